From an optimization exercise on the open Yosys and OpenROAD flow, aimed at small area, a short achievable clock period and few clock cycles per item; shortcuts taken in it are not production practice. RTL that was checked went through simulation tests only; none was proved equivalent to the original. The runs stand in the order in which they began. Some may have run side by side, so a run need not build on the results above it, and the first need not be the original design. Not every run is shown, and edits may drop behaviour that the tests do not exercise. Function not checked in runs 2 to 8, 12, 14 to 22, 25, 27, 28, 30, 33 and 34: the RTL went through the layout flow alone.

--- design/flow/config.mk ---
export PLATFORM = sky130hd
export DESIGN_NAME = mandel_engine
export DESIGN_NICKNAME = mandel_engine
export VERILOG_FILES = /design/flow/design.v
export SDC_FILE = /design/flow/constraint.sdc
export NUM_CORES = 4
export LEC_CHECK = 0
export CAP_MARGIN = 20
export CORE_MARGIN = 2
export CORE_UTILIZATION = 40
export SLEW_MARGIN = 20
--- design/flow/constraint.sdc ---
create_clock -name core_clock -period 20.0 [get_ports {clk}]
set_input_delay 4.0000 -clock core_clock [delete_from_list [all_inputs] [get_ports {clk}]]
set_output_delay 4.0000 -clock core_clock [all_outputs]
set_load 0.01 [all_outputs]
--- design/flow/design.v ---
module fix_mpy #(
    parameter DW = 16,         
    parameter FRAC_BITS = 11   
) (
    input  [DW-1:0] md,   
    input  [DW-1:0] mr,   
    output [DW-1:0] out   
);
localparam NIN = DW-FRAC_BITS;   
wire [DW-1:0]d;     
wire [DW-2:0]r;     
assign r=mr[DW-1]? ((~mr[DW-2:0])+1) : mr[DW-2:0];
assign d=mr[DW-1]? ((~md)+1) : md;
wire s;   
assign s=d[DW-1];
/*verilator lint_off UNOPTFLAT*/
wire [DW+NIN:0]tsum[1:DW-2];  
generate
  genvar i;
  if (NIN>1)  
    assign tsum[1]= 3 +     
      (r[DW-2] ? {    d[DW-1:0],{{(NIN){1'b0}}}}: 'h0) +
      (r[DW-3] ? { s, d[DW-1:0],{{(NIN-1){1'b0}}}}: 'h0) ;
  else       
    assign tsum[1]= 3 +     
      (r[DW-2] ? { s, d[DW-1:0],1'b0}: 'h0) +
      (r[DW-3] ? { s, s, d[DW-1:0]}: 'h0) ;
  for (i=2; i<=NIN; i=i+1)     
    assign tsum[i] = tsum[i-1] + ( r[DW-2-i] ?  {{(i){s}}, d[DW-1:0],{(NIN-i){1'b0}}} : 'h0 );
  for (i=NIN+1; i<DW-1; i=i+1)  
     assign tsum[i] = tsum[i-1] + ( r[DW-2-i] ?  {{(i+(NIN<2)){s}}, d[DW-1:i-NIN] } : 'h0 );
endgenerate
assign out=tsum[DW-2][DW+1:2];  
/*verilator lint_on UNOPTFLAT*/
endmodule
module mandel_engine (
    input             clk,
    input             reset,      
    input             start,      
    input  [31:0]     x,          
    input  [31:0]     y,          
    input  [20:0]     delta,      
    output            busy,       
    output reg        wr_en,      
    output reg [8:0]  wr_addr,    
    output reg [15:0] wr_data     
);
parameter DW = 32;     
reg [DW-1:0] a;    
reg [DW-1:0] b;    
wire [DW-1:0] a2;
wire [DW-1:0] b2;
wire [DW-1:0] ab;
wire [DW:0] abs2;
fix_mpy #(.DW(DW), .FRAC_BITS(DW-5)) fmul0 (.md(a), .mr(a), .out(a2));
fix_mpy #(.DW(DW), .FRAC_BITS(DW-5)) fmul1 (.md(b), .mr(a), .out(ab));
fix_mpy #(.DW(DW), .FRAC_BITS(DW-5)) fmul2 (.md(b), .mr(b), .out(b2));
assign abs2 = a2 + b2;     
wire plus4;                
assign plus4 = abs2[DW] | abs2[DW-1] | abs2[DW-2] | abs2[DW-3];
reg [8:0] icount;          
wire init;                 
assign init = plus4 | (icount[8]);
reg running;               
reg [DW-1:0] c;            
reg [DW-1:0] d;            
reg [DW-1:0] xr;           
reg [DW-12:0] dr;          
reg [11:0] pix3;           
reg [10:0] pixcnt;         
wire [3:0] pix;            
assign pix = (icount[7:0] > 8'd133) ? 4'd15 : (
             (icount[7:0] > 8'd96) ? 4'd14 : (
             (icount[7:0] > 8'd69) ? 4'd13 : (
             (icount[7:0] > 8'd50) ? 4'd12 : (
             (icount[7:0] > 8'd36) ? 4'd11 : (
             (icount[7:0] > 8'd26) ? 4'd10 : (
             (icount[7:0] > 8'd19) ? 4'd9 : (
             (icount[7:0] > 8'd13) ? 4'd8 : (
             (icount[7:0] > 8'd10) ? 4'd7 : (
             (icount[7:0] >= 8'd7) ? 4'd6 : (
             (icount[7:0] >= 8'd5) ? 4'd5 : icount[3:0] ))))))))));
assign busy = running | wr_en;
always @(posedge clk) begin
    wr_en <= 0;
    if (reset) begin
        running <= 0;
    end else if (!running) begin
        if (start & ~wr_en) begin
            running <= 1;
            xr <= x;
            dr <= delta;
            c <= x - {delta, 5'h0};
            d <= y + {delta, 4'h0};
            a <= 0;
            b <= 0;
            icount <= 0;
            pixcnt <= 0;
        end
    end else begin
        a <= init ? 0 : a2 - b2 + c;
        b <= init ? 0 : {ab[DW-2:0], 1'b0} + d;
        icount <= init ? 0 : icount + 1;
        if (init) begin
            pixcnt <= pixcnt + 1;
            pix3 <= {pix3[7:0], pix};
            c <= (pixcnt[5:0] == 63) ? (xr - {dr, 5'h0}) : (c + dr);
            if (pixcnt[5:0] == 63)
                d <= d - dr;
            if (pixcnt[1:0] == 2'b11) begin
                wr_en <= 1;
                wr_data <= {pix3, pix};
                wr_addr <= pixcnt[10:2];
            end
            if (pixcnt == 11'd2047)
                running <= 0;
        end
    end
end
endmodule
--- design/flow/run.sh ---
#!/bin/bash
# synth_recipe.tcl (not shown) runs the flow's synth.tcl, then flattens the netlist and writes it again
# the make line also repeats each setting of config.mk as NAME=value (left out here)
make -C /OpenROAD-flow-scripts/flow DESIGN_CONFIG=/design/flow/config.mk WORK_HOME=/design/flow/orfs CLKGATE_MAP_FILE= SYNTH_SCRIPT=/design/flow/synth_recipe.tcl finish
==> results.yml, run 1 <==
run_status:
  status: "timing/DRC/antenna clean"
floorplanning:
  coreArea_sq_um: 212100
  start_util_pct: 40.22
  placementRows: 169
  die_h_um: 465.8
  ios: 115
  dieArea_sq_um: 216900
  dieWidth_um: 465.8
clock_tree:
  cts.path.max_buffers: 3
  cts_tree: "done"
  cts_root_buffer: "clkbuf_16"
  cts_setup_buffers: 0
  cts_buffers: 29
  path_clk_slew_ns: 0.07
  postCtsHoldBufs: 0
  postCtsResizedCells: 0
  cts_num_sinks: 240
  clock_latency_ns: 0.62
  cts_htree_levels: 1
global_routing:
  grt.busiest_layer: "met2"
  grt_use_met1_pct: 34.67
  grt_pass1_wl_um: 424600
  grt_max_degree: 81
  grt_util_met2_pct: 43.32
  grtUsageMet3_pct: 3.824
  antenna_found_initial: 8
  gr-total-overflow: 0
  grt_pass1_vias: 68630
  gr-usage-all-layers_pct: 26.11
finish:
  area_growth_syn_to_layout_pct: 7.826
  layout.nets: 11800
  drive_above_1_share_pct: 3.759
drt:
  drt_iter0_drc: 4714
  wl_um: 274500
  wire_per_inst_um: 22.92
  first_pass_iters: 6
  drtAntennaViolNets: 0
  drc: 0
  detailroute.via_count: 62630
  viasPerCell: 5.230
worst_hold_path:
  worstHoldStart: "pix3[9]"
  hold_depth: 0
  min_to: "wr_data[13]"
  worstHoldPathType: "flop to flop"
yosys:
  yosys-top-cells-count: "inv_1, fa_1, nand2_1, nor2_1, ha_1"
  synth_top_area_share_pct: 51.89
  syn_area_sq_um: 85300
  yosys_warnings: 2
  synth.distinct_cells: 85
  async_reset_ff_share_pct: 0
  ys_seq_area_share_pct: 8.426
  synth-edff-count: 238
  ys.flop_type: "edfxtp_1"
  synthCells: 9057
  synth_top_area_cell: "fa_1"
  avgSynthCellArea_sq_um: 9.418
  synthTopCellsByArea: "fa_1, inv_1, edfxtp_1, ha_1, nand2_1"
  yosysMostFrequentCell: "inv_1"
  ys_seq_elements: 240
sta:
  drv_slew: 0
  final-setup-viol-count: 0
  skew_ns: 0.03994
  rsz0062_at_grt: "no"
  final-hold-violation-count: 0
  fmax_mhz: 66.20
  fin_crit_sh_pct: 75.53
  relSlewSlack_pct: 21.04
  worst_pin_slew_ns: 1.179
  post-route-min-period_ns: 15.11
  tns_ns: 0
placed_design:
  hpwl_um: 227500
  io_buffers: 114
  globalplace.congestion: 0.9584
critical_path:
  crit_path_frequent_cell: "fa_1"
  crit_path_end_kind: "flop"
  cp-startpoint: "b[0]"
  required_ns: 20.37
  r2r-start: "b[0]"
  cp_max_fo: 58
  r2r-end: "a[4]"
  rr_worst_depth: 48
  critPathLaunchType: "flop"
  slowest_delay_ns: 0.61
  cpMaxStageDelayCell: "edfxtp_1"
  cp.arrival_ns: 15.47
  regToRegSetupSlack_ns: 4.89
  worst-setup-path-type: "flop to flop"
job:
  max_cap_viol_count: 0
layout make-up:
class	count	area, sq um
Fill cell	20530	120100
Inverter	2454	9211
Timing Repair Buffer	282	2426
Antenna cell	4	10.01
Clock inverter	22	206.4
Multi-Input combinational cell	6122	68650
Tap cell	2821	3530
Clock buffer	32	747.0
Sequential cell	240	7191
worst max-delay path: cells and delay by family, from the launching register on:
family                   cells  cell delay [ns]
AO/OA/AOI/OAI               13             2.19
XOR/XNOR                     1             0.14
adder cells (fa/ha/maj)     11             4.94
buffers and inverters        9             1.94
flip-flops                   1             0.61
multiplexers                 1             0.34
AND/OR/NAND/NOR             13             4.58
worst max-delay path by stage:
stage / to / cells after the start
2_1_floorplan: c[0] / 38
3_3_place_gp: wr_data[1] / 47
5_1_grt: wr_data[7] / 44
3_5_place_dp: a[5] / 46
6_report: a[4] / 48
4_1_cts: wr_data[1] / 45
cells by family (layout without fill, tap and decap cells):
kind of cell | count (synthesis) | count (layout) | synth area share, %
buffers and inverters | 2720 | 2790 | 12.01
adder cells (fa/ha/maj) | 2580 | 2580 | 57.31
AND/OR/NAND/NOR | 2186 | 2186 | 10.87
AO/OA/AOI/OAI | 854 | 854 | 6.397
XOR/XNOR | 466 | 466 | 4.876
flip-flops | 240 | 240 | 8.426
multiplexers | 9 | 9 | 0.1086
other | 2 | 31 | 0.008805
stage by stage:
step / utilization, % / cell area, sq um / std cells / hold WS [ns] / setup WS (ns)
floorplan: - / 85390 / 9082 / 0.4003 / 5.338
global placement: 42.87 / 90910 / 11920 / 0.4109 / 4.367
detailed placement: 42.89 / 90970 / 11920 / 0.4095 / 5.122
CTS: 43.34 / 91920 / 11970 / 0.4320 / 5.038
global route: 43.36 / 91960 / 11970 / 0.4416 / 4.260
finish: 43.36 / 91970 / 11980 / 0.4318 / 4.893
cells in the final DEF (no fill, tap or decap), types with 32 or more instances in the layout:
cell	count
clkdlybuf4s50_1	114
edfxtp_1	238
a21o_1	111
ha_1	369
o21ai_0	186
xor2_1	142
or3_1	36
a31oi_1	36
o21a_1	53
fa_1	2211
inv_1	2438
a21oi_1	257
nand3_1	67
and2_1	38
nor2_1	674
nand2_1	1045
nand2b_1	59
nor3_1	67
xnor2_2	38
o21bai_1	32
xnor2_1	251
nor2b_1	48
buf_4	165
state kept, by name, summed over array words and instances, names as in the netlist, 11 cells and up:
signal	count
pixcnt	11
d	32
dr	21
xr	32
b	32
pix3	12
c	32
wr_data	16
a	32
metal layers:
| metal | vias to the layer above | wire (um) | part of all wire (%) |
|---|---|---|---|
| met2 | 2496 | 130900 | 48 |
| met3 | 530 | 20970 | 7.6 |
| met5 | - | 16 | 0.0058 |
| met1 | 32760 | 109400 | 40 |
| li1 | 26850 | - | - |
| met4 | 2 | 13150 | 4.8 |
Testbench counts, summed over its fixed seeds: cycles 7,993,201, pixels 98,304.
Power of run 1 is left out: the tool's default activity adds up to more than one toggle a clock period on the data nets, which glitch-free logic cannot reach.
## Run 2: large edit since run 1, in outline
design/flow/design.v: 120 -> 6476 lines; modules unchanged: 0
  me_sq: new, 1694 lines, not shown
  me_mul: new, 3754 lines, shown in part
  me_suma: new, 517 lines, not shown
  me_sumb: new, 253 lines, not shown
  me_por: new, 83 lines
  mandel_engine: edited, 85 -> 175 lines, not shown
  removed: fix_mpy
==> module me_mul as of run 2, first 141 of 3754 lines <==
module me_mul (input [30:0] r, input [31:0] D, output [33:0] X, output [33:0] Y);
wire t_p0;
wire t_p1;
wire t_p2;
wire t_p3;
wire t_p4;
wire t_p5;
wire t_p6;
wire t_p7;
wire t_p8;
wire t_p9;
wire t_p10;
wire t_p11;
wire t_p12;
wire t_p13;
wire t_p14;
wire t_p15;
wire t_p16;
wire t_p17;
wire t_p18;
wire t_p19;
wire t_p20;
wire t_p21;
wire t_p22;
wire t_p23;
wire t_p24;
wire t_p25;
wire t_p26;
wire t_p27;
wire t_p28;
wire t_p29;
wire t_p30;
wire t_p31;
wire t_p32;
wire t_p33;
wire t_p34;
wire t_p35;
wire t_p36;
wire t_p37;
wire t_p38;
wire t_p39;
wire t_p40;
wire t_p41;
wire t_p42;
wire t_p43;
wire t_p44;
wire t_p45;
wire t_p46;
wire t_p47;
wire t_p48;
wire t_p49;
wire t_p50;
wire t_p51;
wire t_p52;
wire t_p53;
wire t_p54;
wire t_p55;
wire t_p56;
wire t_p57;
wire t_p58;
wire t_p59;
wire t_p60;
wire t_p61;
wire t_p62;
wire t_p63;
wire t_p64;
wire t_p65;
wire t_p66;
wire t_p67;
wire t_p68;
wire t_p69;
wire t_p70;
wire t_p71;
wire t_p72;
wire t_p73;
wire t_p74;
wire t_p75;
wire t_p76;
wire t_p77;
wire t_p78;
wire t_p79;
wire t_p80;
wire t_p81;
wire t_p82;
wire t_p83;
wire t_p84;
wire t_p85;
wire t_p86;
wire t_p87;
wire t_p88;
wire t_p89;
wire t_p90;
wire t_p91;
wire t_p92;
wire t_p93;
wire t_p94;
wire t_p95;
wire t_p96;
wire t_p97;
wire t_p98;
wire t_p99;
wire t_p100;
wire t_p101;
wire t_p102;
wire t_p103;
wire t_p104;
wire t_p105;
wire t_p106;
wire t_p107;
wire t_p108;
wire t_p109;
wire t_p110;
wire t_p111;
wire t_p112;
wire t_p113;
wire t_p114;
wire t_p115;
wire t_p116;
wire t_p117;
wire t_p118;
wire t_p119;
wire t_p120;
wire t_p121;
wire t_p122;
wire t_p123;
wire t_p124;
wire t_p125;
wire t_p126;
wire t_p127;
wire t_p128;
wire t_p129;
wire t_p130;
wire t_p131;
wire t_p132;
wire t_p133;
wire t_p134;
wire t_p135;
wire t_p136;
wire t_p137;
wire t_p138;
wire t_p139;
==> module me_por as of run 2 <==
module me_por (input [31:0] x, output [31:0] P);
wire o0_1 = x[1] | x[0];
wire o0_3 = x[3] | x[2];
wire o0_5 = x[5] | x[4];
wire o0_7 = x[7] | x[6];
wire o0_9 = x[9] | x[8];
wire o0_11 = x[11] | x[10];
wire o0_13 = x[13] | x[12];
wire o0_15 = x[15] | x[14];
wire o0_17 = x[17] | x[16];
wire o0_19 = x[19] | x[18];
wire o0_21 = x[21] | x[20];
wire o0_23 = x[23] | x[22];
wire o0_25 = x[25] | x[24];
wire o0_27 = x[27] | x[26];
wire o0_29 = x[29] | x[28];
wire o0_31 = x[31] | x[30];
wire o1_2 = x[2] | o0_1;
wire o1_3 = o0_3 | o0_1;
wire o1_6 = x[6] | o0_5;
wire o1_7 = o0_7 | o0_5;
wire o1_10 = x[10] | o0_9;
wire o1_11 = o0_11 | o0_9;
wire o1_14 = x[14] | o0_13;
wire o1_15 = o0_15 | o0_13;
wire o1_18 = x[18] | o0_17;
wire o1_19 = o0_19 | o0_17;
wire o1_22 = x[22] | o0_21;
wire o1_23 = o0_23 | o0_21;
wire o1_26 = x[26] | o0_25;
wire o1_27 = o0_27 | o0_25;
wire o1_30 = x[30] | o0_29;
wire o1_31 = o0_31 | o0_29;
wire o2_4 = x[4] | o1_3;
wire o2_5 = o0_5 | o1_3;
wire o2_6 = o1_6 | o1_3;
wire o2_7 = o1_7 | o1_3;
wire o2_12 = x[12] | o1_11;
wire o2_13 = o0_13 | o1_11;
wire o2_14 = o1_14 | o1_11;
wire o2_15 = o1_15 | o1_11;
wire o2_20 = x[20] | o1_19;
wire o2_21 = o0_21 | o1_19;
wire o2_22 = o1_22 | o1_19;
wire o2_23 = o1_23 | o1_19;
wire o2_28 = x[28] | o1_27;
wire o2_29 = o0_29 | o1_27;
wire o2_30 = o1_30 | o1_27;
wire o2_31 = o1_31 | o1_27;
wire o3_8 = x[8] | o2_7;
wire o3_9 = o0_9 | o2_7;
wire o3_10 = o1_10 | o2_7;
wire o3_11 = o1_11 | o2_7;
wire o3_12 = o2_12 | o2_7;
wire o3_13 = o2_13 | o2_7;
wire o3_14 = o2_14 | o2_7;
wire o3_15 = o2_15 | o2_7;
wire o3_24 = x[24] | o2_23;
wire o3_25 = o0_25 | o2_23;
wire o3_26 = o1_26 | o2_23;
wire o3_27 = o1_27 | o2_23;
wire o3_28 = o2_28 | o2_23;
wire o3_29 = o2_29 | o2_23;
wire o3_30 = o2_30 | o2_23;
wire o3_31 = o2_31 | o2_23;
wire o4_16 = x[16] | o3_15;
wire o4_17 = o0_17 | o3_15;
wire o4_18 = o1_18 | o3_15;
wire o4_19 = o1_19 | o3_15;
wire o4_20 = o2_20 | o3_15;
wire o4_21 = o2_21 | o3_15;
wire o4_22 = o2_22 | o3_15;
wire o4_23 = o2_23 | o3_15;
wire o4_24 = o3_24 | o3_15;
wire o4_25 = o3_25 | o3_15;
wire o4_26 = o3_26 | o3_15;
wire o4_27 = o3_27 | o3_15;
wire o4_28 = o3_28 | o3_15;
wire o4_29 = o3_29 | o3_15;
wire o4_30 = o3_30 | o3_15;
wire o4_31 = o3_31 | o3_15;
assign P = {o4_30, o4_29, o4_28, o4_27, o4_26, o4_25, o4_24, o4_23, o4_22, o4_21, o4_20, o4_19, o4_18, o4_17, o4_16, o3_15, o3_14, o3_13, o3_12, o3_11, o3_10, o3_9, o3_8, o2_7, o2_6, o2_5, o2_4, o1_3, o1_2, o0_1, x[0], 1'b0};
endmodule
==> results.yml, run 2 <==
yosys:
  synth_top_area_share_pct: 30.98
  yosys_warnings: 1
  synthCells: 8603
  ys_seq_elements: 778
  synth-edff-count: 136
  yosys-top-cells-count: "inv_1, fa_1, and2_1, nand2_1, dfxtp_1"
  yosysMostFrequentCell: "inv_1"
  synthTopCellsByArea: "fa_1, dfxtp_1, and2_1, inv_1, ha_1"
  ys.flop_type: "dfxtp_1"
  synth_top_area_cell: "fa_1"
  async_reset_ff_share_pct: 0
  avgSynthCellArea_sq_um: 9.218
  synth.distinct_cells: 91
  syn_area_sq_um: 79300
  ys_seq_area_share_pct: 21.36
critical_path:
  crit_path_frequent_cell: "a21oi_1"
  worst-setup-path-type: "flop to flop"
  cp_max_fo: 86
  critPathLaunchType: "flop"
  slowest_delay_ns: 0.76
  cpMaxStageDelayCell: "buf_4"
  cp.arrival_ns: 9.37
  required_ns: 20.59
  crit_path_end_kind: "flop"
drt:
  wl_um: 254400
  wire_per_inst_um: 22.60
  drc: 0
  drtAntennaViolNets: 0
  drt_iter0_drc: 4601
  detailroute.via_count: 59470
  first_pass_iters: 8
  viasPerCell: 5.283
job:
  max_cap_viol_count: 0
global_routing:
  gr-total-overflow: 0
  grt_pass1_vias: 62100
  gr-usage-all-layers_pct: 25.19
  antenna_found_initial: 21
  grt_pass1_wl_um: 385200
  grt_max_degree: 87
sta:
  drv_slew: 0
  skew_ns: 0.06039
  final-hold-violation-count: 0
  fin_crit_sh_pct: 43.91
  tns_ns: 0
  worst_pin_slew_ns: 1.170
  post-route-min-period_ns: 8.782
  rsz0062_at_grt: "no"
  fmax_mhz: 113.9
  relSlewSlack_pct: 21.91
  final-setup-viol-count: 0
floorplanning:
  die_h_um: 449.3
  dieWidth_um: 449.3
  placementRows: 163
  dieArea_sq_um: 201800
  ios: 115
  start_util_pct: 40.21
  coreArea_sq_um: 197200
finish:
  area_growth_syn_to_layout_pct: 9.287
  fill_cells: 19050
  layout_commonest_cell: "inv_1"
  most-common-layout-cells: "inv_1, fa_1, and2_1, nand2_1, dfxtp_1"
  layout.nets: 10230
  drive_above_1_share_pct: 5.479
  top_regs: "sv0 (64), sv1 (64)"
clock_tree:
  cts_htree_levels: 3
  cts_tree: "done"
  clock_latency_ns: 0.74
  postCtsHoldBufs: 0
  path_clk_slew_ns: 0.06
  postCtsResizedCells: 0
  cts_setup_buffers: 0
  cts_buffers: 93
  cts_num_sinks: 778
  cts.path.max_buffers: 3
  cts_root_buffer: "clkbuf_16"
worst_hold_path:
  worstHoldPathType: "flop to flop"
run_status:
  status: "timing/DRC/antenna clean"
placed_design:
  io_buffers: 114
  hpwl_um: 187500
  globalplace.congestion: 0.9206
-- run 2: cell types whose count changed after synthesis, moves of 71 or more --
cell      before   now
dfxtp_1        2   642
mux2_2         2    85
and2_1        39   989
a21oi_1      259   330
clkbuf_1     229   382
fa_1        2211  1227
nand2_1     1048   706
edfxtp_1     238   136
inv_1       2439  1586
nor2_1       678   336
o21ai_0      186   294
-- run 2: worst paths after layout --
kind | startpoint | endpoint | slack [ns] | depth (start not counted)
worst min-delay path | d0[1] | d1[1] | 0.31 | 0
worst min register to register | d0[1] | d1[1] | 0.31 | 0
worst max register to register | xb[1] | d0[20] | 11.22 | 33
worst max-delay path | xb[1] | d0[20] | 11.22 | 33
-- run 2: area by class of cell --
type                            count  area (sq um)  area share, %
Tap cell                         2640          3303          3.812
Multi-Input combinational cell   5831         54920          63.37
Sequential cell                   778         16990          19.60
Antenna cell                        3         7.507       0.008663
Timing Repair Buffer              243          2122          2.449
Clock buffer                      123          2689          3.103
Inverter                         1588          5961          6.878
Clock inverter                     51         678.2         0.7825
-- run 2: metrics by stage --
step	instances	area (sq um)	util, %	setup slack (ns)	hold WS (ns)
after detailed placement	11080	83280	42.23	11.19	0.3121
after CTS	11250	86650	43.94	11.18	0.3091
after global placement	11080	83280	42.23	11.23	0.3100
final	11260	86660	43.94	11.22	0.3066
after floorplan	8603	79300	-	12.12	0.3096
after global routing	11250	86660	43.94	10.43	0.3173
-- run 2: kinds of logic (layout without fill, tap and decap cells) --
kind of cell	Yosys count	count (layout)	synth area share, %
simple gates	2522	2522	16.56
xor+xnor	428	428	4.727
fa+ha+maj	1605	1605	36.94
compound gates	1147	1147	9.188
flops	778	778	21.36
buf+inv	1994	2005	9.462
other cells	0	3	0
mux	129	129	1.762
-- run 2: critical path: cells and delay by family, from the launching register on --
kind	cells	cell delay, ns
adder cells (fa/ha/maj)	3	0.94
AND/OR/NAND/NOR	9	1.47
AO/OA/AOI/OAI	15	4.19
flip-flops	1	0.30
XOR/XNOR	1	0.17
buffers and inverters	5	1.45
-- run 2: routing by layer --
layer  part of all wire [%]  track usage, %  wire length (um)  vias to the layer above
li1                       -               -                 -                    26690
met1                     42           32.87            106100                    30230
met2                     47           41.75            120300                     2029
met3                    6.7           4.036             17080                      521
met4                    4.3           10.00             10910                        2
met5                 0.0079               0                20                        -
Power of run 2 is left out for the same reason.
## Run 3: large edit since run 2, in outline
design/flow/design.v: 6476 -> 5225 lines; modules unchanged: 1
  me_fa: new, 4 lines
  me_ha: new, 4 lines
  me_sq: edited, 1694 -> 1425 lines, not shown
  me_mul: edited, 3754 -> 3147 lines, shown in part
  me_suma: edited, 517 -> 197 lines, not shown
  me_sumb: edited, 253 -> 191 lines, not shown
  mandel_engine: edited, 175 -> 174 lines
==> module me_fa as of run 3 <==
module me_fa (input a, input b, input c, output s, output co);
assign s = a ^ b ^ c;
assign co = (a & b) | (a & c) | (b & c);
endmodule
==> module me_ha as of run 3 <==
module me_ha (input a, input b, output s, output co);
assign s = a ^ b;
assign co = a & b;
endmodule
==> module me_mul as of run 3, first 141 of 3147 lines <==
module me_mul (input [30:0] r, input [31:0] D, output [33:0] X, output [33:0] Y);
wire t_p0;
wire t_p1;
wire t_p2;
wire t_p3;
wire t_p4;
wire t_p5;
wire t_p6;
wire t_p7;
wire t_p8;
wire t_p9;
wire t_p10;
wire t_p11;
wire t_p12;
wire t_p13;
wire t_p14;
wire t_p15;
wire t_p16;
wire t_p17;
wire t_p18;
wire t_p19;
wire t_p20;
wire t_p21;
wire t_p22;
wire t_p23;
wire t_p24;
wire t_p25;
wire t_p26;
wire t_p27;
wire t_p28;
wire t_p29;
wire t_p30;
wire t_p31;
wire t_p32;
wire t_p33;
wire t_p34;
wire t_p35;
wire t_p36;
wire t_p37;
wire t_p38;
wire t_p39;
wire t_p40;
wire t_p41;
wire t_p42;
wire t_p43;
wire t_p44;
wire t_p45;
wire t_p46;
wire t_p47;
wire t_p48;
wire t_p49;
wire t_p50;
wire t_p51;
wire t_p52;
wire t_p53;
wire t_p54;
wire t_p55;
wire t_p56;
wire t_p57;
wire t_p58;
wire t_p59;
wire t_p60;
wire t_p61;
wire t_p62;
wire t_p63;
wire t_p64;
wire t_p65;
wire t_p66;
wire t_p67;
wire t_p68;
wire t_p69;
wire t_p70;
wire t_p71;
wire t_p72;
wire t_p73;
wire t_p74;
wire t_p75;
wire t_p76;
wire t_p77;
wire t_p78;
wire t_p79;
wire t_p80;
wire t_p81;
wire t_p82;
wire t_p83;
wire t_p84;
wire t_p85;
wire t_p86;
wire t_p87;
wire t_p88;
wire t_p89;
wire t_p90;
wire t_p91;
wire t_p92;
wire t_p93;
wire t_p94;
wire t_p95;
wire t_p96;
wire t_p97;
wire t_p98;
wire t_p99;
wire t_p100;
wire t_p101;
wire t_p102;
wire t_p103;
wire t_p104;
wire t_p105;
wire t_p106;
wire t_p107;
wire t_p108;
wire t_p109;
wire t_p110;
wire t_p111;
wire t_p112;
wire t_p113;
wire t_p114;
wire t_p115;
wire t_p116;
wire t_p117;
wire t_p118;
wire t_p119;
wire t_p120;
wire t_p121;
wire t_p122;
wire t_p123;
wire t_p124;
wire t_p125;
wire t_p126;
wire t_p127;
wire t_p128;
wire t_p129;
wire t_p130;
wire t_p131;
wire t_p132;
wire t_p133;
wire t_p134;
wire t_p135;
wire t_p136;
wire t_p137;
wire t_p138;
wire t_p139;
==> module mandel_engine, changes in run 3 <==
@@ -31,4 +31,5 @@
 reg        act0;
-reg [33:0] xa, ya, xb, yb;
-reg [32:0] xab, yab;
+reg [31:0] a2, b2;        
+reg [30:0] xab, yab;      
+reg        cab;           
 reg        cyc1;
@@ -48,7 +49,11 @@
 wire save   = (k0[2:0] == 3'd0);
+wire [33:0] sqa_s = txa + tya;
+wire [33:0] sqb_s = txb + tyb;
+wire tcab = (txab[1] & tyab[1]) | ((txab[1] | tyab[1]) & txab[0] & tyab[0]);
 always @(posedge clk) begin
-    xa   <= txa;  ya  <= tya;
-    xb   <= txb;  yb  <= tyb;
-    xab  <= txab[32:0];
-    yab  <= tyab[32:0];
+    a2   <= sqa_s[33:2];
+    b2   <= sqb_s[33:2];
+    xab  <= txab[32:2];
+    yab  <= tyab[32:2];
+    cab  <= tcab;
     cyc1 <= cmp_en & (st == sv0);
@@ -60,13 +65,7 @@
 end
-wire ca  = (xa[1] & ya[1])   | ((xa[1] | ya[1])   & xa[0] & ya[0]);
-wire cb  = (xb[1] & yb[1])   | ((xb[1] | yb[1])   & xb[0] & yb[0]);
-wire cab = (xab[1] & yab[1]) | ((xab[1] | yab[1]) & xab[0] & yab[0]);
-wire [31:0] a2 = xa[33:2] + ya[33:2] + {31'd0, ca};
-wire [31:0] b2 = xb[33:2] + yb[33:2] + {31'd0, cb};
-wire [32:0] s2 = {1'b0, a2} + {1'b0, b2};
-wire esc = |s2[32:29];
+wire [29:0] s29 = {1'b0, a2[28:0]} + {1'b0, b2[28:0]};
+wire esc = (|a2[31:29]) | (|b2[31:29]) | s29[29];
 wire [31:0] an, bn;
-me_suma suma (.xa(xa[33:2]), .ya(ya[33:2]), .xb(xb[33:2]), .yb(yb[33:2]),
-              .c(c1), .ca(ca), .cb(cb), .S(an));
-me_sumb sumb (.x(xab[32:2]), .y(yab[32:2]), .d(d1), .cab(cab), .S(bn));
+me_suma suma (.a2(a2), .b2(b2), .c(c1), .S(an));
+me_sumb sumb (.x(xab), .y(yab), .d(d1), .cab(cab), .S(bn));
 wire [31:0] pan, pbn;
==> results.yml, run 3 <==
sta:
  tns_ns: 0
  rsz0062_at_grt: "no"
  worst_pin_slew_ns: 1.157
  post-route-min-period_ns: 7.809
  fin_crit_sh_pct: 39.05
  final-hold-violation-count: 0
  skew_ns: 0.07310
  fmax_mhz: 128.1
  final-setup-viol-count: 0
  timing.hold.ws_ns: 0.3105
  relSlewSlack_pct: 22.83
  drv_slew: 0
floorplanning:
  die_h_um: 439.4
  ios: 115
  dieArea_sq_um: 193100
  placementRows: 159
  coreArea_sq_um: 188000
  start_util_pct: 40.34
  dieWidth_um: 439.4
critical_path:
  critPathLaunchType: "flop"
  required_ns: 20.59
  crit_path_end_kind: "flop"
  cp_max_fo: 43
  cp.arrival_ns: 8.39
  worst-setup-path-type: "flop to flop"
yosys:
  synthTopCellsByArea: "fa_1, dfxtp_1, inv_1, and2_1, ha_1"
  ys_seq_area_share_pct: 20.46
  synth.distinct_cells: 100
  synth-edff-count: 136
  synth_top_area_cell: "fa_1"
  yosysMostFrequentCell: "inv_1"
  ys.flop_type: "dfxtp_1"
  async_reset_ff_share_pct: 0
  synth_top_area_share_pct: 30.64
  synthCells: 8344
  syn_area_sq_um: 75850
  ys_seq_elements: 707
  yosys-top-cells-count: "inv_1, fa_1, and2_1, nand2_1, dfxtp_1"
  avgSynthCellArea_sq_um: 9.090
  yosys_warnings: 1
drt:
  wire_per_inst_um: 21.72
  wl_um: 235700
  viasPerCell: 5.231
  drc: 0
  drt_iter0_drc: 4362
  first_pass_iters: 5
  detailroute.via_count: 56760
  drtAntennaViolNets: 0
clock_tree:
  clock_latency_ns: 0.72
  cts_num_sinks: 707
  postCtsHoldBufs: 0
  cts.path.max_buffers: 3
  cts_htree_levels: 3
  path_clk_slew_ns: 0.06
  cts_root_buffer: "clkbuf_16"
  cts_buffers: 85
  cts_setup_buffers: 0
  cts_tree: "done"
  postCtsResizedCells: 0
finish:
  area_growth_syn_to_layout_pct: 8.626
  fill_cells: 18330
  top_regs: "sv0 (64), sv1 (64)"
  layout_commonest_cell: "inv_1"
  drive_above_1_share_pct: 5.228
  most-common-layout-cells: "inv_1, fa_1, and2_1, nand2_1, dfxtp_1"
  design_area_sq_um: 82390
  layout.nets: 9898
  fin_util_pct: 43.82
global_routing:
  antenna_found_initial: 14
  grt_pass1_wl_um: 361800
  grt_pass1_vias: 59160
  gr-usage-all-layers_pct: 24.76
  grt_max_degree: 85
  gr-total-overflow: 0
placed_design:
  io_buffers: 114
  hpwl_um: 176200
  post_dp_cell_area_sq_um: 79500
  globalplace.congestion: 0.9317
worst_hold_path:
  worstHoldPathType: "flop to flop"
run_status:
  status: "timing/DRC/antenna clean"
job:
  max_cap_viol_count: 0
-- run 3: changes by cell type after synthesis, moves of 20 or more --
cell,previous run,this run
o21ai_0,294,226
a21oi_1,330,310
clkbuf_1,382,352
and2_1,989,869
fa_1,1227,1161
dfxtp_1,642,571
nand2_1,706,760
mux2_2,85,111
o21ai_1,9,57
inv_1,1586,1564
xor2_1,177,203
nor2_1,336,414
nand3_1,95,65
or3_1,59,28
-- run 3: per-layer routing --
| layer | GRT usage, % | vias to the layer above | wire [um] |
|---|---|---|---|
| li1 | - | 25720 | - |
| met1 | 32.87 | 28560 | 97730 |
| met4 | 11.17 | 12 | 12050 |
| met3 | 4.380 | 480 | 17620 |
| met5 | 0 | - | 92 |
| met2 | 39.42 | 1991 | 108200 |
-- run 3: worst max-delay path: stages (launching register included) --
cell and delay, ns:
dfxtp_2 0.54, buf_4 0.60, and2_1 0.26, fa_1 0.46, fa_1 0.52, fa_1 0.53, fa_1 0.46, fa_1 0.55
inv_1 0.06, fa_1 0.54, inv_1 0.04, ha_1 0.33, o21a_1 0.12, o21a_1 0.13, and2_1 0.16, a21boi_0 0.12
o31ai_1 0.65, a31oi_1 0.23, o31ai_1 0.56, nand4_1 0.20, a41oi_1 0.22, o21ai_0 0.13, a21oi_1 0.16, a31oi_1 0.05
-- run 3: logic make-up (layout without fill, tap and decap cells) --
logic type	after synthesis	count (layout)	share of synthesized area [%]
other	0	16	0
XOR/XNOR	455	455	5.254
multiplexers	147	147	2.123
adder cells (fa/ha/maj)	1541	1541	36.91
buffers and inverters	1953	1949	9.756
AO/OA/AOI/OAI	1080	1080	9.034
flip-flops	707	707	20.46
AND/OR/NAND/NOR	2461	2461	16.46
-- run 3: layout make-up --
class,instances,area [sq um],area share [%]
multi-input cells,5684,52990,64.32
flip-flops and latches,707,15540,18.86
inverters,1568,5886,7.144
well taps,2495,3122,3.789
clock buffers,114,2397,2.910
repair buffers,223,1959,2.378
clock inverters,44,451.7,0.5482
diodes,16,40.04,0.04860
-- run 3: worst paths after layout --
path | slack [ns] | to | cells past startpoint | start
min reg2reg | 0.31 | c1[22] | 0 | c0[22]
min | 0.31 | c1[22] | 0 | c0[22]
max | 12.19 | a2[31] | 23 | ra[28]
max reg2reg | 12.19 | a2[31] | 23 | ra[28]
-- run 3: metrics by stage --
stage               std cells  setup WS, ns
finish                  10850         12.19
global route            10840         11.84
CTS                     10840         12.20
detailed placement      10680         12.24
global placement        10680         12.40
floorplan                8344         13.32
Power of run 3 is left out for the same reason.
==> run 4, diff against run 3 <==
--- a/design/flow/config.mk
+++ b/design/flow/config.mk
@@ -7,2 +7,3 @@
 export LEC_CHECK = 0
+export ABC_CLOCK_PERIOD_IN_PS = 4000
 export CAP_MARGIN = 20
==> results.yml, run 4 <==
critical_path:
  cp_max_fo: 43
  cp.arrival_ns: 8.39
  critPathLaunchType: "flop"
  crit_path_end_kind: "flop"
  worst-setup-path-type: "flop to flop"
  required_ns: 20.59
yosys:
  ys.flop_type: "dfxtp_1"
  async_reset_ff_share_pct: 0
  synth_top_area_share_pct: 30.64
  avgSynthCellArea_sq_um: 9.090
  synth-edff-count: 136
  yosys_warnings: 1
  yosys-top-cells-count: "inv_1, fa_1, and2_1, nand2_1, dfxtp_1"
  synthCells: 8344
  yosysMostFrequentCell: "inv_1"
  ys_seq_elements: 707
  syn_area_sq_um: 75850
  synth_top_area_cell: "fa_1"
  synth.distinct_cells: 100
  ys_seq_area_share_pct: 20.46
  synthTopCellsByArea: "fa_1, dfxtp_1, inv_1, and2_1, ha_1"
drt:
  detailroute.via_count: 56760
  viasPerCell: 5.231
  drtAntennaViolNets: 0
  drt_iter0_drc: 4362
  wl_um: 235700
  drc: 0
  wire_per_inst_um: 21.72
  first_pass_iters: 5
placed_design:
  post_dp_cell_area_sq_um: 79500
  io_buffers: 114
  globalplace.congestion: 0.9317
  hpwl_um: 176200
clock_tree:
  cts.path.max_buffers: 3
  clock_latency_ns: 0.72
  cts_buffers: 85
  cts_root_buffer: "clkbuf_16"
  path_clk_slew_ns: 0.06
  postCtsResizedCells: 0
  cts_htree_levels: 3
  cts_num_sinks: 707
  cts_tree: "done"
  postCtsHoldBufs: 0
  cts_setup_buffers: 0
floorplanning:
  dieArea_sq_um: 193100
  dieWidth_um: 439.4
  ios: 115
  start_util_pct: 40.34
  die_h_um: 439.4
  coreArea_sq_um: 188000
  placementRows: 159
run_status:
  status: "timing/DRC/antenna clean"
sta:
  fmax_mhz: 128.1
  worst_pin_slew_ns: 1.157
  final-hold-violation-count: 0
  final-setup-viol-count: 0
  relSlewSlack_pct: 22.83
  drv_slew: 0
  post-route-min-period_ns: 7.809
  rsz0062_at_grt: "no"
  tns_ns: 0
  fin_crit_sh_pct: 39.05
  skew_ns: 0.07310
finish:
  layout_commonest_cell: "inv_1"
  top_regs: "sv0 (64), sv1 (64)"
  area_growth_syn_to_layout_pct: 8.626
  most-common-layout-cells: "inv_1, fa_1, and2_1, nand2_1, dfxtp_1"
  design_area_sq_um: 82390
  layout.nets: 9898
  drive_above_1_share_pct: 5.228
global_routing:
  gr-usage-all-layers_pct: 24.76
  grt_pass1_wl_um: 361800
  antenna_found_initial: 14
  gr-total-overflow: 0
  grt_max_degree: 85
  grt_pass1_vias: 59160
job:
  max_cap_viol_count: 0
worst_hold_path:
  worstHoldPathType: "flop to flop"
## run 4: cell counts after synthesis
Identical to the previous run, type by type.
## run 4: cells by family after synthesis
group           synth area share [%]
compound gates                 9.034
xor+xnor                       5.254
fa+ha+maj                      36.91
buf+inv                        9.756
flops                          20.46
mux                            2.123
simple gates                   16.46
## run 4: worst paths after layout
| kind | startpoint | to | slack (ns) | depth (start not counted) |
|---|---|---|---|---|
| min | c0[22] | c1[22] | 0.31 | 0 |
| max reg2reg | ra[28] | a2[31] | 12.19 | 23 |
| max | ra[28] | a2[31] | 12.19 | 23 |
| min reg2reg | c0[22] | c1[22] | 0.31 | 0 |
## run 4: final cells by class
cell class              count  area, sq um
multi-input cells        5684        52990
inverters                1568         5886
fillers                 18330       105600
clock buffers             114         2397
well taps                2495         3122
flip-flops and latches    707        15540
diodes                     16        40.04
repair buffers            223         1959
clock inverters            44        451.7
## run 4: routing by layer
layer	part of all wire [%]	global-route usage [%]	vias to the layer above
met1	41	32.87	28560
li1	-	-	25720
met5	0.039	0	-
met4	5.1	11.17	12
met2	46	39.42	1991
met3	7.5	4.380	480
## run 4: metrics by stage
stage / hold WS [ns] / utilization, % / std cells / setup WS [ns]
3_5_place_dp: 0.3121 / 42.29 / 10680 / 12.24
4_1_cts: 0.3027 / 43.80 / 10840 / 12.20
6_report: 0.3105 / 43.82 / 10850 / 12.19
3_3_place_gp: 0.3095 / 42.29 / 10680 / 12.40
2_1_floorplan: 0.3096 / - / 8344 / 13.32
5_1_grt: 0.3113 / 43.81 / 10840 / 11.84
## run 4: worst max-delay path: stages, from the launching register on
cell and delay [ns]:
dfxtp_2 0.54, buf_4 0.60, and2_1 0.26, fa_1 0.46, fa_1 0.52, fa_1 0.53
fa_1 0.46, fa_1 0.55, inv_1 0.06, fa_1 0.54, inv_1 0.04, ha_1 0.33
o21a_1 0.12, o21a_1 0.13, and2_1 0.16, a21boi_0 0.12, o31ai_1 0.65, a31oi_1 0.23
o31ai_1 0.56, nand4_1 0.20, a41oi_1 0.22, o21ai_0 0.13, a21oi_1 0.16, a31oi_1 0.05
Power of run 4 is left out for the same reason.
==> run 5, diff against run 4 <==
==> design/flow/flow/run.sh (new file) <==
#!/bin/bash
# Standard ORFS layout, with timing repair aimed below the design's period:
# the SDC is unchanged (20 ns); repair_timing is asked to leave MARGIN ns of
# setup slack, so it optimises the paths as if the clock were faster.
set -euo pipefail
MARGIN=${MARGIN:-14}
bash standard.sh synth > synth.log 2>&1
bash standard.sh SETUP_SLACK_MARGIN=$MARGIN finish > layout.log 2>&1
==> design/flow/standard.sh (new file) <==
#!/bin/bash
# synth_recipe.tcl (not shown) runs the flow's synth.tcl, then flattens the netlist and writes it again
# the make line also repeats each setting of config.mk as NAME=value (left out here)
make -C /OpenROAD-flow-scripts/flow DESIGN_CONFIG=/design/flow/config.mk WORK_HOME=/design/flow/orfs CLKGATE_MAP_FILE= SYNTH_SCRIPT=/design/flow/synth_recipe.tcl "${@:-finish}"
--- a/design/flow/config.mk
+++ b/design/flow/config.mk
@@ -7,3 +7,2 @@
 export LEC_CHECK = 0
-export ABC_CLOCK_PERIOD_IN_PS = 4000
 export CAP_MARGIN = 20
removed: design/flow/run.sh
==> results.yml, run 5 <==
global_routing:
  grt_max_degree: 74
  gr-usage-all-layers_pct: 25.40
  gr-total-overflow: 0
  antenna_found_initial: 25
  grt_pass1_wl_um: 370800
  grt_pass1_vias: 60110
yosys:
  synthCells: 8344
  async_reset_ff_share_pct: 0
  synthTopCellsByArea: "fa_1, dfxtp_1, inv_1, and2_1, ha_1"
  ys_seq_area_share_pct: 20.46
  synth.distinct_cells: 100
  avgSynthCellArea_sq_um: 9.090
  yosys-top-cells-count: "inv_1, fa_1, and2_1, nand2_1, dfxtp_1"
  ys_seq_elements: 707
  synth_top_area_share_pct: 30.64
  yosys_warnings: 1
  ys.flop_type: "dfxtp_1"
  syn_area_sq_um: 75850
  yosysMostFrequentCell: "inv_1"
  synth_top_area_cell: "fa_1"
  synth-edff-count: 136
sta:
  final-hold-violation-count: 0
  drv_slew: 0
  fmax_mhz: 163.5
  post-route-min-period_ns: 6.117
  worst_pin_slew_ns: 1.178
  rsz0062_at_grt: "yes"
  timing.hold.ws_ns: 0.3144
  tns_ns: 0
  fin_crit_sh_pct: 30.58
  final-setup-viol-count: 0
  skew_ns: 0.05418
  relSlewSlack_pct: 21.49
finish:
  area_growth_syn_to_layout_pct: 12.01
  drive_above_1_share_pct: 8.079
  layout.nets: 10010
  top_regs: "sv0 (64), sv1 (64)"
  fin_util_pct: 45.19
  fill_cells: 18020
  layout_commonest_cell: "inv_1"
  most-common-layout-cells: "inv_1, fa_1, and2_1, nand2_1, dfxtp_1"
critical_path:
  r2r-end: "a2[31]"
  regToRegSetupSlack_ns: 13.88
  critPathLaunchType: "flop"
  required_ns: 20.62
  cp-endpoint: "a2[31]"
  rr_worst_depth: 26
  cp_max_fo: 8
  cp.arrival_ns: 6.73
  crit_path_end_kind: "flop"
  cp-startpoint: "ra[24]"
  worst-setup-path-type: "flop to flop"
  r2r-start: "ra[24]"
floorplanning:
  dieWidth_um: 439.4
  dieArea_sq_um: 193100
  start_util_pct: 40.34
  coreArea_sq_um: 188000
  die_h_um: 439.4
  ios: 115
  placementRows: 159
drt:
  first_pass_iters: 6
  drtAntennaViolNets: 0
  wire_per_inst_um: 22.38
  viasPerCell: 5.292
  wl_um: 244900
  drt_iter0_drc: 4389
  detailroute.via_count: 57910
  drc: 0
clock_tree:
  cts_num_sinks: 707
  cts.path.max_buffers: 3
  path_clk_slew_ns: 0.06
  cts_root_buffer: "clkbuf_16"
  cts_htree_levels: 3
  cts_tree: "done"
  clock_latency_ns: 0.72
  cts_buffers: 82
job:
  max_cap_viol_count: 0
run_status:
  status: "timing/DRC/antenna clean"
placed_design:
  globalplace.congestion: 0.9289
  hpwl_um: 176200
  io_buffers: 114
worst_hold_path:
  worstHoldPathType: "flop to flop"
-- run 5: cell counts after synthesis --
Identical to the previous run, type by type.
-- run 5: worst min path at each step --
stage | start | to | slack [ns] | cells past startpoint
2_1_floorplan | c0[0] | c1[0] | 0.31 | 0
3_3_place_gp | c0[5] | c1[5] | 0.31 | 0
3_5_place_dp | c0[19] | c1[19] | 0.31 | 0
4_1_cts | sv1[11] | sv0[11] | 0.31 | 0
5_1_grt | sv1[11] | sv0[11] | 0.31 | 0
6_report | sv1[11] | sv0[11] | 0.31 | 0
-- run 5: metrics by stage --
step	cells	instance area, sq um	setup WS [ns]
after CTS	10910	84280	13.86
after floorplan	8344	76020	13.98
final	10940	84960	13.88
after global routing	10940	84950	13.66
after global placement	10680	79610	12.98
after detailed placement	10680	79620	12.96
-- run 5: logic make-up (layout without fill, tap and decap cells) --
family | after synthesis | count (layout) | share of synthesized area, %
mux | 147 | 147 | 2.123
compound gates | 1080 | 1080 | 9.034
other cells | 0 | 6 | 0
fa+ha+maj | 1541 | 1541 | 36.91
xor+xnor | 455 | 455 | 5.254
buf+inv | 1953 | 2051 | 9.756
simple gates | 2461 | 2461 | 16.46
flops | 707 | 707 | 20.46
-- run 5: layer usage --
layer  wire length [um]  track usage (%)
met1             102500            34.21
met3              17710            3.902
met4              11330            9.988
met5                 61                0
met2             113200            40.98
-- run 5: layout make-up --
class	count	area, sq um	area share, %
Antenna cell	6	15.01	0.01767
Clock buffer	108	2301	2.708
Clock inverter	40	505.5	0.5950
Inverter	1568	5912	6.959
Multi-Input combinational cell	5684	53600	63.09
Sequential cell	707	15650	18.42
Tap cell	2495	3122	3.675
Timing Repair Buffer	335	3852	4.535
-- run 5: timing repair --
action / 4_1_cts / 5_1_grt
hold buffers: 0 / 0
buffers inserted: 66 / 22
pin swaps: 45 / 60
setup endpoints to repair: 42 / 31
cloned: 14 / 5
gates resized for setup: 219 / 103
-- run 5: critical path, cell delays in order (launching register included) --
cell and delay (ns):
dfxtp_4 0.35, buf_12 0.13, buf_12 0.13, and2_4 0.16
fa_2 0.40, fa_1 0.51, fa_1 0.55, inv_1 0.05
fa_2 0.33, inv_2 0.06, fa_1 0.42, inv_2 0.08
fa_1 0.42, inv_2 0.08, ha_4 0.21, a21o_1 0.15
a21o_1 0.21, a2111oi_4 0.39, a21boi_4 0.28, o31ai_4 0.10
a31oi_4 0.25, o31ai_4 0.08, nand4_1 0.14, a41oi_2 0.15
o21ai_2 0.18, a21oi_1 0.08, a31oi_1 0.15
Power of run 5 is left out for the same reason.
==> run 6, diff against run 5 <==
--- a/design/flow/flow/run.sh
+++ b/design/flow/flow/run.sh
@@ -5,3 +5,3 @@
 set -euo pipefail
-MARGIN=${MARGIN:-14}
+MARGIN=${MARGIN:-12}
 bash standard.sh synth > synth.log 2>&1
==> results.yml, run 6 <==
drt:
  viasPerCell: 5.229
  first_pass_iters: 5
  wl_um: 235600
  detailroute.via_count: 56750
  drc: 0
  wire_per_inst_um: 21.72
  drt_iter0_drc: 4363
  drtAntennaViolNets: 0
clock_tree:
  cts_setup_buffers: 0
  cts.path.max_buffers: 3
  cts_tree: "done"
  cts_num_sinks: 707
  cts_root_buffer: "clkbuf_16"
  path_clk_slew_ns: 0.06
  cts_buffers: 85
  clock_latency_ns: 0.72
  cts_htree_levels: 3
yosys:
  synth_top_area_cell: "fa_1"
  synth-edff-count: 136
  synth_compound_area_share_pct: 9.034
  ys.flop_type: "dfxtp_1"
  synth_fa_ha_area_share_pct: 36.91
  yosys_warnings: 1
  avgSynthCellArea_sq_um: 9.090
  ys_seq_area_share_pct: 20.46
  synth.distinct_cells: 100
  yosys-top-cells-count: "inv_1, fa_1, and2_1, nand2_1, dfxtp_1"
  ys_seq_elements: 707
  synth_top_family_by_area: "adder cells"
  synth_xor_area_share_pct: 5.254
  synthCells: 8344
  synthTopCellsByArea: "fa_1, dfxtp_1, inv_1, and2_1, ha_1"
  async_reset_ff_share_pct: 0
  yosysMostFrequentCell: "inv_1"
  syn_area_sq_um: 75850
  synth_top_area_share_pct: 30.64
  synthSimpleGateAreaFrac_pct: 16.46
  synth.mux.area_fraction_pct: 2.123
floorplanning:
  coreArea_sq_um: 188000
  ios: 115
  die_h_um: 439.4
  placementRows: 159
  dieArea_sq_um: 193100
  dieWidth_um: 439.4
  start_util_pct: 40.34
sta:
  tns_ns: 0
  relSlewSlack_pct: 22.83
  rsz0062_at_grt: "no"
  fmax_mhz: 130.9
  worst_pin_slew_ns: 1.157
  fin_crit_sh_pct: 38.20
  skew_ns: 0.07315
  final-setup-viol-count: 0
  drv_slew: 0
  final-hold-violation-count: 0
  post-route-min-period_ns: 7.639
placed_design:
  globalplace.congestion: 0.9317
  hpwl_um: 176200
  post_dp_cell_area_sq_um: 79500
  io_buffers: 114
critical_path:
  cp.arrival_ns: 8.22
  worst-setup-path-type: "flop to flop"
  crit_path_frequent_cell: "fa_1"
  critPathLaunchType: "flop"
  rr_worst_depth: 23
  cp_max_fo: 43
  crit_path_end_kind: "flop"
  worstPathCellList: "buf_6 > and2_1 > fa_1 > fa_1 > fa_1 > fa_1 > fa_1 > inv_1 > fa_1 > inv_1 > ha_1 > o21a_1 > o21a_1 > and2_1 > a21boi_0 > o31ai_1 > a31oi_1 > o31ai_1 > nand4_1 > a41oi_1 > o21ai_0 > a21oi_1 > a31oi_1"
  slowest_delay_ns: 0.65
  required_ns: 20.59
  cpMaxStageDelayCell: "o31ai_1"
global_routing:
  grt_pass1_vias: 59160
  gr-usage-all-layers_pct: 24.76
  grt_pass1_wl_um: 361800
  gr-total-overflow: 0
  grt_max_degree: 85
  antenna_found_initial: 14
finish:
  top_regs: "sv0 (64), sv1 (64)"
  layout.nets: 9898
  drive_above_1_share_pct: 5.228
  design_area_sq_um: 82390
  area_growth_syn_to_layout_pct: 8.631
  most-common-layout-cells: "inv_1, fa_1, and2_1, nand2_1, dfxtp_1"
  fill_cells: 18330
  layout_commonest_cell: "inv_1"
worst_hold_path:
  worstHoldPathType: "flop to flop"
  hold_depth: 0
run_status:
  status: "timing/DRC/antenna clean"
job:
  max_cap_viol_count: 0
==> run 6: cell counts after synthesis <==
No cell type changed its count.
==> run 6: worst max-delay path: cells and delay by family (launching register included) <==
family / cells / cell delay (ns)
flops: 1 / 0.55
fa+ha+maj: 7 / 3.39
buf+inv: 3 / 0.55
simple gates: 3 / 0.60
compound gates: 10 / 2.37
==> run 6: layout make-up <==
| cell class | instances | area, sq um | share of cell area (%) |
|---|---|---|---|
| multi-input cells | 5684 | 52990 | 64.32 |
| clock inverters | 44 | 451.7 | 0.5482 |
| diodes | 16 | 40.04 | 0.04860 |
| repair buffers | 223 | 1963 | 2.383 |
| clock buffers | 114 | 2397 | 2.910 |
| inverters | 1568 | 5886 | 7.144 |
| flip-flops and latches | 707 | 15540 | 18.86 |
| well taps | 2495 | 3122 | 3.789 |
==> run 6: path summary, 6_finish.rpt <==
path                            startpoint  endpoint  slack [ns]
worst max-delay path                ra[28]    a2[31]       12.36
worst min-delay path                c0[22]    c1[22]        0.31
worst min register to register      c0[22]    c1[22]        0.31
worst max register to register      ra[28]    a2[31]       12.36
==> run 6: cells by family after synthesis <==
group	Yosys count
adders and majority gates	1541
muxes	147
buffers and inverters	1953
xor gates and xnor gates	455
AOI/OAI and AO/OA	1080
and+or+nand+nor	2461
DFF	707
==> run 6: what timing repair did <==
| action | CTS | global route |
|---|---|---|
| setup endpoints to repair | 0 | 1 |
| resized for setup | 0 | 1 |
| hold buffers | 0 | 0 |
==> run 6: through the flow <==
step | setup WS (ns) | utilization, % | cells | hold slack (ns)
3_5_place_dp | 12.24 | 42.29 | 10680 | 0.3121
3_3_place_gp | 12.40 | 42.29 | 10680 | 0.3095
5_1_grt | 12.01 | 43.81 | 10840 | 0.3113
4_1_cts | 12.20 | 43.80 | 10840 | 0.3027
6_report | 12.36 | 43.83 | 10850 | 0.3106
2_1_floorplan | 13.32 | - | 8344 | 0.3096
==> run 6: routing by layer <==
metal  global-route usage (%)  share of wire [%]
met1                    32.87                 41
met2                    39.42                 46
met3                    4.380                7.5
met4                    11.17                5.1
met5                        0              0.039
Power of run 6 is left out for the same reason.
==> run 7, diff against run 6 <==
--- a/design/flow/design.v
+++ b/design/flow/design.v
@@ -4580,3 +4580,3 @@
 endmodule
-module me_suma (input [31:0] a2, input [31:0] b2, input [31:0] c, output [31:0] S);
+module me_suma (input [31:0] xa, input [31:0] ya, input [31:0] xb, input [31:0] yb, input [31:0] c, input ca, input cb, output [31:0] S);
 wire u_s0;
@@ -4709,68 +4709,260 @@
 wire u_c127;
-me_ha hu_s0 (.a(a2[0]), .b(~b2[0]), .s(u_s0), .co(u_c1));
-me_ha hu_s2 (.a(a2[1]), .b(~b2[1]), .s(u_s2), .co(u_c3));
-me_ha hu_s4 (.a(a2[2]), .b(~b2[2]), .s(u_s4), .co(u_c5));
-me_ha hu_s6 (.a(a2[3]), .b(~b2[3]), .s(u_s6), .co(u_c7));
-me_ha hu_s8 (.a(a2[4]), .b(~b2[4]), .s(u_s8), .co(u_c9));
-me_ha hu_s10 (.a(a2[5]), .b(~b2[5]), .s(u_s10), .co(u_c11));
-me_ha hu_s12 (.a(a2[6]), .b(~b2[6]), .s(u_s12), .co(u_c13));
-me_ha hu_s14 (.a(a2[7]), .b(~b2[7]), .s(u_s14), .co(u_c15));
-me_ha hu_s16 (.a(a2[8]), .b(~b2[8]), .s(u_s16), .co(u_c17));
-me_ha hu_s18 (.a(a2[9]), .b(~b2[9]), .s(u_s18), .co(u_c19));
-me_ha hu_s20 (.a(a2[10]), .b(~b2[10]), .s(u_s20), .co(u_c21));
-me_ha hu_s22 (.a(a2[11]), .b(~b2[11]), .s(u_s22), .co(u_c23));
-me_ha hu_s24 (.a(a2[12]), .b(~b2[12]), .s(u_s24), .co(u_c25));
-me_ha hu_s26 (.a(a2[13]), .b(~b2[13]), .s(u_s26), .co(u_c27));
-me_ha hu_s28 (.a(a2[14]), .b(~b2[14]), .s(u_s28), .co(u_c29));
-me_ha hu_s30 (.a(a2[15]), .b(~b2[15]), .s(u_s30), .co(u_c31));
-me_ha hu_s32 (.a(a2[16]), .b(~b2[16]), .s(u_s32), .co(u_c33));
-me_ha hu_s34 (.a(a2[17]), .b(~b2[17]), .s(u_s34), .co(u_c35));
-me_ha hu_s36 (.a(a2[18]), .b(~b2[18]), .s(u_s36), .co(u_c37));
-me_ha hu_s38 (.a(a2[19]), .b(~b2[19]), .s(u_s38), .co(u_c39));
-me_ha hu_s40 (.a(a2[20]), .b(~b2[20]), .s(u_s40), .co(u_c41));
-me_ha hu_s42 (.a(a2[21]), .b(~b2[21]), .s(u_s42), .co(u_c43));
-me_ha hu_s44 (.a(a2[22]), .b(~b2[22]), .s(u_s44), .co(u_c45));
-me_ha hu_s46 (.a(a2[23]), .b(~b2[23]), .s(u_s46), .co(u_c47));
-me_ha hu_s48 (.a(a2[24]), .b(~b2[24]), .s(u_s48), .co(u_c49));
-me_ha hu_s50 (.a(a2[25]), .b(~b2[25]), .s(u_s50), .co(u_c51));
-me_ha hu_s52 (.a(a2[26]), .b(~b2[26]), .s(u_s52), .co(u_c53));
-me_ha hu_s54 (.a(a2[27]), .b(~b2[27]), .s(u_s54), .co(u_c55));
-me_ha hu_s56 (.a(a2[28]), .b(~b2[28]), .s(u_s56), .co(u_c57));
-me_ha hu_s58 (.a(a2[29]), .b(~b2[29]), .s(u_s58), .co(u_c59));
-me_ha hu_s60 (.a(a2[30]), .b(~b2[30]), .s(u_s60), .co(u_c61));
-me_ha hu_s62 (.a(a2[31]), .b(~b2[31]), .s(u_s62), .co(u_c63));
-me_ha hu_s64 (.a(c[0]), .b(1'b1), .s(u_s64), .co(u_c65));
-me_fa fu_s66 (.a(c[1]), .b(u_c1), .c(u_s2), .s(u_s66), .co(u_c67));
-me_fa fu_s68 (.a(c[2]), .b(u_c3), .c(u_s4), .s(u_s68), .co(u_c69));
-me_fa fu_s70 (.a(c[3]), .b(u_c5), .c(u_s6), .s(u_s70), .co(u_c71));
-me_fa fu_s72 (.a(c[4]), .b(u_c7), .c(u_s8), .s(u_s72), .co(u_c73));
-me_fa fu_s74 (.a(c[5]), .b(u_c9), .c(u_s10), .s(u_s74), .co(u_c75));
-me_fa fu_s76 (.a(c[6]), .b(u_c11), .c(u_s12), .s(u_s76), .co(u_c77));
-me_fa fu_s78 (.a(c[7]), .b(u_c13), .c(u_s14), .s(u_s78), .co(u_c79));
-me_fa fu_s80 (.a(c[8]), .b(u_c15), .c(u_s16), .s(u_s80), .co(u_c81));
-me_fa fu_s82 (.a(c[9]), .b(u_c17), .c(u_s18), .s(u_s82), .co(u_c83));
-me_fa fu_s84 (.a(c[10]), .b(u_c19), .c(u_s20), .s(u_s84), .co(u_c85));
-me_fa fu_s86 (.a(c[11]), .b(u_c21), .c(u_s22), .s(u_s86), .co(u_c87));
-me_fa fu_s88 (.a(c[12]), .b(u_c23), .c(u_s24), .s(u_s88), .co(u_c89));
-me_fa fu_s90 (.a(c[13]), .b(u_c25), .c(u_s26), .s(u_s90), .co(u_c91));
-me_fa fu_s92 (.a(c[14]), .b(u_c27), .c(u_s28), .s(u_s92), .co(u_c93));
-me_fa fu_s94 (.a(c[15]), .b(u_c29), .c(u_s30), .s(u_s94), .co(u_c95));
-me_fa fu_s96 (.a(c[16]), .b(u_c31), .c(u_s32), .s(u_s96), .co(u_c97));
-me_fa fu_s98 (.a(c[17]), .b(u_c33), .c(u_s34), .s(u_s98), .co(u_c99));
-me_fa fu_s100 (.a(c[18]), .b(u_c35), .c(u_s36), .s(u_s100), .co(u_c101));
-me_fa fu_s102 (.a(c[19]), .b(u_c37), .c(u_s38), .s(u_s102), .co(u_c103));
-me_fa fu_s104 (.a(c[20]), .b(u_c39), .c(u_s40), .s(u_s104), .co(u_c105));
-me_fa fu_s106 (.a(c[21]), .b(u_c41), .c(u_s42), .s(u_s106), .co(u_c107));
-me_fa fu_s108 (.a(c[22]), .b(u_c43), .c(u_s44), .s(u_s108), .co(u_c109));
-me_fa fu_s110 (.a(c[23]), .b(u_c45), .c(u_s46), .s(u_s110), .co(u_c111));
-me_fa fu_s112 (.a(c[24]), .b(u_c47), .c(u_s48), .s(u_s112), .co(u_c113));
-me_fa fu_s114 (.a(c[25]), .b(u_c49), .c(u_s50), .s(u_s114), .co(u_c115));
-me_fa fu_s116 (.a(c[26]), .b(u_c51), .c(u_s52), .s(u_s116), .co(u_c117));
-me_fa fu_s118 (.a(c[27]), .b(u_c53), .c(u_s54), .s(u_s118), .co(u_c119));
-me_fa fu_s120 (.a(c[28]), .b(u_c55), .c(u_s56), .s(u_s120), .co(u_c121));
-me_fa fu_s122 (.a(c[29]), .b(u_c57), .c(u_s58), .s(u_s122), .co(u_c123));
-me_fa fu_s124 (.a(c[30]), .b(u_c59), .c(u_s60), .s(u_s124), .co(u_c125));
-me_fa fu_s126 (.a(c[31]), .b(u_c61), .c(u_s62), .s(u_s126), .co(u_c127));
-wire [31:0] X = {u_s126, u_s124, u_s122, u_s120, u_s118, u_s116, u_s114, u_s112, u_s110, u_s108, u_s106, u_s104, u_s102, u_s100, u_s98, u_s96, u_s94, u_s92, u_s90, u_s88, u_s86, u_s84, u_s82, u_s80, u_s78, u_s76, u_s74, u_s72, u_s70, u_s68, u_s66, u_s0};
-wire [31:0] Y = {u_c125, u_c123, u_c121, u_c119, u_c117, u_c115, u_c113, u_c111, u_c109, u_c107, u_c105, u_c103, u_c101, u_c99, u_c97, u_c95, u_c93, u_c91, u_c89, u_c87, u_c85, u_c83, u_c81, u_c79, u_c77, u_c75, u_c73, u_c71, u_c69, u_c67, u_c65, u_s64};
+wire u_s128;
+wire u_c129;
+wire u_s130;
+wire u_c131;
+wire u_s132;
+wire u_c133;
+wire u_s134;
+wire u_c135;
+wire u_s136;
+wire u_c137;
+wire u_s138;
+wire u_c139;
+wire u_s140;
+wire u_c141;
+wire u_s142;
+wire u_c143;
+wire u_s144;
+wire u_c145;
+wire u_s146;
+wire u_c147;
+wire u_s148;
+wire u_c149;
+wire u_s150;
+wire u_c151;
+wire u_s152;
+wire u_c153;
+wire u_s154;
+wire u_c155;
+wire u_s156;
+wire u_c157;
+wire u_s158;
+wire u_c159;
+wire u_s160;
+wire u_c161;
+wire u_s162;
+wire u_c163;
+wire u_s164;
+wire u_c165;
+wire u_s166;
+wire u_c167;
+wire u_s168;
+wire u_c169;
+wire u_s170;
+wire u_c171;
+wire u_s172;
+wire u_c173;
+wire u_s174;
+wire u_c175;
+wire u_s176;
+wire u_c177;
+wire u_s178;
+wire u_c179;
+wire u_s180;
+wire u_c181;
+wire u_s182;
+wire u_c183;
+wire u_s184;
+wire u_c185;
+wire u_s186;
+wire u_c187;
+wire u_s188;
+wire u_c189;
+wire u_s190;
+wire u_c191;
+wire u_s192;
+wire u_c193;
+wire u_s194;
+wire u_c195;
+wire u_s196;
+wire u_c197;
+wire u_s198;
+wire u_c199;
+wire u_s200;
+wire u_c201;
+wire u_s202;
+wire u_c203;
+wire u_s204;
+wire u_c205;
+wire u_s206;
+wire u_c207;
+wire u_s208;
+wire u_c209;
+wire u_s210;
+wire u_c211;
+wire u_s212;
+wire u_c213;
+wire u_s214;
+wire u_c215;
+wire u_s216;
+wire u_c217;
+wire u_s218;
+wire u_c219;
+wire u_s220;
+wire u_c221;
+wire u_s222;
+wire u_c223;
+wire u_s224;
+wire u_c225;
+wire u_s226;
+wire u_c227;
+wire u_s228;
+wire u_c229;
+wire u_s230;
+wire u_c231;
+wire u_s232;
+wire u_c233;
+wire u_s234;
+wire u_c235;
+wire u_s236;
+wire u_c237;
+wire u_s238;
+wire u_c239;
+wire u_s240;
+wire u_c241;
+wire u_s242;
+wire u_c243;
+wire u_s244;
+wire u_c245;
+wire u_s246;
+wire u_c247;
+wire u_s248;
+wire u_c249;
+wire u_s250;
+wire u_c251;
+wire u_s252;
+wire u_c253;
+wire u_s254;
+wire u_c255;
+me_fa fu_s0 (.a(xa[0]), .b(ya[0]), .c(~xb[0]), .s(u_s0), .co(u_c1));
+me_fa fu_s2 (.a(~yb[0]), .b(c[0]), .c(ca), .s(u_s2), .co(u_c3));
+me_fa fu_s4 (.a(xa[1]), .b(ya[1]), .c(~xb[1]), .s(u_s4), .co(u_c5));
+me_ha hu_s6 (.a(~yb[1]), .b(c[1]), .s(u_s6), .co(u_c7));
+me_fa fu_s8 (.a(xa[2]), .b(ya[2]), .c(~xb[2]), .s(u_s8), .co(u_c9));
+me_ha hu_s10 (.a(~yb[2]), .b(c[2]), .s(u_s10), .co(u_c11));
+me_fa fu_s12 (.a(xa[3]), .b(ya[3]), .c(~xb[3]), .s(u_s12), .co(u_c13));
+me_ha hu_s14 (.a(~yb[3]), .b(c[3]), .s(u_s14), .co(u_c15));
+me_fa fu_s16 (.a(xa[4]), .b(ya[4]), .c(~xb[4]), .s(u_s16), .co(u_c17));
+me_ha hu_s18 (.a(~yb[4]), .b(c[4]), .s(u_s18), .co(u_c19));
+me_fa fu_s20 (.a(xa[5]), .b(ya[5]), .c(~xb[5]), .s(u_s20), .co(u_c21));
+me_ha hu_s22 (.a(~yb[5]), .b(c[5]), .s(u_s22), .co(u_c23));
+me_fa fu_s24 (.a(xa[6]), .b(ya[6]), .c(~xb[6]), .s(u_s24), .co(u_c25));
+me_ha hu_s26 (.a(~yb[6]), .b(c[6]), .s(u_s26), .co(u_c27));
+me_fa fu_s28 (.a(xa[7]), .b(ya[7]), .c(~xb[7]), .s(u_s28), .co(u_c29));
+me_ha hu_s30 (.a(~yb[7]), .b(c[7]), .s(u_s30), .co(u_c31));
+me_fa fu_s32 (.a(xa[8]), .b(ya[8]), .c(~xb[8]), .s(u_s32), .co(u_c33));
+me_ha hu_s34 (.a(~yb[8]), .b(c[8]), .s(u_s34), .co(u_c35));
+me_fa fu_s36 (.a(xa[9]), .b(ya[9]), .c(~xb[9]), .s(u_s36), .co(u_c37));
+me_ha hu_s38 (.a(~yb[9]), .b(c[9]), .s(u_s38), .co(u_c39));
+me_fa fu_s40 (.a(xa[10]), .b(ya[10]), .c(~xb[10]), .s(u_s40), .co(u_c41));
+me_ha hu_s42 (.a(~yb[10]), .b(c[10]), .s(u_s42), .co(u_c43));
+me_fa fu_s44 (.a(xa[11]), .b(ya[11]), .c(~xb[11]), .s(u_s44), .co(u_c45));
+me_ha hu_s46 (.a(~yb[11]), .b(c[11]), .s(u_s46), .co(u_c47));
+me_fa fu_s48 (.a(xa[12]), .b(ya[12]), .c(~xb[12]), .s(u_s48), .co(u_c49));
+me_ha hu_s50 (.a(~yb[12]), .b(c[12]), .s(u_s50), .co(u_c51));
+me_fa fu_s52 (.a(xa[13]), .b(ya[13]), .c(~xb[13]), .s(u_s52), .co(u_c53));
+me_ha hu_s54 (.a(~yb[13]), .b(c[13]), .s(u_s54), .co(u_c55));
+me_fa fu_s56 (.a(xa[14]), .b(ya[14]), .c(~xb[14]), .s(u_s56), .co(u_c57));
+me_ha hu_s58 (.a(~yb[14]), .b(c[14]), .s(u_s58), .co(u_c59));
+me_fa fu_s60 (.a(xa[15]), .b(ya[15]), .c(~xb[15]), .s(u_s60), .co(u_c61));
+me_ha hu_s62 (.a(~yb[15]), .b(c[15]), .s(u_s62), .co(u_c63));
+me_fa fu_s64 (.a(xa[16]), .b(ya[16]), .c(~xb[16]), .s(u_s64), .co(u_c65));
+me_ha hu_s66 (.a(~yb[16]), .b(c[16]), .s(u_s66), .co(u_c67));
+me_fa fu_s68 (.a(xa[17]), .b(ya[17]), .c(~xb[17]), .s(u_s68), .co(u_c69));
+me_ha hu_s70 (.a(~yb[17]), .b(c[17]), .s(u_s70), .co(u_c71));
+me_fa fu_s72 (.a(xa[18]), .b(ya[18]), .c(~xb[18]), .s(u_s72), .co(u_c73));
+me_ha hu_s74 (.a(~yb[18]), .b(c[18]), .s(u_s74), .co(u_c75));
+me_fa fu_s76 (.a(xa[19]), .b(ya[19]), .c(~xb[19]), .s(u_s76), .co(u_c77));
+me_ha hu_s78 (.a(~yb[19]), .b(c[19]), .s(u_s78), .co(u_c79));
+me_fa fu_s80 (.a(xa[20]), .b(ya[20]), .c(~xb[20]), .s(u_s80), .co(u_c81));
+me_ha hu_s82 (.a(~yb[20]), .b(c[20]), .s(u_s82), .co(u_c83));
+me_fa fu_s84 (.a(xa[21]), .b(ya[21]), .c(~xb[21]), .s(u_s84), .co(u_c85));
+me_ha hu_s86 (.a(~yb[21]), .b(c[21]), .s(u_s86), .co(u_c87));
+me_fa fu_s88 (.a(xa[22]), .b(ya[22]), .c(~xb[22]), .s(u_s88), .co(u_c89));
+me_ha hu_s90 (.a(~yb[22]), .b(c[22]), .s(u_s90), .co(u_c91));
+me_fa fu_s92 (.a(xa[23]), .b(ya[23]), .c(~xb[23]), .s(u_s92), .co(u_c93));
+me_ha hu_s94 (.a(~yb[23]), .b(c[23]), .s(u_s94), .co(u_c95));
+me_fa fu_s96 (.a(xa[24]), .b(ya[24]), .c(~xb[24]), .s(u_s96), .co(u_c97));
+me_ha hu_s98 (.a(~yb[24]), .b(c[24]), .s(u_s98), .co(u_c99));
+me_fa fu_s100 (.a(xa[25]), .b(ya[25]), .c(~xb[25]), .s(u_s100), .co(u_c101));
+me_ha hu_s102 (.a(~yb[25]), .b(c[25]), .s(u_s102), .co(u_c103));
+me_fa fu_s104 (.a(xa[26]), .b(ya[26]), .c(~xb[26]), .s(u_s104), .co(u_c105));
+me_ha hu_s106 (.a(~yb[26]), .b(c[26]), .s(u_s106), .co(u_c107));
+me_fa fu_s108 (.a(xa[27]), .b(ya[27]), .c(~xb[27]), .s(u_s108), .co(u_c109));
+me_ha hu_s110 (.a(~yb[27]), .b(c[27]), .s(u_s110), .co(u_c111));
+me_fa fu_s112 (.a(xa[28]), .b(ya[28]), .c(~xb[28]), .s(u_s112), .co(u_c113));
+me_ha hu_s114 (.a(~yb[28]), .b(c[28]), .s(u_s114), .co(u_c115));
+me_fa fu_s116 (.a(xa[29]), .b(ya[29]), .c(~xb[29]), .s(u_s116), .co(u_c117));
+me_ha hu_s118 (.a(~yb[29]), .b(c[29]), .s(u_s118), .co(u_c119));
+me_fa fu_s120 (.a(xa[30]), .b(ya[30]), .c(~xb[30]), .s(u_s120), .co(u_c121));
+me_ha hu_s122 (.a(~yb[30]), .b(c[30]), .s(u_s122), .co(u_c123));
+me_fa fu_s124 (.a(xa[31]), .b(ya[31]), .c(~xb[31]), .s(u_s124), .co(u_c125));
+me_ha hu_s126 (.a(~yb[31]), .b(c[31]), .s(u_s126), .co(u_c127));
+me_ha hu_s128 (.a(1'b1), .b(~cb), .s(u_s128), .co(u_c129));
+me_fa fu_s130 (.a(u_s6), .b(u_c1), .c(u_c3), .s(u_s130), .co(u_c131));
+me_fa fu_s132 (.a(u_c7), .b(u_s10), .c(u_c5), .s(u_s132), .co(u_c133));
+me_fa fu_s134 (.a(u_c11), .b(u_s14), .c(u_c9), .s(u_s134), .co(u_c135));
+me_fa fu_s136 (.a(u_c15), .b(u_s18), .c(u_c13), .s(u_s136), .co(u_c137));
+me_fa fu_s138 (.a(u_c19), .b(u_s22), .c(u_c17), .s(u_s138), .co(u_c139));
+me_fa fu_s140 (.a(u_c23), .b(u_s26), .c(u_c21), .s(u_s140), .co(u_c141));
+me_fa fu_s142 (.a(u_c27), .b(u_s30), .c(u_c25), .s(u_s142), .co(u_c143));
+me_fa fu_s144 (.a(u_c31), .b(u_s34), .c(u_c29), .s(u_s144), .co(u_c145));
+me_fa fu_s146 (.a(u_c35), .b(u_s38), .c(u_c33), .s(u_s146), .co(u_c147));
+me_fa fu_s148 (.a(u_c39), .b(u_s42), .c(u_c37), .s(u_s148), .co(u_c149));
+me_fa fu_s150 (.a(u_c43), .b(u_s46), .c(u_c41), .s(u_s150), .co(u_c151));
+me_fa fu_s152 (.a(u_c47), .b(u_s50), .c(u_c45), .s(u_s152), .co(u_c153));
+me_fa fu_s154 (.a(u_c51), .b(u_s54), .c(u_c49), .s(u_s154), .co(u_c155));
+me_fa fu_s156 (.a(u_c55), .b(u_s58), .c(u_c53), .s(u_s156), .co(u_c157));
+me_fa fu_s158 (.a(u_c59), .b(u_s62), .c(u_c57), .s(u_s158), .co(u_c159));
+me_fa fu_s160 (.a(u_c63), .b(u_s66), .c(u_c61), .s(u_s160), .co(u_c161));
+me_fa fu_s162 (.a(u_c67), .b(u_s70), .c(u_c65), .s(u_s162), .co(u_c163));
+me_fa fu_s164 (.a(u_c71), .b(u_s74), .c(u_c69), .s(u_s164), .co(u_c165));
+me_fa fu_s166 (.a(u_c75), .b(u_s78), .c(u_c73), .s(u_s166), .co(u_c167));
+me_fa fu_s168 (.a(u_c79), .b(u_s82), .c(u_c77), .s(u_s168), .co(u_c169));
+me_fa fu_s170 (.a(u_c83), .b(u_s86), .c(u_c81), .s(u_s170), .co(u_c171));
+me_fa fu_s172 (.a(u_c87), .b(u_s90), .c(u_c85), .s(u_s172), .co(u_c173));
+me_fa fu_s174 (.a(u_c91), .b(u_s94), .c(u_c89), .s(u_s174), .co(u_c175));
+me_fa fu_s176 (.a(u_c95), .b(u_s98), .c(u_c93), .s(u_s176), .co(u_c177));
+me_fa fu_s178 (.a(u_c99), .b(u_s102), .c(u_c97), .s(u_s178), .co(u_c179));
+me_fa fu_s180 (.a(u_c103), .b(u_s106), .c(u_c101), .s(u_s180), .co(u_c181));
+me_fa fu_s182 (.a(u_c107), .b(u_s110), .c(u_c105), .s(u_s182), .co(u_c183));
+me_fa fu_s184 (.a(u_c111), .b(u_s114), .c(u_c109), .s(u_s184), .co(u_c185));
+me_fa fu_s186 (.a(u_c115), .b(u_s118), .c(u_c113), .s(u_s186), .co(u_c187));
+me_fa fu_s188 (.a(u_c119), .b(u_s122), .c(u_c117), .s(u_s188), .co(u_c189));
+me_fa fu_s190 (.a(u_c123), .b(u_s126), .c(u_c121), .s(u_s190), .co(u_c191));
+me_ha hu_s192 (.a(u_s128), .b(u_s0), .s(u_s192), .co(u_c193));
+me_fa fu_s194 (.a(u_c129), .b(u_s4), .c(u_s130), .s(u_s194), .co(u_c195));
+me_fa fu_s196 (.a(u_s8), .b(u_c131), .c(u_s132), .s(u_s196), .co(u_c197));
+me_fa fu_s198 (.a(u_s12), .b(u_c133), .c(u_s134), .s(u_s198), .co(u_c199));
+me_fa fu_s200 (.a(u_s16), .b(u_c135), .c(u_s136), .s(u_s200), .co(u_c201));
+me_fa fu_s202 (.a(u_s20), .b(u_c137), .c(u_s138), .s(u_s202), .co(u_c203));
+me_fa fu_s204 (.a(u_s24), .b(u_c139), .c(u_s140), .s(u_s204), .co(u_c205));
+me_fa fu_s206 (.a(u_s28), .b(u_c141), .c(u_s142), .s(u_s206), .co(u_c207));
+me_fa fu_s208 (.a(u_s32), .b(u_c143), .c(u_s144), .s(u_s208), .co(u_c209));
+me_fa fu_s210 (.a(u_s36), .b(u_c145), .c(u_s146), .s(u_s210), .co(u_c211));
+me_fa fu_s212 (.a(u_s40), .b(u_c147), .c(u_s148), .s(u_s212), .co(u_c213));
+me_fa fu_s214 (.a(u_s44), .b(u_c149), .c(u_s150), .s(u_s214), .co(u_c215));
+me_fa fu_s216 (.a(u_s48), .b(u_c151), .c(u_s152), .s(u_s216), .co(u_c217));
+me_fa fu_s218 (.a(u_s52), .b(u_c153), .c(u_s154), .s(u_s218), .co(u_c219));
+me_fa fu_s220 (.a(u_s56), .b(u_c155), .c(u_s156), .s(u_s220), .co(u_c221));
+me_fa fu_s222 (.a(u_s60), .b(u_c157), .c(u_s158), .s(u_s222), .co(u_c223));
+me_fa fu_s224 (.a(u_s64), .b(u_c159), .c(u_s160), .s(u_s224), .co(u_c225));
+me_fa fu_s226 (.a(u_s68), .b(u_c161), .c(u_s162), .s(u_s226), .co(u_c227));
+me_fa fu_s228 (.a(u_s72), .b(u_c163), .c(u_s164), .s(u_s228), .co(u_c229));
+me_fa fu_s230 (.a(u_s76), .b(u_c165), .c(u_s166), .s(u_s230), .co(u_c231));
+me_fa fu_s232 (.a(u_s80), .b(u_c167), .c(u_s168), .s(u_s232), .co(u_c233));
+me_fa fu_s234 (.a(u_s84), .b(u_c169), .c(u_s170), .s(u_s234), .co(u_c235));
+me_fa fu_s236 (.a(u_s88), .b(u_c171), .c(u_s172), .s(u_s236), .co(u_c237));
+me_fa fu_s238 (.a(u_s92), .b(u_c173), .c(u_s174), .s(u_s238), .co(u_c239));
+me_fa fu_s240 (.a(u_s96), .b(u_c175), .c(u_s176), .s(u_s240), .co(u_c241));
+me_fa fu_s242 (.a(u_s100), .b(u_c177), .c(u_s178), .s(u_s242), .co(u_c243));
+me_fa fu_s244 (.a(u_s104), .b(u_c179), .c(u_s180), .s(u_s244), .co(u_c245));
+me_fa fu_s246 (.a(u_s108), .b(u_c181), .c(u_s182), .s(u_s246), .co(u_c247));
+me_fa fu_s248 (.a(u_s112), .b(u_c183), .c(u_s184), .s(u_s248), .co(u_c249));
+me_fa fu_s250 (.a(u_s116), .b(u_c185), .c(u_s186), .s(u_s250), .co(u_c251));
+me_fa fu_s252 (.a(u_s120), .b(u_c187), .c(u_s188), .s(u_s252), .co(u_c253));
+me_fa fu_s254 (.a(u_s124), .b(u_c189), .c(u_s190), .s(u_s254), .co(u_c255));
+wire [31:0] X = {u_s254, u_s252, u_s250, u_s248, u_s246, u_s244, u_s242, u_s240, u_s238, u_s236, u_s234, u_s232, u_s230, u_s228, u_s226, u_s224, u_s222, u_s220, u_s218, u_s216, u_s214, u_s212, u_s210, u_s208, u_s206, u_s204, u_s202, u_s200, u_s198, u_s196, u_s194, u_s2};
+wire [31:0] Y = {u_c253, u_c251, u_c249, u_c247, u_c245, u_c243, u_c241, u_c239, u_c237, u_c235, u_c233, u_c231, u_c229, u_c227, u_c225, u_c223, u_c221, u_c219, u_c217, u_c215, u_c213, u_c211, u_c209, u_c207, u_c205, u_c203, u_c201, u_c199, u_c197, u_c195, u_c193, u_s192};
 assign S = X + Y;
@@ -4968,2 +5160,297 @@
 endmodule
+module me_esct (input [31:0] xa, input [31:0] ya, input [31:0] xb, input [31:0] yb, input ca, input cb, output [33:0] U, output [33:0] V);
+wire e_s0;
+wire e_c1;
+wire e_s2;
+wire e_c3;
+wire e_s4;
+wire e_c5;
+wire e_s6;
+wire e_c7;
+wire e_s8;
+wire e_c9;
+wire e_s10;
+wire e_c11;
+wire e_s12;
+wire e_c13;
+wire e_s14;
+wire e_c15;
+wire e_s16;
+wire e_c17;
+wire e_s18;
+wire e_c19;
+wire e_s20;
+wire e_c21;
+wire e_s22;
+wire e_c23;
+wire e_s24;
+wire e_c25;
+wire e_s26;
+wire e_c27;
+wire e_s28;
+wire e_c29;
+wire e_s30;
+wire e_c31;
+wire e_s32;
+wire e_c33;
+wire e_s34;
+wire e_c35;
+wire e_s36;
+wire e_c37;
+wire e_s38;
+wire e_c39;
+wire e_s40;
+wire e_c41;
+wire e_s42;
+wire e_c43;
+wire e_s44;
+wire e_c45;
+wire e_s46;
+wire e_c47;
+wire e_s48;
+wire e_c49;
+wire e_s50;
+wire e_c51;
+wire e_s52;
+wire e_c53;
+wire e_s54;
+wire e_c55;
+wire e_s56;
+wire e_c57;
+wire e_s58;
+wire e_c59;
+wire e_s60;
+wire e_c61;
+wire e_s62;
+wire e_c63;
+wire e_s64;
+wire e_c65;
+wire e_s66;
+wire e_c67;
+wire e_s68;
+wire e_c69;
+wire e_s70;
+wire e_c71;
+wire e_s72;
+wire e_c73;
+wire e_s74;
+wire e_c75;
+wire e_s76;
+wire e_c77;
+wire e_s78;
+wire e_c79;
+wire e_s80;
+wire e_c81;
+wire e_s82;
+wire e_c83;
+wire e_s84;
+wire e_c85;
+wire e_s86;
+wire e_c87;
+wire e_s88;
+wire e_c89;
+wire e_s90;
+wire e_c91;
+wire e_s92;
+wire e_c93;
+wire e_s94;
+wire e_c95;
+wire e_s96;
+wire e_c97;
+wire e_s98;
+wire e_c99;
+wire e_s100;
+wire e_c101;
+wire e_s102;
+wire e_c103;
+wire e_s104;
+wire e_c105;
+wire e_s106;
+wire e_c107;
+wire e_s108;
+wire e_c109;
+wire e_s110;
+wire e_c111;
+wire e_s112;
+wire e_c113;
+wire e_s114;
+wire e_c115;
+wire e_s116;
+wire e_c117;
+wire e_s118;
+wire e_c119;
+wire e_s120;
+wire e_c121;
+wire e_s122;
+wire e_c123;
+wire e_s124;
+wire e_c125;
+wire e_s126;
+wire e_c127;
+wire e_s128;
+wire e_c129;
+wire e_s130;
+wire e_c131;
+wire e_s132;
+wire e_c133;
+wire e_s134;
+wire e_c135;
+wire e_s136;
+wire e_c137;
+wire e_s138;
+wire e_c139;
+wire e_s140;
+wire e_c141;
+wire e_s142;
+wire e_c143;
+wire e_s144;
+wire e_c145;
+wire e_s146;
+wire e_c147;
+wire e_s148;
+wire e_c149;
+wire e_s150;
+wire e_c151;
+wire e_s152;
+wire e_c153;
+wire e_s154;
+wire e_c155;
+wire e_s156;
+wire e_c157;
+wire e_s158;
+wire e_c159;
+wire e_s160;
+wire e_c161;
+wire e_s162;
+wire e_c163;
+wire e_s164;
+wire e_c165;
+wire e_s166;
+wire e_c167;
+wire e_s168;
+wire e_c169;
+wire e_s170;
+wire e_c171;
+wire e_s172;
+wire e_c173;
+wire e_s174;
+wire e_c175;
+wire e_s176;
+wire e_c177;
+wire e_s178;
+wire e_c179;
+wire e_s180;
+wire e_c181;
+wire e_s182;
+wire e_c183;
+wire e_s184;
+wire e_c185;
+wire e_s186;
+wire e_c187;
+wire e_s188;
+wire e_c189;
+wire e_s190;
+wire e_c191;
+wire e_s192;
+wire e_c193;
+me_fa fe_s0 (.a(xa[0]), .b(ya[0]), .c(xb[0]), .s(e_s0), .co(e_c1));
+me_ha he_s2 (.a(xa[1]), .b(ya[1]), .s(e_s2), .co(e_c3));
+me_ha he_s4 (.a(xa[2]), .b(ya[2]), .s(e_s4), .co(e_c5));
+me_ha he_s6 (.a(xa[3]), .b(ya[3]), .s(e_s6), .co(e_c7));
+me_ha he_s8 (.a(xa[4]), .b(ya[4]), .s(e_s8), .co(e_c9));
+me_ha he_s10 (.a(xa[5]), .b(ya[5]), .s(e_s10), .co(e_c11));
+me_ha he_s12 (.a(xa[6]), .b(ya[6]), .s(e_s12), .co(e_c13));
+me_ha he_s14 (.a(xa[7]), .b(ya[7]), .s(e_s14), .co(e_c15));
+me_ha he_s16 (.a(xa[8]), .b(ya[8]), .s(e_s16), .co(e_c17));
+me_ha he_s18 (.a(xa[9]), .b(ya[9]), .s(e_s18), .co(e_c19));
+me_ha he_s20 (.a(xa[10]), .b(ya[10]), .s(e_s20), .co(e_c21));
+me_ha he_s22 (.a(xa[11]), .b(ya[11]), .s(e_s22), .co(e_c23));
+me_ha he_s24 (.a(xa[12]), .b(ya[12]), .s(e_s24), .co(e_c25));
+me_ha he_s26 (.a(xa[13]), .b(ya[13]), .s(e_s26), .co(e_c27));
+me_ha he_s28 (.a(xa[14]), .b(ya[14]), .s(e_s28), .co(e_c29));
+me_ha he_s30 (.a(xa[15]), .b(ya[15]), .s(e_s30), .co(e_c31));
+me_ha he_s32 (.a(xa[16]), .b(ya[16]), .s(e_s32), .co(e_c33));
+me_ha he_s34 (.a(xa[17]), .b(ya[17]), .s(e_s34), .co(e_c35));
+me_ha he_s36 (.a(xa[18]), .b(ya[18]), .s(e_s36), .co(e_c37));
+me_ha he_s38 (.a(xa[19]), .b(ya[19]), .s(e_s38), .co(e_c39));
+me_ha he_s40 (.a(xa[20]), .b(ya[20]), .s(e_s40), .co(e_c41));
+me_ha he_s42 (.a(xa[21]), .b(ya[21]), .s(e_s42), .co(e_c43));
+me_ha he_s44 (.a(xa[22]), .b(ya[22]), .s(e_s44), .co(e_c45));
+me_ha he_s46 (.a(xa[23]), .b(ya[23]), .s(e_s46), .co(e_c47));
+me_ha he_s48 (.a(xa[24]), .b(ya[24]), .s(e_s48), .co(e_c49));
+me_ha he_s50 (.a(xa[25]), .b(ya[25]), .s(e_s50), .co(e_c51));
+me_ha he_s52 (.a(xa[26]), .b(ya[26]), .s(e_s52), .co(e_c53));
+me_ha he_s54 (.a(xa[27]), .b(ya[27]), .s(e_s54), .co(e_c55));
+me_ha he_s56 (.a(xa[28]), .b(ya[28]), .s(e_s56), .co(e_c57));
+me_ha he_s58 (.a(xa[29]), .b(ya[29]), .s(e_s58), .co(e_c59));
+me_ha he_s60 (.a(xa[30]), .b(ya[30]), .s(e_s60), .co(e_c61));
+me_ha he_s62 (.a(xa[31]), .b(ya[31]), .s(e_s62), .co(e_c63));
+me_ha he_s64 (.a(yb[0]), .b(ca), .s(e_s64), .co(e_c65));
+me_fa fe_s66 (.a(xb[1]), .b(yb[1]), .c(e_s2), .s(e_s66), .co(e_c67));
+me_fa fe_s68 (.a(xb[2]), .b(yb[2]), .c(e_c3), .s(e_s68), .co(e_c69));
+me_fa fe_s70 (.a(xb[3]), .b(yb[3]), .c(e_c5), .s(e_s70), .co(e_c71));
+me_fa fe_s72 (.a(xb[4]), .b(yb[4]), .c(e_c7), .s(e_s72), .co(e_c73));
+me_fa fe_s74 (.a(xb[5]), .b(yb[5]), .c(e_c9), .s(e_s74), .co(e_c75));
+me_fa fe_s76 (.a(xb[6]), .b(yb[6]), .c(e_c11), .s(e_s76), .co(e_c77));
+me_fa fe_s78 (.a(xb[7]), .b(yb[7]), .c(e_c13), .s(e_s78), .co(e_c79));
+me_fa fe_s80 (.a(xb[8]), .b(yb[8]), .c(e_c15), .s(e_s80), .co(e_c81));
+me_fa fe_s82 (.a(xb[9]), .b(yb[9]), .c(e_c17), .s(e_s82), .co(e_c83));
+me_fa fe_s84 (.a(xb[10]), .b(yb[10]), .c(e_c19), .s(e_s84), .co(e_c85));
+me_fa fe_s86 (.a(xb[11]), .b(yb[11]), .c(e_c21), .s(e_s86), .co(e_c87));
+me_fa fe_s88 (.a(xb[12]), .b(yb[12]), .c(e_c23), .s(e_s88), .co(e_c89));
+me_fa fe_s90 (.a(xb[13]), .b(yb[13]), .c(e_c25), .s(e_s90), .co(e_c91));
+me_fa fe_s92 (.a(xb[14]), .b(yb[14]), .c(e_c27), .s(e_s92), .co(e_c93));
+me_fa fe_s94 (.a(xb[15]), .b(yb[15]), .c(e_c29), .s(e_s94), .co(e_c95));
+me_fa fe_s96 (.a(xb[16]), .b(yb[16]), .c(e_c31), .s(e_s96), .co(e_c97));
+me_fa fe_s98 (.a(xb[17]), .b(yb[17]), .c(e_c33), .s(e_s98), .co(e_c99));
+me_fa fe_s100 (.a(xb[18]), .b(yb[18]), .c(e_c35), .s(e_s100), .co(e_c101));
+me_fa fe_s102 (.a(xb[19]), .b(yb[19]), .c(e_c37), .s(e_s102), .co(e_c103));
+me_fa fe_s104 (.a(xb[20]), .b(yb[20]), .c(e_c39), .s(e_s104), .co(e_c105));
+me_fa fe_s106 (.a(xb[21]), .b(yb[21]), .c(e_c41), .s(e_s106), .co(e_c107));
+me_fa fe_s108 (.a(xb[22]), .b(yb[22]), .c(e_c43), .s(e_s108), .co(e_c109));
+me_fa fe_s110 (.a(xb[23]), .b(yb[23]), .c(e_c45), .s(e_s110), .co(e_c111));
+me_fa fe_s112 (.a(xb[24]), .b(yb[24]), .c(e_c47), .s(e_s112), .co(e_c113));
+me_fa fe_s114 (.a(xb[25]), .b(yb[25]), .c(e_c49), .s(e_s114), .co(e_c115));
+me_fa fe_s116 (.a(xb[26]), .b(yb[26]), .c(e_c51), .s(e_s116), .co(e_c117));
+me_fa fe_s118 (.a(xb[27]), .b(yb[27]), .c(e_c53), .s(e_s118), .co(e_c119));
+me_fa fe_s120 (.a(xb[28]), .b(yb[28]), .c(e_c55), .s(e_s120), .co(e_c121));
+me_fa fe_s122 (.a(xb[29]), .b(yb[29]), .c(e_c57), .s(e_s122), .co(e_c123));
+me_fa fe_s124 (.a(xb[30]), .b(yb[30]), .c(e_c59), .s(e_s124), .co(e_c125));
+me_fa fe_s126 (.a(xb[31]), .b(yb[31]), .c(e_c61), .s(e_s126), .co(e_c127));
+me_ha he_s128 (.a(cb), .b(e_s64), .s(e_s128), .co(e_c129));
+me_fa fe_s130 (.a(e_c65), .b(e_c1), .c(e_s66), .s(e_s130), .co(e_c131));
+me_fa fe_s132 (.a(e_s4), .b(e_s68), .c(e_c67), .s(e_s132), .co(e_c133));
+me_fa fe_s134 (.a(e_s6), .b(e_c69), .c(e_s70), .s(e_s134), .co(e_c135));
+me_fa fe_s136 (.a(e_s8), .b(e_c71), .c(e_s72), .s(e_s136), .co(e_c137));
+me_fa fe_s138 (.a(e_s10), .b(e_c73), .c(e_s74), .s(e_s138), .co(e_c139));
+me_fa fe_s140 (.a(e_s12), .b(e_c75), .c(e_s76), .s(e_s140), .co(e_c141));
+me_fa fe_s142 (.a(e_s14), .b(e_c77), .c(e_s78), .s(e_s142), .co(e_c143));
+me_fa fe_s144 (.a(e_s16), .b(e_c79), .c(e_s80), .s(e_s144), .co(e_c145));
+me_fa fe_s146 (.a(e_s18), .b(e_c81), .c(e_s82), .s(e_s146), .co(e_c147));
+me_fa fe_s148 (.a(e_s20), .b(e_c83), .c(e_s84), .s(e_s148), .co(e_c149));
+me_fa fe_s150 (.a(e_s22), .b(e_c85), .c(e_s86), .s(e_s150), .co(e_c151));
+me_fa fe_s152 (.a(e_s24), .b(e_c87), .c(e_s88), .s(e_s152), .co(e_c153));
+me_fa fe_s154 (.a(e_s26), .b(e_c89), .c(e_s90), .s(e_s154), .co(e_c155));
+me_fa fe_s156 (.a(e_s28), .b(e_c91), .c(e_s92), .s(e_s156), .co(e_c157));
+me_fa fe_s158 (.a(e_s30), .b(e_c93), .c(e_s94), .s(e_s158), .co(e_c159));
+me_fa fe_s160 (.a(e_s32), .b(e_c95), .c(e_s96), .s(e_s160), .co(e_c161));
+me_fa fe_s162 (.a(e_s34), .b(e_c97), .c(e_s98), .s(e_s162), .co(e_c163));
+me_fa fe_s164 (.a(e_s36), .b(e_c99), .c(e_s100), .s(e_s164), .co(e_c165));
+me_fa fe_s166 (.a(e_s38), .b(e_c101), .c(e_s102), .s(e_s166), .co(e_c167));
+me_fa fe_s168 (.a(e_s40), .b(e_c103), .c(e_s104), .s(e_s168), .co(e_c169));
+me_fa fe_s170 (.a(e_s42), .b(e_c105), .c(e_s106), .s(e_s170), .co(e_c171));
+me_fa fe_s172 (.a(e_s44), .b(e_c107), .c(e_s108), .s(e_s172), .co(e_c173));
+me_fa fe_s174 (.a(e_s46), .b(e_c109), .c(e_s110), .s(e_s174), .co(e_c175));
+me_fa fe_s176 (.a(e_s48), .b(e_c111), .c(e_s112), .s(e_s176), .co(e_c177));
+me_fa fe_s178 (.a(e_s50), .b(e_c113), .c(e_s114), .s(e_s178), .co(e_c179));
+me_fa fe_s180 (.a(e_s52), .b(e_c115), .c(e_s116), .s(e_s180), .co(e_c181));
+me_fa fe_s182 (.a(e_s54), .b(e_c117), .c(e_s118), .s(e_s182), .co(e_c183));
+me_fa fe_s184 (.a(e_s56), .b(e_c119), .c(e_s120), .s(e_s184), .co(e_c185));
+me_fa fe_s186 (.a(e_s58), .b(e_c121), .c(e_s122), .s(e_s186), .co(e_c187));
+me_fa fe_s188 (.a(e_s60), .b(e_c123), .c(e_s124), .s(e_s188), .co(e_c189));
+me_fa fe_s190 (.a(e_s62), .b(e_c125), .c(e_s126), .s(e_s190), .co(e_c191));
+me_ha he_s192 (.a(e_c63), .b(e_c127), .s(e_s192), .co(e_c193));
+assign U = {e_c193, e_s192, e_s190, e_s188, e_s186, e_s184, e_s182, e_s180, e_s178, e_s176, e_s174, e_s172, e_s170, e_s168, e_s166, e_s164, e_s162, e_s160, e_s158, e_s156, e_s154, e_s152, e_s150, e_s148, e_s146, e_s144, e_s142, e_s140, e_s138, e_s136, e_s134, e_s132, e_s130, e_s0};
+assign V = {1'b0, e_c191, e_c189, e_c187, e_c185, e_c183, e_c181, e_c179, e_c177, e_c175, e_c173, e_c171, e_c169, e_c167, e_c165, e_c163, e_c161, e_c159, e_c157, e_c155, e_c153, e_c151, e_c149, e_c147, e_c145, e_c143, e_c141, e_c139, e_c137, e_c135, e_c133, e_c131, e_c129, e_s128};
+endmodule
 module me_por (input [31:0] x, output [31:0] P);
@@ -5070,3 +5557,2 @@
 reg        gv;            
-reg [9:0]  wcnt;          
 assign busy = running;
@@ -5082,5 +5568,6 @@
 reg        act0;
-reg [31:0] a2, b2;        
-reg [30:0] xab, yab;      
-reg        cab;           
+reg [31:0] xa, ya, xb, yb;    
+reg        ca, cb;            
+reg [30:0] xab, yab;          
+reg        cab;
 reg        cyc1;
@@ -5100,11 +5587,9 @@
 wire save   = (k0[2:0] == 3'd0);
-wire [33:0] sqa_s = txa + tya;
-wire [33:0] sqb_s = txb + tyb;
+wire tca  = (txa[1] & tya[1])   | ((txa[1] | tya[1])   & txa[0] & tya[0]);
+wire tcb  = (txb[1] & tyb[1])   | ((txb[1] | tyb[1])   & txb[0] & tyb[0]);
 wire tcab = (txab[1] & tyab[1]) | ((txab[1] | tyab[1]) & txab[0] & tyab[0]);
 always @(posedge clk) begin
-    a2   <= sqa_s[33:2];
-    b2   <= sqb_s[33:2];
-    xab  <= txab[32:2];
-    yab  <= tyab[32:2];
-    cab  <= tcab;
+    xa   <= txa[33:2];  ya  <= tya[33:2];  ca  <= tca;
+    xb   <= txb[33:2];  yb  <= tyb[33:2];  cb  <= tcb;
+    xab  <= txab[32:2]; yab <= tyab[32:2]; cab <= tcab;
     cyc1 <= cmp_en & (st == sv0);
@@ -5116,6 +5601,13 @@
 end
-wire [29:0] s29 = {1'b0, a2[28:0]} + {1'b0, b2[28:0]};
-wire esc = (|a2[31:29]) | (|b2[31:29]) | s29[29];
+wire [33:0] eu, ev;
+me_esct esct (.xa(xa), .ya(ya), .xb(xb), .yb(yb), .ca(ca), .cb(cb), .U(eu), .V(ev));
+wire [29:0] e29 = {1'b0, eu[28:0]} + {1'b0, ev[28:0]};
+wire [4:0]  eh  = eu[33:29] + ev[33:29] + {4'd0, e29[29]};
+wire [32:0] oa32 = {1'b0, xa} + {1'b0, ya} + {32'd0, ca};
+wire [32:0] ob32 = {1'b0, xb} + {1'b0, yb} + {32'd0, cb};
+wire oa = oa32[32];
+wire ob = ob32[32];
+wire esc = (eh != {oa & ob, oa ^ ob, 3'd0});
 wire [31:0] an, bn;
-me_suma suma (.a2(a2), .b2(b2), .c(c1), .S(an));
+me_suma suma (.xa(xa), .ya(ya), .xb(xb), .yb(yb), .c(c1), .ca(ca), .cb(cb), .S(an));
 me_sumb sumb (.x(xab), .y(yab), .d(d1), .cab(cab), .S(bn));
@@ -5195,3 +5687,3 @@
         end
-        if (wr_en && wcnt == 10'd511)
+        if (!ini && !gv && !act0 && !act1)
             running <= 1'b0;
@@ -5209,3 +5701,2 @@
         gw <= 9'd0;
-        wcnt <= 10'd0;
     end else begin
@@ -5220,4 +5711,2 @@
         end
-        if (wr_en)
-            wcnt <= wcnt + 10'd1;
     end
--- a/design/flow/flow/run.sh
+++ b/design/flow/flow/run.sh
@@ -5,3 +5,3 @@
 set -euo pipefail
-MARGIN=${MARGIN:-12}
+MARGIN=${MARGIN:-15}
 bash standard.sh synth > synth.log 2>&1
==> results.yml, run 7 <==
yosys:
  synthCells: 8452
  ys.flop_type: "dfxtp_1"
  yosys_warnings: 1
  synth_top_area_share_pct: 32.84
  yosysMostFrequentCell: "inv_1"
  avgSynthCellArea_sq_um: 9.289
  syn_area_sq_um: 78510
  synth.distinct_cells: 96
  yosys-top-cells-count: "inv_1, fa_1, and2_1, nand2_1, dfxtp_1"
  ys_seq_elements: 763
  ys_seq_area_share_pct: 21.06
  synth_top_area_cell: "fa_1"
  synth-edff-count: 126
  async_reset_ff_share_pct: 0
  synthTopCellsByArea: "fa_1, dfxtp_1, inv_1, and2_1, ha_1"
sta:
  tns_ns: 0
  skew_ns: 0.05875
  relSlewSlack_pct: 15.80
  drv_slew: 0
  timing.hold.ws_ns: 0.3012
  worst_pin_slew_ns: 1.261
  post-route-min-period_ns: 6.175
  final-setup-viol-count: 0
  fmax_mhz: 161.9
  final-hold-violation-count: 0
  rsz0062_at_grt: "yes"
  fin_crit_sh_pct: 30.88
drt:
  detailroute.via_count: 59080
  first_pass_iters: 6
  wl_um: 255800
  drtAntennaViolNets: 0
  drt_iter0_drc: 4811
  drc: 0
  viasPerCell: 5.291
  wire_per_inst_um: 22.91
global_routing:
  grt_use_met1_pct: 35.29
  grt_pass1_vias: 61160
  grtUsageMet3_pct: 3.844
  gr-usage-all-layers_pct: 25.90
  grt_pass1_wl_um: 387000
  antenna_found_initial: 26
  grt.busiest_layer: "met2"
  gr-total-overflow: 0
  grt_max_degree: 66
  grt_util_met2_pct: 41.34
clock_tree:
  clock_latency_ns: 0.73
  cts_tree: "done"
  cts_num_sinks: 763
  cts_buffers: 83
  postCtsHoldBufs: 0
  cts.path.max_buffers: 3
  cts_htree_levels: 3
  path_clk_slew_ns: 0.06
  cts_root_buffer: "clkbuf_16"
critical_path:
  critPathLaunchType: "flop"
  slowest_delay_ns: 0.50
  crit_path_frequent_cell: "a21o_1"
  cp_max_fo: 5
  crit_path_end_kind: "flop"
  cp.arrival_ns: 6.61
  worst-setup-path-type: "flop to flop"
  cpMaxStageDelayCell: "fa_1"
  required_ns: 20.44
placed_design:
  io_buffers: 114
  globalplace.congestion: 0.9252
  hpwl_um: 181300
finish:
  area_growth_syn_to_layout_pct: 11.86
  layout_commonest_cell: "inv_1"
  top_regs: "sv0 (64), sv1 (64)"
  most-common-layout-cells: "inv_1, fa_1, and2_1, nand2_1, dfxtp_1"
  layout.nets: 10230
  drive_above_1_share_pct: 8.367
run_status:
  status: "timing/DRC/antenna clean"
floorplanning:
  dieWidth_um: 447.0
  placementRows: 162
  start_util_pct: 40.27
  coreArea_sq_um: 195000
  dieArea_sq_um: 199800
  die_h_um: 447.0
  ios: 115
worst_hold_path:
  worstHoldPathType: "flop to flop"
job:
  max_cap_viol_count: 0
run 7: through the flow:
step	area, sq um	setup WS [ns]	util [%]	cells
2_1_floorplan	78810	14.12	-	8452
3_5_place_dp	82630	12.82	42.38	10910
4_1_cts	87470	13.83	44.86	11150
5_1_grt	87810	13.62	45.03	11160
3_3_place_gp	82630	12.82	42.38	10910
6_report	87830	13.82	45.04	11170
run 7: worst paths after layout:
path,start,endpoint,slack [ns],depth (start not counted)
hold reg to reg,c0[7],c1[7],0.30,0
setup / recovery,xa[1],gw[8],13.82,33
setup reg to reg,xa[1],gw[8],13.82,33
hold / removal,c0[7],c1[7],0.30,0
run 7: routing by layer:
| layer | routed length, um | part of all wire, % |
|---|---|---|
| met2 | 116900 | 46 |
| met3 | 20500 | 8.0 |
| met4 | 12410 | 4.9 |
| met1 | 105900 | 41 |
| met5 | 48 | 0.019 |
run 7: kinds of logic (layout without fill, tap and decap cells):
logic type / after synthesis / in the layout / synth area share [%]
simple gates: 2478 / 2480 / 16.42
buf+inv: 2083 / 2162 / 9.974
fa+ha+maj: 1674 / 1674 / 38.99
compound gates: 945 / 946 / 7.531
flops: 763 / 763 / 21.06
xor+xnor: 387 / 387 / 4.317
mux: 122 / 122 / 1.702
other cells: 0 / 8 / 0
run 7: critical path, delay by kind of cell (launching register included):
family / cells / cell delay (ns)
XOR/XNOR: 1 / 0.15
flip-flops: 1 / 0.33
adder cells (fa/ha/maj): 6 / 2.09
buffers and inverters: 6 / 0.54
AND/OR/NAND/NOR: 5 / 0.43
AO/OA/AOI/OAI: 15 / 2.34
run 7: layout make-up:
class                      instances  area [sq um]
antenna                            8         20.02
inverter                        1680          6310
fill                           18800        107200
clock inverter                    45         558.0
clock buffer                     103          2322
tap                             2624          3283
sequential                       763         16640
timing repair buffer             334          3884
multi-input combinational       5609         54820
run 7: repair_timing:
action	in CTS	in global routing
pin swaps	47	12
cloned	34	2
buffers inserted	51	11
gates resized for setup	310	80
setup endpoints to repair	319	317
Power of run 7 is left out for the same reason.
==> run 8, diff against run 7 <==
--- a/design/flow/config.mk
+++ b/design/flow/config.mk
@@ -11 +11,3 @@
 export SLEW_MARGIN = 20
+export SYNTH_HIERARCHICAL = 1
+export SYNTH_MINIMUM_KEEP_SIZE = 0
==> results.yml, run 8 <==
run_status:
  status: "timing/DRC/antenna clean"
clock_tree:
  cts.path.max_buffers: 3
  cts_root_buffer: "clkbuf_16"
  clock_latency_ns: 0.72
  cts_buffers: 89
  postCtsHoldBufs: 0
  cts_tree: "done"
  cts_htree_levels: 3
  path_clk_slew_ns: 0.06
  cts_num_sinks: 765
global_routing:
  gr-total-overflow: 0
  grt_pass1_vias: 58310
  gr-usage-all-layers_pct: 25.38
  grt_pass1_wl_um: 377800
  antenna_found_initial: 32
  grt_max_degree: 72
critical_path:
  crit_path_end_kind: "flop"
  worst-setup-path-type: "flop to flop"
  critPathLaunchType: "flop"
  cp_max_fo: 6
  cp.arrival_ns: 6.55
  required_ns: 20.41
drt:
  wire_per_inst_um: 25.71
  drc: 0
  wl_um: 251200
  detailroute.via_count: 54450
  viasPerCell: 5.571
  first_pass_iters: 7
  drt_iter0_drc: 4513
  drtAntennaViolNets: 0
sta:
  rsz0062_at_grt: "yes"
  post-route-min-period_ns: 6.139
  final-hold-violation-count: 0
  fin_crit_sh_pct: 30.70
  worst_pin_slew_ns: 1.278
  drv_slew: 0
  tns_ns: 0
  final-setup-viol-count: 0
  relSlewSlack_pct: 14.42
  skew_ns: 0.04672
  fmax_mhz: 162.9
floorplanning:
  placementRows: 162
  start_util_pct: 40.20
  dieArea_sq_um: 199300
  coreArea_sq_um: 194800
  ios: 115
  die_h_um: 446.5
  dieWidth_um: 446.5
placed_design:
  io_buffers: 114
  globalplace.congestion: 0.9310
  hpwl_um: 177800
yosys:
  syn_area_sq_um: 78310
  avgSynthCellArea_sq_um: 10.50
  synthCells: 7455
  yosys_warnings: 7
job:
  max_cap_viol_count: 0
worst_hold_path:
  worstHoldPathType: "flop to flop"
finish:
  regArea_sq_um: 16670
  multiInputGateArea_sq_um: 57590
  most-common-layout-cells: "fa_1, and2_1, dfxtp_1, nand2_1, ha_1"
  fill_cells: 18150
  top_regs: "sv0 (64), sv1 (64)"
  layout.nets: 8868
  area_growth_syn_to_layout_pct: 8.149
  layout_commonest_cell: "fa_1"
  drive_above_1_share_pct: 12.10
[run 8: cell types whose count changed in the layout (fill, tap and decap cells not counted), sizes merged, moves of 17 or more]
cell,change
nor3,-26
nor2b,-20
a21o,+27
xnor2,+23
and2,+281
inv,-1478
ha,+18
o21ai,-120
nand2,-213
o21bai,+17
buf,-55
a21oi,+104
[run 8: routing by layer]
layer  track usage, %  routed length [um]  vias up
li1                 -                   -    23320
met1            34.01              104200    28270
met2            40.99              116900     2341
met3            4.523               20190      508
met4            9.368                9880        6
met5                0                  37        -
[run 8: final timing paths]
kind	endpoint	start	cells after the start	slack (ns)
setup reg to reg	gd[3]	xa[1]	24	13.86
hold / removal	d1[10]	d0[10]	0	0.32
setup / recovery	gd[3]	xa[1]	24	13.86
hold reg to reg	d1[10]	d0[10]	0	0.32
[run 8: critical path, cell delays in order (launching register included)]
cell and delay [ns]:
dfxtp_4 0.35, ha_4 0.26, fa_1 0.42, fa_1 0.54, ha_4 0.21, a31o_4 0.20
a21o_1 0.16, a21o_1 0.16, a21o_1 0.20, a211oi_2 0.22, o21bai_1 0.10, a21oi_2 0.25
o311ai_4 0.14, a221o_1 0.37, fa_2 0.36, inv_2 0.06, fa_2 0.42, nand3b_1 0.16
a211oi_4 0.08, a21bo_2 0.25, buf_12 0.14, o21ai_4 0.22, and2_4 0.24, nand2_8 0.12
o21ai_4 0.22
[run 8: area by class of cell]
| cell class | instances | share of cell area (%) |
|---|---|---|
| Antenna cell | 7 | 0.02068 |
| Clock buffer | 112 | 3.011 |
| Clock inverter | 48 | 0.6545 |
| Inverter | 200 | 0.8864 |
| Multi-Input combinational cell | 5739 | 68.00 |
| Sequential cell | 765 | 19.68 |
| Tap cell | 2624 | 3.877 |
| Timing Repair Buffer | 278 | 3.869 |
[run 8: repair_timing]
item | CTS | global route
gates cloned | 29 | 8
gates resized for setup | 256 | 239
pin swaps | 32 | 52
endpoints found under the setup margin | 318 | 307
buffers inserted | 28 | 5
[run 8: metrics by stage]
step | area (sq um) | hold slack, ns | instances | worst slack, ns | util [%]
floorplan | 78640 | 0.3096 | 7459 | 14.36 | -
global placement | 79050 | 0.3095 | 9536 | 12.41 | 40.58
detailed placement | 79050 | 0.3121 | 9536 | 12.30 | 40.58
CTS | 83530 | 0.3202 | 9753 | 13.83 | 42.88
global route | 84680 | 0.3283 | 9768 | 13.67 | 43.47
finish | 84690 | 0.3182 | 9773 | 13.86 | 43.48
Power of run 8 is left out for the same reason.
==> run 9, diff against run 8 <==
--- a/design/flow/design.v
+++ b/design/flow/design.v
@@ -5562,3 +5562,4 @@
 reg [31:0] c0, d0;
-reg [7:0]  k0;
+reg [7:0]  k0;            
+reg        e0;            
 reg [63:0] sv0;           
@@ -5575,2 +5576,3 @@
 reg [7:0]  k1;
+reg        e1;
 reg [63:0] sv1;
@@ -5585,4 +5587,4 @@
 wire [63:0] st = {sa, ra, sb, rb};
-wire cmp_en = (k0 > 8'd8);
-wire save   = (k0[2:0] == 3'd0);
+wire cmp_en = (k0[7:3] != 5'd0);
+wire save   = (k0[2:0] == 3'd7);
 wire tca  = (txa[1] & tya[1])   | ((txa[1] | tya[1])   & txa[0] & tya[0]);
@@ -5598,2 +5600,3 @@
     k1   <= k0;   pi1 <= pi0;
+    e1   <= e0;
     wa1  <= wa0;  p31 <= p30;
@@ -5620,3 +5623,3 @@
 wire [31:0] dab_n  = an[31] ? nbn : bn;
-wire done = act1 & (esc | cyc1 | (k1 == 8'd255));
+wire done = act1 & (e1 | cyc1 | (k1 == 8'd255));
 wire last = (pi1 == 2'd3);
@@ -5645,3 +5648,3 @@
                 (kk >= 8'd5)  ? 4'd5  : kk[3:0] ))))))))));
-wire [3:0] pix = esc ? pm : 4'd0;
+wire [3:0] pix = e1 ? pm : 4'd0;
 wire ld = done | take;
@@ -5653,3 +5656,4 @@
         c0  <= nc;      d0 <= nd;
-        k0  <= 8'd1;
+        k0  <= 8'd0;
+        e0  <= 1'b0;
     end else begin
@@ -5660,2 +5664,3 @@
         k0  <= k1 + 8'd1;
+        e0  <= esc;
     end
--- a/design/flow/config.mk
+++ b/design/flow/config.mk
@@ -11,3 +11 @@
 export SLEW_MARGIN = 20
-export SYNTH_HIERARCHICAL = 1
-export SYNTH_MINIMUM_KEEP_SIZE = 0
==> results.yml, run 9 <==
critical_path:
  rr_worst_depth: 19
  r2r-end: "ra[29]"
  crit_path_end_kind: "flop"
  r2r-start: "ya[1]"
  path_delay_family: "adder cells"
  cp_max_fo: 4
  required_ns: 20.56
  cpMaxStageDelayCell: "fa_1"
  crit_buf_inv: 4
  regToRegSetupSlack_ns: 14.76
  cp.arrival_ns: 5.80
  worstPathCellList: "inv_2 > fa_2 > inv_2 > fa_1 > fa_1 > ha_4 > buf_4 > o21ai_1 > or2_2 > a21o_1 > a2111oi_4 > o2111ai_2 > or4_4 > and4bb_4 > nand3_4 > buf_4 > o31ai_4 > xor2_1 > mux2i_1"
  slowest_delay_ns: 0.54
  critPathLaunchType: "flop"
  worst-setup-path-type: "flop to flop"
drt:
  drtAntennaViolNets: 0
  wl_um: 254300
  viasPerCell: 5.279
  drt_iter0_drc: 4736
  detailroute.via_count: 59550
  first_pass_iters: 6
  wire_per_inst_um: 22.55
  drc: 0
sta:
  skew_ns: 0.07366
  relSlewSlack_pct: 18.92
  fmax_mhz: 191.0
  post-route-min-period_ns: 5.235
  tns_ns: 0
  drv_slew: 0
  final-hold-violation-count: 0
  rsz0062_at_grt: "yes"
  final-setup-viol-count: 0
  worst_pin_slew_ns: 1.208
  fin_crit_sh_pct: 26.18
global_routing:
  antenna_found_initial: 31
  grt_pass1_wl_um: 386100
  gr-total-overflow: 0
  grt_pass1_vias: 62180
  gr-usage-all-layers_pct: 25.17
  grt_max_degree: 178
clock_tree:
  cts_root_buffer: "clkbuf_16"
  cts_tree: "done"
  clock_latency_ns: 0.71
  cts_buffers: 84
  cts_htree_levels: 3
  cts_num_sinks: 765
  path_clk_slew_ns: 0.07
  cts.path.max_buffers: 3
yosys:
  ys_seq_elements: 765
  async_reset_ff_share_pct: 0
  synth_top_area_cell: "fa_1"
  synthCells: 8605
  synth_xor_area_share_pct: 4.228
  synth-edff-count: 126
  syn_area_sq_um: 79540
  yosys-top-cells-count: "inv_1, fa_1, and2_1, nand2_1, dfxtp_1"
  synthSimpleGateAreaFrac_pct: 16.71
  avgSynthCellArea_sq_um: 9.244
  synth_top_area_share_pct: 32.42
  ys.flop_type: "dfxtp_1"
  synth.mux.area_fraction_pct: 1.691
  ys_seq_area_share_pct: 20.84
  synthTopCellsByArea: "fa_1, dfxtp_1, inv_1, and2_1, ha_1"
  synth_top_family_by_area: "adder cells"
  yosysMostFrequentCell: "inv_1"
  synth_fa_ha_area_share_pct: 38.49
  yosys_warnings: 1
  synth.distinct_cells: 96
  synth_compound_area_share_pct: 8.109
job:
  max_cap_viol_count: 0
floorplanning:
  dieArea_sq_um: 202400
  start_util_pct: 40.29
  coreArea_sq_um: 197400
  placementRows: 163
  ios: 115
  dieWidth_um: 449.9
  die_h_um: 449.9
placed_design:
  hpwl_um: 187500
  globalplace.congestion: 0.9612
  post_dp_cell_area_sq_um: 83500
  io_buffers: 114
finish:
  layout.nets: 10330
  area_growth_syn_to_layout_pct: 10.49
  layout_commonest_cell: "inv_1"
  most-common-layout-cells: "inv_1, fa_1, and2_1, nand2_1, dfxtp_1"
  top_regs: "sv0 (64), sv1 (64)"
  drive_above_1_share_pct: 7.956
  design_area_sq_um: 87890
run_status:
  status: "timing/DRC/antenna clean"
worst_hold_path:
  worstHoldPathType: "flop to flop"
  worstHoldStart: "c0[5]"
  hold_depth: 0
  min_to: "c1[5]"
[run 9: cell count changes in the layout (fill, tap and decap cells not counted), sizes merged, moves of 21 or more]
| cell | delta |
|---|---|
| a21oi | -73 |
| and2 | -282 |
| inv | +1489 |
| nand2 | +250 |
| nor2 | -30 |
| nor3 | +37 |
| o21ai | +87 |
| or3 | +21 |
| xor2 | -28 |
[run 9: worst max-delay path by stage]
stage / slack, ns / end / depth (start not counted) / from
2_1_floorplan: 14.87 / ra[30] / 16 / ya[3]
3_5_place_dp: 14.22 / ra[30] / 18 / ca
6_report: 14.76 / ra[29] / 19 / ya[1]
3_3_place_gp: 14.27 / rb[30] / 17 / xab[8]
4_1_cts: 14.67 / ra[30] / 18 / ya[1]
5_1_grt: 14.57 / ra[27] / 19 / xa[0]
[run 9: metrics by stage]
step	hold WS (ns)	cells	setup WS [ns]	utilization [%]
floorplan	0.3096	8605	14.87	-
global placement	0.3098	11070	14.27	42.28
detailed placement	0.3121	11070	14.22	42.29
CTS	0.2991	11250	14.67	44.03
global route	0.3056	11280	14.57	44.52
finish	0.3008	11280	14.76	44.52
[run 9: per-layer routing]
metal	vias up	routed length [um]	track usage, %
li1	26480	-	-
met1	30350	103400	32.89
met2	2171	120100	41.27
met3	539	18660	4.193
met4	2	12180	10.53
met5	-	13	0
[run 9: final cells by class]
| type | count | area (sq um) |
|---|---|---|
| flip-flops and latches | 765 | 16680 |
| clock buffers | 113 | 2405 |
| well taps | 2640 | 3303 |
| diodes | 6 | 15.01 |
| fillers | 19200 | 109500 |
| clock inverters | 40 | 434.2 |
| multi-input cells | 5739 | 56080 |
| inverters | 1693 | 6359 |
| repair buffers | 285 | 2614 |
[run 9: cell families after synthesis]
| kind of cell | count (synthesis) |
|---|---|
| and+or+nand+nor | 2546 |
| AOI/OAI and AO/OA | 1010 |
| adders and majority gates | 1674 |
| xor gates and xnor gates | 384 |
| muxes | 124 |
| buffers and inverters | 2102 |
| DFF | 765 |
[run 9: what timing repair did]
| action | in CTS | in global routing |
|---|---|---|
| endpoints found under the setup margin | 146 | 139 |
| gates cloned | 0 | 1 |
| gates resized for setup | 249 | 150 |
| pin swaps | 34 | 59 |
| hold buffers | 0 | 0 |
| buffers inserted | 29 | 25 |
Testbench counts for the RTL of run 9, summed over its fixed seeds: cycles 4,239,862, pixels 98,304.
Power of run 9 is left out for the same reason.
==> run 10, diff against run 9 <==
--- a/design/flow/config.mk
+++ b/design/flow/config.mk
@@ -7,2 +7,3 @@
 export LEC_CHECK = 0
+export ABC_AREA = 1
 export CAP_MARGIN = 20
@@ -11 +12,3 @@
 export SLEW_MARGIN = 20
+export SYNTH_HIERARCHICAL = 1
+export SYNTH_MINIMUM_KEEP_SIZE = 0
==> results.yml, run 10 <==
global_routing:
  antenna_found_initial: 28
  grt_use_met1_pct: 37.11
  grt_pass1_wl_um: 454400
  grt.busiest_layer: "met2"
  grt_pass1_vias: 67990
  gr-usage-all-layers_pct: 28.85
  grt_util_met2_pct: 45.84
  grtUsageMet3_pct: 4.211
  grt_max_degree: 116
  gr-total-overflow: 0
sta:
  fin_crit_sh_pct: 25.91
  final-setup-viol-count: 0
  post-route-min-period_ns: 5.182
  rsz0062_at_grt: "yes"
  worst_pin_slew_ns: 1.186
  fmax_mhz: 193.0
  tns_ns: 0
  final-hold-violation-count: 0
  relSlewSlack_pct: 20.85
  worst_slack_ns: 14.82
  drv_slew: 0
  skew_ns: 0.03625
drt:
  drtAntennaViolNets: 0
  viasPerCell: 5.120
  wire_per_inst_um: 23.87
  drc: 0
  detailroute.via_count: 66430
  wl_um: 309700
  drt_iter0_drc: 6605
  first_pass_iters: 6
clock_tree:
  clock_latency_ns: 0.75
  path_clk_slew_ns: 0.06
  cts.path.max_buffers: 3
  cts_root_buffer: "clkbuf_16"
  cts_num_sinks: 767
  cts_tree: "done"
  cts_htree_levels: 3
  cts_buffers: 94
worst_hold_path:
  hold_depth: 0
  worstHoldPathType: "flop to flop"
  worstHoldStart: "sv1[12]"
  min_to: "sv0[12]"
critical_path:
  cpMaxStageDelayCell: "dfxtp_1"
  r2r-end: "xab[8]"
  cp_max_fo: 1
  worstPathCellList: "buf_2"
  crit_buf_inv: 1
  path_delay_family: "flip-flops"
  slowest_delay_ns: 0.31
  crit_path_end_kind: "primary output"
  rr_worst_depth: 11
  worst-setup-path-type: "flop to primary output"
  cp.arrival_ns: 1.18
  required_ns: 16.00
  regToRegSetupSlack_ns: 15.12
  critPathLaunchType: "flop"
  r2r-start: "dab[29]"
placed_design:
  post_dp_cell_area_sq_um: 84420
  io_buffers: 114
  hpwl_um: 237700
  dpl_worst_slack_ns: 14.96
  globalplace.congestion: 1.023
finish:
  layout.nets: 11860
  design_area_sq_um: 87710
  fill_cells: 21010
  most-common-layout-cells: "nand2_1, inv_1, fa_1, dfxtp_1, nor2_1"
  top_regs: "sv0 (64), sv1 (64)"
  layout_commonest_cell: "nand2_1"
  area_growth_syn_to_layout_pct: 4.035
  drive_above_1_share_pct: 5.275
job:
  max_cap_viol_count: 0
yosys:
  syn_area_sq_um: 84310
  yosys_warnings: 7
  avgSynthCellArea_sq_um: 8.015
  synthCells: 10520
floorplanning:
  placementRows: 168
  die_h_um: 463.1
  dieWidth_um: 463.1
  dieArea_sq_um: 214500
  coreArea_sq_um: 209600
  ios: 115
  start_util_pct: 40.23
run_status:
  status: "timing/DRC/antenna clean"
## run 10: how the worst max path moves through the flow
stage | startpoint | to | slack [ns] | cells after the start
2_1_floorplan | y[23] | gd[23] | 15.40 | 3
3_3_place_gp | y[23] | gd[23] | 14.95 | 4
3_5_place_dp | y[23] | gd[23] | 14.96 | 4
4_1_cts | wr_data[11] | wr_data[11] | 14.76 | 1
5_1_grt | wr_data[0] | wr_data[0] | 14.78 | 1
6_report | wr_data[0] | wr_data[0] | 14.82 | 1
## run 10: final cells by class
class	instances	area (sq um)	share of cell area, %
multi-input combinational	6906	54550	62.20
sequential	767	16700	19.04
inverter	2070	7780	8.870
tap	2805	3510	4.001
clock buffer	122	2643	3.013
timing repair buffer	228	2001	2.281
clock inverter	50	465.4	0.5307
antenna	25	62.56	0.07132
## run 10: repair_timing
item,CTS,global route
endpoints found under the setup margin,28,90
resized for setup,131,47
setup buffers,0,6
pin swaps,0,1
gates cloned,0,0
hold buffers,0,0
## run 10: per-layer routing
metal,part of all wire (%),vias up,wire length (um)
li1,-,30050,-
met1,40,32760,123000
met2,46,2929,140900
met3,7.5,675,23150
met4,7.3,12,22540
met5,0.030,-,92
## run 10: through the flow
stage / util (%) / instances / hold slack, ns
floorplan: - / 10520 / 0.3096
global placement: 40.28 / 12770 / 0.3096
detailed placement: 40.28 / 12770 / 0.3121
CTS: 41.74 / 12940 / 0.3025
global route: 41.85 / 12970 / 0.3132
finish: 41.85 / 12970 / 0.3065
Power of run 10 is left out for the same reason.
==> run 11, diff against run 10 <==
--- a/design/flow/config.mk
+++ b/design/flow/config.mk
@@ -7,3 +7,2 @@
 export LEC_CHECK = 0
-export ABC_AREA = 1
 export CAP_MARGIN = 20
@@ -11,2 +10,4 @@
 export CORE_UTILIZATION = 40
+export CTS_CLUSTER_DIAMETER = 100
+export CTS_CLUSTER_SIZE = 30
 export SLEW_MARGIN = 20
==> results.yml, run 11 <==
floorplanning:
  coreArea_sq_um: 195200
  start_util_pct: 40.32
  placementRows: 162
  ios: 115
  dieArea_sq_um: 200300
  dieWidth_um: 447.6
  die_h_um: 447.6
drt:
  drtAntennaViolNets: 0
  viasPerCell: 5.529
  drc: 0
  wl_um: 238800
  wire_per_inst_um: 24.73
  drt_iter0_drc: 4521
  detailroute.via_count: 53380
  first_pass_iters: 5
yosys:
  avgSynthCellArea_sq_um: 10.54
  yosys_warnings: 7
  synthCells: 7467
  syn_area_sq_um: 78700
clock_tree:
  cts.path.max_buffers: 3
  cts_buffers: 41
  cts_tree: "done"
  clock_latency_ns: 0.71
  cts_htree_levels: 2
  path_clk_slew_ns: 0.11
  cts_root_buffer: "clkbuf_16"
  postCtsHoldBufs: 0
  cts_num_sinks: 767
critical_path:
  cp_max_fo: 2
  r2r-start: "xa[1]"
  crit_path_end_kind: "primary output"
  required_ns: 16.00
  worstPathCellList: "buf_6"
  cp.depth: 1
  regToRegSetupSlack_ns: 14.92
  cpMaxStageDelayCell: "dfxtp_4"
  path_delay_family: "flip-flops"
  worst-setup-path-type: "flop to primary output"
  cp-startpoint: "running"
  crit_buf_inv: 1
  cp.arrival_ns: 1.18
  slowest_delay_ns: 0.37
  rr_worst_depth: 22
  critPathLaunchType: "flop"
  r2r-end: "e0"
global_routing:
  grt_use_met1_pct: 32.09
  grt_pass1_vias: 56460
  grt_pass1_wl_um: 360500
  grt.busiest_layer: "met2"
  grt_max_degree: 100
  antenna_found_initial: 23
  gr-total-overflow: 0
  grtUsageMet3_pct: 4.553
  grt_util_met2_pct: 38.57
  gr-usage-all-layers_pct: 24.03
sta:
  post-route-min-period_ns: 5.180
  worst_pin_slew_ns: 1.115
  rsz0062_at_grt: "yes"
  fmax_mhz: 193.1
  skew_ns: 0.08646
  final-setup-viol-count: 0
  relSlewSlack_pct: 25.58
  drv_slew: 0
  tns_ns: 0
  final-hold-violation-count: 0
  fin_crit_sh_pct: 25.90
placed_design:
  hpwl_um: 175400
  globalplace.congestion: 0.8964
  io_buffers: 114
run_status:
  status: "timing/DRC/antenna clean"
worst_hold_path:
  worstHoldStart: "sv1[36]"
  min_to: "sv0[36]"
  worstHoldPathType: "flop to flop"
  hold_depth: 0
finish:
  drive_above_1_share_pct: 9.541
  top_regs: "sv0 (64), sv1 (64)"
  area_growth_syn_to_layout_pct: 3.835
  layout.nets: 8777
  layout_commonest_cell: "fa_1"
  most-common-layout-cells: "fa_1, and2_1, dfxtp_1, nand2_1, ha_1"
job:
  max_cap_viol_count: 0
## run 11: final cells by class
type,count,area [sq um]
Fill cell,18520,113500
Multi-Input combinational cell,5738,57220
Tap cell,2624,3283
Sequential cell,767,16750
Timing Repair Buffer,229,2048
Clock inverter,24,466.7
Antenna cell,19,47.55
Clock buffer,49,1120
Inverter,205,769.5
## run 11: per-layer routing
metal,vias up,part of all wire (%)
met1,27670,42
met3,431,7.4
met5,-,0.013
met4,4,4.2
met2,2043,46
li1,23230,-
## run 11: worst max path at each step
stage	slack, ns	to
3_3_place_gp	13.98	e0
2_1_floorplan	14.98	ra[30]
4_1_cts	14.77	busy
5_1_grt	14.71	e0
3_5_place_dp	14.20	e0
6_report	14.82	busy
## run 11: stage by stage
step	area [sq um]	utilization, %	hold slack, ns	worst slack [ns]	std cells
finish	81710	41.86	0.3152	14.82	9655
floorplan	78730	-	0.3096	14.98	7471
global route	81670	41.84	0.3153	14.71	9637
global placement	79230	40.59	0.3095	13.98	9542
detailed placement	79230	40.59	0.3121	14.20	9542
CTS	81110	41.55	0.3162	14.77	9624
## run 11: what timing repair did
action                                  in CTS  in global routing
endpoints found under the setup margin     125                107
pin swaps                                   32                 33
gates resized for setup                    198                125
buffers inserted                             9                 12
Power of run 11 is left out for the same reason.
--- run 12: outline of the changes from run 11 ---
design/flow/design.v: 5719 -> 7270 lines; modules unchanged: 3
  me_fa1: new, 4 lines
  me_sq: edited, 1425 -> 1425 lines, not shown
  me_sqc: new, 1459 lines, not shown
  me_mulc: new, 3147 lines, shown in part
  me_suma: edited, 389 -> 389 lines, not shown
  me_sumnb: new, 193 lines, not shown
  me_esct: edited, 295 -> 295 lines, not shown
  me_pand: new, 83 lines
  mandel_engine: edited, 181 -> 184 lines, not shown
  removed: me_mul, me_sumb
==> module me_fa1 as of run 12 <==
module me_fa1 (input a, input b, output s, output co);
assign s = ~(a ^ b);
assign co = a | b;
endmodule
==> module me_mulc as of run 12, first 141 of 3147 lines <==
module me_mulc (input [30:0] r, input [31:0] D, output [33:0] X, output [33:0] Y);
wire t_p0;
wire t_p1;
wire t_p2;
wire t_p3;
wire t_p4;
wire t_p5;
wire t_p6;
wire t_p7;
wire t_p8;
wire t_p9;
wire t_p10;
wire t_p11;
wire t_p12;
wire t_p13;
wire t_p14;
wire t_p15;
wire t_p16;
wire t_p17;
wire t_p18;
wire t_p19;
wire t_p20;
wire t_p21;
wire t_p22;
wire t_p23;
wire t_p24;
wire t_p25;
wire t_p26;
wire t_p27;
wire t_p28;
wire t_p29;
wire t_p30;
wire t_p31;
wire t_p32;
wire t_p33;
wire t_p34;
wire t_p35;
wire t_p36;
wire t_p37;
wire t_p38;
wire t_p39;
wire t_p40;
wire t_p41;
wire t_p42;
wire t_p43;
wire t_p44;
wire t_p45;
wire t_p46;
wire t_p47;
wire t_p48;
wire t_p49;
wire t_p50;
wire t_p51;
wire t_p52;
wire t_p53;
wire t_p54;
wire t_p55;
wire t_p56;
wire t_p57;
wire t_p58;
wire t_p59;
wire t_p60;
wire t_p61;
wire t_p62;
wire t_p63;
wire t_p64;
wire t_p65;
wire t_p66;
wire t_p67;
wire t_p68;
wire t_p69;
wire t_p70;
wire t_p71;
wire t_p72;
wire t_p73;
wire t_p74;
wire t_p75;
wire t_p76;
wire t_p77;
wire t_p78;
wire t_p79;
wire t_p80;
wire t_p81;
wire t_p82;
wire t_p83;
wire t_p84;
wire t_p85;
wire t_p86;
wire t_p87;
wire t_p88;
wire t_p89;
wire t_p90;
wire t_p91;
wire t_p92;
wire t_p93;
wire t_p94;
wire t_p95;
wire t_p96;
wire t_p97;
wire t_p98;
wire t_p99;
wire t_p100;
wire t_p101;
wire t_p102;
wire t_p103;
wire t_p104;
wire t_p105;
wire t_p106;
wire t_p107;
wire t_p108;
wire t_p109;
wire t_p110;
wire t_p111;
wire t_p112;
wire t_p113;
wire t_p114;
wire t_p115;
wire t_p116;
wire t_p117;
wire t_p118;
wire t_p119;
wire t_p120;
wire t_p121;
wire t_p122;
wire t_p123;
wire t_p124;
wire t_p125;
wire t_p126;
wire t_p127;
wire t_p128;
wire t_p129;
wire t_p130;
wire t_p131;
wire t_p132;
wire t_p133;
wire t_p134;
wire t_p135;
wire t_p136;
wire t_p137;
wire t_p138;
wire t_p139;
==> module me_pand as of run 12 <==
module me_pand (input [31:0] x, output [31:0] P);
wire o0_1 = x[1] & x[0];
wire o0_3 = x[3] & x[2];
wire o0_5 = x[5] & x[4];
wire o0_7 = x[7] & x[6];
wire o0_9 = x[9] & x[8];
wire o0_11 = x[11] & x[10];
wire o0_13 = x[13] & x[12];
wire o0_15 = x[15] & x[14];
wire o0_17 = x[17] & x[16];
wire o0_19 = x[19] & x[18];
wire o0_21 = x[21] & x[20];
wire o0_23 = x[23] & x[22];
wire o0_25 = x[25] & x[24];
wire o0_27 = x[27] & x[26];
wire o0_29 = x[29] & x[28];
wire o0_31 = x[31] & x[30];
wire o1_2 = x[2] & o0_1;
wire o1_3 = o0_3 & o0_1;
wire o1_6 = x[6] & o0_5;
wire o1_7 = o0_7 & o0_5;
wire o1_10 = x[10] & o0_9;
wire o1_11 = o0_11 & o0_9;
wire o1_14 = x[14] & o0_13;
wire o1_15 = o0_15 & o0_13;
wire o1_18 = x[18] & o0_17;
wire o1_19 = o0_19 & o0_17;
wire o1_22 = x[22] & o0_21;
wire o1_23 = o0_23 & o0_21;
wire o1_26 = x[26] & o0_25;
wire o1_27 = o0_27 & o0_25;
wire o1_30 = x[30] & o0_29;
wire o1_31 = o0_31 & o0_29;
wire o2_4 = x[4] & o1_3;
wire o2_5 = o0_5 & o1_3;
wire o2_6 = o1_6 & o1_3;
wire o2_7 = o1_7 & o1_3;
wire o2_12 = x[12] & o1_11;
wire o2_13 = o0_13 & o1_11;
wire o2_14 = o1_14 & o1_11;
wire o2_15 = o1_15 & o1_11;
wire o2_20 = x[20] & o1_19;
wire o2_21 = o0_21 & o1_19;
wire o2_22 = o1_22 & o1_19;
wire o2_23 = o1_23 & o1_19;
wire o2_28 = x[28] & o1_27;
wire o2_29 = o0_29 & o1_27;
wire o2_30 = o1_30 & o1_27;
wire o2_31 = o1_31 & o1_27;
wire o3_8 = x[8] & o2_7;
wire o3_9 = o0_9 & o2_7;
wire o3_10 = o1_10 & o2_7;
wire o3_11 = o1_11 & o2_7;
wire o3_12 = o2_12 & o2_7;
wire o3_13 = o2_13 & o2_7;
wire o3_14 = o2_14 & o2_7;
wire o3_15 = o2_15 & o2_7;
wire o3_24 = x[24] & o2_23;
wire o3_25 = o0_25 & o2_23;
wire o3_26 = o1_26 & o2_23;
wire o3_27 = o1_27 & o2_23;
wire o3_28 = o2_28 & o2_23;
wire o3_29 = o2_29 & o2_23;
wire o3_30 = o2_30 & o2_23;
wire o3_31 = o2_31 & o2_23;
wire o4_16 = x[16] & o3_15;
wire o4_17 = o0_17 & o3_15;
wire o4_18 = o1_18 & o3_15;
wire o4_19 = o1_19 & o3_15;
wire o4_20 = o2_20 & o3_15;
wire o4_21 = o2_21 & o3_15;
wire o4_22 = o2_22 & o3_15;
wire o4_23 = o2_23 & o3_15;
wire o4_24 = o3_24 & o3_15;
wire o4_25 = o3_25 & o3_15;
wire o4_26 = o3_26 & o3_15;
wire o4_27 = o3_27 & o3_15;
wire o4_28 = o3_28 & o3_15;
wire o4_29 = o3_29 & o3_15;
wire o4_30 = o3_30 & o3_15;
wire o4_31 = o3_31 & o3_15;
assign P = {o4_30, o4_29, o4_28, o4_27, o4_26, o4_25, o4_24, o4_23, o4_22, o4_21, o4_20, o4_19, o4_18, o4_17, o4_16, o3_15, o3_14, o3_13, o3_12, o3_11, o3_10, o3_9, o3_8, o2_7, o2_6, o2_5, o2_4, o1_3, o1_2, o0_1, x[0], 1'b1};
endmodule
--- a/design/flow/config.mk
+++ b/design/flow/config.mk
@@ -10,4 +10,2 @@
 export CORE_UTILIZATION = 40
-export CTS_CLUSTER_DIAMETER = 100
-export CTS_CLUSTER_SIZE = 30
 export SLEW_MARGIN = 20
==> results.yml, run 12 <==
global_routing:
  grt_pass1_vias: 58110
  antenna_found_initial: 17
  grt_max_degree: 102
  grt_pass1_wl_um: 368500
  gr-usage-all-layers_pct: 25.24
  gr-total-overflow: 0
drt:
  drc: 0
  wl_um: 244600
  viasPerCell: 5.605
  drtAntennaViolNets: 0
  first_pass_iters: 6
  wire_per_inst_um: 25.10
  detailroute.via_count: 54620
  drt_iter0_drc: 4631
sta:
  relSlewSlack_pct: 16.74
  tns_ns: 0
  skew_ns: 0.06705
  post-route-min-period_ns: 5.172
  final-hold-violation-count: 0
  worst_pin_slew_ns: 1.249
  drv_slew: 0
  fmax_mhz: 193.4
  fin_crit_sh_pct: 25.86
  rsz0062_at_grt: "yes"
  final-setup-viol-count: 0
finish:
  area_growth_syn_to_layout_pct: 6.307
  layout_commonest_cell: "nand2_1"
  drive_above_1_share_pct: 9.975
  most-common-layout-cells: "nand2_1, fa_1, dfxtp_1, ha_1, nor2_1"
  top_regs: "sv0 (64), sv1 (64)"
  layout.nets: 8950
critical_path:
  worst-setup-path-type: "flop to primary output"
  cp.arrival_ns: 1.17
  slowest_delay_ns: 0.33
  cp_max_fo: 2
  path_delay_family: "flip-flops"
  crit_buf_inv: 1
  critPathLaunchType: "flop"
  required_ns: 16.00
  crit_path_end_kind: "primary output"
  cpMaxStageDelayCell: "dfxtp_2"
  worstPathCellList: "buf_6"
yosys:
  avgSynthCellArea_sq_um: 10.12
  synthCells: 7567
  syn_area_sq_um: 76590
  yosys_warnings: 7
clock_tree:
  path_clk_slew_ns: 0.08
  cts_buffers: 88
  cts_num_sinks: 767
  cts_root_buffer: "clkbuf_16"
  cts_tree: "done"
  postCtsHoldBufs: 0
  cts.path.max_buffers: 3
  clock_latency_ns: 0.75
  cts_htree_levels: 3
placed_design:
  globalplace.congestion: 0.9558
  hpwl_um: 176400
  io_buffers: 114
floorplanning:
  start_util_pct: 40.27
  coreArea_sq_um: 190200
  placementRows: 160
  die_h_um: 441.6
  dieWidth_um: 441.6
  ios: 115
  dieArea_sq_um: 195000
run_status:
  status: "timing/DRC/antenna clean"
worst_hold_path:
  worstHoldPathType: "flop to flop"
job:
  max_cap_viol_count: 0
==> run 12: final timing paths <==
path	from	end	slack, ns	depth (start not counted)
worst max-delay path	running	busy	14.83	1
worst min-delay path	sv1[34]	sv0[34]	0.30	0
worst max register to register	d1[2]	rb[25]	14.84	19
worst min register to register	sv1[34]	sv0[34]	0.30	0
==> run 12: layout make-up <==
class	count	area [sq um]
antenna	5	12.51
clock buffer	115	2539
clock inverter	48	644.4
fill	18080	108800
inverter	333	1255
multi-input combinational	5688	54570
sequential	767	16740
tap	2511	3142
timing repair buffer	277	2515
==> run 12: metrics by stage <==
| step | area, sq um | std cells | worst slack (ns) | hold slack [ns] | utilization (%) |
|---|---|---|---|---|---|
| after global placement | 76700 | 9513 | 14.16 | 0.3100 | 40.33 |
| after global routing | 81410 | 9739 | 14.64 | 0.3181 | 42.81 |
| after CTS | 80730 | 9711 | 14.78 | 0.3141 | 42.45 |
| final | 81420 | 9744 | 14.83 | 0.3035 | 42.81 |
| after floorplan | 76610 | 7567 | 14.98 | 0.3096 | - |
| after detailed placement | 76700 | 9513 | 14.07 | 0.3121 | 40.33 |
==> run 12: repair_timing <==
action                                  CTS  global route
resized for setup                       286           104
endpoints found under the setup margin  152           128
cloned                                    2             1
setup buffers                            33            24
pin swaps                                80            56
==> run 12: per-layer routing <==
metal	wire length [um]	GRT usage (%)	part of all wire [%]	up-vias
li1	-	-	-	23330
met1	100100	33.71	41	28150
met2	111700	39.78	46	2551
met3	19760	4.543	8.1	586
met4	12930	11.84	5.3	2
met5	18	0	0.0074	-
Power of run 12 is left out for the same reason.
==> run 13, diff against run 12 <==
==> design/flow/design.v: back to that of run 9 <==
==> results.yml, run 13 <==
run_status:
  status: "timing/DRC/antenna clean"
clock_tree:
  cts_num_sinks: 767
  cts_tree: "done"
  path_clk_slew_ns: 0.06
  cts.path.max_buffers: 3
  clock_latency_ns: 0.71
  cts_root_buffer: "clkbuf_16"
  postCtsHoldBufs: 0
  cts_buffers: 90
  cts_htree_levels: 3
sta:
  final-setup-viol-count: 0
  fmax_mhz: 191.0
  drv_slew: 0
  relSlewSlack_pct: 24.99
  timing.hold.ws_ns: 0.3173
  tns_ns: 0
  worst_slack_ns: 14.77
  fin_crit_sh_pct: 26.17
  worst_pin_slew_ns: 1.124
  rsz0062_at_grt: "yes"
  skew_ns: 0.04005
  post-route-min-period_ns: 5.234
  final-hold-violation-count: 0
job:
  max_cap_viol_count: 0
finish:
  layout.nets: 8831
  fill_cells: 18400
  area_growth_syn_to_layout_pct: 5.625
  most-common-layout-cells: "fa_1, and2_1, dfxtp_1, nand2_1, ha_1"
  layout_commonest_cell: "fa_1"
  top_regs: "sv0 (64), sv1 (64)"
  drive_above_1_share_pct: 10.18
floorplanning:
  start_util_pct: 40.32
  coreArea_sq_um: 195200
  placementRows: 162
  ios: 115
  dieArea_sq_um: 200300
  die_h_um: 447.6
  dieWidth_um: 447.6
critical_path:
  critPathLaunchType: "flop"
  cp.arrival_ns: 5.84
  cp_max_fo: 3
  required_ns: 20.61
  worst-setup-path-type: "flop to flop"
  crit_path_end_kind: "flop"
placed_design:
  hpwl_um: 175400
  io_buffers: 114
  globalplace.congestion: 0.8964
  dpl_worst_slack_ns: 14.20
drt:
  drc: 0
  first_pass_iters: 6
  viasPerCell: 5.507
  drt_iter0_drc: 4568
  wl_um: 240500
  wire_per_inst_um: 24.67
  detailroute.via_count: 53700
  drtAntennaViolNets: 0
global_routing:
  antenna_found_initial: 25
  grt_max_degree: 100
  grt_pass1_wl_um: 363100
  gr-total-overflow: 0
  gr-usage-all-layers_pct: 24.23
  grt_pass1_vias: 56980
yosys:
  yosys_warnings: 7
  synthCells: 7467
  avgSynthCellArea_sq_um: 10.54
  syn_area_sq_um: 78700
worst_hold_path:
  worstHoldPathType: "flop to flop"
[run 13: layout make-up]
| cell class | count | area (sq um) | share of cell area (%) |
|---|---|---|---|
| Inverter | 205 | 769.5 | 0.9257 |
| Sequential cell | 767 | 16730 | 20.13 |
| Antenna cell | 17 | 42.54 | 0.05118 |
| Tap cell | 2624 | 3283 | 3.950 |
| Clock buffer | 117 | 2580 | 3.104 |
| Multi-Input combinational cell | 5738 | 57100 | 68.70 |
| Timing Repair Buffer | 234 | 2082 | 2.505 |
| Clock inverter | 49 | 534.3 | 0.6427 |
[run 13: timing repair]
item	4_1_cts	5_1_grt
gates cloned	0	1
setup endpoints to repair	123	100
pin swaps	37	32
resized for setup	209	70
setup buffers	11	14
[run 13: worst max-delay path: stages, from the launching register on]
cell,delay [ns]
dfxtp_2,0.35
inv_2,0.05
fa_2,0.38
fa_1,0.57
fa_1,0.47
fa_2,0.39
a21o_1,0.21
a221oi_4,0.32
o211ai_4,0.14
a31o_4,0.27
a31oi_4,0.23
o21ai_1,0.10
xor2_1,0.19
or4_4,0.56
nor4_4,0.32
nand2_1,0.12
nand2_2,0.10
xnor2_2,0.12
nor2_1,0.07
a31oi_1,0.18
[run 13: through the flow]
step	instances	cell area (sq um)	utilization (%)
final	9751	83120	42.58
after global routing	9735	83080	42.56
after CTS	9719	82690	42.36
after detailed placement	9542	79230	40.59
after global placement	9542	79230	40.59
after floorplan	7471	78730	-
[run 13: metal layers]
| layer | GRT usage (%) | vias to the layer above | wire length (um) |
|---|---|---|---|
| li1 | - | 23370 | - |
| met1 | 32.21 | 27780 | 101600 |
| met2 | 38.44 | 2049 | 110500 |
| met3 | 5.066 | 496 | 17810 |
| met4 | 9.888 | 6 | 10570 |
| met5 | 0.1465 | - | 59 |
[run 13: path summary, 6_finish.rpt]
path                 from      end  slack (ns)  depth (start not counted)
setup / recovery    xb[0]   ra[28]       14.77                         19
setup reg to reg    xb[0]   ra[28]       14.77                         19
hold reg to reg   sv1[35]  sv0[35]        0.32                          0
hold / removal    sv1[35]  sv0[35]        0.32                          0
Testbench counts for the RTL of run 13, summed over its fixed seeds: cycles 4,239,862, pixels 98,304.
Power of run 13 is left out for the same reason.
==> run 14, diff against run 13 <==
==> design/flow/design.v: back to that of run 12 <==
--- a/design/flow/config.mk
+++ b/design/flow/config.mk
@@ -10,2 +10,4 @@
 export CORE_UTILIZATION = 40
+export CTS_CLUSTER_DIAMETER = 100
+export CTS_CLUSTER_SIZE = 25
 export SLEW_MARGIN = 20
==> results.yml, run 14 <==
run_status:
  status: "timing/DRC/antenna clean"
finish:
  layout_commonest_cell: "nand2_1"
  finalNonFillerCells: 9641
  design_area_sq_um: 79720
  drive_above_1_share_pct: 9.111
  most-common-layout-cells: "nand2_1, fa_1, dfxtp_1, ha_1, nor2_1"
  fill_cells: 18210
  top_regs: "sv0 (64), sv1 (64)"
  area_growth_syn_to_layout_pct: 4.082
  layout.nets: 8897
critical_path:
  cpMaxStageDelayCell: "dfxtp_2"
  worstPathCellList: "buf_6"
  required_ns: 16.00
  worst-setup-path-type: "flop to primary output"
  cp-endpoint: "busy"
  crit_path_end_kind: "primary output"
  cp.depth: 1
  regToRegSetupSlack_ns: 14.86
  slowest_delay_ns: 0.34
  cp_max_fo: 2
  cp-startpoint: "running"
  rr_worst_depth: 22
  cp.arrival_ns: 1.14
  critPathLaunchType: "flop"
  crit_buf_inv: 1
  r2r-end: "rb[19]"
  r2r-start: "yabn[1]"
  path_delay_family: "flip-flops"
placed_design:
  io_buffers: 114
  place_inst: 9513
  globalplace.congestion: 0.9558
  post_dp_cell_area_sq_um: 76700
  hpwl_um: 176400
  dpl_worst_slack_ns: 14.07
clock_tree:
  cts.path.max_buffers: 3
  postCtsHoldBufs: 0
  cts_htree_levels: 2
  cts_root_buffer: "clkbuf_16"
  clock_latency_ns: 0.69
  path_clk_slew_ns: 0.11
  cts_num_sinks: 767
  cts_tree: "done"
  cts_buffers: 39
yosys:
  synthCells: 7567
  avgSynthCellArea_sq_um: 10.12
  syn_area_sq_um: 76590
  yosys_warnings: 7
drt:
  drc: 0
  drt_iter0_drc: 4569
  wire_per_inst_um: 25.21
  wl_um: 243000
  detailroute.via_count: 54170
  drtAntennaViolNets: 0
  first_pass_iters: 7
  viasPerCell: 5.619
sta:
  final-setup-viol-count: 0
  relSlewSlack_pct: 19.83
  worst_pin_slew_ns: 1.190
  fmax_mhz: 194.7
  rsz0062_at_grt: "yes"
  worst_slack_ns: 14.86
  fin_crit_sh_pct: 25.68
  skew_ns: 0.06170
  post-route-min-period_ns: 5.137
  tns_ns: 0
  drv_slew: 0
  final-hold-violation-count: 0
floorplanning:
  coreArea_sq_um: 190200
  dieWidth_um: 441.6
  dieArea_sq_um: 195000
  placementRows: 160
  start_util_pct: 40.27
  die_h_um: 441.6
  ios: 115
global_routing:
  antenna_found_initial: 21
  grt_max_degree: 102
  grt_pass1_wl_um: 365200
  grt_pass1_vias: 57480
  gr-usage-all-layers_pct: 24.94
  gr-total-overflow: 0
job:
  max_cap_viol_count: 0
worst_hold_path:
  worstHoldPathType: "flop to flop"
[run 14: cell type report]
| class | instances | area, sq um | area share [%] |
|---|---|---|---|
| multi-input combinational | 5688 | 54840 | 68.79 |
| clock inverter | 10 | 142.6 | 0.1789 |
| inverter | 333 | 1255 | 1.574 |
| tap | 2511 | 3142 | 3.941 |
| antenna | 7 | 17.52 | 0.02197 |
| clock buffer | 52 | 1066 | 1.337 |
| timing repair buffer | 273 | 2500 | 3.136 |
| sequential | 767 | 16760 | 21.02 |
[run 14: through the flow]
stage | hold slack, ns | util [%]
after detailed placement | 0.3121 | 40.33
after floorplan | 0.3096 | -
after CTS | 0.3191 | 41.41
after global routing | 0.3303 | 41.91
after global placement | 0.3100 | 40.33
final | 0.3236 | 41.92
[run 14: timing repair]
| item | 4_1_cts | 5_1_grt |
|---|---|---|
| endpoints found under the setup margin | 152 | 142 |
| pin swaps | 72 | 86 |
| cloned | 2 | 1 |
| setup buffers | 27 | 26 |
| gates resized for setup | 289 | 177 |
[run 14: how the worst min path moves through the flow]
stage            from  endpoint  slack [ns]  cells past startpoint
2_1_floorplan   c0[0]     c1[0]        0.31                      0
3_3_place_gp   d0[14]    d1[14]        0.31                      0
3_5_place_dp   c0[29]    c1[29]        0.31                      0
4_1_cts        pi0[0]    pi1[0]        0.32                      0
5_1_grt        pi0[0]    pi1[0]        0.33                      0
6_report       pi0[0]    pi1[0]        0.32                      0
[run 14: layer usage]
metal	GRT usage (%)	vias up	part of all wire (%)
met5	0	-	0.030
met4	10.37	8	4.8
met3	4.114	585	8.1
met2	39.91	2470	46
met1	33.55	27950	41
li1	-	23160	-
Power of run 14 is left out for the same reason.
==> run 15, diff against run 14 <==
--- a/design/flow/config.mk
+++ b/design/flow/config.mk
@@ -10,4 +10,4 @@
 export CORE_UTILIZATION = 40
-export CTS_CLUSTER_DIAMETER = 100
-export CTS_CLUSTER_SIZE = 25
+export CTS_CLUSTER_DIAMETER = 70
+export CTS_CLUSTER_SIZE = 30
 export SLEW_MARGIN = 20
==> results.yml, run 15 <==
critical_path:
  critPathLaunchType: "flop"
  cp-startpoint: "running"
  cp_max_fo: 2
  rr_worst_depth: 20
  cp-endpoint: "busy"
  r2r-start: "yabn[1]"
  regToRegSetupSlack_ns: 14.87
  worstPathCellList: "buf_6"
  path_delay_family: "flip-flops"
  cp.arrival_ns: 1.17
  cpMaxStageDelayCell: "dfxtp_2"
  slowest_delay_ns: 0.34
  cp.depth: 1
  crit_path_end_kind: "primary output"
  worst-setup-path-type: "flop to primary output"
  crit_buf_inv: 1
  required_ns: 16.00
  r2r-end: "rb[8]"
yosys:
  synthCells: 7567
  avgSynthCellArea_sq_um: 10.12
  syn_area_sq_um: 76590
  yosys_warnings: 7
drt:
  wl_um: 243100
  wire_per_inst_um: 25.11
  viasPerCell: 5.599
  drt_iter0_drc: 4642
  drc: 0
  drtAntennaViolNets: 0
  first_pass_iters: 5
  detailroute.via_count: 54220
run_status:
  status: "timing/DRC/antenna clean"
sta:
  final-hold-violation-count: 0
  post-route-min-period_ns: 5.172
  drv_slew: 0
  fin_crit_sh_pct: 25.86
  worst_pin_slew_ns: 1.251
  rsz0062_at_grt: "yes"
  fmax_mhz: 193.3
  relSlewSlack_pct: 16.59
  skew_ns: 0.06994
  final-setup-viol-count: 0
  tns_ns: 0
clock_tree:
  postCtsHoldBufs: 0
  cts_root_buffer: "clkbuf_16"
  cts_num_sinks: 767
  clock_latency_ns: 0.73
  cts_tree: "done"
  cts_htree_levels: 2
  cts_buffers: 53
  path_clk_slew_ns: 0.10
  cts.path.max_buffers: 3
worst_hold_path:
  worstHoldPathType: "flop to flop"
  worstHoldStart: "d0[0]"
floorplanning:
  placementRows: 160
  dieWidth_um: 441.6
  die_h_um: 441.6
  coreArea_sq_um: 190200
  start_util_pct: 40.27
  ios: 115
  dieArea_sq_um: 195000
finish:
  layout.nets: 8914
  multiInputGateArea_sq_um: 54720
  regArea_sq_um: 16760
  drive_above_1_share_pct: 9.647
  area_growth_syn_to_layout_pct: 5.218
  fill_cells: 18110
  layout_commonest_cell: "nand2_1"
  top_regs: "sv0 (64), sv1 (64)"
  most-common-layout-cells: "nand2_1, fa_1, dfxtp_1, ha_1, nor2_1"
global_routing:
  antenna_found_initial: 19
  grt_pass1_wl_um: 366000
  grtUsageMet3_pct: 4.177
  gr-total-overflow: 0
  grt_util_met2_pct: 39.70
  grt_use_met1_pct: 33.56
  gr-usage-all-layers_pct: 25.02
  grt_max_degree: 102
  grt.busiest_layer: "met2"
  grt_pass1_vias: 57770
placed_design:
  globalplace.congestion: 0.9558
  hpwl_um: 176400
  io_buffers: 114
job:
  max_cap_viol_count: 0
run 15: layer usage:
metal / vias to the layer above / routed length (um)
met1: 27940 / 100400
met4: 6 / 12160
met2: 2472 / 111600
met3: 573 / 19010
met5: - / 38
li1: 23230 / -
run 15: how the worst min path moves through the flow:
stage / to / cells after the start / slack [ns]
final: d1[0] / 0 / 0.32
after global routing: sv0[62] / 0 / 0.33
after CTS: d1[0] / 0 / 0.33
after detailed placement: c1[29] / 0 / 0.31
after global placement: d1[14] / 0 / 0.31
after floorplan: c1[0] / 0 / 0.31
run 15: area by class of cell:
type                    instances  share of cell area, %
diodes                          9                0.02795
well taps                    2511                  3.898
clock inverters                42                 0.9222
repair buffers                276                  3.144
clock buffers                  57                  1.756
flip-flops and latches        767                  20.79
inverters                     333                  1.557
multi-input cells            5688                  67.90
run 15: through the flow:
stage | hold WS (ns) | instance area [sq um] | util [%] | setup WS, ns | instances
2_1_floorplan | 0.3096 | 76610 | - | 14.98 | 7567
3_3_place_gp | 0.3100 | 76700 | 40.33 | 14.16 | 9513
3_5_place_dp | 0.3121 | 76700 | 40.33 | 14.07 | 9513
4_1_cts | 0.3263 | 79890 | 42.01 | 14.79 | 9652
5_1_grt | 0.3343 | 80570 | 42.36 | 14.66 | 9674
6_report | 0.3230 | 80590 | 42.38 | 14.83 | 9683
run 15: what timing repair did:
| item | in CTS | in global routing |
|---|---|---|
| buffers inserted | 37 | 19 |
| cloned | 3 | 1 |
| pin swaps | 92 | 73 |
| resized for setup | 339 | 118 |
| setup endpoints to repair | 152 | 126 |
Power of run 15 is left out for the same reason.
==> run 16, diff against run 15 <==
--- a/design/flow/design.v
+++ b/design/flow/design.v
@@ -6043,3 +6043,3 @@
 endmodule
-module me_suma (input [31:0] xa, input [31:0] ya, input [31:0] xbn, input [31:0] ybn, input [31:0] c, input ca, input cbn, output [31:0] S);
+module me_suma (input [31:0] xa, input [31:0] ya, input [31:0] xbn, input [31:0] ybn, input [31:0] c, input ca, input cbn, output [31:0] U, output [31:0] V);
 wire u_s0;
@@ -6428,7 +6428,6 @@
 me_fa fu_s254 (.a(u_s124), .b(u_c189), .c(u_s190), .s(u_s254), .co(u_c255));
-wire [31:0] X = {u_s254, u_s252, u_s250, u_s248, u_s246, u_s244, u_s242, u_s240, u_s238, u_s236, u_s234, u_s232, u_s230, u_s228, u_s226, u_s224, u_s222, u_s220, u_s218, u_s216, u_s214, u_s212, u_s210, u_s208, u_s206, u_s204, u_s202, u_s200, u_s198, u_s196, u_s194, u_s2};
-wire [31:0] Y = {u_c253, u_c251, u_c249, u_c247, u_c245, u_c243, u_c241, u_c239, u_c237, u_c235, u_c233, u_c231, u_c229, u_c227, u_c225, u_c223, u_c221, u_c219, u_c217, u_c215, u_c213, u_c211, u_c209, u_c207, u_c205, u_c203, u_c201, u_c199, u_c197, u_c195, u_c193, u_s192};
-assign S = X + Y;
+assign U = {u_s254, u_s252, u_s250, u_s248, u_s246, u_s244, u_s242, u_s240, u_s238, u_s236, u_s234, u_s232, u_s230, u_s228, u_s226, u_s224, u_s222, u_s220, u_s218, u_s216, u_s214, u_s212, u_s210, u_s208, u_s206, u_s204, u_s202, u_s200, u_s198, u_s196, u_s194, u_s2};
+assign V = {u_c253, u_c251, u_c249, u_c247, u_c245, u_c243, u_c241, u_c239, u_c237, u_c235, u_c233, u_c231, u_c229, u_c227, u_c225, u_c223, u_c221, u_c219, u_c217, u_c215, u_c213, u_c211, u_c209, u_c207, u_c205, u_c203, u_c201, u_c199, u_c197, u_c195, u_c193, u_s192};
 endmodule
-module me_sumnb (input [30:0] xn, input [30:0] yn, input [31:0] dn, input cabn, output [31:0] S);
+module me_sumnb (input [30:0] xn, input [30:0] yn, input [31:0] dn, input cabn, output [31:0] U, output [31:0] V);
 wire u_s0;
@@ -6621,5 +6620,4 @@
 me_fa fu_s123 (.a(dn[31]), .b(u_c60), .c(u_s61), .s(u_s123), .co(u_c124));
-wire [31:0] X = {u_s123, u_s121, u_s119, u_s117, u_s115, u_s113, u_s111, u_s109, u_s107, u_s105, u_s103, u_s101, u_s99, u_s97, u_s95, u_s93, u_s91, u_s89, u_s87, u_s85, u_s83, u_s81, u_s79, u_s77, u_s75, u_s73, u_s71, u_s69, u_s67, u_s65, u_s1, 1'b1};
-wire [31:0] Y = {u_c122, u_c120, u_c118, u_c116, u_c114, u_c112, u_c110, u_c108, u_c106, u_c104, u_c102, u_c100, u_c98, u_c96, u_c94, u_c92, u_c90, u_c88, u_c86, u_c84, u_c82, u_c80, u_c78, u_c76, u_c74, u_c72, u_c70, u_c68, u_c66, u_c64, u_s63, dn[0]};
-assign S = X + Y;
+assign U = {u_s123, u_s121, u_s119, u_s117, u_s115, u_s113, u_s111, u_s109, u_s107, u_s105, u_s103, u_s101, u_s99, u_s97, u_s95, u_s93, u_s91, u_s89, u_s87, u_s85, u_s83, u_s81, u_s79, u_s77, u_s75, u_s73, u_s71, u_s69, u_s67, u_s65, u_s1, 1'b1};
+assign V = {u_c122, u_c120, u_c118, u_c116, u_c114, u_c112, u_c110, u_c108, u_c106, u_c104, u_c102, u_c100, u_c98, u_c96, u_c94, u_c92, u_c90, u_c88, u_c86, u_c84, u_c82, u_c80, u_c78, u_c76, u_c74, u_c72, u_c70, u_c68, u_c66, u_c64, u_s63, dn[0]};
 endmodule
@@ -7003,2 +7001,11 @@
 endmodule
+module me_addp (input [31:0] x, input [31:0] y, output [31:0] S, output [31:0] P);
+assign S = x + y;
+wire [31:0] h = x ^ y;
+wire [31:0] o = x | y;
+wire [31:0] t = h ^ {o[30:0], 1'b0};    
+wire [31:0] q;
+me_por pq (.x(t), .P(q));
+assign P = q;
+endmodule
 module me_pand (input [31:0] x, output [31:0] P);
@@ -7157,3 +7164,4 @@
 wire [29:0] e29 = {1'b0, eu[28:0]} + {1'b0, ev[28:0]};
-wire [4:0]  eh  = eu[33:29] + ev[33:29] + {4'd0, e29[29]};
+wire [4:0]  eh0 = eu[33:29] + ev[33:29];
+wire [4:0]  eh1 = eu[33:29] + ev[33:29] + 5'd1;
 wire [32:0] oa32 = {1'b0, xa} + {1'b0, ya} + {32'd0, ca};
@@ -7162,13 +7170,14 @@
 wire ob = ~ob32[32];
-wire esc = (eh != {oa & ob, oa ^ ob, 3'd0});
-wire [31:0] an, nbn;
-me_suma  suma  (.xa(xa), .ya(ya), .xbn(xbn), .ybn(ybn), .c(c1), .ca(ca), .cbn(~cb), .S(an));
-me_sumnb sumnb (.xn(xabn), .yn(yabn), .dn(d1), .cabn(~cab), .S(nbn));    
-wire [31:0] pan, pnb;
-me_por pora (.x(an), .P(pan));
-me_por porb (.x(nbn), .P(pnb));
+wire [4:0] ek = {oa & ob, oa ^ ob, 3'd0};
+wire esc = e29[29] ? (eh1 != ek) : (eh0 != ek);
+wire [31:0] au, av, bu, bv;
+me_suma  suma  (.xa(xa), .ya(ya), .xbn(xbn), .ybn(ybn), .c(c1), .ca(ca), .cbn(~cb), .U(au), .V(av));
+me_sumnb sumnb (.xn(xabn), .yn(yabn), .dn(d1), .cabn(~cab), .U(bu), .V(bv));
+wire [31:0] an, nbn, pan, pnb;
+me_addp adda (.x(au), .y(av), .S(an), .P(pan));      
+me_addp addb (.x(bu), .y(bv), .S(nbn), .P(pnb));     
 wire [31:0] bn = nbn ^ pnb;                        
-wire [30:0] an_abs = an[30:0] ^ ({31{an[31]}} & pan[30:0]);
-wire [30:0] bn_abs = bn[31] ? nbn[30:0] : bn[30:0];
-wire [31:0] dab_n  = an[31] ? nbn : bn;
+wire [30:0] an_abs = an[30:0]  ^ ({31{an[31]}}  & pan[30:0]);
+wire [30:0] bn_abs = nbn[30:0] ^ ({31{nbn[31]}} & pnb[30:0]);    
+wire [31:0] dab_n  = nbn ^ ({32{~an[31]}} & pnb);                
 wire done = act1 & (e1 | cyc1 | (k1 == 8'd255));
--- a/design/flow/config.mk
+++ b/design/flow/config.mk
@@ -10,4 +10,4 @@
 export CORE_UTILIZATION = 40
-export CTS_CLUSTER_DIAMETER = 70
-export CTS_CLUSTER_SIZE = 30
+export CTS_CLUSTER_DIAMETER = 100
+export CTS_CLUSTER_SIZE = 25
 export SLEW_MARGIN = 20
==> results.yml, run 16 <==
critical_path:
  cpMaxStageDelayCell: "dfxtp_4"
  crit_buf_inv: 2
  slowest_delay_ns: 0.37
  cp.arrival_ns: 1.29
  regToRegSetupSlack_ns: 15.08
  r2r-end: "xabn[6]"
  worst-setup-path-type: "flop to primary output"
  critPathLaunchType: "flop"
  cp_max_fo: 2
  rr_worst_depth: 12
  path_delay_family: "flip-flops"
  worstPathCellList: "buf_12 > buf_6"
  crit_path_end_kind: "primary output"
  required_ns: 16.00
  r2r-start: "dab[24]"
drt:
  drtAntennaViolNets: 0
  top_layer: "met5"
  first_pass_iters: 6
  wl_um: 253700
  detailroute.via_count: 56100
  met1Wirelength_um: 102700
  drc: 0
  wire_per_inst_um: 25.21
  wl_met3_um: 21310
  viasPerCell: 5.576
  drt_iter0_drc: 5418
  met2_length_um: 115900
clock_tree:
  cts_root_buffer: "clkbuf_16"
  cts.path.max_buffers: 3
  cts_num_sinks: 767
  cts_buffers: 46
  cts_tree: "done"
  path_clk_slew_ns: 0.11
  cts_htree_levels: 2
  clock_latency_ns: 0.71
sta:
  drv_slew: 0
  fin_crit_sh_pct: 26.44
  post-route-min-period_ns: 5.287
  final-hold-violation-count: 0
  skew_ns: 0.06173
  worst_pin_slew_ns: 1.153
  relSlewSlack_pct: 23.16
  fmax_mhz: 189.1
  rsz0062_at_grt: "yes"
  tns_ns: 0
  final-setup-viol-count: 0
finish:
  area_growth_syn_to_layout_pct: 1.426
  top_regs: "sv0 (64), sv1 (64)"
  multiInputGateArea_sq_um: 55550
  fill_cells: 19230
  most-common-layout-cells: "nand2_1, fa_1, dfxtp_1, ha_1, inv_1"
  regArea_sq_um: 16680
  design_area_sq_um: 80970
  finalNonFillerCells: 10060
  layout_commonest_cell: "nand2_1"
  layout.nets: 9244
  drive_above_1_share_pct: 6.312
worst_hold_path:
  worstHoldStart: "c0[13]"
  hold_depth: 0
  min_to: "c1[13]"
  worstHoldPathType: "flop to flop"
placed_design:
  place_inst: 9970
  globalplace.congestion: 0.9624
  io_buffers: 114
  post_dp_cell_area_sq_um: 79180
  hpwl_um: 186500
global_routing:
  gr-usage-all-layers_pct: 24.75
  grt_pass1_wl_um: 378600
  grt_max_degree: 106
  antenna_found_initial: 15
  gr-total-overflow: 0
  grt_pass1_vias: 58970
yosys:
  synthCells: 8027
  avgSynthCellArea_sq_um: 9.945
  syn_area_sq_um: 79830
  yosys_warnings: 7
floorplanning:
  die_h_um: 450.7
  start_util_pct: 40.35
  ios: 115
  placementRows: 163
  dieArea_sq_um: 203200
  dieWidth_um: 450.7
  coreArea_sq_um: 197800
run_status:
  status: "timing/DRC/antenna clean"
job:
  max_cap_viol_count: 0
==> run 16: cell count changes in the layout (fill, tap and decap cells not counted), sizes merged, moves of 7 or more <==
cell,before,now
ha,409,474
a311oi,10,1
a21oi,268,294
clkinv,15,8
buf,188,149
mux2,75,82
o21ai,231,220
nand4,42,53
nand2,1372,1342
o221ai,4,11
a21o,90,97
xnor2,265,309
nor2,341,389
inv,356,460
==> run 16: layer usage <==
| metal | vias up | track usage, % |
|---|---|---|
| met5 | - | 0.1420 |
| met4 | 8 | 11.33 |
| met3 | 692 | 4.274 |
| met2 | 2774 | 39.65 |
| met1 | 28580 | 32.66 |
| li1 | 24050 | - |
==> run 16: worst max-delay path by stage <==
stage | from | to | slack (ns) | cells past startpoint
after floorplan | x[28] | gc[28] | 15.02 | 5
after global placement | x[28] | gc[28] | 14.42 | 6
after detailed placement | running | busy | 14.48 | 2
after CTS | running | busy | 14.66 | 2
after global routing | running | busy | 14.66 | 2
final | running | busy | 14.71 | 2
==> run 16: layout make-up <==
type / instances / area share [%]
Tap cell: 2640 / 4.080
Timing Repair Buffer: 238 / 2.660
Inverter: 446 / 2.068
Antenna cell: 8 / 0.02473
Multi-Input combinational cell: 5886 / 68.62
Clock buffer: 53 / 1.480
Clock inverter: 24 / 0.4729
Sequential cell: 767 / 20.60
==> run 16: worst register-to-register path, stage by stage, from the launching register on <==
cell and delay [ns]:
dfxtp_1 0.60, buf_6 0.43, nand2_1 0.12, inv_1 0.08, ha_1 0.14, inv_1 0.05
fa_1 0.51, fa_1 0.48, fa_1 0.54, fa_1 0.44, fa_1 0.40, fa_1 0.54
fa_1 0.41
==> run 16: per-stage QoR <==
| step | hold slack (ns) | setup WS [ns] | utilization (%) |
|---|---|---|---|
| 6_report | 0.3183 | 14.71 | 40.93 |
| 4_1_cts | 0.3147 | 14.66 | 40.85 |
| 2_1_floorplan | 0.3096 | 15.02 | - |
| 3_3_place_gp | 0.3097 | 14.42 | 40.02 |
| 3_5_place_dp | 0.3121 | 14.48 | 40.02 |
| 5_1_grt | 0.3228 | 14.66 | 40.92 |
==> run 16: timing repair <==
item,in CTS,in global routing
buffers inserted,2,2
hold buffers,0,0
cloned,2,0
setup endpoints to repair,63,99
gates resized for setup,138,32
Power of run 16 is left out for the same reason.
==> run 17, diff against run 16 <==
--- a/design/flow/config.mk
+++ b/design/flow/config.mk
@@ -10,4 +10,4 @@
 export CORE_UTILIZATION = 40
-export CTS_CLUSTER_DIAMETER = 100
-export CTS_CLUSTER_SIZE = 25
+export CTS_CLUSTER_DIAMETER = 70
+export CTS_CLUSTER_SIZE = 30
 export SLEW_MARGIN = 20
==> results.yml, run 17 <==
run_status:
  status: "timing/DRC/antenna clean"
clock_tree:
  cts_tree: "done"
  postCtsHoldBufs: 0
  cts_htree_levels: 3
  cts_root_buffer: "clkbuf_16"
  path_clk_slew_ns: 0.10
  cts_num_sinks: 767
  cts.path.max_buffers: 3
  clock_latency_ns: 0.71
  cts_buffers: 69
placed_design:
  globalplace.congestion: 0.9624
  hpwl_um: 186500
  io_buffers: 114
drt:
  first_pass_iters: 6
  drt_iter0_drc: 5846
  drtAntennaViolNets: 0
  wire_per_inst_um: 25.14
  wl_um: 254200
  detailroute.via_count: 56260
  drc: 0
  viasPerCell: 5.564
sta:
  final-setup-viol-count: 0
  tns_ns: 0
  drv_slew: 0
  fin_crit_sh_pct: 26.51
  post-route-min-period_ns: 5.301
  relSlewSlack_pct: 23.94
  skew_ns: 0.04474
  worst_pin_slew_ns: 1.141
  fmax_mhz: 188.6
  rsz0062_at_grt: "yes"
  final-hold-violation-count: 0
yosys:
  avgSynthCellArea_sq_um: 9.945
  synthCells: 8027
  syn_area_sq_um: 79830
  yosys_warnings: 7
floorplanning:
  start_util_pct: 40.35
  coreArea_sq_um: 197800
  die_h_um: 450.7
  dieWidth_um: 450.7
  dieArea_sq_um: 203200
  placementRows: 163
  ios: 115
global_routing:
  gr-total-overflow: 0
  gr-usage-all-layers_pct: 24.85
  antenna_found_initial: 11
  grt_max_degree: 106
  grt_pass1_vias: 59260
  grt_pass1_wl_um: 379500
finish:
  area_growth_syn_to_layout_pct: 2.661
  drive_above_1_share_pct: 6.954
  layout.nets: 9267
  layout_commonest_cell: "nand2_1"
  top_regs: "sv0 (64), sv1 (64)"
  most-common-layout-cells: "nand2_1, fa_1, dfxtp_1, ha_1, inv_1"
critical_path:
  cp_max_fo: 2
  critPathLaunchType: "flop"
  r2r-end: "xabn[10]"
  rr_worst_depth: 8
  required_ns: 16.00
  worst-setup-path-type: "flop to primary output"
  r2r-start: "ra[15]"
  crit_path_end_kind: "primary output"
  cp-startpoint: "running"
  cp.arrival_ns: 1.30
  regToRegSetupSlack_ns: 15.07
job:
  max_cap_viol_count: 0
worst_hold_path:
  worstHoldStart: "sv1[53]"
  min_to: "sv0[53]"
  hold_depth: 0
  worstHoldPathType: "flop to flop"
run 17: changes by cell type in the layout (fill, tap and decap cells not counted), sizes merged:
cell,change
clkbuf,+21
clkinv,+14
inv,+10
bufinv,+2
clkinvlp,+2
run 17: worst max path at each step:
stage	to	cells past startpoint	slack, ns
2_1_floorplan	gc[28]	5	15.02
3_3_place_gp	gc[28]	6	14.42
3_5_place_dp	busy	2	14.48
4_1_cts	busy	2	14.66
5_1_grt	busy	2	14.65
6_report	busy	2	14.70
run 17: worst max-delay path: stages, from the launching register on:
cell and delay [ns]:
dfxtp_4 0.36, buf_12 0.12, buf_6 0.11
run 17: routing by layer:
layer  GRT usage [%]  routed length [um]
met1           32.51              103600
met2           39.71              116300
met4           11.67               14100
met3           4.738               20170
met5               0                  39
run 17: layout make-up:
| class | instances | area (sq um) |
|---|---|---|
| antenna | 8 | 20.02 |
| clock buffer | 74 | 1767 |
| clock inverter | 52 | 813.3 |
| fill | 19130 | 115900 |
| inverter | 446 | 1674 |
| multi-input combinational | 5886 | 55550 |
| sequential | 767 | 16680 |
| tap | 2640 | 3303 |
| timing repair buffer | 238 | 2141 |
run 17: timing repair:
item	in CTS	in global routing
gates resized for setup	136	35
hold endpoints to repair	0	0
setup buffers	4	0
gates cloned	2	0
endpoints found under the setup margin	64	101
run 17: metrics by stage:
step / std cells / area, sq um / util [%] / hold WS [ns] / worst slack, ns
floorplan: 8027 / 79830 / - / 0.3096 / 15.02
detailed placement: 9970 / 79180 / 40.02 / 0.3121 / 14.48
CTS: 10100 / 81810 / 41.36 / 0.2962 / 14.66
global placement: 9970 / 79170 / 40.02 / 0.3097 / 14.42
finish: 10110 / 81950 / 41.43 / 0.3007 / 14.70
global route: 10110 / 81940 / 41.42 / 0.2937 / 14.65
Power of run 17 is left out for the same reason.
==> run 18, diff against run 17 <==
--- a/design/flow/design.v
+++ b/design/flow/design.v
@@ -7109,3 +7109,2 @@
 reg [31:0] gdn;           
-reg [31:0] cs;            
 reg [20:0] dr;            
@@ -7228,3 +7227,3 @@
     pi0 <= take ? 2'd0 : (done ? pi1 + 2'd1 : pi1);
-    wa0 <= take ? gw : wa1;
+    wa0 <= take ? gwa : wa1;
     p30 <= done ? {p31[7:0], pix} : p31;
@@ -7235,2 +7234,10 @@
 end
+wire       row_end = (gw[3:0] == 4'd15);
+wire       dir     = gw[4];
+wire [8:0] gwa     = {gw[8:4], dir ? ~gw[3:0] : gw[3:0]};
+wire        cneg = ini | dir;
+wire [31:0] cm   = ini ? {6'd0, dr, 5'd0} : {9'd0, dr, 2'd0};
+wire [31:0] gc_n = gc + (cm ^ {32{cneg}}) + {31'd0, cneg};
+wire [31:0] dm   = ini ? {7'd0, dr, 4'd0} : {11'd0, dr};
+wire [31:0] gd_n = gdn + (dm ^ {32{ini}}) + {31'd0, ini};
 always @(posedge clk) begin
@@ -7258,20 +7265,14 @@
     if (!running) begin
-        gc <= x;
+        gc  <= x;
         gdn <= ~y;
-        dr <= delta;
-    end else if (ini) begin
-        gc <= gc - {6'd0, dr, 5'd0};
-        cs <= gc - {6'd0, dr, 5'd0};
-        gdn <= gdn - {7'd0, dr, 4'd0};
-        gw <= 9'd0;
+        dr  <= delta;
     end else begin
-        if (take) begin
+        if (ini || (take && !row_end))
+            gc <= gc_n;
+        if (ini || (take && row_end))
+            gdn <= gd_n;
+        if (ini)
+            gw <= 9'd0;
+        else if (take)
             gw <= gw + 9'd1;
-            if (gw[3:0] == 4'd15) begin
-                gc <= cs;
-                gdn <= gdn + {11'd0, dr};
-            end else begin
-                gc <= gc + {9'd0, dr, 2'd0};
-            end
-        end
     end
==> design/flow/flow/run.sh (replaced) <==
#!/bin/bash
# Standard ORFS layout, with two changes to how it is made (the SDC, the
# period and the constraints are the standard flow's, unchanged):
#  - timing repair is asked to leave MARGIN ns of setup slack, so it
#    optimises the paths as if the clock were faster than the 20 ns it is
#    signed off at;
#  - the port buffers that the standard flow inserts on every input and
#    output are plain buf cells (buffer_ports -buffer_cell).
# Each make run writes its full output to its own log here; ORFS keeps the
# per-step logs under orfs/logs.
set -euo pipefail
MARGIN=${MARGIN:-15}
PORTBUF=${PORTBUF:-sky130_fd_sc_hd__buf_1}
bash standard.sh synth > synth.log 2>&1
bash standard.sh SETUP_SLACK_MARGIN=$MARGIN "BUFFER_PORTS_ARGS=-buffer_cell $PORTBUF" finish > layout.log 2>&1
--- a/design/flow/config.mk
+++ b/design/flow/config.mk
@@ -10,4 +10,4 @@
 export CORE_UTILIZATION = 40
-export CTS_CLUSTER_DIAMETER = 70
-export CTS_CLUSTER_SIZE = 30
+export CTS_CLUSTER_DIAMETER = 100
+export CTS_CLUSTER_SIZE = 25
 export SLEW_MARGIN = 20
==> results.yml, run 18 <==
clock_tree:
  path_clk_slew_ns: 0.10
  cts_htree_levels: 2
  cts_buffers: 42
  postCtsHoldBufs: 0
  cts_tree: "done"
  cts_root_buffer: "clkbuf_16"
  clock_latency_ns: 0.67
  cts.path.max_buffers: 3
  cts_num_sinks: 735
sta:
  fmax_mhz: 193.4
  post-route-min-period_ns: 5.170
  final-setup-viol-count: 0
  skew_ns: 0.04160
  worst_pin_slew_ns: 1.152
  fin_crit_sh_pct: 25.85
  final-hold-violation-count: 0
  tns_ns: 0
  rsz0062_at_grt: "yes"
  drv_slew: 0
  timing.hold.ws_ns: 0.3149
  relSlewSlack_pct: 23.10
critical_path:
  r2r-start: "dr[10]"
  worst-setup-path-type: "flop to primary output"
  path_delay_family: "flip-flops"
  required_ns: 16.00
  cp-endpoint: "wr_addr[1]"
  cpMaxStageDelayCell: "dfxtp_4"
  slowest_delay_ns: 0.38
  cp_max_fo: 1
  cp.depth: 1
  crit_buf_inv: 1
  crit_path_end_kind: "primary output"
  r2r-end: "ra[23]"
  critPathLaunchType: "flop"
  rr_worst_depth: 14
  worstPathCellList: "buf_6"
  cp.arrival_ns: 1.17
  regToRegSetupSlack_ns: 15.07
  cp-startpoint: "wr_addr[1]"
yosys:
  syn_area_sq_um: 77490
  avgSynthCellArea_sq_um: 10.02
  synthCells: 7736
  yosys_warnings: 7
drt:
  drc: 0
  first_pass_iters: 5
  drt_iter0_drc: 4702
  met2_length_um: 105100
  wl_met3_um: 18110
  detailroute.via_count: 52830
  wl_um: 231300
  viasPerCell: 5.485
  drtAntennaViolNets: 0
  met1Wirelength_um: 96840
  wire_per_inst_um: 24.02
  top_layer: "met5"
global_routing:
  gr-usage-all-layers_pct: 23.49
  gr-total-overflow: 0
  antenna_found_initial: 4
  grt_max_degree: 112
  grt_pass1_vias: 56440
  grt_pass1_wl_um: 352600
floorplanning:
  placementRows: 161
  start_util_pct: 40.24
  dieWidth_um: 444.2
  dieArea_sq_um: 197300
  ios: 115
  die_h_um: 444.2
  coreArea_sq_um: 192600
finish:
  area_growth_syn_to_layout_pct: 0.1291
  layout_commonest_cell: "nand2_1"
  layout.nets: 8910
  top_regs: "sv0 (64), sv1 (64)"
  most-common-layout-cells: "nand2_1, fa_1, dfxtp_1, ha_1, inv_1"
  fin_util_pct: 40.29
  drive_above_1_share_pct: 6.591
  finalNonFillerCells: 9631
placed_design:
  globalplace.congestion: 0.9503
  io_buffers: 114
  place_inst: 9551
  hpwl_um: 174100
run_status:
  status: "timing/DRC/antenna clean"
job:
  max_cap_viol_count: 0
worst_hold_path:
  worstHoldPathType: "flop to flop"
-- run 18: cell type report --
cell class	count	area, sq um
antenna	4	10.01
clock buffer	51	1116
clock inverter	19	250.2
fill	18710	115000
inverter	426	1604
multi-input combinational	5651	54230
sequential	735	15730
tap	2526	3161
timing repair buffer	219	1491
-- run 18: metal layers --
| layer | GRT usage [%] | vias up |
|---|---|---|
| met1 | 32.06 | 27210 |
| met5 | 0 | - |
| met3 | 4.076 | 492 |
| li1 | - | 22870 |
| met2 | 37.02 | 2252 |
| met4 | 9.508 | 4 |
-- run 18: how the worst min path moves through the flow --
stage	start	to	slack, ns	depth (start not counted)
floorplan	c0[0]	c1[0]	0.31	0
global placement	sv1[62]	sv0[62]	0.31	0
detailed placement	sv1[36]	sv0[36]	0.31	0
CTS	sv1[26]	sv0[26]	0.31	0
global route	sv1[26]	sv0[26]	0.31	0
finish	sv1[26]	sv0[26]	0.31	0
-- run 18: metrics by stage --
step	instance area, sq um	setup slack, ns
final	77590	14.83
after global routing	77580	14.80
after CTS	77350	14.80
after detailed placement	75820	14.67
after global placement	75820	14.72
after floorplan	77490	15.28
-- run 18: timing repair --
item                       CTS  global route
buffers inserted             0             4
gates resized for setup     68            41
hold endpoints to repair     0             0
gates cloned                 0             1
setup endpoints to repair   92           108
pin swaps                    0             1
Power of run 18 is left out for the same reason.
==> run 19, diff against run 18 <==
--- a/design/flow/design.v
+++ b/design/flow/design.v
@@ -7105,3 +7105,4 @@
 );
-reg        running;
+reg        running;       
+reg        idle;          
 reg        ini;           
@@ -7245,7 +7246,9 @@
         running <= 1'b0;
+        idle    <= 1'b1;
         ini     <= 1'b0;
         gv      <= 1'b0;
-    end else if (!running) begin
+    end else if (idle) begin
         if (start) begin
             running <= 1'b1;
+            idle    <= 1'b0;
             ini     <= 1'b1;
@@ -7259,4 +7262,6 @@
         end
-        if (!ini && !gv && !act0 && !act1)
+        if (!ini && !gv && !act0 && !act1) begin
             running <= 1'b0;
+            idle    <= 1'b1;
+        end
     end
@@ -7264,3 +7269,3 @@
 always @(posedge clk) begin
-    if (!running) begin
+    if (idle) begin
         gc  <= x;
--- a/design/flow/config.mk
+++ b/design/flow/config.mk
@@ -9,3 +9,3 @@
 export CORE_MARGIN = 2
-export CORE_UTILIZATION = 40
+export CORE_UTILIZATION = 55
 export CTS_CLUSTER_DIAMETER = 100
==> results.yml, run 19 <==
run_status:
  status: "timing/DRC/antenna clean"
critical_path:
  crit_buf_inv: 1
  cp.arrival_ns: 1.18
  path_delay_family: "flip-flops"
  rr_worst_depth: 10
  cp_max_fo: 1
  worstPathCellList: "buf_6"
  cpMaxStageDelayCell: "dfxtp_2"
  slowest_delay_ns: 0.37
  required_ns: 16.00
  crit_path_end_kind: "primary output"
  worst-setup-path-type: "flop to primary output"
  r2r-start: "ra[26]"
  critPathLaunchType: "flop"
  regToRegSetupSlack_ns: 15.08
  r2r-end: "xabn[5]"
finish:
  top_regs: "sv0 (64), sv1 (64)"
  drive_above_1_share_pct: 6.206
  layout_commonest_cell: "fa_1"
  area_growth_syn_to_layout_pct: -0.8012
  layout.nets: 8945
  most-common-layout-cells: "fa_1, nand2_1, dfxtp_1, ha_1, inv_1"
  finalNonFillerCells: 9024
  fill_cells: 12430
worst_hold_path:
  worstHoldStart: "p31[1]"
  min_to: "wr_data[5]"
  worstHoldPathType: "flop to flop"
  hold_depth: 0
clock_tree:
  postCtsHoldBufs: 0
  cts_tree: "done"
  cts.path.max_buffers: 3
  cts_buffers: 42
  path_clk_slew_ns: 0.11
  cts_htree_levels: 2
  clock_latency_ns: 0.70
  cts_root_buffer: "clkbuf_16"
  cts_num_sinks: 736
drt:
  viasPerCell: 5.926
  wl_um: 235800
  first_pass_iters: 6
  detailroute.via_count: 53480
  drtAntennaViolNets: 0
  drt_iter0_drc: 4461
  drc: 0
  wire_per_inst_um: 26.13
job:
  max_cap_viol_count: 0
yosys:
  yosys_warnings: 7
  syn_area_sq_um: 77460
  synthCells: 7782
  avgSynthCellArea_sq_um: 9.954
sta:
  worst_pin_slew_ns: 1.087
  fin_crit_sh_pct: 25.90
  rsz0062_at_grt: "yes"
  final-setup-viol-count: 0
  relSlewSlack_pct: 27.53
  tns_ns: 0
  post-route-min-period_ns: 5.179
  final-hold-violation-count: 0
  skew_ns: 0.05544
  drv_slew: 0
  fmax_mhz: 193.1
floorplanning:
  ios: 115
  placementRows: 137
  die_h_um: 379.3
  coreArea_sq_um: 139700
  dieWidth_um: 379.3
  dieArea_sq_um: 143900
  start_util_pct: 55.45
placed_design:
  globalplace.congestion: 0.9763
  place_inst: 8937
  hpwl_um: 175200
  io_buffers: 114
global_routing:
  gr-usage-all-layers_pct: 33.50
  gr-total-overflow: 0
  antenna_found_initial: 11
  grt_pass1_wl_um: 356500
  grt_max_degree: 75
  grt_pass1_vias: 56310
==> run 19: repair_timing <==
| action | CTS | global route |
|---|---|---|
| pin swaps | 0 | 1 |
| buffers inserted | 2 | 3 |
| gates resized for setup | 69 | 43 |
| setup endpoints to repair | 63 | 101 |
==> run 19: final cells by class <==
class,count,area [sq um],area share (%)
Multi-Input combinational cell,5673,54130,70.45
Sequential cell,736,15750,20.50
Tap cell,1876,2347,3.055
Inverter,436,1637,2.130
Timing Repair Buffer,221,1516,1.974
Clock buffer,52,1109,1.443
Clock inverter,20,324.1,0.4217
Antenna cell,10,25.02,0.03257
==> run 19: layer usage <==
metal,share of wire [%],GRT usage [%],up-vias
li1,-,-,23130
met1,40,44.68,27340
met2,46,52.71,2409
met4,5.5,15.37,0
met3,8.5,6.794,597
met5,0,0,-
==> run 19: per-stage QoR <==
step	hold WS (ns)	instance area (sq um)	utilization, %	setup slack [ns]
after CTS	0.3112	76630	54.85	14.78
after global placement	0.3099	74950	53.65	14.48
after global routing	0.3271	76820	54.99	14.77
after detailed placement	0.3121	74980	53.67	14.54
final	0.3220	76840	55.00	14.82
after floorplan	0.3096	77460	-	15.12
==> run 19: how the worst max path moves through the flow <==
stage	start	to	slack, ns	cells after the start
2_1_floorplan	x[28]	gc[28]	15.12	2
3_3_place_gp	dr[0]	ra[29]	14.48	15
3_5_place_dp	dr[0]	ra[29]	14.54	14
4_1_cts	wr_data[5]	wr_data[5]	14.78	1
5_1_grt	wr_data[9]	wr_data[9]	14.77	1
6_report	wr_data[5]	wr_data[5]	14.82	1
Power of run 19 is left out for the same reason.
==> run 20, diff against run 19 <==
--- a/design/flow/config.mk
+++ b/design/flow/config.mk
@@ -9,3 +9,3 @@
 export CORE_MARGIN = 2
-export CORE_UTILIZATION = 55
+export CORE_UTILIZATION = 65
 export CTS_CLUSTER_DIAMETER = 100
==> results.yml, run 20 <==
critical_path:
  slowest_delay_ns: 0.38
  crit_buf_inv: 1
  worstPathCellList: "buf_6"
  cpMaxStageDelayCell: "dfxtp_4"
  critPathLaunchType: "flop"
  crit_path_end_kind: "primary output"
  worst-setup-path-type: "flop to primary output"
  cp.arrival_ns: 1.16
  cp_max_fo: 1
  regToRegSetupSlack_ns: 15.08
  required_ns: 16.00
  path_delay_family: "flip-flops"
drt:
  first_pass_iters: 8
  drc: 0
  detailroute.via_count: 53760
  wl_um: 229400
  drt_iter0_drc: 4960
  drtAntennaViolNets: 0
  viasPerCell: 6.186
  wire_per_inst_um: 26.39
clock_tree:
  cts_root_buffer: "clkbuf_16"
  cts_tree: "done"
  path_clk_slew_ns: 0.10
  cts_buffers: 42
  clock_latency_ns: 0.67
  cts.path.max_buffers: 3
  postCtsHoldBufs: 0
  cts_htree_levels: 2
  cts_num_sinks: 736
finish:
  drive_above_1_share_pct: 6.535
  regArea_sq_um: 15760
  layout_commonest_cell: "fa_1"
  layout.nets: 8952
  top_regs: "sv0 (64), sv1 (64)"
  area_growth_syn_to_layout_pct: -1.334
  multiInputGateArea_sq_um: 54140
  most-common-layout-cells: "fa_1, nand2_1, dfxtp_1, ha_1, inv_1"
  fill_cells: 9685
yosys:
  avgSynthCellArea_sq_um: 9.954
  syn_area_sq_um: 77460
  synthCells: 7782
  yosys_warnings: 7
placed_design:
  globalplace.congestion: 0.9764
  io_buffers: 114
  hpwl_um: 170100
floorplanning:
  coreArea_sq_um: 118100
  placementRows: 126
  start_util_pct: 65.60
  ios: 115
  die_h_um: 349.2
  dieArea_sq_um: 121900
  dieWidth_um: 349.2
global_routing:
  gr-usage-all-layers_pct: 38.34
  gr-total-overflow: 0
  antenna_found_initial: 22
  grt_max_degree: 113
  grt_pass1_wl_um: 347600
  grt_pass1_vias: 56150
sta:
  post-route-min-period_ns: 5.165
  skew_ns: 0.04429
  final-setup-viol-count: 0
  drv_slew: 0
  relSlewSlack_pct: 18.83
  fmax_mhz: 193.6
  worst_pin_slew_ns: 1.216
  fin_crit_sh_pct: 25.82
  tns_ns: 0
  rsz0062_at_grt: "yes"
  final-hold-violation-count: 0
run_status:
  status: "timing/DRC/antenna clean"
job:
  max_cap_viol_count: 0
worst_hold_path:
  worstHoldPathType: "flop to flop"
[run 20: cell types whose count changed in the layout (fill, tap and decap cells not counted), sizes merged]
cell and change:
buf +6, clkbuf +1, clkinv -3, diode -2, inv +4
[run 20: area by class of cell]
cell class,instances,share of cell area (%)
clock inverters,21,0.3634
clock buffers,52,1.521
multi-input cells,5673,70.84
repair buffers,228,1.971
diodes,8,0.02619
inverters,436,2.141
well taps,1536,2.515
flip-flops and latches,736,20.62
[run 20: worst paths after layout]
check / from / to / depth (start not counted)
max: wr_data[7] / wr_data[7] / 1
max reg2reg: ra[14] / xabn[13] / 9
min: sv1[42] / sv0[42] / 0
min reg2reg: sv1[42] / sv0[42] / 0
[run 20: repair_timing]
item / 4_1_cts / 5_1_grt
pin swaps: 0 / 1
cloned: 0 / 1
endpoints found under the hold margin: 0 / 0
setup endpoints to repair: 99 / 98
buffers inserted: 0 / 1
resized for setup: 61 / 53
[run 20: per-layer routing]
metal | part of all wire [%] | global-route usage, %
met5 | 0.050 | 0
met4 | 6.0 | 18.94
met3 | 9.9 | 8.250
met2 | 44 | 58.45
met1 | 40 | 52.16
[run 20: per-stage QoR]
step / setup WS, ns / cell area, sq um / std cells / utilization [%] / hold WS (ns)
final: 14.84 / 76430 / 8690 / 64.72 / 0.3125
after global routing: 14.82 / 76420 / 8688 / 64.72 / 0.3202
after CTS: 14.82 / 76210 / 8680 / 64.54 / 0.3197
after detailed placement: 14.44 / 74630 / 8607 / 63.20 / 0.3121
after global placement: 14.42 / 74620 / 8607 / 63.19 / 0.3098
after floorplan: 15.12 / 77460 / 7782 / - / 0.3096
Power of run 20 is left out for the same reason.
==> run 21, diff against run 20 <==
--- a/design/flow/design.v
+++ b/design/flow/design.v
@@ -9,4 +9,10 @@
 module me_fa1 (input a, input b, output s, output co);
-assign s = ~(a ^ b);
-assign co = a | b;
+me_xnor2 xs (.a(a), .b(b), .y(s));
+me_or2 xc (.a(a), .b(b), .y(co));
+endmodule
+module me_xnor2 (input a, input b, output y);
+assign y = ~(a ^ b);
+endmodule
+module me_or2 (input a, input b, output y);
+assign y = a | b;
 endmodule
--- a/design/flow/config.mk
+++ b/design/flow/config.mk
@@ -9,5 +9,5 @@
 export CORE_MARGIN = 2
-export CORE_UTILIZATION = 65
-export CTS_CLUSTER_DIAMETER = 100
-export CTS_CLUSTER_SIZE = 25
+export CORE_UTILIZATION = 60
+export CTS_CLUSTER_DIAMETER = 60
+export CTS_CLUSTER_SIZE = 40
 export SLEW_MARGIN = 20
==> results.yml, run 21 <==
run_status:
  status: "timing/DRC/antenna clean"
sta:
  final-hold-violation-count: 0
  fin_crit_sh_pct: 25.83
  rsz0062_at_grt: "yes"
  post-route-min-period_ns: 5.166
  skew_ns: 0.05731
  relSlewSlack_pct: 26.10
  worst_slack_ns: 14.83
  drv_slew: 0
  worst_pin_slew_ns: 1.109
  tns_ns: 0
  fmax_mhz: 193.6
  final-setup-viol-count: 0
placed_design:
  globalplace.congestion: 0.9704
  io_buffers: 114
  dpl_worst_slack_ns: 14.34
  post_dp_cell_area_sq_um: 74100
  hpwl_um: 169700
worst_hold_path:
  hold_depth: 0
  worstHoldPathType: "flop to flop"
  worstHoldStart: "sv1[33]"
  min_to: "sv0[33]"
floorplanning:
  placementRows: 131
  ios: 115
  dieWidth_um: 361.8
  coreArea_sq_um: 127400
  die_h_um: 361.8
  dieArea_sq_um: 130900
  start_util_pct: 60.32
drt:
  wire_per_inst_um: 26.09
  viasPerCell: 5.995
  first_pass_iters: 7
  wl_um: 229500
  drc: 0
  drtAntennaViolNets: 0
  detailroute.via_count: 52740
  drt_iter0_drc: 4714
global_routing:
  grt_max_degree: 86
  grt_pass1_vias: 54860
  gr-total-overflow: 0
  gr-usage-all-layers_pct: 35.86
  antenna_found_initial: 13
  grt_pass1_wl_um: 348900
clock_tree:
  clock_latency_ns: 0.72
  cts_num_sinks: 736
  cts_htree_levels: 3
  cts_root_buffer: "clkbuf_16"
  cts.path.max_buffers: 3
  cts_buffers: 84
  path_clk_slew_ns: 0.08
  cts_tree: "done"
critical_path:
  crit_buf_inv: 1
  cp_max_fo: 2
  path_delay_family: "flip-flops"
  cp.arrival_ns: 1.17
  cpMaxStageDelayCell: "dfxtp_2"
  r2r-start: "dab[20]"
  worst-setup-path-type: "flop to primary output"
  required_ns: 16.00
  r2r-end: "xabn[3]"
  critPathLaunchType: "flop"
  crit_path_end_kind: "primary output"
  regToRegSetupSlack_ns: 15.08
  rr_worst_depth: 8
  worstPathCellList: "buf_6"
  slowest_delay_ns: 0.33
finish:
  multiInputGateArea_sq_um: 53980
  design_area_sq_um: 77550
  layout.nets: 8865
  most-common-layout-cells: "nand2_1, fa_1, dfxtp_1, ha_1, nor2_1"
  regArea_sq_um: 15750
  drive_above_1_share_pct: 7.493
  layout_commonest_cell: "nand2_1"
  area_growth_syn_to_layout_pct: 0.9545
  top_regs: "sv0 (64), sv1 (64)"
  fill_cells: 10740
yosys:
  syn_area_sq_um: 76820
  avgSynthCellArea_sq_um: 10.01
  synthCells: 7674
  yosys_warnings: 7
job:
  max_cap_viol_count: 0
-- run 21: cell types whose count changed in the layout (fill, tap and decap cells not counted), moves of 28 or more --
cell | before | now
inv_1 | 430 | 305
a31oi_1 | 81 | 17
nand2_1 | 1280 | 1337
xor2_1 | 119 | 175
clkbuf_16 | 46 | 85
or3_1 | 52 | 20
o21ai_1 | 10 | 38
-- run 21: per-layer routing --
metal / track usage (%) / wire, um / vias up
met2: 55.11 / 103900 / 2497
met1: 50.44 / 94990 / 26900
met5: 0 / 39 / -
li1: - / - / 22840
met3: 7.731 / 21070 / 499
met4: 12.59 / 9498 / 6
-- run 21: worst max-delay path by stage --
| stage | from | to | slack [ns] | cells after the start |
|---|---|---|---|---|
| floorplan | y[20] | gdn[20] | 15.40 | 2 |
| global route | running | busy | 14.79 | 1 |
| detailed placement | xa[18] | ra[23] | 14.34 | 16 |
| finish | running | busy | 14.83 | 1 |
| global placement | c1[0] | ra[23] | 14.35 | 16 |
| CTS | running | busy | 14.79 | 1 |
-- run 21: final cells by class --
class                      instances  area share [%]
tap                             1662           2.681
inverter                         309           1.502
antenna                            8         0.02581
clock inverter                    67           1.168
clock buffer                      89           2.762
timing repair buffer             223           1.951
multi-input combinational       5703           69.60
sequential                       736           20.31
-- run 21: what timing repair did --
action,4_1_cts,5_1_grt
hold buffers,0,0
resized for setup,74,46
setup buffers,1,4
setup endpoints to repair,63,80
-- run 21: through the flow --
stage                     util, %  hold WS, ns  instances
final                       60.90       0.3090       8797
after detailed placement    58.19       0.3121       8628
after global placement      58.19       0.3097       8628
after global routing        60.88       0.3027       8791
after floorplan                 -       0.3096       7674
after CTS                   60.73       0.3101       8785
Power of run 21 is left out for the same reason.
==> run 22, diff against run 21 <==
--- a/design/flow/config.mk
+++ b/design/flow/config.mk
@@ -10,4 +10,4 @@
 export CORE_UTILIZATION = 60
-export CTS_CLUSTER_DIAMETER = 60
-export CTS_CLUSTER_SIZE = 40
+export CTS_CLUSTER_DIAMETER = 80
+export CTS_CLUSTER_SIZE = 35
 export SLEW_MARGIN = 20
==> results.yml, run 22 <==
run_status:
  status: "timing/DRC/antenna clean"
clock_tree:
  cts.path.max_buffers: 3
  clock_latency_ns: 0.72
  cts_htree_levels: 2
  cts_tree: "done"
  path_clk_slew_ns: 0.12
  cts_root_buffer: "clkbuf_16"
  cts_buffers: 52
  cts_num_sinks: 736
global_routing:
  gr-usage-all-layers_pct: 35.63
  grt.busiest_layer: "met2"
  grt_max_degree: 86
  grt_util_met2_pct: 55.15
  antenna_found_initial: 10
  grt_pass1_vias: 54600
  grtUsageMet3_pct: 6.879
  grt_use_met1_pct: 50.47
  grt_pass1_wl_um: 347300
  gr-total-overflow: 0
finish:
  fill_cells: 10810
  top_regs: "sv0 (64), sv1 (64)"
  layout_commonest_cell: "nand2_1"
  area_growth_syn_to_layout_pct: -0.1580
  most-common-layout-cells: "nand2_1, fa_1, dfxtp_1, ha_1, nor2_1"
  drive_above_1_share_pct: 6.802
  layout.nets: 8836
sta:
  post-route-min-period_ns: 5.184
  fin_crit_sh_pct: 25.92
  final-setup-viol-count: 0
  worst_pin_slew_ns: 1.116
  drv_slew: 0
  relSlewSlack_pct: 25.59
  skew_ns: 0.06026
  rsz0062_at_grt: "yes"
  fmax_mhz: 192.9
  final-hold-violation-count: 0
  worst_slack_ns: 14.82
  tns_ns: 0
critical_path:
  worstPathCellList: "buf_6"
  path_delay_family: "flip-flops"
  cp_max_fo: 2
  r2r-start: "ra[18]"
  cp-startpoint: "running"
  cpMaxStageDelayCell: "dfxtp_2"
  slowest_delay_ns: 0.35
  critPathLaunchType: "flop"
  required_ns: 16.00
  worst-setup-path-type: "flop to primary output"
  crit_path_end_kind: "primary output"
  crit_buf_inv: 1
  cp.arrival_ns: 1.18
placed_design:
  globalplace.congestion: 0.9704
  dpl_worst_slack_ns: 14.34
  hpwl_um: 169700
  io_buffers: 114
worst_hold_path:
  worstHoldPathType: "flop to flop"
  worstHoldStart: "c0[21]"
drt:
  first_pass_iters: 9
  wl_um: 228500
  drtAntennaViolNets: 0
  drc: 0
  detailroute.via_count: 52450
  wire_per_inst_um: 26.14
  drt_iter0_drc: 4561
  viasPerCell: 6.001
yosys:
  yosys_warnings: 7
  synthCells: 7674
  avgSynthCellArea_sq_um: 10.01
  syn_area_sq_um: 76820
floorplanning:
  dieWidth_um: 361.8
  coreArea_sq_um: 127400
  ios: 115
  placementRows: 131
  die_h_um: 361.8
  dieArea_sq_um: 130900
  start_util_pct: 60.32
job:
  max_cap_viol_count: 0
==> run 22: cell types whose count changed in the layout (fill, tap and decap cells not counted), sizes merged <==
cell      delta
clkbuf      -36
clkinv       -9
inv          -9
clkinvlp     -4
buf          +3
bufinv       -1
diode        -1
==> run 22: worst reg2reg max path, cell delays in order (launching register included) <==
cell	delay, ns
dfxtp_2	0.38
buf_4	0.74
nand2_1	0.21
fa_1	0.54
fa_1	0.59
fa_1	0.45
fa_1	0.53
fa_1	0.41
fa_1	0.52
fa_1	0.44
==> run 22: timing repair <==
| action | in CTS | in global routing |
|---|---|---|
| buffers inserted | 1 | 7 |
| endpoints found under the setup margin | 70 | 107 |
| pin swaps | 0 | 0 |
| hold buffers | 0 | 0 |
| resized for setup | 71 | 41 |
==> run 22: cell type report <==
type | instances | area, sq um | area share (%)
Multi-Input combinational cell | 5703 | 53990 | 70.39
Sequential cell | 736 | 15750 | 20.53
Tap cell | 1662 | 2079 | 2.711
Timing Repair Buffer | 226 | 1525 | 1.989
Clock buffer | 53 | 1305 | 1.701
Inverter | 309 | 1165 | 1.519
Clock inverter | 44 | 869.6 | 1.134
Antenna cell | 7 | 17.52 | 0.02284
==> run 22: worst paths after layout <==
kind                  end  slack [ns]  cells past startpoint
setup / recovery     busy       14.82                      1
hold / removal     c1[21]        0.32                      0
setup reg to reg  xabn[2]       15.08                      9
hold reg to reg    c1[21]        0.32                      0
==> run 22: stage by stage <==
step,hold WS (ns),instance area (sq um),instances,util (%)
floorplan,0.3096,76820,7674,-
global placement,0.3097,74100,8628,58.19
detailed placement,0.3121,74100,8628,58.19
CTS,0.3268,76460,8726,60.03
global route,0.3270,76690,8735,60.21
finish,0.3215,76700,8740,60.22
==> run 22: metal layers <==
| metal | share of wire (%) | up-vias |
|---|---|---|
| met5 | 0.011 | - |
| met4 | 3.9 | 4 |
| met3 | 8.9 | 432 |
| met2 | 45 | 2387 |
| met1 | 42 | 26890 |
| li1 | - | 22740 |
Power of run 22 is left out for the same reason.
==> run 23, diff against run 22 <==
--- a/design/flow/design.v
+++ b/design/flow/design.v
@@ -7007,2 +7007,419 @@
 endmodule
+module me_addbk (input [31:0] a, input [31:0] b, input ci, output [31:0] s);
+wire p0 = a[0] ^ b[0];
+wire g0 = a[0] & b[0];
+wire p1 = a[1] ^ b[1];
+wire g1 = a[1] & b[1];
+wire p2 = a[2] ^ b[2];
+wire g2 = a[2] & b[2];
+wire p3 = a[3] ^ b[3];
+wire g3 = a[3] & b[3];
+wire p4 = a[4] ^ b[4];
+wire g4 = a[4] & b[4];
+wire p5 = a[5] ^ b[5];
+wire g5 = a[5] & b[5];
+wire p6 = a[6] ^ b[6];
+wire g6 = a[6] & b[6];
+wire p7 = a[7] ^ b[7];
+wire g7 = a[7] & b[7];
+wire p8 = a[8] ^ b[8];
+wire g8 = a[8] & b[8];
+wire p9 = a[9] ^ b[9];
+wire g9 = a[9] & b[9];
+wire p10 = a[10] ^ b[10];
+wire g10 = a[10] & b[10];
+wire p11 = a[11] ^ b[11];
+wire g11 = a[11] & b[11];
+wire p12 = a[12] ^ b[12];
+wire g12 = a[12] & b[12];
+wire p13 = a[13] ^ b[13];
+wire g13 = a[13] & b[13];
+wire p14 = a[14] ^ b[14];
+wire g14 = a[14] & b[14];
+wire p15 = a[15] ^ b[15];
+wire g15 = a[15] & b[15];
+wire p16 = a[16] ^ b[16];
+wire g16 = a[16] & b[16];
+wire p17 = a[17] ^ b[17];
+wire g17 = a[17] & b[17];
+wire p18 = a[18] ^ b[18];
+wire g18 = a[18] & b[18];
+wire p19 = a[19] ^ b[19];
+wire g19 = a[19] & b[19];
+wire p20 = a[20] ^ b[20];
+wire g20 = a[20] & b[20];
+wire p21 = a[21] ^ b[21];
+wire g21 = a[21] & b[21];
+wire p22 = a[22] ^ b[22];
+wire g22 = a[22] & b[22];
+wire p23 = a[23] ^ b[23];
+wire g23 = a[23] & b[23];
+wire p24 = a[24] ^ b[24];
+wire g24 = a[24] & b[24];
+wire p25 = a[25] ^ b[25];
+wire g25 = a[25] & b[25];
+wire p26 = a[26] ^ b[26];
+wire g26 = a[26] & b[26];
+wire p27 = a[27] ^ b[27];
+wire g27 = a[27] & b[27];
+wire p28 = a[28] ^ b[28];
+wire g28 = a[28] & b[28];
+wire p29 = a[29] ^ b[29];
+wire g29 = a[29] & b[29];
+wire p30 = a[30] ^ b[30];
+wire g30 = a[30] & b[30];
+wire p31 = a[31] ^ b[31];
+wire g31 = a[31] & b[31];
+wire G_1 = g0 | (p0 & ci);
+wire P_1 = p0 & 1'b0;
+wire G_2 = g2 | (p2 & g1);
+wire P_2 = p2 & p1;
+wire G_3 = g4 | (p4 & g3);
+wire P_3 = p4 & p3;
+wire G_4 = g6 | (p6 & g5);
+wire P_4 = p6 & p5;
+wire G_5 = g8 | (p8 & g7);
+wire P_5 = p8 & p7;
+wire G_6 = g10 | (p10 & g9);
+wire P_6 = p10 & p9;
+wire G_7 = g12 | (p12 & g11);
+wire P_7 = p12 & p11;
+wire G_8 = g14 | (p14 & g13);
+wire P_8 = p14 & p13;
+wire G_9 = g16 | (p16 & g15);
+wire P_9 = p16 & p15;
+wire G_10 = g18 | (p18 & g17);
+wire P_10 = p18 & p17;
+wire G_11 = g20 | (p20 & g19);
+wire P_11 = p20 & p19;
+wire G_12 = g22 | (p22 & g21);
+wire P_12 = p22 & p21;
+wire G_13 = g24 | (p24 & g23);
+wire P_13 = p24 & p23;
+wire G_14 = g26 | (p26 & g25);
+wire P_14 = p26 & p25;
+wire G_15 = g28 | (p28 & g27);
+wire P_15 = p28 & p27;
+wire G_16 = g30 | (p30 & g29);
+wire P_16 = p30 & p29;
+wire G_17 = G_2 | (P_2 & G_1);
+wire P_17 = P_2 & P_1;
+wire G_18 = G_4 | (P_4 & G_3);
+wire P_18 = P_4 & P_3;
+wire G_19 = G_6 | (P_6 & G_5);
+wire P_19 = P_6 & P_5;
+wire G_20 = G_8 | (P_8 & G_7);
+wire P_20 = P_8 & P_7;
+wire G_21 = G_10 | (P_10 & G_9);
+wire P_21 = P_10 & P_9;
+wire G_22 = G_12 | (P_12 & G_11);
+wire P_22 = P_12 & P_11;
+wire G_23 = G_14 | (P_14 & G_13);
+wire P_23 = P_14 & P_13;
+wire G_24 = G_16 | (P_16 & G_15);
+wire P_24 = P_16 & P_15;
+wire G_25 = G_18 | (P_18 & G_17);
+wire P_25 = P_18 & P_17;
+wire G_26 = G_20 | (P_20 & G_19);
+wire P_26 = P_20 & P_19;
+wire G_27 = G_22 | (P_22 & G_21);
+wire P_27 = P_22 & P_21;
+wire G_28 = G_24 | (P_24 & G_23);
+wire P_28 = P_24 & P_23;
+wire G_29 = G_26 | (P_26 & G_25);
+wire P_29 = P_26 & P_25;
+wire G_30 = G_28 | (P_28 & G_27);
+wire P_30 = P_28 & P_27;
+wire G_31 = G_30 | (P_30 & G_29);
+wire P_31 = P_30 & P_29;
+wire G_32 = G_27 | (P_27 & G_29);
+wire P_32 = P_27 & P_29;
+wire G_33 = G_19 | (P_19 & G_25);
+wire P_33 = P_19 & P_25;
+wire G_34 = G_21 | (P_21 & G_29);
+wire P_34 = P_21 & P_29;
+wire G_35 = G_23 | (P_23 & G_32);
+wire P_35 = P_23 & P_32;
+wire G_36 = G_3 | (P_3 & G_17);
+wire P_36 = P_3 & P_17;
+wire G_37 = G_5 | (P_5 & G_25);
+wire P_37 = P_5 & P_25;
+wire G_38 = G_7 | (P_7 & G_33);
+wire P_38 = P_7 & P_33;
+wire G_39 = G_9 | (P_9 & G_29);
+wire P_39 = P_9 & P_29;
+wire G_40 = G_11 | (P_11 & G_34);
+wire P_40 = P_11 & P_34;
+wire G_41 = G_13 | (P_13 & G_32);
+wire P_41 = P_13 & P_32;
+wire G_42 = G_15 | (P_15 & G_35);
+wire P_42 = P_15 & P_35;
+wire G_43 = g1 | (p1 & G_1);
+wire P_43 = p1 & P_1;
+wire G_44 = g3 | (p3 & G_17);
+wire P_44 = p3 & P_17;
+wire G_45 = g5 | (p5 & G_36);
+wire P_45 = p5 & P_36;
+wire G_46 = g7 | (p7 & G_25);
+wire P_46 = p7 & P_25;
+wire G_47 = g9 | (p9 & G_37);
+wire P_47 = p9 & P_37;
+wire G_48 = g11 | (p11 & G_33);
+wire P_48 = p11 & P_33;
+wire G_49 = g13 | (p13 & G_38);
+wire P_49 = p13 & P_38;
+wire G_50 = g15 | (p15 & G_29);
+wire P_50 = p15 & P_29;
+wire G_51 = g17 | (p17 & G_39);
+wire P_51 = p17 & P_39;
+wire G_52 = g19 | (p19 & G_34);
+wire P_52 = p19 & P_34;
+wire G_53 = g21 | (p21 & G_40);
+wire P_53 = p21 & P_40;
+wire G_54 = g23 | (p23 & G_32);
+wire P_54 = p23 & P_32;
+wire G_55 = g25 | (p25 & G_41);
+wire P_55 = p25 & P_41;
+wire G_56 = g27 | (p27 & G_35);
+wire P_56 = p27 & P_35;
+wire G_57 = g29 | (p29 & G_42);
+wire P_57 = p29 & P_42;
+wire G_58 = g31 | (p31 & G_31);
+wire P_58 = p31 & P_31;
+assign s[0] = p0 ^ ci;
+assign s[1] = p1 ^ G_1;
+assign s[2] = p2 ^ G_43;
+assign s[3] = p3 ^ G_17;
+assign s[4] = p4 ^ G_44;
+assign s[5] = p5 ^ G_36;
+assign s[6] = p6 ^ G_45;
+assign s[7] = p7 ^ G_25;
+assign s[8] = p8 ^ G_46;
+assign s[9] = p9 ^ G_37;
+assign s[10] = p10 ^ G_47;
+assign s[11] = p11 ^ G_33;
+assign s[12] = p12 ^ G_48;
+assign s[13] = p13 ^ G_38;
+assign s[14] = p14 ^ G_49;
+assign s[15] = p15 ^ G_29;
+assign s[16] = p16 ^ G_50;
+assign s[17] = p17 ^ G_39;
+assign s[18] = p18 ^ G_51;
+assign s[19] = p19 ^ G_34;
+assign s[20] = p20 ^ G_52;
+assign s[21] = p21 ^ G_40;
+assign s[22] = p22 ^ G_53;
+assign s[23] = p23 ^ G_32;
+assign s[24] = p24 ^ G_54;
+assign s[25] = p25 ^ G_41;
+assign s[26] = p26 ^ G_55;
+assign s[27] = p27 ^ G_35;
+assign s[28] = p28 ^ G_56;
+assign s[29] = p29 ^ G_42;
+assign s[30] = p30 ^ G_57;
+assign s[31] = p31 ^ G_31;
+endmodule
+module me_addbk21 (input [31:0] a, input [20:0] b, input ci, output [31:0] s);
+wire p0 = a[0] ^ b[0];
+wire g0 = a[0] & b[0];
+wire p1 = a[1] ^ b[1];
+wire g1 = a[1] & b[1];
+wire p2 = a[2] ^ b[2];
+wire g2 = a[2] & b[2];
+wire p3 = a[3] ^ b[3];
+wire g3 = a[3] & b[3];
+wire p4 = a[4] ^ b[4];
+wire g4 = a[4] & b[4];
+wire p5 = a[5] ^ b[5];
+wire g5 = a[5] & b[5];
+wire p6 = a[6] ^ b[6];
+wire g6 = a[6] & b[6];
+wire p7 = a[7] ^ b[7];
+wire g7 = a[7] & b[7];
+wire p8 = a[8] ^ b[8];
+wire g8 = a[8] & b[8];
+wire p9 = a[9] ^ b[9];
+wire g9 = a[9] & b[9];
+wire p10 = a[10] ^ b[10];
+wire g10 = a[10] & b[10];
+wire p11 = a[11] ^ b[11];
+wire g11 = a[11] & b[11];
+wire p12 = a[12] ^ b[12];
+wire g12 = a[12] & b[12];
+wire p13 = a[13] ^ b[13];
+wire g13 = a[13] & b[13];
+wire p14 = a[14] ^ b[14];
+wire g14 = a[14] & b[14];
+wire p15 = a[15] ^ b[15];
+wire g15 = a[15] & b[15];
+wire p16 = a[16] ^ b[16];
+wire g16 = a[16] & b[16];
+wire p17 = a[17] ^ b[17];
+wire g17 = a[17] & b[17];
+wire p18 = a[18] ^ b[18];
+wire g18 = a[18] & b[18];
+wire p19 = a[19] ^ b[19];
+wire g19 = a[19] & b[19];
+wire p20 = a[20] ^ b[20];
+wire g20 = a[20] & b[20];
+wire p21 = a[21];
+wire p22 = a[22];
+wire p23 = a[23];
+wire p24 = a[24];
+wire p25 = a[25];
+wire p26 = a[26];
+wire p27 = a[27];
+wire p28 = a[28];
+wire p29 = a[29];
+wire p30 = a[30];
+wire p31 = a[31];
+wire G_1 = g0 | (p0 & ci);
+wire P_1 = p0 & 1'b0;
+wire G_2 = g2 | (p2 & g1);
+wire P_2 = p2 & p1;
+wire G_3 = g4 | (p4 & g3);
+wire P_3 = p4 & p3;
+wire G_4 = g6 | (p6 & g5);
+wire P_4 = p6 & p5;
+wire G_5 = g8 | (p8 & g7);
+wire P_5 = p8 & p7;
+wire G_6 = g10 | (p10 & g9);
+wire P_6 = p10 & p9;
+wire G_7 = g12 | (p12 & g11);
+wire P_7 = p12 & p11;
+wire G_8 = g14 | (p14 & g13);
+wire P_8 = p14 & p13;
+wire G_9 = g16 | (p16 & g15);
+wire P_9 = p16 & p15;
+wire G_10 = g18 | (p18 & g17);
+wire P_10 = p18 & p17;
+wire G_11 = g20 | (p20 & g19);
+wire P_11 = p20 & p19;
+wire G_12 = p22 & 1'b0;
+wire P_12 = p22 & p21;
+wire G_13 = p24 & 1'b0;
+wire P_13 = p24 & p23;
+wire G_14 = p26 & 1'b0;
+wire P_14 = p26 & p25;
+wire G_15 = p28 & 1'b0;
+wire P_15 = p28 & p27;
+wire G_16 = p30 & 1'b0;
+wire P_16 = p30 & p29;
+wire G_17 = G_2 | (P_2 & G_1);
+wire P_17 = P_2 & P_1;
+wire G_18 = G_4 | (P_4 & G_3);
+wire P_18 = P_4 & P_3;
+wire G_19 = G_6 | (P_6 & G_5);
+wire P_19 = P_6 & P_5;
+wire G_20 = G_8 | (P_8 & G_7);
+wire P_20 = P_8 & P_7;
+wire G_21 = G_10 | (P_10 & G_9);
+wire P_21 = P_10 & P_9;
+wire G_22 = G_12 | (P_12 & G_11);
+wire P_22 = P_12 & P_11;
+wire G_23 = G_14 | (P_14 & G_13);
+wire P_23 = P_14 & P_13;
+wire G_24 = G_16 | (P_16 & G_15);
+wire P_24 = P_16 & P_15;
+wire G_25 = G_18 | (P_18 & G_17);
+wire P_25 = P_18 & P_17;
+wire G_26 = G_20 | (P_20 & G_19);
+wire P_26 = P_20 & P_19;
+wire G_27 = G_22 | (P_22 & G_21);
+wire P_27 = P_22 & P_21;
+wire G_28 = G_24 | (P_24 & G_23);
+wire P_28 = P_24 & P_23;
+wire G_29 = G_26 | (P_26 & G_25);
+wire P_29 = P_26 & P_25;
+wire G_30 = G_28 | (P_28 & G_27);
+wire P_30 = P_28 & P_27;
+wire G_31 = G_30 | (P_30 & G_29);
+wire P_31 = P_30 & P_29;
+wire G_32 = G_27 | (P_27 & G_29);
+wire P_32 = P_27 & P_29;
+wire G_33 = G_19 | (P_19 & G_25);
+wire P_33 = P_19 & P_25;
+wire G_34 = G_21 | (P_21 & G_29);
+wire P_34 = P_21 & P_29;
+wire G_35 = G_23 | (P_23 & G_32);
+wire P_35 = P_23 & P_32;
+wire G_36 = G_3 | (P_3 & G_17);
+wire P_36 = P_3 & P_17;
+wire G_37 = G_5 | (P_5 & G_25);
+wire P_37 = P_5 & P_25;
+wire G_38 = G_7 | (P_7 & G_33);
+wire P_38 = P_7 & P_33;
+wire G_39 = G_9 | (P_9 & G_29);
+wire P_39 = P_9 & P_29;
+wire G_40 = G_11 | (P_11 & G_34);
+wire P_40 = P_11 & P_34;
+wire G_41 = G_13 | (P_13 & G_32);
+wire P_41 = P_13 & P_32;
+wire G_42 = G_15 | (P_15 & G_35);
+wire P_42 = P_15 & P_35;
+wire G_43 = g1 | (p1 & G_1);
+wire P_43 = p1 & P_1;
+wire G_44 = g3 | (p3 & G_17);
+wire P_44 = p3 & P_17;
+wire G_45 = g5 | (p5 & G_36);
+wire P_45 = p5 & P_36;
+wire G_46 = g7 | (p7 & G_25);
+wire P_46 = p7 & P_25;
+wire G_47 = g9 | (p9 & G_37);
+wire P_47 = p9 & P_37;
+wire G_48 = g11 | (p11 & G_33);
+wire P_48 = p11 & P_33;
+wire G_49 = g13 | (p13 & G_38);
+wire P_49 = p13 & P_38;
+wire G_50 = g15 | (p15 & G_29);
+wire P_50 = p15 & P_29;
+wire G_51 = g17 | (p17 & G_39);
+wire P_51 = p17 & P_39;
+wire G_52 = g19 | (p19 & G_34);
+wire P_52 = p19 & P_34;
+wire G_53 = p21 & G_40;
+wire P_53 = p21 & P_40;
+wire G_54 = p23 & G_32;
+wire P_54 = p23 & P_32;
+wire G_55 = p25 & G_41;
+wire P_55 = p25 & P_41;
+wire G_56 = p27 & G_35;
+wire P_56 = p27 & P_35;
+wire G_57 = p29 & G_42;
+wire P_57 = p29 & P_42;
+wire G_58 = p31 & G_31;
+wire P_58 = p31 & P_31;
+assign s[0] = p0 ^ ci;
+assign s[1] = p1 ^ G_1;
+assign s[2] = p2 ^ G_43;
+assign s[3] = p3 ^ G_17;
+assign s[4] = p4 ^ G_44;
+assign s[5] = p5 ^ G_36;
+assign s[6] = p6 ^ G_45;
+assign s[7] = p7 ^ G_25;
+assign s[8] = p8 ^ G_46;
+assign s[9] = p9 ^ G_37;
+assign s[10] = p10 ^ G_47;
+assign s[11] = p11 ^ G_33;
+assign s[12] = p12 ^ G_48;
+assign s[13] = p13 ^ G_38;
+assign s[14] = p14 ^ G_49;
+assign s[15] = p15 ^ G_29;
+assign s[16] = p16 ^ G_50;
+assign s[17] = p17 ^ G_39;
+assign s[18] = p18 ^ G_51;
+assign s[19] = p19 ^ G_34;
+assign s[20] = p20 ^ G_52;
+assign s[21] = p21 ^ G_40;
+assign s[22] = p22 ^ G_53;
+assign s[23] = p23 ^ G_32;
+assign s[24] = p24 ^ G_54;
+assign s[25] = p25 ^ G_41;
+assign s[26] = p26 ^ G_55;
+assign s[27] = p27 ^ G_35;
+assign s[28] = p28 ^ G_56;
+assign s[29] = p29 ^ G_42;
+assign s[30] = p30 ^ G_57;
+assign s[31] = p31 ^ G_31;
+endmodule
 module me_addp (input [31:0] x, input [31:0] y, output [31:0] S, output [31:0] P);
@@ -7192,3 +7609,5 @@
 wire inword = act1 & ~last;
-wire [31:0] nc = inword ? (c1 + {11'd0, dr}) : gc;
+wire [31:0] c1dr;
+me_addbk21 addc (.a(c1), .b(dr), .ci(1'b0), .s(c1dr));
+wire [31:0] nc = inword ? c1dr : gc;
 wire [31:0] ndn = inword ? d1 : gdn;               
@@ -7246,5 +7665,6 @@
 wire [31:0] cm   = ini ? {6'd0, dr, 5'd0} : {9'd0, dr, 2'd0};
-wire [31:0] gc_n = gc + (cm ^ {32{cneg}}) + {31'd0, cneg};
+wire [31:0] gc_n, gd_n;
+me_addbk addgc (.a(gc), .b(cm ^ {32{cneg}}), .ci(cneg), .s(gc_n));
 wire [31:0] dm   = ini ? {7'd0, dr, 4'd0} : {11'd0, dr};
-wire [31:0] gd_n = gdn + (dm ^ {32{ini}}) + {31'd0, ini};
+me_addbk addgd (.a(gdn), .b(dm ^ {32{ini}}), .ci(ini), .s(gd_n));
 always @(posedge clk) begin
--- a/design/flow/flow/run.sh
+++ b/design/flow/flow/run.sh
@@ -11,3 +11,3 @@
 set -euo pipefail
-MARGIN=${MARGIN:-15}
+MARGIN=${MARGIN:-14.8}
 PORTBUF=${PORTBUF:-sky130_fd_sc_hd__buf_1}
--- a/design/flow/config.mk
+++ b/design/flow/config.mk
@@ -9,5 +9,5 @@
 export CORE_MARGIN = 2
-export CORE_UTILIZATION = 60
-export CTS_CLUSTER_DIAMETER = 80
-export CTS_CLUSTER_SIZE = 35
+export CORE_UTILIZATION = 50
+export CTS_CLUSTER_DIAMETER = 100
+export CTS_CLUSTER_SIZE = 25
 export SLEW_MARGIN = 20
==> results.yml, run 23 <==
run_status:
  status: "timing/DRC/antenna clean"
yosys:
  syn_area_sq_um: 76600
  avgSynthCellArea_sq_um: 10.30
  yosys_warnings: 7
  synthCells: 7437
critical_path:
  crit_path_end_kind: "primary output"
  slowest_delay_ns: 0.37
  critPathLaunchType: "flop"
  r2r-start: "ra[23]"
  cp.arrival_ns: 1.16
  crit_buf_inv: 1
  required_ns: 16.00
  worst-setup-path-type: "flop to primary output"
  worstPathCellList: "buf_6"
  regToRegSetupSlack_ns: 14.89
  r2r-end: "xabn[6]"
  rr_worst_depth: 9
  path_delay_family: "flip-flops"
  cpMaxStageDelayCell: "dfxtp_2"
  cp_max_fo: 1
finish:
  area_growth_syn_to_layout_pct: -1.344
  layout.nets: 8614
  layout_commonest_cell: "fa_1"
  drive_above_1_share_pct: 6.203
  most-common-layout-cells: "fa_1, nand2_1, dfxtp_1, ha_1, inv_1"
  top_regs: "sv0 (64), sv1 (64)"
drt:
  wire_per_inst_um: 24.90
  wl_um: 219600
  drt_iter0_drc: 3826
  drtAntennaViolNets: 0
  first_pass_iters: 6
  detailroute.via_count: 49900
  drc: 0
  viasPerCell: 5.659
clock_tree:
  cts_htree_levels: 2
  clock_latency_ns: 0.69
  cts.path.max_buffers: 3
  postCtsHoldBufs: 0
  cts_root_buffer: "clkbuf_16"
  cts_num_sinks: 736
  cts_buffers: 42
  cts_tree: "done"
  path_clk_slew_ns: 0.10
sta:
  tns_ns: 0
  final-setup-viol-count: 0
  skew_ns: 0.05224
  post-route-min-period_ns: 5.155
  worst_pin_slew_ns: 1.135
  drv_slew: 0
  relSlewSlack_pct: 24.34
  fin_crit_sh_pct: 25.78
  fmax_mhz: 194.0
  final-hold-violation-count: 0
  rsz0062_at_grt: "no"
global_routing:
  grt_max_degree: 114
  grt_pass1_wl_um: 335400
  gr-usage-all-layers_pct: 28.58
  grt_pass1_vias: 53360
  gr-total-overflow: 0
  antenna_found_initial: 7
worst_hold_path:
  min_to: "sv0[45]"
  hold_depth: 0
  worstHoldStart: "sv1[45]"
  worstHoldPathType: "flop to flop"
job:
  max_cap_viol_count: 0
floorplanning:
  dieArea_sq_um: 156300
  die_h_um: 395.4
  ios: 115
  dieWidth_um: 395.4
  start_util_pct: 50.36
  coreArea_sq_um: 152100
  placementRows: 143
placed_design:
  hpwl_um: 163500
  io_buffers: 114
  globalplace.congestion: 0.9287
==> run 23: worst max path at each step <==
stage / startpoint / endpoint / slack (ns) / cells past startpoint
finish: wr_en / wr_en / 14.84 / 1
global route: wr_addr[0] / wr_addr[0] / 14.80 / 1
floorplan: ra[3] / xabn[7] / 15.47 / 11
global placement: c1[1] / ra[21] / 14.76 / 15
CTS: wr_en / wr_en / 14.80 / 1
detailed placement: c1[1] / ra[21] / 14.75 / 15
==> run 23: area by class of cell <==
class / instances / area (sq um)
Sequential cell: 736 / 15720
Clock inverter: 20 / 270.3
Fill cell: 13890 / 76520
Timing Repair Buffer: 202 / 1136
Antenna cell: 1 / 2.502
Tap cell: 2030 / 2540
Multi-Input combinational cell: 5413 / 53420
Inverter: 368 / 1381
Clock buffer: 48 / 1095
==> run 23: what timing repair did <==
action                     4_1_cts  5_1_grt
setup buffers                    0        1
gates resized for setup         13       13
setup endpoints to repair       10       14
==> run 23: through the flow <==
step                worst slack (ns)  hold WS (ns)  instance area, sq um  cells  util (%)
floorplan                      15.47        0.3096                 76600   7437         -
global placement               14.76        0.3095                 74130   8748     48.74
detailed placement             14.75        0.3121                 74130   8748     48.74
CTS                            14.80        0.3095                 75510   8816     49.65
global route                   14.80        0.3119                 75570   8818     49.69
finish                         14.84        0.3068                 75570   8818     49.69
==> run 23: per-layer routing <==
metal  global-route usage, %  share of wire [%]  vias up
li1                        -                  -    21760
met1                   39.78                 42    25770
met2                   45.10                 46     1973
met3                   5.405                8.2      395
met4                   9.241                3.7        0
met5                       0                  0        -
Testbench counts for the RTL of run 23, summed over its fixed seeds: cycles 4,240,632, pixels 98,304.
Power of run 23 is left out for the same reason.
==> run 24, diff against run 23 <==
--- a/design/flow/flow/run.sh
+++ b/design/flow/flow/run.sh
@@ -11,3 +11,3 @@
 set -euo pipefail
-MARGIN=${MARGIN:-14.8}
+MARGIN=${MARGIN:-15}
 PORTBUF=${PORTBUF:-sky130_fd_sc_hd__buf_1}
==> results.yml, run 24 <==
run_status:
  status: "timing/DRC/antenna clean"
global_routing:
  grt_pass1_vias: 53370
  grt_pass1_wl_um: 335500
  gr-usage-all-layers_pct: 28.58
  gr-total-overflow: 0
  grt_max_degree: 114
  antenna_found_initial: 7
clock_tree:
  cts_htree_levels: 2
  cts.path.max_buffers: 3
  clock_latency_ns: 0.69
  cts_num_sinks: 736
  cts_buffers: 42
  path_clk_slew_ns: 0.10
  cts_tree: "done"
  postCtsHoldBufs: 0
  cts_root_buffer: "clkbuf_16"
job:
  max_cap_viol_count: 0
placed_design:
  globalplace.congestion: 0.9287
  io_buffers: 114
  place_inst: 8748
  post_dp_cell_area_sq_um: 74130
  hpwl_um: 163500
critical_path:
  critPathLaunchType: "flop"
  cp_max_fo: 1
  crit_buf_inv: 1
  worstPathCellList: "buf_6"
  required_ns: 16.00
  cpMaxStageDelayCell: "dfxtp_2"
  worst-setup-path-type: "flop to primary output"
  crit_path_end_kind: "primary output"
  slowest_delay_ns: 0.37
  cp.arrival_ns: 1.15
  path_delay_family: "flip-flops"
finish:
  top_regs: "sv0 (64), sv1 (64)"
  fill_cells: 13870
  design_area_sq_um: 75790
  layout.nets: 8614
  multiInputGateArea_sq_um: 53450
  regArea_sq_um: 15740
  area_growth_syn_to_layout_pct: -1.058
  layout_commonest_cell: "fa_1"
  finalNonFillerCells: 8818
  drive_above_1_share_pct: 6.748
  most-common-layout-cells: "fa_1, nand2_1, dfxtp_1, ha_1, inv_1"
yosys:
  synthCells: 7437
  avgSynthCellArea_sq_um: 10.30
  yosys_warnings: 7
  syn_area_sq_um: 76600
floorplanning:
  coreArea_sq_um: 152100
  ios: 115
  start_util_pct: 50.36
  die_h_um: 395.4
  dieWidth_um: 395.4
  placementRows: 143
  dieArea_sq_um: 156300
sta:
  skew_ns: 0.05205
  fmax_mhz: 194.0
  fin_crit_sh_pct: 25.77
  tns_ns: 0
  drv_slew: 0
  relSlewSlack_pct: 25.30
  timing.hold.ws_ns: 0.3072
  rsz0062_at_grt: "yes"
  post-route-min-period_ns: 5.155
  worst_pin_slew_ns: 1.120
  final-hold-violation-count: 0
  final-setup-viol-count: 0
drt:
  first_pass_iters: 6
  wire_per_inst_um: 24.92
  drtAntennaViolNets: 0
  viasPerCell: 5.662
  drt_iter0_drc: 3840
  drc: 0
  wl_um: 219800
  detailroute.via_count: 49930
worst_hold_path:
  worstHoldPathType: "flop to flop"
-- run 24: cell types whose count changed in the layout (fill, tap and decap cells not counted), moves of 4 or more --
cell | before | now
buf_6 | 7 | 32
buf_1 | 104 | 87
dfxtp_1 | 608 | 595
buf_4 | 81 | 69
dfxtp_2 | 33 | 45
buf_2 | 7 | 11
-- run 24: worst paths after layout --
path                start  endpoint  slack [ns]  cells past startpoint
hold / removal    sv1[45]   sv0[45]        0.31                      0
setup / recovery    wr_en     wr_en       14.85                      1
hold reg to reg   sv1[45]   sv0[45]        0.31                      0
setup reg to reg   ra[23]   xabn[6]       15.09                      9
-- run 24: what timing repair did --
| item | CTS | global route |
|---|---|---|
| endpoints found under the setup margin | 45 | 78 |
| hold endpoints to repair | 0 | 0 |
| resized for setup | 51 | 47 |
| setup buffers | 0 | 1 |
| pin swaps | 0 | 0 |
-- run 24: per-layer routing --
layer / share of wire, % / vias to the layer above / track usage, % / wire, um
li1: - / 21760 / - / -
met4: 3.7 / 0 / 9.241 / 8209
met5: 0 / - / 0 / 0
met2: 46 / 2010 / 45.10 / 100800
met3: 8.2 / 424 / 5.413 / 18070
met1: 42 / 25730 / 39.78 / 92660
-- run 24: final cells by class --
class                      instances  area share [%]
timing repair buffer             202           1.729
inverter                         368           1.823
multi-input combinational       5413           70.52
clock buffer                      48           1.445
antenna                            1        0.003302
sequential                       736           20.77
tap                             2030           3.351
clock inverter                    20          0.3566
-- run 24: metrics by stage --
stage	utilization [%]	setup slack [ns]
finish	49.83	14.85
global placement	48.74	14.76
floorplan	-	15.47
CTS	49.71	14.80
detailed placement	48.74	14.75
global route	49.83	14.81
Power of run 24 is left out for the same reason.
==> run 25, diff against run 24 <==
--- a/design/flow/design.v
+++ b/design/flow/design.v
@@ -7425,4 +7425,134 @@
 module me_addp (input [31:0] x, input [31:0] y, output [31:0] S, output [31:0] P);
-assign S = x + y;
 wire [31:0] h = x ^ y;
+wire [31:0] gg = x & y;
+wire G0_1 = gg[1] | (h[1] & gg[0]);
+wire G0_3 = gg[3] | (h[3] & gg[2]);
+wire P0_3 = h[3] & h[2];
+wire G0_5 = gg[5] | (h[5] & gg[4]);
+wire P0_5 = h[5] & h[4];
+wire G0_7 = gg[7] | (h[7] & gg[6]);
+wire P0_7 = h[7] & h[6];
+wire G0_9 = gg[9] | (h[9] & gg[8]);
+wire P0_9 = h[9] & h[8];
+wire G0_11 = gg[11] | (h[11] & gg[10]);
+wire P0_11 = h[11] & h[10];
+wire G0_13 = gg[13] | (h[13] & gg[12]);
+wire P0_13 = h[13] & h[12];
+wire G0_15 = gg[15] | (h[15] & gg[14]);
+wire P0_15 = h[15] & h[14];
+wire G0_17 = gg[17] | (h[17] & gg[16]);
+wire P0_17 = h[17] & h[16];
+wire G0_19 = gg[19] | (h[19] & gg[18]);
+wire P0_19 = h[19] & h[18];
+wire G0_21 = gg[21] | (h[21] & gg[20]);
+wire P0_21 = h[21] & h[20];
+wire G0_23 = gg[23] | (h[23] & gg[22]);
+wire P0_23 = h[23] & h[22];
+wire G0_25 = gg[25] | (h[25] & gg[24]);
+wire P0_25 = h[25] & h[24];
+wire G0_27 = gg[27] | (h[27] & gg[26]);
+wire P0_27 = h[27] & h[26];
+wire G0_29 = gg[29] | (h[29] & gg[28]);
+wire P0_29 = h[29] & h[28];
+wire G0_31 = gg[31] | (h[31] & gg[30]);
+wire P0_31 = h[31] & h[30];
+wire G1_2 = gg[2] | (h[2] & G0_1);
+wire G1_3 = G0_3 | (P0_3 & G0_1);
+wire G1_6 = gg[6] | (h[6] & G0_5);
+wire P1_6 = h[6] & P0_5;
+wire G1_7 = G0_7 | (P0_7 & G0_5);
+wire P1_7 = P0_7 & P0_5;
+wire G1_10 = gg[10] | (h[10] & G0_9);
+wire P1_10 = h[10] & P0_9;
+wire G1_11 = G0_11 | (P0_11 & G0_9);
+wire P1_11 = P0_11 & P0_9;
+wire G1_14 = gg[14] | (h[14] & G0_13);
+wire P1_14 = h[14] & P0_13;
+wire G1_15 = G0_15 | (P0_15 & G0_13);
+wire P1_15 = P0_15 & P0_13;
+wire G1_18 = gg[18] | (h[18] & G0_17);
+wire P1_18 = h[18] & P0_17;
+wire G1_19 = G0_19 | (P0_19 & G0_17);
+wire P1_19 = P0_19 & P0_17;
+wire G1_22 = gg[22] | (h[22] & G0_21);
+wire P1_22 = h[22] & P0_21;
+wire G1_23 = G0_23 | (P0_23 & G0_21);
+wire P1_23 = P0_23 & P0_21;
+wire G1_26 = gg[26] | (h[26] & G0_25);
+wire P1_26 = h[26] & P0_25;
+wire G1_27 = G0_27 | (P0_27 & G0_25);
+wire P1_27 = P0_27 & P0_25;
+wire G1_30 = gg[30] | (h[30] & G0_29);
+wire P1_30 = h[30] & P0_29;
+wire G1_31 = G0_31 | (P0_31 & G0_29);
+wire P1_31 = P0_31 & P0_29;
+wire G2_4 = gg[4] | (h[4] & G1_3);
+wire G2_5 = G0_5 | (P0_5 & G1_3);
+wire G2_6 = G1_6 | (P1_6 & G1_3);
+wire G2_7 = G1_7 | (P1_7 & G1_3);
+wire G2_12 = gg[12] | (h[12] & G1_11);
+wire P2_12 = h[12] & P1_11;
+wire G2_13 = G0_13 | (P0_13 & G1_11);
+wire P2_13 = P0_13 & P1_11;
+wire G2_14 = G1_14 | (P1_14 & G1_11);
+wire P2_14 = P1_14 & P1_11;
+wire G2_15 = G1_15 | (P1_15 & G1_11);
+wire P2_15 = P1_15 & P1_11;
+wire G2_20 = gg[20] | (h[20] & G1_19);
+wire P2_20 = h[20] & P1_19;
+wire G2_21 = G0_21 | (P0_21 & G1_19);
+wire P2_21 = P0_21 & P1_19;
+wire G2_22 = G1_22 | (P1_22 & G1_19);
+wire P2_22 = P1_22 & P1_19;
+wire G2_23 = G1_23 | (P1_23 & G1_19);
+wire P2_23 = P1_23 & P1_19;
+wire G2_28 = gg[28] | (h[28] & G1_27);
+wire P2_28 = h[28] & P1_27;
+wire G2_29 = G0_29 | (P0_29 & G1_27);
+wire P2_29 = P0_29 & P1_27;
+wire G2_30 = G1_30 | (P1_30 & G1_27);
+wire P2_30 = P1_30 & P1_27;
+wire G2_31 = G1_31 | (P1_31 & G1_27);
+wire P2_31 = P1_31 & P1_27;
+wire G3_8 = gg[8] | (h[8] & G2_7);
+wire G3_9 = G0_9 | (P0_9 & G2_7);
+wire G3_10 = G1_10 | (P1_10 & G2_7);
+wire G3_11 = G1_11 | (P1_11 & G2_7);
+wire G3_12 = G2_12 | (P2_12 & G2_7);
+wire G3_13 = G2_13 | (P2_13 & G2_7);
+wire G3_14 = G2_14 | (P2_14 & G2_7);
+wire G3_15 = G2_15 | (P2_15 & G2_7);
+wire G3_24 = gg[24] | (h[24] & G2_23);
+wire P3_24 = h[24] & P2_23;
+wire G3_25 = G0_25 | (P0_25 & G2_23);
+wire P3_25 = P0_25 & P2_23;
+wire G3_26 = G1_26 | (P1_26 & G2_23);
+wire P3_26 = P1_26 & P2_23;
+wire G3_27 = G1_27 | (P1_27 & G2_23);
+wire P3_27 = P1_27 & P2_23;
+wire G3_28 = G2_28 | (P2_28 & G2_23);
+wire P3_28 = P2_28 & P2_23;
+wire G3_29 = G2_29 | (P2_29 & G2_23);
+wire P3_29 = P2_29 & P2_23;
+wire G3_30 = G2_30 | (P2_30 & G2_23);
+wire P3_30 = P2_30 & P2_23;
+wire G3_31 = G2_31 | (P2_31 & G2_23);
+wire P3_31 = P2_31 & P2_23;
+wire G4_16 = gg[16] | (h[16] & G3_15);
+wire G4_17 = G0_17 | (P0_17 & G3_15);
+wire G4_18 = G1_18 | (P1_18 & G3_15);
+wire G4_19 = G1_19 | (P1_19 & G3_15);
+wire G4_20 = G2_20 | (P2_20 & G3_15);
+wire G4_21 = G2_21 | (P2_21 & G3_15);
+wire G4_22 = G2_22 | (P2_22 & G3_15);
+wire G4_23 = G2_23 | (P2_23 & G3_15);
+wire G4_24 = G3_24 | (P3_24 & G3_15);
+wire G4_25 = G3_25 | (P3_25 & G3_15);
+wire G4_26 = G3_26 | (P3_26 & G3_15);
+wire G4_27 = G3_27 | (P3_27 & G3_15);
+wire G4_28 = G3_28 | (P3_28 & G3_15);
+wire G4_29 = G3_29 | (P3_29 & G3_15);
+wire G4_30 = G3_30 | (P3_30 & G3_15);
+wire G4_31 = G3_31 | (P3_31 & G3_15);
+assign S = h ^ {G4_30, G4_29, G4_28, G4_27, G4_26, G4_25, G4_24, G4_23, G4_22, G4_21, G4_20, G4_19, G4_18, G4_17, G4_16, G3_15, G3_14, G3_13, G3_12, G3_11, G3_10, G3_9, G3_8, G2_7, G2_6, G2_5, G2_4, G1_3, G1_2, G0_1, gg[0], 1'b0};
 wire [31:0] o = x | y;
==> results.yml, run 25 <==
placed_design:
  io_buffers: 114
  place_inst: 8594
  globalplace.congestion: 0.9241
  hpwl_um: 159200
  dpl_worst_slack_ns: 14.41
yosys:
  syn_area_sq_um: 75550
  avgSynthCellArea_sq_um: 10.43
  yosys_warnings: 7
  synthCells: 7246
sta:
  worst_slack_ns: 14.85
  post-route-min-period_ns: 5.146
  fin_crit_sh_pct: 25.73
  timing.hold.ws_ns: 0.3237
  final-hold-violation-count: 0
  rsz0062_at_grt: "yes"
  final-setup-viol-count: 0
  relSlewSlack_pct: 24.09
  fmax_mhz: 194.3
  tns_ns: 0
  skew_ns: 0.05204
  drv_slew: 0
  worst_pin_slew_ns: 1.139
critical_path:
  rr_worst_depth: 9
  regToRegSetupSlack_ns: 15.07
  r2r-end: "xabn[7]"
  required_ns: 16.00
  worst-setup-path-type: "flop to primary output"
  path_delay_family: "flip-flops"
  cpMaxStageDelayCell: "dfxtp_2"
  cp.arrival_ns: 1.15
  slowest_delay_ns: 0.34
  r2r-start: "ra[13]"
  cp_max_fo: 1
  crit_buf_inv: 1
  critPathLaunchType: "flop"
  worstPathCellList: "buf_6"
  crit_path_end_kind: "primary output"
drt:
  wire_per_inst_um: 24.78
  detailroute.via_count: 48730
  wl_um: 215300
  viasPerCell: 5.609
  drc: 0
  drt_iter0_drc: 3661
  drtAntennaViolNets: 0
  first_pass_iters: 5
floorplanning:
  placementRows: 142
  coreArea_sq_um: 150000
  ios: 115
  dieWidth_um: 392.7
  dieArea_sq_um: 154200
  start_util_pct: 50.38
  die_h_um: 392.7
finish:
  regArea_sq_um: 15750
  drive_above_1_share_pct: 7.728
  most-common-layout-cells: "fa_1, nand2_1, dfxtp_1, ha_1, inv_1"
  layout.nets: 8494
  area_growth_syn_to_layout_pct: -0.2236
  finalNonFillerCells: 8688
  fill_cells: 13550
  layout_commonest_cell: "fa_1"
  top_regs: "sv0 (64), sv1 (64)"
  multiInputGateArea_sq_um: 52700
clock_tree:
  cts.path.max_buffers: 3
  cts_htree_levels: 2
  cts_root_buffer: "clkbuf_16"
  path_clk_slew_ns: 0.10
  postCtsHoldBufs: 0
  cts_tree: "done"
  cts_num_sinks: 736
  cts_buffers: 43
  clock_latency_ns: 0.70
global_routing:
  grt_pass1_wl_um: 325200
  antenna_found_initial: 5
  grt_max_degree: 91
  gr-usage-all-layers_pct: 28.44
  gr-total-overflow: 0
  grt_pass1_vias: 52080
worst_hold_path:
  worstHoldPathType: "flop to flop"
  min_to: "d1[19]"
  hold_depth: 0
  worstHoldStart: "d0[19]"
run_status:
  status: "timing/DRC/antenna clean"
job:
  max_cap_viol_count: 0
==> run 25: final cells by class <==
class	instances	area share, %
Inverter	384	1.912
Tap cell	2016	3.346
Timing Repair Buffer	226	2.022
Clock buffer	49	1.485
Multi-Input combinational cell	5246	69.91
Antenna cell	8	0.02656
Clock inverter	23	0.4083
Sequential cell	736	20.89
==> run 25: through the flow <==
stage	instance area [sq um]	utilization, %
global route	75360	50.26
floorplan	75550	-
global placement	73290	48.88
detailed placement	73330	48.90
finish	75380	50.27
CTS	74890	49.94
==> run 25: metal layers <==
| metal | vias up | global-route usage [%] | part of all wire (%) |
|---|---|---|---|
| met5 | - | 0 | 0.013 |
| met4 | 4 | 10.51 | 4.2 |
| met3 | 388 | 6.962 | 9.4 |
| met2 | 2111 | 43.66 | 44 |
| met1 | 25070 | 39.05 | 42 |
| li1 | 21150 | - | - |
==> run 25: worst max-delay path by stage <==
stage | from | to | slack, ns | cells past startpoint
2_1_floorplan | ra[3] | xabn[7] | 15.47 | 11
3_3_place_gp | k1[0] | ra[11] | 14.37 | 9
3_5_place_dp | xa[6] | ra[11] | 14.41 | 16
4_1_cts | wr_addr[7] | wr_addr[7] | 14.82 | 1
5_1_grt | wr_addr[6] | wr_addr[6] | 14.81 | 1
6_report | wr_addr[6] | wr_addr[6] | 14.85 | 1
==> run 25: repair_timing <==
action / 4_1_cts / 5_1_grt
buffers inserted: 0 / 12
gates resized for setup: 53 / 72
endpoints found under the setup margin: 93 / 105
cloned: 0 / 2
pin swaps: 0 / 12
Power of run 25 is left out for the same reason.
==> run 26, diff against run 25 <==
--- a/design/flow/design.v
+++ b/design/flow/design.v
@@ -7667,2 +7667,5 @@
 assign busy = running;
+wire       row_end = (gw[3:0] == 4'd15);
+wire       dir     = gw[4];
+wire [8:0] gwa     = {gw[8:4], dir ? ~gw[3:0] : gw[3:0]};
 reg [30:0] ra, rb;        
@@ -7673,2 +7676,3 @@
 reg        e0;            
+reg        f0;            
 reg [63:0] sv0;           
@@ -7683,6 +7687,6 @@
 reg        cab;
+reg        z1;                
 reg        cyc1;
 reg [31:0] c1, d1;
-reg [7:0]  k1;
-reg        e1;
+reg [7:0]  k1;                
 reg [63:0] sv1;
@@ -7696,5 +7700,2 @@
 me_mulc mab (.r(ra), .D(dab), .X(txab), .Y(tyab));   
-wire [63:0] st = {sa, ra, sb, rb};
-wire cmp_en = (k0[7:3] != 5'd0);
-wire save   = (k0[2:0] == 3'd7);
 wire tca  = (txa[1] & tya[1])   | ((txa[1] | tya[1])   & txa[0] & tya[0]);
@@ -7702,14 +7703,58 @@
 wire tcab = (~txab[1] & ~tyab[1]) | ((~txab[1] | ~tyab[1]) & ~txab[0] & ~tyab[0]);
+wire fin  = act0 & f0;                        
+wire last = (pi0 == 2'd3);
+wire take = (~act0 | (fin & last)) & gv;      
+wire nw   = fin | take;                       
+wire inword = act0 & ~last;
+wire [7:0] kk = k0;
+wire [3:0] pm = (kk > 8'd133) ? 4'd15 : (
+                (kk > 8'd96)  ? 4'd14 : (
+                (kk > 8'd69)  ? 4'd13 : (
+                (kk > 8'd50)  ? 4'd12 : (
+                (kk > 8'd36)  ? 4'd11 : (
+                (kk > 8'd26)  ? 4'd10 : (
+                (kk > 8'd19)  ? 4'd9  : (
+                (kk > 8'd13)  ? 4'd8  : (
+                (kk > 8'd10)  ? 4'd7  : (
+                (kk >= 8'd7)  ? 4'd6  : (
+                (kk >= 8'd5)  ? 4'd5  : kk[3:0] ))))))))));
+wire [3:0] pix = e0 ? pm : 4'd0;
+wire [31:0] c0dr;
+me_addbk21 addc (.a(c0), .b(dr), .ci(1'b0), .s(c0dr));
+wire [63:0] st = {sa, ra, sb, rb};
+wire cmp_en = (k0[7:3] != 5'd0) & ~nw;
+wire save   = (k0[2:0] == 3'd7);
 always @(posedge clk) begin
-    xa   <= txa[33:2];  ya  <= tya[33:2];  ca  <= tca;
+    xa   <= txa[33:2];  ya   <= tya[33:2];  ca  <= tca;
     xbn  <= txb[33:2];  ybn  <= tyb[33:2];  cb  <= tcb;
     xabn <= txab[32:2]; yabn <= tyab[32:2]; cab <= tcab;
+    z1   <= nw;
     cyc1 <= cmp_en & (st == sv0);
     sv1  <= save ? st : sv0;
-    c1   <= c0;   d1  <= d0;
-    k1   <= k0;   pi1 <= pi0;
-    e1   <= e0;
-    wa1  <= wa0;  p31 <= p30;
-    act1 <= reset ? 1'b0 : act0;
+    if (nw) begin
+        c1 <= inword ? c0dr : gc;
+        d1 <= inword ? d0 : gdn;
+        k1 <= 8'd0;
+    end else begin
+        c1 <= c0;
+        d1 <= d0;
+        k1 <= k0 + 8'd1;
+    end
+    pi1  <= take ? 2'd0 : (fin ? pi0 + 2'd1 : pi0);
+    wa1  <= take ? gwa : wa0;
+    p31  <= fin ? {p30[7:0], pix} : p30;
+    act1 <= reset ? 1'b0 : (take | (act0 & ~(fin & last)));
+    wr_en   <= ~reset & fin & last;
+    wr_addr <= wa0;
+    wr_data <= {p30, pix};
 end
+wire [31:0] xa_g   = xa & {32{~z1}};
+wire [31:0] ya_g   = ya & {32{~z1}};
+wire [31:0] xbn_g  = xbn | {32{z1}};
+wire [31:0] ybn_g  = ybn | {32{z1}};
+wire [30:0] xabn_g = xabn | {31{z1}};
+wire [30:0] yabn_g = yabn | {31{z1}};
+wire ca_g  = ca & ~z1;
+wire cb_g  = cb & ~z1;
+wire cab_g = cab & ~z1;
 wire [33:0] eu, ev;
@@ -7724,6 +7769,6 @@
 wire [4:0] ek = {oa & ob, oa ^ ob, 3'd0};
-wire esc = e29[29] ? (eh1 != ek) : (eh0 != ek);
+wire esc = ~z1 & (e29[29] ? (eh1 != ek) : (eh0 != ek));
 wire [31:0] au, av, bu, bv;
-me_suma  suma  (.xa(xa), .ya(ya), .xbn(xbn), .ybn(ybn), .c(c1), .ca(ca), .cbn(~cb), .U(au), .V(av));
-me_sumnb sumnb (.xn(xabn), .yn(yabn), .dn(d1), .cabn(~cab), .U(bu), .V(bv));
+me_suma  suma  (.xa(xa_g), .ya(ya_g), .xbn(xbn_g), .ybn(ybn_g), .c(c1), .ca(ca_g), .cbn(~cb_g), .U(au), .V(av));
+me_sumnb sumnb (.xn(xabn_g), .yn(yabn_g), .dn(d1), .cabn(~cab_g), .U(bu), .V(bv));
 wire [31:0] an, nbn, pan, pnb;
@@ -7735,60 +7780,16 @@
 wire [31:0] dab_n  = nbn ^ ({32{~an[31]}} & pnb);                
-wire done = act1 & (e1 | cyc1 | (k1 == 8'd255));
-wire last = (pi1 == 2'd3);
-wire take = (~act1 | (done & last)) & gv;
-wire inword = act1 & ~last;
-wire [31:0] c1dr;
-me_addbk21 addc (.a(c1), .b(dr), .ci(1'b0), .s(c1dr));
-wire [31:0] nc = inword ? c1dr : gc;
-wire [31:0] ndn = inword ? d1 : gdn;               
-wire [31:0] nd = ~ndn;
-wire [31:0] pnc, pnd;
-me_por  porc (.x(nc), .P(pnc));
-me_pand pord (.x(ndn), .P(pnd));
-wire [31:0] nnd = ndn ^ pnd;                       
-wire [30:0] nc_abs = nc[30:0] ^ ({31{nc[31]}} & pnc[30:0]);
-wire [30:0] nd_abs = nd[31] ? nnd[30:0] : nd[30:0];
-wire [31:0] dab_i  = nc[31] ? nnd : nd;
-wire [7:0] kk = k1;
-wire [3:0] pm = (kk > 8'd133) ? 4'd15 : (
-                (kk > 8'd96)  ? 4'd14 : (
-                (kk > 8'd69)  ? 4'd13 : (
-                (kk > 8'd50)  ? 4'd12 : (
-                (kk > 8'd36)  ? 4'd11 : (
-                (kk > 8'd26)  ? 4'd10 : (
-                (kk > 8'd19)  ? 4'd9  : (
-                (kk > 8'd13)  ? 4'd8  : (
-                (kk > 8'd10)  ? 4'd7  : (
-                (kk >= 8'd7)  ? 4'd6  : (
-                (kk >= 8'd5)  ? 4'd5  : kk[3:0] ))))))))));
-wire [3:0] pix = e1 ? pm : 4'd0;
-wire ld = done | take;
 always @(posedge clk) begin
-    if (ld) begin
-        ra  <= nc_abs;  sa <= nc[31];
-        rb  <= nd_abs;  sb <= nd[31];
-        dab <= dab_i;
-        c0  <= nc;      d0 <= ndn;
-        k0  <= 8'd0;
-        e0  <= 1'b0;
-    end else begin
-        ra  <= an_abs;  sa <= an[31];
-        rb  <= bn_abs;  sb <= bn[31];
-        dab <= dab_n;
-        c0  <= c1;      d0 <= d1;
-        k0  <= k1 + 8'd1;
-        e0  <= esc;
-    end
+    ra  <= an_abs;  sa <= an[31];
+    rb  <= bn_abs;  sb <= bn[31];
+    dab <= dab_n;
+    c0  <= c1;      d0 <= d1;
+    k0  <= k1;
+    e0  <= esc;
+    f0  <= esc | cyc1 | (k1 == 8'd255);
     sv0 <= sv1;
-    pi0 <= take ? 2'd0 : (done ? pi1 + 2'd1 : pi1);
-    wa0 <= take ? gwa : wa1;
-    p30 <= done ? {p31[7:0], pix} : p31;
-    act0 <= reset ? 1'b0 : (take | (act1 & ~(done & last)));
-    wr_en   <= ~reset & done & last;
-    wr_addr <= wa1;
-    wr_data <= {p31, pix};
+    pi0 <= pi1;
+    wa0 <= wa1;
+    p30 <= p31;
+    act0 <= reset ? 1'b0 : act1;
 end
-wire       row_end = (gw[3:0] == 4'd15);
-wire       dir     = gw[4];
-wire [8:0] gwa     = {gw[8:4], dir ? ~gw[3:0] : gw[3:0]};
 wire        cneg = ini | dir;
==> results.yml, run 26 <==
run_status:
  status: "timing/DRC/antenna clean"
critical_path:
  critPathLaunchType: "flop"
  worst-setup-path-type: "flop to primary output"
  required_ns: 16.00
  path_delay_family: "flip-flops"
  cp.arrival_ns: 1.13
  worstPathCellList: "buf_6"
  slowest_delay_ns: 0.34
  crit_buf_inv: 1
  cp_max_fo: 1
  cpMaxStageDelayCell: "dfxtp_2"
  crit_path_end_kind: "primary output"
clock_tree:
  cts_tree: "done"
  cts_buffers: 40
  cts_root_buffer: "clkbuf_16"
  clock_latency_ns: 0.68
  cts_num_sinks: 737
  path_clk_slew_ns: 0.10
  postCtsHoldBufs: 0
  cts_htree_levels: 2
  cts.path.max_buffers: 3
drt:
  first_pass_iters: 6
  detailroute.via_count: 46670
  drtAntennaViolNets: 0
  drt_iter0_drc: 3598
  drc: 0
  wl_um: 211700
  wire_per_inst_um: 25.79
  viasPerCell: 5.686
placed_design:
  globalplace.congestion: 0.9255
  dpl_worst_slack_ns: 13.65
  hpwl_um: 148500
  io_buffers: 114
sta:
  fmax_mhz: 194.8
  rsz0062_at_grt: "yes"
  tns_ns: 0
  worst_slack_ns: 14.87
  drv_slew: 0
  worst_pin_slew_ns: 1.087
  relSlewSlack_pct: 27.54
  skew_ns: 0.03914
  final-hold-violation-count: 0
  final-setup-viol-count: 0
  post-route-min-period_ns: 5.132
  fin_crit_sh_pct: 25.66
finish:
  multiInputGateArea_sq_um: 51580
  most-common-layout-cells: "fa_1, nand2_1, dfxtp_1, ha_1, and2_1"
  area_growth_syn_to_layout_pct: 1.731
  layout_commonest_cell: "fa_1"
  top_regs: "sv0 (64), sv1 (64)"
  layout.nets: 8114
  regArea_sq_um: 15790
  fill_cells: 12960
  drive_above_1_share_pct: 11.76
floorplanning:
  ios: 115
  placementRows: 140
  dieArea_sq_um: 148900
  start_util_pct: 50.23
  dieWidth_um: 385.9
  coreArea_sq_um: 145200
  die_h_um: 385.9
job:
  max_cap_viol_count: 0
global_routing:
  grt_pass1_vias: 49990
  grt_pass1_wl_um: 315900
  antenna_found_initial: 4
  gr-total-overflow: 0
  gr-usage-all-layers_pct: 28.65
  grt_max_degree: 70
worst_hold_path:
  worstHoldPathType: "flop to flop"
yosys:
  avgSynthCellArea_sq_um: 10.77
  syn_area_sq_um: 72940
  yosys_warnings: 7
  synthCells: 6770
## run 26: final cells by class
type,instances,area share [%]
Tap cell,1917,3.233
Clock inverter,18,0.3170
Inverter,310,1.568
Timing Repair Buffer,242,2.619
Sequential cell,737,21.27
Antenna cell,6,0.02024
Clock buffer,52,1.455
Multi-Input combinational cell,4925,69.51
## run 26: repair_timing
action	in CTS	in global routing
endpoints found under the setup margin	151	140
hold endpoints to repair	0	0
cloned	3	11
buffers inserted	11	10
pin swaps	8	32
gates resized for setup	72	183
## run 26: routing by layer
layer	share of wire (%)	global-route usage, %	up-vias
met1	40	38.19	24160
li1	-	-	19830
met3	8.8	5.789	527
met4	4.2	9.951	0
met2	46	46.54	2151
met5	0	0	-
## run 26: per-stage QoR
stage | utilization (%) | hold slack, ns | instance area [sq um] | std cells
after global routing | 51.09 | 0.3245 | 74190 | 8202
after floorplan | - | 0.3096 | 72940 | 6770
final | 51.10 | 0.3199 | 74200 | 8207
after global placement | 49.06 | 0.3096 | 71240 | 8096
after CTS | 50.27 | 0.3211 | 73000 | 8180
after detailed placement | 49.07 | 0.3121 | 71260 | 8096
## run 26: worst paths after layout
check / start / endpoint / slack (ns) / depth (start not counted)
max: wr_addr[0] / wr_addr[0] / 14.87 / 1
min reg2reg: sv1[35] / sv0[35] / 0.32 / 0
min: sv1[35] / sv0[35] / 0.32 / 0
max reg2reg: ra[12] / xabn[6] / 14.99 / 10
Testbench counts for the RTL of run 26, summed over its fixed seeds: cycles 4,261,994, pixels 98,304.
Power of run 26 is left out for the same reason.
==> run 27, diff against run 26 <==
--- a/design/flow/design.v
+++ b/design/flow/design.v
@@ -7667,2 +7667,3 @@
 assign busy = running;
+wire [31:0] sum_c;       
 wire       row_end = (gw[3:0] == 4'd15);
@@ -7721,4 +7722,2 @@
 wire [3:0] pix = e0 ? pm : 4'd0;
-wire [31:0] c0dr;
-me_addbk21 addc (.a(c0), .b(dr), .ci(1'b0), .s(c0dr));
 wire [63:0] st = {sa, ra, sb, rb};
@@ -7734,3 +7733,3 @@
     if (nw) begin
-        c1 <= inword ? c0dr : gc;
+        c1 <= inword ? sum_c : gc;
         d1 <= inword ? d0 : gdn;
@@ -7796,4 +7795,6 @@
 wire [31:0] cm   = ini ? {6'd0, dr, 5'd0} : {9'd0, dr, 2'd0};
-wire [31:0] gc_n, gd_n;
-me_addbk addgc (.a(gc), .b(cm ^ {32{cneg}}), .ci(cneg), .s(gc_n));
+wire        use_c = fin & inword;
+wire [31:0] gd_n;
+me_addbk addgc (.a(use_c ? c0 : gc), .b(use_c ? {11'd0, dr} : (cm ^ {32{cneg}})),
+                .ci(~use_c & cneg), .s(sum_c));
 wire [31:0] dm   = ini ? {7'd0, dr, 4'd0} : {11'd0, dr};
@@ -7832,3 +7833,3 @@
         if (ini || (take && !row_end))
-            gc <= gc_n;
+            gc <= sum_c;
         if (ini || (take && row_end))
==> results.yml, run 27 <==
drt:
  detailroute.via_count: 45890
  wl_um: 206500
  drtAntennaViolNets: 0
  first_pass_iters: 17
  viasPerCell: 5.616
  drc: 0
  drt_iter0_drc: 3702
  wire_per_inst_um: 25.27
job:
  max_cap_viol_count: 0
yosys:
  avgSynthCellArea_sq_um: 10.71
  synthCells: 6759
  yosys_warnings: 7
  syn_area_sq_um: 72390
sta:
  rsz0062_at_grt: "yes"
  final-setup-viol-count: 0
  relSlewSlack_pct: 19.08
  worst_pin_slew_ns: 1.212
  final-hold-violation-count: 0
  fin_crit_sh_pct: 25.67
  fmax_mhz: 194.8
  post-route-min-period_ns: 5.134
  tns_ns: 0
  drv_slew: 0
  worst_slack_ns: 14.87
  skew_ns: 0.06283
critical_path:
  cp.depth: 1
  r2r-start: "z1"
  rr_worst_depth: 19
  critPathLaunchType: "flop"
  crit_path_end_kind: "primary output"
  worst-setup-path-type: "flop to primary output"
  cp.arrival_ns: 1.13
  r2r-end: "dab[1]"
  cp-endpoint: "wr_addr[1]"
  cp-startpoint: "wr_addr[1]"
  regToRegSetupSlack_ns: 14.99
  cpMaxStageDelayCell: "dfxtp_2"
  worstPathCellList: "buf_6"
  required_ns: 16.00
  crit_buf_inv: 1
  slowest_delay_ns: 0.34
  cp_max_fo: 1
  path_delay_family: "flip-flops"
clock_tree:
  cts_buffers: 40
  path_clk_slew_ns: 0.10
  clock_latency_ns: 0.69
  cts.path.max_buffers: 3
  cts_htree_levels: 2
  cts_num_sinks: 737
  cts_root_buffer: "clkbuf_16"
  cts_tree: "done"
  postCtsHoldBufs: 0
floorplanning:
  die_h_um: 384.5
  start_util_pct: 50.39
  placementRows: 139
  dieArea_sq_um: 147800
  coreArea_sq_um: 143700
  ios: 115
  dieWidth_um: 384.5
global_routing:
  antenna_found_initial: 7
  grt_max_degree: 86
  grt_pass1_wl_um: 311900
  grt_pass1_vias: 49530
  gr-total-overflow: 0
  gr-usage-all-layers_pct: 28.25
finish:
  layout_commonest_cell: "fa_1"
  layout.nets: 8062
  most-common-layout-cells: "fa_1, nand2_1, dfxtp_1, ha_1, and2_1"
  regArea_sq_um: 15760
  drive_above_1_share_pct: 10.82
  finalNonFillerCells: 8172
  fill_cells: 12800
  multiInputGateArea_sq_um: 50830
  area_growth_syn_to_layout_pct: 1.460
  top_regs: "sv0 (64), sv1 (64)"
placed_design:
  io_buffers: 114
  hpwl_um: 144800
  globalplace.congestion: 0.9090
  place_inst: 8060
  dpl_worst_slack_ns: 13.56
worst_hold_path:
  worstHoldPathType: "flop to flop"
run_status:
  status: "timing/DRC/antenna clean"
[run 27: layout make-up]
| class | count | share of cell area [%] |
|---|---|---|
| diodes | 2 | 0.006814 |
| inverters | 285 | 1.456 |
| multi-input cells | 4928 | 69.21 |
| repair buffers | 248 | 2.755 |
| clock buffers | 53 | 1.487 |
| well taps | 1903 | 3.242 |
| flip-flops and latches | 737 | 21.46 |
| clock inverters | 16 | 0.3867 |
[run 27: worst min path at each step]
stage / startpoint / end / cells after the start
floorplan: p31[0] / p30[0] / 0
global placement: p31[5] / p30[5] / 0
detailed placement: p31[4] / p30[4] / 0
CTS: sv1[6] / sv0[6] / 0
global route: sv1[6] / sv0[6] / 0
finish: sv1[6] / sv0[6] / 0
[run 27: per-layer routing]
layer,share of wire (%),up-vias,global-route usage [%]
met3,7.9,432,5.114
met1,43,23760,40.27
met4,3.8,0,8.927
met5,0,-,0
li1,-,19730,-
met2,45,1966,43.80
[run 27: worst register-to-register path: cells and delay by family, from the launching register on]
kind,cells,cell delay (ns)
compound gates,3,0.90
xor+xnor,2,0.22
flops,1,0.41
simple gates,5,0.96
fa+ha+maj,4,1.55
buf+inv,5,0.79
[run 27: timing repair]
item | CTS | global route
endpoints found under the setup margin | 169 | 137
gates cloned | 6 | 12
pin swaps | 12 | 38
gates resized for setup | 92 | 93
setup buffers | 10 | 13
hold endpoints to repair | 0 | 0
[run 27: per-stage QoR]
stage                     hold WS (ns)  area, sq um  utilization, %
after detailed placement        0.3121        70710           49.22
after global placement          0.3100        70680           49.20
after global routing            0.3224        73450           51.13
final                           0.3216        73450           51.13
after CTS                       0.3220        72660           50.58
after floorplan                 0.3096        72390               -
Power of run 27 is left out for the same reason.
==> run 28, diff against run 27 <==
--- a/design/flow/design.v
+++ b/design/flow/design.v
@@ -7704,3 +7704,6 @@
 wire tcab = (~txab[1] & ~tyab[1]) | ((~txab[1] | ~tyab[1]) & ~txab[0] & ~tyab[0]);
-wire fin  = act0 & f0;                        
+wire big_a = (ra >= 31'h10100000) & (ra < 31'h2D000000);
+wire big_b = (rb >= 31'h10100000) & (rb < 31'h2D000000);
+wire ee   = act0 & ~f0 & (big_a | big_b);     
+wire fin  = (act0 & f0) | ee;                 
 wire last = (pi0 == 2'd3);
@@ -7709,3 +7712,4 @@
 wire inword = act0 & ~last;
-wire [7:0] kk = k0;
+wire [7:0] k0p1 = k0 + 8'd1;
+wire [7:0] kk = f0 ? k0 : k0p1;
 wire [3:0] pm = (kk > 8'd133) ? 4'd15 : (
@@ -7721,3 +7725,3 @@
                 (kk >= 8'd5)  ? 4'd5  : kk[3:0] ))))))))));
-wire [3:0] pix = e0 ? pm : 4'd0;
+wire [3:0] pix = (f0 & ~e0) ? 4'd0 : pm;
 wire [63:0] st = {sa, ra, sb, rb};
@@ -7739,3 +7743,3 @@
         d1 <= d0;
-        k1 <= k0 + 8'd1;
+        k1 <= k0p1;
     end
==> results.yml, run 28 <==
clock_tree:
  path_clk_slew_ns: 0.10
  clock_latency_ns: 0.67
  cts_htree_levels: 2
  cts.path.max_buffers: 3
  cts_buffers: 41
  cts_num_sinks: 737
  cts_tree: "done"
  cts_root_buffer: "clkbuf_16"
  postCtsHoldBufs: 0
finish:
  layout_commonest_cell: "fa_1"
  area_growth_syn_to_layout_pct: 2.802
  regArea_sq_um: 15790
  most-common-layout-cells: "fa_1, nand2_1, dfxtp_1, ha_1, and2_1"
  top_regs: "sv0 (64), sv1 (64)"
  layout.nets: 8098
  fill_cells: 12660
  drive_above_1_share_pct: 12.75
  multiInputGateArea_sq_um: 51490
placed_design:
  io_buffers: 114
  globalplace.congestion: 0.8884
  hpwl_um: 147200
yosys:
  avgSynthCellArea_sq_um: 10.77
  synthCells: 6755
  yosys_warnings: 7
  syn_area_sq_um: 72750
critical_path:
  path_delay_family: "flip-flops"
  crit_buf_inv: 1
  required_ns: 16.00
  r2r-start: "ra[20]"
  cpMaxStageDelayCell: "dfxtp_2"
  r2r-end: "gc[30]"
  cp.arrival_ns: 1.14
  cp_max_fo: 1
  regToRegSetupSlack_ns: 14.97
  slowest_delay_ns: 0.36
  crit_path_end_kind: "primary output"
  critPathLaunchType: "flop"
  worstPathCellList: "buf_6"
  rr_worst_depth: 18
  worst-setup-path-type: "flop to primary output"
global_routing:
  antenna_found_initial: 6
  grt_pass1_wl_um: 310200
  grtUsageMet3_pct: 5.217
  grt_max_degree: 90
  grt_util_met2_pct: 44.78
  gr-total-overflow: 0
  gr-usage-all-layers_pct: 27.93
  grt_pass1_vias: 49690
  grt.busiest_layer: "met2"
  grt_use_met1_pct: 38.73
worst_hold_path:
  worstHoldPathType: "flop to flop"
  hold_depth: 0
  worstHoldStart: "sv1[0]"
  min_to: "sv0[0]"
sta:
  rsz0062_at_grt: "yes"
  fmax_mhz: 194.7
  tns_ns: 0
  relSlewSlack_pct: 19.35
  final-setup-viol-count: 0
  worst_pin_slew_ns: 1.199
  fin_crit_sh_pct: 25.68
  drv_slew: 0
  final-hold-violation-count: 0
  skew_ns: 0.05818
  post-route-min-period_ns: 5.135
drt:
  wire_per_inst_um: 25.60
  wl_um: 210300
  drtAntennaViolNets: 0
  drc: 0
  detailroute.via_count: 46430
  first_pass_iters: 5
  drt_iter0_drc: 3884
  viasPerCell: 5.652
floorplanning:
  placementRows: 139
  ios: 115
  die_h_um: 385.5
  dieWidth_um: 385.5
  coreArea_sq_um: 144000
  dieArea_sq_um: 148600
  start_util_pct: 50.52
run_status:
  status: "timing/DRC/antenna clean"
job:
  max_cap_viol_count: 0
## run 28: cell type report
class | count | area share (%)
diodes | 3 | 0.01004
well taps | 1903 | 3.184
clock buffers | 55 | 1.484
clock inverters | 17 | 0.3212
multi-input cells | 4915 | 68.85
flip-flops and latches | 737 | 21.12
inverters | 290 | 1.455
repair buffers | 294 | 3.577
## run 28: timing repair
action / in CTS / in global routing
endpoints found under the setup margin: 191 / 160
pin swaps: 14 / 43
cloned: 4 / 17
gates resized for setup: 114 / 218
setup buffers: 15 / 45
## run 28: worst max-delay path by stage
| stage | end | from | slack, ns | cells after the start |
|---|---|---|---|---|
| floorplan | ra[19] | z1 | 14.99 | 20 |
| finish | wr_en | wr_en | 14.86 | 1 |
| CTS | wr_en | wr_en | 14.82 | 1 |
| global placement | ra[15] | z1 | 14.14 | 16 |
| detailed placement | dab[7] | z1 | 14.04 | 16 |
| global route | gc[30] | rb[22] | 14.80 | 18 |
## run 28: per-stage QoR
step	hold WS, ns	utilization [%]	instance area (sq um)	std cells	setup slack (ns)
final	0.2885	51.94	74790	8214	14.86
after CTS	0.2908	50.71	73020	8149	14.82
after detailed placement	0.3121	49.32	71030	8058	14.04
after floorplan	0.3096	-	72750	6755	14.99
after global routing	0.2948	51.93	74780	8211	14.80
after global placement	0.3096	49.32	71030	8058	14.14
## run 28: per-layer routing
layer | up-vias | routed length [um]
met4 | 8 | 7757
met3 | 440 | 17800
met2 | 2082 | 96450
met1 | 24030 | 88190
met5 | - | 81
li1 | 19870 | -
Power of run 28 is left out for the same reason.
==> run 29, diff against run 28 <==
--- a/design/flow/design.v
+++ b/design/flow/design.v
@@ -18,1427 +18,2 @@
 endmodule
-module me_sq (input [30:0] r, output [33:0] X, output [33:0] Y);
-wire t_p0;
-wire t_p1;
-wire t_p2;
-wire t_p3;
-wire t_p4;
-wire t_p5;
-wire t_p6;
-wire t_p7;
-wire t_p8;
-wire t_p9;
-wire t_p10;
-wire t_p11;
-wire t_p12;
-wire t_p13;
-wire t_p14;
-wire t_p15;
-wire t_p16;
-wire t_p17;
-wire t_p18;
-wire t_p19;
-wire t_p20;
-wire t_p21;
-wire t_p22;
-wire t_p23;
-wire t_p24;
-wire t_p25;
-wire t_p26;
-wire t_p27;
-wire t_p28;
-wire t_p29;
-wire t_p30;
-wire t_p31;
-wire t_p32;
-wire t_p33;
-wire t_p34;
-wire t_p35;
-wire t_p36;
-wire t_p37;
-wire t_p38;
-wire t_p39;
-wire t_p40;
-wire t_p41;
-wire t_p42;
-wire t_p43;
-wire t_p44;
-wire t_p45;
-wire t_p46;
-wire t_p47;
-wire t_p48;
-wire t_p49;
-wire t_p50;
-wire t_p51;
-wire t_p52;
-wire t_p53;
-wire t_p54;
-wire t_p55;
-wire t_p56;
-wire t_p57;
-wire t_p58;
-wire t_p59;
-wire t_p60;
-wire t_p61;
-wire t_p62;
-wire t_p63;
-wire t_p64;
-wire t_p65;
-wire t_p66;
-wire t_p67;
-wire t_p68;
-wire t_p69;
-wire t_p70;
-wire t_p71;
-wire t_p72;
-wire t_p73;
-wire t_p74;
-wire t_p75;
-wire t_p76;
-wire t_p77;
-wire t_p78;
-wire t_p79;
-wire t_p80;
-wire t_p81;
-wire t_p82;
-wire t_p83;
-wire t_p84;
-wire t_p85;
-wire t_p86;
-wire t_p87;
-wire t_p88;
-wire t_p89;
-wire t_p90;
-wire t_p91;
-wire t_p92;
-wire t_p93;
-wire t_p94;
-wire t_p95;
-wire t_p96;
-wire t_p97;
-wire t_p98;
-wire t_p99;
-wire t_p100;
-wire t_p101;
-wire t_p102;
-wire t_p103;
-wire t_p104;
-wire t_p105;
-wire t_p106;
-wire t_p107;
-wire t_p108;
-wire t_p109;
-wire t_p110;
-wire t_p111;
-wire t_p112;
-wire t_p113;
-wire t_p114;
-wire t_p115;
-wire t_p116;
-wire t_p117;
-wire t_p118;
-wire t_p119;
-wire t_p120;
-wire t_p121;
-wire t_p122;
-wire t_p123;
-wire t_p124;
-wire t_p125;
-wire t_p126;
-wire t_p127;
-wire t_p128;
-wire t_p129;
-wire t_p130;
-wire t_p131;
-wire t_p132;
-wire t_p133;
-wire t_p134;
-wire t_p135;
-wire t_p136;
-wire t_p137;
-wire t_p138;
-wire t_p139;
-wire t_p140;
-wire t_p141;
-wire t_p142;
-wire t_p143;
-wire t_p144;
-wire t_p145;
-wire t_p146;
-wire t_p147;
-wire t_p148;
-wire t_p149;
-wire t_p150;
-wire t_p151;
-wire t_p152;
-wire t_p153;
-wire t_p154;
-wire t_p155;
-wire t_p156;
-wire t_p157;
-wire t_p158;
-wire t_p159;
-wire t_p160;
-wire t_p161;
-wire t_p162;
-wire t_p163;
-wire t_p164;
-wire t_p165;
-wire t_p166;
-wire t_p167;
-wire t_p168;
-wire t_p169;
-wire t_p170;
-wire t_p171;
-wire t_p172;
-wire t_p173;
-wire t_p174;
-wire t_p175;
-wire t_p176;
-wire t_p177;
-wire t_p178;
-wire t_p179;
-wire t_p180;
-wire t_p181;
-wire t_p182;
-wire t_p183;
-wire t_p184;
-wire t_p185;
-wire t_p186;
-wire t_p187;
-wire t_p188;
-wire t_p189;
-wire t_p190;
-wire t_p191;
-wire t_p192;
-wire t_p193;
-wire t_p194;
-wire t_p195;
-wire t_p196;
-wire t_p197;
-wire t_p198;
-wire t_p199;
-wire t_p200;
-wire t_p201;
-wire t_p202;
-wire t_p203;
-wire t_p204;
-wire t_p205;
-wire t_p206;
-wire t_p207;
-wire t_p208;
-wire t_p209;
-wire t_p210;
-wire t_p211;
-wire t_p212;
-wire t_p213;
-wire t_p214;
-wire t_p215;
-wire t_p216;
-wire t_p217;
-wire t_p218;
-wire t_p219;
-wire t_p220;
-wire t_p221;
-wire t_p222;
-wire t_p223;
-wire t_p224;
-wire t_p225;
-wire t_p226;
-wire t_p227;
-wire t_p228;
-wire t_p229;
-wire t_p230;
-wire t_p231;
-wire t_p232;
-wire t_p233;
-wire t_p234;
-wire t_p235;
-wire t_p236;
-wire t_p237;
-wire t_p238;
-wire t_p239;
-wire t_p240;
-wire t_p241;
-wire t_p242;
-wire t_p243;
-wire t_p244;
-wire t_p245;
-wire t_p246;
-wire t_p247;
-wire t_p248;
-wire t_p249;
-wire t_p250;
-wire t_p251;
-wire t_p252;
-wire t_p253;
-wire t_p254;
-wire t_p255;
-wire t_p256;
-wire t_p257;
-wire t_p258;
-wire t_p259;
-wire t_p260;
-wire t_p261;
-wire t_p262;
-wire t_p263;
-wire t_p264;
-wire t_p265;
-wire t_p266;
-wire t_p267;
-wire t_p268;
-wire t_p269;
-wire t_p270;
-wire t_p271;
-wire t_p272;
-wire t_p273;
-wire t_p274;
-wire t_p275;
-wire t_p276;
-wire t_p277;
-wire t_p278;
-wire t_p279;
-wire t_p280;
-wire t_p281;
-wire t_p282;
-wire t_p283;
-wire t_p284;
-wire t_p285;
-wire t_p286;
-wire t_p287;
-wire t_p288;
-wire t_p289;
-wire t_p290;
-wire t_p291;
-wire t_p292;
-wire t_p293;
-wire t_p294;
-wire t_p295;
-wire t_p296;
-wire t_p297;
-wire t_p298;
-wire t_p299;
-wire t_p300;
-wire t_p301;
-wire t_p302;
-wire t_p303;
-wire t_p304;
-wire t_p305;
-wire t_p306;
-wire t_s307;
-wire t_c308;
-wire t_s309;
-wire t_c310;
-wire t_s311;
-wire t_c312;
-wire t_s313;
-wire t_c314;
-wire t_s315;
-wire t_c316;
-wire t_s317;
-wire t_c318;
-wire t_s319;
-wire t_c320;
-wire t_s321;
-wire t_c322;
-wire t_s323;
-wire t_c324;
-wire t_s325;
-wire t_c326;
-wire t_s327;
-wire t_c328;
-wire t_s329;
-wire t_c330;
-wire t_s331;
-wire t_c332;
-wire t_s333;
-wire t_c334;
-wire t_s335;
-wire t_c336;
-wire t_s337;
-wire t_c338;
-wire t_s339;
-wire t_c340;
-wire t_s341;
-wire t_c342;
-wire t_s343;
-wire t_c344;
-wire t_s345;
-wire t_c346;
-wire t_s347;
-wire t_c348;
-wire t_s349;
-wire t_c350;
-wire t_s351;
-wire t_c352;
-wire t_s353;
-wire t_c354;
-wire t_s355;
-wire t_c356;
-wire t_s357;
-wire t_c358;
-wire t_s359;
-wire t_c360;
-wire t_s361;
-wire t_c362;
-wire t_s363;
-wire t_c364;
-wire t_s365;
-wire t_c366;
-wire t_s367;
-wire t_c368;
-wire t_s369;
-wire t_c370;
-wire t_s371;
-wire t_c372;
-wire t_s373;
-wire t_c374;
-wire t_s375;
-wire t_c376;
-wire t_s377;
-wire t_c378;
-wire t_s379;
-wire t_c380;
-wire t_s381;
-wire t_c382;
-wire t_s383;
-wire t_c384;
-wire t_s385;
-wire t_c386;
-wire t_s387;
-wire t_c388;
-wire t_s389;
-wire t_c390;
-wire t_s391;
-wire t_c392;
-wire t_s393;
-wire t_c394;
-wire t_s395;
-wire t_c396;
-wire t_s397;
-wire t_c398;
-wire t_s399;
-wire t_c400;
-wire t_s401;
-wire t_c402;
-wire t_s403;
-wire t_c404;
-wire t_s405;
-wire t_c406;
-wire t_s407;
-wire t_c408;
-wire t_s409;
-wire t_c410;
-wire t_s411;
-wire t_c412;
-wire t_s413;
-wire t_c414;
-wire t_s415;
-wire t_c416;
-wire t_s417;
-wire t_c418;
-wire t_s419;
-wire t_c420;
-wire t_s421;
-wire t_c422;
-wire t_s423;
-wire t_c424;
-wire t_s425;
-wire t_c426;
-wire t_s427;
-wire t_c428;
-wire t_s429;
-wire t_c430;
-wire t_s431;
-wire t_c432;
-wire t_s433;
-wire t_c434;
-wire t_s435;
-wire t_c436;
-wire t_s437;
-wire t_c438;
-wire t_s439;
-wire t_c440;
-wire t_s441;
-wire t_c442;
-wire t_s443;
-wire t_c444;
-wire t_s445;
-wire t_c446;
-wire t_s447;
-wire t_c448;
-wire t_s449;
-wire t_c450;
-wire t_s451;
-wire t_c452;
-wire t_s453;
-wire t_c454;
-wire t_s455;
-wire t_c456;
-wire t_s457;
-wire t_c458;
-wire t_s459;
-wire t_c460;
-wire t_s461;
-wire t_c462;
-wire t_s463;
-wire t_c464;
-wire t_s465;
-wire t_c466;
-wire t_s467;
-wire t_c468;
-wire t_s469;
-wire t_c470;
-wire t_s471;
-wire t_c472;
-wire t_s473;
-wire t_c474;
-wire t_s475;
-wire t_c476;
-wire t_s477;
-wire t_c478;
-wire t_s479;
-wire t_c480;
-wire t_s481;
-wire t_c482;
-wire t_s483;
-wire t_c484;
-wire t_s485;
-wire t_c486;
-wire t_s487;
-wire t_c488;
-wire t_s489;
-wire t_c490;
-wire t_s491;
-wire t_c492;
-wire t_s493;
-wire t_c494;
-wire t_s495;
-wire t_c496;
-wire t_s497;
-wire t_c498;
-wire t_s499;
-wire t_c500;
-wire t_s501;
-wire t_c502;
-wire t_s503;
-wire t_c504;
-wire t_s505;
-wire t_c506;
-wire t_s507;
-wire t_c508;
-wire t_s509;
-wire t_c510;
-wire t_s511;
-wire t_c512;
-wire t_s513;
-wire t_c514;
-wire t_s515;
-wire t_c516;
-wire t_s517;
-wire t_c518;
-wire t_s519;
-wire t_c520;
-wire t_s521;
-wire t_c522;
-wire t_s523;
-wire t_c524;
-wire t_s525;
-wire t_c526;
-wire t_s527;
-wire t_c528;
-wire t_s529;
-wire t_c530;
-wire t_s531;
-wire t_c532;
-wire t_s533;
-wire t_c534;
-wire t_s535;
-wire t_c536;
-wire t_s537;
-wire t_c538;
-wire t_s539;
-wire t_c540;
-wire t_s541;
-wire t_c542;
-wire t_s543;
-wire t_c544;
-wire t_s545;
-wire t_c546;
-wire t_s547;
-wire t_c548;
-wire t_s549;
-wire t_c550;
-wire t_s551;
-wire t_c552;
-wire t_s553;
-wire t_c554;
-wire t_s555;
-wire t_c556;
-wire t_s557;
-wire t_c558;
-wire t_s559;
-wire t_c560;
-wire t_s561;
-wire t_c562;
-wire t_s563;
-wire t_c564;
-wire t_s565;
-wire t_c566;
-wire t_s567;
-wire t_c568;
-wire t_s569;
-wire t_c570;
-wire t_s571;
-wire t_c572;
-wire t_s573;
-wire t_c574;
-wire t_s575;
-wire t_c576;
-wire t_s577;
-wire t_c578;
-wire t_s579;
-wire t_c580;
-wire t_s581;
-wire t_c582;
-wire t_s583;
-wire t_c584;
-wire t_s585;
-wire t_c586;
-wire t_s587;
-wire t_c588;
-wire t_s589;
-wire t_c590;
-wire t_s591;
-wire t_c592;
-wire t_s593;
-wire t_c594;
-wire t_s595;
-wire t_c596;
-wire t_s597;
-wire t_c598;
-wire t_s599;
-wire t_c600;
-wire t_s601;
-wire t_c602;
-wire t_s603;
-wire t_c604;
-wire t_s605;
-wire t_c606;
-wire t_s607;
-wire t_c608;
-wire t_s609;
-wire t_c610;
-wire t_s611;
-wire t_c612;
-wire t_s613;
-wire t_c614;
-wire t_s615;
-wire t_c616;
-wire t_s617;
-wire t_c618;
-wire t_s619;
-wire t_c620;
-wire t_s621;
-wire t_c622;
-wire t_s623;
-wire t_c624;
-wire t_s625;
-wire t_c626;
-wire t_s627;
-wire t_c628;
-wire t_s629;
-wire t_c630;
-wire t_s631;
-wire t_c632;
-wire t_s633;
-wire t_c634;
-wire t_s635;
-wire t_c636;
-wire t_s637;
-wire t_c638;
-wire t_s639;
-wire t_c640;
-wire t_s641;
-wire t_c642;
-wire t_s643;
-wire t_c644;
-wire t_s645;
-wire t_c646;
-wire t_s647;
-wire t_c648;
-wire t_s649;
-wire t_c650;
-wire t_s651;
-wire t_c652;
-wire t_s653;
-wire t_c654;
-wire t_s655;
-wire t_c656;
-wire t_s657;
-wire t_c658;
-wire t_s659;
-wire t_c660;
-wire t_s661;
-wire t_c662;
-wire t_s663;
-wire t_c664;
-wire t_s665;
-wire t_c666;
-wire t_s667;
-wire t_c668;
-wire t_s669;
-wire t_c670;
-wire t_s671;
-wire t_c672;
-wire t_s673;
-wire t_c674;
-wire t_s675;
-wire t_c676;
-wire t_s677;
-wire t_c678;
-wire t_s679;
-wire t_c680;
-wire t_s681;
-wire t_c682;
-wire t_s683;
-wire t_c684;
-wire t_s685;
-wire t_c686;
-wire t_s687;
-wire t_c688;
-wire t_s689;
-wire t_c690;
-wire t_s691;
-wire t_c692;
-wire t_s693;
-wire t_c694;
-wire t_s695;
-wire t_c696;
-wire t_s697;
-wire t_c698;
-wire t_s699;
-wire t_c700;
-wire t_s701;
-wire t_c702;
-wire t_s703;
-wire t_c704;
-wire t_s705;
-wire t_c706;
-wire t_s707;
-wire t_c708;
-wire t_s709;
-wire t_c710;
-wire t_s711;
-wire t_c712;
-wire t_s713;
-wire t_c714;
-wire t_s715;
-wire t_c716;
-wire t_s717;
-wire t_c718;
-wire t_s719;
-wire t_c720;
-wire t_s721;
-wire t_c722;
-wire t_s723;
-wire t_c724;
-wire t_s725;
-wire t_c726;
-wire t_s727;
-wire t_c728;
-wire t_s729;
-wire t_c730;
-wire t_s731;
-wire t_c732;
-wire t_s733;
-wire t_c734;
-wire t_s735;
-wire t_c736;
-wire t_s737;
-wire t_c738;
-wire t_s739;
-wire t_c740;
-wire t_s741;
-wire t_c742;
-wire t_s743;
-wire t_c744;
-wire t_s745;
-wire t_c746;
-wire t_s747;
-wire t_c748;
-wire t_s749;
-wire t_c750;
-wire t_s751;
-wire t_c752;
-wire t_s753;
-wire t_c754;
-wire t_s755;
-wire t_c756;
-wire t_s757;
-wire t_c758;
-wire t_s759;
-wire t_c760;
-wire t_s761;
-wire t_c762;
-wire t_s763;
-wire t_c764;
-wire t_s765;
-wire t_c766;
-wire t_s767;
-wire t_c768;
-wire t_s769;
-wire t_c770;
-wire t_s771;
-wire t_c772;
-wire t_s773;
-wire t_c774;
-wire t_s775;
-wire t_c776;
-wire t_s777;
-wire t_c778;
-wire t_s779;
-wire t_c780;
-wire t_s781;
-wire t_c782;
-wire t_s783;
-wire t_c784;
-wire t_s785;
-wire t_c786;
-wire t_s787;
-wire t_c788;
-wire t_s789;
-wire t_c790;
-wire t_s791;
-wire t_c792;
-wire t_s793;
-wire t_c794;
-wire t_s795;
-wire t_c796;
-wire t_s797;
-wire t_c798;
-wire t_s799;
-wire t_c800;
-wire t_s801;
-wire t_c802;
-wire t_s803;
-wire t_c804;
-wire t_s805;
-wire t_c806;
-wire t_s807;
-wire t_c808;
-wire t_s809;
-wire t_c810;
-wire t_s811;
-wire t_c812;
-wire t_s813;
-wire t_c814;
-wire t_s815;
-wire t_c816;
-wire t_s817;
-wire t_c818;
-wire t_s819;
-wire t_c820;
-wire t_s821;
-wire t_c822;
-wire t_s823;
-wire t_c824;
-wire t_s825;
-wire t_c826;
-wire t_s827;
-wire t_c828;
-wire t_s829;
-wire t_c830;
-wire t_s831;
-wire t_c832;
-wire t_s833;
-wire t_c834;
-wire t_s835;
-wire t_c836;
-wire t_s837;
-wire t_c838;
-wire t_s839;
-wire t_c840;
-wire t_s841;
-wire t_c842;
-wire t_s843;
-wire t_c844;
-assign t_p0 = r[0] & r[25];
-assign t_p1 = r[0] & r[26];
-assign t_p2 = r[0] & r[27];
-assign t_p3 = r[0] & r[28];
-assign t_p4 = r[0] & r[29];
-assign t_p5 = r[0] & r[30];
-assign t_p6 = r[1] & r[24];
-assign t_p7 = r[1] & r[25];
-assign t_p8 = r[1] & r[26];
-assign t_p9 = r[1] & r[27];
-assign t_p10 = r[1] & r[28];
-assign t_p11 = r[1] & r[29];
-assign t_p12 = r[1] & r[30];
-assign t_p13 = r[2] & r[23];
-assign t_p14 = r[2] & r[24];
-assign t_p15 = r[2] & r[25];
-assign t_p16 = r[2] & r[26];
-assign t_p17 = r[2] & r[27];
-assign t_p18 = r[2] & r[28];
-assign t_p19 = r[2] & r[29];
-assign t_p20 = r[2] & r[30];
-assign t_p21 = r[3] & r[22];
-assign t_p22 = r[3] & r[23];
-assign t_p23 = r[3] & r[24];
-assign t_p24 = r[3] & r[25];
-assign t_p25 = r[3] & r[26];
-assign t_p26 = r[3] & r[27];
-assign t_p27 = r[3] & r[28];
-assign t_p28 = r[3] & r[29];
-assign t_p29 = r[3] & r[30];
-assign t_p30 = r[4] & r[21];
-assign t_p31 = r[4] & r[22];
-assign t_p32 = r[4] & r[23];
-assign t_p33 = r[4] & r[24];
-assign t_p34 = r[4] & r[25];
-assign t_p35 = r[4] & r[26];
-assign t_p36 = r[4] & r[27];
-assign t_p37 = r[4] & r[28];
-assign t_p38 = r[4] & r[29];
-assign t_p39 = r[4] & r[30];
-assign t_p40 = r[5] & r[20];
-assign t_p41 = r[5] & r[21];
-assign t_p42 = r[5] & r[22];
-assign t_p43 = r[5] & r[23];
-assign t_p44 = r[5] & r[24];
-assign t_p45 = r[5] & r[25];
-assign t_p46 = r[5] & r[26];
-assign t_p47 = r[5] & r[27];
-assign t_p48 = r[5] & r[28];
-assign t_p49 = r[5] & r[29];
-assign t_p50 = r[5] & r[30];
-assign t_p51 = r[6] & r[19];
-assign t_p52 = r[6] & r[20];
-assign t_p53 = r[6] & r[21];
-assign t_p54 = r[6] & r[22];
-assign t_p55 = r[6] & r[23];
-assign t_p56 = r[6] & r[24];
-assign t_p57 = r[6] & r[25];
-assign t_p58 = r[6] & r[26];
-assign t_p59 = r[6] & r[27];
-assign t_p60 = r[6] & r[28];
-assign t_p61 = r[6] & r[29];
-assign t_p62 = r[6] & r[30];
-assign t_p63 = r[7] & r[18];
-assign t_p64 = r[7] & r[19];
-assign t_p65 = r[7] & r[20];
-assign t_p66 = r[7] & r[21];
-assign t_p67 = r[7] & r[22];
-assign t_p68 = r[7] & r[23];
-assign t_p69 = r[7] & r[24];
-assign t_p70 = r[7] & r[25];
-assign t_p71 = r[7] & r[26];
-assign t_p72 = r[7] & r[27];
-assign t_p73 = r[7] & r[28];
-assign t_p74 = r[7] & r[29];
-assign t_p75 = r[7] & r[30];
-assign t_p76 = r[8] & r[17];
-assign t_p77 = r[8] & r[18];
-assign t_p78 = r[8] & r[19];
-assign t_p79 = r[8] & r[20];
-assign t_p80 = r[8] & r[21];
-assign t_p81 = r[8] & r[22];
-assign t_p82 = r[8] & r[23];
-assign t_p83 = r[8] & r[24];
-assign t_p84 = r[8] & r[25];
-assign t_p85 = r[8] & r[26];
-assign t_p86 = r[8] & r[27];
-assign t_p87 = r[8] & r[28];
-assign t_p88 = r[8] & r[29];
-assign t_p89 = r[8] & r[30];
-assign t_p90 = r[9] & r[16];
-assign t_p91 = r[9] & r[17];
-assign t_p92 = r[9] & r[18];
-assign t_p93 = r[9] & r[19];
-assign t_p94 = r[9] & r[20];
-assign t_p95 = r[9] & r[21];
-assign t_p96 = r[9] & r[22];
-assign t_p97 = r[9] & r[23];
-assign t_p98 = r[9] & r[24];
-assign t_p99 = r[9] & r[25];
-assign t_p100 = r[9] & r[26];
-assign t_p101 = r[9] & r[27];
-assign t_p102 = r[9] & r[28];
-assign t_p103 = r[9] & r[29];
-assign t_p104 = r[9] & r[30];
-assign t_p105 = r[10] & r[15];
-assign t_p106 = r[10] & r[16];
-assign t_p107 = r[10] & r[17];
-assign t_p108 = r[10] & r[18];
-assign t_p109 = r[10] & r[19];
-assign t_p110 = r[10] & r[20];
-assign t_p111 = r[10] & r[21];
-assign t_p112 = r[10] & r[22];
-assign t_p113 = r[10] & r[23];
-assign t_p114 = r[10] & r[24];
-assign t_p115 = r[10] & r[25];
-assign t_p116 = r[10] & r[26];
-assign t_p117 = r[10] & r[27];
-assign t_p118 = r[10] & r[28];
-assign t_p119 = r[10] & r[29];
-assign t_p120 = r[10] & r[30];
-assign t_p121 = r[11] & r[14];
-assign t_p122 = r[11] & r[15];
-assign t_p123 = r[11] & r[16];
-assign t_p124 = r[11] & r[17];
-assign t_p125 = r[11] & r[18];
-assign t_p126 = r[11] & r[19];
-assign t_p127 = r[11] & r[20];
-assign t_p128 = r[11] & r[21];
-assign t_p129 = r[11] & r[22];
-assign t_p130 = r[11] & r[23];
-assign t_p131 = r[11] & r[24];
-assign t_p132 = r[11] & r[25];
-assign t_p133 = r[11] & r[26];
-assign t_p134 = r[11] & r[27];
-assign t_p135 = r[11] & r[28];
-assign t_p136 = r[11] & r[29];
-assign t_p137 = r[11] & r[30];
-assign t_p138 = r[12] & r[13];
-assign t_p139 = r[12] & r[14];
-assign t_p140 = r[12] & r[15];
-assign t_p141 = r[12] & r[16];
-assign t_p142 = r[12] & r[17];
-assign t_p143 = r[12] & r[18];
-assign t_p144 = r[12] & r[19];
-assign t_p145 = r[12] & r[20];
-assign t_p146 = r[12] & r[21];
-assign t_p147 = r[12] & r[22];
-assign t_p148 = r[12] & r[23];
-assign t_p149 = r[12] & r[24];
-assign t_p150 = r[12] & r[25];
-assign t_p151 = r[12] & r[26];
-assign t_p152 = r[12] & r[27];
-assign t_p153 = r[12] & r[28];
-assign t_p154 = r[12] & r[29];
-assign t_p155 = r[12] & r[30];
-assign t_p156 = r[13] & r[14];
-assign t_p157 = r[13] & r[15];
-assign t_p158 = r[13] & r[16];
-assign t_p159 = r[13] & r[17];
-assign t_p160 = r[13] & r[18];
-assign t_p161 = r[13] & r[19];
-assign t_p162 = r[13] & r[20];
-assign t_p163 = r[13] & r[21];
-assign t_p164 = r[13] & r[22];
-assign t_p165 = r[13] & r[23];
-assign t_p166 = r[13] & r[24];
-assign t_p167 = r[13] & r[25];
-assign t_p168 = r[13] & r[26];
-assign t_p169 = r[13] & r[27];
-assign t_p170 = r[13] & r[28];
-assign t_p171 = r[13] & r[29];
-assign t_p172 = r[13] & r[30];
-assign t_p173 = r[14] & r[15];
-assign t_p174 = r[14] & r[16];
-assign t_p175 = r[14] & r[17];
-assign t_p176 = r[14] & r[18];
-assign t_p177 = r[14] & r[19];
-assign t_p178 = r[14] & r[20];
-assign t_p179 = r[14] & r[21];
-assign t_p180 = r[14] & r[22];
-assign t_p181 = r[14] & r[23];
-assign t_p182 = r[14] & r[24];
-assign t_p183 = r[14] & r[25];
-assign t_p184 = r[14] & r[26];
-assign t_p185 = r[14] & r[27];
-assign t_p186 = r[14] & r[28];
-assign t_p187 = r[14] & r[29];
-assign t_p188 = r[14] & r[30];
-assign t_p189 = r[15] & r[16];
-assign t_p190 = r[15] & r[17];
-assign t_p191 = r[15] & r[18];
-assign t_p192 = r[15] & r[19];
-assign t_p193 = r[15] & r[20];
-assign t_p194 = r[15] & r[21];
-assign t_p195 = r[15] & r[22];
-assign t_p196 = r[15] & r[23];
-assign t_p197 = r[15] & r[24];
-assign t_p198 = r[15] & r[25];
-assign t_p199 = r[15] & r[26];
-assign t_p200 = r[15] & r[27];
-assign t_p201 = r[15] & r[28];
-assign t_p202 = r[15] & r[29];
-assign t_p203 = r[15] & r[30];
-assign t_p204 = r[16] & r[17];
-assign t_p205 = r[16] & r[18];
-assign t_p206 = r[16] & r[19];
-assign t_p207 = r[16] & r[20];
-assign t_p208 = r[16] & r[21];
-assign t_p209 = r[16] & r[22];
-assign t_p210 = r[16] & r[23];
-assign t_p211 = r[16] & r[24];
-assign t_p212 = r[16] & r[25];
-assign t_p213 = r[16] & r[26];
-assign t_p214 = r[16] & r[27];
-assign t_p215 = r[16] & r[28];
-assign t_p216 = r[16] & r[29];
-assign t_p217 = r[16] & r[30];
-assign t_p218 = r[17] & r[18];
-assign t_p219 = r[17] & r[19];
-assign t_p220 = r[17] & r[20];
-assign t_p221 = r[17] & r[21];
-assign t_p222 = r[17] & r[22];
-assign t_p223 = r[17] & r[23];
-assign t_p224 = r[17] & r[24];
-assign t_p225 = r[17] & r[25];
-assign t_p226 = r[17] & r[26];
-assign t_p227 = r[17] & r[27];
-assign t_p228 = r[17] & r[28];
-assign t_p229 = r[17] & r[29];
-assign t_p230 = r[17] & r[30];
-assign t_p231 = r[18] & r[19];
-assign t_p232 = r[18] & r[20];
-assign t_p233 = r[18] & r[21];
-assign t_p234 = r[18] & r[22];
-assign t_p235 = r[18] & r[23];
-assign t_p236 = r[18] & r[24];
-assign t_p237 = r[18] & r[25];
-assign t_p238 = r[18] & r[26];
-assign t_p239 = r[18] & r[27];
-assign t_p240 = r[18] & r[28];
-assign t_p241 = r[18] & r[29];
-assign t_p242 = r[18] & r[30];
-assign t_p243 = r[19] & r[20];
-assign t_p244 = r[19] & r[21];
-assign t_p245 = r[19] & r[22];
-assign t_p246 = r[19] & r[23];
-assign t_p247 = r[19] & r[24];
-assign t_p248 = r[19] & r[25];
-assign t_p249 = r[19] & r[26];
-assign t_p250 = r[19] & r[27];
-assign t_p251 = r[19] & r[28];
-assign t_p252 = r[19] & r[29];
-assign t_p253 = r[19] & r[30];
-assign t_p254 = r[20] & r[21];
-assign t_p255 = r[20] & r[22];
-assign t_p256 = r[20] & r[23];
-assign t_p257 = r[20] & r[24];
-assign t_p258 = r[20] & r[25];
-assign t_p259 = r[20] & r[26];
-assign t_p260 = r[20] & r[27];
-assign t_p261 = r[20] & r[28];
-assign t_p262 = r[20] & r[29];
-assign t_p263 = r[20] & r[30];
-assign t_p264 = r[21] & r[22];
-assign t_p265 = r[21] & r[23];
-assign t_p266 = r[21] & r[24];
-assign t_p267 = r[21] & r[25];
-assign t_p268 = r[21] & r[26];
-assign t_p269 = r[21] & r[27];
-assign t_p270 = r[21] & r[28];
-assign t_p271 = r[21] & r[29];
-assign t_p272 = r[21] & r[30];
-assign t_p273 = r[22] & r[23];
-assign t_p274 = r[22] & r[24];
-assign t_p275 = r[22] & r[25];
-assign t_p276 = r[22] & r[26];
-assign t_p277 = r[22] & r[27];
-assign t_p278 = r[22] & r[28];
-assign t_p279 = r[22] & r[29];
-assign t_p280 = r[22] & r[30];
-assign t_p281 = r[23] & r[24];
-assign t_p282 = r[23] & r[25];
-assign t_p283 = r[23] & r[26];
-assign t_p284 = r[23] & r[27];
-assign t_p285 = r[23] & r[28];
-assign t_p286 = r[23] & r[29];
-assign t_p287 = r[23] & r[30];
-assign t_p288 = r[24] & r[25];
-assign t_p289 = r[24] & r[26];
-assign t_p290 = r[24] & r[27];
-assign t_p291 = r[24] & r[28];
-assign t_p292 = r[24] & r[29];
-assign t_p293 = r[24] & r[30];
-assign t_p294 = r[25] & r[26];
-assign t_p295 = r[25] & r[27];
-assign t_p296 = r[25] & r[28];
-assign t_p297 = r[25] & r[29];
-assign t_p298 = r[25] & r[30];
-assign t_p299 = r[26] & r[27];
-assign t_p300 = r[26] & r[28];
-assign t_p301 = r[26] & r[29];
-assign t_p302 = r[26] & r[30];
-assign t_p303 = r[27] & r[28];
-assign t_p304 = r[27] & r[29];
-assign t_p305 = r[27] & r[30];
-assign t_p306 = r[28] & r[29];
-me_fa1 ht_s307 (.a(r[13]), .b(t_p0), .s(t_s307), .co(t_c308));
-me_ha ht_s309 (.a(t_p1), .b(t_p7), .s(t_s309), .co(t_c310));
-me_fa ft_s311 (.a(r[14]), .b(t_p2), .c(t_p8), .s(t_s311), .co(t_c312));
-me_ha ht_s313 (.a(t_p15), .b(t_p23), .s(t_s313), .co(t_c314));
-me_fa ft_s315 (.a(t_p3), .b(t_p9), .c(t_p16), .s(t_s315), .co(t_c316));
-me_ha ht_s317 (.a(t_p24), .b(t_p33), .s(t_s317), .co(t_c318));
-me_fa ft_s319 (.a(r[15]), .b(t_p4), .c(t_p10), .s(t_s319), .co(t_c320));
-me_fa ft_s321 (.a(t_p17), .b(t_p25), .c(t_p34), .s(t_s321), .co(t_c322));
-me_ha ht_s323 (.a(t_p44), .b(t_p55), .s(t_s323), .co(t_c324));
-me_fa ft_s325 (.a(t_p5), .b(t_p11), .c(t_p18), .s(t_s325), .co(t_c326));
-me_fa ft_s327 (.a(t_p26), .b(t_p35), .c(t_p45), .s(t_s327), .co(t_c328));
-me_ha ht_s329 (.a(t_p56), .b(t_p68), .s(t_s329), .co(t_c330));
-me_fa ft_s331 (.a(r[16]), .b(t_p12), .c(t_p19), .s(t_s331), .co(t_c332));
-me_fa ft_s333 (.a(t_p27), .b(t_p36), .c(t_p46), .s(t_s333), .co(t_c334));
-me_fa ft_s335 (.a(t_p57), .b(t_p69), .c(t_p82), .s(t_s335), .co(t_c336));
-me_fa ft_s337 (.a(t_p20), .b(t_p28), .c(t_p37), .s(t_s337), .co(t_c338));
-me_fa ft_s339 (.a(t_p47), .b(t_p58), .c(t_p70), .s(t_s339), .co(t_c340));
-me_fa ft_s341 (.a(r[17]), .b(t_p29), .c(t_p38), .s(t_s341), .co(t_c342));
-me_fa ft_s343 (.a(t_p48), .b(t_p59), .c(t_p71), .s(t_s343), .co(t_c344));
-me_fa ft_s345 (.a(t_p39), .b(t_p49), .c(t_p60), .s(t_s345), .co(t_c346));
-me_fa ft_s347 (.a(r[18]), .b(t_p50), .c(t_p61), .s(t_s347), .co(t_c348));
-me_fa ft_s349 (.a(t_p6), .b(t_p13), .c(t_p21), .s(t_s349), .co(t_c350));
-me_fa ft_s351 (.a(t_p30), .b(t_p40), .c(t_p51), .s(t_s351), .co(t_c352));
-me_fa ft_s353 (.a(t_p14), .b(t_p22), .c(t_p31), .s(t_s353), .co(t_c354));
-me_fa ft_s355 (.a(t_p41), .b(t_p52), .c(t_p64), .s(t_s355), .co(t_c356));
-me_fa ft_s357 (.a(t_p77), .b(t_p91), .c(t_p106), .s(t_s357), .co(t_c358));
-me_fa ft_s359 (.a(t_p32), .b(t_p42), .c(t_p53), .s(t_s359), .co(t_c360));
-me_fa ft_s361 (.a(t_p65), .b(t_p78), .c(t_p92), .s(t_s361), .co(t_c362));
-me_fa ft_s363 (.a(t_p107), .b(t_p123), .c(t_p140), .s(t_s363), .co(t_c364));
-me_ha ht_s365 (.a(t_p156), .b(t_c310), .s(t_s365), .co(t_c366));
-me_fa ft_s367 (.a(t_p43), .b(t_p54), .c(t_p66), .s(t_s367), .co(t_c368));
-me_fa ft_s369 (.a(t_p79), .b(t_p93), .c(t_p108), .s(t_s369), .co(t_c370));
-me_fa ft_s371 (.a(t_p124), .b(t_p141), .c(t_p157), .s(t_s371), .co(t_c372));
-me_fa ft_s373 (.a(t_c314), .b(t_s317), .c(t_c312), .s(t_s373), .co(t_c374));
-me_fa ft_s375 (.a(t_p67), .b(t_p80), .c(t_p94), .s(t_s375), .co(t_c376));
-me_fa ft_s377 (.a(t_p109), .b(t_p125), .c(t_p142), .s(t_s377), .co(t_c378));
-me_fa ft_s379 (.a(t_p158), .b(t_p173), .c(t_c318), .s(t_s379), .co(t_c380));
-me_fa ft_s381 (.a(t_s323), .b(t_c316), .c(t_s319), .s(t_s381), .co(t_c382));
-me_fa ft_s383 (.a(t_p81), .b(t_p95), .c(t_p110), .s(t_s383), .co(t_c384));
-me_fa ft_s385 (.a(t_p126), .b(t_p143), .c(t_p159), .s(t_s385), .co(t_c386));
-me_fa ft_s387 (.a(t_p174), .b(t_c324), .c(t_s329), .s(t_s387), .co(t_c388));
-me_fa ft_s389 (.a(t_c320), .b(t_c322), .c(t_s325), .s(t_s389), .co(t_c390));
-me_fa ft_s391 (.a(t_p96), .b(t_p111), .c(t_p127), .s(t_s391), .co(t_c392));
-me_fa ft_s393 (.a(t_p144), .b(t_p160), .c(t_p175), .s(t_s393), .co(t_c394));
-me_fa ft_s395 (.a(t_p189), .b(t_c330), .c(t_c326), .s(t_s395), .co(t_c396));
-me_fa ft_s397 (.a(t_c328), .b(t_s331), .c(t_s333), .s(t_s397), .co(t_c398));
-me_fa ft_s399 (.a(t_p83), .b(t_p97), .c(t_p112), .s(t_s399), .co(t_c400));
-me_fa ft_s401 (.a(t_p128), .b(t_p145), .c(t_p161), .s(t_s401), .co(t_c402));
-me_fa ft_s403 (.a(t_p176), .b(t_p190), .c(t_c332), .s(t_s403), .co(t_c404));
-me_fa ft_s405 (.a(t_c334), .b(t_c336), .c(t_s337), .s(t_s405), .co(t_c406));
-me_fa ft_s407 (.a(t_p84), .b(t_p98), .c(t_p113), .s(t_s407), .co(t_c408));
-me_fa ft_s409 (.a(t_p129), .b(t_p146), .c(t_p162), .s(t_s409), .co(t_c410));
-me_fa ft_s411 (.a(t_p177), .b(t_p191), .c(t_p204), .s(t_s411), .co(t_c412));
-me_fa ft_s413 (.a(t_c338), .b(t_c340), .c(t_s341), .s(t_s413), .co(t_c414));
-me_fa ft_s415 (.a(t_p72), .b(t_p85), .c(t_p99), .s(t_s415), .co(t_c416));
-me_fa ft_s417 (.a(t_p114), .b(t_p130), .c(t_p147), .s(t_s417), .co(t_c418));
-me_fa ft_s419 (.a(t_p163), .b(t_p178), .c(t_p192), .s(t_s419), .co(t_c420));
-me_fa ft_s421 (.a(t_p205), .b(t_c342), .c(t_c344), .s(t_s421), .co(t_c422));
-me_fa ft_s423 (.a(t_p73), .b(t_p86), .c(t_p100), .s(t_s423), .co(t_c424));
-me_fa ft_s425 (.a(t_p115), .b(t_p131), .c(t_p148), .s(t_s425), .co(t_c426));
-me_fa ft_s427 (.a(t_p164), .b(t_p179), .c(t_p193), .s(t_s427), .co(t_c428));
-me_fa ft_s429 (.a(t_p206), .b(t_p218), .c(t_c346), .s(t_s429), .co(t_c430));
-me_fa ft_s431 (.a(t_p62), .b(t_p74), .c(t_p87), .s(t_s431), .co(t_c432));
-me_fa ft_s433 (.a(t_p101), .b(t_p116), .c(t_p132), .s(t_s433), .co(t_c434));
-me_fa ft_s435 (.a(t_p149), .b(t_p165), .c(t_p180), .s(t_s435), .co(t_c436));
-me_fa ft_s437 (.a(t_p194), .b(t_p207), .c(t_p219), .s(t_s437), .co(t_c438));
-me_fa ft_s439 (.a(r[19]), .b(t_p75), .c(t_p88), .s(t_s439), .co(t_c440));
-me_fa ft_s441 (.a(t_p102), .b(t_p117), .c(t_p133), .s(t_s441), .co(t_c442));
-me_fa ft_s443 (.a(t_p150), .b(t_p166), .c(t_p181), .s(t_s443), .co(t_c444));
-me_fa ft_s445 (.a(t_p195), .b(t_p208), .c(t_p220), .s(t_s445), .co(t_c446));
-me_fa ft_s447 (.a(t_p89), .b(t_p103), .c(t_p118), .s(t_s447), .co(t_c448));
-me_fa ft_s449 (.a(t_p134), .b(t_p151), .c(t_p167), .s(t_s449), .co(t_c450));
-me_fa ft_s451 (.a(t_p182), .b(t_p196), .c(t_p209), .s(t_s451), .co(t_c452));
-me_fa ft_s453 (.a(r[20]), .b(t_p104), .c(t_p119), .s(t_s453), .co(t_c454));
-me_fa ft_s455 (.a(t_p135), .b(t_p152), .c(t_p168), .s(t_s455), .co(t_c456));
-me_fa ft_s457 (.a(t_p183), .b(t_p197), .c(t_p210), .s(t_s457), .co(t_c458));
-me_fa ft_s459 (.a(t_p120), .b(t_p136), .c(t_p153), .s(t_s459), .co(t_c460));
-me_fa ft_s461 (.a(t_p169), .b(t_p184), .c(t_p198), .s(t_s461), .co(t_c462));
-me_fa ft_s463 (.a(r[21]), .b(t_p137), .c(t_p154), .s(t_s463), .co(t_c464));
-me_fa ft_s465 (.a(t_p170), .b(t_p185), .c(t_p199), .s(t_s465), .co(t_c466));
-me_fa ft_s467 (.a(t_p155), .b(t_p171), .c(t_p186), .s(t_s467), .co(t_c468));
-me_fa ft_s469 (.a(r[22]), .b(t_p172), .c(t_p187), .s(t_s469), .co(t_c470));
-me_fa ft_s471 (.a(t_p63), .b(t_p76), .c(t_p90), .s(t_s471), .co(t_c472));
-me_ha ht_s473 (.a(t_p105), .b(t_p121), .s(t_s473), .co(t_c474));
-me_fa ft_s475 (.a(t_p122), .b(t_p139), .c(t_c308), .s(t_s475), .co(t_c476));
-me_fa ft_s477 (.a(t_s309), .b(t_c350), .c(t_c352), .s(t_s477), .co(t_c478));
-me_ha ht_s479 (.a(t_s353), .b(t_s355), .s(t_s479), .co(t_c480));
-me_fa ft_s481 (.a(t_s313), .b(t_c354), .c(t_c356), .s(t_s481), .co(t_c482));
-me_fa ft_s483 (.a(t_c358), .b(t_s311), .c(t_s359), .s(t_s483), .co(t_c484));
-me_fa ft_s485 (.a(t_s361), .b(t_s363), .c(t_s365), .s(t_s485), .co(t_c486));
-me_fa ft_s487 (.a(t_c360), .b(t_c362), .c(t_c364), .s(t_s487), .co(t_c488));
-me_fa ft_s489 (.a(t_c366), .b(t_s315), .c(t_s367), .s(t_s489), .co(t_c490));
-me_fa ft_s491 (.a(t_s369), .b(t_s371), .c(t_s373), .s(t_s491), .co(t_c492));
-me_fa ft_s493 (.a(t_c368), .b(t_c370), .c(t_c372), .s(t_s493), .co(t_c494));
-me_fa ft_s495 (.a(t_s321), .b(t_s375), .c(t_s377), .s(t_s495), .co(t_c496));
-me_fa ft_s497 (.a(t_s379), .b(t_c374), .c(t_s381), .s(t_s497), .co(t_c498));
-me_fa ft_s499 (.a(t_c376), .b(t_c378), .c(t_s327), .s(t_s499), .co(t_c500));
-me_fa ft_s501 (.a(t_s383), .b(t_s385), .c(t_c380), .s(t_s501), .co(t_c502));
-me_fa ft_s503 (.a(t_s387), .b(t_c382), .c(t_s389), .s(t_s503), .co(t_c504));
-me_fa ft_s505 (.a(t_c384), .b(t_c386), .c(t_s335), .s(t_s505), .co(t_c506));
-me_fa ft_s507 (.a(t_s391), .b(t_s393), .c(t_c388), .s(t_s507), .co(t_c508));
-me_fa ft_s509 (.a(t_s395), .b(t_c390), .c(t_s397), .s(t_s509), .co(t_c510));
-me_fa ft_s511 (.a(t_c392), .b(t_c394), .c(t_s339), .s(t_s511), .co(t_c512));
-me_fa ft_s513 (.a(t_s399), .b(t_s401), .c(t_c396), .s(t_s513), .co(t_c514));
-me_fa ft_s515 (.a(t_s403), .b(t_c398), .c(t_s405), .s(t_s515), .co(t_c516));
-me_fa ft_s517 (.a(t_c400), .b(t_c402), .c(t_s343), .s(t_s517), .co(t_c518));
-me_fa ft_s519 (.a(t_s407), .b(t_s409), .c(t_s411), .s(t_s519), .co(t_c520));
-me_fa ft_s521 (.a(t_c404), .b(t_c406), .c(t_s413), .s(t_s521), .co(t_c522));
-me_fa ft_s523 (.a(t_c408), .b(t_c410), .c(t_c412), .s(t_s523), .co(t_c524));
-me_fa ft_s525 (.a(t_s345), .b(t_s415), .c(t_s417), .s(t_s525), .co(t_c526));
-me_fa ft_s527 (.a(t_s419), .b(t_s421), .c(t_c414), .s(t_s527), .co(t_c528));
-me_fa ft_s529 (.a(t_c416), .b(t_c418), .c(t_c420), .s(t_s529), .co(t_c530));
-me_fa ft_s531 (.a(t_s347), .b(t_s423), .c(t_s425), .s(t_s531), .co(t_c532));
-me_fa ft_s533 (.a(t_s427), .b(t_c422), .c(t_s429), .s(t_s533), .co(t_c534));
-me_fa ft_s535 (.a(t_c348), .b(t_c424), .c(t_c426), .s(t_s535), .co(t_c536));
-me_fa ft_s537 (.a(t_c428), .b(t_s431), .c(t_s433), .s(t_s537), .co(t_c538));
-me_fa ft_s539 (.a(t_s435), .b(t_s437), .c(t_c430), .s(t_s539), .co(t_c540));
-me_fa ft_s541 (.a(t_p231), .b(t_c432), .c(t_c434), .s(t_s541), .co(t_c542));
-me_fa ft_s543 (.a(t_c436), .b(t_c438), .c(t_s439), .s(t_s543), .co(t_c544));
-me_fa ft_s545 (.a(t_s441), .b(t_s443), .c(t_s445), .s(t_s545), .co(t_c546));
-me_fa ft_s547 (.a(t_p221), .b(t_p232), .c(t_c440), .s(t_s547), .co(t_c548));
-me_fa ft_s549 (.a(t_c442), .b(t_c444), .c(t_c446), .s(t_s549), .co(t_c550));
-me_fa ft_s551 (.a(t_s447), .b(t_s449), .c(t_s451), .s(t_s551), .co(t_c552));
-me_fa ft_s553 (.a(t_p222), .b(t_p233), .c(t_p243), .s(t_s553), .co(t_c554));
-me_fa ft_s555 (.a(t_c448), .b(t_c450), .c(t_c452), .s(t_s555), .co(t_c556));
-me_fa ft_s557 (.a(t_s453), .b(t_s455), .c(t_s457), .s(t_s557), .co(t_c558));
-me_fa ft_s559 (.a(t_p211), .b(t_p223), .c(t_p234), .s(t_s559), .co(t_c560));
-me_fa ft_s561 (.a(t_p244), .b(t_c454), .c(t_c456), .s(t_s561), .co(t_c562));
-me_fa ft_s563 (.a(t_c458), .b(t_s459), .c(t_s461), .s(t_s563), .co(t_c564));
-me_fa ft_s565 (.a(t_p212), .b(t_p224), .c(t_p235), .s(t_s565), .co(t_c566));
-me_fa ft_s567 (.a(t_p245), .b(t_p254), .c(t_c460), .s(t_s567), .co(t_c568));
-me_fa ft_s569 (.a(t_c462), .b(t_s463), .c(t_s465), .s(t_s569), .co(t_c570));
-me_fa ft_s571 (.a(t_p200), .b(t_p213), .c(t_p225), .s(t_s571), .co(t_c572));
-me_fa ft_s573 (.a(t_p236), .b(t_p246), .c(t_p255), .s(t_s573), .co(t_c574));
-me_fa ft_s575 (.a(t_c464), .b(t_c466), .c(t_s467), .s(t_s575), .co(t_c576));
-me_fa ft_s577 (.a(t_p201), .b(t_p214), .c(t_p226), .s(t_s577), .co(t_c578));
-me_fa ft_s579 (.a(t_p237), .b(t_p247), .c(t_p256), .s(t_s579), .co(t_c580));
-me_fa ft_s581 (.a(t_p264), .b(t_c468), .c(t_s469), .s(t_s581), .co(t_c582));
-me_fa ft_s583 (.a(t_p188), .b(t_p202), .c(t_p215), .s(t_s583), .co(t_c584));
-me_fa ft_s585 (.a(t_p227), .b(t_p238), .c(t_p248), .s(t_s585), .co(t_c586));
-me_fa ft_s587 (.a(t_p257), .b(t_p265), .c(t_c470), .s(t_s587), .co(t_c588));
-me_fa ft_s589 (.a(r[23]), .b(t_p203), .c(t_p216), .s(t_s589), .co(t_c590));
-me_fa ft_s591 (.a(t_p228), .b(t_p239), .c(t_p249), .s(t_s591), .co(t_c592));
-me_fa ft_s593 (.a(t_p258), .b(t_p266), .c(t_p273), .s(t_s593), .co(t_c594));
-me_fa ft_s595 (.a(t_p217), .b(t_p229), .c(t_p240), .s(t_s595), .co(t_c596));
-me_fa ft_s597 (.a(t_p250), .b(t_p259), .c(t_p267), .s(t_s597), .co(t_c598));
-me_fa ft_s599 (.a(r[24]), .b(t_p230), .c(t_p241), .s(t_s599), .co(t_c600));
-me_fa ft_s601 (.a(t_p251), .b(t_p260), .c(t_p268), .s(t_s601), .co(t_c602));
-me_fa ft_s603 (.a(t_p242), .b(t_p252), .c(t_p261), .s(t_s603), .co(t_c604));
-me_fa ft_s605 (.a(r[25]), .b(t_p253), .c(t_p262), .s(t_s605), .co(t_c606));
-me_fa ft_s607 (.a(t_p138), .b(t_s307), .c(t_s473), .s(t_s607), .co(t_c608));
-me_fa ft_s609 (.a(t_c474), .b(t_c472), .c(t_s357), .s(t_s609), .co(t_c610));
-me_ha ht_s611 (.a(t_s475), .b(t_s479), .s(t_s611), .co(t_c612));
-me_fa ft_s613 (.a(t_c476), .b(t_c480), .c(t_c478), .s(t_s613), .co(t_c614));
-me_fa ft_s615 (.a(t_s481), .b(t_s483), .c(t_s485), .s(t_s615), .co(t_c616));
-me_fa ft_s617 (.a(t_c482), .b(t_s487), .c(t_c484), .s(t_s617), .co(t_c618));
-me_fa ft_s619 (.a(t_c486), .b(t_s489), .c(t_s491), .s(t_s619), .co(t_c620));
-me_fa ft_s621 (.a(t_c488), .b(t_s493), .c(t_c490), .s(t_s621), .co(t_c622));
-me_fa ft_s623 (.a(t_s495), .b(t_c492), .c(t_s497), .s(t_s623), .co(t_c624));
-me_fa ft_s625 (.a(t_c494), .b(t_c496), .c(t_s499), .s(t_s625), .co(t_c626));
-me_fa ft_s627 (.a(t_s501), .b(t_c498), .c(t_s503), .s(t_s627), .co(t_c628));
-me_fa ft_s629 (.a(t_c500), .b(t_s505), .c(t_c502), .s(t_s629), .co(t_c630));
-me_fa ft_s631 (.a(t_s507), .b(t_c504), .c(t_s509), .s(t_s631), .co(t_c632));
-me_fa ft_s633 (.a(t_c506), .b(t_s511), .c(t_c508), .s(t_s633), .co(t_c634));
-me_fa ft_s635 (.a(t_s513), .b(t_c510), .c(t_s515), .s(t_s635), .co(t_c636));
-me_fa ft_s637 (.a(t_c512), .b(t_s517), .c(t_s519), .s(t_s637), .co(t_c638));
-me_fa ft_s639 (.a(t_c514), .b(t_c516), .c(t_s521), .s(t_s639), .co(t_c640));
-me_fa ft_s641 (.a(t_s523), .b(t_c518), .c(t_c520), .s(t_s641), .co(t_c642));
-me_fa ft_s643 (.a(t_s525), .b(t_s527), .c(t_c522), .s(t_s643), .co(t_c644));
-me_fa ft_s645 (.a(t_c524), .b(t_s529), .c(t_c526), .s(t_s645), .co(t_c646));
-me_fa ft_s647 (.a(t_s531), .b(t_c528), .c(t_s533), .s(t_s647), .co(t_c648));
-me_fa ft_s649 (.a(t_c530), .b(t_s535), .c(t_c532), .s(t_s649), .co(t_c650));
-me_fa ft_s651 (.a(t_s537), .b(t_s539), .c(t_c534), .s(t_s651), .co(t_c652));
-me_fa ft_s653 (.a(t_c536), .b(t_s541), .c(t_c538), .s(t_s653), .co(t_c654));
-me_fa ft_s655 (.a(t_s543), .b(t_s545), .c(t_c540), .s(t_s655), .co(t_c656));
-me_fa ft_s657 (.a(t_c542), .b(t_s547), .c(t_s549), .s(t_s657), .co(t_c658));
-me_fa ft_s659 (.a(t_c544), .b(t_c546), .c(t_s551), .s(t_s659), .co(t_c660));
-me_fa ft_s661 (.a(t_s553), .b(t_c548), .c(t_c550), .s(t_s661), .co(t_c662));
-me_fa ft_s663 (.a(t_s555), .b(t_c552), .c(t_s557), .s(t_s663), .co(t_c664));
-me_fa ft_s665 (.a(t_c554), .b(t_s559), .c(t_c556), .s(t_s665), .co(t_c666));
-me_fa ft_s667 (.a(t_s561), .b(t_c558), .c(t_s563), .s(t_s667), .co(t_c668));
-me_fa ft_s669 (.a(t_c560), .b(t_s565), .c(t_c562), .s(t_s669), .co(t_c670));
-me_fa ft_s671 (.a(t_s567), .b(t_c564), .c(t_s569), .s(t_s671), .co(t_c672));
-me_fa ft_s673 (.a(t_c566), .b(t_s571), .c(t_s573), .s(t_s673), .co(t_c674));
-me_fa ft_s675 (.a(t_c568), .b(t_c570), .c(t_s575), .s(t_s675), .co(t_c676));
-me_fa ft_s677 (.a(t_c572), .b(t_c574), .c(t_s577), .s(t_s677), .co(t_c678));
-me_fa ft_s679 (.a(t_s579), .b(t_c576), .c(t_s581), .s(t_s679), .co(t_c680));
-me_fa ft_s681 (.a(t_c578), .b(t_c580), .c(t_s583), .s(t_s681), .co(t_c682));
-me_fa ft_s683 (.a(t_s585), .b(t_s587), .c(t_c582), .s(t_s683), .co(t_c684));
-me_fa ft_s685 (.a(t_c584), .b(t_c586), .c(t_s589), .s(t_s685), .co(t_c686));
-me_fa ft_s687 (.a(t_s591), .b(t_s593), .c(t_c588), .s(t_s687), .co(t_c688));
-me_fa ft_s689 (.a(t_p274), .b(t_c590), .c(t_c592), .s(t_s689), .co(t_c690));
-me_fa ft_s691 (.a(t_c594), .b(t_s595), .c(t_s597), .s(t_s691), .co(t_c692));
-me_fa ft_s693 (.a(t_p275), .b(t_p281), .c(t_c596), .s(t_s693), .co(t_c694));
-me_fa ft_s695 (.a(t_c598), .b(t_s599), .c(t_s601), .s(t_s695), .co(t_c696));
-me_fa ft_s697 (.a(t_p269), .b(t_p276), .c(t_p282), .s(t_s697), .co(t_c698));
-me_fa ft_s699 (.a(t_c600), .b(t_c602), .c(t_s603), .s(t_s699), .co(t_c700));
-me_fa ft_s701 (.a(t_p270), .b(t_p277), .c(t_p283), .s(t_s701), .co(t_c702));
-me_fa ft_s703 (.a(t_p288), .b(t_c604), .c(t_s605), .s(t_s703), .co(t_c704));
-me_fa ft_s705 (.a(t_p263), .b(t_p271), .c(t_p278), .s(t_s705), .co(t_c706));
-me_fa ft_s707 (.a(t_p284), .b(t_p289), .c(t_c606), .s(t_s707), .co(t_c708));
-me_fa ft_s709 (.a(r[26]), .b(t_p272), .c(t_p279), .s(t_s709), .co(t_c710));
-me_fa ft_s711 (.a(t_p285), .b(t_p290), .c(t_p294), .s(t_s711), .co(t_c712));
-me_fa ft_s713 (.a(t_p280), .b(t_p286), .c(t_p291), .s(t_s713), .co(t_c714));
-me_fa ft_s715 (.a(r[27]), .b(t_p287), .c(t_p292), .s(t_s715), .co(t_c716));
-me_ha ht_s717 (.a(t_s349), .b(t_s351), .s(t_s717), .co(t_c718));
-me_fa ft_s719 (.a(t_c608), .b(t_s477), .c(t_s609), .s(t_s719), .co(t_c720));
-me_fa ft_s721 (.a(t_c610), .b(t_c612), .c(t_s613), .s(t_s721), .co(t_c722));
-me_fa ft_s723 (.a(t_c614), .b(t_s617), .c(t_c616), .s(t_s723), .co(t_c724));
-me_fa ft_s725 (.a(t_c618), .b(t_s621), .c(t_c620), .s(t_s725), .co(t_c726));
-me_fa ft_s727 (.a(t_c622), .b(t_s625), .c(t_c624), .s(t_s727), .co(t_c728));
-me_fa ft_s729 (.a(t_c626), .b(t_s629), .c(t_c628), .s(t_s729), .co(t_c730));
-me_fa ft_s731 (.a(t_c630), .b(t_s633), .c(t_c632), .s(t_s731), .co(t_c732));
-me_fa ft_s733 (.a(t_s637), .b(t_c634), .c(t_c636), .s(t_s733), .co(t_c734));
-me_fa ft_s735 (.a(t_s641), .b(t_c638), .c(t_s643), .s(t_s735), .co(t_c736));
-me_fa ft_s737 (.a(t_c642), .b(t_s645), .c(t_c644), .s(t_s737), .co(t_c738));
-me_fa ft_s739 (.a(t_c646), .b(t_s649), .c(t_c648), .s(t_s739), .co(t_c740));
-me_fa ft_s741 (.a(t_c650), .b(t_s653), .c(t_s655), .s(t_s741), .co(t_c742));
-me_fa ft_s743 (.a(t_c654), .b(t_s657), .c(t_s659), .s(t_s743), .co(t_c744));
-me_fa ft_s745 (.a(t_s661), .b(t_c658), .c(t_c660), .s(t_s745), .co(t_c746));
-me_fa ft_s747 (.a(t_c662), .b(t_s665), .c(t_c664), .s(t_s747), .co(t_c748));
-me_fa ft_s749 (.a(t_c666), .b(t_s669), .c(t_c668), .s(t_s749), .co(t_c750));
-me_fa ft_s751 (.a(t_s673), .b(t_c670), .c(t_c672), .s(t_s751), .co(t_c752));
-me_fa ft_s753 (.a(t_c674), .b(t_s677), .c(t_c676), .s(t_s753), .co(t_c754));
-me_fa ft_s755 (.a(t_c678), .b(t_s681), .c(t_s683), .s(t_s755), .co(t_c756));
-me_fa ft_s757 (.a(t_c682), .b(t_s685), .c(t_s687), .s(t_s757), .co(t_c758));
-me_fa ft_s759 (.a(t_s689), .b(t_c686), .c(t_s691), .s(t_s759), .co(t_c760));
-me_fa ft_s761 (.a(t_c690), .b(t_s693), .c(t_c692), .s(t_s761), .co(t_c762));
-me_fa ft_s763 (.a(t_s697), .b(t_c694), .c(t_c696), .s(t_s763), .co(t_c764));
-me_fa ft_s765 (.a(t_c698), .b(t_s701), .c(t_c700), .s(t_s765), .co(t_c766));
-me_fa ft_s767 (.a(t_c702), .b(t_s705), .c(t_s707), .s(t_s767), .co(t_c768));
-me_fa ft_s769 (.a(t_c706), .b(t_s709), .c(t_s711), .s(t_s769), .co(t_c770));
-me_fa ft_s771 (.a(t_p295), .b(t_c710), .c(t_c712), .s(t_s771), .co(t_c772));
-me_fa ft_s773 (.a(t_p296), .b(t_p299), .c(t_c714), .s(t_s773), .co(t_c774));
-me_fa ft_s775 (.a(t_p293), .b(t_p297), .c(t_p300), .s(t_s775), .co(t_c776));
-me_fa ft_s777 (.a(r[28]), .b(t_p298), .c(t_p301), .s(t_s777), .co(t_c778));
-me_ha ht_s779 (.a(t_s471), .b(t_s607), .s(t_s779), .co(t_c780));
-me_fa ft_s781 (.a(t_c718), .b(t_s611), .c(t_s719), .s(t_s781), .co(t_c782));
-me_fa ft_s783 (.a(t_c720), .b(t_s615), .c(t_s721), .s(t_s783), .co(t_c784));
-me_fa ft_s785 (.a(t_c722), .b(t_s619), .c(t_s723), .s(t_s785), .co(t_c786));
-me_fa ft_s787 (.a(t_c724), .b(t_s623), .c(t_s725), .s(t_s787), .co(t_c788));
-me_fa ft_s789 (.a(t_s627), .b(t_c726), .c(t_s727), .s(t_s789), .co(t_c790));
-me_fa ft_s791 (.a(t_s631), .b(t_c728), .c(t_s729), .s(t_s791), .co(t_c792));
-me_fa ft_s793 (.a(t_s635), .b(t_c730), .c(t_s731), .s(t_s793), .co(t_c794));
-me_fa ft_s795 (.a(t_s639), .b(t_c732), .c(t_s733), .s(t_s795), .co(t_c796));
-me_fa ft_s797 (.a(t_c640), .b(t_c734), .c(t_s735), .s(t_s797), .co(t_c798));
-me_fa ft_s799 (.a(t_s647), .b(t_s737), .c(t_c736), .s(t_s799), .co(t_c800));
-me_fa ft_s801 (.a(t_s651), .b(t_c738), .c(t_s739), .s(t_s801), .co(t_c802));
-me_fa ft_s803 (.a(t_c652), .b(t_c740), .c(t_s741), .s(t_s803), .co(t_c804));
-me_fa ft_s805 (.a(t_c656), .b(t_s743), .c(t_c742), .s(t_s805), .co(t_c806));
-me_fa ft_s807 (.a(t_s663), .b(t_s745), .c(t_c744), .s(t_s807), .co(t_c808));
-me_fa ft_s809 (.a(t_s667), .b(t_c746), .c(t_s747), .s(t_s809), .co(t_c810));
-me_fa ft_s811 (.a(t_s671), .b(t_c748), .c(t_s749), .s(t_s811), .co(t_c812));
-me_fa ft_s813 (.a(t_s675), .b(t_c750), .c(t_s751), .s(t_s813), .co(t_c814));
-me_fa ft_s815 (.a(t_s679), .b(t_c752), .c(t_s753), .s(t_s815), .co(t_c816));
-me_fa ft_s817 (.a(t_c680), .b(t_c754), .c(t_s755), .s(t_s817), .co(t_c818));
-me_fa ft_s819 (.a(t_c684), .b(t_c756), .c(t_s757), .s(t_s819), .co(t_c820));
-me_fa ft_s821 (.a(t_c688), .b(t_s759), .c(t_c758), .s(t_s821), .co(t_c822));
-me_fa ft_s823 (.a(t_s695), .b(t_s761), .c(t_c760), .s(t_s823), .co(t_c824));
-me_fa ft_s825 (.a(t_s699), .b(t_c762), .c(t_s763), .s(t_s825), .co(t_c826));
-me_fa ft_s827 (.a(t_s703), .b(t_c764), .c(t_s765), .s(t_s827), .co(t_c828));
-me_fa ft_s829 (.a(t_c704), .b(t_c766), .c(t_s767), .s(t_s829), .co(t_c830));
-me_fa ft_s831 (.a(t_c708), .b(t_s769), .c(t_c768), .s(t_s831), .co(t_c832));
-me_fa ft_s833 (.a(t_s713), .b(t_s771), .c(t_c770), .s(t_s833), .co(t_c834));
-me_fa ft_s835 (.a(t_s715), .b(t_c772), .c(t_s773), .s(t_s835), .co(t_c836));
-me_fa ft_s837 (.a(t_c716), .b(t_s775), .c(t_c774), .s(t_s837), .co(t_c838));
-me_fa ft_s839 (.a(t_p303), .b(t_c776), .c(t_s777), .s(t_s839), .co(t_c840));
-me_fa ft_s841 (.a(t_p302), .b(t_p304), .c(t_c778), .s(t_s841), .co(t_c842));
-me_fa ft_s843 (.a(r[29]), .b(t_p305), .c(t_p306), .s(t_s843), .co(t_c844));
-assign X = {t_s843, t_s841, t_s839, t_s837, t_s835, t_s833, t_s831, t_s829, t_s827, t_s825, t_s823, t_s821, t_s819, t_s817, t_s815, t_s813, t_s811, t_s809, t_s807, t_s805, t_s803, t_s801, t_s799, t_s797, t_s795, t_s793, t_s791, t_s789, t_s787, t_s785, t_s783, t_s781, t_s717, 1'b1};
-assign Y = {t_c842, t_c840, t_c838, t_c836, t_c834, t_c832, t_c830, t_c828, t_c826, t_c824, t_c822, t_c820, t_c818, t_c816, t_c814, t_c812, t_c810, t_c808, t_c806, t_c804, t_c802, t_c800, t_c798, t_c796, t_c794, t_c792, t_c790, t_c788, t_c786, t_c784, t_c782, t_c780, t_s779, 1'b0};
-endmodule
 module me_sqc (input [30:0] r, output [33:0] X, output [33:0] Y);
@@ -6629,3 +5204,3 @@
 endmodule
-module me_esct (input [31:0] xa, input [31:0] ya, input [31:0] xbn, input [31:0] ybn, input ca, input cb, output [33:0] U, output [33:0] V);
+module me_esct (input [31:0] xan, input [31:0] yan, input [31:0] xbn, input [31:0] ybn, input can, input cbn, output [33:0] U, output [33:0] V);
 wire u_s0;
@@ -6824,67 +5399,67 @@
 wire u_c193;
-me_fa fu_s0 (.a(xa[0]), .b(ya[0]), .c(~xbn[0]), .s(u_s0), .co(u_c1));
-me_ha hu_s2 (.a(xa[1]), .b(ya[1]), .s(u_s2), .co(u_c3));
-me_ha hu_s4 (.a(xa[2]), .b(ya[2]), .s(u_s4), .co(u_c5));
-me_ha hu_s6 (.a(xa[3]), .b(ya[3]), .s(u_s6), .co(u_c7));
-me_ha hu_s8 (.a(xa[4]), .b(ya[4]), .s(u_s8), .co(u_c9));
-me_ha hu_s10 (.a(xa[5]), .b(ya[5]), .s(u_s10), .co(u_c11));
-me_ha hu_s12 (.a(xa[6]), .b(ya[6]), .s(u_s12), .co(u_c13));
-me_ha hu_s14 (.a(xa[7]), .b(ya[7]), .s(u_s14), .co(u_c15));
-me_ha hu_s16 (.a(xa[8]), .b(ya[8]), .s(u_s16), .co(u_c17));
-me_ha hu_s18 (.a(xa[9]), .b(ya[9]), .s(u_s18), .co(u_c19));
-me_ha hu_s20 (.a(xa[10]), .b(ya[10]), .s(u_s20), .co(u_c21));
-me_ha hu_s22 (.a(xa[11]), .b(ya[11]), .s(u_s22), .co(u_c23));
-me_ha hu_s24 (.a(xa[12]), .b(ya[12]), .s(u_s24), .co(u_c25));
-me_ha hu_s26 (.a(xa[13]), .b(ya[13]), .s(u_s26), .co(u_c27));
-me_ha hu_s28 (.a(xa[14]), .b(ya[14]), .s(u_s28), .co(u_c29));
-me_ha hu_s30 (.a(xa[15]), .b(ya[15]), .s(u_s30), .co(u_c31));
-me_ha hu_s32 (.a(xa[16]), .b(ya[16]), .s(u_s32), .co(u_c33));
-me_ha hu_s34 (.a(xa[17]), .b(ya[17]), .s(u_s34), .co(u_c35));
-me_ha hu_s36 (.a(xa[18]), .b(ya[18]), .s(u_s36), .co(u_c37));
-me_ha hu_s38 (.a(xa[19]), .b(ya[19]), .s(u_s38), .co(u_c39));
-me_ha hu_s40 (.a(xa[20]), .b(ya[20]), .s(u_s40), .co(u_c41));
-me_ha hu_s42 (.a(xa[21]), .b(ya[21]), .s(u_s42), .co(u_c43));
-me_ha hu_s44 (.a(xa[22]), .b(ya[22]), .s(u_s44), .co(u_c45));
-me_ha hu_s46 (.a(xa[23]), .b(ya[23]), .s(u_s46), .co(u_c47));
-me_ha hu_s48 (.a(xa[24]), .b(ya[24]), .s(u_s48), .co(u_c49));
-me_ha hu_s50 (.a(xa[25]), .b(ya[25]), .s(u_s50), .co(u_c51));
-me_ha hu_s52 (.a(xa[26]), .b(ya[26]), .s(u_s52), .co(u_c53));
-me_ha hu_s54 (.a(xa[27]), .b(ya[27]), .s(u_s54), .co(u_c55));
-me_ha hu_s56 (.a(xa[28]), .b(ya[28]), .s(u_s56), .co(u_c57));
-me_ha hu_s58 (.a(xa[29]), .b(ya[29]), .s(u_s58), .co(u_c59));
-me_ha hu_s60 (.a(xa[30]), .b(ya[30]), .s(u_s60), .co(u_c61));
-me_ha hu_s62 (.a(xa[31]), .b(ya[31]), .s(u_s62), .co(u_c63));
-me_ha hu_s64 (.a(~ybn[0]), .b(ca), .s(u_s64), .co(u_c65));
-me_fa fu_s66 (.a(~xbn[1]), .b(~ybn[1]), .c(u_s2), .s(u_s66), .co(u_c67));
-me_fa fu_s68 (.a(~xbn[2]), .b(~ybn[2]), .c(u_c3), .s(u_s68), .co(u_c69));
-me_fa fu_s70 (.a(~xbn[3]), .b(~ybn[3]), .c(u_c5), .s(u_s70), .co(u_c71));
-me_fa fu_s72 (.a(~xbn[4]), .b(~ybn[4]), .c(u_c7), .s(u_s72), .co(u_c73));
-me_fa fu_s74 (.a(~xbn[5]), .b(~ybn[5]), .c(u_c9), .s(u_s74), .co(u_c75));
-me_fa fu_s76 (.a(~xbn[6]), .b(~ybn[6]), .c(u_c11), .s(u_s76), .co(u_c77));
-me_fa fu_s78 (.a(~xbn[7]), .b(~ybn[7]), .c(u_c13), .s(u_s78), .co(u_c79));
-me_fa fu_s80 (.a(~xbn[8]), .b(~ybn[8]), .c(u_c15), .s(u_s80), .co(u_c81));
-me_fa fu_s82 (.a(~xbn[9]), .b(~ybn[9]), .c(u_c17), .s(u_s82), .co(u_c83));
-me_fa fu_s84 (.a(~xbn[10]), .b(~ybn[10]), .c(u_c19), .s(u_s84), .co(u_c85));
-me_fa fu_s86 (.a(~xbn[11]), .b(~ybn[11]), .c(u_c21), .s(u_s86), .co(u_c87));
-me_fa fu_s88 (.a(~xbn[12]), .b(~ybn[12]), .c(u_c23), .s(u_s88), .co(u_c89));
-me_fa fu_s90 (.a(~xbn[13]), .b(~ybn[13]), .c(u_c25), .s(u_s90), .co(u_c91));
-me_fa fu_s92 (.a(~xbn[14]), .b(~ybn[14]), .c(u_c27), .s(u_s92), .co(u_c93));
-me_fa fu_s94 (.a(~xbn[15]), .b(~ybn[15]), .c(u_c29), .s(u_s94), .co(u_c95));
-me_fa fu_s96 (.a(~xbn[16]), .b(~ybn[16]), .c(u_c31), .s(u_s96), .co(u_c97));
-me_fa fu_s98 (.a(~xbn[17]), .b(~ybn[17]), .c(u_c33), .s(u_s98), .co(u_c99));
-me_fa fu_s100 (.a(~xbn[18]), .b(~ybn[18]), .c(u_c35), .s(u_s100), .co(u_c101));
-me_fa fu_s102 (.a(~xbn[19]), .b(~ybn[19]), .c(u_c37), .s(u_s102), .co(u_c103));
-me_fa fu_s104 (.a(~xbn[20]), .b(~ybn[20]), .c(u_c39), .s(u_s104), .co(u_c105));
-me_fa fu_s106 (.a(~xbn[21]), .b(~ybn[21]), .c(u_c41), .s(u_s106), .co(u_c107));
-me_fa fu_s108 (.a(~xbn[22]), .b(~ybn[22]), .c(u_c43), .s(u_s108), .co(u_c109));
-me_fa fu_s110 (.a(~xbn[23]), .b(~ybn[23]), .c(u_c45), .s(u_s110), .co(u_c111));
-me_fa fu_s112 (.a(~xbn[24]), .b(~ybn[24]), .c(u_c47), .s(u_s112), .co(u_c113));
-me_fa fu_s114 (.a(~xbn[25]), .b(~ybn[25]), .c(u_c49), .s(u_s114), .co(u_c115));
-me_fa fu_s116 (.a(~xbn[26]), .b(~ybn[26]), .c(u_c51), .s(u_s116), .co(u_c117));
-me_fa fu_s118 (.a(~xbn[27]), .b(~ybn[27]), .c(u_c53), .s(u_s118), .co(u_c119));
-me_fa fu_s120 (.a(~xbn[28]), .b(~ybn[28]), .c(u_c55), .s(u_s120), .co(u_c121));
-me_fa fu_s122 (.a(~xbn[29]), .b(~ybn[29]), .c(u_c57), .s(u_s122), .co(u_c123));
-me_fa fu_s124 (.a(~xbn[30]), .b(~ybn[30]), .c(u_c59), .s(u_s124), .co(u_c125));
-me_fa fu_s126 (.a(~xbn[31]), .b(~ybn[31]), .c(u_c61), .s(u_s126), .co(u_c127));
-me_ha hu_s128 (.a(cb), .b(u_s64), .s(u_s128), .co(u_c129));
+me_fa fu_s0 (.a(xan[0]), .b(yan[0]), .c(xbn[0]), .s(u_s0), .co(u_c1));
+me_fa1 hu_s2 (.a(xan[1]), .b(yan[1]), .s(u_s2), .co(u_c3));
+me_fa1 hu_s4 (.a(xan[2]), .b(yan[2]), .s(u_s4), .co(u_c5));
+me_fa1 hu_s6 (.a(xan[3]), .b(yan[3]), .s(u_s6), .co(u_c7));
+me_fa1 hu_s8 (.a(xan[4]), .b(yan[4]), .s(u_s8), .co(u_c9));
+me_fa1 hu_s10 (.a(xan[5]), .b(yan[5]), .s(u_s10), .co(u_c11));
+me_fa1 hu_s12 (.a(xan[6]), .b(yan[6]), .s(u_s12), .co(u_c13));
+me_fa1 hu_s14 (.a(xan[7]), .b(yan[7]), .s(u_s14), .co(u_c15));
+me_fa1 hu_s16 (.a(xan[8]), .b(yan[8]), .s(u_s16), .co(u_c17));
+me_fa1 hu_s18 (.a(xan[9]), .b(yan[9]), .s(u_s18), .co(u_c19));
+me_fa1 hu_s20 (.a(xan[10]), .b(yan[10]), .s(u_s20), .co(u_c21));
+me_fa1 hu_s22 (.a(xan[11]), .b(yan[11]), .s(u_s22), .co(u_c23));
+me_fa1 hu_s24 (.a(xan[12]), .b(yan[12]), .s(u_s24), .co(u_c25));
+me_fa1 hu_s26 (.a(xan[13]), .b(yan[13]), .s(u_s26), .co(u_c27));
+me_fa1 hu_s28 (.a(xan[14]), .b(yan[14]), .s(u_s28), .co(u_c29));
+me_fa1 hu_s30 (.a(xan[15]), .b(yan[15]), .s(u_s30), .co(u_c31));
+me_fa1 hu_s32 (.a(xan[16]), .b(yan[16]), .s(u_s32), .co(u_c33));
+me_fa1 hu_s34 (.a(xan[17]), .b(yan[17]), .s(u_s34), .co(u_c35));
+me_fa1 hu_s36 (.a(xan[18]), .b(yan[18]), .s(u_s36), .co(u_c37));
+me_fa1 hu_s38 (.a(xan[19]), .b(yan[19]), .s(u_s38), .co(u_c39));
+me_fa1 hu_s40 (.a(xan[20]), .b(yan[20]), .s(u_s40), .co(u_c41));
+me_fa1 hu_s42 (.a(xan[21]), .b(yan[21]), .s(u_s42), .co(u_c43));
+me_fa1 hu_s44 (.a(xan[22]), .b(yan[22]), .s(u_s44), .co(u_c45));
+me_fa1 hu_s46 (.a(xan[23]), .b(yan[23]), .s(u_s46), .co(u_c47));
+me_fa1 hu_s48 (.a(xan[24]), .b(yan[24]), .s(u_s48), .co(u_c49));
+me_fa1 hu_s50 (.a(xan[25]), .b(yan[25]), .s(u_s50), .co(u_c51));
+me_fa1 hu_s52 (.a(xan[26]), .b(yan[26]), .s(u_s52), .co(u_c53));
+me_fa1 hu_s54 (.a(xan[27]), .b(yan[27]), .s(u_s54), .co(u_c55));
+me_fa1 hu_s56 (.a(xan[28]), .b(yan[28]), .s(u_s56), .co(u_c57));
+me_fa1 hu_s58 (.a(xan[29]), .b(yan[29]), .s(u_s58), .co(u_c59));
+me_fa1 hu_s60 (.a(xan[30]), .b(yan[30]), .s(u_s60), .co(u_c61));
+me_fa1 hu_s62 (.a(xan[31]), .b(yan[31]), .s(u_s62), .co(u_c63));
+me_fa1 hu_s64 (.a(ybn[0]), .b(can), .s(u_s64), .co(u_c65));
+me_fa fu_s66 (.a(xbn[1]), .b(ybn[1]), .c(u_s2), .s(u_s66), .co(u_c67));
+me_fa fu_s68 (.a(xbn[2]), .b(ybn[2]), .c(u_c3), .s(u_s68), .co(u_c69));
+me_fa fu_s70 (.a(xbn[3]), .b(ybn[3]), .c(u_c5), .s(u_s70), .co(u_c71));
+me_fa fu_s72 (.a(xbn[4]), .b(ybn[4]), .c(u_c7), .s(u_s72), .co(u_c73));
+me_fa fu_s74 (.a(xbn[5]), .b(ybn[5]), .c(u_c9), .s(u_s74), .co(u_c75));
+me_fa fu_s76 (.a(xbn[6]), .b(ybn[6]), .c(u_c11), .s(u_s76), .co(u_c77));
+me_fa fu_s78 (.a(xbn[7]), .b(ybn[7]), .c(u_c13), .s(u_s78), .co(u_c79));
+me_fa fu_s80 (.a(xbn[8]), .b(ybn[8]), .c(u_c15), .s(u_s80), .co(u_c81));
+me_fa fu_s82 (.a(xbn[9]), .b(ybn[9]), .c(u_c17), .s(u_s82), .co(u_c83));
+me_fa fu_s84 (.a(xbn[10]), .b(ybn[10]), .c(u_c19), .s(u_s84), .co(u_c85));
+me_fa fu_s86 (.a(xbn[11]), .b(ybn[11]), .c(u_c21), .s(u_s86), .co(u_c87));
+me_fa fu_s88 (.a(xbn[12]), .b(ybn[12]), .c(u_c23), .s(u_s88), .co(u_c89));
+me_fa fu_s90 (.a(xbn[13]), .b(ybn[13]), .c(u_c25), .s(u_s90), .co(u_c91));
+me_fa fu_s92 (.a(xbn[14]), .b(ybn[14]), .c(u_c27), .s(u_s92), .co(u_c93));
+me_fa fu_s94 (.a(xbn[15]), .b(ybn[15]), .c(u_c29), .s(u_s94), .co(u_c95));
+me_fa fu_s96 (.a(xbn[16]), .b(ybn[16]), .c(u_c31), .s(u_s96), .co(u_c97));
+me_fa fu_s98 (.a(xbn[17]), .b(ybn[17]), .c(u_c33), .s(u_s98), .co(u_c99));
+me_fa fu_s100 (.a(xbn[18]), .b(ybn[18]), .c(u_c35), .s(u_s100), .co(u_c101));
+me_fa fu_s102 (.a(xbn[19]), .b(ybn[19]), .c(u_c37), .s(u_s102), .co(u_c103));
+me_fa fu_s104 (.a(xbn[20]), .b(ybn[20]), .c(u_c39), .s(u_s104), .co(u_c105));
+me_fa fu_s106 (.a(xbn[21]), .b(ybn[21]), .c(u_c41), .s(u_s106), .co(u_c107));
+me_fa fu_s108 (.a(xbn[22]), .b(ybn[22]), .c(u_c43), .s(u_s108), .co(u_c109));
+me_fa fu_s110 (.a(xbn[23]), .b(ybn[23]), .c(u_c45), .s(u_s110), .co(u_c111));
+me_fa fu_s112 (.a(xbn[24]), .b(ybn[24]), .c(u_c47), .s(u_s112), .co(u_c113));
+me_fa fu_s114 (.a(xbn[25]), .b(ybn[25]), .c(u_c49), .s(u_s114), .co(u_c115));
+me_fa fu_s116 (.a(xbn[26]), .b(ybn[26]), .c(u_c51), .s(u_s116), .co(u_c117));
+me_fa fu_s118 (.a(xbn[27]), .b(ybn[27]), .c(u_c53), .s(u_s118), .co(u_c119));
+me_fa fu_s120 (.a(xbn[28]), .b(ybn[28]), .c(u_c55), .s(u_s120), .co(u_c121));
+me_fa fu_s122 (.a(xbn[29]), .b(ybn[29]), .c(u_c57), .s(u_s122), .co(u_c123));
+me_fa fu_s124 (.a(xbn[30]), .b(ybn[30]), .c(u_c59), .s(u_s124), .co(u_c125));
+me_fa fu_s126 (.a(xbn[31]), .b(ybn[31]), .c(u_c61), .s(u_s126), .co(u_c127));
+me_fa1 hu_s128 (.a(cbn), .b(u_s64), .s(u_s128), .co(u_c129));
 me_fa fu_s130 (.a(u_c65), .b(u_c1), .c(u_s66), .s(u_s130), .co(u_c131));
@@ -6920,5 +5495,5 @@
 me_fa fu_s190 (.a(u_s62), .b(u_c125), .c(u_s126), .s(u_s190), .co(u_c191));
-me_ha hu_s192 (.a(u_c63), .b(u_c127), .s(u_s192), .co(u_c193));
+me_fa1 hu_s192 (.a(u_c63), .b(u_c127), .s(u_s192), .co(u_c193));
 assign U = {u_c193, u_s192, u_s190, u_s188, u_s186, u_s184, u_s182, u_s180, u_s178, u_s176, u_s174, u_s172, u_s170, u_s168, u_s166, u_s164, u_s162, u_s160, u_s158, u_s156, u_s154, u_s152, u_s150, u_s148, u_s146, u_s144, u_s142, u_s140, u_s138, u_s136, u_s134, u_s132, u_s130, u_s0};
-assign V = {1'b0, u_c191, u_c189, u_c187, u_c185, u_c183, u_c181, u_c179, u_c177, u_c175, u_c173, u_c171, u_c169, u_c167, u_c165, u_c163, u_c161, u_c159, u_c157, u_c155, u_c153, u_c151, u_c149, u_c147, u_c145, u_c143, u_c141, u_c139, u_c137, u_c135, u_c133, u_c131, u_c129, u_s128};
+assign V = {1'b1, u_c191, u_c189, u_c187, u_c185, u_c183, u_c181, u_c179, u_c177, u_c175, u_c173, u_c171, u_c169, u_c167, u_c165, u_c163, u_c161, u_c159, u_c157, u_c155, u_c153, u_c151, u_c149, u_c147, u_c145, u_c143, u_c141, u_c139, u_c137, u_c135, u_c133, u_c131, u_c129, u_s128};
 endmodule
@@ -7683,3 +6258,3 @@
 reg        act0;
-reg [31:0] xa, ya;            
+reg [31:0] xan, yan;          
 reg [31:0] xbn, ybn;          
@@ -7698,6 +6273,6 @@
 wire [33:0] txa, tya, txb, tyb, txab, tyab;
-me_sq   sqa (.r(ra), .X(txa), .Y(tya));
+me_sqc  sqa (.r(ra), .X(txa), .Y(tya));            
 me_sqc  sqb (.r(rb), .X(txb), .Y(tyb));            
 me_mulc mab (.r(ra), .D(dab), .X(txab), .Y(tyab));   
-wire tca  = (txa[1] & tya[1])   | ((txa[1] | tya[1])   & txa[0] & tya[0]);
+wire tca  = (~txa[1] & ~tya[1])   | ((~txa[1] | ~tya[1])   & ~txa[0] & ~tya[0]);
 wire tcb  = (~txb[1] & ~tyb[1])   | ((~txb[1] | ~tyb[1])   & ~txb[0] & ~tyb[0]);
@@ -7730,3 +6305,3 @@
 always @(posedge clk) begin
-    xa   <= txa[33:2];  ya   <= tya[33:2];  ca  <= tca;
+    xan  <= txa[33:2];  yan  <= tya[33:2];  ca  <= tca;
     xbn  <= txb[33:2];  ybn  <= tyb[33:2];  cb  <= tcb;
@@ -7753,4 +6328,4 @@
 end
-wire [31:0] xa_g   = xa & {32{~z1}};
-wire [31:0] ya_g   = ya & {32{~z1}};
+wire [31:0] xa_g   = ~(xan | {32{z1}});
+wire [31:0] ya_g   = ~(yan | {32{z1}});
 wire [31:0] xbn_g  = xbn | {32{z1}};
@@ -7762,10 +6337,11 @@
 wire cab_g = cab & ~z1;
-wire [33:0] eu, ev;
-me_esct esct (.xa(xa), .ya(ya), .xbn(xbn), .ybn(ybn), .ca(ca), .cb(cb), .U(eu), .V(ev));
-wire [29:0] e29 = {1'b0, eu[28:0]} + {1'b0, ev[28:0]};
-wire [4:0]  eh0 = eu[33:29] + ev[33:29];
-wire [4:0]  eh1 = eu[33:29] + ev[33:29] + 5'd1;
-wire [32:0] oa32 = {1'b0, xa} + {1'b0, ya} + {32'd0, ca};
+wire [33:0] eun, evn;
+me_esct esct (.xan(xan), .yan(yan), .xbn(xbn), .ybn(ybn), .can(~ca), .cbn(~cb), .U(eun), .V(evn));
+wire [29:0] e29n = {1'b0, eun[28:0]} + {1'b0, evn[28:0]} + 30'd1;
+wire [29:0] e29 = {~e29n[29], 29'd0};
+wire [4:0]  eh0 = ~eun[33:29] + ~evn[33:29];
+wire [4:0]  eh1 = ~eun[33:29] + ~evn[33:29] + 5'd1;
+wire [32:0] oa32 = {1'b0, xan} + {1'b0, yan} + {32'd0, ~ca};
 wire [32:0] ob32 = {1'b0, xbn} + {1'b0, ybn} + {32'd0, ~cb};
-wire oa = oa32[32];
+wire oa = ~oa32[32];
 wire ob = ~ob32[32];
==> results.yml, run 29 <==
placed_design:
  globalplace.congestion: 0.9128
  dpl_worst_slack_ns: 13.72
  hpwl_um: 145700
  io_buffers: 114
  post_dp_cell_area_sq_um: 69970
sta:
  post-route-min-period_ns: 5.103
  final-setup-viol-count: 0
  worst_slack_ns: 14.90
  fin_crit_sh_pct: 25.51
  fmax_mhz: 196.0
  tns_ns: 0
  drv_slew: 0
  timing.hold.ws_ns: 0.3203
  rsz0062_at_grt: "yes"
  relSlewSlack_pct: 16.47
  final-hold-violation-count: 0
  worst_pin_slew_ns: 1.251
  skew_ns: 0.04253
critical_path:
  critPathLaunchType: "flop"
  slowest_delay_ns: 0.34
  path_delay_family: "flip-flops"
  worst-setup-path-type: "flop to primary output"
  cp_max_fo: 1
  cpMaxStageDelayCell: "dfxtp_2"
  crit_path_end_kind: "primary output"
  cp.arrival_ns: 1.10
  required_ns: 16.00
  worstPathCellList: "buf_6"
  crit_buf_inv: 1
drt:
  wire_per_inst_um: 24.78
  detailroute.via_count: 46180
  viasPerCell: 5.620
  drt_iter0_drc: 3525
  drc: 0
  wl_um: 203600
  drtAntennaViolNets: 0
  first_pass_iters: 5
clock_tree:
  cts_root_buffer: "clkbuf_16"
  cts_htree_levels: 2
  cts_tree: "done"
  cts_buffers: 40
  cts.path.max_buffers: 3
  path_clk_slew_ns: 0.10
  cts_num_sinks: 737
  postCtsHoldBufs: 0
  clock_latency_ns: 0.65
job:
  max_cap_viol_count: 0
finish:
  layout_commonest_cell: "nand2_1"
  fill_cells: 12720
  regArea_sq_um: 15780
  layout.nets: 8060
  top_regs: "sv0 (64), sv1 (64)"
  most-common-layout-cells: "nand2_1, fa_1, dfxtp_1, ha_1, xnor2_1"
  drive_above_1_share_pct: 10.08
  design_area_sq_um: 72730
  multiInputGateArea_sq_um: 50150
  area_growth_syn_to_layout_pct: 1.101
yosys:
  syn_area_sq_um: 71940
  synthCells: 6810
  yosys_warnings: 7
  avgSynthCellArea_sq_um: 10.56
run_status:
  status: "timing/DRC/antenna clean"
floorplanning:
  ios: 115
  coreArea_sq_um: 143100
  die_h_um: 383.3
  start_util_pct: 50.26
  dieWidth_um: 383.3
  dieArea_sq_um: 146900
  placementRows: 139
global_routing:
  grt_pass1_wl_um: 307900
  gr-total-overflow: 0
  grt_max_degree: 75
  antenna_found_initial: 3
  gr-usage-all-layers_pct: 27.99
  grt_pass1_vias: 49380
worst_hold_path:
  worstHoldPathType: "flop to flop"
[run 29: cell types whose count changed in the layout (fill, tap and decap cells not counted), moves of 23 or more]
cell      previous run  this run
a21oi_1            139        92
nand2_1           1136      1572
and2_1             327        46
nand2b_1            33        60
or2_1               27        71
mux2_2             151       114
buf_4              122        97
nor2b_1             76        18
xnor2_1            260       311
o21ai_0            102       133
ha_1               371       339
nand2b_4            24         1
inv_1              282       238
[run 29: layout make-up]
class / count / share of cell area (%)
antenna: 2 / 0.006881
multi-input combinational: 5001 / 68.95
clock inverter: 14 / 0.3079
timing repair buffer: 257 / 2.957
sequential: 737 / 21.70
tap: 1903 / 3.274
clock buffer: 55 / 1.526
inverter: 248 / 1.280
[run 29: routing by layer]
layer / vias up / part of all wire (%) / GRT usage [%] / wire length [um]
met4: 0 / 3.8 / 9.412 / 7705
li1: 19890 / - / - / -
met1: 23870 / 43 / 39.66 / 87580
met2: 2005 / 45 / 43.43 / 91960
met5: - / 0 / 0 / 0
met3: 414 / 8.0 / 5.034 / 16370
[run 29: through the flow]
stage | std cells | utilization (%)
4_1_cts | 8191 | 50.39
3_5_place_dp | 8102 | 48.89
6_report | 8217 | 50.81
3_3_place_gp | 8101 | 48.87
5_1_grt | 8215 | 50.81
2_1_floorplan | 6810 | -
[run 29: final timing paths]
check / start / to / slack, ns / cells after the start
setup reg to reg: z1 / dab[27] / 14.99 / 18
setup / recovery: wr_addr[8] / wr_addr[8] / 14.90 / 1
hold / removal: sv1[57] / sv0[57] / 0.32 / 0
hold reg to reg: sv1[57] / sv0[57] / 0.32 / 0
[run 29: worst register-to-register path, cell delays in order, from the launching register on]
cell and delay (ns):
dfxtp_4 0.44, clkbuf_16 0.21, or2_2 0.31, fa_1 0.38, fa_1 0.47, fa_1 0.52, inv_1 0.07, ha_4 0.32
nand4_4 0.14, nor3_4 0.27, o2111ai_4 0.20, a2111oi_4 0.50, nor3_4 0.09, a21oi_4 0.19, xnor2_4 0.11, buf_12 0.19
clkbuf_16 0.20, nand2b_1 0.17, xnor2_1 0.12
[run 29: what timing repair did]
action,4_1_cts,5_1_grt
setup endpoints to repair,204,144
setup buffers,14,16
gates resized for setup,148,82
pin swaps,15,37
gates cloned,6,8
Testbench counts for the RTL of run 29, summed over its fixed seeds: cycles 4,210,944, pixels 98,304.
Power of run 29 is left out for the same reason.
==> run 30, diff against run 29 <==
--- a/design/flow/design.v
+++ b/design/flow/design.v
@@ -6247,3 +6247,2 @@
 reg [30:0] ra, rb;        
-reg        sa, sb;        
 reg [31:0] dab;           
@@ -6253,3 +6252,3 @@
 reg        f0;            
-reg [63:0] sv0;           
+reg [62:0] sv0;           
 reg [1:0]  pi0;           
@@ -6267,3 +6266,3 @@
 reg [7:0]  k1;                
-reg [63:0] sv1;
+reg [62:0] sv1;
 reg [1:0]  pi1;
@@ -6301,3 +6300,3 @@
 wire [3:0] pix = (f0 & ~e0) ? 4'd0 : pm;
-wire [63:0] st = {sa, ra, sb, rb};
+wire [62:0] st = {ra, dab};
 wire cmp_en = (k0[7:3] != 5'd0) & ~nw;
@@ -6360,4 +6359,4 @@
 always @(posedge clk) begin
-    ra  <= an_abs;  sa <= an[31];
-    rb  <= bn_abs;  sb <= bn[31];
+    ra  <= an_abs;
+    rb  <= bn_abs;
     dab <= dab_n;
==> results.yml, run 30 <==
run_status:
  status: "timing/DRC/antenna clean"
drt:
  drtAntennaViolNets: 0
  wire_per_inst_um: 25.89
  wl_um: 214300
  detailroute.via_count: 47290
  first_pass_iters: 6
  drc: 0
  viasPerCell: 5.714
  drt_iter0_drc: 3782
clock_tree:
  cts_buffers: 44
  path_clk_slew_ns: 0.10
  postCtsHoldBufs: 0
  cts_num_sinks: 733
  cts_root_buffer: "clkbuf_16"
  cts_htree_levels: 2
  cts.path.max_buffers: 3
  clock_latency_ns: 0.70
  cts_tree: "done"
finish:
  layout_commonest_cell: "nand2_1"
  drive_above_1_share_pct: 12.70
  layout.nets: 8109
  area_growth_syn_to_layout_pct: 3.294
  most-common-layout-cells: "nand2_1, fa_1, dfxtp_1, ha_1, xnor2_1"
  top_regs: "sv0 (63), sv1 (63)"
floorplanning:
  ios: 115
  start_util_pct: 50.22
  placementRows: 139
  coreArea_sq_um: 143300
  dieArea_sq_um: 147000
  dieWidth_um: 383.4
  die_h_um: 383.4
global_routing:
  grt_max_degree: 82
  grt_pass1_vias: 50440
  gr-total-overflow: 0
  gr-usage-all-layers_pct: 29.38
  antenna_found_initial: 7
  grt_pass1_wl_um: 321900
critical_path:
  crit_buf_inv: 1
  crit_path_end_kind: "primary output"
  required_ns: 16.00
  cp.arrival_ns: 1.15
  cp_max_fo: 2
  cp.depth: 1
  path_delay_family: "flip-flops"
  cpMaxStageDelayCell: "dfxtp_2"
  critPathLaunchType: "flop"
  worst-setup-path-type: "flop to primary output"
  slowest_delay_ns: 0.34
  worstPathCellList: "buf_6"
  rr_worst_depth: 20
yosys:
  synthCells: 6826
  yosys_warnings: 7
  syn_area_sq_um: 71970
  avgSynthCellArea_sq_um: 10.54
sta:
  rsz0062_at_grt: "yes"
  drv_slew: 0
  post-route-min-period_ns: 5.150
  tns_ns: 0
  skew_ns: 0.05641
  relSlewSlack_pct: 25.05
  worst_pin_slew_ns: 1.123
  fin_crit_sh_pct: 25.75
  final-hold-violation-count: 0
  final-setup-viol-count: 0
  fmax_mhz: 194.2
job:
  max_cap_viol_count: 0
placed_design:
  io_buffers: 114
  globalplace.congestion: 0.9058
  hpwl_um: 151100
worst_hold_path:
  hold_depth: 0
  worstHoldPathType: "flop to flop"
-- run 30: layout make-up --
cell class | count | area [sq um]
antenna | 5 | 12.51
clock buffer | 56 | 1187
clock inverter | 24 | 347.8
fill | 12640 | 68970
inverter | 247 | 927.1
multi-input combinational | 5019 | 51070
sequential | 733 | 15700
tap | 1903 | 2381
timing repair buffer | 289 | 2710
-- run 30: timing repair --
item,in CTS,in global routing
gates resized for setup,190,163
pin swaps,29,66
setup buffers,31,30
setup endpoints to repair,168,134
gates cloned,14,6
-- run 30: per-stage QoR --
step                util [%]  instances  setup WS [ns]  area (sq um)  hold WS [ns]
floorplan                  -       6826          15.03         71980        0.3096
global placement       48.85       8108          13.75         70010        0.3098
detailed placement     48.85       8108          13.60         70010        0.3121
CTS                    51.00       8233          14.80         73090        0.3278
global route           51.87       8271          14.80         74330        0.3368
finish                 51.88       8276          14.85         74340        0.3209
-- run 30: final timing paths --
check,from,end,slack [ns]
setup / recovery,running,busy,14.85
setup reg to reg,z1,dab[5],14.99
hold reg to reg,sv1[2],sv0[2],0.32
hold / removal,sv1[2],sv0[2],0.32
-- run 30: layer usage --
layer	vias to the layer above	GRT usage (%)	part of all wire [%]
li1	20040	-	-
met1	24450	39.64	41
met2	2264	46.10	45
met3	534	7.262	9.3
met4	2	10.68	4.5
met5	-	0	0.0051
Power of run 30 is left out for the same reason.
==> run 31, diff against run 30 <==
--- a/design/flow/design.v
+++ b/design/flow/design.v
@@ -6247,2 +6247,3 @@
 reg [30:0] ra, rb;        
+reg        sa, sb;        
 reg [31:0] dab;           
@@ -6252,3 +6253,3 @@
 reg        f0;            
-reg [62:0] sv0;           
+reg [63:0] sv0;           
 reg [1:0]  pi0;           
@@ -6266,3 +6267,3 @@
 reg [7:0]  k1;                
-reg [62:0] sv1;
+reg [63:0] sv1;
 reg [1:0]  pi1;
@@ -6300,3 +6301,3 @@
 wire [3:0] pix = (f0 & ~e0) ? 4'd0 : pm;
-wire [62:0] st = {ra, dab};
+wire [63:0] st = {sa, ra, sb, rb};
 wire cmp_en = (k0[7:3] != 5'd0) & ~nw;
@@ -6359,4 +6360,4 @@
 always @(posedge clk) begin
-    ra  <= an_abs;
-    rb  <= bn_abs;
+    ra  <= an_abs;  sa <= an[31];
+    rb  <= bn_abs;  sb <= bn[31];
     dab <= dab_n;
--- a/design/flow/config.mk
+++ b/design/flow/config.mk
@@ -15 +15,2 @@
 export SYNTH_MINIMUM_KEEP_SIZE = 0
+export TNS_END_PERCENT = 10
==> results.yml, run 31 <==
critical_path:
  slowest_delay_ns: 0.34
  worstPathCellList: "buf_6"
  rr_worst_depth: 19
  r2r-end: "dab[13]"
  cp.arrival_ns: 1.11
  r2r-start: "z1"
  cp-startpoint: "wr_addr[7]"
  cpMaxStageDelayCell: "dfxtp_2"
  path_delay_family: "flip-flops"
  worst-setup-path-type: "flop to primary output"
  crit_path_end_kind: "primary output"
  crit_buf_inv: 1
  regToRegSetupSlack_ns: 14.98
  required_ns: 16.00
  cp_max_fo: 1
  cp-endpoint: "wr_addr[7]"
  critPathLaunchType: "flop"
  cp.depth: 1
sta:
  worst_pin_slew_ns: 1.300
  final-setup-viol-count: 0
  skew_ns: 0.04770
  fmax_mhz: 195.7
  drv_slew: 0
  post-route-min-period_ns: 5.109
  worst_slack_ns: 14.89
  relSlewSlack_pct: 13.20
  fin_crit_sh_pct: 25.55
  rsz0062_at_grt: "yes"
  tns_ns: 0
  final-hold-violation-count: 0
drt:
  viasPerCell: 5.636
  detailroute.via_count: 46420
  drc: 0
  wl_met3_um: 17040
  wl_um: 205700
  wire_per_inst_um: 24.97
  met1Wirelength_um: 87730
  drt_iter0_drc: 3692
  first_pass_iters: 6
  met2_length_um: 93110
  top_layer: "met5"
  drtAntennaViolNets: 0
floorplanning:
  coreArea_sq_um: 143100
  start_util_pct: 50.26
  ios: 115
  placementRows: 139
  die_h_um: 383.3
  dieArea_sq_um: 146900
  dieWidth_um: 383.3
clock_tree:
  cts_root_buffer: "clkbuf_16"
  cts_buffers: 40
  cts_tree: "done"
  cts_num_sinks: 737
  cts.path.max_buffers: 3
  cts_htree_levels: 2
  clock_latency_ns: 0.66
  path_clk_slew_ns: 0.11
  postCtsHoldBufs: 0
yosys:
  synthCells: 6810
  syn_area_sq_um: 71940
  yosys_warnings: 7
  avgSynthCellArea_sq_um: 10.56
finish:
  finalNonFillerCells: 8236
  layout_commonest_cell: "nand2_1"
  top_regs: "sv0 (64), sv1 (64)"
  multiInputGateArea_sq_um: 50200
  most-common-layout-cells: "nand2_1, fa_1, dfxtp_1, ha_1, xnor2_1"
  drive_above_1_share_pct: 10.44
  num_antenna_cells: 0
  layout.nets: 8081
  regArea_sq_um: 15780
  area_growth_syn_to_layout_pct: 1.555
  fill_cells: 12710
placed_design:
  io_buffers: 114
  place_inst: 8102
  hpwl_um: 145700
  dpl_worst_slack_ns: 13.72
  globalplace.congestion: 0.9128
global_routing:
  grt_pass1_vias: 49350
  gr-usage-all-layers_pct: 27.96
  antenna_found_initial: 3
  grt_pass1_wl_um: 307500
  grt_max_degree: 75
  gr-total-overflow: 0
job:
  max_cap_viol_count: 0
worst_hold_path:
  worstHoldPathType: "flop to flop"
run_status:
  status: "timing/DRC/antenna clean"
[run 31: changes by cell type in the layout (fill, tap and decap cells not counted), sizes merged, moves of 6 or more]
cell / previous run / this run
a21o: 52 / 43
or3: 14 / 8
o211ai: 16 / 9
xor2: 91 / 97
buf: 281 / 259
inv: 263 / 255
a31oi: 17 / 8
clkbuf: 62 / 73
nand2b: 54 / 61
[run 31: worst min-delay path by stage]
stage	cells after the start	startpoint	slack, ns	endpoint
6_report	0	pi1[0]	0.32	pi0[0]
5_1_grt	0	sv1[1]	0.33	sv0[1]
4_1_cts	0	sv1[1]	0.32	sv0[1]
3_5_place_dp	0	p31[2]	0.31	p30[2]
3_3_place_gp	0	wa1[7]	0.31	wa0[7]
2_1_floorplan	0	p31[0]	0.31	p30[0]
[run 31: what timing repair did]
item	4_1_cts	5_1_grt
gates cloned	5	18
setup buffers	10	32
pin swaps	12	55
setup endpoints to repair	204	175
gates resized for setup	113	125
[run 31: per-stage QoR]
step	utilization, %	hold WS (ns)	instance area (sq um)
5_1_grt	51.04	0.3282	73060
6_report	51.04	0.3182	73060
3_3_place_gp	48.87	0.3100	69950
2_1_floorplan	-	0.3096	71940
4_1_cts	50.27	0.3157	71950
3_5_place_dp	48.89	0.3121	69970
[run 31: per-layer routing]
layer	vias up	track usage (%)
met4	2	9.259
met3	396	5.236
li1	19940	-
met5	-	0
met2	2107	43.46
met1	23970	39.49
[run 31: layout make-up]
cell class              instances  area share, %
repair buffers                278          3.321
multi-input cells            5001          68.71
well taps                    1903          3.259
clock buffers                  55          1.519
inverters                     248          1.274
clock inverters                14         0.3066
flip-flops and latches        737          21.61
Testbench counts for the RTL of run 31, summed over its fixed seeds: cycles 4,210,944, pixels 98,304.
Power of run 31 is left out for the same reason.
==> run 32, diff against run 31 <==
--- a/design/flow/config.mk
+++ b/design/flow/config.mk
@@ -15,2 +15,2 @@
 export SYNTH_MINIMUM_KEEP_SIZE = 0
-export TNS_END_PERCENT = 10
+export TNS_END_PERCENT = 30
==> results.yml, run 32 <==
floorplanning:
  dieArea_sq_um: 146900
  placementRows: 139
  start_util_pct: 50.26
  ios: 115
  dieWidth_um: 383.3
  die_h_um: 383.3
  coreArea_sq_um: 143100
clock_tree:
  cts.path.max_buffers: 3
  cts_htree_levels: 2
  cts_num_sinks: 737
  cts_root_buffer: "clkbuf_16"
  cts_buffers: 40
  path_clk_slew_ns: 0.10
  clock_latency_ns: 0.66
  cts_tree: "done"
critical_path:
  critPathLaunchType: "flop"
  cp_max_fo: 1
  slowest_delay_ns: 0.32
  worstPathCellList: "buf_2"
  path_delay_family: "flip-flops"
  required_ns: 16.00
  cpMaxStageDelayCell: "dfxtp_2"
  cp.arrival_ns: 1.10
  worst-setup-path-type: "flop to primary output"
  crit_buf_inv: 1
  crit_path_end_kind: "primary output"
drt:
  drt_iter0_drc: 3582
  first_pass_iters: 6
  wire_per_inst_um: 24.78
  drc: 0
  detailroute.via_count: 46130
  wl_um: 203600
  drtAntennaViolNets: 0
  viasPerCell: 5.616
global_routing:
  gr-total-overflow: 0
  gr-usage-all-layers_pct: 27.99
  antenna_found_initial: 3
  grt_pass1_wl_um: 307900
  grt_max_degree: 75
  grt_pass1_vias: 49380
finish:
  num_antenna_cells: 0
  design_area_sq_um: 72630
  layout.nets: 8060
  top_regs: "sv0 (64), sv1 (64)"
  area_growth_syn_to_layout_pct: 0.9671
  layout_commonest_cell: "nand2_1"
  most-common-layout-cells: "nand2_1, fa_1, dfxtp_1, ha_1, xnor2_1"
  drive_above_1_share_pct: 9.933
  fill_cells: 12730
sta:
  tns_ns: 0
  fmax_mhz: 196.0
  rsz0062_at_grt: "yes"
  timing.hold.ws_ns: 0.3196
  fin_crit_sh_pct: 25.51
  worst_pin_slew_ns: 1.267
  skew_ns: 0.04354
  relSlewSlack_pct: 15.39
  final-hold-violation-count: 0
  drv_slew: 0
  post-route-min-period_ns: 5.101
  final-setup-viol-count: 0
yosys:
  yosys_warnings: 7
  synthCells: 6810
  avgSynthCellArea_sq_um: 10.56
  syn_area_sq_um: 71940
placed_design:
  globalplace.congestion: 0.9128
  io_buffers: 114
  hpwl_um: 145700
  post_dp_cell_area_sq_um: 69970
job:
  max_cap_viol_count: 0
run_status:
  status: "timing/DRC/antenna clean"
worst_hold_path:
  worstHoldPathType: "flop to flop"
## run 32: per-stage QoR
| stage | cells | setup WS (ns) | utilization, % |
|---|---|---|---|
| after floorplan | 6810 | 14.99 | - |
| after global routing | 8215 | 14.84 | 50.74 |
| after CTS | 8191 | 14.86 | 50.38 |
| final | 8215 | 14.90 | 50.74 |
| after detailed placement | 8102 | 13.72 | 48.89 |
| after global placement | 8101 | 13.83 | 48.87 |
## run 32: final cells by class
cell class / count / area [sq um] / share of cell area, %
multi-input combinational: 5001 / 50140 / 69.03
clock buffer: 55 / 1110 / 1.528
clock inverter: 14 / 224.0 / 0.3084
inverter: 248 / 930.9 / 1.282
tap: 1903 / 2381 / 3.278
timing repair buffer: 257 / 2077 / 2.860
sequential: 737 / 15770 / 21.71
## run 32: timing repair
item | CTS | global route
gates resized for setup | 142 | 62
cloned | 6 | 8
setup endpoints to repair | 204 | 162
hold buffers | 0 | 0
buffers inserted | 14 | 16
pin swaps | 15 | 37
## run 32: per-layer routing
| layer | global-route usage, % | wire length, um |
|---|---|---|
| met5 | 0 | 0 |
| met4 | 9.412 | 7689 |
| met3 | 5.034 | 16420 |
| met2 | 43.43 | 91830 |
| met1 | 39.66 | 87650 |
## run 32: worst paths after layout
check,to,start,depth (start not counted),slack [ns]
setup / recovery,wr_data[5],wr_data[5],1,14.90
hold / removal,sv0[57],sv1[57],0,0.32
setup reg to reg,xabn[10],dab[15],9,14.96
hold reg to reg,sv0[57],sv1[57],0,0.32
Power of run 32 is left out for the same reason.
==> run 33, diff against run 32 <==
--- a/design/flow/design.v
+++ b/design/flow/design.v
@@ -6235,3 +6235,3 @@
 reg        idle;          
-reg        ini;           
+reg        ini, ini2;     
 reg [31:0] gc;            
@@ -6247,3 +6247,2 @@
 reg [30:0] ra, rb;        
-reg        sa, sb;        
 reg [31:0] dab;           
@@ -6253,3 +6252,3 @@
 reg        f0;            
-reg [63:0] sv0;           
+reg [62:0] sv0;           
 reg [1:0]  pi0;           
@@ -6267,3 +6266,3 @@
 reg [7:0]  k1;                
-reg [63:0] sv1;
+reg [62:0] sv1;
 reg [1:0]  pi1;
@@ -6301,3 +6300,3 @@
 wire [3:0] pix = (f0 & ~e0) ? 4'd0 : pm;
-wire [63:0] st = {sa, ra, sb, rb};
+wire [62:0] st = {ra, dab};
 wire cmp_en = (k0[7:3] != 5'd0) & ~nw;
@@ -6360,4 +6359,4 @@
 always @(posedge clk) begin
-    ra  <= an_abs;  sa <= an[31];
-    rb  <= bn_abs;  sb <= bn[31];
+    ra  <= an_abs;
+    rb  <= bn_abs;
     dab <= dab_n;
@@ -6373,10 +6372,11 @@
 end
-wire        cneg = ini | dir;
-wire [31:0] cm   = ini ? {6'd0, dr, 5'd0} : {9'd0, dr, 2'd0};
 wire        use_c = fin & inword;
-wire [31:0] gd_n;
-me_addbk addgc (.a(use_c ? c0 : gc), .b(use_c ? {11'd0, dr} : (cm ^ {32{cneg}})),
-                .ci(~use_c & cneg), .s(sum_c));
-wire [31:0] dm   = ini ? {7'd0, dr, 4'd0} : {11'd0, dr};
-me_addbk addgd (.a(gdn), .b(dm ^ {32{ini}}), .ci(ini), .s(gd_n));
+wire        use_d = ini2 | (take & row_end);
+wire        cneg  = ini | dir;
+wire [31:0] cm    = ini ? {6'd0, dr, 5'd0} : {9'd0, dr, 2'd0};
+wire [31:0] dm    = ini2 ? ~{7'd0, dr, 4'd0} : {11'd0, dr};
+wire [31:0] ad_a  = use_c ? c0 : (use_d ? gdn : gc);
+wire [31:0] ad_b  = use_c ? {11'd0, dr} : (use_d ? dm : (cm ^ {32{cneg}}));
+wire        ad_ci = use_c ? 1'b0 : (use_d ? ini2 : cneg);
+me_addbk addgc (.a(ad_a), .b(ad_b), .ci(ad_ci), .s(sum_c));
 always @(posedge clk) begin
@@ -6386,2 +6386,3 @@
         ini     <= 1'b0;
+        ini2    <= 1'b0;
         gv      <= 1'b0;
@@ -6394,4 +6395,5 @@
     end else begin
-        ini <= 1'b0;
-        if (ini) begin
+        ini  <= 1'b0;
+        ini2 <= ini;
+        if (ini2) begin
             gv <= 1'b1;
@@ -6400,3 +6402,3 @@
         end
-        if (!ini && !gv && !act0 && !act1) begin
+        if (!ini && !ini2 && !gv && !act0 && !act1) begin
             running <= 1'b0;
@@ -6414,4 +6416,4 @@
             gc <= sum_c;
-        if (ini || (take && row_end))
-            gdn <= gd_n;
+        if (use_d)
+            gdn <= sum_c;
         if (ini)
--- a/design/flow/config.mk
+++ b/design/flow/config.mk
@@ -15,2 +15 @@
 export SYNTH_MINIMUM_KEEP_SIZE = 0
-export TNS_END_PERCENT = 30
==> results.yml, run 33 <==
global_routing:
  antenna_found_initial: 9
  gr-usage-all-layers_pct: 30.15
  grt_pass1_wl_um: 323400
  gr-total-overflow: 0
  grt_pass1_vias: 49890
  grt_max_degree: 94
worst_hold_path:
  worstHoldPathType: "flop to flop"
clock_tree:
  cts_buffers: 42
  cts.path.max_buffers: 3
  cts_htree_levels: 2
  cts_root_buffer: "clkbuf_16"
  clock_latency_ns: 0.68
  cts_num_sinks: 734
  cts_tree: "done"
  path_clk_slew_ns: 0.10
sta:
  timing.hold.ws_ns: 0.3303
  tns_ns: 0
  fin_crit_sh_pct: 26.19
  relSlewSlack_pct: 27.60
  worst_pin_slew_ns: 1.084
  post-route-min-period_ns: 5.239
  drv_slew: 0
  final-setup-viol-count: 0
  skew_ns: 0.04678
  fmax_mhz: 190.9
  final-hold-violation-count: 0
  rsz0062_at_grt: "yes"
yosys:
  avgSynthCellArea_sq_um: 10.62
  synthCells: 6678
  syn_area_sq_um: 70910
  yosys_warnings: 7
run_status:
  status: "timing/DRC/antenna clean"
placed_design:
  hpwl_um: 157100
  post_dp_cell_area_sq_um: 68930
  globalplace.congestion: 0.9470
  io_buffers: 114
finish:
  top_regs: "sv0 (63), sv1 (63)"
  drive_above_1_share_pct: 13.83
  area_growth_syn_to_layout_pct: 3.753
  layout_commonest_cell: "nand2_1"
  most-common-layout-cells: "nand2_1, fa_1, dfxtp_1, xnor2_1, ha_1"
  design_area_sq_um: 73570
  layout.nets: 7932
drt:
  drt_iter0_drc: 3728
  drc: 0
  wl_um: 217100
  first_pass_iters: 6
  viasPerCell: 5.690
  drtAntennaViolNets: 0
  detailroute.via_count: 46230
  wire_per_inst_um: 26.73
floorplanning:
  start_util_pct: 50.21
  ios: 115
  placementRows: 138
  coreArea_sq_um: 141200
  dieWidth_um: 380.6
  dieArea_sq_um: 144900
  die_h_um: 380.6
critical_path:
  crit_buf_inv: 2
  worstPathCellList: "buf_12 > or4_4 > o211ai_4 > a41oi_4 > o21bai_4 > nand2_4 > buf_12 > o31a_4 > fa_2 > a211oi_2 > o21ai_2 > o211ai_1 > a311o_1 > o21a_4 > o21ai_4 > a21bo_1 > fa_2 > xor2_2 > mux2_2"
  crit_path_end_kind: "flop"
  path_delay_family: "compound AO/OA/AOI/OAI gates"
  worst-setup-path-type: "flop to flop"
  slowest_delay_ns: 0.54
  cpMaxStageDelayCell: "or4_4"
  critPathLaunchType: "flop"
  cp.arrival_ns: 5.68
  cp_max_fo: 6
  required_ns: 20.44
job:
  max_cap_viol_count: 0
==> run 33: repair_timing <==
item | 4_1_cts | 5_1_grt
resized for setup | 251 | 195
pin swaps | 49 | 34
buffers inserted | 61 | 22
cloned | 13 | 4
endpoints found under the setup margin | 237 | 189
hold buffers | 0 | 0
==> run 33: per-layer routing <==
| metal | up-vias | GRT usage, % | part of all wire, % | wire [um] |
|---|---|---|---|---|
| met5 | - | 0 | 0.010 | 22 |
| met4 | 4 | 15.16 | 6.1 | 13180 |
| met3 | 532 | 5.662 | 8.0 | 17290 |
| met2 | 2187 | 48.94 | 47 | 101400 |
| met1 | 23880 | 38.73 | 39 | 85260 |
| li1 | 19630 | - | - | - |
==> run 33: final cells by class <==
class                           count  area [sq um]
Inverter                          230         867.1
Timing Repair Buffer              311          2883
Multi-Input combinational cell   4884         50330
Antenna cell                        3         7.507
Clock inverter                     23         322.8
Fill cell                       12550         67670
Tap cell                         1890          2365
Clock buffer                       49          1087
Sequential cell                   734         15710
==> run 33: worst paths after layout <==
path,slack [ns],to,start,depth (start not counted)
min,0.33,p30[8],p31[8],0
max reg2reg,14.76,gc[30],ra[25],19
max,14.76,gc[30],ra[25],19
min reg2reg,0.33,p30[8],p31[8],0
==> run 33: per-stage QoR <==
stage	setup WS, ns	std cells	util [%]
floorplan	15.03	6678	-
global placement	13.42	7948	48.81
detailed placement	13.41	7948	48.81
CTS	14.74	8094	51.18
global route	14.61	8121	52.09
finish	14.76	8124	52.09
Power of run 33 is left out for the same reason.
==> run 34, diff against run 33 <==
--- a/design/flow/design.v
+++ b/design/flow/design.v
@@ -6372,3 +6372,3 @@
 end
-wire        use_c = fin & inword;
+wire        sel_d = ini2 | (row_end & ~ini);
 wire        use_d = ini2 | (take & row_end);
@@ -6377,5 +6377,5 @@
 wire [31:0] dm    = ini2 ? ~{7'd0, dr, 4'd0} : {11'd0, dr};
-wire [31:0] ad_a  = use_c ? c0 : (use_d ? gdn : gc);
-wire [31:0] ad_b  = use_c ? {11'd0, dr} : (use_d ? dm : (cm ^ {32{cneg}}));
-wire        ad_ci = use_c ? 1'b0 : (use_d ? ini2 : cneg);
+wire [31:0] ad_a  = inword ? c0 : (sel_d ? gdn : gc);
+wire [31:0] ad_b  = inword ? {11'd0, dr} : (sel_d ? dm : (cm ^ {32{cneg}}));
+wire        ad_ci = inword ? 1'b0 : (sel_d ? ini2 : cneg);
 me_addbk addgc (.a(ad_a), .b(ad_b), .ci(ad_ci), .s(sum_c));
==> results.yml, run 34 <==
run_status:
  status: "timing/DRC/antenna clean"
placed_design:
  dpl_worst_slack_ns: 12.84
  globalplace.congestion: 0.9312
  io_buffers: 114
  hpwl_um: 149300
critical_path:
  crit_path_end_kind: "flop"
  critPathLaunchType: "flop"
  regToRegSetupSlack_ns: 14.84
  required_ns: 20.59
  cp_max_fo: 5
  worst-setup-path-type: "flop to flop"
  cp.arrival_ns: 5.75
drt:
  viasPerCell: 5.745
  first_pass_iters: 6
  drtAntennaViolNets: 0
  drc: 0
  wl_um: 213200
  drt_iter0_drc: 3861
  detailroute.via_count: 46830
  wire_per_inst_um: 26.16
global_routing:
  grt_max_degree: 67
  grt_pass1_wl_um: 318100
  gr-usage-all-layers_pct: 29.46
  grt_pass1_vias: 50180
  antenna_found_initial: 11
  gr-total-overflow: 0
sta:
  tns_ns: 0
  drv_slew: 0
  final-hold-violation-count: 0
  relSlewSlack_pct: 25.32
  worst_slack_ns: 14.84
  final-setup-viol-count: 0
  fin_crit_sh_pct: 25.81
  post-route-min-period_ns: 5.163
  rsz0062_at_grt: "yes"
  worst_pin_slew_ns: 1.114
  fmax_mhz: 193.7
  skew_ns: 0.06015
clock_tree:
  cts_htree_levels: 2
  cts_root_buffer: "clkbuf_16"
  cts.path.max_buffers: 3
  cts_tree: "done"
  postCtsHoldBufs: 0
  clock_latency_ns: 0.69
  cts_buffers: 43
  cts_num_sinks: 734
  path_clk_slew_ns: 0.10
finish:
  layout.nets: 7960
  layout_commonest_cell: "nand2_1"
  drive_above_1_share_pct: 12.12
  fin_util_pct: 51.62
  top_regs: "sv0 (63), sv1 (63)"
  area_growth_syn_to_layout_pct: 2.698
  most-common-layout-cells: "nand2_1, fa_1, dfxtp_1, xnor2_1, ha_1"
floorplanning:
  start_util_pct: 50.26
  dieArea_sq_um: 144800
  dieWidth_um: 380.6
  die_h_um: 380.6
  ios: 115
  coreArea_sq_um: 141100
  placementRows: 138
yosys:
  yosys_warnings: 7
  synthCells: 6724
  avgSynthCellArea_sq_um: 10.54
  syn_area_sq_um: 70900
job:
  max_cap_viol_count: 0
worst_hold_path:
  worstHoldPathType: "flop to flop"
-- run 34: per-layer routing --
metal	up-vias	GRT usage, %	routed length, um
met5	-	0	32
met4	6	13.18	11830
met3	607	7.678	21400
met2	2392	47.35	97810
met1	24100	37.49	82130
li1	19720	-	-
-- run 34: path summary, 6_finish.rpt --
check	startpoint	to	depth (start not counted)
worst max-delay path	z1	dab[13]	22
worst min-delay path	sv1[4]	sv0[4]	0
worst max register to register	z1	dab[13]	22
worst min register to register	sv1[4]	sv0[4]	0
-- run 34: through the flow --
stage / area, sq um / hold slack (ns) / std cells
floorplan: 70910 / 0.3096 / 6724
global placement: 68900 / 0.3098 / 7993
detailed placement: 68900 / 0.3121 / 7993
CTS: 71490 / 0.3151 / 8105
global route: 72810 / 0.3193 / 8150
finish: 72820 / 0.3057 / 8151
-- run 34: final cells by class --
| cell class | count | area [sq um] |
|---|---|---|
| antenna | 1 | 2.502 |
| clock inverter | 21 | 341.6 |
| sequential | 734 | 15730 |
| multi-input combinational | 4925 | 49870 |
| fill | 12540 | 68250 |
| clock buffer | 53 | 1134 |
| inverter | 234 | 878.3 |
| tap | 1890 | 2365 |
| timing repair buffer | 293 | 2496 |
-- run 34: timing repair --
action,CTS,global route
cloned,12,4
resized for setup,129,178
setup buffers,26,40
pin swaps,21,51
endpoints found under the setup margin,188,167
-- run 34: critical path: stages, from the launching register on --
cell,delay [ns]
dfxtp_4,0.42
buf_12,0.15
buf_4,0.14
or2_2,0.30
ha_1,0.33
fa_1,0.48
fa_1,0.55
inv_1,0.08
ha_4,0.25
buf_4,0.16
a21oi_2,0.20
o22ai_4,0.10
o2111ai_4,0.30
a2111oi_4,0.11
buf_4,0.17
nor3_4,0.20
a21oi_4,0.13
buf_6,0.13
buf_6,0.10
buf_12,0.13
xnor2_4,0.29
nand2b_4,0.19
xnor2_1,0.11
Power of run 34 is left out for the same reason.

-- re-timing with driven ports --
Ports are ideal in the flow. The routed layouts listed here were re-timed in OpenROAD.
Step 1 sets driving cells, clkbuf_16 on the clock port and buf_2 on the other inputs (assumed; they add their load-dependent delay and slew).
Step 2 times the ports against the registers' clock, not the clock port: input delays grow and output delays shrink by t, the midpoint of the rising clock arrivals with the driver on.
a / b / c = ideal ports / drivers / drivers and shift; a / b = the first two.
run | shift t [ns] | setup WS [ns] | worst setup path after step 2 | worst slew at a driven data input, ns
run 1 | 0.668 | 4.893 / 4.893 / 4.893 | register to register | 0.13
run 2 | 0.784 | 11.218 / 11.218 / 11.218 | register to register | 0.09
run 3 | 0.756 | 12.191 / 12.191 / 12.191 | register to register | 0.09
run 4 | 0.756 | 12.191 / 12.191 / 12.191 | register to register | 0.09
run 5 | 0.776 | 13.883 / 13.883 / 13.883 | register to register | 0.07
run 6 | 0.756 | 12.361 / 12.361 / 12.361 | register to register | 0.09
run 7 | 0.782 | 13.825 / 13.825 / 13.825 | register to register | 0.08
run 8 | 0.783 | 13.861 / 13.861 / 13.861 | register to register | 0.10
run 9 | 0.754 | 14.765 / 14.747 / 14.765 | register to register | 0.07
run 10 | 0.828 | 14.818 / 14.721 / 14.961 | input to register | 0.08
run 11 | 0.747 | 14.820 / 14.736 / 14.653 | input to register | 0.16
run 12 | 0.797 | 14.828 / 14.742 / 14.574 | input to register | 0.07
run 13 | 0.773 | 14.766 / 14.759 / 14.608 | input to register | 0.14
run 14 | 0.753 | 14.863 / 14.767 / 14.574 | input to register | 0.07
run 15 | 0.786 | 14.828 / 14.735 / 14.564 | input to register | 0.07
run 16 | 0.764 | 14.713 / 14.632 / 14.455 | input to register | 0.06
run 17 | 0.774 | 14.699 / 14.616 / 14.473 | input to register | 0.06
run 18 | 0.731 | 14.830 / 14.754 / 15.042 | input to register | 0.11
run 19 | 0.748 | 14.821 / 14.745 / 15.050 | input to register | 0.09
run 20 | 0.725 | 14.835 / 14.762 / 15.030 | input to register | 0.14
run 21 | 0.770 | 14.834 / 14.760 / 15.076 | register to register | 0.11
run 22 | 0.760 | 14.816 / 14.746 / 15.084 | register to register | 0.11
run 23 | 0.742 | 14.845 / 14.763 / 14.893 | register to register | 0.10
run 24 | 0.740 | 14.845 / 14.764 / 15.092 | register to register | 0.10
run 25 | 0.753 | 14.854 / 14.775 / 15.070 | register to register | 0.05
run 26 | 0.742 | 14.868 / 14.783 / 14.990 | register to register | 0.10
run 27 | 0.732 | 14.866 / 14.788 / 14.994 | register to register | 0.08
run 28 | 0.719 | 14.865 / 14.790 / 14.968 | register to register | 0.08
run 29 | 0.720 | 14.897 / 14.814 / 14.986 | register to register | 0.07
run 30 | 0.760 | 14.850 / 14.769 / 14.985 | register to register | 0.06
run 31 | 0.724 | 14.891 / 14.808 / 14.980 | register to register | 0.07
run 32 | 0.720 | 14.899 / 14.815 / 14.964 | register to register | 0.07
run 33 | 0.736 | 14.761 / 14.761 / 14.761 | register to register | 0.05
run 34 | 0.750 | 14.837 / 14.769 / 14.837 | register to register | 0.05
After both steps every run listed still meets setup and hold. The setup slack of run 14, which loses most, moves by -0.096 ns with the drivers and by -0.289 ns with both steps.
